Background: an optimization exercise with open tools, aiming at small area, a short achievable clock period and few clock cycles per item. Do not read the settings as production practice. RTL that was checked went through simulation tests only; none was proved equivalent to the original. Order is by start time. A run may have started before the one above it ended, and the first run may already hold edits. The series may have gaps, and a smaller design here may also do less where the tests do not look. For runs 4, 8, 11, 12, 17, 21, 23, 24, 26, 28 and 29, only the layout was checked, not whether the RTL still works.

==> design.v <==
module JAM (
input CLK,
input RST,
output reg [2:0] W,
output reg [2:0] J,
input [6:0] Cost,
output reg [3:0] MatchCount,
output reg [9:0] MinCost,
output reg Valid );
reg [5:0]state;
reg [2:0]num[0:7];
reg [2:0]back_num[0:7];
reg [3:0]ans_count;  
reg [9:0]ans_min;    
reg [15:0]count;     
reg [15:0]sum_cost;
reg [15:0] i;
reg [15:0] r;
reg [15:0] change_point1;   
reg [15:0] change_point2;   
reg [15:0] right_min;  
always @(posedge CLK or posedge RST) 
begin
    if(RST)
    begin
        state <= 0;
        num[0] <= 0;
        num[1] <= 1;
        num[2] <= 2;
        num[3] <= 3;
        num[4] <= 4;
        num[5] <= 5;
        num[6] <= 6;
        num[7] <= 7;
        back_num[0] <= 0;
        back_num[1] <= 0;
        back_num[2] <= 0;
        back_num[3] <= 0;
        back_num[4] <= 0;
        back_num[5] <= 0;
        back_num[6] <= 0;
        back_num[7] <= 0;
        ans_count <= 0;
        ans_min <= 1023;
        count <= 1;
        sum_cost <= 0;
        i <= 0;
        r <= 7;
        W <= 0;
        J <= 0;
        MatchCount <= 0;
        MinCost <= 0;
        Valid <= 0;
    end
    else 
    begin
    	case(state)
    		5'd0:    
    		begin
    			W <= i;
    			J <= num[i[2:0]];
    			if(i>0)begin
    				sum_cost <= sum_cost + Cost;
    			end
    			i <= i + 1;
    			state <= 0;
    			if(i == 8)begin    
    				W <= i;
    				J <= num[i[2:0]];
    				sum_cost <= sum_cost + Cost;
				state <= 1;
    			end
    		end
    		5'd1:
    		begin
    			if(sum_cost < ans_min)    
    			begin
    				ans_min <= sum_cost;
    				ans_count <= 1;   
    			end
    			else if(sum_cost == ans_min)   
    			begin
    				ans_count <= ans_count + 1;
    			end
    			else    
    			begin	
    			end
    			if( num[0]==7 && num[1]==6 && num[2]==5 && num[3]==4 && num[4]==3 && num[5]==2 && num[6]==1 && num[7]==0)
    			begin   
    				state <= 5;   
    			end
    			r <= 7;
    			if(num[7]>num[6])begin
    				change_point1 <= 6;   
    				i <= 7;
    				change_point2 <= 7;
    				right_min <= num[7];   
    				state <= 2;
    			end
    			else if(num[6]>num[5])begin
    				change_point1 <= 5;   
    				i <= 6;
    				change_point2 <= 6;
    				right_min <= num[6];   
    				state <= 2;
    			end
    			else if(num[5]>num[4])begin
    				change_point1 <= 4;   
    				i <= 5;
    				change_point2 <= 5;
    				right_min <= num[5];   
    				state <= 2;
    			end
    			else if(num[4]>num[3])begin
    				change_point1 <= 3;   
    				i <= 4;
    				change_point2 <= 4;
    				right_min <= num[4];   
    				state <= 2;
    			end
    			else if(num[3]>num[2])begin
    				change_point1 <= 2;   
    				i <= 3;
    				change_point2 <= 3;
    				right_min <= num[3];   
    				state <= 2;
    			end
    			else if(num[2]>num[1])begin
    				change_point1 <= 1;   
    				i <= 2;
    				change_point2 <= 2;
    				right_min <= num[2];   
    				state <= 2;
    			end
    			else if(num[1]>num[0])begin
    				change_point1 <= 0;   
    				i <= 1;
    				change_point2 <= 1;
    				right_min <= num[1];   
    				state <= 2;
    			end
    		end
    		5'd5:    
    		begin
    			MatchCount <= ans_count;
    			MinCost <= ans_min;
    			Valid <= 1;
    		end
    		5'd2:    
    		begin
    			if(i <= 7)
    			begin
    				i <= i + 1;
    				if(num[i] < right_min && num[i] > num[change_point1] )   
    				begin
    					right_min <= num[i];
    					change_point2 <= i;
    				end
    			end
    			else    
    			begin
    				num[change_point1] <= num[change_point2];
    				num[change_point2] <= num[change_point1];	
    				r <= 0;
    				state <= 3;
    			end
    		end
    		5'd3:
    		begin
    			back_num[0] <= num[7];
    			back_num[1] <= num[6];
    			back_num[2] <= num[5];
    			back_num[3] <= num[4];
    			back_num[4] <= num[3];
    			back_num[5] <= num[2];
    			back_num[6] <= num[1];
    			back_num[7] <= num[0];
    			change_point1 <= change_point1 + 1;
    			r <= 0;
    			state <= 4;
    		end
    		5'd4:     
    		begin
    			if(change_point1 == 7)
    			begin
    				num[7] <= back_num[0];
    				i <= 0;
    				r <= 7;
    				sum_cost <= 0;
    				state <= 0;
    			end
    			else if(change_point1 == 6)
    			begin
    				num[6] <= back_num[0];
    				num[7] <= back_num[1];
    				i <= 0;
    				r <= 7;
    				sum_cost <= 0;
    				state <= 0;
    			end
    			else if(change_point1 == 5)
    			begin
    				num[5] <= back_num[0];
    				num[6] <= back_num[1];
    				num[7] <= back_num[2];
    				i <= 0;
    				r <= 7;
    				sum_cost <= 0;
    				state <= 0;
    			end
    			else if(change_point1 == 4)
    			begin
    				num[4] <= back_num[0];
    				num[5] <= back_num[1];
    				num[6] <= back_num[2];
    				num[7] <= back_num[3];
    				i <= 0;
    				r <= 7;
    				sum_cost <= 0;
    				state <= 0;
    			end
    			else if(change_point1 == 3)
    			begin
    				num[3] <= back_num[0];
    				num[4] <= back_num[1];
    				num[5] <= back_num[2];
    				num[6] <= back_num[3];
    				num[7] <= back_num[4];
    				i <= 0;
    				r <= 7;
    				sum_cost <= 0;
    				state <= 0;
    			end
    			else if(change_point1 == 2)
    			begin
    				num[2] <= back_num[0];
    				num[3] <= back_num[1];
    				num[4] <= back_num[2];
    				num[5] <= back_num[3];
    				num[6] <= back_num[4];
    				num[7] <= back_num[5];
    				i <= 0;
    				r <= 7;
    				sum_cost <= 0;
    				state <= 0;
    			end
    			else if(change_point1 == 1)
    			begin
    				num[1] <= back_num[0];
    				num[2] <= back_num[1];
    				num[3] <= back_num[2];
    				num[4] <= back_num[3];
    				num[5] <= back_num[4];
    				num[6] <= back_num[5];
    				num[7] <= back_num[6];
    				i <= 0;
    				r <= 7;
    				sum_cost <= 0;
    				state <= 0;
    			end
    			else if(change_point1 == 0)
    			begin
    				num[0] <= back_num[0];
    				num[1] <= back_num[1];
    				num[2] <= back_num[2];
    				num[3] <= back_num[3];
    				num[4] <= back_num[4];
    				num[5] <= back_num[5];
    				num[6] <= back_num[6];
    				num[7] <= back_num[7];
    				i <= 0;
    				r <= 7;
    				sum_cost <= 0;
    				state <= 0;
    			end
    		end
    	endcase
    end
end
endmodule
==> run.sh <==
#!/bin/bash
# synth_recipe.tcl (not shown) runs the flow's synth.tcl, then flattens the netlist and writes it again
# the make line also repeats each setting of config.mk as NAME=value (left out here)
make -C /OpenROAD-flow-scripts/flow DESIGN_CONFIG=/design/flow/config.mk WORK_HOME=/design/flow/orfs CLKGATE_MAP_FILE= SYNTH_SCRIPT=/design/flow/synth_recipe.tcl finish
==> config.mk <==
export PLATFORM = sky130hd
export DESIGN_NAME = JAM
export DESIGN_NICKNAME = JAM
export VERILOG_FILES = /design/flow/design.v
export SDC_FILE = /design/flow/constraint.sdc
export NUM_CORES = 4
export LEC_CHECK = 0
export CAP_MARGIN = 20
export CORE_MARGIN = 2
export CORE_UTILIZATION = 40
export SLEW_MARGIN = 20
==> constraint.sdc <==
create_clock -name core_clock -period 5.0 [get_ports {CLK}]
set_input_delay 1.0000 -clock core_clock [delete_from_list [all_inputs] [get_ports {CLK}]]
set_output_delay 1.0000 -clock core_clock [all_outputs]
set_load 0.01 [all_outputs]
==> results_dict.tcl, run 1 <==
set metrics [dict create \
    status "complete, no violations" \
    synth_ff_type "dfrtp_1" \
    core_um2 25100 \
    worstSetupEndpointType "flip-flop" \
    start_util 0.405 \
    async_reset_ff_frac 0.843 \
    hp-start "MinCost[5]" \
    worstHoldPathCells 2 \
    min_period_ns 3.99 \
    ctsHoldBuffers 0 \
    remaining_drc_errors 0 \
    slew_viol_final 0 \
    finalSetupTns_ns 0 \
    slew_headroom 0.372 \
    synth_edf_count 22 \
    cts_tree "yes" \
    syn_nets 1229 \
    cp-start-kind "flip-flop" \
    synthMuxAreaShare 0.0660 \
    dpl.hpwl_um 22400 \
    antenna_cells 0 \
    period_share 0.799 \
    grt_pass1_vias 8748 \
    num_rows 58 \
    cap_violations 0 \
    drt_first_pass_iters 8 \
    seq_area_frac_synth 0.358 \
    grt_use_total 0.241 \
    routedWlPerCell_um 20.9 \
    grt_pass1_wl_um 49700 \
    cts.repair.resized 0 \
    numCtsBuffers 17 \
    clk_path_buf_depth 2 \
    io_pins 30 \
    fp.dieH_um 164 \
    skew_ns 0.0124 \
    num_vias 9173 \
    drt_iter0_drc 1057 \
    post_cts_buffers 0 \
    r2r-end "change_point2[0]" \
    path_clk_slew_ns 0.07 \
    cp_data_arrival_time_ns 4.06 \
    routed_wl_um 31500 \
    rr_worst_depth 12 \
    grt-ovfl-total 0 \
    synth-xor-area-share 0.0181 \
    rsz0062_at_grt "false" \
    die_x_um 164 \
    synthAdderAreaFrac 0.0708 \
    yosysUniqueCellTypes 97 \
    ff2ff_setup_slack_ns 1.01 \
    holdPathEnd "MinCost[5]" \
    nets 1227 \
    fmax_mhz 250 \
    ys.warnings.count 3 \
    reg2reg_from "change_point1[2]" \
    drive_gt1_frac 0.120 \
    htree_levels 4 \
    die_area_um2 26700 \
    clock-sinks 140 \
    ant_nets 0 \
    cts_root_buf "clkbuf_16" \
    antenna_found_initial 0 \
    hp-class "reg2reg" \
    synth_compound_area_frac 0.229 \
    required_ns 5.07 \
    avgSynthCellArea_um2 8.75 \
    ys_ff_latch 140 \
    synth_simple_gate_area_frac 0.204 \
    area_growth_syn_to_layout_pct 10.8 \
    hold_violations 0 \
    vias_per_cell 6.10 \
    gp_congestion 0.997 \
    insertion_delay_ns 0.44 \
    port_buffers 29 \
    setup_violations 0 \
    grt_max_degree 62 \
    synth_top_family_by_area "compound AO/OA/AOI/OAI gates" \
    syn_area_um2 10200 \
    crit_type "reg2reg" \
    tightest_slew_ns 0.942 \
    synthCells 1163 \
    cp_max_fo 31 \
]
==> sequential cells by signal (all words and copies together), names as in the netlist, 4 cells and up <==
| register | flops |
|---|---|
| MatchCount | 4 |
| ans_min | 10 |
| back_num | 24 |
| i | 16 |
| sum_cost | 16 |
| MinCost | 10 |
| ans_count | 4 |
| change_point1 | 16 |
| num | 24 |
==> how the worst max path moves through the flow <==
| stage | slack [ns] | cells after the start | to | start |
|---|---|---|---|---|
| global placement | 1.14 | 12 | change_point2[0] | change_point1[2] |
| floorplan | 0.91 | 1 | J[0] | RST |
| detailed placement | 1.08 | 12 | change_point2[1] | change_point1[2] |
| global route | 0.82 | 12 | change_point2[2] | change_point1[2] |
| finish | 1.01 | 12 | change_point2[0] | change_point1[2] |
| CTS | 1.07 | 12 | change_point2[0] | change_point1[2] |
==> per-stage QoR <==
| stage | cell area [µm²] | util | hold slack (ns) | setup slack (ns) | cells |
|---|---|---|---|---|---|
| 2_1_floorplan | 10200 | - | 0.445 | 0.907 | 1163 |
| 3_3_place_gp | 10700 | 0.426 | 0.451 | 1.14 | 1472 |
| 3_5_place_dp | 10700 | 0.426 | 0.469 | 1.08 | 1472 |
| 4_1_cts | 11300 | 0.449 | 0.484 | 1.07 | 1504 |
| 5_1_grt | 11300 | 0.449 | 0.512 | 0.817 | 1504 |
| 6_report | 11300 | 0.449 | 0.480 | 1.01 | 1504 |
==> logic make-up after synthesis <==
family | Yosys count
compound gates | 344
xor+xnor | 21
fa+ha+maj | 57
buf+inv | 129
flops | 140
mux | 62
simple gates | 410
==> critical path, cell delays in order, from the launching register on <==
cell and delay, ns:
edfxtp_1 0.32, buf_4 0.32, inv_2 0.21, ha_1 0.31, a22oi_1 0.21, o21ai_0 0.14, o32ai_2 0.68, ha_1 0.24
nor2b_1 0.15, o21a_1 0.12, o2111ai_1 0.09, a311o_1 0.35, a21oi_1 0.47
==> cell usage after synthesis, drive strengths merged, types with 21 or more instances <==
cell type	n	share of area
nand2	147	0.055
o21ai	120	0.059
nor2	98	0.037
dfrtp	96	0.24
inv	67	0.025
ha	56	0.069
a21oi	50	0.025
mux2i	42	0.041
nand3	40	0.021
clkbuf	34	0.013
buf	28	0.017
nor3	28	0.017
a211oi	24	0.020
dfstp	22	0.057
edfxtp	22	0.065
a31oi	21	0.013
==> layout make-up <==
| class | count | area [µm²] |
|---|---|---|
| fillers | 2512 | 13800 |
| multi-input cells | 894 | 6000 |
| flip-flops and latches | 140 | 3640 |
| clock buffers | 17 | 425 |
| well taps | 330 | 413 |
| repair buffers | 41 | 393 |
| inverters | 67 | 254 |
| clock inverters | 15 | 149 |
==> cell usage in the layout (no fill, tap or decap), types with 10 or more instances in the layout <==
cell	netlist	final
a21oi_1	48	48
dfrtp_1	96	96
o211ai_1	13	13
nand4_1	13	13
a31oi_1	21	21
xor2_1	15	15
clkbuf_16	0	17
mux2i_1	42	42
nor2b_1	11	11
mux2_2	15	15
buf_4	6	11
nor2_1	95	95
clkdlybuf4s50_1	0	29
inv_1	64	63
dfstp_2	22	22
a211oi_1	21	20
o31ai_1	10	10
edfxtp_1	22	22
a22oi_1	15	15
nand3_1	37	37
o21ai_0	114	114
nand2_1	146	146
ha_1	56	56
and3_1	13	13
nor3_1	23	21
==> routing by layer <==
layer  up-vias  global-route usage  part of all wire
met4         0              0.0909             0.033
li1       4289                   -                 -
met3        89              0.0460             0.090
met2       432               0.366              0.44
met1      4363               0.339              0.44
met5         -                   0                 0
Testbench counts, summed over its fixed seeds: cycles 14,242,368, items 24.
Power of run 1 is not shown: the default activity estimate is doubtful for this run.
==> inputs of run 2 (changes only) <==
==> design.v (replaced) <==
module JAM #(parameter Q = 1) (
input CLK,
input RST,
output reg [2:0] W,
output reg [2:0] J,
input [6:0] Cost,
output [3:0] MatchCount,
output [9:0] MinCost,
output reg Valid );
localparam P = 1 << Q;
localparam K_NONE = 3'd0, K_CR = 3'd1, K_INIT = 3'd2, K_H = 3'd3, K_SCAN = 3'd4, K_EXT = 3'd5;
localparam S_CR = 4'd0, S_WCR = 4'd1, S_INIT = 4'd2, S_WROW = 4'd3, S_SCAN = 4'd4,
           S_EXT = 4'd5, S_WEXT = 4'd6, S_RY = 4'd8, S_RYW = 4'd9, S_DONE = 4'd10;
function [3:0] pop8;
    input [7:0] x;
    pop8 = x[0] + x[1] + x[2] + x[3] + x[4] + x[5] + x[6] + x[7];
endfunction
function [3:0] mul16;
    input [3:0] a, b;
    reg [7:0] t;
    begin
        t = a * b;
        mul16 = t[3:0];
    end
endfunction
reg [3:0] st;
reg [2:0] ak;           
reg       afirst, alast;
reg [7:0] vsel;         
reg [2:0] bk;           
reg       ev;           
reg [7:0] rowasg;       
reg       aug_on;
reg       s1v;
reg [2:0] bi, bj;
reg       bfirst, blast;
reg [7:0] cs;           
reg [7:0] v [0:7];      
reg [7:0] d [0:7];      
reg [2:0] prow [0:7];   
reg [7:0] pval;         
reg [2:0] way [0:7];    
reg [7:0] wset;         
reg [7:0] ready;
reg [7:0] rv; reg rtb; reg [2:0] rj; reg [7:0] rmask;
reg [7:0] mu; reg [2:0] jst; reg jst_m;
reg [8:0] base;
reg [2:0] js;
reg [2:0] row_cur, aug_row, aug_j;
reg [7:0] pend;
reg [9:0] acc;
reg [7:0] T [0:7];
reg [7:0] Fr, Gp, U0, U1, X;
reg [3:0] racc;
assign MinCost = acc;
assign MatchCount = racc;
wire       is_cr = bk == K_CR, is_init = bk == K_INIT, is_scan = bk == K_SCAN, is_ext = bk == K_EXT;
wire [7:0] dold = d[bj];
wire [9:0] nd = {base[8], base} + {2'b00, cs};
wire       lt = nd[8:0] < {1'b0, dold};
reg  [7:0] cv; reg ctb; reg [2:0] cidx;
always @* begin
    cv = cs; ctb = 1'b0; cidx = bj;
    case (bk)
        K_CR:   begin ctb = rowasg[bi]; cidx = bi; end
        K_INIT: begin ctb = pval[bj]; end
        K_SCAN: begin cv = lt ? nd[7:0] : dold; ctb = pval[bj]; end
        default: ;
    endcase
end
wire       take = bfirst || ({cv, ctb} < {rv, rtb});
wire       same = cv == rv;
wire [7:0] fv = take ? cv : rv;
wire       ftb = take ? ctb : rtb;
wire [2:0] fidx = take ? cidx : rj;
wire [7:0] ohj = 8'd1 << bj;
wire [7:0] fmask = (bfirst || cv < rv) ? ohj : same ? (rmask | ohj) : rmask;
wire       decide = ev && st == S_WROW;
wire       dec_free = decide && !jst_m;
wire       dec_exp = decide && jst_m;
wire       start_next = (ev && st == S_WCR) || dec_free;
wire       any_todo = ~rowasg != 8'd0;
reg  [2:0] next_row;
integer k;
always @* begin
    next_row = 3'd0;
    for (k = 7; k >= 0; k = k - 1)
        if (!rowasg[k]) next_row = k;
end
wire       vu_en = start_next || st == S_INIT || (st == S_EXT && !(W == 3'd7 && J == 3'd7));
wire [2:0] icol = start_next ? 3'd0 : J + 3'd1;
wire [7:0] vnew = ready[icol] ? v[icol] + d[icol] - mu : v[icol];
reg  [2:0] sj;
always @* begin
    sj = 3'd0;
    for (k = 7; k >= 0; k = k - 1)
        if (pend[k]) sj = k;
end
wire [7:0] pend_n = pend & ~(8'd1 << sj);
wire       slast = pend_n == 8'd0;
wire [7:0] Xn = (X - Gp) & Gp;
reg  [7:0] Fc;
always @* begin
    Fc = 8'd0;
    for (k = 0; k < 8; k = k + 1)
        if (T[k] != 8'd0 && (T[k] & (T[k] - 8'd1)) == 8'd0) Fc = Fc | T[k];
end
wire [7:0] Gc = ~Fc;
wire [7:0] u0c = Gc & (~Gc + 8'd1);
wire [7:0] G1 = Gc & ~u0c;
wire [7:0] u0q = (Q >= 1) ? u0c : 8'd0;
wire [7:0] u1c = (Q >= 2) ? (G1 & (~G1 + 8'd1)) : 8'd0;
reg [15:0] pp [0:P-1];
reg        psg [0:P-1];
reg        pv [0:P-1];
genvar g;
generate for (g = 0; g < P; g = g + 1) begin : ry
    wire [7:0] pat = ((g & 1) ? U0 : 8'd0) | ((g & 2) ? U1 : 8'd0);
    wire       ok = !((g & 1) && U0 == 8'd0) && !((g & 2) && U1 == 8'd0);
    wire [7:0] S = Fr | X | pat;
    wire [3:0] r0 = pop8(T[0] & S), r1 = pop8(T[1] & S), r2 = pop8(T[2] & S), r3 = pop8(T[3] & S);
    wire [3:0] r4 = pop8(T[4] & S), r5 = pop8(T[5] & S), r6 = pop8(T[6] & S), r7 = pop8(T[7] & S);
    always @(posedge CLK) begin
        pp[g] <= {mul16(r0, r1), mul16(r2, r3), mul16(r4, r5), mul16(r6, r7)};
        psg[g] <= ^S;
        pv[g] <= ok;
    end
    wire [3:0] prod = mul16(mul16(pp[g][15:12], pp[g][11:8]), mul16(pp[g][7:4], pp[g][3:0]));
    wire [3:0] term = !pv[g] ? 4'd0 : psg[g] ? (4'd0 - prod) : prod;
end endgenerate
wire [3:0] tsum;
generate
    if (P == 1) assign tsum = ry[0].term;
    else if (P == 2) assign tsum = ry[0].term + ry[1].term;
    else assign tsum = ry[0].term + ry[1].term + ry[2].term + ry[3].term;
endgenerate
always @(posedge CLK or posedge RST) begin
    if (RST) begin
        st <= S_CR; W <= 3'd0; J <= 3'd0; ak <= K_CR; afirst <= 1'b1; alast <= 1'b0;
        vsel <= 8'd0; bk <= K_NONE; ev <= 1'b0; rowasg <= 8'd0; aug_on <= 1'b0;
        s1v <= 1'b0; Valid <= 1'b0;
    end else begin
        bk <= ak;
        ev <= blast && ((is_cr && bj == 3'd7) || is_init || is_scan || (is_ext && bi == 3'd7));
        if (is_cr && blast && !ftb) rowasg[fidx] <= 1'b1;
        if (dec_free) aug_on <= wset[jst];
        else if (aug_on) aug_on <= wset[aug_j];
        s1v <= st == S_RY;
        vsel <= vnew;
        case (st)
            S_CR: begin
                if (W == 3'd7 && J == 3'd7) begin
                    st <= S_WCR; ak <= K_NONE;
                end else begin
                    W <= W + 3'd1; if (W == 3'd7) J <= J + 3'd1;
                    ak <= K_CR; afirst <= W == 3'd7; alast <= W == 3'd6;
                end
                vsel <= 8'd0;
            end
            S_INIT: begin
                J <= J + 3'd1; ak <= K_INIT; afirst <= 1'b0; alast <= J == 3'd6;
                if (J == 3'd6) st <= S_WROW;
            end
            S_SCAN: begin
                J <= sj; ak <= K_SCAN; afirst <= ak == K_H; alast <= slast;
                vsel <= v[sj];
                if (slast) st <= S_WROW;
            end
            S_EXT: begin
                if (W == 3'd7 && J == 3'd7) begin
                    st <= S_WEXT; ak <= K_NONE;
                end else begin
                    J <= J + 3'd1; if (J == 3'd7) W <= W + 3'd1;
                    ak <= K_EXT; afirst <= J == 3'd7; alast <= J == 3'd6;
                end
            end
            S_WCR, S_WROW: begin
                ak <= K_NONE;
                if (dec_exp) begin
                    W <= prow[jst]; J <= jst; ak <= K_H; afirst <= 1'b0; alast <= 1'b0;
                    vsel <= v[jst]; st <= S_SCAN;
                end
            end
            S_WEXT: begin
                ak <= K_NONE;
                if (ev) st <= S_RY;
            end
            S_RY: if (Xn == 8'd0) st <= S_RYW;
            S_RYW: begin Valid <= 1'b1; st <= S_DONE; end
            default: ;
        endcase
        if (start_next) begin
            J <= 3'd0; afirst <= 1'b1; alast <= 1'b0;
            if (any_todo) begin
                rowasg[next_row] <= 1'b1; W <= next_row; ak <= K_INIT; st <= S_INIT;
            end else begin
                W <= 3'd0; ak <= K_EXT; st <= S_EXT;
            end
        end
    end
end
always @(posedge CLK) begin
    cs <= {1'b0, Cost} - vsel;
    bi <= W; bj <= J; bfirst <= afirst; blast <= alast;
    if (is_cr || is_init || is_scan || is_ext) begin
        rv <= fv; rtb <= ftb; rj <= fidx; rmask <= fmask;
    end
    if (is_init) d[bj] <= cs;
    if (is_scan && lt) begin
        d[bj] <= nd[7:0]; way[bj] <= js; wset[bj] <= 1'b1;
    end
    if (bk == K_H) base <= {1'b0, mu} - {1'b0, cs};
    if (blast && (is_init || is_scan)) begin
        mu <= fv; jst <= fidx; jst_m <= ftb;
    end
    if (blast && is_cr) begin
        v[bj] <= fv; prow[bj] <= fidx; pval[bj] <= ~ftb;
        acc <= (bj == 3'd0 ? 10'd0 : acc) + {2'b00, fv};
    end
    if (blast && is_ext) T[bi] <= fmask;
    if (st == S_CR) ready <= 8'd0;
    if (vu_en) begin
        v[icol] <= vnew;
        if (icol == 3'd7) begin
            ready <= 8'd0;
            if (st == S_INIT) wset <= 8'd0;
        end
    end
    if (dec_exp) begin
        ready[jst] <= 1'b1; js <= jst;
        pend <= ~ready & ~(8'd1 << jst);
    end
    if (st == S_SCAN) pend <= pend_n;
    if (start_next && any_todo) row_cur <= next_row;
    if (dec_free) begin
        acc <= acc + {2'b00, mu};
        prow[jst] <= wset[jst] ? prow[way[jst]] : row_cur; pval[jst] <= 1'b1;
        aug_j <= way[jst]; aug_row <= row_cur;
    end else if (aug_on) begin
        prow[aug_j] <= wset[aug_j] ? prow[way[aug_j]] : aug_row;
        aug_j <= way[aug_j];
    end
    if (st == S_WEXT) begin
        Fr <= Fc; Gp <= Gc & ~u0q & ~u1c; U0 <= u0q; U1 <= u1c; X <= 8'd0; racc <= 4'd0;
    end
    if (st == S_RY) X <= Xn;
    if (s1v) racc <= racc + tsum;
end
endmodule
==> results_dict.tcl, run 2 <==
set metrics [dict create \
    status "complete, but fails checks" \
    so_faults "negative setup slack" \
    yosysUniqueCellTypes 111 \
    drive_gt1_frac 0.199 \
    area_growth_syn_to_layout_pct 19.8 \
    synth_area_leader_cell "edfxtp_1" \
    synth_edf_count 345 \
    worstSetupEndpointType "flip-flop" \
    hold_violations 0 \
    hp-class "reg2reg" \
    place_inst 4303 \
    avgSynthCellArea_um2 10.4 \
    routed_wl_um 100000 \
    fmax_mhz 157 \
    insertion_delay_ns 0.61 \
    r2r-end "acc[8]" \
    fin_cells 4428 \
    crit_type "reg2reg" \
    cp_slowest_cell "edfxtp_1" \
    slew_viol_final 0 \
    crit_path_start "base[0]" \
    async_reset_ff_frac 0.0819 \
    setup_slack_ns -1.38 \
    holdPathEnd "blast" \
    reg2reg_from "base[0]" \
    cap_violations 0 \
    clk_path_buf_depth 3 \
    min_period_ns 6.38 \
    cp_data_arrival_time_ns 6.73 \
    die_x_um 285 \
    grt-ovfl-total 0 \
    nets 3627 \
    htree_levels 2 \
    drt_first_pass_iters 7 \
    tightest_slew_ns 1.13 \
    period_share 1.28 \
    yosysTopAreaCellShare 0.328 \
    syn_nets 3343 \
    hp-start "alast" \
    grt_pass1_wl_um 151000 \
    fillers 7270 \
    remaining_drc_errors 0 \
    routedWlPerCell_um 22.7 \
    cts_root_buf "clkbuf_16" \
    cp-start-kind "flip-flop" \
    reg.largest.list "T: 64 flops, d: 64 flops, v: 64 flops" \
    rsz0062_at_grt "true" \
    num_vias 25200 \
    gp_congestion 0.942 \
    synthCells 3052 \
    setup_violations 209 \
    syn_area_um2 31600 \
    drt_iter0_drc 2414 \
    synth_most_common_cell "nand2_1" \
    ant_nets 0 \
    cts_tree "yes" \
    seq_area_frac_synth 0.409 \
    layout_common_cells "386 x nand2_1, 345 x edfxtp_1, 291 x buf_4" \
    num_rows 103 \
    path_clk_slew_ns 0.06 \
    rr_worst_depth 36 \
    core_um2 78600 \
    required_ns 5.36 \
    slew_headroom 0.247 \
    grt_use_total 0.242 \
    port_buffers 29 \
    synth_ff_type "edfxtp_1" \
    ys_ff_latch 464 \
    final_area_um2 37900 \
    max_stage_delay_ns 0.36 \
    synth_common_cells "393 x nand2_1, 345 x edfxtp_1, 212 x nor2_1" \
    io_pins 30 \
    antenna_cells 0 \
    dpl.hpwl_um 76100 \
    ff2ff_setup_slack_ns -1.38 \
    grt_max_degree 39 \
    skew_ns 0.0236 \
    start_util 0.402 \
    dpl-instance-area_um2 35100 \
    worstHoldPathCells 0 \
    fp.dieH_um 285 \
    ys.warnings.count 4 \
    whs_ns 0.383 \
    clock-sinks 464 \
    synth_area_leaders "edfxtp_1 33%, ha_1 8.0%, dfxtp_1 5.1%" \
    numCtsBuffers 51 \
    cp_max_fo 7 \
    final_common_cell "nand2_1" \
    die_area_um2 81300 \
    antenna_found_initial 1 \
    finalSetupTns_ns -57.94 \
    vias_per_cell 5.69 \
    grt_pass1_vias 25100 \
]
run 2: through the flow:
stage,utilization,setup slack [ns]
2_1_floorplan,-,-1.31
3_3_place_gp,0.447,-1.34
3_5_place_dp,0.447,-1.42
4_1_cts,0.473,-1.31
5_1_grt,0.482,-1.76
6_report,0.482,-1.38
run 2: kinds of logic after synthesis:
kind of cell               Yosys count  synth area share
AOI/OAI and AO/OA                  579             0.124
xor gates and xnor gates           167            0.0478
adders and majority gates          285             0.132
buffers and inverters              302            0.0378
DFF                                464             0.409
muxes                              180            0.0842
and+or+nand+nor                   1075             0.166
run 2: routing by layer:
| metal | track usage | routed length (µm) | up-vias |
|---|---|---|---|
| li1 | - | - | 11700 |
| met1 | 0.297 | 39700 | 12300 |
| met2 | 0.421 | 49500 | 977 |
| met3 | 0.0355 | 6490 | 276 |
| met4 | 0.105 | 4820 | 0 |
| met5 | 0 | 0 | - |
run 2: worst max-delay path by stage:
stage / slack [ns] / depth (start not counted) / to
global placement: -1.34 / 34 / acc[8]
CTS: -1.31 / 32 / acc[8]
finish: -1.38 / 36 / acc[8]
floorplan: -1.31 / 33 / acc[8]
detailed placement: -1.42 / 34 / acc[8]
global route: -1.76 / 34 / acc[8]
run 2: what timing repair did:
item                                    4_1_cts  5_1_grt
hold endpoints to repair                      0        0
cloned                                        0        1
endpoints found under the setup margin      217      224
hold buffers                                  0        0
resized for setup                            45      112
pin swaps                                    20       51
setup buffers                                13       18
run 2: critical path: cells and delay by family (launching register included):
| family | cells | cell delay [ns] |
|---|---|---|
| flops | 1 | 0.36 |
| compound gates | 14 | 2.58 |
| simple gates | 10 | 1.31 |
| buf+inv | 7 | 0.68 |
| fa+ha+maj | 5 | 1.17 |
run 2: area by class of cell:
class                      instances  area, µm²  area share
inverter                         189        709      0.0187
clock buffer                      64       1450      0.0383
timing repair buffer             344       2820      0.0745
sequential                       464      12900       0.341
tap                             1050       1310      0.0347
clock inverter                    31        355     0.00938
multi-input combinational       2286      18300       0.483
Testbench counts for the RTL of run 2, summed over its fixed seeds: cycles 5,795, items 24.
Power of run 2 is not shown: the default activity estimate is doubtful for this run.
==> inputs of run 3 (changes only) <==
--- a/design.v
+++ b/design.v
@@ -1,3 +1,3 @@
-module JAM #(parameter Q = 1) (
+module JAM #(parameter Q = 2) (
 input CLK,
 input RST,
==> results_dict.tcl, run 3 <==
set metrics [dict create \
    seq_area_frac_synth 0.360 \
    setup_violations 227 \
    numCtsBuffers 57 \
    htree_levels 2 \
    synth_edf_count 350 \
    required_ns 5.42 \
    synth_common_cells "491 x nand2_1, 350 x edfxtp_1, 310 x ha_1" \
    cp_max_fo 7 \
    worstSetupEndpointType "flip-flop" \
    fin_cells 5524 \
    so_faults "negative setup slack" \
    clk_path_buf_depth 3 \
    port_buffers 29 \
    clock-sinks 505 \
    remaining_drc_errors 0 \
    setup_slack_ns -2.05 \
    slew_viol_final 0 \
    dpl.hpwl_um 93400 \
    tightest_slew_ns 1.15 \
    die_area_um2 98400 \
    num_rows 113 \
    syn_nets 4293 \
    synth_most_common_cell "nand2_1" \
    routedWlPerCell_um 22.4 \
    yosysUniqueCellTypes 114 \
    path_clk_slew_ns 0.06 \
    holdPathEnd "blast" \
    die_x_um 314 \
    ant_nets 0 \
    antenna_cells 0 \
    rr_worst_depth 35 \
    r2r-end "acc[9]" \
    hp-start "alast" \
    crit_family "compound AO/OA/AOI/OAI gates" \
    max_stage_delay_ns 0.47 \
    status "complete, but fails checks" \
    crit_buf_inv 3 \
    antenna_found_initial 2 \
    yosysTopAreaCellShare 0.274 \
    crit_type "reg2reg" \
    drive_gt1_frac 0.205 \
    fp.dieH_um 314 \
    grt_use_total 0.251 \
    fmax_mhz 142 \
    hold_violations 0 \
    grt_max_degree 39 \
    synth_area_leaders "edfxtp_1 27%, ha_1 10%, fa_1 7.7%" \
    worstHoldPathCells 0 \
    syn_area_um2 38400 \
    gp_congestion 0.999 \
    start_util 0.404 \
    vias_per_cell 5.60 \
    cts_tree "yes" \
    grt_pass1_vias 31100 \
    cts_root_buf "clkbuf_16" \
    place_inst 5343 \
    reg2reg_from "base[1]" \
    skew_ns 0.0480 \
    final_common_cell "nand2_1" \
    routed_wl_um 124000 \
    nets 4677 \
    drt_iter0_drc 2726 \
    cp-start-kind "flip-flop" \
    min_period_ns 7.05 \
    period_share 1.41 \
    insertion_delay_ns 0.67 \
    post-place-ws_ns -2.14 \
    hp-class "reg2reg" \
    ys_ff_latch 505 \
    ff2ff_setup_slack_ns -2.05 \
    drt_first_pass_iters 6 \
    async_reset_ff_frac 0.0752 \
    layout_common_cells "488 x nand2_1, 387 x buf_4, 350 x edfxtp_1" \
    slew_headroom 0.227 \
    rsz0062_at_grt "true" \
    synthCells 3826 \
    grt-ovfl-total 0 \
    io_pins 30 \
    area_growth_syn_to_layout_pct 20.5 \
    grt_pass1_wl_um 188000 \
    ys.warnings.count 4 \
    fillers 8790 \
    synth_ff_type "edfxtp_1" \
    crit_path_frequent_cell "a21o_1" \
    cap_violations 0 \
    cp_data_arrival_time_ns 7.47 \
    avgSynthCellArea_um2 10.0 \
    cp_slowest_cell "a2111o_1" \
    num_vias 30900 \
    synth_area_leader_cell "edfxtp_1" \
    core_um2 95000 \
]
run 3: changes by cell type after synthesis, moves of 22 or more:
cell,delta
a21oi_1,+41
a22oi_1,+22
and2_1,+76
dfxtp_1,+36
fa_1,+68
ha_1,+108
inv_1,+91
nand2_1,+98
nor2b_1,+48
o21ai_0,-38
xnor2_1,+97
run 3: how the worst max path moves through the flow:
stage	start	to	cells past startpoint
final	base[1]	acc[9]	35
after global routing	base[1]	acc[9]	35
after CTS	base[0]	acc[9]	34
after detailed placement	base[0]	acc[9]	35
after global placement	base[1]	acc[9]	34
after floorplan	base[1]	acc[9]	33
run 3: area by class of cell:
type                    instances  area (µm²)  area share
multi-input cells            2901       24100       0.520
flip-flops and latches        505       13800       0.299
well taps                    1265        1580      0.0342
repair buffers                460        3770      0.0816
clock buffers                  73        1550      0.0335
clock inverters                35         408     0.00882
inverters                     285        1070      0.0232
run 3: worst reg2reg max path: cells and delay by family (launching register included):
family                   cells  cell delay (ns)
adder cells (fa/ha/maj)      4             0.90
flip-flops                   1             0.38
AND/OR/NAND/NOR              7             0.94
AO/OA/AOI/OAI               20             3.84
buffers and inverters        3             0.44
multiplexers                 1             0.33
run 3: cells by family (layout without fill, tap and decap cells):
group,Yosys count,in the layout,synth area share
xor+xnor,281,281,0.0661
buf+inv,427,853,0.0444
compound gates,617,624,0.109
mux,172,172,0.0636
flops,505,505,0.360
simple gates,1359,1359,0.177
fa+ha+maj,465,465,0.180
run 3: through the flow:
| stage | cell area [µm²] | hold WS [ns] | TNS, ns | utilization |
|---|---|---|---|---|
| 5_1_grt | 46300 | 0.407 | -191.05 | 0.487 |
| 6_report | 46300 | 0.390 | -126.88 | 0.487 |
| 3_3_place_gp | 42800 | 0.359 | -129.17 | 0.450 |
| 3_5_place_dp | 42800 | 0.371 | -144.53 | 0.450 |
| 2_1_floorplan | 38700 | 0.347 | -60.84 | - |
| 4_1_cts | 46100 | 0.387 | -122.99 | 0.485 |
run 3: routing by layer:
metal	wire [µm]	vias to the layer above	GRT usage
li1	-	14300	-
met1	51300	15200	0.327
met3	9240	271	0.0410
met2	58000	1237	0.416
met4	5320	2	0.0992
met5	13	-	0
run 3: what timing repair did:
item	CTS	global route
gates resized for setup	207	22
pin swaps	187	48
setup endpoints to repair	229	232
buffers inserted	61	9
hold buffers	0	0
gates cloned	9	0
Testbench counts for the RTL of run 3, summed over its fixed seeds: cycles 5,155, items 24.
Power of run 3 is not shown: the default activity estimate is doubtful for this run.
==> inputs of run 4 (changes only) <==
==> design.v (replaced) <==
module JAM (
input CLK,
input RST,
output reg [2:0] W,
output reg [2:0] J,
input [6:0] Cost,
output [3:0] MatchCount,
output reg [9:0] MinCost,
output reg Valid );
localparam K_NONE = 3'd0, K_CR = 3'd1, K_INIT = 3'd2, K_H = 3'd3, K_SCAN = 3'd4, K_EXT = 3'd5;
localparam S_CR = 4'd0, S_WCR = 4'd1, S_INIT = 4'd2, S_WROW = 4'd3, S_HB = 4'd4, S_SCAN = 4'd5,
           S_EXT = 4'd6, S_WEXT = 4'd7, S_RY = 4'd8, S_RYW = 4'd9, S_DONE = 4'd10;
function [3:0] pop8;
    input [7:0] x;
    pop8 = x[0] + x[1] + x[2] + x[3] + x[4] + x[5] + x[6] + x[7];
endfunction
function [3:0] mul16;
    input [3:0] a, b;
    reg [7:0] t;
    begin
        t = a * b;
        mul16 = t[3:0];
    end
endfunction
reg [3:0] st;
reg [2:0] ak;           
reg       afirst, alast;
reg [9:0] vsel;         
reg [2:0] bk;           
reg       ev;           
reg       accf, accl;        
reg [7:0] rowasg;       
reg       aug_on;
reg       s1v;
reg [2:0] bi, bj;
reg       bfirst, blast;
reg [8:0] cs;           
reg [7:0] dB;           
reg [7:0] v [0:7];      
reg [7:0] d [0:7];      
reg [2:0] prow [0:7];   
reg [7:0] pval;         
reg [2:0] way [0:7];    
reg [7:0] wset;         
reg [7:0] ready;
reg [7:0] rv; reg rtb; reg [2:0] rj; reg [7:0] rmask;
reg [7:0] mu; reg [2:0] jst; reg jst_m;
reg [7:0] hreg;
reg [2:0] js;
reg [2:0] row_cur, aug_row, aug_j;
reg [7:0] pend;
reg [3:0] rcnt;         
reg [7:0] Fm;           
reg [3:0] rs [0:7];     
reg [7:0] Gp, Xg, B, cr, cu;
reg       fin, par;
reg [2:0] ic;           
reg [2:0] sj;           
reg [3:0] racc;
assign MatchCount = racc;
wire is_cr = bk == K_CR, is_init = bk == K_INIT, is_scan = bk == K_SCAN, is_ext = bk == K_EXT;
wire       ctb = is_cr ? (rowasg[bi] || (accf && !rtb && rj == bi)) : is_ext ? 1'b0 : pval[bj];
wire       lt = cs < {1'b0, dB};
wire       k1 = {cs, ctb} < {1'b0, rv, rtb};
wire       k2 = {dB, ctb} < {rv, rtb};
wire       take = bfirst || (is_scan && !lt ? k2 : k1);
wire [7:0] cv = is_scan && !lt ? dB : cs[7:0];
wire [7:0] fv = take ? cv : rv;
wire       ftb = take ? ctb : rtb;
wire [2:0] cidx = is_cr ? bi : bj;
wire [2:0] fidx = take ? cidx : rj;
wire [7:0] ohj = 8'd1 << bj;
wire       ceq = cs[7:0] == rv;
wire [7:0] fmask = (bfirst || k1) ? ohj : ceq ? (rmask | ohj) : rmask;
wire [3:0] fcnt = (bfirst || k1) ? 4'd1 : ceq ? rcnt + 4'd1 : rcnt;
wire       decide = ev && st == S_WROW;
wire       dec_free = decide && !jst_m;
wire       dec_exp = decide && jst_m;
wire       start_next = (ev && st == S_WCR) || dec_free;
wire       any_todo = ~rowasg != 8'd0;
reg  [2:0] next_row;
integer k;
always @* begin
    next_row = 3'd0;
    for (k = 7; k >= 0; k = k - 1)
        if (!rowasg[k]) next_row = k;
end
wire       vu_en = start_next || st == S_INIT || (st == S_EXT && !(W == 3'd7 && J == 3'd7));
wire [2:0] icol = ic;
wire [7:0] vnew = ready[icol] ? v[icol] + d[icol] - mu : v[icol];
function [2:0] low3;
    input [7:0] x;
    integer m;
    begin
        low3 = 3'd0;
        for (m = 7; m >= 0; m = m - 1)
            if (x[m]) low3 = m;
    end
endfunction
wire [7:0] pend_n = pend & ~(8'd1 << sj);
wire       slast = pend_n == 8'd0;
wire [7:0] pend_0 = ~ready & ~(8'd1 << jst);
wire [7:0] hsrc = bk == K_H ? cs[7:0] : hreg;
wire [7:0] vs = v[sj];
wire [9:0] vscan = {{2{vs[7]}}, vs} - {2'b00, mu} + {2'b00, hsrc};
wire [7:0] vj = v[jst];
wire [7:0] Gc = ~Fm;
wire [7:0] u0c = Gc & (~Gc + 8'd1);
wire [7:0] G1 = Gc & ~u0c;
wire [7:0] Bn = (B - Gp) & Gp;
reg  [7:0] tcol;        
always @* begin
    for (k = 0; k < 8; k = k + 1)
        tcol[k] = (d[k] & cr) != 8'd0;
end
wire       cin = (Xg & cr) != 8'd0;    
reg [7:0] pp0, pp1;
reg       pv1, par1;
reg [3:0] ra [0:7];
reg [3:0] rb [0:7];
always @* begin
    for (k = 0; k < 8; k = k + 1) begin
        ra[k] = rs[k];
        rb[k] = rs[k] - {3'b000, cu[k]};
    end
end
always @(posedge CLK) begin
    pp0 <= {mul16(mul16(ra[0], ra[1]), mul16(ra[2], ra[3])), mul16(mul16(ra[4], ra[5]), mul16(ra[6], ra[7]))};
    pp1 <= {mul16(mul16(rb[0], rb[1]), mul16(rb[2], rb[3])), mul16(mul16(rb[4], rb[5]), mul16(rb[6], rb[7]))};
end
wire [3:0] prod0 = mul16(pp0[7:4], pp0[3:0]);
wire [3:0] prod1 = mul16(pp1[7:4], pp1[3:0]);
wire [3:0] tsum = (par1 ? 4'd0 - prod0 : prod0) + (!pv1 ? 4'd0 : par1 ? prod1 : 4'd0 - prod1);
always @(posedge CLK or posedge RST) begin
    if (RST) begin
        st <= S_CR; W <= 3'd0; J <= 3'd0; ak <= K_CR; afirst <= 1'b1; alast <= 1'b0;
        vsel <= 10'd0; bk <= K_NONE; ev <= 1'b0; accf <= 1'b0; accl <= 1'b0; rowasg <= 8'd0; aug_on <= 1'b0;
        s1v <= 1'b0; Valid <= 1'b0; MinCost <= 10'd0;
    end else begin
        bk <= ak;
        ev <= (blast && (is_init || is_scan || (is_ext && bi == 3'd7))) || (accf && accl);
        accf <= blast && is_cr;
        accl <= blast && is_cr && bj == 3'd7;
        if (accf) MinCost <= MinCost + {2'b00, rv};
        if (dec_free) MinCost <= MinCost + {2'b00, mu};
        if (accf && !rtb) rowasg[rj] <= 1'b1;
        if (dec_free) aug_on <= wset[jst];
        else if (aug_on) aug_on <= wset[aug_j];
        s1v <= st == S_RY;
        if (st == S_RY && fin) st <= S_RYW;
        vsel <= {{2{vnew[7]}}, vnew};
        case (st)
            S_CR: begin
                if (W == 3'd7 && J == 3'd7) begin
                    st <= S_WCR; ak <= K_NONE;
                end else begin
                    W <= W + 3'd1; if (W == 3'd7) J <= J + 3'd1;
                    ak <= K_CR; afirst <= W == 3'd7; alast <= W == 3'd6;
                end
                vsel <= 10'd0;
            end
            S_INIT: begin
                J <= J + 3'd1; ak <= K_INIT; afirst <= 1'b0; alast <= J == 3'd6;
                if (J == 3'd6) st <= S_WROW;
            end
            S_HB: begin
                ak <= K_NONE; st <= S_SCAN;
            end
            S_SCAN: begin
                J <= sj; ak <= K_SCAN; afirst <= bk == K_H; alast <= slast;
                vsel <= vscan;
                if (slast) st <= S_WROW;
            end
            S_EXT: begin
                if (W == 3'd7 && J == 3'd7) begin
                    st <= S_WEXT; ak <= K_NONE;
                end else begin
                    J <= J + 3'd1; if (J == 3'd7) W <= W + 3'd1;
                    ak <= K_EXT; afirst <= J == 3'd7; alast <= J == 3'd6;
                end
            end
            S_WCR, S_WROW: begin
                ak <= K_NONE;
                if (dec_exp) begin
                    W <= prow[jst]; J <= jst; ak <= K_H; afirst <= 1'b0; alast <= 1'b0;
                    vsel <= {{2{vj[7]}}, vj}; st <= S_HB;
                end
            end
            S_WEXT: begin
                ak <= K_NONE;
                if (ev) st <= S_RY;
            end
            S_RYW: begin Valid <= 1'b1; st <= S_DONE; end
            default: ;
        endcase
        if (start_next) begin
            J <= 3'd0; afirst <= 1'b1; alast <= 1'b0;
            if (any_todo) begin
                rowasg[next_row] <= 1'b1; W <= next_row; ak <= K_INIT; st <= S_INIT;
            end else begin
                W <= 3'd0; ak <= K_EXT; st <= S_EXT;
            end
        end
    end
end
always @(posedge CLK) begin
    cs <= {3'b000, Cost} - vsel;
    dB <= d[J];
    bi <= W; bj <= J; bfirst <= afirst; blast <= alast;
    if (is_cr || is_init || is_scan || is_ext) begin
        rv <= fv; rtb <= ftb; rj <= fidx; rmask <= fmask;
    end
    if (is_init) d[bj] <= cs[7:0];
    if (is_scan && lt) begin
        d[bj] <= cs[7:0]; way[bj] <= js; wset[bj] <= 1'b1;
    end
    if (bk == K_H) hreg <= cs[7:0];
    if (blast && (is_init || is_scan)) begin
        mu <= fv; jst <= fidx; jst_m <= ftb;
    end
    if (blast && is_cr) begin
        v[bj] <= fv; prow[bj] <= fidx; pval[bj] <= ~ftb;
    end
    if (blast && is_ext) begin
        d[bi] <= fmask; rs[bi] <= fcnt;
        if (fcnt == 4'd1) Fm <= Fm | fmask;
    end
    if (is_ext) rcnt <= fcnt;
    if (st == S_CR) Fm <= 8'd0;
    if (st == S_CR) ready <= 8'd0;
    if (st == S_CR) ic <= 3'd0;
    if (vu_en) begin
        ic <= ic + 3'd1;
        v[icol] <= vnew;
        if (icol == 3'd7) begin
            ready <= 8'd0;
            if (st == S_INIT) wset <= 8'd0;
        end
    end
    if (dec_exp) begin
        ready[jst] <= 1'b1; js <= jst;
        pend <= pend_0; sj <= low3(pend_0);
    end
    if (st == S_SCAN) begin
        pend <= pend_n; sj <= low3(pend_n);
    end
    if (start_next && any_todo) row_cur <= next_row;
    if (dec_free) begin
        prow[jst] <= wset[jst] ? prow[way[jst]] : row_cur; pval[jst] <= 1'b1;
        aug_j <= way[jst]; aug_row <= row_cur;
    end else if (aug_on) begin
        prow[aug_j] <= wset[aug_j] ? prow[way[aug_j]] : aug_row;
        aug_j <= way[aug_j];
    end
    if (st == S_WEXT) begin
        Gp <= G1; Xg <= G1; B <= G1 & (~G1 + 8'd1); cr <= G1 & (~G1 + 8'd1); fin <= G1 == 8'd0;
        for (k = 0; k < 8; k = k + 1) cu[k] <= (d[k] & u0c) != 8'd0;
        pv1 <= u0c != 8'd0; par <= 1'b0; racc <= 4'd0;
    end
    if (st == S_RY) begin
        par1 <= par;
        if (!fin) begin
            for (k = 0; k < 8; k = k + 1)
                if (tcol[k]) rs[k] <= cin ? rs[k] - 4'd1 : rs[k] + 4'd1;
            Xg <= Xg ^ cr; par <= !par;
            B <= Bn; cr <= Bn & (~Bn + 8'd1); fin <= Bn == 8'd0;
        end
    end
    if (s1v) racc <= racc + tsum;
end
endmodule
==> results_dict.tcl, run 4 <==
set metrics [dict create \
    worstSetupEndpointType "flip-flop" \
    multi_input_area_um2 15600 \
    fmax_mhz 223 \
    dpl.hpwl_um 61400 \
    r2r-end "v[2][6]" \
    io_pins 30 \
    cts_root_buf "clkbuf_16" \
    crit_type "reg2reg" \
    worstHoldPathCells 0 \
    period_share 0.896 \
    avgSynthCellArea_um2 11.2 \
    yosysTopAreaCellShare 0.302 \
    grt_pass1_vias 21500 \
    required_ns 5.45 \
    max_stage_delay_ns 0.66 \
    synth_area_leader_cell "edfxtp_1" \
    drive_gt1_frac 0.129 \
    antenna_cells 0 \
    seq_area_frac_synth 0.428 \
    cap_violations 0 \
    clock-sinks 460 \
    slew_viol_final 0 \
    num_rows 98 \
    hp-class "reg2reg" \
    min_period_ns 4.48 \
    fp.dieH_um 273 \
    cts.repair.resized 0 \
    async_reset_ff_frac 0.111 \
    ys_ff_latch 460 \
    remaining_drc_errors 0 \
    rsz0062_at_grt "false" \
    grt_use_total 0.217 \
    synth_edf_count 291 \
    ys.warnings.count 3 \
    cp-start-kind "flip-flop" \
    post_cts_buffers 0 \
    port_buffers 29 \
    syn_nets 2822 \
    die_x_um 273 \
    ant_nets 0 \
    clk_path_buf_depth 3 \
    hp-start "alast" \
    synth_most_common_cell "edfxtp_1" \
    fillers 6610 \
    core_um2 71600 \
    finalSetupTns_ns 0 \
    numCtsBuffers 51 \
    routedWlPerCell_um 22.4 \
    yosysUniqueCellTypes 78 \
    insertion_delay_ns 0.62 \
    cts_tree "yes" \
    ctsHoldBuffers 0 \
    worstPathCellList "buf_4 > mux4_2 > mux2i_1 > ha_1 > inv_1 > ha_1 > fa_1 > a21o_1 > a21oi_1 > o21bai_1 > a21oi_1 > xor2_1 > o21ai_1 > nand2_1 > o21ai_1" \
    syn_area_um2 28900 \
    area_growth_syn_to_layout_pct 11.0 \
    drt_first_pass_iters 6 \
    gp_congestion 0.917 \
    grt-ovfl-total 0 \
    start_util 0.404 \
    cp_slowest_cell "dfxtp_2" \
    path_clk_slew_ns 0.06 \
    htree_levels 2 \
    slew_headroom 0.282 \
    synth_ff_type "edfxtp_1" \
    antenna_found_initial 0 \
    ff2ff_setup_slack_ns 0.52 \
    skew_ns 0.0232 \
    num_vias 20800 \
    nets 2844 \
    holdPathEnd "blast" \
    grt_pass1_wl_um 126000 \
    regArea_um2 12400 \
    cp_max_fo 14 \
    cp_data_arrival_time_ns 4.93 \
    vias_per_cell 5.77 \
    final_common_cell "edfxtp_1" \
    status "complete, no violations" \
    synth_common_cells "291 x edfxtp_1, 239 x nand2_1, 190 x ha_1" \
    synth_area_leaders "edfxtp_1 30%, mux4_2 9.3%, ha_1 8.2%" \
    routed_wl_um 80700 \
    whs_ns 0.376 \
    rr_worst_depth 15 \
    die_area_um2 74500 \
    drt_iter0_drc 1671 \
    grt_max_degree 33 \
    synthCells 2593 \
    reg.largest.list "d: 64 flops, v: 64 flops, rs: 32 flops" \
    hold_violations 0 \
    layout_common_cells "291 x edfxtp_1, 239 x nand2_1, 190 x ha_1" \
    setup_violations 0 \
    tightest_slew_ns 1.07 \
]
[run 4: cell count changes after synthesis, moves of 68 or more]
cell and change:
and2_1 -124, nand2_1 -252, fa_1 -118, inv_1 -152
ha_1 -120, nor2b_1 -101, mux4_2 +68
[run 4: stage by stage]
step	setup slack (ns)	std cells	instance area (µm²)	util
global placement	0.741	3512	30400	0.424
global route	0.196	3608	32100	0.448
detailed placement	0.587	3512	30400	0.424
CTS	0.559	3608	32100	0.448
finish	0.521	3608	32100	0.448
floorplan	0.190	2593	28900	-
[run 4: worst max path at each step]
stage	endpoint	slack (ns)	cells past startpoint
2_1_floorplan	v[0][7]	0.19	17
3_3_place_gp	v[7][7]	0.74	14
3_5_place_dp	v[2][6]	0.59	15
4_1_cts	v[2][6]	0.56	15
5_1_grt	v[3][6]	0.20	15
6_report	v[2][6]	0.52	15
[run 4: per-layer routing]
layer / part of all wire / global-route usage / vias to the layer above
li1: - / - / 9636
met1: 0.43 / 0.286 / 10400
met2: 0.49 / 0.373 / 630
met3: 0.048 / 0.0237 / 134
met4: 0.029 / 0.0677 / 0
met5: 0 / 0 / -
[run 4: logic make-up after synthesis]
family,after synthesis,synth area share
adders and majority gates,221,0.103
AOI/OAI and AO/OA,511,0.113
other,1,0.000130
xor gates and xnor gates,178,0.0539
DFF,460,0.428
and+or+nand+nor,663,0.106
muxes,305,0.161
buffers and inverters,254,0.0339
[run 4: cell type report]
| type | count | share of cell area |
|---|---|---|
| Multi-Input combinational cell | 1879 | 0.486 |
| Sequential cell | 460 | 0.386 |
| Clock buffer | 67 | 0.0425 |
| Tap cell | 950 | 0.0370 |
| Timing Repair Buffer | 84 | 0.0219 |
| Inverter | 139 | 0.0162 |
| Clock inverter | 29 | 0.0111 |
[run 4: worst max-delay path, delay by kind of cell (launching register included)]
kind	cells	cell delay, ns
DFF	1	0.66
AOI/OAI and AO/OA	6	1.36
adders and majority gates	3	0.84
muxes	2	0.85
buffers and inverters	2	0.39
and+or+nand+nor	1	0.11
xor gates and xnor gates	1	0.10
Power of run 4 is not shown: the default activity estimate is doubtful for this run.
==> inputs of run 5 (changes only) <==
--- a/design.v
+++ b/design.v
@@ -11,8 +11,4 @@
 localparam S_CR = 4'd0, S_WCR = 4'd1, S_INIT = 4'd2, S_WROW = 4'd3, S_HB = 4'd4, S_SCAN = 4'd5,
            S_EXT = 4'd6, S_WEXT = 4'd7, S_RY = 4'd8, S_RYW = 4'd9, S_DONE = 4'd10;
-function [3:0] pop8;
-    input [7:0] x;
-    pop8 = x[0] + x[1] + x[2] + x[3] + x[4] + x[5] + x[6] + x[7];
-endfunction
 function [3:0] mul16;
     input [3:0] a, b;
@@ -23,18 +19,29 @@
     end
 endfunction
+function [2:0] low3;
+    input [7:0] x;
+    integer m;
+    begin
+        low3 = 3'd0;
+        for (m = 7; m >= 0; m = m - 1)
+            if (x[m]) low3 = m;
+    end
+endfunction
 reg [3:0] st;
 reg [2:0] ak;           
 reg       afirst, alast;
-reg [9:0] vsel;         
+reg [7:0] vsel;         
+reg [9:0] corr;         
 reg [2:0] bk;           
 reg       ev;           
-reg       accf, accl;        
+reg       accf, accl;   
 reg [7:0] rowasg;       
 reg       aug_on;
 reg       s1v;
+reg [2:0] vi;           
 reg [2:0] bi, bj;
 reg       bfirst, blast;
 reg [8:0] cs;           
-reg [7:0] dB;           
+reg [7:0] dA, dB;       
 reg [7:0] v [0:7];      
 reg [7:0] d [0:7];      
@@ -44,17 +51,15 @@
 reg [7:0] wset;         
 reg [7:0] ready;
-reg [7:0] rv; reg rtb; reg [2:0] rj; reg [7:0] rmask;
+reg [7:0] rv; reg rtb; reg [2:0] rj; reg [7:0] rmask; reg [3:0] rcnt;
 reg [7:0] mu; reg [2:0] jst; reg jst_m;
-reg [7:0] hreg;
+reg [9:0] mvj;          
 reg [2:0] js;
+reg       fresh;        
 reg [2:0] row_cur, aug_row, aug_j;
 reg [7:0] pend;
-reg [3:0] rcnt;         
 reg [7:0] Fm;           
 reg [3:0] rs [0:7];     
 reg [7:0] Gp, Xg, B, cr, cu;
 reg       fin, par;
-reg [2:0] ic;           
-reg [2:0] sj;           
 reg [3:0] racc;
 assign MatchCount = racc;
@@ -86,23 +91,9 @@
         if (!rowasg[k]) next_row = k;
 end
-wire       vu_en = start_next || st == S_INIT || (st == S_EXT && !(W == 3'd7 && J == 3'd7));
-wire [2:0] icol = ic;
-wire [7:0] vnew = ready[icol] ? v[icol] + d[icol] - mu : v[icol];
-function [2:0] low3;
-    input [7:0] x;
-    integer m;
-    begin
-        low3 = 3'd0;
-        for (m = 7; m >= 0; m = m - 1)
-            if (x[m]) low3 = m;
-    end
-endfunction
-wire [7:0] pend_n = pend & ~(8'd1 << sj);
+wire [7:0] vv = v[vi];
+wire [7:0] dv = d[vi];
+wire [9:0] cnew = ready[vi] ? {2'b00, dv} - {2'b00, mu} : 10'd0;
+wire [7:0] pend_n = pend & ~(8'd1 << vi);
 wire       slast = pend_n == 8'd0;
-wire [7:0] pend_0 = ~ready & ~(8'd1 << jst);
-wire [7:0] hsrc = bk == K_H ? cs[7:0] : hreg;
-wire [7:0] vs = v[sj];
-wire [9:0] vscan = {{2{vs[7]}}, vs} - {2'b00, mu} + {2'b00, hsrc};
-wire [7:0] vj = v[jst];
 wire [7:0] Gc = ~Fm;
 wire [7:0] u0c = Gc & (~Gc + 8'd1);
@@ -135,6 +126,6 @@
     if (RST) begin
         st <= S_CR; W <= 3'd0; J <= 3'd0; ak <= K_CR; afirst <= 1'b1; alast <= 1'b0;
-        vsel <= 10'd0; bk <= K_NONE; ev <= 1'b0; accf <= 1'b0; accl <= 1'b0; rowasg <= 8'd0; aug_on <= 1'b0;
-        s1v <= 1'b0; Valid <= 1'b0; MinCost <= 10'd0;
+        vsel <= 8'd0; corr <= 10'd0; bk <= K_NONE; ev <= 1'b0; accf <= 1'b0; accl <= 1'b0;
+        rowasg <= 8'd0; aug_on <= 1'b0; s1v <= 1'b0; Valid <= 1'b0; MinCost <= 10'd0; vi <= 3'd0;
     end else begin
         bk <= ak;
@@ -145,9 +136,8 @@
         if (dec_free) MinCost <= MinCost + {2'b00, mu};
         if (accf && !rtb) rowasg[rj] <= 1'b1;
-        if (dec_free) aug_on <= wset[jst];
+        if (dec_free) aug_on <= 1'b1;
         else if (aug_on) aug_on <= wset[aug_j];
         s1v <= st == S_RY;
-        if (st == S_RY && fin) st <= S_RYW;
-        vsel <= {{2{vnew[7]}}, vnew};
+        vsel <= vv; corr <= cnew;
         case (st)
             S_CR: begin
@@ -158,16 +148,19 @@
                     ak <= K_CR; afirst <= W == 3'd7; alast <= W == 3'd6;
                 end
-                vsel <= 10'd0;
+                vsel <= 8'd0; corr <= 10'd0;
             end
             S_INIT: begin
-                J <= J + 3'd1; ak <= K_INIT; afirst <= 1'b0; alast <= J == 3'd6;
-                if (J == 3'd6) st <= S_WROW;
+                J <= vi; vi <= vi + 3'd1;
+                ak <= K_INIT; afirst <= 1'b0; alast <= vi == 3'd7;
+                if (vi == 3'd7) st <= S_WROW;
             end
             S_HB: begin
-                ak <= K_NONE; st <= S_SCAN;
+                ak <= K_NONE; st <= S_SCAN; vi <= low3(pend);
             end
             S_SCAN: begin
-                J <= sj; ak <= K_SCAN; afirst <= bk == K_H; alast <= slast;
-                vsel <= vscan;
+                J <= vi; vi <= slast ? 3'd0 : low3(pend_n);
+                ak <= K_SCAN; afirst <= bk == K_H; alast <= slast;
+                if (bk == K_H) corr <= {1'b0, cs} - mvj;
+                else corr <= corr;
                 if (slast) st <= S_WROW;
             end
@@ -176,5 +169,5 @@
                     st <= S_WEXT; ak <= K_NONE;
                 end else begin
-                    J <= J + 3'd1; if (J == 3'd7) W <= W + 3'd1;
+                    J <= vi; vi <= vi + 3'd1; if (J == 3'd7) W <= W + 3'd1;
                     ak <= K_EXT; afirst <= J == 3'd7; alast <= J == 3'd6;
                 end
@@ -184,5 +177,5 @@
                 if (dec_exp) begin
                     W <= prow[jst]; J <= jst; ak <= K_H; afirst <= 1'b0; alast <= 1'b0;
-                    vsel <= {{2{vj[7]}}, vj}; st <= S_HB;
+                    vsel <= 8'd0; corr <= 10'd0; vi <= jst; st <= S_HB;
                 end
             end
@@ -191,9 +184,10 @@
                 if (ev) st <= S_RY;
             end
+            S_RY: if (fin) st <= S_RYW;
             S_RYW: begin Valid <= 1'b1; st <= S_DONE; end
             default: ;
         endcase
         if (start_next) begin
-            J <= 3'd0; afirst <= 1'b1; alast <= 1'b0;
+            J <= 3'd0; vi <= 3'd1; afirst <= 1'b1; alast <= 1'b0;
             if (any_todo) begin
                 rowasg[next_row] <= 1'b1; W <= next_row; ak <= K_INIT; st <= S_INIT;
@@ -205,9 +199,11 @@
 end
 always @(posedge CLK) begin
-    cs <= {3'b000, Cost} - vsel;
-    dB <= d[J];
+    dA <= dv;
+    cs <= {3'b000, Cost} - {{2{vsel[7]}}, vsel} - corr;
+    dB <= dA;
     bi <= W; bj <= J; bfirst <= afirst; blast <= alast;
+    if (ak == K_INIT || ak == K_EXT) v[J] <= vsel + corr[7:0];
     if (is_cr || is_init || is_scan || is_ext) begin
-        rv <= fv; rtb <= ftb; rj <= fidx; rmask <= fmask;
+        rv <= fv; rtb <= ftb; rj <= fidx; rmask <= fmask; rcnt <= fcnt;
     end
     if (is_init) d[bj] <= cs[7:0];
@@ -215,5 +211,4 @@
         d[bj] <= cs[7:0]; way[bj] <= js; wset[bj] <= 1'b1;
     end
-    if (bk == K_H) hreg <= cs[7:0];
     if (blast && (is_init || is_scan)) begin
         mu <= fv; jst <= fidx; jst_m <= ftb;
@@ -226,27 +221,22 @@
         if (fcnt == 4'd1) Fm <= Fm | fmask;
     end
-    if (is_ext) rcnt <= fcnt;
-    if (st == S_CR) Fm <= 8'd0;
-    if (st == S_CR) ready <= 8'd0;
-    if (st == S_CR) ic <= 3'd0;
-    if (vu_en) begin
-        ic <= ic + 3'd1;
-        v[icol] <= vnew;
-        if (icol == 3'd7) begin
-            ready <= 8'd0;
-            if (st == S_INIT) wset <= 8'd0;
-        end
-    end
+    if (st == S_CR) begin
+        ready <= 8'd0; Fm <= 8'd0;
+    end
+    if ((st == S_INIT || st == S_EXT) && vi == 3'd7) ready <= 8'd0;
+    if (decide) fresh <= 1'b0;
+    if (decide && fresh) wset <= 8'd0;
     if (dec_exp) begin
         ready[jst] <= 1'b1; js <= jst;
-        pend <= pend_0; sj <= low3(pend_0);
-    end
-    if (st == S_SCAN) begin
-        pend <= pend_n; sj <= low3(pend_n);
-    end
-    if (start_next && any_todo) row_cur <= next_row;
+        pend <= ~ready & ~(8'd1 << jst);
+    end
+    if (st == S_HB) mvj <= {2'b00, mu} + {{2{vv[7]}}, vv};
+    if (st == S_SCAN) pend <= pend_n;
+    if (start_next) begin
+        fresh <= 1'b1;
+        if (any_todo) row_cur <= next_row;
+    end
     if (dec_free) begin
-        prow[jst] <= wset[jst] ? prow[way[jst]] : row_cur; pval[jst] <= 1'b1;
-        aug_j <= way[jst]; aug_row <= row_cur;
+        pval[jst] <= 1'b1; aug_j <= jst; aug_row <= row_cur;
     end else if (aug_on) begin
         prow[aug_j] <= wset[aug_j] ? prow[way[aug_j]] : aug_row;
==> results_dict.tcl, run 5 <==
set metrics [dict create \
    skew_ns 0.0307 \
    reg2reg_from "bj[2]" \
    yosysTopAreaCellShare 0.315 \
    rsz0062_at_grt "false" \
    final_common_cell "nand2_1" \
    crit_path_frequent_cell "o21ai_0" \
    avgSynthCellArea_um2 10.6 \
    hold_violations 0 \
    grt_pass1_wl_um 121000 \
    remaining_drc_errors 0 \
    worstSetupEndpointType "flip-flop" \
    cp_slowest_cell "dfxtp_1" \
    synth_ff_type "edfxtp_1" \
    layout_common_cells "305 x nand2_1, 294 x edfxtp_1, 215 x ha_1" \
    reg.largest.list "d: 64 flops, v: 64 flops, rs: 32 flops" \
    drive_gt1_frac 0.0893 \
    tightest_slew_ns 1.11 \
    dpl.hpwl_um 58300 \
    htree_levels 2 \
    fp.dieH_um 269 \
    routed_wl_um 77600 \
    setup_violations 0 \
    worstPathCellList "nor2_1 > buf_4 > a221o_1 > o21ai_0 > o21ai_0 > a311oi_1 > a21o_1 > buf_4 > mux2i_2 > o21ai_0" \
    seq_area_frac_synth 0.452 \
    synth_area_leaders "edfxtp_1 32%, ha_1 9.6%, dfxtp_1 8.1%" \
    grt-ovfl-total 0 \
    rr_worst_depth 10 \
    holdPathEnd "dB[5]" \
    clock-sinks 469 \
    syn_area_um2 28000 \
    hp-class "reg2reg" \
    area_growth_syn_to_layout_pct 11.8 \
    core_um2 68900 \
    ff2ff_setup_slack_ns 0.95 \
    routedWlPerCell_um 21.2 \
    num_vias 20500 \
    antenna_cells 0 \
    clk_path_buf_depth 3 \
    synth_edf_count 294 \
    drt_first_pass_iters 6 \
    cp_data_arrival_time_ns 4.37 \
    finalSetupTns_ns 0 \
    grt_use_total 0.217 \
    synth_most_common_cell "nand2_1" \
    ys_ff_latch 469 \
    synth_common_cells "305 x nand2_1, 294 x edfxtp_1, 215 x ha_1" \
    crit_family "compound AO/OA/AOI/OAI gates" \
    ant_nets 0 \
    cp-start-kind "flip-flop" \
    synthCells 2652 \
    required_ns 5.32 \
    cts_tree "yes" \
    r2r-end "v[4][3]" \
    insertion_delay_ns 0.63 \
    min_period_ns 4.05 \
    cp_max_fo 18 \
    io_pins 30 \
    yosysUniqueCellTypes 75 \
    hp-start "dA[5]" \
    grt_max_degree 34 \
    vias_per_cell 5.59 \
    cts.repair.resized 0 \
    cts_root_buf "clkbuf_16" \
    start_util 0.406 \
    syn_nets 2901 \
    max_stage_delay_ns 0.89 \
    grt_pass1_vias 20300 \
    crit_buf_inv 2 \
    numCtsBuffers 54 \
    post_cts_buffers 0 \
    worstHoldPathCells 0 \
    slew_viol_final 0 \
    ctsHoldBuffers 0 \
    drt_iter0_drc 1716 \
    period_share 0.810 \
    die_area_um2 72100 \
    port_buffers 29 \
    num_rows 96 \
    fmax_mhz 247 \
    synth_area_leader_cell "edfxtp_1" \
    slew_headroom 0.257 \
    crit_type "reg2reg" \
    antenna_found_initial 1 \
    gp_congestion 0.967 \
    ys.warnings.count 3 \
    cap_violations 0 \
    nets 2935 \
    status "complete, no violations" \
    path_clk_slew_ns 0.06 \
    die_x_um 269 \
    async_reset_ff_frac 0.132 \
]
-- run 5: changes by cell type in the layout (fill, tap and decap cells not counted), moves of 14 or more --
cell	change
inv_1	+37
mux4_2	-68
ha_1	+25
mux2_2	-23
mux2i_1	-46
a22o_1	-14
nand2_1	+66
nand3_1	+16
a31oi_1	+14
o21ai_0	+49
o21ai_1	-20
-- run 5: worst reg2reg max path, delay by kind of cell (launching register included) --
| kind | cells | cell delay [ns] |
|---|---|---|
| flops | 1 | 0.89 |
| mux | 1 | 0.60 |
| buf+inv | 2 | 0.61 |
| simple gates | 1 | 0.10 |
| compound gates | 6 | 1.56 |
-- run 5: kinds of logic after synthesis --
kind of cell               Yosys count  share of synthesized area
xor gates and xnor gates           190                     0.0595
adders and majority gates          242                      0.115
DFF                                469                      0.452
and+or+nand+nor                    762                      0.123
AOI/OAI and AO/OA                  558                      0.126
muxes                              168                     0.0887
buffers and inverters              262                     0.0359
other                                1                   0.000134
-- run 5: cell type report --
| class | instances | area, µm² |
|---|---|---|
| Timing Repair Buffer | 73 | 621 |
| Fill cell | 6472 | 37600 |
| Clock buffer | 69 | 1500 |
| Clock inverter | 33 | 348 |
| Tap cell | 931 | 1160 |
| Multi-Input combinational cell | 1921 | 14400 |
| Sequential cell | 469 | 12600 |
| Inverter | 167 | 627 |
-- run 5: how the worst max path moves through the flow --
stage / to / startpoint / cells after the start / slack, ns
after global placement: v[4][3] / bj[2] / 10 / 1.14
after CTS: v[4][3] / bj[2] / 10 / 1.04
after global routing: v[1][3] / bj[2] / 10 / 0.71
after floorplan: mvj[7] / vi[0] / 13 / 1.30
final: v[4][3] / bj[2] / 10 / 0.95
after detailed placement: v[4][3] / bj[2] / 10 / 1.07
-- run 5: per-stage QoR --
| stage | instances | hold WS, ns | util | area (µm²) | worst slack [ns] |
|---|---|---|---|---|---|
| CTS | 3662 | 0.326 | 0.454 | 31300 | 1.04 |
| floorplan | 2652 | 0.310 | - | 28000 | 1.30 |
| global route | 3663 | 0.337 | 0.454 | 31300 | 0.713 |
| finish | 3663 | 0.322 | 0.454 | 31300 | 0.949 |
| detailed placement | 3560 | 0.315 | 0.427 | 29400 | 1.07 |
| global placement | 3560 | 0.315 | 0.427 | 29400 | 1.14 |
-- run 5: layer usage --
metal  track usage  routed length (µm)  up-vias
met5             0                   8        -
met3        0.0282                4400      127
met2         0.361               36800      598
met1         0.297               34500    10100
li1              -                   -     9650
met4        0.0617                1890        2
Testbench counts for the RTL of run 5, summed over its fixed seeds: cycles 5,898, items 24.
Power of run 5 is not shown: the default activity estimate is doubtful for this run.
==> inputs of run 6 (changes only) <==
--- a/config.mk
+++ b/config.mk
@@ -8,4 +8,5 @@
 export CAP_MARGIN = 20
 export CORE_MARGIN = 2
-export CORE_UTILIZATION = 40
+export CORE_UTILIZATION = 60
+export SETUP_SLACK_MARGIN = 1.5
 export SLEW_MARGIN = 20
==> results_dict.tcl, run 6 <==
set metrics [dict create \
    antenna_found_initial 0 \
    start_util 0.605 \
    synth_top_family_by_area "compound AO/OA/AOI/OAI gates" \
    min_period_ns 3.58 \
    yosysUniqueCellTypes 75 \
    grt_pass1_vias 20800 \
    fmax_mhz 279 \
    synthCells 2652 \
    synthAdderAreaFrac 0.115 \
    regArea_um2 12700 \
    crit_type "reg2reg" \
    multi_input_area_um2 15000 \
    tightest_slew_ns 1.16 \
    cp-start-kind "flip-flop" \
    fp.dieH_um 220 \
    core_um2 46300 \
    area_growth_syn_to_layout_pct 12.9 \
    synth_compound_area_frac 0.126 \
    cp_data_arrival_time_ns 3.92 \
    ctsHoldBuffers 0 \
    io_pins 30 \
    reg.largest.list "d: 64 flops, v: 64 flops, rs: 32 flops" \
    syn_nets 2901 \
    ant_nets 0 \
    avgSynthCellArea_um2 10.6 \
    required_ns 5.34 \
    slew_headroom 0.221 \
    skew_ns 0.0234 \
    hold_violations 0 \
    num_vias 21300 \
    port_buffers 29 \
    grt_max_degree 40 \
    drt_iter0_drc 2134 \
    drive_gt1_frac 0.127 \
    status "complete, no violations" \
    cts_tree "yes" \
    synthMuxAreaShare 0.0887 \
    max_stage_delay_ns 0.39 \
    synth_most_common_cell "nand2_1" \
    finalSetupTns_ns 0 \
    cp_max_fo 5 \
    rsz0062_at_grt "true" \
    remaining_drc_errors 0 \
    synth_simple_gate_area_frac 0.123 \
    vias_per_cell 6.33 \
    synth_edf_count 294 \
    routed_wl_um 79700 \
    numCtsBuffers 50 \
    nets 2961 \
    ys_ff_latch 469 \
    routedWlPerCell_um 23.7 \
    worstPathCellList "and2_4 > ha_4 > inv_2 > ha_4 > mux2_4 > nand2_4 > fa_1 > inv_1 > ha_2 > inv_2 > fa_2 > xnor2_2 > xnor2_2 > xnor2_1 > xnor2_1 > nand3_1 > and3b_1" \
    yosysTopAreaCellShare 0.315 \
    antenna_cells 0 \
    dpl.hpwl_um 57400 \
    worstSetupEndpointType "flip-flop" \
    cap_violations 0 \
    drt_first_pass_iters 5 \
    ff2ff_setup_slack_ns 1.42 \
    cp_slowest_cell "fa_1" \
    crit_path_start "pp1[4]" \
    period_share 0.716 \
    synth_ff_type "edfxtp_1" \
    num_rows 79 \
    crit_path_end "racc[3]" \
    ys.warnings.count 3 \
    grt_pass1_wl_um 121000 \
    rr_worst_depth 17 \
    layout_common_cells "303 x nand2_1, 294 x edfxtp_1, 194 x nor2_1" \
    die_x_um 220 \
    synth_common_cells "305 x nand2_1, 294 x edfxtp_1, 215 x ha_1" \
    async_reset_ff_frac 0.132 \
    hp-class "reg2reg" \
    grt-ovfl-total 0 \
    slew_viol_final 0 \
    die_area_um2 48400 \
    htree_levels 2 \
    clk_path_buf_depth 3 \
    cts_root_buf "clkbuf_16" \
    synth_area_leader_cell "edfxtp_1" \
    synth_area_leaders "edfxtp_1 32%, ha_1 9.6%, dfxtp_1 8.1%" \
    setup_violations 0 \
    fillers 3522 \
    seq_area_frac_synth 0.452 \
    insertion_delay_ns 0.61 \
    path_clk_slew_ns 0.06 \
    syn_area_um2 28000 \
    r2r-end "racc[3]" \
    whs_ns 0.327 \
    reg2reg_from "pp1[4]" \
    gp_congestion 0.961 \
    grt_use_total 0.330 \
    clock-sinks 469 \
    synth-xor-area-share 0.0595 \
    final_common_cell "nand2_1" \
]
-- run 6: cell counts after synthesis --
No cell type changed its count.
-- run 6: kinds of logic (layout without fill, tap and decap cells) --
kind of cell / Yosys count / after routing
fa+ha+maj: 242 / 242
other cells: 1 / 1
compound gates: 558 / 558
simple gates: 762 / 762
buf+inv: 262 / 359
flops: 469 / 469
mux: 168 / 173
xor+xnor: 190 / 190
-- run 6: what timing repair did --
item | CTS | global route
setup endpoints to repair | 193 | 220
buffers inserted | 13 | 17
cloned | 0 | 5
pin swaps | 26 | 29
gates resized for setup | 56 | 56
-- run 6: layout make-up --
type	count	share of cell area
Sequential cell	469	0.401
Clock inverter	23	0.00705
Inverter	167	0.0199
Multi-Input combinational cell	1926	0.473
Tap cell	607	0.0240
Clock buffer	71	0.0456
Timing Repair Buffer	98	0.0292
-- run 6: worst min-delay path by stage --
stage | cells after the start | slack [ns] | start | end
6_report | 0 | 0.33 | dA[2] | dB[2]
5_1_grt | 0 | 0.33 | dA[2] | dB[2]
4_1_cts | 0 | 0.33 | dA[2] | dB[2]
3_5_place_dp | 0 | 0.31 | dA[4] | dB[4]
3_3_place_gp | 0 | 0.31 | dA[5] | dB[5]
2_1_floorplan | 0 | 0.31 | dA[0] | dB[0]
-- run 6: metrics by stage --
stage,worst slack (ns),util,std cells,instance area (µm²)
final,1.42,0.683,3361,31600
after global routing,1.26,0.683,3361,31600
after CTS,1.40,0.671,3338,31100
after detailed placement,0.977,0.628,3231,29000
after global placement,1.02,0.628,3231,29000
after floorplan,1.51,-,2652,28000
-- run 6: routing by layer --
| layer | GRT usage | vias to the layer above | share of wire |
|---|---|---|---|
| li1 | - | 9726 | - |
| met1 | 0.425 | 10500 | 0.41 |
| met2 | 0.564 | 858 | 0.49 |
| met4 | 0.132 | 0 | 0.042 |
| met3 | 0.0458 | 225 | 0.063 |
| met5 | 0 | - | 0 |
-- run 6: critical path, delay by kind of cell, from the launching register on --
family / cells / cell delay (ns)
adder cells (fa/ha/maj): 5 / 1.38
AND/OR/NAND/NOR: 4 / 0.51
multiplexers: 1 / 0.29
buffers and inverters: 3 / 0.15
flip-flops: 1 / 0.36
XOR/XNOR: 4 / 0.65
Power of run 6 is not shown: the default activity estimate is doubtful for this run.
==> inputs of run 7 (changes only) <==
--- a/config.mk
+++ b/config.mk
@@ -9,4 +9,4 @@
 export CORE_MARGIN = 2
 export CORE_UTILIZATION = 60
-export SETUP_SLACK_MARGIN = 1.5
+export SETUP_SLACK_MARGIN = 2.2
 export SLEW_MARGIN = 20
==> results_dict.tcl, run 7 <==
set metrics [dict create \
    rsz0062_at_grt "true" \
    drt_iter0_drc 1998 \
    crit_buf_inv 0 \
    cp_max_fo 3 \
    period_share 0.699 \
    num_rows 79 \
    antenna_cells 0 \
    clock-sinks 469 \
    cts_tree "yes" \
    dpl.hpwl_um 56600 \
    reg.largest.list "d: 64 flops, v: 64 flops, rs: 32 flops" \
    synth_area_leader_cell "edfxtp_1" \
    fmax_mhz 286 \
    grt-ovfl-total 0 \
    worstPathCellList "and2_4 > ha_4 > ha_4 > ha_4 > xor2_1 > nand2_1 > fa_1 > fa_2 > xnor2_2 > xnor2_1 > xnor2_1 > xnor2_1 > nand3_1 > and3b_1" \
    insertion_delay_ns 0.63 \
    grt_use_total 0.339 \
    cap_violations 0 \
    start_util 0.605 \
    core_um2 46300 \
    status "complete, no violations" \
    synth_area_leaders "edfxtp_1 32%, ha_1 9.6%, dfxtp_1 8.1%" \
    cts_root_buf "clkbuf_16" \
    port_buffers 29 \
    ff2ff_setup_slack_ns 1.50 \
    worstSetupEndpointType "flip-flop" \
    cp-start-kind "flip-flop" \
    ys_ff_latch 469 \
    antenna_found_initial 0 \
    gp_congestion 1.00 \
    synth_edf_count 294 \
    remaining_drc_errors 0 \
    vias_per_cell 6.27 \
    slew_viol_final 0 \
    required_ns 5.37 \
    syn_nets 2901 \
    layout_common_cells "294 x edfxtp_1, 281 x nand2_1, 177 x nor2_1" \
    skew_ns 0.0305 \
    synth_ff_type "edfxtp_1" \
    io_pins 30 \
    tightest_slew_ns 0.939 \
    hold_violations 0 \
    grt_pass1_vias 21700 \
    routedWlPerCell_um 24.0 \
    avgSynthCellArea_um2 10.6 \
    ys.warnings.count 3 \
    cp_data_arrival_time_ns 3.87 \
    hp-class "reg2reg" \
    cp_slowest_cell "fa_1" \
    numCtsBuffers 52 \
    synth_most_common_cell "nand2_1" \
    area_growth_syn_to_layout_pct 25.1 \
    fillers 3064 \
    crit_family "adder cells" \
    die_area_um2 48400 \
    yosysTopAreaCellShare 0.315 \
    ctsHoldBuffers 0 \
    async_reset_ff_frac 0.132 \
    htree_levels 2 \
    fp.dieH_um 220 \
    path_clk_slew_ns 0.07 \
    nets 3108 \
    die_x_um 220 \
    min_period_ns 3.50 \
    final_common_cell "edfxtp_1" \
    slew_headroom 0.369 \
    finalSetupTns_ns 0 \
    drive_gt1_frac 0.252 \
    num_vias 22000 \
    grt_pass1_wl_um 124000 \
    ant_nets 0 \
    seq_area_frac_synth 0.452 \
    crit_type "reg2reg" \
    synthCells 2652 \
    drt_first_pass_iters 8 \
    max_stage_delay_ns 0.49 \
    setup_violations 0 \
    grt_max_degree 41 \
    routed_wl_um 84000 \
    clk_path_buf_depth 3 \
    yosysUniqueCellTypes 75 \
    synth_common_cells "305 x nand2_1, 294 x edfxtp_1, 215 x ha_1" \
    syn_area_um2 28000 \
]
[run 7: layer usage]
metal  global-route usage  share of wire
met5                    0              0
met1                0.410           0.38
met4                0.153          0.051
met3               0.0576          0.066
met2                0.592           0.50
[run 7: worst reg2reg max path: stages (launching register included)]
cell     delay, ns
dfxtp_2       0.33
and2_4        0.16
ha_4          0.26
ha_4          0.20
ha_4          0.26
xor2_1        0.15
nand2_1       0.10
fa_1          0.50
fa_2          0.42
xnor2_2       0.14
xnor2_1       0.16
xnor2_1       0.16
xnor2_1       0.17
nand3_1       0.09
and3b_1       0.17
[run 7: logic make-up (layout without fill, tap and decap cells)]
logic type / Yosys count / after routing / synth area share
XOR/XNOR: 190 / 190 / 0.0595
other: 1 / 1 / 0.000134
flip-flops: 469 / 469 / 0.452
buffers and inverters: 262 / 506 / 0.0359
AO/OA/AOI/OAI: 558 / 558 / 0.126
AND/OR/NAND/NOR: 762 / 764 / 0.123
multiplexers: 168 / 172 / 0.0887
adder cells (fa/ha/maj): 242 / 242 / 0.115
[run 7: final cells by class]
cell class                      count  area [µm²]  share of cell area
Multi-Input combinational cell   1927       16500               0.471
Sequential cell                   469       12700               0.363
Timing Repair Buffer              242        2560              0.0732
Clock buffer                       65        1440              0.0412
Tap cell                          607         759              0.0217
Inverter                          167         654              0.0187
Clock inverter                     32         394              0.0113
[run 7: final timing paths]
check,from,to,cells after the start
worst max-delay path,pp1[5],racc[3],14
worst min-delay path,dA[5],dB[5],0
worst max register to register,pp1[5],racc[3],14
worst min register to register,dA[5],dB[5],0
max in group asynchronous,RST,afirst,3
min in group asynchronous,RST,rowasg[7],2
[run 7: repair_timing]
item	in CTS	in global routing
endpoints found under the hold margin	0	0
endpoints found under the setup margin	451	416
buffers inserted	116	56
gates resized for setup	263	238
gates cloned	10	2
pin swaps	115	123
[run 7: metrics by stage]
stage          cells  instance area [µm²]  hold WS [ns]  utilization  setup WS (ns)
6_report        3509                35000         0.328        0.757           1.50
2_1_floorplan   2652                28400         0.310            -           1.56
4_1_cts         3451                33600         0.311        0.725           1.46
3_3_place_gp    3228                29300         0.314        0.632           1.28
5_1_grt         3509                35000         0.320        0.757           1.37
3_5_place_dp    3228                29300         0.315        0.632           1.16
Power of run 7 is not shown: the default activity estimate is doubtful for this run.
==> inputs of run 8 (changes only) <==
--- a/design.v
+++ b/design.v
@@ -10,5 +10,5 @@
 localparam K_NONE = 3'd0, K_CR = 3'd1, K_INIT = 3'd2, K_H = 3'd3, K_SCAN = 3'd4, K_EXT = 3'd5;
 localparam S_CR = 4'd0, S_WCR = 4'd1, S_INIT = 4'd2, S_WROW = 4'd3, S_HB = 4'd4, S_SCAN = 4'd5,
-           S_EXT = 4'd6, S_WEXT = 4'd7, S_RY = 4'd8, S_RYW = 4'd9, S_DONE = 4'd10;
+           S_EXT = 4'd6, S_WEXT = 4'd7, S_RY = 4'd8, S_RYW = 4'd9, S_RYW2 = 4'd11, S_DONE = 4'd10;
 function [3:0] mul16;
     input [3:0] a, b;
@@ -35,5 +35,5 @@
 reg [2:0] bk;           
 reg       ev;           
-reg       accf, accl;   
+reg       accf;         
 reg [7:0] rowasg;       
 reg       aug_on;
@@ -83,5 +83,6 @@
 wire       dec_exp = decide && jst_m;
 wire       start_next = (ev && st == S_WCR) || dec_free;
-wire       any_todo = ~rowasg != 8'd0;
+wire [7:0] rowasg_f = rowasg | ((accf && !rtb) ? (8'd1 << rj) : 8'd0);
+wire       any_todo = ~rowasg_f != 8'd0;
 reg  [2:0] next_row;
 integer k;
@@ -89,5 +90,5 @@
     next_row = 3'd0;
     for (k = 7; k >= 0; k = k - 1)
-        if (!rowasg[k]) next_row = k;
+        if (!rowasg_f[k]) next_row = k;
 end
 wire [7:0] vv = v[vi];
@@ -122,15 +123,19 @@
 wire [3:0] prod0 = mul16(pp0[7:4], pp0[3:0]);
 wire [3:0] prod1 = mul16(pp1[7:4], pp1[3:0]);
-wire [3:0] tsum = (par1 ? 4'd0 - prod0 : prod0) + (!pv1 ? 4'd0 : par1 ? prod1 : 4'd0 - prod1);
+reg  [3:0] q0, q1;
+reg        par2, s2v;
+always @(posedge CLK) begin
+    q0 <= prod0; q1 <= pv1 ? prod1 : 4'd0; par2 <= par1;
+end
+wire [3:0] tsum = par2 ? q1 - q0 : q0 - q1;
 always @(posedge CLK or posedge RST) begin
     if (RST) begin
         st <= S_CR; W <= 3'd0; J <= 3'd0; ak <= K_CR; afirst <= 1'b1; alast <= 1'b0;
-        vsel <= 8'd0; corr <= 10'd0; bk <= K_NONE; ev <= 1'b0; accf <= 1'b0; accl <= 1'b0;
-        rowasg <= 8'd0; aug_on <= 1'b0; s1v <= 1'b0; Valid <= 1'b0; MinCost <= 10'd0; vi <= 3'd0;
+        vsel <= 8'd0; corr <= 10'd0; bk <= K_NONE; ev <= 1'b0; accf <= 1'b0;
+        rowasg <= 8'd0; aug_on <= 1'b0; s1v <= 1'b0; s2v <= 1'b0; Valid <= 1'b0; MinCost <= 10'd0; vi <= 3'd0;
     end else begin
         bk <= ak;
-        ev <= (blast && (is_init || is_scan || (is_ext && bi == 3'd7))) || (accf && accl);
+        ev <= blast && ((is_cr && bj == 3'd7) || is_init || is_scan || (is_ext && bi == 3'd7));
         accf <= blast && is_cr;
-        accl <= blast && is_cr && bj == 3'd7;
         if (accf) MinCost <= MinCost + {2'b00, rv};
         if (dec_free) MinCost <= MinCost + {2'b00, mu};
@@ -139,4 +144,5 @@
         else if (aug_on) aug_on <= wset[aug_j];
         s1v <= st == S_RY;
+        s2v <= s1v;
         vsel <= vv; corr <= cnew;
         case (st)
@@ -185,5 +191,6 @@
             end
             S_RY: if (fin) st <= S_RYW;
-            S_RYW: begin Valid <= 1'b1; st <= S_DONE; end
+            S_RYW: st <= S_RYW2;
+            S_RYW2: begin Valid <= 1'b1; st <= S_DONE; end
             default: ;
         endcase
@@ -257,5 +264,5 @@
         end
     end
-    if (s1v) racc <= racc + tsum;
+    if (s2v) racc <= racc + tsum;
 end
 endmodule
--- a/config.mk
+++ b/config.mk
@@ -9,4 +9,4 @@
 export CORE_MARGIN = 2
 export CORE_UTILIZATION = 60
-export SETUP_SLACK_MARGIN = 2.2
+export SETUP_SLACK_MARGIN = 1.5
 export SLEW_MARGIN = 20
==> results_dict.tcl, run 8 <==
set metrics [dict create \
    synth_compound_area_frac 0.126 \
    max_stage_delay_ns 0.42 \
    yosysTopAreaCellShare 0.311 \
    cp_num_cells 16 \
    core_um2 46600 \
    finalSetupTns_ns 0 \
    top_layer "met5" \
    required_ns 5.47 \
    cp_max_fo 6 \
    skew_ns 0.0195 \
    cp_data_arrival_time_ns 3.91 \
    worstHoldPathCells 0 \
    synth_common_cells "303 x nand2_1, 294 x edfxtp_1, 223 x ha_1" \
    crit_path_start "st[3]" \
    avgSynthCellArea_um2 10.7 \
    synthMuxAreaShare 0.0900 \
    synthAdderAreaFrac 0.116 \
    tightest_slew_ns 1.13 \
    syn_nets 2906 \
    hold_violations 0 \
    final_util 0.686 \
    rr_worst_depth 16 \
    cts_root_buf "clkbuf_16" \
    min_period_ns 3.44 \
    worstPathCellList "nor2b_1 > and3_2 > nand2b_4 > clkinvlp_4 > buf_4 > o21ai_0 > ha_1 > fa_1 > a21o_1 > a21oi_2 > nor2b_1 > o21a_1 > o21a_1 > o21ai_0 > a21oi_1 > xor2_1" \
    num_rows 79 \
    synth_edf_count 294 \
    setup_violations 0 \
    rsz0062_at_grt "true" \
    ys_ff_latch 478 \
    cts_tree "yes" \
    antenna_cells 0 \
    drt-met1-wl_um 31600 \
    grt_pass1_wl_um 120000 \
    insertion_delay_ns 0.61 \
    hp-class "reg2reg" \
    clk_path_buf_depth 3 \
    crit_buf_inv 2 \
    met2_length_um 38300 \
    remaining_drc_errors 0 \
    synth_simple_gate_area_frac 0.124 \
    clock-sinks 478 \
    dpl.hpwl_um 57200 \
    synthCells 2650 \
    area_growth_syn_to_layout_pct 12.6 \
    port_buffers 29 \
    path_clk_slew_ns 0.06 \
    wl_met3_um 4430 \
    final_common_cell "nand2_1" \
    crit_family "compound AO/OA/AOI/OAI gates" \
    status "complete, no violations" \
    synth_most_common_cell "nand2_1" \
    nets 2983 \
    period_share 0.688 \
    num_vias 21000 \
    final_area_um2 31900 \
    cp-start-kind "flip-flop" \
    grt_pass1_vias 21000 \
    syn_area_um2 28300 \
    ys.warnings.count 3 \
    slew_viol_final 0 \
    crit_type "reg2reg" \
    grt_use_total 0.313 \
    ant_nets 0 \
    reg2reg_from "st[3]" \
    yosysUniqueCellTypes 81 \
    synth_area_leader_cell "edfxtp_1" \
    seq_area_frac_synth 0.452 \
    drt_iter0_drc 1741 \
    cap_violations 0 \
    synth_area_leaders "edfxtp_1 31%, ha_1 9.8%, dfxtp_1 8.6%" \
    die_area_um2 49000 \
    fmax_mhz 291 \
    fp.dieH_um 221 \
    routedWlPerCell_um 22.8 \
    drive_gt1_frac 0.122 \
    cp_slowest_cell "fa_1" \
    vias_per_cell 6.22 \
    numCtsBuffers 51 \
    gp_congestion 1.00 \
    antenna_found_initial 1 \
    reg.largest.list "d: 64 flops, v: 64 flops, rs: 32 flops" \
    drt_first_pass_iters 7 \
    hp-start "dA[4]" \
    worstSetupEndpointType "flip-flop" \
    ctsHoldBuffers 0 \
    grt-ovfl-total 0 \
    dpl-instance-area_um2 29400 \
    layout_common_cells "302 x nand2_1, 294 x edfxtp_1, 214 x nor2_1" \
    routed_wl_um 77000 \
    synth_top_family_by_area "compound AO/OA/AOI/OAI gates" \
    htree_levels 2 \
    async_reset_ff_frac 0.130 \
    synth-xor-area-share 0.0575 \
    slew_headroom 0.239 \
    grt_max_degree 37 \
    io_pins 30 \
    start_util 0.609 \
    synth_ff_type "edfxtp_1" \
    die_x_um 221 \
]
[run 8: final timing paths]
kind,to,slack [ns]
max,MinCost[8],1.56
max in group asynchronous,vsel[1],3.20
min in group asynchronous,s2v,0.88
min reg2reg,dB[4],0.33
min,dB[4],0.33
max reg2reg,MinCost[8],1.56
[run 8: worst reg2reg max path: cells and delay by family, from the launching register on]
family	cells	cell delay (ns)
and+or+nand+nor	4	0.68
adders and majority gates	2	0.65
AOI/OAI and AO/OA	7	1.09
buffers and inverters	2	0.32
DFF	1	0.38
xor gates and xnor gates	1	0.19
[run 8: cell type report]
class,count,area [µm²]
inverter,156,591
timing repair buffer,114,1070
sequential,478,12800
clock buffer,75,1500
clock inverter,20,188
fill,3519,14600
multi-input combinational,1926,15000
tap,607,759
[run 8: per-layer routing]
layer  GRT usage  vias to the layer above
met5           0                        -
met4       0.105                        2
met3      0.0390                      196
met2       0.546                      825
met1       0.406                    10300
li1            -                     9736
[run 8: metrics by stage]
step / hold slack, ns / setup slack [ns] / instances
global route: 0.336 / 1.37 / 3376
global placement: 0.315 / 1.04 / 3233
detailed placement: 0.313 / 0.987 / 3233
floorplan: 0.310 / 1.49 / 2650
CTS: 0.331 / 1.39 / 3356
finish: 0.330 / 1.56 / 3376
[run 8: logic make-up after synthesis]
group           count (synthesis)
compound gates                552
xor+xnor                      186
fa+ha+maj                     249
buf+inv                       248
flops                         478
mux                           168
other cells                     1
simple gates                  768
[run 8: repair_timing]
action                                 in CTS  in global routing
setup buffers                              28                 17
gates cloned                                0                  2
gates resized for setup                    16                 51
setup endpoints to repair                 135                138
pin swaps                                  11                 20
endpoints found under the hold margin       0                  0
Power of run 8 is not shown: the default activity estimate is doubtful for this run.
==> inputs of run 9 (changes only) <==
==> design.v (replaced) <==
module JAM (
input CLK,
input RST,
output reg [2:0] W,
output reg [2:0] J,
input [6:0] Cost,
output [3:0] MatchCount,
output reg [9:0] MinCost,
output reg Valid );
localparam K_NONE = 3'd0, K_CR = 3'd1, K_INIT = 3'd2, K_H = 3'd3, K_SCAN = 3'd4, K_EXT = 3'd5;
localparam S_CR = 0, S_WCR = 1, S_INIT = 2, S_WROW = 3, S_HB = 4, S_SCAN = 5,
           S_EXT = 6, S_WEXT = 7, S_RY = 8, S_RYW = 9, S_RYW2 = 10, S_DONE = 11;
function [3:0] mul16;
    input [3:0] a, b;
    reg [7:0] t;
    begin
        t = a * b;
        mul16 = t[3:0];
    end
endfunction
function [2:0] low3;
    input [7:0] x;
    integer m;
    begin
        low3 = 3'd0;
        for (m = 7; m >= 0; m = m - 1)
            if (x[m]) low3 = m;
    end
endfunction
reg [11:0] st;
reg [2:0] ak;           
reg       afirst, alast;
reg [7:0] vsel;         
reg [9:0] corr;         
reg [2:0] bk;           
reg       ev;           
reg       accf, dfd;    
reg [7:0] rowasg;       
reg       aug_on;
reg       s1v;
reg [7:0] vo;           
reg [2:0] bi, bj;
reg       bfirst, blast;
reg [8:0] cs;           
reg [7:0] dA, dB;       
reg [7:0] v [0:7];      
reg [7:0] d [0:7];      
reg [2:0] prow [0:7];   
reg [7:0] pval;         
reg [2:0] way [0:7];    
reg [7:0] wset;         
reg [7:0] ready;
reg [7:0] rv; reg rtb; reg [2:0] rj; reg [7:0] rmask; reg [3:0] rcnt;
reg [7:0] mu; reg [2:0] jst; reg jst_m;
reg [2:0] cbj;           
reg       fresh;        
reg [2:0] row_cur, aug_row, aug_j;
reg [7:0] pend;
reg [7:0] Fm;           
reg [3:0] rs [0:7];     
reg [7:0] Gp, Xg, B, cr, cu;
reg       fin, par;
reg [3:0] racc;
assign MatchCount = racc;
wire is_cr = bk == K_CR, is_init = bk == K_INIT, is_scan = bk == K_SCAN, is_ext = bk == K_EXT;
wire       ctb = is_cr ? (rowasg[bi] || (accf && !rtb && rj == bi)) : is_ext ? 1'b0 : pval[bj];
wire       lt = cs < {1'b0, dB};
wire       k1 = {cs, ctb} < {1'b0, rv, rtb};
wire       k2 = {dB, ctb} < {rv, rtb};
wire       take = bfirst || (is_scan && !lt ? k2 : k1);
wire [7:0] cv = is_scan && !lt ? dB : cs[7:0];
wire [7:0] fv = take ? cv : rv;
wire       ftb = take ? ctb : rtb;
wire [2:0] cidx = is_cr ? bi : bj;
wire [2:0] fidx = take ? cidx : rj;
wire [7:0] ohj = 8'd1 << bj;
wire       ceq = cs[7:0] == rv;
wire [7:0] fmask = (bfirst || k1) ? ohj : ceq ? (rmask | ohj) : rmask;
wire [3:0] fcnt = (bfirst || k1) ? 4'd1 : ceq ? rcnt + 4'd1 : rcnt;
wire       decide = ev && st[S_WROW];
wire       dec_free = decide && !jst_m;
wire       dec_exp = decide && jst_m;
wire       start_next = (ev && st[S_WCR]) || dec_free;
wire [7:0] rowasg_f = rowasg | ((accf && !rtb) ? (8'd1 << rj) : 8'd0);
wire       any_todo = ~rowasg_f != 8'd0;
reg  [2:0] next_row;
integer k;
always @* begin
    next_row = 3'd0;
    for (k = 7; k >= 0; k = k - 1)
        if (!rowasg_f[k]) next_row = k;
end
reg  [7:0] vv, dv;
always @* begin
    vv = 8'd0; dv = 8'd0;
    for (k = 0; k < 8; k = k + 1) begin
        vv = vv | (v[k] & {8{vo[k]}});
        dv = dv | (d[k] & {8{vo[k]}});
    end
end
wire [9:0] cnew = (ready & vo) != 8'd0 ? {2'b00, dv} - {2'b00, mu} : 10'd0;
wire [7:0] pend_n = pend & ~vo;
wire       slast = pend_n == 8'd0;
wire [7:0] pend_0 = ~ready & ~vo;    
wire [2:0] vo_e = {vo[4] | vo[5] | vo[6] | vo[7], vo[2] | vo[3] | vo[6] | vo[7], vo[1] | vo[3] | vo[5] | vo[7]};
wire [7:0] vo_r = {vo[6:0], vo[7]};
wire [7:0] Gc = ~Fm;
wire [7:0] u0c = Gc & (~Gc + 8'd1);
wire [7:0] G1 = Gc & ~u0c;
wire [7:0] Bn = (B - Gp) & Gp;
reg  [7:0] tcol;        
always @* begin
    for (k = 0; k < 8; k = k + 1)
        tcol[k] = (d[k] & cr) != 8'd0;
end
wire       cin = (Xg & cr) != 8'd0;    
reg [15:0] pp0, pp1;
reg       pv1, par1;
reg [3:0] ra [0:7];
reg [3:0] rb [0:7];
always @* begin
    for (k = 0; k < 8; k = k + 1) begin
        ra[k] = rs[k];
        rb[k] = rs[k] - {3'b000, cu[k]};
    end
end
always @(posedge CLK) begin
    pp0 <= {mul16(ra[0], ra[1]), mul16(ra[2], ra[3]), mul16(ra[4], ra[5]), mul16(ra[6], ra[7])};
    pp1 <= {mul16(rb[0], rb[1]), mul16(rb[2], rb[3]), mul16(rb[4], rb[5]), mul16(rb[6], rb[7])};
end
wire [3:0] prod0 = mul16(mul16(pp0[15:12], pp0[11:8]), mul16(pp0[7:4], pp0[3:0]));
wire [3:0] prod1 = mul16(mul16(pp1[15:12], pp1[11:8]), mul16(pp1[7:4], pp1[3:0]));
reg  [3:0] q0, q1;
reg        par2, s2v;
always @(posedge CLK) begin
    q0 <= prod0; q1 <= pv1 ? prod1 : 4'd0; par2 <= par1;
end
wire [3:0] tsum = par2 ? q1 - q0 : q0 - q1;
always @(posedge CLK or posedge RST) begin
    if (RST) begin
        st <= 12'd1 << S_CR; W <= 3'd0; J <= 3'd0; ak <= K_CR; afirst <= 1'b1; alast <= 1'b0;
        vsel <= 8'd0; corr <= 10'd0; bk <= K_NONE; ev <= 1'b0; accf <= 1'b0; dfd <= 1'b0;
        rowasg <= 8'd0; aug_on <= 1'b0; s1v <= 1'b0; s2v <= 1'b0; Valid <= 1'b0; MinCost <= 10'd0; vo <= 8'd1;
    end else begin
        bk <= ak;
        ev <= blast && ((is_cr && bj == 3'd7) || is_init || is_scan || (is_ext && bi == 3'd7));
        if (blast && (is_init || is_scan)) vo <= ftb ? (8'd1 << fidx) : 8'd1;
        accf <= blast && is_cr;
        dfd <= dec_free;
        if (accf || dfd) MinCost <= MinCost + {2'b00, rv};
        if (accf && !rtb) rowasg[rj] <= 1'b1;
        if (dec_free) aug_on <= 1'b1;
        else if (aug_on) aug_on <= wset[aug_j];
        s1v <= st[S_RY];
        s2v <= s1v;
        vsel <= vv; corr <= cnew;
            if (st[S_CR]) begin
                if (W == 3'd7 && J == 3'd7) begin
                    st <= 12'd1 << S_WCR; ak <= K_NONE;
                end else begin
                    W <= W + 3'd1; if (W == 3'd7) J <= J + 3'd1;
                    ak <= K_CR; afirst <= W == 3'd7; alast <= W == 3'd6;
                end
                vsel <= 8'd0; corr <= 10'd0;
            end
            if (st[S_INIT]) begin
                J <= vo_e; vo <= vo_r;
                ak <= K_INIT; afirst <= 1'b0; alast <= vo[7];
                if (vo[7]) st <= 12'd1 << S_WROW;
            end
            if (st[S_HB]) begin
                ak <= K_NONE; st <= 12'd1 << S_SCAN;
            end
            if (st[S_SCAN]) begin
                J <= vo_e; vo <= slast ? 8'd1 : pend_n & (~pend_n + 8'd1);
                ak <= K_SCAN; afirst <= bk == K_H; alast <= slast;
                if (bk == K_H) corr <= {1'b0, cs} - {2'b00, mu};
                else corr <= corr;
                if (slast) st <= 12'd1 << S_WROW;
            end
            if (st[S_EXT]) begin
                if (W == 3'd7 && J == 3'd7) begin
                    st <= 12'd1 << S_WEXT; ak <= K_NONE;
                end else begin
                    J <= vo_e; vo <= vo_r; if (J == 3'd7) W <= W + 3'd1;
                    ak <= K_EXT; afirst <= J == 3'd7; alast <= J == 3'd6;
                end
            end
            if (st[S_WCR] || st[S_WROW]) begin
                ak <= K_NONE;
                if (dec_exp) begin
                    W <= prow[jst]; J <= jst; ak <= K_H; afirst <= 1'b0; alast <= 1'b0;
                    corr <= 10'd0; vo <= pend_0 & (~pend_0 + 8'd1); st <= 12'd1 << S_HB;
                end
            end
            if (st[S_WEXT]) begin
                ak <= K_NONE;
                if (ev) st <= 12'd1 << S_RY;
            end
            if (st[S_RY]) if (fin) st <= 12'd1 << S_RYW;
            if (st[S_RYW]) st <= 12'd1 << S_RYW2;
            if (st[S_RYW2]) begin Valid <= 1'b1; st <= 12'd1 << S_DONE; end
        if (start_next) begin
            J <= 3'd0; vo <= 8'd2; afirst <= 1'b1; alast <= 1'b0;
            if (any_todo) begin
                rowasg[next_row] <= 1'b1; W <= next_row; ak <= K_INIT; st <= 12'd1 << S_INIT;
            end else begin
                W <= 3'd0; ak <= K_EXT; st <= 12'd1 << S_EXT;
            end
        end
    end
end
always @(posedge CLK) begin
    dA <= dv;
    cs <= {3'b000, Cost} - {{2{vsel[7]}}, vsel} - corr;
    dB <= dA;
    bi <= W; bj <= J; bfirst <= afirst; blast <= alast;
    if (ak == K_INIT || ak == K_EXT) v[J] <= vsel + corr[7:0];
    if (is_cr || is_init || is_scan || is_ext) begin
        rv <= fv; rtb <= ftb; rj <= fidx; rmask <= fmask; rcnt <= fcnt;
    end
    if (is_init) d[bj] <= cs[7:0];
    if (is_scan && lt) begin
        d[bj] <= cs[7:0]; way[bj] <= jst; wset[bj] <= 1'b1;
    end
    if (blast && (is_init || is_scan)) begin
        mu <= fv; jst <= fidx; jst_m <= ftb;
    end
    if (blast && is_cr) cbj <= bj;
    if (accf) begin
        v[cbj] <= rv; prow[cbj] <= rj; pval[cbj] <= ~rtb;
    end
    if (blast && is_ext) begin
        d[bi] <= fmask; rs[bi] <= fcnt;
        if (fcnt == 4'd1) Fm <= Fm | fmask;
    end
    if (st[S_CR]) begin
        ready <= 8'd0; Fm <= 8'd0;
    end
    if ((st[S_INIT] || st[S_EXT]) && vo[7]) ready <= 8'd0;
    if (decide) fresh <= 1'b0;
    if (decide && fresh) wset <= 8'd0;
    if (dec_exp) begin
        ready[jst] <= 1'b1;
        pend <= pend_0;
    end
    if (st[S_SCAN]) pend <= pend_n;
    if (start_next) begin
        fresh <= 1'b1;
        if (any_todo) row_cur <= next_row;
    end
    if (dec_free) begin
        pval[jst] <= 1'b1; aug_j <= jst; aug_row <= row_cur;
    end else if (aug_on) begin
        prow[aug_j] <= wset[aug_j] ? prow[way[aug_j]] : aug_row;
        aug_j <= way[aug_j];
    end
    if (st[S_WEXT]) begin
        Gp <= G1; Xg <= G1; B <= G1 & (~G1 + 8'd1); cr <= G1 & (~G1 + 8'd1); fin <= G1 == 8'd0;
        for (k = 0; k < 8; k = k + 1) cu[k] <= (d[k] & u0c) != 8'd0;
        pv1 <= u0c != 8'd0; par <= 1'b0; racc <= 4'd0;
    end
    if (st[S_RY]) begin
        par1 <= par;
        if (!fin) begin
            for (k = 0; k < 8; k = k + 1)
                if (tcol[k]) rs[k] <= cin ? rs[k] - 4'd1 : rs[k] + 4'd1;
            Xg <= Xg ^ cr; par <= !par;
            B <= Bn; cr <= Bn & (~Bn + 8'd1); fin <= Bn == 8'd0;
        end
    end
    if (s2v) racc <= racc + tsum;
end
endmodule
--- a/config.mk
+++ b/config.mk
@@ -9,4 +9,4 @@
 export CORE_MARGIN = 2
 export CORE_UTILIZATION = 60
-export SETUP_SLACK_MARGIN = 1.5
+export SETUP_SLACK_MARGIN = 2.5
 export SLEW_MARGIN = 20
==> results_dict.tcl, run 9 <==
set metrics [dict create \
    status "complete, no violations" \
    drt-met1-wl_um 34300 \
    cts_tree "yes" \
    skew_ns 0.0203 \
    worstPathCellList "inv_2 > ha_4 > nand4_1 > buf_4 > nor2_4 > and2_4 > nand4_1 > xor2_2 > o21ai_2 > a211o_4 > o22ai_1" \
    cp-start-kind "flip-flop" \
    min_period_ns 2.79 \
    cp_slowest_cell "a211o_4" \
    cp_max_fo 8 \
    seq_area_frac_synth 0.466 \
    synth_most_common_cell "nand2_1" \
    numCtsBuffers 54 \
    clock-sinks 498 \
    grt_pass1_vias 22800 \
    path_clk_slew_ns 0.07 \
    clk_path_buf_depth 3 \
    fillers 2980 \
    crit_type "reg2reg" \
    num_vias 23300 \
    avgSynthCellArea_um2 10.3 \
    async_reset_ff_frac 0.151 \
    place_inst 3300 \
    ys.warnings.count 3 \
    crit_buf_inv 2 \
    drive_gt1_frac 0.267 \
    ys_ff_latch 498 \
    cp_data_arrival_time_ns 3.32 \
    dpl.hpwl_um 58800 \
    synthCells 2759 \
    finalSetupTns_ns 0 \
    vias_per_cell 6.43 \
    regArea_um2 13300 \
    synth_area_leader_cell "edfxtp_1" \
    htree_levels 2 \
    cts_root_buf "clkbuf_16" \
    multi_input_area_um2 16300 \
    final_area_um2 35300 \
    grt-ovfl-total 0 \
    core_um2 46600 \
    yosysUniqueCellTypes 83 \
    port_buffers 29 \
    grt_max_degree 34 \
    synth_common_cells "295 x nand2_1, 285 x edfxtp_1, 233 x nor2_1" \
    reg.largest.list "d: 64 flops, v: 64 flops, rs: 32 flops" \
    required_ns 5.53 \
    routed_wl_um 89900 \
    grt_pass1_wl_um 134000 \
    crit_family "simple AND/OR/NAND/NOR gates" \
    rsz0062_at_grt "true" \
    synth_area_leaders "edfxtp_1 30%, dfxtp_1 9.7%, ha_1 9.3%" \
    whs_ns 0.325 \
    antenna_found_initial 1 \
    antenna_cells 0 \
    ant_nets 0 \
    syn_nets 3002 \
    fp.dieH_um 221 \
    top_layer "met5" \
    hp-class "reg2reg" \
    dpl-instance-area_um2 29500 \
    slew_viol_final 0 \
    routedWlPerCell_um 24.8 \
    crit_path_frequent_cell "nand4_1" \
    gp_congestion 0.999 \
    io_pins 30 \
    num_rows 79 \
    met2_length_um 42600 \
    yosysTopAreaCellShare 0.302 \
    period_share 0.558 \
    synth_ff_type "edfxtp_1" \
    insertion_delay_ns 0.61 \
    tightest_slew_ns 1.02 \
    synth_edf_count 285 \
    fin_cells 3622 \
    syn_area_um2 28300 \
    cap_violations 0 \
    worstSetupEndpointType "flip-flop" \
    wl_met3_um 8360 \
    nets 3213 \
    start_util 0.609 \
    slew_headroom 0.315 \
    die_x_um 221 \
    die_area_um2 49000 \
    area_growth_syn_to_layout_pct 24.5 \
    hold_violations 0 \
    final_common_cell "edfxtp_1" \
    remaining_drc_errors 0 \
    drt_first_pass_iters 6 \
    grt_use_total 0.355 \
    setup_violations 0 \
    max_stage_delay_ns 0.41 \
    drt_iter0_drc 2894 \
    ctsHoldBuffers 0 \
    layout_common_cells "285 x edfxtp_1, 280 x nand2_1, 205 x nor2_1" \
    fmax_mhz 358 \
]
[run 9: changes by cell type after synthesis, sizes merged, moves of 19 or more]
cell	before	now
mux2i	91	61
clkbuf	74	108
o21ai	155	177
mux4	56	15
a22oi	42	115
mux2	21	54
nor2	215	235
nand3	25	44
[run 9: final timing paths]
check | startpoint | end | slack [ns] | cells past startpoint
hold reg to reg | dA[5] | dB[5] | 0.32 | 0
max in group asynchronous | RST | corr[0] | 3.23 | 3
setup / recovery | rv[6] | Fm[5] | 2.21 | 11
min in group asynchronous | RST | J[0] | 0.83 | 2
hold / removal | dA[5] | dB[5] | 0.32 | 0
setup reg to reg | rv[6] | Fm[5] | 2.21 | 11
[run 9: through the flow]
stage / setup WS, ns / utilization
4_1_cts: 2.33 / 0.735
3_5_place_dp: 1.37 / 0.633
5_1_grt: 2.13 / 0.758
3_3_place_gp: 1.58 / 0.633
2_1_floorplan: 2.18 / -
6_report: 2.21 / 0.758
[run 9: metal layers]
layer,vias up,track usage
met5,-,0
met4,2,0.161
met3,300,0.0555
met2,1322,0.589
met1,11300,0.461
li1,10400,-
[run 9: cell families (layout without fill, tap and decap cells)]
| logic type | after synthesis | in the layout | synth area share |
|---|---|---|---|
| AND/OR/NAND/NOR | 805 | 810 | 0.130 |
| AO/OA/AOI/OAI | 631 | 632 | 0.146 |
| flip-flops | 498 | 498 | 0.466 |
| buffers and inverters | 283 | 533 | 0.0381 |
| adder cells (fa/ha/maj) | 234 | 234 | 0.109 |
| XOR/XNOR | 177 | 177 | 0.0547 |
| multiplexers | 130 | 130 | 0.0556 |
| other | 1 | 1 | 0.000132 |
[run 9: timing repair]
item | in CTS | in global routing
buffers inserted | 167 | 45
setup endpoints to repair | 432 | 348
resized for setup | 353 | 165
cloned | 6 | 3
pin swaps | 155 | 95
[run 9: layout make-up]
class                   count  share of cell area
flip-flops and latches    498               0.378
repair buffers            269              0.0674
inverters                 163              0.0178
multi-input cells        1984               0.463
clock inverters            28             0.00883
clock buffers              73              0.0437
well taps                 607              0.0215
Testbench counts for the RTL of run 9, summed over its fixed seeds: cycles 5,898, items 24.
Power of run 9 is not shown: the default activity estimate is doubtful for this run.
==> inputs of run 10 (changes only) <==
--- a/config.mk
+++ b/config.mk
@@ -9,4 +9,4 @@
 export CORE_MARGIN = 2
 export CORE_UTILIZATION = 60
-export SETUP_SLACK_MARGIN = 2.5
+export SETUP_SLACK_MARGIN = 2.0
 export SLEW_MARGIN = 20
==> results_dict.tcl, run 10 <==
set metrics [dict create \
    start_util 0.609 \
    min_period_ns 3.01 \
    cp_max_fo 15 \
    synth_common_cells "295 x nand2_1, 285 x edfxtp_1, 233 x nor2_1" \
    synth_area_leader_cell "edfxtp_1" \
    skew_ns 0.0325 \
    cp_slowest_cell "dfrtp_1" \
    antenna_cells 0 \
    crit_family "simple AND/OR/NAND/NOR gates" \
    routedWlPerCell_um 23.4 \
    vias_per_cell 6.36 \
    reg.largest.list "d: 64 flops, v: 64 flops, rs: 32 flops" \
    cap_violations 0 \
    drive_gt1_frac 0.117 \
    hold_violations 0 \
    gp_congestion 1.01 \
    fin_cells 3450 \
    fmax_mhz 332 \
    grt_pass1_wl_um 124000 \
    die_area_um2 49000 \
    seq_area_frac_synth 0.466 \
    fillers 3625 \
    reg2reg_from "vo[2]" \
    grt_use_total 0.325 \
    hp-class "reg2reg" \
    fp.dieH_um 221 \
    syn_area_um2 28300 \
    place_inst 3307 \
    synth_compound_area_frac 0.146 \
    cts_root_buf "clkbuf_16" \
    numCtsBuffers 53 \
    grt-ovfl-total 0 \
    final_common_cell "nand2_1" \
    grt_pass1_vias 21400 \
    synthAdderAreaFrac 0.109 \
    area_growth_syn_to_layout_pct 12.0 \
    synth_simple_gate_area_frac 0.130 \
    ctsHoldBuffers 0 \
    synth_area_leaders "edfxtp_1 30%, dfxtp_1 9.7%, ha_1 9.3%" \
    period_share 0.602 \
    required_ns 5.53 \
    routed_wl_um 80700 \
    io_pins 30 \
    crit_type "reg2reg" \
    cts_tree "yes" \
    cp-start-kind "flip-flop" \
    crit_path_frequent_cell "o21ai_0" \
    synth-xor-area-share 0.0547 \
    async_reset_ff_frac 0.151 \
    layout_common_cells "294 x nand2_1, 285 x edfxtp_1, 230 x nor2_1" \
    drt_first_pass_iters 6 \
    grt_max_degree 43 \
    crit_buf_inv 1 \
    nets 3041 \
    num_rows 79 \
    ys_ff_latch 498 \
    synthCells 2759 \
    drt_iter0_drc 2132 \
    synth_ff_type "edfxtp_1" \
    die_x_um 221 \
    synth_most_common_cell "nand2_1" \
    ant_nets 0 \
    htree_levels 2 \
    insertion_delay_ns 0.63 \
    core_um2 46600 \
    num_vias 21900 \
    tightest_slew_ns 1.11 \
    dpl.hpwl_um 58200 \
    ys.warnings.count 3 \
    synth_top_family_by_area "compound AO/OA/AOI/OAI gates" \
    synthMuxAreaShare 0.0556 \
    slew_viol_final 0 \
    antenna_found_initial 0 \
    slew_headroom 0.258 \
    hp-start "dA[2]" \
    path_clk_slew_ns 0.07 \
    synth_edf_count 285 \
    clk_path_buf_depth 3 \
    rsz0062_at_grt "false" \
    yosysTopAreaCellShare 0.302 \
    status "complete, no violations" \
    max_stage_delay_ns 0.76 \
    clock-sinks 498 \
    port_buffers 29 \
    cp_data_arrival_time_ns 3.54 \
    syn_nets 3002 \
    remaining_drc_errors 0 \
    worstPathCellList "buf_4 > nand2b_1 > o21ai_0 > nor4_1 > o21ai_0 > or4_1 > a31oi_1 > o2bb2ai_1" \
    worstSetupEndpointType "flip-flop" \
    finalSetupTns_ns 0 \
    avgSynthCellArea_um2 10.3 \
    yosysUniqueCellTypes 83 \
    crit_path_start "vo[2]" \
    setup_violations 0 \
]
run 10: routing by layer:
layer  GRT usage  vias to the layer above  part of all wire
met5           0                        -                 0
met4       0.135                        0             0.043
met3      0.0451                      216             0.081
met2       0.536                     1025              0.47
met1       0.434                    10700              0.40
li1            -                    10000                 -
run 10: worst paths after layout:
path	endpoint	slack, ns	cells after the start
setup / recovery	vo[0]	1.99	8
hold / removal	dB[2]	0.32	0
setup reg to reg	vo[0]	1.99	8
hold reg to reg	dB[2]	0.32	0
max in group asynchronous	vo[5]	3.11	3
min in group asynchronous	dfd	0.83	2
run 10: cell type report:
cell class,count,area [µm²],area share
Multi-Input combinational cell,1980,14500,0.455
Tap cell,607,759,0.0239
Timing Repair Buffer,102,871,0.0274
Sequential cell,498,13200,0.417
Inverter,163,617,0.0194
Clock inverter,34,344,0.0108
Clock buffer,66,1470,0.0463
run 10: per-stage QoR:
step                      area [µm²]  hold WS, ns   util  setup WS (ns)
after floorplan                28300        0.310      -           2.05
after global placement         29200        0.313  0.627           1.42
after detailed placement       29200        0.314  0.627           1.30
after CTS                      31300        0.330  0.673           1.77
after global routing           31800        0.330  0.682           1.96
final                          31800        0.324  0.682           1.99
run 10: repair_timing:
action	4_1_cts	5_1_grt
resized for setup	36	65
pin swaps	6	14
gates cloned	2	0
endpoints found under the setup margin	208	283
buffers inserted	17	24
run 10: cells by family after synthesis:
logic type,count (synthesis)
compound gates,631
other cells,1
mux,130
xor+xnor,177
simple gates,805
fa+ha+maj,234
flops,498
buf+inv,283
Power of run 10 is not shown: the default activity estimate is doubtful for this run.
==> inputs of run 11 (changes only) <==
--- a/design.v
+++ b/design.v
@@ -19,4 +19,16 @@
     end
 endfunction
+function [7:0] lowbit;
+    input [7:0] x;
+    integer m;
+    reg seen;
+    begin
+        seen = 1'b0;
+        for (m = 0; m < 8; m = m + 1) begin
+            lowbit[m] = x[m] & ~seen;
+            seen = seen | x[m];
+        end
+    end
+endfunction
 function [2:0] low3;
     input [7:0] x;
@@ -31,6 +43,7 @@
 reg [2:0] ak;           
 reg       afirst, alast;
-reg [7:0] vsel;         
-reg [9:0] corr;         
+reg [9:0] off;          
+reg [8:0] hm;           
+reg       fsc;          
 reg [2:0] bk;           
 reg       ev;           
@@ -99,5 +112,11 @@
     end
 end
-wire [9:0] cnew = (ready & vo) != 8'd0 ? {2'b00, dv} - {2'b00, mu} : 10'd0;
+wire [9:0] vx = {{2{vv[7]}}, vv};
+wire       rdy = (ready & vo) != 8'd0;
+wire [9:0] madd = rdy ? -{2'b00, mu} : (st[S_WROW] && jst_m) ? {2'b00, mu} : 10'd0;
+wire [9:0] off_ie = vx + madd;
+wire [9:0] sa = fsc ? off : vx;
+wire [8:0] sb = fsc ? cs : hm;
+wire [9:0] off_sc = sa + {sb[8], sb};
 wire [7:0] pend_n = pend & ~vo;
 wire       slast = pend_n == 8'd0;
@@ -106,5 +125,5 @@
 wire [7:0] vo_r = {vo[6:0], vo[7]};
 wire [7:0] Gc = ~Fm;
-wire [7:0] u0c = Gc & (~Gc + 8'd1);
+wire [7:0] u0c = lowbit(Gc);
 wire [7:0] G1 = Gc & ~u0c;
 wire [7:0] Bn = (B - Gp) & Gp;
@@ -140,5 +159,5 @@
     if (RST) begin
         st <= 12'd1 << S_CR; W <= 3'd0; J <= 3'd0; ak <= K_CR; afirst <= 1'b1; alast <= 1'b0;
-        vsel <= 8'd0; corr <= 10'd0; bk <= K_NONE; ev <= 1'b0; accf <= 1'b0; dfd <= 1'b0;
+        off <= 10'd0; bk <= K_NONE; ev <= 1'b0; accf <= 1'b0; dfd <= 1'b0;
         rowasg <= 8'd0; aug_on <= 1'b0; s1v <= 1'b0; s2v <= 1'b0; Valid <= 1'b0; MinCost <= 10'd0; vo <= 8'd1;
     end else begin
@@ -154,5 +173,5 @@
         s1v <= st[S_RY];
         s2v <= s1v;
-        vsel <= vv; corr <= cnew;
+        off <= off_ie;
             if (st[S_CR]) begin
                 if (W == 3'd7 && J == 3'd7) begin
@@ -162,5 +181,5 @@
                     ak <= K_CR; afirst <= W == 3'd7; alast <= W == 3'd6;
                 end
-                vsel <= 8'd0; corr <= 10'd0;
+                off <= 10'd0;
             end
             if (st[S_INIT]) begin
@@ -173,8 +192,7 @@
             end
             if (st[S_SCAN]) begin
-                J <= vo_e; vo <= slast ? 8'd1 : pend_n & (~pend_n + 8'd1);
-                ak <= K_SCAN; afirst <= bk == K_H; alast <= slast;
-                if (bk == K_H) corr <= {1'b0, cs} - {2'b00, mu};
-                else corr <= corr;
+                J <= vo_e; vo <= slast ? 8'd1 : lowbit(pend_n);
+                ak <= K_SCAN; afirst <= fsc; alast <= slast;
+                off <= off_sc;
                 if (slast) st <= 12'd1 << S_WROW;
             end
@@ -191,5 +209,5 @@
                 if (dec_exp) begin
                     W <= prow[jst]; J <= jst; ak <= K_H; afirst <= 1'b0; alast <= 1'b0;
-                    corr <= 10'd0; vo <= pend_0 & (~pend_0 + 8'd1); st <= 12'd1 << S_HB;
+                    vo <= lowbit(pend_0); st <= 12'd1 << S_HB;
                 end
             end
@@ -213,8 +231,10 @@
 always @(posedge CLK) begin
     dA <= dv;
-    cs <= {3'b000, Cost} - {{2{vsel[7]}}, vsel} - corr;
+    cs <= {3'b000, Cost} - off;
+    if (fsc) hm <= cs;
+    fsc <= st[S_HB];
     dB <= dA;
     bi <= W; bj <= J; bfirst <= afirst; blast <= alast;
-    if (ak == K_INIT || ak == K_EXT) v[J] <= vsel + corr[7:0];
+    if (ak == K_INIT || ak == K_EXT || ak == K_H) v[J] <= off[7:0];
     if (is_cr || is_init || is_scan || is_ext) begin
         rv <= fv; rtb <= ftb; rj <= fidx; rmask <= fmask; rcnt <= fcnt;
@@ -257,5 +277,5 @@
     end
     if (st[S_WEXT]) begin
-        Gp <= G1; Xg <= G1; B <= G1 & (~G1 + 8'd1); cr <= G1 & (~G1 + 8'd1); fin <= G1 == 8'd0;
+        Gp <= G1; Xg <= G1; B <= lowbit(G1); cr <= lowbit(G1); fin <= G1 == 8'd0;
         for (k = 0; k < 8; k = k + 1) cu[k] <= (d[k] & u0c) != 8'd0;
         pv1 <= u0c != 8'd0; par <= 1'b0; racc <= 4'd0;
@@ -265,7 +285,7 @@
         if (!fin) begin
             for (k = 0; k < 8; k = k + 1)
-                if (tcol[k]) rs[k] <= cin ? rs[k] - 4'd1 : rs[k] + 4'd1;
+                if (tcol[k]) rs[k] <= rs[k] + {cin, cin, cin, 1'b1};
             Xg <= Xg ^ cr; par <= !par;
-            B <= Bn; cr <= Bn & (~Bn + 8'd1); fin <= Bn == 8'd0;
+            B <= Bn; cr <= lowbit(Bn); fin <= Bn == 8'd0;
         end
     end
==> results_dict.tcl, run 11 <==
set metrics [dict create \
    status "complete, no violations" \
    gp_congestion 1.01 \
    crit_type "reg2reg" \
    htree_levels 2 \
    drt_iter0_drc 2503 \
    vias_per_cell 6.43 \
    seq_area_frac_synth 0.472 \
    grt_pass1_wl_um 126000 \
    tightest_slew_ns 1.08 \
    antenna_cells 0 \
    grt_pass1_vias 21600 \
    dpl-instance-area_um2 28800 \
    syn_area_um2 27900 \
    grt_max_degree 43 \
    slew_viol_final 0 \
    start_util 0.604 \
    yosysUniqueCellTypes 82 \
    dpl.hpwl_um 59800 \
    reg.largest.list "d: 64 flops, v: 64 flops, rs: 32 flops" \
    clock-sinks 500 \
    drt_first_pass_iters 7 \
    regArea_um2 13300 \
    path_clk_slew_ns 0.06 \
    num_rows 79 \
    slew_headroom 0.271 \
    syn_nets 2956 \
    port_buffers 29 \
    hp-class "reg2reg" \
    ys_ff_latch 500 \
    cp_max_fo 3 \
    synth_most_common_cell "nand2_1" \
    area_growth_syn_to_layout_pct 16.3 \
    synth_common_cells "312 x nand2_1, 285 x edfxtp_1, 219 x nor2_1" \
    multi_input_area_um2 14600 \
    yosysTopAreaCellShare 0.306 \
    cts_root_buf "clkbuf_16" \
    cp_data_arrival_time_ns 3.70 \
    die_x_um 220 \
    synth_area_leaders "edfxtp_1 31%, dfxtp_1 11%, ha_1 8.8%" \
    cts_tree "yes" \
    min_period_ns 3.19 \
    final_common_cell "nand2_1" \
    layout_common_cells "308 x nand2_1, 285 x edfxtp_1, 208 x nor2_1" \
    fillers 3376 \
    ant_nets 0 \
    ys.warnings.count 3 \
    fp.dieH_um 220 \
    routed_wl_um 84700 \
    grt-ovfl-total 0 \
    cp-start-kind "flip-flop" \
    rsz0062_at_grt "true" \
    routedWlPerCell_um 24.2 \
    grt_use_total 0.346 \
    num_vias 22500 \
    fmax_mhz 313 \
    antenna_found_initial 1 \
    insertion_delay_ns 0.62 \
    finalSetupTns_ns 0 \
    cap_violations 0 \
    worstSetupEndpointType "flip-flop" \
    ctsHoldBuffers 0 \
    remaining_drc_errors 0 \
    hold_violations 0 \
    synth_ff_type "edfxtp_1" \
    io_pins 30 \
    numCtsBuffers 54 \
    die_area_um2 48300 \
    async_reset_ff_frac 0.134 \
    setup_violations 0 \
    period_share 0.639 \
    synthCells 2736 \
    required_ns 5.51 \
    skew_ns 0.0245 \
    setup_slack_ns 1.81 \
    synth_edf_count 285 \
    avgSynthCellArea_um2 10.2 \
    drive_gt1_frac 0.164 \
    nets 3063 \
    clk_path_buf_depth 3 \
    core_um2 46300 \
    synth_area_leader_cell "edfxtp_1" \
    final_area_um2 32500 \
    post-place-ws_ns 1.26 \
]
## run 11: cell types whose count changed in the layout (fill, tap and decap cells not counted), moves of 12 or more
| cell | before | now |
|---|---|---|
| buf_4 | 69 | 114 |
| buf_6 | 2 | 15 |
| ha_1 | 201 | 183 |
| inv_1 | 157 | 124 |
| mux2i_1 | 58 | 46 |
| nand2_1 | 294 | 308 |
| nand2b_1 | 25 | 13 |
| nand4_1 | 19 | 31 |
| nor2_1 | 230 | 208 |
| nor2b_1 | 20 | 32 |
## run 11: path summary, 6_finish.rpt
kind	start	to	slack, ns	depth (start not counted)
max	vo[6]	off[8]	1.81	15
min	dA[2]	dB[2]	0.34	0
max reg2reg	vo[6]	off[8]	1.81	15
min reg2reg	dA[2]	dB[2]	0.34	0
max in group asynchronous	RST	ak[0]	3.08	3
min in group asynchronous	RST	MinCost[9]	0.92	2
## run 11: per-layer routing
| metal | routed length, µm | track usage | vias to the layer above |
|---|---|---|---|
| li1 | - | - | 10200 |
| met1 | 33200 | 0.445 | 10800 |
| met2 | 40000 | 0.571 | 1187 |
| met3 | 6890 | 0.0587 | 283 |
| met4 | 4620 | 0.164 | 2 |
| met5 | 10 | 0 | - |
## run 11: final cells by class
type	instances	area share
inverters	136	0.0160
clock inverters	22	0.00458
flip-flops and latches	500	0.408
well taps	607	0.0234
clock buffers	79	0.0506
repair buffers	170	0.0494
multi-input cells	1981	0.448
## run 11: cells by family (layout without fill, tap and decap cells)
family | after synthesis | count (layout) | synth area share
muxes | 119 | 119 | 0.0519
and+or+nand+nor | 818 | 818 | 0.135
buffers and inverters | 256 | 407 | 0.0352
xor gates and xnor gates | 172 | 172 | 0.0539
DFF | 500 | 500 | 0.472
adders and majority gates | 212 | 212 | 0.0989
AOI/OAI and AO/OA | 659 | 660 | 0.153
## run 11: stage by stage
| step | hold WS, ns | instances | utilization |
|---|---|---|---|
| after floorplan | 0.310 | 2736 | - |
| after global placement | 0.321 | 3283 | 0.622 |
| after detailed placement | 0.317 | 3283 | 0.622 |
| after CTS | 0.344 | 3446 | 0.683 |
| after global routing | 0.346 | 3495 | 0.703 |
| final | 0.335 | 3495 | 0.703 |
## run 11: critical path, cell delays in order, from the launching register on
cell and delay (ns):
dfrtp_2 0.43, buf_12 0.14, a22oi_2 0.15, nand4_1 0.12
buf_6 0.15, mux2_4 0.28, ha_4 0.17, fa_2 0.34
a21o_1 0.20, a21oi_2 0.16, o21bai_1 0.11, a21oi_2 0.19
o21bai_1 0.10, a21oi_1 0.22, xor2_1 0.11, a22o_1 0.22
## run 11: what timing repair did
action,4_1_cts,5_1_grt
cloned,4,2
setup endpoints to repair,260,263
gates resized for setup,116,120
setup buffers,58,47
pin swaps,29,62
Power of run 11 is not shown: the default activity estimate is doubtful for this run.
==> inputs of run 12 (changes only) <==
--- a/design.v
+++ b/design.v
@@ -43,6 +43,6 @@
 reg [2:0] ak;           
 reg       afirst, alast;
-reg [9:0] off;          
-reg [8:0] hm;           
+reg [7:0] off;          
+reg [9:0] corr;         
 reg       fsc;          
 reg [2:0] bk;           
@@ -75,5 +75,5 @@
 reg       fin, par;
 reg [3:0] racc;
-assign MatchCount = racc;
+assign MatchCount = racc + (s2v ? tsum : 4'd0);
 wire is_cr = bk == K_CR, is_init = bk == K_INIT, is_scan = bk == K_SCAN, is_ext = bk == K_EXT;
 wire       ctb = is_cr ? (rowasg[bi] || (accf && !rtb && rj == bi)) : is_ext ? 1'b0 : pval[bj];
@@ -114,9 +114,6 @@
 wire [9:0] vx = {{2{vv[7]}}, vv};
 wire       rdy = (ready & vo) != 8'd0;
-wire [9:0] madd = rdy ? -{2'b00, mu} : (st[S_WROW] && jst_m) ? {2'b00, mu} : 10'd0;
-wire [9:0] off_ie = vx + madd;
-wire [9:0] sa = fsc ? off : vx;
-wire [8:0] sb = fsc ? cs : hm;
-wire [9:0] off_sc = sa + {sb[8], sb};
+wire [9:0] cnew = rdy ? -{2'b00, mu} : (st[S_WROW] && jst_m) ? {2'b00, mu} : 10'd0;
+wire [9:0] ceff = fsc ? {cs[8], cs} : corr;
 wire [7:0] pend_n = pend & ~vo;
 wire       slast = pend_n == 8'd0;
@@ -159,5 +156,5 @@
     if (RST) begin
         st <= 12'd1 << S_CR; W <= 3'd0; J <= 3'd0; ak <= K_CR; afirst <= 1'b1; alast <= 1'b0;
-        off <= 10'd0; bk <= K_NONE; ev <= 1'b0; accf <= 1'b0; dfd <= 1'b0;
+        off <= 8'd0; corr <= 10'd0; bk <= K_NONE; ev <= 1'b0; accf <= 1'b0; dfd <= 1'b0;
         rowasg <= 8'd0; aug_on <= 1'b0; s1v <= 1'b0; s2v <= 1'b0; Valid <= 1'b0; MinCost <= 10'd0; vo <= 8'd1;
     end else begin
@@ -173,5 +170,5 @@
         s1v <= st[S_RY];
         s2v <= s1v;
-        off <= off_ie;
+        off <= vv; corr <= cnew;
             if (st[S_CR]) begin
                 if (W == 3'd7 && J == 3'd7) begin
@@ -181,5 +178,5 @@
                     ak <= K_CR; afirst <= W == 3'd7; alast <= W == 3'd6;
                 end
-                off <= 10'd0;
+                off <= 8'd0; corr <= 10'd0;
             end
             if (st[S_INIT]) begin
@@ -188,11 +185,8 @@
                 if (vo[7]) st <= 12'd1 << S_WROW;
             end
-            if (st[S_HB]) begin
-                ak <= K_NONE; st <= 12'd1 << S_SCAN;
-            end
             if (st[S_SCAN]) begin
                 J <= vo_e; vo <= slast ? 8'd1 : lowbit(pend_n);
-                ak <= K_SCAN; afirst <= fsc; alast <= slast;
-                off <= off_sc;
+                ak <= K_SCAN; afirst <= ak == K_H; alast <= slast;
+                corr <= ceff;
                 if (slast) st <= 12'd1 << S_WROW;
             end
@@ -209,5 +203,5 @@
                 if (dec_exp) begin
                     W <= prow[jst]; J <= jst; ak <= K_H; afirst <= 1'b0; alast <= 1'b0;
-                    vo <= lowbit(pend_0); st <= 12'd1 << S_HB;
+                    vo <= lowbit(pend_0); st <= 12'd1 << S_SCAN;
                 end
             end
@@ -217,6 +211,5 @@
             end
             if (st[S_RY]) if (fin) st <= 12'd1 << S_RYW;
-            if (st[S_RYW]) st <= 12'd1 << S_RYW2;
-            if (st[S_RYW2]) begin Valid <= 1'b1; st <= 12'd1 << S_DONE; end
+            if (st[S_RYW]) begin Valid <= 1'b1; st <= 12'd1 << S_DONE; end
         if (start_next) begin
             J <= 3'd0; vo <= 8'd2; afirst <= 1'b1; alast <= 1'b0;
@@ -231,10 +224,9 @@
 always @(posedge CLK) begin
     dA <= dv;
-    cs <= {3'b000, Cost} - off;
-    if (fsc) hm <= cs;
-    fsc <= st[S_HB];
+    cs <= {3'b000, Cost} - {{2{off[7]}}, off} - ceff;
+    fsc <= st[S_SCAN] && ak == K_H;
     dB <= dA;
     bi <= W; bj <= J; bfirst <= afirst; blast <= alast;
-    if (ak == K_INIT || ak == K_EXT || ak == K_H) v[J] <= off[7:0];
+    if (ak == K_INIT || ak == K_EXT || ak == K_H) v[J] <= off + corr[7:0];
     if (is_cr || is_init || is_scan || is_ext) begin
         rv <= fv; rtb <= ftb; rj <= fidx; rmask <= fmask; rcnt <= fcnt;
==> results_dict.tcl, run 12 <==
set metrics [dict create \
    dpl.hpwl_um 55300 \
    synth_ff_type "edfxtp_1" \
    seq_area_frac_synth 0.477 \
    synth_most_common_cell "nand2_1" \
    crit_family "adder cells" \
    skew_ns 0.0348 \
    remaining_drc_errors 0 \
    clk_path_buf_depth 3 \
    cp_data_arrival_time_ns 2.92 \
    drive_gt1_frac 0.144 \
    core_um2 45400 \
    min_period_ns 3.92 \
    die_area_um2 47800 \
    routedWlPerCell_um 23.3 \
    multi_input_area_um2 14300 \
    worstSetupEndpointType "output pin" \
    path_clk_slew_ns 0.06 \
    synth_area_leaders "edfxtp_1 31%, dfxtp_1 10%, ha_1 8.9%" \
    avgSynthCellArea_um2 10.3 \
    hold_violations 0 \
    max_stage_delay_ns 0.39 \
    syn_nets 2899 \
    syn_area_um2 27600 \
    regArea_um2 13200 \
    synth_common_cells "293 x nand2_1, 285 x edfxtp_1, 235 x nor2_1" \
    ys.warnings.count 3 \
    slew_headroom 0.244 \
    drt_first_pass_iters 7 \
    required_ns 4.00 \
    status "complete, no violations" \
    cts_tree "yes" \
    synthMuxAreaShare 0.0457 \
    ant_nets 0 \
    tightest_slew_ns 1.13 \
    ys_ff_latch 497 \
    async_reset_ff_frac 0.147 \
    crit_buf_inv 4 \
    num_rows 78 \
    ctsHoldBuffers 0 \
    synth_simple_gate_area_frac 0.132 \
    layout_common_cells "291 x nand2_1, 285 x edfxtp_1, 223 x nor2_1" \
    fin_cells 3376 \
    fillers 3437 \
    numCtsBuffers 52 \
    cap_violations 0 \
    synth_edf_count 285 \
    synth-xor-area-share 0.0580 \
    htree_levels 2 \
    area_growth_syn_to_layout_pct 14.2 \
    clock-sinks 497 \
    rsz0062_at_grt "true" \
    start_util 0.609 \
    grt-ovfl-total 0 \
    finalSetupTns_ns 0 \
    synth_area_leader_cell "edfxtp_1" \
    synthCells 2672 \
    worstHoldPathCells 0 \
    reg.largest.list "d: 64 flops, v: 64 flops, rs: 32 flops" \
    synth_compound_area_frac 0.151 \
    die_x_um 219 \
    drt_iter0_drc 2043 \
    vias_per_cell 6.32 \
    rr_worst_depth 11 \
    grt_max_degree 44 \
    grt_pass1_vias 21200 \
    insertion_delay_ns 0.62 \
    yosysTopAreaCellShare 0.310 \
    fp.dieH_um 219 \
    antenna_found_initial 1 \
    synth_top_family_by_area "compound AO/OA/AOI/OAI gates" \
    worstPathCellList "inv_4 > ha_4 > inv_4 > fa_1 > mux2_4 > nand2_4 > inv_2 > ha_4 > a21o_1 > a21oi_2 > xnor2_2 > xnor2_1 > buf_2" \
    yosysUniqueCellTypes 81 \
    cp_slowest_cell "fa_1" \
    num_vias 21300 \
    cts_root_buf "clkbuf_16" \
    antenna_cells 0 \
    cp_num_cells 13 \
    gp_congestion 0.937 \
    setup_violations 0 \
    nets 2961 \
    grt_use_total 0.329 \
    cp_max_fo 2 \
    final_common_cell "nand2_1" \
    grt_pass1_wl_um 121000 \
    port_buffers 29 \
    crit_type "reg2out" \
    slew_viol_final 0 \
    routed_wl_um 78500 \
    fmax_mhz 255 \
    synthAdderAreaFrac 0.104 \
    period_share 0.784 \
    cp-start-kind "flip-flop" \
    place_inst 3213 \
    io_pins 30 \
    hp-class "reg2reg" \
]
run 12: cell types whose count changed after synthesis, moves of 14 or more:
cell | before | now
a22oi_1 | 117 | 93
a21oi_1 | 124 | 164
nand2_1 | 312 | 293
o21ai_0 | 188 | 158
mux2_2 | 58 | 39
nor2_1 | 219 | 235
nand4_1 | 31 | 16
xor2_1 | 48 | 62
run 12: per-layer routing:
layer | track usage | vias to the layer above | share of wire | wire length [µm]
met2 | 0.560 | 928 | 0.49 | 38300
li1 | - | 9779 | - | -
met3 | 0.0429 | 239 | 0.067 | 5240
met4 | 0.146 | 2 | 0.046 | 3600
met1 | 0.419 | 10400 | 0.40 | 31300
met5 | 0 | - | 0.00013 | 10
run 12: path summary, 6_finish.rpt:
kind                            endpoint  slack, ns   from
max                        MatchCount[3]       1.08  q0[0]
min                                dB[1]       0.32  dA[1]
max reg2reg                        mu[4]       2.01  bj[1]
min reg2reg                        dB[1]       0.32  dA[1]
max in group asynchronous          st[5]       3.11    RST
min in group asynchronous            s2v       0.78    RST
run 12: what timing repair did:
action | CTS | global route
buffers inserted | 34 | 29
pin swaps | 35 | 31
gates cloned | 2 | 1
setup endpoints to repair | 262 | 208
gates resized for setup | 126 | 76
run 12: layout make-up:
type / instances / share of cell area
clock inverter: 33 / 0.0108
sequential: 497 / 0.419
inverter: 126 / 0.0154
clock buffer: 63 / 0.0439
multi-input combinational: 1939 / 0.454
timing repair buffer: 117 / 0.0334
tap: 600 / 0.0238
timing repair inverter: 1 / 0.000159
run 12: cells by family (layout without fill, tap and decap cells):
group | after synthesis | in the layout
adder cells (fa/ha/maj) | 218 | 218
multiplexers | 105 | 105
flip-flops | 497 | 497
buffers and inverters | 236 | 340
AO/OA/AOI/OAI | 642 | 642
AND/OR/NAND/NOR | 791 | 791
XOR/XNOR | 183 | 183
run 12: per-stage QoR:
stage | setup slack, ns | util | area, µm² | hold slack, ns
after global placement | 1.20 | 0.627 | 28400 | 0.333
after global routing | 0.991 | 0.695 | 31600 | 0.334
final | 1.08 | 0.695 | 31600 | 0.322
after CTS | 1.01 | 0.683 | 31000 | 0.325
after detailed placement | 1.18 | 0.627 | 28400 | 0.315
after floorplan | 1.77 | - | 27700 | 0.310
Power of run 12 is not shown: the default activity estimate is doubtful for this run.
==> inputs of run 13 (changes only) <==
--- a/design.v
+++ b/design.v
@@ -75,5 +75,5 @@
 reg       fin, par;
 reg [3:0] racc;
-assign MatchCount = racc + (s2v ? tsum : 4'd0);
+assign MatchCount = racc;
 wire is_cr = bk == K_CR, is_init = bk == K_INIT, is_scan = bk == K_SCAN, is_ext = bk == K_EXT;
 wire       ctb = is_cr ? (rowasg[bi] || (accf && !rtb && rj == bi)) : is_ext ? 1'b0 : pval[bj];
@@ -211,5 +211,6 @@
             end
             if (st[S_RY]) if (fin) st <= 12'd1 << S_RYW;
-            if (st[S_RYW]) begin Valid <= 1'b1; st <= 12'd1 << S_DONE; end
+            if (st[S_RYW]) st <= 12'd1 << S_RYW2;
+            if (st[S_RYW2]) begin Valid <= 1'b1; st <= 12'd1 << S_DONE; end
         if (start_next) begin
             J <= 3'd0; vo <= 8'd2; afirst <= 1'b1; alast <= 1'b0;
==> results_dict.tcl, run 13 <==
set metrics [dict create \
    hp-class "reg2reg" \
    slew_viol_final 0 \
    status "complete, no violations" \
    drive_gt1_frac 0.115 \
    holdPathEnd "dB[5]" \
    cp_slowest_cell "dfxtp_2" \
    synth_edf_count 285 \
    seq_area_frac_synth 0.474 \
    cts_tree "yes" \
    setup_violations 0 \
    rr_worst_depth 8 \
    port_buffers 29 \
    hp-start "dA[5]" \
    synth_ff_type "edfxtp_1" \
    crit_type "reg2reg" \
    syn_nets 2948 \
    worstPathCellList "inv_2 > a2111oi_0 > nor4_2 > o41ai_2 > a21oi_1 > buf_4 > a22oi_1 > o21ai_2" \
    final_common_cell "nand2_1" \
    remaining_drc_errors 0 \
    fp.dieH_um 219 \
    path_clk_slew_ns 0.06 \
    reg.largest.list "d: 64 flops, v: 64 flops, rs: 32 flops" \
    yosysUniqueCellTypes 86 \
    area_growth_syn_to_layout_pct 12.7 \
    synth_most_common_cell "nand2_1" \
    crit_family "compound AO/OA/AOI/OAI gates" \
    finalSetupTns_ns 0 \
    htree_levels 2 \
    cp-start-kind "flip-flop" \
    clock-sinks 498 \
    reg2reg_from "bj[0]" \
    start_util 0.611 \
    ys.warnings.count 3 \
    fmax_mhz 331 \
    skew_ns 0.0233 \
    ff2ff_setup_slack_ns 1.98 \
    synth_area_leader_cell "edfxtp_1" \
    grt_pass1_wl_um 126000 \
    max_stage_delay_ns 0.50 \
    drt_first_pass_iters 7 \
    worstSetupEndpointType "flip-flop" \
    hold_violations 0 \
    avgSynthCellArea_um2 10.2 \
    nets 2986 \
    cts_root_buf "clkbuf_16" \
    layout_common_cells "301 x nand2_1, 285 x edfxtp_1, 226 x nor2_1" \
    core_um2 45600 \
    r2r-end "d[4][1]" \
    whs_ns 0.344 \
    yosysTopAreaCellShare 0.307 \
    io_pins 30 \
    syn_area_um2 27900 \
    clk_path_buf_depth 3 \
    numCtsBuffers 53 \
    ys_ff_latch 498 \
    cp_data_arrival_time_ns 3.35 \
    min_period_ns 3.02 \
    synth_common_cells "302 x nand2_1, 285 x edfxtp_1, 232 x nor2_1" \
    num_rows 78 \
    cp_max_fo 14 \
    vias_per_cell 6.44 \
    required_ns 5.33 \
    gp_congestion 0.992 \
    grt_use_total 0.346 \
    cap_violations 0 \
    synth_area_leaders "edfxtp_1 31%, dfxtp_1 10%, ha_1 8.7%" \
    tightest_slew_ns 1.08 \
    async_reset_ff_frac 0.149 \
    drt_iter0_drc 2325 \
    slew_headroom 0.278 \
    period_share 0.604 \
    synthCells 2726 \
    grt_pass1_vias 21600 \
    ant_nets 0 \
    dpl.hpwl_um 60400 \
    antenna_cells 0 \
    crit_buf_inv 2 \
    insertion_delay_ns 0.61 \
    worstHoldPathCells 0 \
    grt-ovfl-total 0 \
    routed_wl_um 82700 \
    num_vias 22000 \
    die_area_um2 48200 \
    rsz0062_at_grt "true" \
    fillers 3417 \
    antenna_found_initial 0 \
    routedWlPerCell_um 24.3 \
    grt_max_degree 35 \
    die_x_um 219 \
]
-- run 13: through the flow --
stage / utilization / std cells / setup slack, ns / instance area [µm²]
6_report: 0.689 / 3409 / 1.98 / 31400
5_1_grt: 0.689 / 3409 / 1.90 / 31400
4_1_cts: 0.678 / 3382 / 2.00 / 30900
3_5_place_dp: 0.629 / 3266 / 1.14 / 28700
3_3_place_gp: 0.629 / 3266 / 1.24 / 28700
2_1_floorplan: - / 2726 / 1.98 / 27900
-- run 13: area by class of cell --
class | count | area, µm² | share of cell area
clock buffers | 71 | 1490 | 0.0474
multi-input cells | 1983 | 14200 | 0.452
inverters | 129 | 485 | 0.0155
repair buffers | 99 | 818 | 0.0261
well taps | 600 | 751 | 0.0239
flip-flops and latches | 498 | 13200 | 0.422
clock inverters | 29 | 410 | 0.0131
-- run 13: worst max-delay path by stage --
stage | startpoint | to | slack [ns] | cells past startpoint
6_report | bj[0] | d[4][1] | 1.98 | 8
5_1_grt | bj[2] | d[4][1] | 1.90 | 8
4_1_cts | bj[1] | d[4][1] | 2.00 | 8
3_5_place_dp | cs[7] | mu[7] | 1.14 | 8
3_3_place_gp | cs[7] | mu[7] | 1.24 | 8
2_1_floorplan | Cost[0] | cs[7] | 1.98 | 10
-- run 13: repair_timing --
action                     CTS  global route
resized for setup           61            64
hold buffers                 0             0
gates cloned                 0             1
buffers inserted            16            26
pin swaps                   19            15
setup endpoints to repair  233           259
-- run 13: cell families (layout without fill, tap and decap cells) --
family / Yosys count / count (layout) / share of synthesized area
simple gates: 849 / 850 / 0.142
flops: 498 / 498 / 0.474
buf+inv: 246 / 328 / 0.0343
mux: 80 / 80 / 0.0387
compound gates: 670 / 670 / 0.157
fa+ha+maj: 214 / 214 / 0.101
xor+xnor: 169 / 169 / 0.0536
-- run 13: routing by layer --
metal | up-vias | share of wire | global-route usage
met2 | 1148 | 0.48 | 0.578
met5 | - | 0 | 0
li1 | 10000 | - | -
met3 | 332 | 0.080 | 0.0613
met4 | 0 | 0.060 | 0.189
met1 | 10500 | 0.38 | 0.427
Testbench counts for the RTL of run 13, summed over its fixed seeds: cycles 5,819, items 24.
Power of run 13 is not shown: the default activity estimate is doubtful for this run.
==> inputs of run 14 (changes only) <==
--- a/config.mk
+++ b/config.mk
@@ -8,5 +8,6 @@
 export CAP_MARGIN = 20
 export CORE_MARGIN = 2
-export CORE_UTILIZATION = 60
+export CORE_UTILIZATION = 70
+export CTS_BUF_LIST = sky130_fd_sc_hd__clkbuf_4
 export SETUP_SLACK_MARGIN = 2.0
 export SLEW_MARGIN = 20
==> results_dict.tcl, run 14 <==
set metrics [dict create \
    status "complete, no violations" \
    io_pins 30 \
    skew_ns 0.0418 \
    vias_per_cell 6.69 \
    num_vias 23300 \
    synth_edf_count 285 \
    yosysTopAreaCellShare 0.307 \
    slew_headroom 0.268 \
    path_clk_slew_ns 0.07 \
    grt_use_total 0.403 \
    rr_worst_depth 9 \
    num_rows 73 \
    insertion_delay_ns 0.91 \
    port_buffers 29 \
    whs_ns 0.332 \
    min_period_ns 3.00 \
    cp_max_fo 17 \
    clk_path_buf_depth 3 \
    async_reset_ff_frac 0.149 \
    routed_wl_um 83900 \
    hp-class "reg2reg" \
    fmax_mhz 333 \
    place_inst 3187 \
    seq_area_frac_synth 0.474 \
    numCtsBuffers 133 \
    cp_slowest_cell "dfxtp_4" \
    reg2reg_from "bj[2]" \
    ff2ff_setup_slack_ns 2.00 \
    clock-sinks 498 \
    antenna_found_initial 3 \
    synth_area_leader_cell "edfxtp_1" \
    drt_first_pass_iters 9 \
    nets 3061 \
    synthCells 2726 \
    worstHoldPathCells 0 \
    syn_nets 2948 \
    holdPathEnd "par2" \
    synth_most_common_cell "nand2_1" \
    routedWlPerCell_um 24.1 \
    final_area_um2 31100 \
    ys.warnings.count 3 \
    avgSynthCellArea_um2 10.2 \
    synthMuxAreaShare 0.0387 \
    setup_violations 0 \
    cp-start-kind "flip-flop" \
    drt_iter0_drc 2499 \
    synth_top_family_by_area "compound AO/OA/AOI/OAI gates" \
    fp.dieH_um 203 \
    die_area_um2 41400 \
    reg.largest.list "d: 64 flops, v: 64 flops, rs: 32 flops" \
    dpl-instance-area_um2 28500 \
    synth_common_cells "302 x nand2_1, 285 x edfxtp_1, 232 x nor2_1" \
    cap_violations 0 \
    synthAdderAreaFrac 0.101 \
    cp_data_arrival_time_ns 3.58 \
    slew_viol_final 0 \
    ys_ff_latch 498 \
    tightest_slew_ns 1.09 \
    ctsHoldBuffers 0 \
    crit_path_frequent_cell "buf_4" \
    synth_simple_gate_area_frac 0.142 \
    cts_root_buf "clkbuf_4" \
    htree_levels 4 \
    start_util 0.704 \
    max_stage_delay_ns 0.46 \
    grt_pass1_vias 23100 \
    die_x_um 203 \
    synth_area_leaders "edfxtp_1 31%, dfxtp_1 10%, ha_1 8.7%" \
    gp_congestion 0.964 \
    worstSetupEndpointType "flip-flop" \
    remaining_drc_errors 0 \
    period_share 0.601 \
    synth_compound_area_frac 0.157 \
    synth_ff_type "edfxtp_1" \
    final_common_cell "nand2_1" \
    worstPathCellList "mux2_2 > o32ai_1 > nor4_1 > o41ai_2 > buf_4 > a21oi_1 > buf_4 > a22oi_1 > o21ai_2" \
    crit_type "reg2reg" \
    dpl.hpwl_um 58200 \
    area_growth_syn_to_layout_pct 11.6 \
    grt_pass1_wl_um 127000 \
    grt_max_degree 40 \
    required_ns 5.58 \
    fin_cells 3478 \
    finalSetupTns_ns 0 \
    synth-xor-area-share 0.0536 \
    drive_gt1_frac 0.151 \
    hold_violations 0 \
    cts_tree "yes" \
    grt-ovfl-total 0 \
    rsz0062_at_grt "true" \
    hp-start "par1" \
    core_um2 39500 \
    syn_area_um2 27900 \
    r2r-end "d[0][7]" \
    layout_common_cells "301 x nand2_1, 285 x edfxtp_1, 227 x nor2_1" \
    ant_nets 0 \
    yosysUniqueCellTypes 86 \
]
==> run 14: cell count changes in the layout (fill, tap and decap cells not counted), moves of 5 or more <==
cell	before	now
clkbuf_4	0	202
clkbuf_16	56	0
clkinv_1	4	29
clkbuf_1	12	0
bufinv_16	10	2
inv_2	1	8
buf_4	70	65
dfxtp_1	122	127
dfxtp_2	13	8
==> run 14: how the worst max path moves through the flow <==
stage | startpoint | end | depth (start not counted)
6_report | bj[2] | d[0][7] | 9
5_1_grt | cs[7] | vo[2] | 8
2_1_floorplan | Cost[0] | cs[7] | 10
3_3_place_gp | cs[7] | mu[7] | 8
4_1_cts | cs[7] | d[2][0] | 8
3_5_place_dp | cs[7] | mu[7] | 8
==> run 14: cell families (layout without fill, tap and decap cells) <==
group,after synthesis,count (layout)
compound gates,670,670
xor+xnor,169,169
fa+ha+maj,214,214
buf+inv,246,469
flops,498,498
mux,80,80
other cells,0,4
simple gates,849,849
==> run 14: layout make-up <==
class                      instances  area (µm²)
multi-input combinational       1982       14200
clock inverter                    43         229
sequential                       498       13200
clock buffer                     202        1520
fill                            2577        8450
antenna                            4        10.0
timing repair buffer              95         798
tap                              525         657
inverter                         129         489
==> run 14: repair_timing <==
| item | in CTS | in global routing |
|---|---|---|
| hold endpoints to repair | 0 | 0 |
| gates cloned | 0 | 0 |
| gates resized for setup | 63 | 45 |
| pin swaps | 21 | 18 |
| setup endpoints to repair | 201 | 255 |
| buffers inserted | 19 | 23 |
==> run 14: layer usage <==
metal  vias to the layer above  part of all wire  GRT usage
met2                      1587              0.48      0.660
met3                       359              0.10     0.0896
met5                         -                 0          0
met1                     11100              0.36      0.487
met4                         0             0.062      0.251
li1                      10300                 -          -
==> run 14: per-stage QoR <==
step,setup slack (ns),util
floorplan,1.98,-
global placement,1.32,0.722
detailed placement,1.27,0.722
CTS,1.85,0.775
global route,1.92,0.786
finish,2.00,0.786
==> run 14: critical path: cells and delay by family, from the launching register on <==
family,cells,cell delay [ns]
AOI/OAI and AO/OA,5,1.28
DFF,1,0.46
buffers and inverters,2,0.41
muxes,1,0.38
and+or+nand+nor,1,0.16
Power of run 14 is not shown: the default activity estimate is doubtful for this run.
==> inputs of run 15 (changes only) <==
--- a/config.mk
+++ b/config.mk
@@ -9,5 +9,5 @@
 export CORE_MARGIN = 2
 export CORE_UTILIZATION = 70
-export CTS_BUF_LIST = sky130_fd_sc_hd__clkbuf_4
+export CTS_BUF_LIST = sky130_fd_sc_hd__clkbuf_8
 export SETUP_SLACK_MARGIN = 2.0
 export SLEW_MARGIN = 20
==> results_dict.tcl, run 15 <==
set metrics [dict create \
    ant_nets 0 \
    drive_gt1_frac 0.121 \
    cts_tree "yes" \
    synth_common_cells "302 x nand2_1, 285 x edfxtp_1, 232 x nor2_1" \
    period_share 0.628 \
    grt_max_degree 40 \
    reg.largest.list "d: 64 flops, v: 64 flops, rs: 32 flops" \
    remaining_drc_errors 0 \
    status "complete, no violations" \
    io_pins 30 \
    fillers 2530 \
    crit_type "reg2reg" \
    seq_area_frac_synth 0.474 \
    htree_levels 3 \
    slew_viol_final 0 \
    tightest_slew_ns 1.25 \
    dpl-instance-area_um2 28500 \
    die_area_um2 41400 \
    vias_per_cell 6.72 \
    r2r-end "q1[3]" \
    drt_first_pass_iters 6 \
    crit_path_end "q1[3]" \
    whs_ns 0.350 \
    grt-ovfl-total 0 \
    die_x_um 203 \
    ys_ff_latch 498 \
    worstSetupEndpointType "flip-flop" \
    ctsHoldBuffers 0 \
    area_growth_syn_to_layout_pct 11.4 \
    port_buffers 29 \
    clk_path_buf_depth 3 \
    routed_wl_um 83600 \
    rr_worst_depth 13 \
    start_util 0.704 \
    max_stage_delay_ns 0.34 \
    final_area_um2 31000 \
    grt_pass1_vias 22700 \
    fmax_mhz 318 \
    antenna_found_initial 1 \
    drt_iter0_drc 2624 \
    setup_violations 0 \
    avgSynthCellArea_um2 10.2 \
    cp_data_arrival_time_ns 3.69 \
    dpl.hpwl_um 58200 \
    finalSetupTns_ns 0 \
    num_vias 22800 \
    ys.warnings.count 3 \
    reg2reg_from "pp1[4]" \
    hp-class "reg2reg" \
    synthCells 2726 \
    synth_area_leader_cell "edfxtp_1" \
    required_ns 5.55 \
    min_period_ns 3.14 \
    path_clk_slew_ns 0.07 \
    nets 3015 \
    slew_headroom 0.161 \
    cp-start-kind "flip-flop" \
    core_um2 39500 \
    skew_ns 0.0350 \
    async_reset_ff_frac 0.149 \
    synth_area_leaders "edfxtp_1 31%, dfxtp_1 10%, ha_1 8.7%" \
    syn_nets 2948 \
    clock-sinks 498 \
    cp_slowest_cell "dfxtp_4" \
    yosysTopAreaCellShare 0.307 \
    cp_max_fo 2 \
    cts_root_buf "clkbuf_8" \
    layout_common_cells "302 x nand2_1, 285 x edfxtp_1, 227 x nor2_1" \
    gp_congestion 0.964 \
    synth_edf_count 285 \
    crit_path_frequent_cell "ha_4" \
    syn_area_um2 27900 \
    multi_input_area_um2 14200 \
    rsz0062_at_grt "true" \
    num_rows 73 \
    grt_pass1_wl_um 127000 \
    numCtsBuffers 82 \
    fp.dieH_um 203 \
    grt_use_total 0.401 \
    synth_ff_type "edfxtp_1" \
    crit_path_start "pp1[4]" \
    ff2ff_setup_slack_ns 1.86 \
    yosysUniqueCellTypes 86 \
    cap_violations 0 \
    worstPathCellList "and2_4 > ha_4 > ha_4 > ha_4 > and3_4 > ha_4 > ha_4 > xnor2_2 > xnor2_2 > xnor2_2 > xnor2_2 > o21ai_2 > and3b_1" \
    final_common_cell "nand2_1" \
    regArea_um2 13200 \
    hold_violations 0 \
    routedWlPerCell_um 24.7 \
    insertion_delay_ns 0.68 \
    synth_most_common_cell "nand2_1" \
]
-- run 15: cell type report --
cell class                      count  area share
Antenna cell                        1   0.0000807
Clock buffer                       94      0.0417
Clock inverter                     59      0.0113
Inverter                          129      0.0158
Multi-Input combinational cell   1982       0.457
Sequential cell                   498       0.426
Tap cell                          525      0.0212
Timing Repair Buffer              100      0.0269
-- run 15: worst max-delay path, delay by kind of cell (launching register included) --
family | cells | cell delay, ns
adders and majority gates | 5 | 1.13
xor gates and xnor gates | 4 | 0.89
and+or+nand+nor | 3 | 0.54
DFF | 1 | 0.34
AOI/OAI and AO/OA | 1 | 0.12
-- run 15: metal layers --
metal,share of wire,track usage
met1,0.36,0.490
met2,0.48,0.660
met3,0.10,0.0724
met4,0.064,0.254
met5,0,0
-- run 15: worst min-delay path by stage --
stage / start / endpoint / slack (ns) / depth (start not counted)
2_1_floorplan: dA[0] / dB[0] / 0.31 / 0
3_3_place_gp: par1 / par2 / 0.33 / 0
3_5_place_dp: par1 / par2 / 0.33 / 0
4_1_cts: par1 / par2 / 0.34 / 0
5_1_grt: s1v / s2v / 0.36 / 0
6_report: par1 / par2 / 0.35 / 0
-- run 15: cells by family after synthesis --
| family | Yosys count | share of synthesized area |
|---|---|---|
| fa+ha+maj | 214 | 0.101 |
| buf+inv | 246 | 0.0343 |
| flops | 498 | 0.474 |
| simple gates | 849 | 0.142 |
| mux | 80 | 0.0387 |
| compound gates | 670 | 0.157 |
| xor+xnor | 169 | 0.0536 |
-- run 15: metrics by stage --
stage	utilization	setup WS [ns]	cells
after global placement	0.722	1.32	3187
final	0.784	1.86	3388
after detailed placement	0.722	1.27	3187
after global routing	0.784	1.77	3387
after CTS	0.773	1.98	3358
after floorplan	-	1.98	2726
-- run 15: what timing repair did --
item	4_1_cts	5_1_grt
buffers inserted	18	28
pin swaps	21	19
endpoints found under the hold margin	0	0
resized for setup	63	46
setup endpoints to repair	203	261
Power of run 15 is not shown: the default activity estimate is doubtful for this run.
==> inputs of run 16 (changes only) <==
--- a/config.mk
+++ b/config.mk
@@ -9,5 +9,4 @@
 export CORE_MARGIN = 2
 export CORE_UTILIZATION = 70
-export CTS_BUF_LIST = sky130_fd_sc_hd__clkbuf_8
 export SETUP_SLACK_MARGIN = 2.0
 export SLEW_MARGIN = 20
==> results_dict.tcl, run 16 <==
set metrics [dict create \
    yosysUniqueCellTypes 86 \
    routed_wl_um 84300 \
    synth_area_leaders "edfxtp_1 31%, dfxtp_1 10%, ha_1 8.7%" \
    grt_max_degree 40 \
    num_rows 73 \
    synth-xor-area-share 0.0536 \
    hold_violations 0 \
    synthMuxAreaShare 0.0387 \
    min_period_ns 3.05 \
    drive_gt1_frac 0.111 \
    grt_use_total 0.402 \
    crit_path_frequent_cell "ha_4" \
    grt_pass1_vias 22700 \
    die_area_um2 41400 \
    max_stage_delay_ns 0.33 \
    numCtsBuffers 51 \
    routedWlPerCell_um 25.3 \
    grt_pass1_wl_um 127000 \
    status "complete, no violations" \
    insertion_delay_ns 0.61 \
    syn_area_um2 27900 \
    ant_nets 0 \
    drt_first_pass_iters 6 \
    cap_violations 0 \
    required_ns 5.50 \
    reg.largest.list "d: 64 flops, v: 64 flops, rs: 32 flops" \
    fmax_mhz 328 \
    layout_common_cells "302 x nand2_1, 285 x edfxtp_1, 227 x nor2_1" \
    ys_ff_latch 498 \
    final_util 0.791 \
    avgSynthCellArea_um2 10.2 \
    clk_path_buf_depth 3 \
    cp_slowest_cell "dfxtp_2" \
    rr_worst_depth 13 \
    r2r-end "q1[3]" \
    syn_nets 2948 \
    tightest_slew_ns 1.14 \
    htree_levels 2 \
    synth_simple_gate_area_frac 0.142 \
    remaining_drc_errors 0 \
    die_x_um 203 \
    final_common_cell "nand2_1" \
    grt-ovfl-total 0 \
    num_vias 22700 \
    fillers 2439 \
    synth_common_cells "302 x nand2_1, 285 x edfxtp_1, 232 x nor2_1" \
    gp_congestion 0.964 \
    io_pins 30 \
    seq_area_frac_synth 0.474 \
    worstHoldPathCells 0 \
    reg2reg_from "pp1[5]" \
    worstSetupEndpointType "flip-flop" \
    nets 2983 \
    worstPathCellList "and2_4 > ha_4 > ha_4 > ha_4 > and3_4 > ha_4 > ha_4 > ha_4 > xor2_4 > xnor2_2 > xnor2_2 > nor3_2 > and3b_1" \
    yosysTopAreaCellShare 0.307 \
    vias_per_cell 6.83 \
    multi_input_area_um2 14200 \
    synth_ff_type "edfxtp_1" \
    period_share 0.610 \
    crit_type "reg2reg" \
    cp-start-kind "flip-flop" \
    cts_tree "yes" \
    setup_violations 0 \
    ys.warnings.count 3 \
    antenna_found_initial 0 \
    path_clk_slew_ns 0.06 \
    slew_headroom 0.232 \
    hp-start "dA[1]" \
    cp_data_arrival_time_ns 3.55 \
    ctsHoldBuffers 0 \
    cp_max_fo 3 \
    core_um2 39500 \
    antenna_cells 0 \
    rsz0062_at_grt "true" \
    synthAdderAreaFrac 0.101 \
    synth_most_common_cell "nand2_1" \
    synthCells 2726 \
    synth_compound_area_frac 0.157 \
    dpl.hpwl_um 58200 \
    fp.dieH_um 203 \
    clock-sinks 498 \
    finalSetupTns_ns 0 \
    holdPathEnd "dB[1]" \
    cts_root_buf "clkbuf_16" \
    synth_area_leader_cell "edfxtp_1" \
    ff2ff_setup_slack_ns 1.95 \
    whs_ns 0.353 \
    skew_ns 0.0156 \
    async_reset_ff_frac 0.149 \
    regArea_um2 13200 \
    slew_viol_final 0 \
    synth_top_family_by_area "compound AO/OA/AOI/OAI gates" \
    hp-class "reg2reg" \
    synth_edf_count 285 \
    drt_iter0_drc 2772 \
    port_buffers 29 \
    start_util 0.704 \
    area_growth_syn_to_layout_pct 12.3 \
]
-- run 16: changes by cell type in the layout (fill, tap and decap cells not counted), sizes merged --
cell	change
clkbuf	-33
inv	-22
clkinv	-12
bufinv	+9
buf	-1
diode	-1
-- run 16: layout make-up --
| cell class | count | share of cell area |
|---|---|---|
| clock buffer | 61 | 0.0441 |
| clock inverter | 34 | 0.0154 |
| inverter | 129 | 0.0156 |
| multi-input combinational | 1982 | 0.454 |
| sequential | 498 | 0.423 |
| tap | 525 | 0.0210 |
| timing repair buffer | 99 | 0.0265 |
-- run 16: repair_timing --
| item | CTS | global route |
|---|---|---|
| gates cloned | 0 | 0 |
| pin swaps | 18 | 26 |
| gates resized for setup | 66 | 45 |
| endpoints found under the setup margin | 206 | 240 |
| setup buffers | 18 | 28 |
-- run 16: routing by layer --
layer / track usage / vias to the layer above / share of wire
met3: 0.0746 / 366 / 0.096
met4: 0.250 / 0 / 0.074
met1: 0.493 / 10900 / 0.36
met2: 0.661 / 1493 / 0.47
li1: - / 9978 / -
met5: 0 / - / 0
-- run 16: worst max-delay path by stage --
stage                     slack (ns)  cells past startpoint  startpoint     to
after floorplan                 1.98                     10     Cost[0]  cs[7]
after global placement          1.32                      8       cs[7]  mu[7]
after detailed placement        1.27                      8       cs[7]  mu[7]
after CTS                       1.97                      8       cs[7]  vo[2]
after global routing            1.92                      8       cs[7]  vo[2]
final                           1.95                     13      pp1[5]  q1[3]
-- run 16: cells by family after synthesis --
group | Yosys count
xor gates and xnor gates | 169
adders and majority gates | 214
AOI/OAI and AO/OA | 670
and+or+nand+nor | 849
buffers and inverters | 246
DFF | 498
muxes | 80
-- run 16: critical path: cells and delay by family (launching register included) --
family	cells	cell delay, ns
XOR/XNOR	3	0.48
AND/OR/NAND/NOR	4	0.76
flip-flops	1	0.33
adder cells (fa/ha/maj)	6	1.36
-- run 16: per-stage QoR --
stage | cell area (µm²) | setup slack, ns | cells
after CTS | 30800 | 1.97 | 3300
final | 31300 | 1.95 | 3328
after floorplan | 27900 | 1.98 | 2726
after global placement | 28500 | 1.32 | 3187
after detailed placement | 28500 | 1.27 | 3187
after global routing | 31300 | 1.92 | 3328
Power of run 16 is not shown: the default activity estimate is doubtful for this run.
==> inputs of run 17 (changes only) <==
--- a/design.v
+++ b/design.v
@@ -48,4 +48,5 @@
 reg [2:0] bk;           
 reg       ev;           
+reg       extd;         
 reg       accf, dfd;    
 reg [7:0] rowasg;       
@@ -66,4 +67,5 @@
 reg [7:0] rv; reg rtb; reg [2:0] rj; reg [7:0] rmask; reg [3:0] rcnt;
 reg [7:0] mu; reg [2:0] jst; reg jst_m;
+reg [2:0] bid;           
 reg [2:0] cbj;           
 reg       fresh;        
@@ -88,4 +90,6 @@
 wire [2:0] fidx = take ? cidx : rj;
 wire [7:0] ohj = 8'd1 << bj;
+wire [7:0] ohc = 8'd1 << cidx;
+wire [7:0] ohr = 8'd1 << rj;
 wire       ceq = cs[7:0] == rv;
 wire [7:0] fmask = (bfirst || k1) ? ohj : ceq ? (rmask | ohj) : rmask;
@@ -156,10 +160,11 @@
     if (RST) begin
         st <= 12'd1 << S_CR; W <= 3'd0; J <= 3'd0; ak <= K_CR; afirst <= 1'b1; alast <= 1'b0;
-        off <= 8'd0; corr <= 10'd0; bk <= K_NONE; ev <= 1'b0; accf <= 1'b0; dfd <= 1'b0;
+        off <= 8'd0; corr <= 10'd0; bk <= K_NONE; ev <= 1'b0; accf <= 1'b0; dfd <= 1'b0; extd <= 1'b0;
         rowasg <= 8'd0; aug_on <= 1'b0; s1v <= 1'b0; s2v <= 1'b0; Valid <= 1'b0; MinCost <= 10'd0; vo <= 8'd1;
     end else begin
         bk <= ak;
-        ev <= blast && ((is_cr && bj == 3'd7) || is_init || is_scan || (is_ext && bi == 3'd7));
-        if (blast && (is_init || is_scan)) vo <= ftb ? (8'd1 << fidx) : 8'd1;
+        ev <= (blast && ((is_cr && bj == 3'd7) || is_init || is_scan)) || (extd && bid == 3'd7);
+        extd <= blast && is_ext;
+        if (blast && (is_init || is_scan)) vo <= take ? (ctb ? ohc : 8'd1) : (rtb ? ohr : 8'd1);
         accf <= blast && is_cr;
         dfd <= dec_free;
@@ -244,7 +249,8 @@
         v[cbj] <= rv; prow[cbj] <= rj; pval[cbj] <= ~rtb;
     end
-    if (blast && is_ext) begin
-        d[bi] <= fmask; rs[bi] <= fcnt;
-        if (fcnt == 4'd1) Fm <= Fm | fmask;
+    if (blast && is_ext) bid <= bi;
+    if (extd) begin
+        d[bid] <= rmask; rs[bid] <= rcnt;
+        if (rcnt == 4'd1) Fm <= Fm | rmask;
     end
     if (st[S_CR]) begin
==> results_dict.tcl, run 17 <==
set metrics [dict create \
    status "complete, no violations" \
    antenna_found_initial 1 \
    syn_area_um2 28300 \
    cap_violations 0 \
    grt_pass1_wl_um 123000 \
    min_period_ns 2.98 \
    die_x_um 205 \
    async_reset_ff_frac 0.149 \
    drt_iter0_drc 2615 \
    synth_edf_count 288 \
    cp_max_fo 19 \
    required_ns 5.36 \
    num_rows 73 \
    gp_congestion 0.990 \
    grt-ovfl-total 0 \
    max_stage_delay_ns 0.90 \
    worstSetupEndpointType "flip-flop" \
    synth_area_leader_cell "edfxtp_1" \
    place_inst 3186 \
    tightest_slew_ns 1.14 \
    start_util 0.710 \
    synth_most_common_cell "nand2_1" \
    synth_area_leaders "edfxtp_1 31%, dfxtp_1 9.8%, ha_1 8.6%" \
    routed_wl_um 81100 \
    dpl.hpwl_um 56800 \
    ys_ff_latch 502 \
    reg2reg_from "st[8]" \
    fillers 2465 \
    slew_viol_final 0 \
    synthCells 2727 \
    io_pins 30 \
    crit_family "compound AO/OA/AOI/OAI gates" \
    grt_max_degree 33 \
    syn_nets 2951 \
    path_clk_slew_ns 0.07 \
    core_um2 39800 \
    grt_pass1_vias 21800 \
    hp-start "dA[0]" \
    slew_headroom 0.232 \
    synth_common_cells "303 x nand2_1, 288 x edfxtp_1, 230 x nor2_1" \
    cp_slowest_cell "a41oi_1" \
    clock-sinks 502 \
    final_area_um2 31500 \
    hp-class "reg2reg" \
    grt_use_total 0.385 \
    nets 2980 \
    crit_type "reg2reg" \
    fmax_mhz 336 \
    cp_data_arrival_time_ns 3.33 \
    period_share 0.595 \
    htree_levels 2 \
    drive_gt1_frac 0.127 \
    routedWlPerCell_um 24.4 \
    setup_violations 0 \
    finalSetupTns_ns 0 \
    vias_per_cell 6.71 \
    num_vias 22300 \
    port_buffers 29 \
    worstPathCellList "nand2b_1 > a41oi_1 > mux2_2" \
    crit_path_start "st[8]" \
    synth_ff_type "edfxtp_1" \
    rsz0062_at_grt "true" \
    yosysUniqueCellTypes 82 \
    fp.dieH_um 205 \
    fin_cells 3323 \
    cts_root_buf "clkbuf_16" \
    cts_tree "yes" \
    final_common_cell "nand2_1" \
    clk_path_buf_depth 3 \
    ctsHoldBuffers 0 \
    hold_violations 0 \
    cp-start-kind "flip-flop" \
    die_area_um2 42000 \
    layout_common_cells "303 x nand2_1, 288 x edfxtp_1, 227 x nor2_1" \
    ys.warnings.count 3 \
    seq_area_frac_synth 0.471 \
    avgSynthCellArea_um2 10.4 \
    remaining_drc_errors 0 \
    whs_ns 0.327 \
    crit_buf_inv 0 \
    dpl-instance-area_um2 29000 \
    numCtsBuffers 50 \
    insertion_delay_ns 0.62 \
    ant_nets 0 \
    reg.largest.list "d: 64 flops, v: 64 flops, rs: 32 flops" \
    skew_ns 0.0215 \
    area_growth_syn_to_layout_pct 11.3 \
    yosysTopAreaCellShare 0.306 \
    drt_first_pass_iters 6 \
]
==> run 17: cell types whose count changed in the layout (fill, tap and decap cells not counted), moves of 12 or more <==
cell / before / now
ha_1: 177 / 190
mux2_2: 21 / 99
nand3_1: 49 / 34
o21ai_0: 134 / 150
o21ai_1: 36 / 5
xnor2_1: 102 / 127
xor2_1: 55 / 43
==> run 17: worst paths after layout <==
kind	cells past startpoint	slack, ns	to
max	3	2.02	rs[5][3]
min reg2reg	0	0.33	dB[0]
min	0	0.33	dB[0]
max in group asynchronous	3	3.36	afirst
min in group asynchronous	2	0.78	MinCost[4]
max reg2reg	3	2.02	rs[5][3]
==> run 17: cell type report <==
class | count | area [µm²] | share of cell area
inverter | 117 | 440 | 0.0140
clock inverter | 19 | 262 | 0.00831
timing repair buffer | 105 | 902 | 0.0287
sequential | 502 | 13300 | 0.424
antenna | 1 | 2.50 | 0.0000796
clock buffer | 74 | 1500 | 0.0475
multi-input combinational | 1980 | 14300 | 0.456
tap | 525 | 657 | 0.0209
==> run 17: cells by family after synthesis <==
kind of cell	Yosys count	share of synthesized area
buffers and inverters	246	0.0335
and+or+nand+nor	815	0.133
adders and majority gates	216	0.101
AOI/OAI and AO/OA	609	0.138
muxes	166	0.0708
DFF	502	0.471
xor gates and xnor gates	173	0.0536
==> run 17: repair_timing <==
| item | 4_1_cts | 5_1_grt |
|---|---|---|
| setup endpoints to repair | 141 | 150 |
| setup buffers | 18 | 24 |
| pin swaps | 9 | 13 |
| cloned | 1 | 0 |
| gates resized for setup | 38 | 46 |
==> run 17: routing by layer <==
layer | global-route usage | up-vias | part of all wire
li1 | - | 9922 | -
met1 | 0.479 | 10700 | 0.37
met2 | 0.640 | 1323 | 0.48
met3 | 0.0730 | 324 | 0.093
met4 | 0.206 | 0 | 0.058
met5 | 0 | - | 0
==> run 17: metrics by stage <==
step / utilization / setup slack (ns)
floorplan: - / 2.05
CTS: 0.779 / 1.86
global placement: 0.727 / 1.43
finish: 0.790 / 2.02
global route: 0.790 / 1.97
detailed placement: 0.727 / 1.37
Power of run 17 is not shown: the default activity estimate is doubtful for this run.
==> inputs of run 18 (changes only) <==
--- a/design.v
+++ b/design.v
@@ -48,5 +48,4 @@
 reg [2:0] bk;           
 reg       ev;           
-reg       extd;         
 reg       accf, dfd;    
 reg [7:0] rowasg;       
@@ -67,5 +66,4 @@
 reg [7:0] rv; reg rtb; reg [2:0] rj; reg [7:0] rmask; reg [3:0] rcnt;
 reg [7:0] mu; reg [2:0] jst; reg jst_m;
-reg [2:0] bid;           
 reg [2:0] cbj;           
 reg       fresh;        
@@ -90,6 +88,4 @@
 wire [2:0] fidx = take ? cidx : rj;
 wire [7:0] ohj = 8'd1 << bj;
-wire [7:0] ohc = 8'd1 << cidx;
-wire [7:0] ohr = 8'd1 << rj;
 wire       ceq = cs[7:0] == rv;
 wire [7:0] fmask = (bfirst || k1) ? ohj : ceq ? (rmask | ohj) : rmask;
@@ -160,11 +156,10 @@
     if (RST) begin
         st <= 12'd1 << S_CR; W <= 3'd0; J <= 3'd0; ak <= K_CR; afirst <= 1'b1; alast <= 1'b0;
-        off <= 8'd0; corr <= 10'd0; bk <= K_NONE; ev <= 1'b0; accf <= 1'b0; dfd <= 1'b0; extd <= 1'b0;
+        off <= 8'd0; corr <= 10'd0; bk <= K_NONE; ev <= 1'b0; accf <= 1'b0; dfd <= 1'b0;
         rowasg <= 8'd0; aug_on <= 1'b0; s1v <= 1'b0; s2v <= 1'b0; Valid <= 1'b0; MinCost <= 10'd0; vo <= 8'd1;
     end else begin
         bk <= ak;
-        ev <= (blast && ((is_cr && bj == 3'd7) || is_init || is_scan)) || (extd && bid == 3'd7);
-        extd <= blast && is_ext;
-        if (blast && (is_init || is_scan)) vo <= take ? (ctb ? ohc : 8'd1) : (rtb ? ohr : 8'd1);
+        ev <= blast && ((is_cr && bj == 3'd7) || is_init || is_scan || (is_ext && bi == 3'd7));
+        if (blast && (is_init || is_scan)) vo <= ftb ? (8'd1 << fidx) : 8'd1;
         accf <= blast && is_cr;
         dfd <= dec_free;
@@ -249,8 +244,7 @@
         v[cbj] <= rv; prow[cbj] <= rj; pval[cbj] <= ~rtb;
     end
-    if (blast && is_ext) bid <= bi;
-    if (extd) begin
-        d[bid] <= rmask; rs[bid] <= rcnt;
-        if (rcnt == 4'd1) Fm <= Fm | rmask;
+    if (blast && is_ext) begin
+        d[bi] <= fmask; rs[bi] <= fcnt;
+        if (fcnt == 4'd1) Fm <= Fm | fmask;
     end
     if (st[S_CR]) begin
--- a/config.mk
+++ b/config.mk
@@ -6,4 +6,5 @@
 export NUM_CORES = 4
 export LEC_CHECK = 0
+export ABC_AREA = 1
 export CAP_MARGIN = 20
 export CORE_MARGIN = 2
==> results_dict.tcl, run 18 <==
set metrics [dict create \
    tightest_slew_ns 1.13 \
    hp-start "dA[1]" \
    finalSetupTns_ns 0 \
    async_reset_ff_frac 0.149 \
    area_growth_syn_to_layout_pct 11.8 \
    grt_pass1_wl_um 126000 \
    drive_gt1_frac 0.100 \
    synth_common_cells "641 x nand2_1, 411 x inv_1, 285 x edfxtp_1" \
    period_share 0.614 \
    insertion_delay_ns 0.61 \
    slew_viol_final 0 \
    drt_first_pass_iters 7 \
    dpl.hpwl_um 58400 \
    htree_levels 2 \
    cap_violations 0 \
    reg.largest.list "d: 64 flops, v: 64 flops, rs: 32 flops" \
    fin_cells 3760 \
    ff2ff_setup_slack_ns 1.93 \
    cp_data_arrival_time_ns 3.60 \
    max_stage_delay_ns 0.39 \
    numCtsBuffers 52 \
    vias_per_cell 6.40 \
    cp-start-kind "flip-flop" \
    syn_nets 3355 \
    final_area_um2 31200 \
    synth_area_leaders "edfxtp_1 31%, dfxtp_1 10%, ha_1 8.6%" \
    reg2reg_from "pp1[2]" \
    dpl-instance-area_um2 28700 \
    clock-sinks 498 \
    nets 3414 \
    layout_common_cells "634 x nand2_1, 399 x inv_1, 285 x edfxtp_1" \
    clk_path_buf_depth 3 \
    syn_area_um2 27900 \
    rsz0062_at_grt "true" \
    slew_headroom 0.249 \
    crit_type "reg2reg" \
    routed_wl_um 83000 \
    post-place-ws_ns 1.20 \
    ant_nets 0 \
    status "complete, no violations" \
    skew_ns 0.0304 \
    ys_ff_latch 498 \
    die_area_um2 41500 \
    yosysTopAreaCellShare 0.306 \
    final_common_cell "nand2_1" \
    cp_slowest_cell "dfxtp_1" \
    crit_path_frequent_cell "ha_4" \
    gp_congestion 1.01 \
    core_um2 39500 \
    num_vias 24000 \
    grt_max_degree 34 \
    synth_edf_count 285 \
    grt-ovfl-total 0 \
    avgSynthCellArea_um2 8.92 \
    worstPathCellList "nand2_2 > inv_2 > ha_4 > ha_4 > ha_4 > inv_1 > nor2_2 > ha_1 > ha_1 > ha_2 > xnor2_2 > xor2_1 > xor2_1 > o21ai_1 > a21oi_1" \
    grt_use_total 0.393 \
    antenna_found_initial 1 \
    die_x_um 204 \
    r2r-end "q1[3]" \
    min_period_ns 3.07 \
    num_rows 73 \
    drt_iter0_drc 2930 \
    setup_slack_ns 1.93 \
    remaining_drc_errors 0 \
    io_pins 30 \
    ctsHoldBuffers 0 \
    rr_worst_depth 15 \
    cts_root_buf "clkbuf_16" \
    holdPathEnd "dB[1]" \
    path_clk_slew_ns 0.06 \
    ys.warnings.count 3 \
    fp.dieH_um 204 \
    hp-class "reg2reg" \
    port_buffers 29 \
    synth_most_common_cell "nand2_1" \
    fillers 2538 \
    setup_violations 0 \
    hold_violations 0 \
    fmax_mhz 326 \
    synth_ff_type "edfxtp_1" \
    cts_tree "yes" \
    yosysUniqueCellTypes 71 \
    seq_area_frac_synth 0.472 \
    start_util 0.706 \
    required_ns 5.53 \
    cp_max_fo 2 \
    place_inst 3628 \
    grt_pass1_vias 23400 \
    synthCells 3133 \
    synth_area_leader_cell "edfxtp_1" \
    worstHoldPathCells 0 \
    worstSetupEndpointType "flip-flop" \
    routedWlPerCell_um 22.1 \
]
## run 18: cell count changes after synthesis, sizes merged, moves of 43 or more
cell	delta
nand2	+351
inv	+306
o21ai	+119
a22oi	-99
mux2	-83
nand3	+65
xnor2	-57
mux2i	-50
nor2b	-45
and2	-43
## run 18: how the worst max path moves through the flow
stage / slack, ns / start / endpoint
after CTS: 2.01 / rv[2] / d[3][5]
after global placement: 1.36 / cr[3] / rs[4][3]
after detailed placement: 1.20 / cr[3] / rs[7][3]
final: 1.93 / pp1[2] / q1[3]
after global routing: 1.82 / pp1[2] / q1[3]
after floorplan: 1.88 / Xg[1] / rs[4][3]
## run 18: final cells by class
cell class / instances / area [µm²] / area share
Multi-Input combinational cell: 2122 / 13200 / 0.424
Sequential cell: 498 / 13200 / 0.424
Clock buffer: 78 / 1520 / 0.0487
Antenna cell: 1 / 2.50 / 0.0000801
Clock inverter: 18 / 171 / 0.00549
Tap cell: 525 / 657 / 0.0210
Inverter: 427 / 1630 / 0.0522
Timing Repair Buffer: 88 / 749 / 0.0240
Timing Repair inverter: 3 / 20.0 / 0.000641
## run 18: critical path, delay by kind of cell (launching register included)
kind                     cells  cell delay (ns)
flip-flops                   1             0.39
AND/OR/NAND/NOR              2             0.12
adder cells (fa/ha/maj)      6             1.47
AO/OA/AOI/OAI                2             0.25
buffers and inverters        2             0.13
XOR/XNOR                     3             0.60
## run 18: cell families after synthesis
group | after synthesis | synth area share
AO/OA/AOI/OAI | 637 | 0.139
XOR/XNOR | 144 | 0.0452
AND/OR/NAND/NOR | 1111 | 0.165
flip-flops | 498 | 0.472
multiplexers | 17 | 0.00681
adder cells (fa/ha/maj) | 213 | 0.101
buffers and inverters | 513 | 0.0705
## run 18: routing by layer
layer  up-vias  global-route usage  part of all wire  routed length, µm
met5         -                   0                 0                  0
met4         0               0.169             0.047               3910
met3       319              0.0810              0.11               9480
met2      1631               0.624              0.45              37700
met1     11300               0.526              0.38              31900
li1      10800                   -                 -                  -
## run 18: timing repair
item	in CTS	in global routing
setup buffers	23	9
endpoints found under the setup margin	245	242
gates resized for setup	61	82
hold endpoints to repair	0	0
pin swaps	10	19
cloned	2	1
## run 18: per-stage QoR
| step | utilization | hold slack, ns |
|---|---|---|
| after floorplan | - | 0.310 |
| final | 0.790 | 0.327 |
| after CTS | 0.779 | 0.329 |
| after detailed placement | 0.727 | 0.315 |
| after global placement | 0.727 | 0.316 |
| after global routing | 0.790 | 0.339 |
Testbench counts for the RTL of run 18, summed over its fixed seeds: cycles 5,819, items 24.
Power of run 18 is not shown: the default activity estimate is doubtful for this run.
==> inputs of run 19 (changes only) <==
--- a/config.mk
+++ b/config.mk
@@ -6,8 +6,7 @@
 export NUM_CORES = 4
 export LEC_CHECK = 0
-export ABC_AREA = 1
 export CAP_MARGIN = 20
 export CORE_MARGIN = 2
 export CORE_UTILIZATION = 70
-export SETUP_SLACK_MARGIN = 2.0
+export SETUP_SLACK_MARGIN = 2.4
 export SLEW_MARGIN = 20
==> results_dict.tcl, run 19 <==
set metrics [dict create \
    min_period_ns 3.24 \
    tightest_slew_ns 1.17 \
    antenna_found_initial 7 \
    cts_root_buf "clkbuf_16" \
    remaining_drc_errors 0 \
    num_vias 24600 \
    cts_tree "yes" \
    synth-xor-area-share 0.0536 \
    numCtsBuffers 51 \
    vias_per_cell 7.07 \
    ys_ff_latch 498 \
    final_util 0.861 \
    crit_type "reg2reg" \
    synth_ff_type "edfxtp_1" \
    grt_pass1_vias 23500 \
    cp-start-kind "flip-flop" \
    async_reset_ff_frac 0.149 \
    synth_simple_gate_area_frac 0.142 \
    yosysTopAreaCellShare 0.307 \
    yosysUniqueCellTypes 86 \
    required_ns 5.51 \
    fp.dieH_um 203 \
    clk_path_buf_depth 3 \
    dpl-instance-area_um2 28700 \
    period_share 0.648 \
    avgSynthCellArea_um2 10.2 \
    synthMuxAreaShare 0.0387 \
    rr_worst_depth 11 \
    clock-sinks 498 \
    grt_pass1_wl_um 133000 \
    gp_congestion 1.03 \
    ys.warnings.count 3 \
    grt_use_total 0.423 \
    place_inst 3194 \
    seq_area_frac_synth 0.474 \
    drt_first_pass_iters 9 \
    cp_max_fo 6 \
    synth_common_cells "302 x nand2_1, 285 x edfxtp_1, 232 x nor2_1" \
    htree_levels 2 \
    finalSetupTns_ns 0 \
    grt-ovfl-total 0 \
    fmax_mhz 309 \
    io_pins 30 \
    final_common_cell "nand2_1" \
    reg.largest.list "d: 64 flops, v: 64 flops, rs: 32 flops" \
    cp_data_arrival_time_ns 3.75 \
    die_area_um2 41400 \
    final_area_um2 34100 \
    ant_nets 0 \
    fin_cells 3473 \
    start_util 0.704 \
    synth_edf_count 285 \
    synth_most_common_cell "nand2_1" \
    setup_violations 0 \
    cap_violations 0 \
    synth_top_family_by_area "compound AO/OA/AOI/OAI gates" \
    worstSetupEndpointType "flip-flop" \
    drt_iter0_drc 3498 \
    slew_viol_final 0 \
    syn_area_um2 27900 \
    synth_compound_area_frac 0.157 \
    status "complete, no violations" \
    area_growth_syn_to_layout_pct 22.3 \
    hp-class "reg2reg" \
    worstHoldPathCells 0 \
    nets 3125 \
    synthCells 2726 \
    dpl.hpwl_um 58900 \
    routedWlPerCell_um 27.8 \
    layout_common_cells "298 x nand2_1, 285 x edfxtp_1, 219 x nor2_1" \
    routed_wl_um 96700 \
    rsz0062_at_grt "true" \
    port_buffers 29 \
    path_clk_slew_ns 0.07 \
    num_rows 73 \
    insertion_delay_ns 0.63 \
    hold_violations 0 \
    grt_max_degree 34 \
    slew_headroom 0.223 \
    syn_nets 2948 \
    die_x_um 203 \
    synth_area_leaders "edfxtp_1 31%, dfxtp_1 10%, ha_1 8.7%" \
    drive_gt1_frac 0.230 \
    skew_ns 0.0250 \
    synthAdderAreaFrac 0.101 \
    core_um2 39500 \
    synth_area_leader_cell "edfxtp_1" \
    ctsHoldBuffers 0 \
]
## run 19: logic make-up (layout without fill, tap and decap cells)
group | count (synthesis) | in the layout
AO/OA/AOI/OAI | 670 | 671
adder cells (fa/ha/maj) | 214 | 214
multiplexers | 80 | 80
AND/OR/NAND/NOR | 849 | 854
XOR/XNOR | 169 | 169
buffers and inverters | 246 | 459
flip-flops | 498 | 498
other | 0 | 3
## run 19: critical path: stages (launching register included)
cell     delay [ns]
dfxtp_1        0.69
and2_1         0.23
ha_1           0.43
and2_1         0.28
ha_4           0.26
ha_4           0.16
xnor2_1        0.22
xnor2_1        0.21
xnor2_2        0.14
xnor2_2        0.21
o21ai_1        0.12
and3b_1        0.19
## run 19: cell type report
class                           instances  area (µm²)
Antenna cell                            3        7.51
Clock buffer                           70        1420
Timing Repair inverter                  1        5.00
Timing Repair Buffer                  234        2030
Clock inverter                         25         297
Multi-Input combinational cell       1988       15900
Inverter                              129         508
Fill cell                            1906        5480
Tap cell                              525         657
Sequential cell                       498       13300
## run 19: per-stage QoR
| step | setup WS, ns | hold slack [ns] |
|---|---|---|
| 3_5_place_dp | 1.36 | 0.313 |
| 2_1_floorplan | 1.98 | 0.310 |
| 4_1_cts | 2.09 | 0.338 |
| 3_3_place_gp | 1.37 | 0.324 |
| 5_1_grt | 1.73 | 0.343 |
| 6_report | 1.76 | 0.345 |
## run 19: repair_timing
action | 4_1_cts | 5_1_grt
gates cloned | 4 | 5
pin swaps | 84 | 125
setup buffers | 92 | 80
gates resized for setup | 205 | 251
setup endpoints to repair | 339 | 316
## run 19: metal layers
metal,share of wire,wire [µm],track usage
met5,0.00023,22,0
met4,0.091,8760,0.290
met3,0.11,10900,0.0949
met2,0.46,44800,0.696
met1,0.33,32200,0.497
## run 19: path summary, 6_finish.rpt
path / start / end / slack [ns]
setup reg to reg: pp1[8] / q1[3] / 1.76
max in group asynchronous: RST / ak[0] / 3.18
min in group asynchronous: RST / off[3] / 0.88
hold / removal: dA[0] / dB[0] / 0.34
setup / recovery: pp1[8] / q1[3] / 1.76
hold reg to reg: dA[0] / dB[0] / 0.34
Power of run 19 is not shown: the default activity estimate is doubtful for this run.
==> inputs of run 20 (changes only) <==
--- a/config.mk
+++ b/config.mk
@@ -9,4 +9,4 @@
 export CORE_MARGIN = 2
 export CORE_UTILIZATION = 70
-export SETUP_SLACK_MARGIN = 2.4
+export SETUP_SLACK_MARGIN = 2.6
 export SLEW_MARGIN = 20
==> results_dict.tcl, run 20 <==
set metrics [dict create \
    syn_area_um2 27900 \
    syn_nets 2948 \
    port_buffers 29 \
    nets 3174 \
    synth_common_cells "302 x nand2_1, 285 x edfxtp_1, 232 x nor2_1" \
    cp_data_arrival_time_ns 3.52 \
    reg.largest.list "d: 64 flops, v: 64 flops, rs: 32 flops" \
    whs_ns 0.342 \
    ys_ff_latch 498 \
    clock-sinks 498 \
    multi_input_area_um2 16500 \
    routedWlPerCell_um 28.6 \
    core_um2 39500 \
    dpl.hpwl_um 57300 \
    finalSetupTns_ns 0 \
    grt_pass1_wl_um 138000 \
    fillers 1618 \
    yosysTopAreaCellShare 0.307 \
    grt.busiest_layer "met2" \
    hp-start "dA[4]" \
    start_util 0.704 \
    final_common_cell "nand2_1" \
    cts_tree "yes" \
    grtUsageMet3 0.0815 \
    grt-ovfl-total 0 \
    synth_area_leaders "edfxtp_1 31%, dfxtp_1 10%, ha_1 8.7%" \
    synth_area_leader_cell "edfxtp_1" \
    max_stage_delay_ns 0.55 \
    num_vias 25400 \
    path_clk_slew_ns 0.07 \
    worstSetupEndpointType "flip-flop" \
    hold_violations 0 \
    htree_levels 2 \
    remaining_drc_errors 0 \
    cts_root_buf "clkbuf_16" \
    numCtsBuffers 50 \
    slew_viol_final 0 \
    rsz0062_at_grt "true" \
    routed_wl_um 101000 \
    seq_area_frac_synth 0.474 \
    drt_first_pass_iters 11 \
    crit_path_start "bj[1]" \
    cp_max_fo 8 \
    grtUsageMet2 0.732 \
    drt_iter0_drc 4317 \
    synthCells 2726 \
    hp-class "reg2reg" \
    status "complete, no violations" \
    cap_violations 0 \
    grt_pass1_vias 24400 \
    ant_nets 0 \
    ys.warnings.count 3 \
    regArea_um2 13300 \
    required_ns 5.38 \
    period_share 0.627 \
    layout_common_cells "292 x nand2_1, 285 x edfxtp_1, 213 x nor2_1" \
    skew_ns 0.0245 \
    min_period_ns 3.14 \
    grt_use_total 0.438 \
    crit_type "reg2reg" \
    setup_violations 0 \
    yosysUniqueCellTypes 86 \
    die_area_um2 41400 \
    die_x_um 203 \
    worstPathCellList "clkinvlp_4 > a2111oi_4 > nor4_2 > buf_4 > buf_6 > a2111o_1 > buf_6 > o21a_4 > buf_12 > nand3_4 > o21ai_2" \
    io_pins 30 \
    place_inst 3196 \
    insertion_delay_ns 0.64 \
    crit_path_frequent_cell "buf_6" \
    tightest_slew_ns 1.08 \
    final_util 0.891 \
    grt_max_degree 36 \
    cp_slowest_cell "a2111oi_4" \
    synth_ff_type "edfxtp_1" \
    fmax_mhz 319 \
    synth_most_common_cell "nand2_1" \
    gp_congestion 0.991 \
    fin_cells 3520 \
    vias_per_cell 7.21 \
    drive_gt1_frac 0.285 \
    async_reset_ff_frac 0.149 \
    clk_path_buf_depth 3 \
    area_growth_syn_to_layout_pct 26.4 \
    slew_headroom 0.272 \
    avgSynthCellArea_um2 10.2 \
    reg2reg_from "bj[1]" \
    fp.dieH_um 203 \
    antenna_found_initial 0 \
    met1_usage 0.512 \
    synth_edf_count 285 \
    cp-start-kind "flip-flop" \
    num_rows 73 \
]
-- run 20: cell counts after synthesis --
No cell type changed its count.
-- run 20: logic make-up after synthesis --
| kind of cell | after synthesis | share of synthesized area |
|---|---|---|
| compound gates | 670 | 0.157 |
| xor+xnor | 169 | 0.0536 |
| fa+ha+maj | 214 | 0.101 |
| buf+inv | 246 | 0.0343 |
| flops | 498 | 0.474 |
| mux | 80 | 0.0387 |
| simple gates | 849 | 0.142 |
-- run 20: layout make-up --
| cell class | instances | share of cell area |
|---|---|---|
| Timing Repair Buffer | 281 | 0.0713 |
| Multi-Input combinational cell | 1991 | 0.470 |
| Sequential cell | 498 | 0.378 |
| Tap cell | 525 | 0.0186 |
| Timing Repair inverter | 1 | 0.000142 |
| Inverter | 129 | 0.0148 |
| Clock inverter | 14 | 0.00238 |
| Antenna cell | 1 | 0.0000710 |
| Clock buffer | 80 | 0.0449 |
-- run 20: repair_timing --
item	in CTS	in global routing
pin swaps	160	125
buffers inserted	152	64
setup endpoints to repair	425	371
cloned	11	1
hold buffers	0	0
gates resized for setup	429	194
-- run 20: worst max-delay path: cells and delay by family, from the launching register on --
family,cells,cell delay [ns]
buf+inv,5,0.86
compound gates,4,1.40
flops,1,0.40
simple gates,2,0.22
-- run 20: path summary, 6_finish.rpt --
| kind | endpoint | slack [ns] | depth (start not counted) |
|---|---|---|---|
| worst min register to register | dB[4] | 0.34 | 0 |
| worst min-delay path | dB[4] | 0.34 | 0 |
| worst max register to register | rv[6] | 1.86 | 11 |
| min in group asynchronous | MinCost[9] | 0.90 | 2 |
| worst max-delay path | rv[6] | 1.86 | 11 |
| max in group asynchronous | accf | 3.03 | 3 |
-- run 20: routing by layer --
metal  wire length [µm]  up-vias
li1                   -    10400
met1              32000    11900
met2              46500     2284
met3              12400      820
met4               9720        2
met5                 35        -
-- run 20: metrics by stage --
stage,worst slack (ns),instance area [µm²]
finish,1.86,35200
global route,1.83,35200
CTS,2.14,33800
detailed placement,1.39,29000
global placement,1.41,29000
floorplan,1.99,28400
Power of run 20 is not shown: the default activity estimate is doubtful for this run.
==> inputs of run 21 (changes only) <==
--- a/design.v
+++ b/design.v
@@ -44,6 +44,7 @@
 reg       afirst, alast;
 reg [7:0] off;          
-reg [9:0] corr;         
+reg       rdyA;         
 reg       fsc;          
+reg [2:0] ck;           
 reg [2:0] bk;           
 reg       ev;           
@@ -55,6 +56,12 @@
 reg [2:0] bi, bj;
 reg       bfirst, blast;
-reg [8:0] cs;           
+reg [9:0] raw;          
+reg       rdyB;
 reg [7:0] dA, dB;       
+reg [9:0] dBc;          
+reg [9:0] hm;           
+reg [2:0] ci, cj;       
+reg       cfirst, clast;
+reg [7:0] cv;           
 reg [7:0] v [0:7];      
 reg [7:0] d [0:7];      
@@ -77,18 +84,23 @@
 assign MatchCount = racc;
 wire is_cr = bk == K_CR, is_init = bk == K_INIT, is_scan = bk == K_SCAN, is_ext = bk == K_EXT;
-wire       ctb = is_cr ? (rowasg[bi] || (accf && !rtb && rj == bi)) : is_ext ? 1'b0 : pval[bj];
-wire       lt = cs < {1'b0, dB};
-wire       k1 = {cs, ctb} < {1'b0, rv, rtb};
-wire       k2 = {dB, ctb} < {rv, rtb};
-wire       take = bfirst || (is_scan && !lt ? k2 : k1);
-wire [7:0] cv = is_scan && !lt ? dB : cs[7:0];
+wire [9:0] c1corr = is_scan ? hm : rdyB ? -{2'b00, mu} : 10'd0;
+wire [9:0] nd = raw - c1corr;
+wire       lt = $signed(raw) < $signed(dBc);
+wire [7:0] cand = (is_scan && !lt) ? dB : nd[7:0];
+wire [9:0] hm_c = raw - {2'b00, mu};
+wire is2_cr = ck == K_CR, is2_init = ck == K_INIT, is2_scan = ck == K_SCAN, is2_ext = ck == K_EXT;
+wire       ctb = is2_cr ? (rowasg[ci] || (accf && !rtb && rj == ci)) : is2_ext ? 1'b0 : pval[cj];
+wire       k1 = {cv, ctb} < {rv, rtb};
+wire       take = cfirst || k1;
 wire [7:0] fv = take ? cv : rv;
 wire       ftb = take ? ctb : rtb;
-wire [2:0] cidx = is_cr ? bi : bj;
+wire [2:0] cidx = is2_cr ? ci : cj;
 wire [2:0] fidx = take ? cidx : rj;
-wire [7:0] ohj = 8'd1 << bj;
-wire       ceq = cs[7:0] == rv;
-wire [7:0] fmask = (bfirst || k1) ? ohj : ceq ? (rmask | ohj) : rmask;
-wire [3:0] fcnt = (bfirst || k1) ? 4'd1 : ceq ? rcnt + 4'd1 : rcnt;
+wire [7:0] ohj = 8'd1 << cj;
+wire [7:0] ohc = 8'd1 << cidx;
+wire [7:0] ohr = 8'd1 << rj;
+wire       ceq = cv == rv;
+wire [7:0] fmask = (cfirst || k1) ? ohj : ceq ? (rmask | ohj) : rmask;
+wire [3:0] fcnt = (cfirst || k1) ? 4'd1 : ceq ? rcnt + 4'd1 : rcnt;
 wire       decide = ev && st[S_WROW];
 wire       dec_free = decide && !jst_m;
@@ -114,6 +126,4 @@
 wire [9:0] vx = {{2{vv[7]}}, vv};
 wire       rdy = (ready & vo) != 8'd0;
-wire [9:0] cnew = rdy ? -{2'b00, mu} : (st[S_WROW] && jst_m) ? {2'b00, mu} : 10'd0;
-wire [9:0] ceff = fsc ? {cs[8], cs} : corr;
 wire [7:0] pend_n = pend & ~vo;
 wire       slast = pend_n == 8'd0;
@@ -145,22 +155,25 @@
     pp1 <= {mul16(rb[0], rb[1]), mul16(rb[2], rb[3]), mul16(rb[4], rb[5]), mul16(rb[6], rb[7])};
 end
-wire [3:0] prod0 = mul16(mul16(pp0[15:12], pp0[11:8]), mul16(pp0[7:4], pp0[3:0]));
-wire [3:0] prod1 = mul16(mul16(pp1[15:12], pp1[11:8]), mul16(pp1[7:4], pp1[3:0]));
-reg  [3:0] q0, q1;
+reg  [7:0] q0, q1;
 reg        par2, s2v;
 always @(posedge CLK) begin
-    q0 <= prod0; q1 <= pv1 ? prod1 : 4'd0; par2 <= par1;
-end
-wire [3:0] tsum = par2 ? q1 - q0 : q0 - q1;
+    q0 <= {mul16(pp0[15:12], pp0[11:8]), mul16(pp0[7:4], pp0[3:0])};
+    q1 <= pv1 ? {mul16(pp1[15:12], pp1[11:8]), mul16(pp1[7:4], pp1[3:0])} : 8'd0;
+    par2 <= par1;
+end
+wire [3:0] prod0 = mul16(q0[7:4], q0[3:0]);
+wire [3:0] prod1 = mul16(q1[7:4], q1[3:0]);
+wire [3:0] tsum = par2 ? prod1 - prod0 : prod0 - prod1;
 always @(posedge CLK or posedge RST) begin
     if (RST) begin
         st <= 12'd1 << S_CR; W <= 3'd0; J <= 3'd0; ak <= K_CR; afirst <= 1'b1; alast <= 1'b0;
-        off <= 8'd0; corr <= 10'd0; bk <= K_NONE; ev <= 1'b0; accf <= 1'b0; dfd <= 1'b0;
+        off <= 8'd0; bk <= K_NONE; ck <= K_NONE; ev <= 1'b0; accf <= 1'b0; dfd <= 1'b0;
         rowasg <= 8'd0; aug_on <= 1'b0; s1v <= 1'b0; s2v <= 1'b0; Valid <= 1'b0; MinCost <= 10'd0; vo <= 8'd1;
     end else begin
         bk <= ak;
-        ev <= blast && ((is_cr && bj == 3'd7) || is_init || is_scan || (is_ext && bi == 3'd7));
-        if (blast && (is_init || is_scan)) vo <= ftb ? (8'd1 << fidx) : 8'd1;
-        accf <= blast && is_cr;
+        ck <= bk == K_H ? K_NONE : bk;
+        ev <= clast && ((is2_cr && cj == 3'd7) || is2_init || is2_scan || (is2_ext && ci == 3'd7));
+        if (clast && (is2_init || is2_scan)) vo <= take ? (ctb ? ohc : 8'd1) : (rtb ? ohr : 8'd1);
+        accf <= clast && is2_cr;
         dfd <= dec_free;
         if (accf || dfd) MinCost <= MinCost + {2'b00, rv};
@@ -170,5 +183,5 @@
         s1v <= st[S_RY];
         s2v <= s1v;
-        off <= vv; corr <= cnew;
+        off <= vv;
             if (st[S_CR]) begin
                 if (W == 3'd7 && J == 3'd7) begin
@@ -178,5 +191,5 @@
                     ak <= K_CR; afirst <= W == 3'd7; alast <= W == 3'd6;
                 end
-                off <= 8'd0; corr <= 10'd0;
+                off <= 8'd0;
             end
             if (st[S_INIT]) begin
@@ -188,5 +201,4 @@
                 J <= vo_e; vo <= slast ? 8'd1 : lowbit(pend_n);
                 ak <= K_SCAN; afirst <= ak == K_H; alast <= slast;
-                corr <= ceff;
                 if (slast) st <= 12'd1 << S_WROW;
             end
@@ -225,25 +237,30 @@
 always @(posedge CLK) begin
     dA <= dv;
-    cs <= {3'b000, Cost} - {{2{off[7]}}, off} - ceff;
+    raw <= {3'b000, Cost} - {{2{off[7]}}, off};
+    rdyA <= rdy;
+    rdyB <= rdyA && (ak == K_INIT || ak == K_EXT);
     fsc <= st[S_SCAN] && ak == K_H;
     dB <= dA;
+    dBc <= {2'b00, dA} + (fsc ? hm_c : hm);
     bi <= W; bj <= J; bfirst <= afirst; blast <= alast;
-    if (ak == K_INIT || ak == K_EXT || ak == K_H) v[J] <= off + corr[7:0];
-    if (is_cr || is_init || is_scan || is_ext) begin
+    if (ak == K_INIT || ak == K_EXT || ak == K_H) v[J] <= off + ((ak == K_H) ? mu : rdyA ? -mu : 8'd0);
+    if (bk == K_H) hm <= hm_c;
+    cv <= cand; ci <= bi; cj <= bj; cfirst <= bfirst; clast <= blast;
+    if (is_init) d[bj] <= nd[7:0];
+    if (is_scan && lt) begin
+        d[bj] <= nd[7:0]; way[bj] <= jst; wset[bj] <= 1'b1;
+    end
+    if (is2_cr || is2_init || is2_scan || is2_ext) begin
         rv <= fv; rtb <= ftb; rj <= fidx; rmask <= fmask; rcnt <= fcnt;
     end
-    if (is_init) d[bj] <= cs[7:0];
-    if (is_scan && lt) begin
-        d[bj] <= cs[7:0]; way[bj] <= jst; wset[bj] <= 1'b1;
-    end
-    if (blast && (is_init || is_scan)) begin
+    if (clast && (is2_init || is2_scan)) begin
         mu <= fv; jst <= fidx; jst_m <= ftb;
     end
-    if (blast && is_cr) cbj <= bj;
+    if (clast && is2_cr) cbj <= cj;
     if (accf) begin
         v[cbj] <= rv; prow[cbj] <= rj; pval[cbj] <= ~rtb;
     end
-    if (blast && is_ext) begin
-        d[bi] <= fmask; rs[bi] <= fcnt;
+    if (clast && is2_ext) begin
+        d[ci] <= fmask; rs[ci] <= fcnt;
         if (fcnt == 4'd1) Fm <= Fm | fmask;
     end
--- a/config.mk
+++ b/config.mk
@@ -9,4 +9,4 @@
 export CORE_MARGIN = 2
 export CORE_UTILIZATION = 70
-export SETUP_SLACK_MARGIN = 2.6
+export SETUP_SLACK_MARGIN = 2.2
 export SLEW_MARGIN = 20
==> results_dict.tcl, run 21 <==
set metrics [dict create \
    status "complete, no violations" \
    synth_top_family_by_area "compound AO/OA/AOI/OAI gates" \
    synth_edf_count 295 \
    setup_violations 0 \
    start_util 0.712 \
    ctsHoldBuffers 0 \
    routed_wl_um 107000 \
    gp_congestion 0.988 \
    crit_type "reg2reg" \
    syn_nets 3149 \
    nets 3297 \
    drt_iter0_drc 3872 \
    synthAdderAreaFrac 0.0951 \
    yosysTopAreaCellShare 0.295 \
    grt_pass1_wl_um 146000 \
    synth_compound_area_frac 0.147 \
    place_inst 3403 \
    routedWlPerCell_um 29.3 \
    path_clk_slew_ns 0.07 \
    antenna_found_initial 4 \
    synthCells 2923 \
    grt_use_total 0.433 \
    grt_max_degree 48 \
    cap_violations 0 \
    tightest_slew_ns 1.23 \
    cts_tree "yes" \
    num_rows 75 \
    ys_ff_latch 538 \
    skew_ns 0.0320 \
    required_ns 5.57 \
    hp-class "reg2reg" \
    grt-ovfl-total 0 \
    io_pins 30 \
    htree_levels 2 \
    whs_ns 0.333 \
    synthMuxAreaShare 0.0635 \
    die_area_um2 44500 \
    period_share 0.711 \
    num_vias 26600 \
    syn_area_um2 30000 \
    synth_simple_gate_area_frac 0.137 \
    fillers 2050 \
    core_um2 42100 \
    slew_viol_final 0 \
    async_reset_ff_frac 0.126 \
    synth_most_common_cell "nand2_1" \
    dpl.hpwl_um 62600 \
    clk_path_buf_depth 3 \
    die_x_um 211 \
    hold_violations 0 \
    synth_ff_type "edfxtp_1" \
    cp-start-kind "flip-flop" \
    synth_common_cells "324 x nand2_1, 295 x edfxtp_1, 230 x nor2_1" \
    numCtsBuffers 54 \
    post-place-ws_ns 1.25 \
    seq_area_frac_synth 0.469 \
    reg.largest.list "d: 64 flops, v: 64 flops, rs: 32 flops" \
    avgSynthCellArea_um2 10.3 \
    vias_per_cell 7.26 \
    min_period_ns 3.56 \
    fmax_mhz 281 \
    drive_gt1_frac 0.201 \
    synth_area_leader_cell "edfxtp_1" \
    grt_pass1_vias 25600 \
    insertion_delay_ns 0.65 \
    port_buffers 29 \
    setup_slack_ns 1.44 \
    worstSetupEndpointType "flip-flop" \
    cp_data_arrival_time_ns 4.13 \
    rsz0062_at_grt "true" \
    fin_cells 3657 \
    layout_common_cells "319 x nand2_1, 295 x edfxtp_1, 219 x nor2_1" \
    slew_headroom 0.171 \
    yosysUniqueCellTypes 76 \
    remaining_drc_errors 0 \
    fp.dieH_um 211 \
    finalSetupTns_ns 0 \
    final_common_cell "nand2_1" \
    cp_max_fo 4 \
    area_growth_syn_to_layout_pct 19.3 \
    synth-xor-area-share 0.0557 \
    cts_root_buf "clkbuf_16" \
    drt_first_pass_iters 10 \
    synth_area_leaders "edfxtp_1 30%, dfxtp_1 12%, ha_1 8.3%" \
    ant_nets 0 \
    ys.warnings.count 3 \
    clock-sinks 538 \
]
run 21: path summary, 6_finish.rpt:
check                        endpoint  slack [ns]  cells past startpoint  startpoint
setup / recovery                cv[7]        1.44                     14       mu[0]
hold / removal                  ci[2]        0.33                      0       bi[2]
setup reg to reg                cv[7]        1.44                     14       mu[0]
hold reg to reg                 ci[2]        0.33                      0       bi[2]
max in group asynchronous   rowasg[5]        3.08                      3         RST
min in group asynchronous  MinCost[2]        0.74                      2         RST
run 21: cell families after synthesis:
group / count (synthesis)
buffers and inverters: 268
XOR/XNOR: 191
multiplexers: 158
AND/OR/NAND/NOR: 883
adder cells (fa/ha/maj): 218
AO/OA/AOI/OAI: 667
flip-flops: 538
run 21: layout make-up:
type / instances / area (µm²) / area share
clock inverters: 17 / 150 / 0.00419
inverters: 148 / 558 / 0.0156
flip-flops and latches: 538 / 14100 / 0.394
clock buffers: 85 / 1660 / 0.0462
diodes: 1 / 2.50 / 0.0000699
well taps: 539 / 674 / 0.0188
repair buffers: 207 / 1940 / 0.0542
multi-input cells: 2122 / 16700 / 0.466
run 21: routing by layer:
metal | part of all wire | vias to the layer above | GRT usage | wire [µm]
met2 | 0.46 | 2346 | 0.727 | 48900
met3 | 0.12 | 839 | 0.0801 | 13300
met1 | 0.32 | 12400 | 0.507 | 34700
met5 | 0.00030 | - | 0 | 32
met4 | 0.093 | 4 | 0.294 | 10000
li1 | - | 10900 | - | -
run 21: worst max-delay path, stage by stage (launching register included):
cell,delay (ns)
edfxtp_1,0.48
buf_4,0.20
or4_4,0.46
nor2_4,0.18
xnor2_1,0.34
a22oi_1,0.21
ha_2,0.34
or3_4,0.38
o21ai_2,0.07
a21oi_2,0.06
xnor2_2,0.15
buf_4,0.17
clkbuf_16,0.16
buf_4,0.14
mux2i_1,0.15
run 21: stage by stage:
step	utilization	instance area (µm²)
6_report	0.850	35800
5_1_grt	0.850	35800
4_1_cts	0.817	34400
3_5_place_dp	0.736	31000
3_3_place_gp	0.736	31000
2_1_floorplan	-	30200
run 21: repair_timing:
item | 4_1_cts | 5_1_grt
pin swaps | 73 | 82
setup buffers | 86 | 55
gates cloned | 6 | 4
endpoints found under the hold margin | 0 | 0
gates resized for setup | 166 | 199
endpoints found under the setup margin | 336 | 332
Power of run 21 is not shown: the default activity estimate is doubtful for this run.
==> inputs of run 22 (changes only) <==
==> design.v: back to that of run 13 <==
==> results_dict.tcl, run 22 <==
set metrics [dict create \
    die_x_um 203 \
    syn_nets 2948 \
    clock-sinks 498 \
    slew_viol_final 0 \
    cp_data_arrival_time_ns 3.36 \
    place_inst 3188 \
    io_pins 30 \
    multi_input_area_um2 14700 \
    routedWlPerCell_um 25.2 \
    grt_use_total 0.396 \
    async_reset_ff_frac 0.149 \
    routed_wl_um 84700 \
    clk_path_buf_depth 3 \
    finalSetupTns_ns 0 \
    remaining_drc_errors 0 \
    num_vias 22900 \
    synth_most_common_cell "nand2_1" \
    setup_violations 0 \
    drive_gt1_frac 0.150 \
    crit_type "reg2reg" \
    setup_slack_ns 2.13 \
    synth_common_cells "302 x nand2_1, 285 x edfxtp_1, 232 x nor2_1" \
    syn_area_um2 27900 \
    period_share 0.574 \
    path_clk_slew_ns 0.06 \
    synthCells 2726 \
    tightest_slew_ns 1.06 \
    avgSynthCellArea_um2 10.2 \
    yosysUniqueCellTypes 86 \
    cts_root_buf "clkbuf_16" \
    hold_violations 0 \
    antenna_cells 0 \
    ant_nets 0 \
    drt_first_pass_iters 8 \
    grt-ovfl-total 0 \
    num_rows 73 \
    slew_headroom 0.283 \
    core_um2 39500 \
    reg.largest.list "d: 64 flops, v: 64 flops, rs: 32 flops" \
    synth_area_leader_cell "edfxtp_1" \
    grt_max_degree 42 \
    drt_iter0_drc 2787 \
    yosysTopAreaCellShare 0.307 \
    vias_per_cell 6.79 \
    hp-class "reg2reg" \
    ctsHoldBuffers 0 \
    synth_area_leaders "edfxtp_1 31%, dfxtp_1 10%, ha_1 8.7%" \
    worstHoldPathCells 0 \
    post-place-ws_ns 1.37 \
    area_growth_syn_to_layout_pct 14.7 \
    gp_congestion 0.996 \
    grt_pass1_vias 22400 \
    port_buffers 29 \
    fillers 2362 \
    rsz0062_at_grt "true" \
    cap_violations 0 \
    cp_max_fo 2 \
    grt_pass1_wl_um 126000 \
    ys.warnings.count 3 \
    numCtsBuffers 52 \
    rr_worst_depth 13 \
    seq_area_frac_synth 0.474 \
    fmax_mhz 348 \
    synth_edf_count 285 \
    start_util 0.704 \
    insertion_delay_ns 0.61 \
    cts_tree "yes" \
    fp.dieH_um 203 \
    layout_common_cells "301 x nand2_1, 285 x edfxtp_1, 223 x nor2_1" \
    antenna_found_initial 1 \
    htree_levels 2 \
    min_period_ns 2.87 \
    final_common_cell "nand2_1" \
    required_ns 5.49 \
    skew_ns 0.0284 \
    nets 3018 \
    fin_cells 3364 \
    worstSetupEndpointType "flip-flop" \
    synth_ff_type "edfxtp_1" \
    status "complete, no violations" \
    dpl.hpwl_um 58200 \
    ys_ff_latch 498 \
    die_area_um2 41400 \
    regArea_um2 13200 \
    cp-start-kind "flip-flop" \
]
run 22: cell types whose count changed in the layout (fill, tap and decap cells not counted), moves of 12 or more:
cell,previous run,this run
a21oi_1,105,156
a21oi_4,18,4
and2_1,57,41
buf_12,15,2
buf_4,146,99
dfxtp_1,153,119
mux2i_1,92,36
nand2_1,319,301
nand2b_1,33,17
nand3_1,30,48
nor3_2,14,1
o21ai_0,150,136
o22ai_1,5,17
run 22: metrics by stage:
stage | util | hold WS [ns] | cell area [µm²]
detailed placement | 0.723 | 0.312 | 28600
global placement | 0.723 | 0.318 | 28600
finish | 0.808 | 0.327 | 31900
floorplan | - | 0.310 | 27900
global route | 0.808 | 0.348 | 31900
CTS | 0.785 | 0.336 | 31000
run 22: critical path, stage by stage, from the launching register on:
cell and delay, ns:
dfxtp_2 0.33, and2_4 0.16, ha_4 0.27, ha_4 0.20
ha_4 0.26, and3_4 0.17, ha_4 0.20, ha_4 0.24
ha_4 0.16, xor2_2 0.14, xnor2_1 0.18, xnor2_1 0.18
o21ai_1 0.10, and3b_1 0.17
run 22: cell families after synthesis:
logic type | count (synthesis) | synth area share
mux | 80 | 0.0387
xor+xnor | 169 | 0.0536
compound gates | 670 | 0.157
simple gates | 849 | 0.142
fa+ha+maj | 214 | 0.101
flops | 498 | 0.474
buf+inv | 246 | 0.0343
run 22: timing repair:
action | in CTS | in global routing
buffers inserted | 38 | 39
gates cloned | 0 | 1
hold endpoints to repair | 0 | 0
setup endpoints to repair | 291 | 293
pin swaps | 32 | 57
gates resized for setup | 100 | 114
run 22: area by class of cell:
| cell class | instances | area share |
|---|---|---|
| clock inverter | 31 | 0.0101 |
| timing repair buffer | 132 | 0.0343 |
| multi-input combinational | 1983 | 0.460 |
| tap | 525 | 0.0206 |
| clock buffer | 66 | 0.0443 |
| inverter | 129 | 0.0157 |
| sequential | 498 | 0.415 |
run 22: worst paths after layout:
path	from	endpoint	slack, ns
worst max-delay path	pp1[5]	q1[3]	2.13
min in group asynchronous	RST	MinCost[7]	0.71
max in group asynchronous	RST	st[0]	3.22
worst min-delay path	dA[0]	dB[0]	0.33
worst min register to register	dA[0]	dB[0]	0.33
worst max register to register	pp1[5]	q1[3]	2.13
run 22: routing by layer:
metal	global-route usage	up-vias	share of wire
li1	-	10100	-
met1	0.495	10900	0.36
met2	0.653	1506	0.47
met3	0.0674	352	0.097
met4	0.230	2	0.067
met5	0	-	0.00015
Testbench counts for the RTL of run 22, summed over its fixed seeds: cycles 5,819, items 24.
Power of run 22 is not shown: the default activity estimate is doubtful for this run.
==> inputs of run 23 (changes only) <==
--- a/design.v
+++ b/design.v
@@ -88,4 +88,6 @@
 wire [2:0] fidx = take ? cidx : rj;
 wire [7:0] ohj = 8'd1 << bj;
+wire [7:0] ohc = 8'd1 << cidx;
+wire [7:0] ohr = 8'd1 << rj;
 wire       ceq = cs[7:0] == rv;
 wire [7:0] fmask = (bfirst || k1) ? ohj : ceq ? (rmask | ohj) : rmask;
@@ -145,12 +147,14 @@
     pp1 <= {mul16(rb[0], rb[1]), mul16(rb[2], rb[3]), mul16(rb[4], rb[5]), mul16(rb[6], rb[7])};
 end
-wire [3:0] prod0 = mul16(mul16(pp0[15:12], pp0[11:8]), mul16(pp0[7:4], pp0[3:0]));
-wire [3:0] prod1 = mul16(mul16(pp1[15:12], pp1[11:8]), mul16(pp1[7:4], pp1[3:0]));
-reg  [3:0] q0, q1;
+reg  [7:0] q0, q1;
 reg        par2, s2v;
 always @(posedge CLK) begin
-    q0 <= prod0; q1 <= pv1 ? prod1 : 4'd0; par2 <= par1;
-end
-wire [3:0] tsum = par2 ? q1 - q0 : q0 - q1;
+    q0 <= {mul16(pp0[15:12], pp0[11:8]), mul16(pp0[7:4], pp0[3:0])};
+    q1 <= pv1 ? {mul16(pp1[15:12], pp1[11:8]), mul16(pp1[7:4], pp1[3:0])} : 8'd0;
+    par2 <= par1;
+end
+wire [3:0] prod0 = mul16(q0[7:4], q0[3:0]);
+wire [3:0] prod1 = mul16(q1[7:4], q1[3:0]);
+wire [3:0] tsum = par2 ? prod1 - prod0 : prod0 - prod1;
 always @(posedge CLK or posedge RST) begin
     if (RST) begin
@@ -161,5 +165,5 @@
         bk <= ak;
         ev <= blast && ((is_cr && bj == 3'd7) || is_init || is_scan || (is_ext && bi == 3'd7));
-        if (blast && (is_init || is_scan)) vo <= ftb ? (8'd1 << fidx) : 8'd1;
+        if (blast && (is_init || is_scan)) vo <= take ? (ctb ? ohc : 8'd1) : (rtb ? ohr : 8'd1);
         accf <= blast && is_cr;
         dfd <= dec_free;
==> results_dict.tcl, run 23 <==
set metrics [dict create \
    start_util 0.714 \
    grt_pass1_wl_um 125000 \
    die_area_um2 41300 \
    crit_path_end "racc[3]" \
    synth_most_common_cell "nand2_1" \
    insertion_delay_ns 0.61 \
    ctsHoldBuffers 0 \
    synth_top_family_by_area "compound AO/OA/AOI/OAI gates" \
    finalSetupTns_ns 0 \
    nets 2976 \
    cp_slowest_cell "dfxtp_1" \
    synth_compound_area_frac 0.146 \
    r2r-end "racc[3]" \
    regArea_um2 13400 \
    ant_nets 0 \
    synthMuxAreaShare 0.0521 \
    grt-ovfl-total 0 \
    hp-start "s1v" \
    remaining_drc_errors 0 \
    routedWlPerCell_um 25.7 \
    area_growth_syn_to_layout_pct 14.8 \
    crit_buf_inv 1 \
    cp_max_fo 2 \
    htree_levels 2 \
    clock-sinks 506 \
    routed_wl_um 85200 \
    reg2reg_from "q0[2]" \
    rr_worst_depth 13 \
    ys_ff_latch 506 \
    synth_ff_type "edfxtp_1" \
    crit_type "reg2reg" \
    grt_pass1_vias 22100 \
    crit_path_frequent_cell "ha_4" \
    fmax_mhz 333 \
    antenna_found_initial 0 \
    port_buffers 29 \
    dpl.hpwl_um 54900 \
    synth_area_leaders "edfxtp_1 31%, dfxtp_1 11%, ha_1 8.6%" \
    io_pins 30 \
    period_share 0.601 \
    worstPathCellList "and2_4 > ha_4 > ha_4 > ha_4 > inv_2 > ha_4 > xnor2_4 > ha_4 > a21oi_4 > xnor2_2 > xnor2_1 > xnor2_1 > and2_1" \
    cp_data_arrival_time_ns 3.36 \
    async_reset_ff_frac 0.146 \
    synthAdderAreaFrac 0.101 \
    final_common_cell "nand2_1" \
    drt_first_pass_iters 6 \
    max_stage_delay_ns 0.40 \
    cts_root_buf "clkbuf_16" \
    reg.largest.list "d: 64 flops, v: 64 flops, rs: 32 flops" \
    numCtsBuffers 52 \
    rsz0062_at_grt "true" \
    setup_violations 0 \
    syn_area_um2 27800 \
    cp-start-kind "flip-flop" \
    fp.dieH_um 203 \
    seq_area_frac_synth 0.481 \
    clk_path_buf_depth 3 \
    multi_input_area_um2 14400 \
    grt_max_degree 37 \
    skew_ns 0.0185 \
    fillers 2177 \
    num_vias 22700 \
    synth_edf_count 285 \
    ys.warnings.count 3 \
    worstSetupEndpointType "flip-flop" \
    tightest_slew_ns 1.17 \
    path_clk_slew_ns 0.06 \
    synth-xor-area-share 0.0549 \
    synth_common_cells "300 x nand2_1, 285 x edfxtp_1, 230 x nor2_1" \
    die_x_um 203 \
    synth_area_leader_cell "edfxtp_1" \
    met2_length_um 41300 \
    yosysTopAreaCellShare 0.308 \
    crit_family "adder cells" \
    crit_path_start "q0[2]" \
    core_um2 38900 \
    status "complete, no violations" \
    grt_use_total 0.394 \
    hold_violations 0 \
    cts_tree "yes" \
    synth_simple_gate_area_frac 0.131 \
    cap_violations 0 \
    drive_gt1_frac 0.145 \
    num_rows 72 \
    syn_nets 2909 \
    vias_per_cell 6.83 \
    drt_iter0_drc 3002 \
    layout_common_cells "296 x nand2_1, 285 x edfxtp_1, 216 x nor2_1" \
    yosysUniqueCellTypes 79 \
    top_layer "met4" \
    slew_viol_final 0 \
    gp_congestion 0.962 \
    drt-met1-wl_um 30500 \
    cp_num_cells 13 \
    wl_met3_um 8400 \
    slew_headroom 0.212 \
    required_ns 5.36 \
    min_period_ns 3.01 \
    synthCells 2689 \
    avgSynthCellArea_um2 10.3 \
    hp-class "reg2reg" \
    ff2ff_setup_slack_ns 1.99 \
]
## run 23: cell count changes in the layout (fill, tap and decap cells not counted), sizes merged, moves of 8 or more
cell	change
and3	-8
and2	+12
o21ai	-9
nand3	-18
xnor2	+11
clkinv	-9
buf	-9
mux2	+15
dfxtp	+8
nand4	-13
a21oi	-14
mux2i	+25
## run 23: final cells by class
type,count,share of cell area
Multi-Input combinational cell,1939,0.451
Sequential cell,506,0.420
Clock buffer,68,0.0440
Timing Repair Buffer,123,0.0340
Tap cell,518,0.0203
Inverter,134,0.0161
Clock inverter,30,0.0142
Antenna cell,1,0.0000785
## run 23: how the worst min path moves through the flow
stage | end | slack (ns) | cells past startpoint
finish | s2v | 0.35 | 0
global route | s2v | 0.36 | 0
CTS | s2v | 0.35 | 0
detailed placement | s2v | 0.34 | 0
global placement | s2v | 0.34 | 0
floorplan | dB[0] | 0.31 | 0
## run 23: cells by family (layout without fill, tap and decap cells)
logic type                 after synthesis  in the layout
AOI/OAI and AO/OA                      633            635
xor gates and xnor gates               174            174
adders and majority gates              212            212
buffers and inverters                  247            355
DFF                                    506            506
muxes                                  116            116
other                                    0              1
and+or+nand+nor                        801            802
## run 23: per-layer routing
layer	vias up	track usage
met1	10900	0.488
met4	0	0.204
met5	-	0
met3	380	0.0698
li1	9860	-
met2	1562	0.665
## run 23: repair_timing
item / 4_1_cts / 5_1_grt
cloned: 2 / 1
gates resized for setup: 89 / 106
pin swaps: 24 / 59
setup buffers: 38 / 35
endpoints found under the setup margin: 281 / 285
## run 23: stage by stage
| step | area [µm²] | utilization | setup slack [ns] | hold WS (ns) | std cells |
|---|---|---|---|---|---|
| 4_1_cts | 31100 | 0.798 | 2.00 | 0.345 | 3282 |
| 2_1_floorplan | 27800 | - | 2.11 | 0.310 | 2689 |
| 3_3_place_gp | 28500 | 0.732 | 1.20 | 0.337 | 3144 |
| 6_report | 31900 | 0.819 | 1.99 | 0.348 | 3319 |
| 5_1_grt | 31900 | 0.819 | 1.93 | 0.356 | 3318 |
| 3_5_place_dp | 28500 | 0.732 | 1.13 | 0.336 | 3144 |
Power of run 23 is not shown: the default activity estimate is doubtful for this run.
==> inputs of run 24 (changes only) <==
--- a/config.mk
+++ b/config.mk
@@ -11,2 +11,3 @@
 export SETUP_SLACK_MARGIN = 2.2
 export SLEW_MARGIN = 20
+export TNS_END_PERCENT = 10
==> results_dict.tcl, run 24 <==
set metrics [dict create \
    setup_slack_ns 2.02 \
    antenna_found_initial 0 \
    hp-start "dA[6]" \
    worstHoldPathCells 0 \
    fp.dieH_um 203 \
    setup_violations 0 \
    synthCells 2689 \
    met2_length_um 39900 \
    final_common_cell "nand2_1" \
    nets 2967 \
    cp_data_arrival_time_ns 3.28 \
    required_ns 5.30 \
    gp_congestion 0.992 \
    crit_type "reg2reg" \
    synth_common_cells "300 x nand2_1, 285 x edfxtp_1, 230 x nor2_1" \
    grt_pass1_vias 22000 \
    remaining_drc_errors 0 \
    ff2ff_setup_slack_ns 2.02 \
    synth_area_leader_cell "edfxtp_1" \
    clk_path_buf_depth 3 \
    finalSetupTns_ns 0 \
    synth_edf_count 285 \
    wl_met3_um 7830 \
    cts_tree "yes" \
    top_layer "met4" \
    syn_area_um2 27800 \
    cp_max_fo 32 \
    num_rows 72 \
    grt_max_degree 38 \
    die_area_um2 41300 \
    tightest_slew_ns 1.10 \
    synth_most_common_cell "nand2_1" \
    dpl.hpwl_um 55400 \
    clock-sinks 506 \
    synth_ff_type "edfxtp_1" \
    async_reset_ff_frac 0.146 \
    synth_area_leaders "edfxtp_1 31%, dfxtp_1 11%, ha_1 8.6%" \
    routedWlPerCell_um 24.8 \
    die_x_um 203 \
    hp-class "reg2reg" \
    ys.warnings.count 3 \
    area_growth_syn_to_layout_pct 13.0 \
    insertion_delay_ns 0.63 \
    status "complete, no violations" \
    hold_violations 0 \
    fmax_mhz 335 \
    layout_common_cells "298 x nand2_1, 285 x edfxtp_1, 220 x nor2_1" \
    seq_area_frac_synth 0.481 \
    start_util 0.714 \
    antenna_cells 0 \
    grt_use_total 0.381 \
    ant_nets 0 \
    r2r-end "rs[2][3]" \
    period_share 0.597 \
    yosysTopAreaCellShare 0.308 \
    worstSetupEndpointType "flip-flop" \
    slew_viol_final 0 \
    vias_per_cell 6.77 \
    cp-start-kind "flip-flop" \
    grt-ovfl-total 0 \
    avgSynthCellArea_um2 10.3 \
    syn_nets 2909 \
    reg2reg_from "cr[1]" \
    drt-met1-wl_um 29200 \
    drt_iter0_drc 2769 \
    cts_root_buf "clkbuf_16" \
    skew_ns 0.0314 \
    rsz0062_at_grt "true" \
    ys_ff_latch 506 \
    min_period_ns 2.98 \
    drive_gt1_frac 0.126 \
    yosysUniqueCellTypes 79 \
    htree_levels 2 \
    num_vias 22400 \
    post-place-ws_ns 1.42 \
    core_um2 38900 \
    rr_worst_depth 10 \
    ctsHoldBuffers 0 \
    whs_ns 0.340 \
    path_clk_slew_ns 0.07 \
    reg.largest.list "d: 64 flops, v: 64 flops, rs: 32 flops" \
    io_pins 30 \
    numCtsBuffers 52 \
    port_buffers 29 \
    grt_pass1_wl_um 121000 \
    holdPathEnd "dB[6]" \
    drt_first_pass_iters 9 \
    routed_wl_um 82200 \
    cap_violations 0 \
    slew_headroom 0.257 \
]
[run 24: timing repair]
| action | in CTS | in global routing |
|---|---|---|
| endpoints found under the setup margin | 278 | 334 |
| resized for setup | 42 | 105 |
| buffers inserted | 18 | 40 |
| pin swaps | 7 | 40 |
| gates cloned | 0 | 2 |
[run 24: logic make-up after synthesis]
group                      count (synthesis)  share of synthesized area
buffers and inverters                    247                     0.0342
AOI/OAI and AO/OA                        633                      0.146
xor gates and xnor gates                 174                     0.0548
muxes                                    116                     0.0521
and+or+nand+nor                          801                      0.131
DFF                                      506                      0.481
adders and majority gates                212                      0.101
[run 24: stage by stage]
step | util | std cells | cell area, µm²
after floorplan | - | 2689 | 27800
after global placement | 0.734 | 3151 | 28500
after detailed placement | 0.734 | 3151 | 28500
after CTS | 0.785 | 3267 | 30600
after global routing | 0.807 | 3309 | 31400
final | 0.807 | 3309 | 31400
[run 24: how the worst max path moves through the flow]
stage	start	end	slack, ns	cells after the start
CTS	cs[4]	d[5][4]	1.98	7
global route	rv[7]	rs[2][3]	1.88	9
global placement	rv[7]	rs[1][0]	1.60	10
floorplan	q0[4]	racc[3]	2.11	13
finish	cr[1]	rs[2][3]	2.02	10
detailed placement	rv[7]	rs[4][0]	1.42	10
[run 24: worst max-delay path, cell delays in order (launching register included)]
cell	delay, ns
dfxtp_1	0.46
ha_1	0.27
nor4_1	0.44
nand2_1	0.14
buf_4	0.29
ha_1	0.34
a21o_1	0.18
a21oi_1	0.17
xnor2_1	0.09
nand2_1	0.10
o21ai_0	0.15
[run 24: final cells by class]
cell class	instances	area [µm²]
Clock buffer	65	1370
Clock inverter	33	325
Fill cell	2251	7530
Inverter	134	515
Multi-Input combinational cell	1936	14100
Sequential cell	506	13400
Tap cell	518	648
Timing Repair Buffer	116	996
Timing Repair inverter	1	5.00
[run 24: per-layer routing]
metal,vias up,global-route usage
met1,10700,0.475
met2,1462,0.643
met5,-,0
met4,0,0.196
li1,9843,-
met3,403,0.0662
Power of run 24 is not shown: the default activity estimate is doubtful for this run.
==> inputs of run 25 (changes only) <==
--- a/design.v
+++ b/design.v
@@ -88,6 +88,4 @@
 wire [2:0] fidx = take ? cidx : rj;
 wire [7:0] ohj = 8'd1 << bj;
-wire [7:0] ohc = 8'd1 << cidx;
-wire [7:0] ohr = 8'd1 << rj;
 wire       ceq = cs[7:0] == rv;
 wire [7:0] fmask = (bfirst || k1) ? ohj : ceq ? (rmask | ohj) : rmask;
@@ -147,14 +145,12 @@
     pp1 <= {mul16(rb[0], rb[1]), mul16(rb[2], rb[3]), mul16(rb[4], rb[5]), mul16(rb[6], rb[7])};
 end
-reg  [7:0] q0, q1;
+wire [3:0] prod0 = mul16(mul16(pp0[15:12], pp0[11:8]), mul16(pp0[7:4], pp0[3:0]));
+wire [3:0] prod1 = mul16(mul16(pp1[15:12], pp1[11:8]), mul16(pp1[7:4], pp1[3:0]));
+reg  [3:0] q0, q1;
 reg        par2, s2v;
 always @(posedge CLK) begin
-    q0 <= {mul16(pp0[15:12], pp0[11:8]), mul16(pp0[7:4], pp0[3:0])};
-    q1 <= pv1 ? {mul16(pp1[15:12], pp1[11:8]), mul16(pp1[7:4], pp1[3:0])} : 8'd0;
-    par2 <= par1;
-end
-wire [3:0] prod0 = mul16(q0[7:4], q0[3:0]);
-wire [3:0] prod1 = mul16(q1[7:4], q1[3:0]);
-wire [3:0] tsum = par2 ? prod1 - prod0 : prod0 - prod1;
+    q0 <= prod0; q1 <= pv1 ? prod1 : 4'd0; par2 <= par1;
+end
+wire [3:0] tsum = par2 ? q1 - q0 : q0 - q1;
 always @(posedge CLK or posedge RST) begin
     if (RST) begin
@@ -165,5 +161,5 @@
         bk <= ak;
         ev <= blast && ((is_cr && bj == 3'd7) || is_init || is_scan || (is_ext && bi == 3'd7));
-        if (blast && (is_init || is_scan)) vo <= take ? (ctb ? ohc : 8'd1) : (rtb ? ohr : 8'd1);
+        if (blast && (is_init || is_scan)) vo <= ftb ? (8'd1 << fidx) : 8'd1;
         accf <= blast && is_cr;
         dfd <= dec_free;
--- a/config.mk
+++ b/config.mk
@@ -9,5 +9,4 @@
 export CORE_MARGIN = 2
 export CORE_UTILIZATION = 70
-export SETUP_SLACK_MARGIN = 2.2
+export SETUP_SLACK_MARGIN = 2.1
 export SLEW_MARGIN = 20
-export TNS_END_PERCENT = 10
==> results_dict.tcl, run 25 <==
set metrics [dict create \
    status "complete, no violations" \
    fillers 2402 \
    hold_violations 0 \
    dpl-instance-area_um2 28600 \
    synthAdderAreaFrac 0.101 \
    antenna_found_initial 0 \
    avgSynthCellArea_um2 10.2 \
    setup_violations 0 \
    final_common_cell "nand2_1" \
    skew_ns 0.0337 \
    port_buffers 29 \
    ant_nets 0 \
    drive_gt1_frac 0.126 \
    insertion_delay_ns 0.63 \
    slew_headroom 0.234 \
    layout_common_cells "301 x nand2_1, 285 x edfxtp_1, 226 x nor2_1" \
    whs_ns 0.351 \
    htree_levels 2 \
    synthCells 2726 \
    ys_ff_latch 498 \
    gp_congestion 0.981 \
    min_period_ns 2.91 \
    slew_viol_final 0 \
    period_share 0.583 \
    crit_type "reg2reg" \
    grt_pass1_wl_um 127000 \
    synth_simple_gate_area_frac 0.142 \
    path_clk_slew_ns 0.06 \
    synth_common_cells "302 x nand2_1, 285 x edfxtp_1, 232 x nor2_1" \
    synth-xor-area-share 0.0536 \
    clk_path_buf_depth 3 \
    ctsHoldBuffers 0 \
    reg.largest.list "d: 64 flops, v: 64 flops, rs: 32 flops" \
    die_area_um2 41400 \
    seq_area_frac_synth 0.474 \
    cp_data_arrival_time_ns 3.42 \
    synth_top_family_by_area "compound AO/OA/AOI/OAI gates" \
    grt_pass1_vias 22300 \
    cp-start-kind "flip-flop" \
    synth_most_common_cell "nand2_1" \
    syn_area_um2 27900 \
    drt_iter0_drc 2840 \
    syn_nets 2948 \
    fmax_mhz 343 \
    numCtsBuffers 52 \
    area_growth_syn_to_layout_pct 12.9 \
    async_reset_ff_frac 0.149 \
    grt-ovfl-total 0 \
    cts_tree "yes" \
    synthMuxAreaShare 0.0387 \
    grt_use_total 0.401 \
    num_vias 22800 \
    synth_ff_type "edfxtp_1" \
    required_ns 5.50 \
    routedWlPerCell_um 25.0 \
    grt_max_degree 45 \
    final_area_um2 31500 \
    ys.warnings.count 3 \
    finalSetupTns_ns 0 \
    synth_area_leader_cell "edfxtp_1" \
    remaining_drc_errors 0 \
    synth_area_leaders "edfxtp_1 31%, dfxtp_1 10%, ha_1 8.7%" \
    cap_violations 0 \
    rsz0062_at_grt "true" \
    nets 3002 \
    dpl.hpwl_um 57800 \
    cts_root_buf "clkbuf_16" \
    tightest_slew_ns 1.14 \
    start_util 0.704 \
    num_rows 73 \
    die_x_um 203 \
    core_um2 39500 \
    final_util 0.796 \
    synth_compound_area_frac 0.157 \
    drt_first_pass_iters 6 \
    hp-class "reg2reg" \
    yosysUniqueCellTypes 86 \
    cp_max_fo 2 \
    io_pins 30 \
    clock-sinks 498 \
    yosysTopAreaCellShare 0.307 \
    synth_edf_count 285 \
    vias_per_cell 6.80 \
    worstSetupEndpointType "flip-flop" \
    routed_wl_um 83600 \
    antenna_cells 0 \
    fp.dieH_um 203 \
]
## run 25: cell types whose count changed in the layout (fill, tap and decap cells not counted), sizes merged, moves of 9 or more
| cell | previous run | this run |
|---|---|---|
| a21oi | 148 | 164 |
| and2 | 63 | 51 |
| clkbuf | 66 | 76 |
| inv | 135 | 126 |
| mux2 | 37 | 22 |
| mux2i | 64 | 39 |
| nand3 | 33 | 51 |
| nand4 | 14 | 27 |
| xnor2 | 122 | 111 |
## run 25: final cells by class
| cell class | instances | area (µm²) | share of cell area |
|---|---|---|---|
| clock buffers | 76 | 1510 | 0.0480 |
| well taps | 525 | 657 | 0.0209 |
| repair buffers | 117 | 966 | 0.0307 |
| flip-flops and latches | 498 | 13200 | 0.421 |
| inverters | 129 | 493 | 0.0157 |
| multi-input cells | 1982 | 14300 | 0.456 |
| clock inverters | 22 | 243 | 0.00771 |
## run 25: final timing paths
path / start / endpoint / slack, ns / cells after the start
worst max-delay path: pp1[4] / q1[3] / 2.09 / 13
max in group asynchronous: RST / st[9] / 3.09 / 3
worst max register to register: pp1[4] / q1[3] / 2.09 / 13
worst min-delay path: s1v / s2v / 0.35 / 0
worst min register to register: s1v / s2v / 0.35 / 0
min in group asynchronous: RST / corr[1] / 0.79 / 2
## run 25: stage by stage
stage                     setup slack [ns]  cells
after floorplan                       1.98   2726
after global placement                1.41   3193
after detailed placement              1.26   3193
after global routing                  2.00   3349
final                                 2.09   3349
after CTS                             2.07   3318
## run 25: what timing repair did
action                     in CTS  in global routing
pin swaps                      24                 24
cloned                          0                  0
buffers inserted               27                 31
gates resized for setup        83                 80
setup endpoints to repair     259                262
## run 25: routing by layer
| layer | vias up | wire [µm] | global-route usage |
|---|---|---|---|
| met2 | 1473 | 39600 | 0.664 |
| li1 | 10000 | - | - |
| met5 | - | 0 | 0.00714 |
| met4 | 0 | 4920 | 0.203 |
| met3 | 336 | 8630 | 0.0791 |
| met1 | 10900 | 30400 | 0.503 |
## run 25: logic make-up after synthesis
kind of cell | count (synthesis)
AO/OA/AOI/OAI | 670
XOR/XNOR | 169
AND/OR/NAND/NOR | 849
multiplexers | 80
flip-flops | 498
adder cells (fa/ha/maj) | 214
buffers and inverters | 246
## run 25: critical path, cell delays in order (launching register included)
cell and delay, ns:
dfxtp_4 0.35, and2_4 0.14, ha_4 0.26, ha_4 0.20
ha_4 0.28, and3_4 0.18, ha_4 0.20, ha_4 0.22
ha_4 0.16, xor2_2 0.18, xnor2_2 0.15, xnor2_1 0.14
nor3_1 0.14, and3b_1 0.20
Testbench counts for the RTL of run 25, summed over its fixed seeds: cycles 5,819, items 24.
Power of run 25 is not shown: the default activity estimate is doubtful for this run.
==> inputs of run 26 (changes only) <==
--- a/design.v
+++ b/design.v
@@ -88,4 +88,6 @@
 wire [2:0] fidx = take ? cidx : rj;
 wire [7:0] ohj = 8'd1 << bj;
+wire [7:0] ohc = 8'd1 << cidx;
+wire [7:0] ohr = 8'd1 << rj;
 wire       ceq = cs[7:0] == rv;
 wire [7:0] fmask = (bfirst || k1) ? ohj : ceq ? (rmask | ohj) : rmask;
@@ -145,12 +147,14 @@
     pp1 <= {mul16(rb[0], rb[1]), mul16(rb[2], rb[3]), mul16(rb[4], rb[5]), mul16(rb[6], rb[7])};
 end
-wire [3:0] prod0 = mul16(mul16(pp0[15:12], pp0[11:8]), mul16(pp0[7:4], pp0[3:0]));
-wire [3:0] prod1 = mul16(mul16(pp1[15:12], pp1[11:8]), mul16(pp1[7:4], pp1[3:0]));
-reg  [3:0] q0, q1;
+reg  [7:0] q0, q1;
 reg        par2, s2v;
 always @(posedge CLK) begin
-    q0 <= prod0; q1 <= pv1 ? prod1 : 4'd0; par2 <= par1;
-end
-wire [3:0] tsum = par2 ? q1 - q0 : q0 - q1;
+    q0 <= {mul16(pp0[15:12], pp0[11:8]), mul16(pp0[7:4], pp0[3:0])};
+    q1 <= pv1 ? {mul16(pp1[15:12], pp1[11:8]), mul16(pp1[7:4], pp1[3:0])} : 8'd0;
+    par2 <= par1;
+end
+wire [3:0] prod0 = mul16(q0[7:4], q0[3:0]);
+wire [3:0] prod1 = mul16(q1[7:4], q1[3:0]);
+wire [3:0] tsum = par2 ? prod1 - prod0 : prod0 - prod1;
 always @(posedge CLK or posedge RST) begin
     if (RST) begin
@@ -161,5 +165,5 @@
         bk <= ak;
         ev <= blast && ((is_cr && bj == 3'd7) || is_init || is_scan || (is_ext && bi == 3'd7));
-        if (blast && (is_init || is_scan)) vo <= ftb ? (8'd1 << fidx) : 8'd1;
+        if (blast && (is_init || is_scan)) vo <= take ? (ctb ? ohc : 8'd1) : (rtb ? ohr : 8'd1);
         accf <= blast && is_cr;
         dfd <= dec_free;
==> results_dict.tcl, run 26 <==
set metrics [dict create \
    slew_viol_final 0 \
    syn_area_um2 27800 \
    antenna_found_initial 0 \
    grt_pass1_wl_um 120000 \
    cts_root_buf "clkbuf_16" \
    synth_ff_type "edfxtp_1" \
    nets 2965 \
    synthCells 2689 \
    numCtsBuffers 52 \
    vias_per_cell 6.63 \
    grt_use_total 0.375 \
    die_area_um2 41300 \
    ys_ff_latch 506 \
    path_clk_slew_ns 0.06 \
    setup_violations 0 \
    place_inst 3149 \
    synth_area_leader_cell "edfxtp_1" \
    gp_congestion 0.984 \
    seq_area_frac_synth 0.481 \
    io_pins 30 \
    routedWlPerCell_um 23.5 \
    ys.warnings.count 3 \
    final_common_cell "nand2_1" \
    insertion_delay_ns 0.61 \
    syn_nets 2909 \
    grt-ovfl-total 0 \
    worstSetupEndpointType "flip-flop" \
    min_period_ns 2.97 \
    cts_tree "yes" \
    htree_levels 2 \
    start_util 0.714 \
    drt_first_pass_iters 8 \
    routed_wl_um 77800 \
    die_x_um 203 \
    synth_edf_count 285 \
    area_growth_syn_to_layout_pct 12.6 \
    synth_most_common_cell "nand2_1" \
    rsz0062_at_grt "true" \
    skew_ns 0.0139 \
    yosysUniqueCellTypes 79 \
    dpl.hpwl_um 54300 \
    drt_iter0_drc 2541 \
    hp-class "reg2reg" \
    synth_area_leaders "edfxtp_1 31%, dfxtp_1 11%, ha_1 8.6%" \
    reg.largest.list "d: 64 flops, v: 64 flops, rs: 32 flops" \
    slew_headroom 0.373 \
    fmax_mhz 337 \
    fillers 2413 \
    grt_pass1_vias 21500 \
    tightest_slew_ns 0.934 \
    finalSetupTns_ns 0 \
    port_buffers 29 \
    clock-sinks 506 \
    hold_violations 0 \
    synth_common_cells "300 x nand2_1, 285 x edfxtp_1, 230 x nor2_1" \
    crit_type "reg2reg" \
    status "complete, no violations" \
    num_rows 72 \
    drive_gt1_frac 0.128 \
    cp_data_arrival_time_ns 3.32 \
    clk_path_buf_depth 3 \
    remaining_drc_errors 0 \
    fin_cells 3306 \
    layout_common_cells "298 x nand2_1, 285 x edfxtp_1, 219 x nor2_1" \
    yosysTopAreaCellShare 0.308 \
    async_reset_ff_frac 0.146 \
    cp-start-kind "flip-flop" \
    required_ns 5.35 \
    period_share 0.594 \
    ctsHoldBuffers 0 \
    core_um2 38900 \
    avgSynthCellArea_um2 10.3 \
    grt_max_degree 37 \
    fp.dieH_um 203 \
    ant_nets 0 \
    cp_max_fo 2 \
    num_vias 21900 \
    cap_violations 0 \
]
-- run 26: area by class of cell --
type | count | area, µm² | share of cell area
multi-input cells | 1938 | 14100 | 0.450
inverters | 134 | 515 | 0.0165
repair buffers | 113 | 963 | 0.0308
flip-flops and latches | 506 | 13400 | 0.428
well taps | 518 | 648 | 0.0207
diodes | 1 | 2.50 | 0.0000800
clock inverters | 26 | 196 | 0.00628
clock buffers | 70 | 1470 | 0.0470
-- run 26: what timing repair did --
action	in CTS	in global routing
pin swaps	16	28
setup buffers	26	32
cloned	1	1
hold endpoints to repair	0	0
setup endpoints to repair	267	277
resized for setup	67	86
-- run 26: worst paths after layout --
kind / slack [ns] / startpoint / depth (start not counted) / to
max: 2.03 / q0[2] / 13 / racc[3]
min: 0.34 / dA[5] / 0 / dB[5]
max reg2reg: 2.03 / q0[2] / 13 / racc[3]
min reg2reg: 0.34 / dA[5] / 0 / dB[5]
max in group asynchronous: 3.41 / RST / 3 / J[2]
min in group asynchronous: 0.75 / RST / 2 / bk[2]
-- run 26: metrics by stage --
| step | util | hold slack (ns) | setup WS (ns) | instance area (µm²) |
|---|---|---|---|---|
| detailed placement | 0.732 | 0.319 | 1.17 | 28500 |
| global placement | 0.732 | 0.334 | 1.27 | 28500 |
| floorplan | - | 0.310 | 2.07 | 27800 |
| CTS | 0.787 | 0.340 | 1.94 | 30600 |
| finish | 0.804 | 0.341 | 2.03 | 31300 |
| global route | 0.804 | 0.347 | 1.96 | 31300 |
-- run 26: logic make-up (layout without fill, tap and decap cells) --
family | count (synthesis) | in the layout | synth area share
compound gates | 633 | 634 | 0.146
other cells | 0 | 1 | 0
xor+xnor | 174 | 174 | 0.0548
flops | 506 | 506 | 0.481
fa+ha+maj | 212 | 212 | 0.101
buf+inv | 247 | 343 | 0.0342
mux | 116 | 116 | 0.0521
simple gates | 801 | 802 | 0.131
-- run 26: worst max-delay path, stage by stage (launching register included) --
cell and delay [ns]:
dfxtp_1 0.33, and2_4 0.17, ha_4 0.28, ha_4 0.20, ha_4 0.27, inv_2 0.05
ha_4 0.25, xnor2_2 0.14, ha_1 0.31, a21oi_2 0.16, xnor2_1 0.15, xnor2_1 0.15
xnor2_1 0.11, and2_1 0.16
-- run 26: routing by layer --
metal	GRT usage	routed length (µm)	vias to the layer above
met5	0	0	-
met4	0.171	3720	0
met3	0.0585	7040	262
met1	0.472	29100	10500
li1	-	-	9833
met2	0.642	38000	1300
Power of run 26 is not shown: the default activity estimate is doubtful for this run.
==> inputs of run 27 (changes only) <==
--- a/design.v
+++ b/design.v
@@ -88,6 +88,4 @@
 wire [2:0] fidx = take ? cidx : rj;
 wire [7:0] ohj = 8'd1 << bj;
-wire [7:0] ohc = 8'd1 << cidx;
-wire [7:0] ohr = 8'd1 << rj;
 wire       ceq = cs[7:0] == rv;
 wire [7:0] fmask = (bfirst || k1) ? ohj : ceq ? (rmask | ohj) : rmask;
@@ -147,14 +145,12 @@
     pp1 <= {mul16(rb[0], rb[1]), mul16(rb[2], rb[3]), mul16(rb[4], rb[5]), mul16(rb[6], rb[7])};
 end
-reg  [7:0] q0, q1;
+wire [3:0] prod0 = mul16(mul16(pp0[15:12], pp0[11:8]), mul16(pp0[7:4], pp0[3:0]));
+wire [3:0] prod1 = mul16(mul16(pp1[15:12], pp1[11:8]), mul16(pp1[7:4], pp1[3:0]));
+reg  [3:0] q0, q1;
 reg        par2, s2v;
 always @(posedge CLK) begin
-    q0 <= {mul16(pp0[15:12], pp0[11:8]), mul16(pp0[7:4], pp0[3:0])};
-    q1 <= pv1 ? {mul16(pp1[15:12], pp1[11:8]), mul16(pp1[7:4], pp1[3:0])} : 8'd0;
-    par2 <= par1;
-end
-wire [3:0] prod0 = mul16(q0[7:4], q0[3:0]);
-wire [3:0] prod1 = mul16(q1[7:4], q1[3:0]);
-wire [3:0] tsum = par2 ? prod1 - prod0 : prod0 - prod1;
+    q0 <= prod0; q1 <= pv1 ? prod1 : 4'd0; par2 <= par1;
+end
+wire [3:0] tsum = par2 ? q1 - q0 : q0 - q1;
 always @(posedge CLK or posedge RST) begin
     if (RST) begin
@@ -165,5 +161,5 @@
         bk <= ak;
         ev <= blast && ((is_cr && bj == 3'd7) || is_init || is_scan || (is_ext && bi == 3'd7));
-        if (blast && (is_init || is_scan)) vo <= take ? (ctb ? ohc : 8'd1) : (rtb ? ohr : 8'd1);
+        if (blast && (is_init || is_scan)) vo <= ftb ? (8'd1 << fidx) : 8'd1;
         accf <= blast && is_cr;
         dfd <= dec_free;
--- a/config.mk
+++ b/config.mk
@@ -9,4 +9,4 @@
 export CORE_MARGIN = 2
 export CORE_UTILIZATION = 70
-export SETUP_SLACK_MARGIN = 2.1
+export SETUP_SLACK_MARGIN = 2.3
 export SLEW_MARGIN = 20
==> results_dict.tcl, run 27 <==
set metrics [dict create \
    rsz0062_at_grt "true" \
    io_pins 30 \
    synth_ff_type "edfxtp_1" \
    htree_levels 2 \
    antenna_found_initial 3 \
    die_area_um2 41400 \
    slew_viol_final 0 \
    finalSetupTns_ns 0 \
    grt_use_total 0.409 \
    nets 3070 \
    remaining_drc_errors 0 \
    die_x_um 203 \
    insertion_delay_ns 0.63 \
    ant_nets 0 \
    layout_common_cells "297 x nand2_1, 285 x edfxtp_1, 224 x nor2_1" \
    async_reset_ff_frac 0.149 \
    period_share 0.583 \
    drive_gt1_frac 0.184 \
    clk_path_buf_depth 3 \
    tightest_slew_ns 1.21 \
    area_growth_syn_to_layout_pct 17.7 \
    grt_pass1_wl_um 129000 \
    ys.warnings.count 3 \
    path_clk_slew_ns 0.07 \
    skew_ns 0.0315 \
    setup_violations 0 \
    synth_common_cells "302 x nand2_1, 285 x edfxtp_1, 232 x nor2_1" \
    min_period_ns 2.92 \
    grt-ovfl-total 0 \
    drt_first_pass_iters 8 \
    reg.largest.list "d: 64 flops, v: 64 flops, rs: 32 flops" \
    grt_pass1_vias 22900 \
    hp-class "reg2reg" \
    yosysTopAreaCellShare 0.307 \
    syn_nets 2948 \
    required_ns 5.50 \
    cp-start-kind "flip-flop" \
    routedWlPerCell_um 26.2 \
    yosysUniqueCellTypes 86 \
    cts_root_buf "clkbuf_16" \
    core_um2 39500 \
    slew_headroom 0.188 \
    hold_violations 0 \
    cp_data_arrival_time_ns 3.42 \
    dpl.hpwl_um 58300 \
    synth_area_leaders "edfxtp_1 31%, dfxtp_1 10%, ha_1 8.7%" \
    drt_iter0_drc 3272 \
    start_util 0.704 \
    routed_wl_um 89600 \
    ys_ff_latch 498 \
    crit_type "reg2reg" \
    synthCells 2726 \
    status "complete, no violations" \
    num_rows 73 \
    worstSetupEndpointType "flip-flop" \
    fp.dieH_um 203 \
    gp_congestion 1.00 \
    syn_area_um2 27900 \
    grt_max_degree 36 \
    synth_most_common_cell "nand2_1" \
    seq_area_frac_synth 0.474 \
    final_common_cell "nand2_1" \
    synth_area_leader_cell "edfxtp_1" \
    fmax_mhz 343 \
    synth_edf_count 285 \
    port_buffers 29 \
    cap_violations 0 \
    vias_per_cell 6.91 \
    cts_tree "yes" \
    num_vias 23600 \
    avgSynthCellArea_um2 10.2 \
    cp_max_fo 2 \
    numCtsBuffers 51 \
    clock-sinks 498 \
]
run 27: metrics by stage:
step / area (µm²) / hold slack (ns) / instances / util / setup slack, ns
after global placement: 28600 / 0.319 / 3186 / 0.723 / 1.39
after detailed placement: 28600 / 0.315 / 3186 / 0.723 / 1.38
after global routing: 32800 / 0.344 / 3416 / 0.829 / 2.04
after CTS: 31500 / 0.336 / 3344 / 0.796 / 2.10
after floorplan: 28000 / 0.310 / 2726 / - / 1.98
final: 32800 / 0.336 / 3418 / 0.829 / 2.08
run 27: final timing paths:
check                           slack (ns)         end  startpoint  depth (start not counted)
worst max-delay path                  2.08       q1[3]      pp1[4]                         13
worst min-delay path                  0.34       dB[0]       dA[0]                          0
worst max register to register        2.08       q1[3]      pp1[4]                         13
worst min register to register        0.34       dB[0]       dA[0]                          0
max in group asynchronous             3.24        accf         RST                          3
min in group asynchronous             0.85  MinCost[7]         RST                          2
run 27: what timing repair did:
item / CTS / global route
hold buffers: 0 / 0
hold endpoints to repair: 0 / 0
setup endpoints to repair: 313 / 304
gates resized for setup: 164 / 156
buffers inserted: 61 / 67
gates cloned: 1 / 5
pin swaps: 61 / 98
run 27: cell type report:
class | instances | area, µm²
repair buffers | 181 | 1490
diodes | 2 | 5.00
multi-input cells | 1987 | 15200
clock inverters | 28 | 234
inverters | 129 | 504
flip-flops and latches | 498 | 13300
well taps | 525 | 657
fillers | 2141 | 6760
clock buffers | 68 | 1460
run 27: kinds of logic (layout without fill, tap and decap cells):
| group | count (synthesis) | in the layout | share of synthesized area |
|---|---|---|---|
| and+or+nand+nor | 849 | 852 | 0.142 |
| AOI/OAI and AO/OA | 670 | 672 | 0.157 |
| DFF | 498 | 498 | 0.474 |
| buffers and inverters | 246 | 406 | 0.0343 |
| adders and majority gates | 214 | 214 | 0.101 |
| xor gates and xnor gates | 169 | 169 | 0.0536 |
| muxes | 80 | 80 | 0.0387 |
| other | 0 | 2 | 0 |
run 27: worst max-delay path, stage by stage, from the launching register on:
cell and delay [ns]:
dfxtp_4 0.35, and2_4 0.16, ha_4 0.26, ha_4 0.20, ha_4 0.27, and3_4 0.18
ha_4 0.20, ha_4 0.24, ha_4 0.16, xor2_2 0.14, xnor2_1 0.19, xnor2_1 0.17
o21ai_1 0.10, and3b_1 0.19
run 27: layer usage:
layer	GRT usage	vias up	routed length, µm
met5	0	-	11
met4	0.256	2	6100
met3	0.0823	435	10200
met2	0.658	1675	41900
met1	0.511	11300	31400
li1	-	10200	-
Testbench counts for the RTL of run 27, summed over its fixed seeds: cycles 5,819, items 24.
Power of run 27 is not shown: the default activity estimate is doubtful for this run.
==> inputs of run 28 (changes only) <==
--- a/design.v
+++ b/design.v
@@ -88,4 +88,6 @@
 wire [2:0] fidx = take ? cidx : rj;
 wire [7:0] ohj = 8'd1 << bj;
+wire [7:0] ohc = 8'd1 << cidx;
+wire [7:0] ohr = 8'd1 << rj;
 wire       ceq = cs[7:0] == rv;
 wire [7:0] fmask = (bfirst || k1) ? ohj : ceq ? (rmask | ohj) : rmask;
@@ -145,12 +147,14 @@
     pp1 <= {mul16(rb[0], rb[1]), mul16(rb[2], rb[3]), mul16(rb[4], rb[5]), mul16(rb[6], rb[7])};
 end
-wire [3:0] prod0 = mul16(mul16(pp0[15:12], pp0[11:8]), mul16(pp0[7:4], pp0[3:0]));
-wire [3:0] prod1 = mul16(mul16(pp1[15:12], pp1[11:8]), mul16(pp1[7:4], pp1[3:0]));
-reg  [3:0] q0, q1;
+reg  [7:0] q0, q1;
 reg        par2, s2v;
 always @(posedge CLK) begin
-    q0 <= prod0; q1 <= pv1 ? prod1 : 4'd0; par2 <= par1;
-end
-wire [3:0] tsum = par2 ? q1 - q0 : q0 - q1;
+    q0 <= {mul16(pp0[15:12], pp0[11:8]), mul16(pp0[7:4], pp0[3:0])};
+    q1 <= pv1 ? {mul16(pp1[15:12], pp1[11:8]), mul16(pp1[7:4], pp1[3:0])} : 8'd0;
+    par2 <= par1;
+end
+wire [3:0] prod0 = mul16(q0[7:4], q0[3:0]);
+wire [3:0] prod1 = mul16(q1[7:4], q1[3:0]);
+wire [3:0] tsum = par2 ? prod1 - prod0 : prod0 - prod1;
 always @(posedge CLK or posedge RST) begin
     if (RST) begin
@@ -161,5 +165,5 @@
         bk <= ak;
         ev <= blast && ((is_cr && bj == 3'd7) || is_init || is_scan || (is_ext && bi == 3'd7));
-        if (blast && (is_init || is_scan)) vo <= ftb ? (8'd1 << fidx) : 8'd1;
+        if (blast && (is_init || is_scan)) vo <= take ? (ctb ? ohc : 8'd1) : (rtb ? ohr : 8'd1);
         accf <= blast && is_cr;
         dfd <= dec_free;
==> results_dict.tcl, run 28 <==
set metrics [dict create \
    die_area_um2 41300 \
    layout_common_cells "293 x nand2_1, 285 x edfxtp_1, 213 x nor2_1" \
    cts_tree "yes" \
    synth_ff_type "edfxtp_1" \
    port_buffers 29 \
    die_x_um 203 \
    required_ns 5.39 \
    grt_pass1_wl_um 127000 \
    fin_cells 3360 \
    synth_area_leaders "edfxtp_1 31%, dfxtp_1 11%, ha_1 8.6%" \
    cp-start-kind "flip-flop" \
    path_clk_slew_ns 0.07 \
    clk_path_buf_depth 3 \
    grtUsageMet2 0.680 \
    start_util 0.714 \
    grt_max_degree 38 \
    cap_violations 0 \
    grt_use_total 0.401 \
    syn_nets 2909 \
    htree_levels 2 \
    numCtsBuffers 51 \
    grt-ovfl-total 0 \
    final_common_cell "nand2_1" \
    ys_ff_latch 506 \
    async_reset_ff_frac 0.146 \
    synth_common_cells "300 x nand2_1, 285 x edfxtp_1, 230 x nor2_1" \
    ant_nets 0 \
    yosysTopAreaCellShare 0.308 \
    met1_usage 0.486 \
    syn_area_um2 27800 \
    antenna_cells 0 \
    routed_wl_um 88800 \
    vias_per_cell 6.88 \
    dpl.hpwl_um 54200 \
    yosysUniqueCellTypes 79 \
    nets 3020 \
    ys.warnings.count 3 \
    reg.largest.list "d: 64 flops, v: 64 flops, rs: 32 flops" \
    routedWlPerCell_um 26.4 \
    antenna_found_initial 4 \
    seq_area_frac_synth 0.481 \
    cts_root_buf "clkbuf_16" \
    hp-class "reg2reg" \
    synth_most_common_cell "nand2_1" \
    drive_gt1_frac 0.184 \
    skew_ns 0.0279 \
    drt_iter0_drc 3379 \
    grtUsageMet3 0.0698 \
    synth_edf_count 285 \
    worstSetupEndpointType "flip-flop" \
    remaining_drc_errors 0 \
    avgSynthCellArea_um2 10.3 \
    fp.dieH_um 203 \
    io_pins 30 \
    drt_first_pass_iters 7 \
    fmax_mhz 315 \
    crit_type "reg2reg" \
    num_vias 23100 \
    insertion_delay_ns 0.64 \
    grt_pass1_vias 22600 \
    tightest_slew_ns 1.15 \
    finalSetupTns_ns 0 \
    cp_max_fo 4 \
    cp_data_arrival_time_ns 3.56 \
    gp_congestion 0.974 \
    status "complete, no violations" \
    setup_violations 0 \
    place_inst 3144 \
    rsz0062_at_grt "true" \
    clock-sinks 506 \
    num_rows 72 \
    period_share 0.635 \
    slew_viol_final 0 \
    synthCells 2689 \
    grt.busiest_layer "met2" \
    synth_area_leader_cell "edfxtp_1" \
    area_growth_syn_to_layout_pct 17.4 \
    core_um2 38900 \
    min_period_ns 3.17 \
    hold_violations 0 \
    slew_headroom 0.232 \
    ctsHoldBuffers 0 \
]
==> run 28: cell types whose count changed in the layout (fill, tap and decap cells not counted), sizes merged, moves of 9 or more <==
cell and delta:
nand3 -18, o21ai -9, mux2 +15, and2 +12, nand4 -13, xnor2 +11, a21oi -16, buf -16
mux2i +25
==> run 28: cells by family (layout without fill, tap and decap cells) <==
| group | Yosys count | after routing | share of synthesized area |
|---|---|---|---|
| muxes | 116 | 116 | 0.0521 |
| and+or+nand+nor | 801 | 804 | 0.131 |
| adders and majority gates | 212 | 212 | 0.101 |
| AOI/OAI and AO/OA | 633 | 634 | 0.146 |
| xor gates and xnor gates | 174 | 174 | 0.0548 |
| buffers and inverters | 247 | 396 | 0.0342 |
| DFF | 506 | 506 | 0.481 |
==> run 28: through the flow <==
stage | setup WS, ns | util | hold slack, ns | cell area (µm²)
4_1_cts | 2.05 | 0.809 | 0.329 | 31500
3_3_place_gp | 1.54 | 0.733 | 0.315 | 28500
3_5_place_dp | 1.48 | 0.733 | 0.312 | 28500
5_1_grt | 1.77 | 0.838 | 0.335 | 32600
2_1_floorplan | 2.11 | - | 0.310 | 27800
6_report | 1.83 | 0.838 | 0.322 | 32600
==> run 28: path summary, 6_finish.rpt <==
kind | endpoint | cells past startpoint | startpoint | slack (ns)
max reg2reg | racc[3] | 13 | q0[4] | 1.83
max in group asynchronous | J[2] | 3 | RST | 3.11
min in group asynchronous | MinCost[8] | 2 | RST | 0.83
max | racc[3] | 13 | q0[4] | 1.83
min | dB[4] | 0 | dA[4] | 0.32
min reg2reg | dB[4] | 0 | dA[4] | 0.32
==> run 28: area by class of cell <==
cell class / count / area, µm²
repair buffers: 167 / 1440
fillers: 2009 / 6290
flip-flops and latches: 506 / 13400
well taps: 518 / 648
clock buffers: 74 / 1470
inverters: 134 / 523
multi-input cells: 1940 / 14800
clock inverters: 21 / 268
==> run 28: worst max-delay path: stages, from the launching register on <==
cell and delay [ns]:
dfxtp_1 0.40, and2_4 0.18, ha_4 0.20, ha_4 0.23, ha_4 0.29, inv_2 0.04, ha_4 0.22, xnor2_2 0.13
ha_1 0.34, a21oi_2 0.17, xnor2_1 0.10, xnor2_1 0.29, xnor2_1 0.16, and2_1 0.18
==> run 28: repair_timing <==
| item | 4_1_cts | 5_1_grt |
|---|---|---|
| gates cloned | 3 | 3 |
| setup buffers | 61 | 52 |
| pin swaps | 62 | 74 |
| resized for setup | 159 | 154 |
| setup endpoints to repair | 320 | 304 |
==> run 28: routing by layer <==
layer  routed length [µm]  vias up
met2                42000     1662
li1                     -     9949
met4                 6400        4
met5                   25        -
met3                 9350      486
met1                31000    11000
Power of run 28 is not shown: the default activity estimate is doubtful for this run.
==> inputs of run 29 (changes only) <==
--- a/config.mk
+++ b/config.mk
@@ -9,4 +9,5 @@
 export CORE_MARGIN = 2
 export CORE_UTILIZATION = 70
-export SETUP_SLACK_MARGIN = 2.3
+export CTS_BUF_LIST = sky130_fd_sc_hd__clkbuf_4
+export SETUP_SLACK_MARGIN = 2.2
 export SLEW_MARGIN = 20
==> results_dict.tcl, run 29 <==
set metrics [dict create \
    min_period_ns 3.44 \
    synth_most_common_cell "nand2_1" \
    cp_num_cells 3 \
    avgSynthCellArea_um2 10.3 \
    period_share 0.689 \
    fp.dieH_um 203 \
    synth_area_leader_cell "edfxtp_1" \
    cp_slowest_cell "a41oi_1" \
    numCtsBuffers 132 \
    r2r-end "rs[2][3]" \
    core_um2 38900 \
    worstSetupEndpointType "flip-flop" \
    die_x_um 203 \
    rsz0062_at_grt "true" \
    hp-class "reg2reg" \
    die_area_um2 41300 \
    synth_area_leaders "edfxtp_1 31%, dfxtp_1 11%, ha_1 8.6%" \
    cts_root_buf "clkbuf_4" \
    num_vias 23200 \
    cap_violations 0 \
    final_common_cell "nand2_1" \
    tightest_slew_ns 1.21 \
    slew_viol_final 0 \
    holdPathEnd "s2v" \
    ctsHoldBuffers 0 \
    area_growth_syn_to_layout_pct 15.0 \
    synth_ff_type "edfxtp_1" \
    nets 3068 \
    seq_area_frac_synth 0.481 \
    slew_headroom 0.186 \
    yosysTopAreaCellShare 0.308 \
    max_stage_delay_ns 1.12 \
    grt_max_degree 37 \
    syn_area_um2 27800 \
    status "complete, no violations" \
    io_pins 30 \
    synthCells 2689 \
    yosysUniqueCellTypes 79 \
    layout_common_cells "295 x nand2_1, 285 x edfxtp_1, 215 x nor2_1" \
    setup_violations 0 \
    crit_buf_inv 0 \
    worstPathCellList "nand2b_1 > a41oi_1 > o21ai_0" \
    vias_per_cell 6.68 \
    routed_wl_um 86700 \
    grt_pass1_vias 22900 \
    fmax_mhz 290 \
    path_clk_slew_ns 0.09 \
    ys_ff_latch 506 \
    gp_congestion 0.962 \
    drive_gt1_frac 0.190 \
    reg.largest.list "d: 64 flops, v: 64 flops, rs: 32 flops" \
    synth_common_cells "300 x nand2_1, 285 x edfxtp_1, 230 x nor2_1" \
    routedWlPerCell_um 24.9 \
    finalSetupTns_ns 0 \
    drt_first_pass_iters 9 \
    grt_use_total 0.398 \
    async_reset_ff_frac 0.146 \
    clk_path_buf_depth 3 \
    cp_data_arrival_time_ns 3.90 \
    start_util 0.714 \
    hold_violations 0 \
    grt_pass1_wl_um 125000 \
    cts_tree "yes" \
    reg2reg_from "st[8]" \
    synth_edf_count 285 \
    remaining_drc_errors 0 \
    port_buffers 29 \
    clock-sinks 506 \
    insertion_delay_ns 0.91 \
    dpl.hpwl_um 54900 \
    cp_max_fo 19 \
    grt-ovfl-total 0 \
    ff2ff_setup_slack_ns 1.56 \
    worstHoldPathCells 0 \
    ant_nets 0 \
    rr_worst_depth 3 \
    crit_family "compound AO/OA/AOI/OAI gates" \
    crit_type "reg2reg" \
    cp-start-kind "flip-flop" \
    antenna_found_initial 3 \
    skew_ns 0.0655 \
    drt_iter0_drc 3152 \
    htree_levels 4 \
    ys.warnings.count 3 \
    syn_nets 2909 \
    required_ns 5.46 \
    num_rows 72 \
    hp-start "s1v" \
]
## run 29: cell counts after synthesis
No cell type changed its count.
## run 29: area by class of cell
cell class	count	area, µm²
repair buffers	136	1160
clock inverters	44	322
multi-input cells	1938	14400
well taps	518	648
flip-flops and latches	506	13400
diodes	1	2.50
fillers	2231	6960
inverters	134	514
clock buffers	201	1510
## run 29: cell families (layout without fill, tap and decap cells)
logic type               after synthesis  in the layout  synth area share
adder cells (fa/ha/maj)              212            212             0.101
other                                  0              1                 0
multiplexers                         116            116            0.0521
XOR/XNOR                             174            174            0.0548
flip-flops                           506            506             0.481
AO/OA/AOI/OAI                        633            634             0.146
buffers and inverters                247            515            0.0342
AND/OR/NAND/NOR                      801            802             0.131
## run 29: worst max path at each step
stage | startpoint | to
2_1_floorplan | q0[4] | racc[3]
3_5_place_dp | dB[7] | flip-flop
5_1_grt | st[8] | rs[2][3]
6_report | st[8] | rs[2][3]
3_3_place_gp | dB[6] | mu[3]
4_1_cts | dB[6] | d[4][5]
## run 29: routing by layer
metal | wire, µm | vias up | track usage
met1 | 30600 | 11000 | 0.477
met4 | 5890 | 4 | 0.229
li1 | - | 10100 | -
met2 | 41200 | 1668 | 0.660
met5 | 26 | - | 0
met3 | 8990 | 462 | 0.0930
## run 29: stage by stage
| step | utilization | hold WS (ns) | std cells | setup WS, ns | cell area, µm² |
|---|---|---|---|---|---|
| 5_1_grt | 0.821 | 0.360 | 3478 | 1.64 | 32000 |
| 6_report | 0.821 | 0.340 | 3478 | 1.56 | 32000 |
| 3_5_place_dp | 0.732 | 0.336 | 3144 | 1.13 | 28500 |
| 4_1_cts | 0.799 | 0.349 | 3436 | 2.00 | 31100 |
| 3_3_place_gp | 0.732 | 0.337 | 3144 | 1.20 | 28500 |
| 2_1_floorplan | - | 0.310 | 2689 | 2.11 | 27800 |
## run 29: what timing repair did
item,4_1_cts,5_1_grt
buffers inserted,46,40
pin swaps,28,49
cloned,1,1
setup endpoints to repair,295,297
gates resized for setup,110,111
Power of run 29 is not shown: the default activity estimate is doubtful for this run.
==> inputs of run 30 (changes only) <==
--- a/design.v
+++ b/design.v
@@ -88,6 +88,4 @@
 wire [2:0] fidx = take ? cidx : rj;
 wire [7:0] ohj = 8'd1 << bj;
-wire [7:0] ohc = 8'd1 << cidx;
-wire [7:0] ohr = 8'd1 << rj;
 wire       ceq = cs[7:0] == rv;
 wire [7:0] fmask = (bfirst || k1) ? ohj : ceq ? (rmask | ohj) : rmask;
@@ -147,14 +145,12 @@
     pp1 <= {mul16(rb[0], rb[1]), mul16(rb[2], rb[3]), mul16(rb[4], rb[5]), mul16(rb[6], rb[7])};
 end
-reg  [7:0] q0, q1;
+wire [3:0] prod0 = mul16(mul16(pp0[15:12], pp0[11:8]), mul16(pp0[7:4], pp0[3:0]));
+wire [3:0] prod1 = mul16(mul16(pp1[15:12], pp1[11:8]), mul16(pp1[7:4], pp1[3:0]));
+reg  [3:0] q0, q1;
 reg        par2, s2v;
 always @(posedge CLK) begin
-    q0 <= {mul16(pp0[15:12], pp0[11:8]), mul16(pp0[7:4], pp0[3:0])};
-    q1 <= pv1 ? {mul16(pp1[15:12], pp1[11:8]), mul16(pp1[7:4], pp1[3:0])} : 8'd0;
-    par2 <= par1;
-end
-wire [3:0] prod0 = mul16(q0[7:4], q0[3:0]);
-wire [3:0] prod1 = mul16(q1[7:4], q1[3:0]);
-wire [3:0] tsum = par2 ? prod1 - prod0 : prod0 - prod1;
+    q0 <= prod0; q1 <= pv1 ? prod1 : 4'd0; par2 <= par1;
+end
+wire [3:0] tsum = par2 ? q1 - q0 : q0 - q1;
 always @(posedge CLK or posedge RST) begin
     if (RST) begin
@@ -165,5 +161,5 @@
         bk <= ak;
         ev <= blast && ((is_cr && bj == 3'd7) || is_init || is_scan || (is_ext && bi == 3'd7));
-        if (blast && (is_init || is_scan)) vo <= take ? (ctb ? ohc : 8'd1) : (rtb ? ohr : 8'd1);
+        if (blast && (is_init || is_scan)) vo <= ftb ? (8'd1 << fidx) : 8'd1;
         accf <= blast && is_cr;
         dfd <= dec_free;
==> results_dict.tcl, run 30 <==
set metrics [dict create \
    vias_per_cell 6.67 \
    tightest_slew_ns 1.04 \
    syn_area_um2 27900 \
    num_vias 23500 \
    final_common_cell "nand2_1" \
    port_buffers 29 \
    cp-start-kind "flip-flop" \
    synthCells 2726 \
    core_um2 39500 \
    path_clk_slew_ns 0.07 \
    async_reset_ff_frac 0.149 \
    cts_root_buf "clkbuf_4" \
    layout_common_cells "301 x nand2_1, 285 x edfxtp_1, 223 x nor2_1" \
    skew_ns 0.0527 \
    synth_most_common_cell "nand2_1" \
    grt_pass1_wl_um 127000 \
    antenna_found_initial 4 \
    yosysUniqueCellTypes 86 \
    ys.warnings.count 3 \
    synth_edf_count 285 \
    syn_nets 2948 \
    synth_area_leader_cell "edfxtp_1" \
    worstSetupEndpointType "flip-flop" \
    multi_input_area_um2 14600 \
    hold_violations 0 \
    fillers 2460 \
    start_util 0.704 \
    finalSetupTns_ns 0 \
    rr_worst_depth 13 \
    routed_wl_um 85600 \
    die_x_um 203 \
    synth_area_leaders "edfxtp_1 31%, dfxtp_1 10%, ha_1 8.7%" \
    reg.largest.list "d: 64 flops, v: 64 flops, rs: 32 flops" \
    nets 3106 \
    ant_nets 0 \
    yosysTopAreaCellShare 0.307 \
    grt-ovfl-total 0 \
    num_rows 73 \
    io_pins 30 \
    grt_pass1_vias 23100 \
    htree_levels 4 \
    grt_max_degree 42 \
    status "complete, no violations" \
    place_inst 3188 \
    drive_gt1_frac 0.189 \
    required_ns 5.79 \
    slew_headroom 0.296 \
    avgSynthCellArea_um2 10.2 \
    area_growth_syn_to_layout_pct 14.6 \
    rsz0062_at_grt "true" \
    setup_violations 0 \
    hp-class "reg2reg" \
    crit_type "reg2reg" \
    insertion_delay_ns 0.90 \
    r2r-end "q1[3]" \
    period_share 0.587 \
    cp_data_arrival_time_ns 3.72 \
    grt_use_total 0.402 \
    clock-sinks 498 \
    holdPathEnd "dB[7]" \
    gp_congestion 0.996 \
    hp-start "dA[7]" \
    worstHoldPathCells 0 \
    cp_max_fo 2 \
    seq_area_frac_synth 0.474 \
    clk_path_buf_depth 3 \
    ys_ff_latch 498 \
    ff2ff_setup_slack_ns 2.07 \
    reg2reg_from "pp1[2]" \
    fp.dieH_um 203 \
    cap_violations 0 \
    drt_first_pass_iters 6 \
    synth_common_cells "302 x nand2_1, 285 x edfxtp_1, 232 x nor2_1" \
    regArea_um2 13300 \
    drt_iter0_drc 2705 \
    synth_ff_type "edfxtp_1" \
    die_area_um2 41400 \
    dpl.hpwl_um 58200 \
    fin_cells 3521 \
    cts_tree "yes" \
    fmax_mhz 341 \
    min_period_ns 2.93 \
    slew_viol_final 0 \
    numCtsBuffers 133 \
    remaining_drc_errors 0 \
    routedWlPerCell_um 24.3 \
]
## run 30: cells by family (layout without fill, tap and decap cells)
group	Yosys count	after routing	share of synthesized area
and+or+nand+nor	849	849	0.142
xor gates and xnor gates	169	169	0.0536
other	0	3	0
AOI/OAI and AO/OA	670	671	0.157
buffers and inverters	246	512	0.0343
muxes	80	80	0.0387
adders and majority gates	214	214	0.101
DFF	498	498	0.474
## run 30: layout make-up
| cell class | instances | share of cell area |
|---|---|---|
| well taps | 525 | 0.0206 |
| multi-input cells | 1983 | 0.457 |
| inverters | 129 | 0.0157 |
| repair buffers | 139 | 0.0349 |
| flip-flops and latches | 498 | 0.415 |
| clock buffers | 204 | 0.0480 |
| diodes | 3 | 0.000235 |
| clock inverters | 40 | 0.00804 |
## run 30: layer usage
layer / up-vias / share of wire / global-route usage
met4: 2 / 0.063 / 0.247
met2: 1563 / 0.48 / 0.655
met5: - / 0.00023 / 0
li1: 10300 / - / -
met3: 370 / 0.10 / 0.0885
met1: 11200 / 0.36 / 0.489
## run 30: worst max-delay path by stage
stage / start / to / slack [ns]
3_5_place_dp: Cost[0] / cs[7] / 1.37
2_1_floorplan: Cost[0] / cs[7] / 1.98
4_1_cts: pp1[4] / q1[3] / 2.09
6_report: pp1[2] / q1[3] / 2.07
5_1_grt: pp1[4] / q1[3] / 1.99
3_3_place_gp: Cost[0] / cs[7] / 1.40
## run 30: what timing repair did
item | in CTS | in global routing
setup endpoints to repair | 289 | 277
hold buffers | 0 | 0
pin swaps | 27 | 47
gates cloned | 0 | 1
resized for setup | 123 | 93
buffers inserted | 41 | 43
## run 30: critical path, cell delays in order, from the launching register on
cell and delay [ns]:
dfxtp_1 0.33, and2_4 0.17, ha_4 0.25, ha_4 0.25
ha_4 0.24, and3_4 0.15, ha_4 0.28, ha_4 0.20
ha_4 0.15, xor2_1 0.16, xnor2_1 0.18, xnor2_1 0.12
nor3_1 0.17, and3b_1 0.20
## run 30: metrics by stage
stage | area, µm² | worst slack (ns) | hold WS (ns) | util
6_report | 31900 | 2.07 | 0.342 | 0.807
5_1_grt | 31900 | 1.99 | 0.351 | 0.807
4_1_cts | 31100 | 2.09 | 0.339 | 0.787
3_5_place_dp | 28600 | 1.37 | 0.312 | 0.723
3_3_place_gp | 28600 | 1.40 | 0.318 | 0.723
2_1_floorplan | 27900 | 1.98 | 0.310 | -
Testbench counts for the RTL of run 30, summed over its fixed seeds: cycles 5,819, items 24.
Power of run 30 is not shown: the default activity estimate is doubtful for this run.
==> inputs of run 31 (changes only) <==
--- a/config.mk
+++ b/config.mk
@@ -9,5 +9,5 @@
 export CORE_MARGIN = 2
 export CORE_UTILIZATION = 70
-export CTS_BUF_LIST = sky130_fd_sc_hd__clkbuf_4
+export CTS_CLUSTER_SIZE = 30
 export SETUP_SLACK_MARGIN = 2.2
 export SLEW_MARGIN = 20
==> results_dict.tcl, run 31 <==
set metrics [dict create \
    die_x_um 203 \
    final_util 0.808 \
    cp-start-kind "flip-flop" \
    regArea_um2 13200 \
    cp_max_fo 2 \
    slew_headroom 0.283 \
    grt_use_total 0.396 \
    layout_common_cells "301 x nand2_1, 285 x edfxtp_1, 223 x nor2_1" \
    vias_per_cell 6.79 \
    antenna_found_initial 1 \
    cp_data_arrival_time_ns 3.36 \
    ys.warnings.count 3 \
    port_buffers 29 \
    skew_ns 0.0284 \
    final_common_cell "nand2_1" \
    cp_slowest_cell "dfxtp_2" \
    cts_tree "yes" \
    synth_top_family_by_area "compound AO/OA/AOI/OAI gates" \
    syn_area_um2 27900 \
    synth_compound_area_frac 0.157 \
    path_clk_slew_ns 0.06 \
    synth_edf_count 285 \
    period_share 0.574 \
    drt_iter0_drc 2787 \
    drt-met1-wl_um 30800 \
    crit_buf_inv 0 \
    remaining_drc_errors 0 \
    status "complete, no violations" \
    numCtsBuffers 52 \
    slew_viol_final 0 \
    synth_area_leaders "edfxtp_1 31%, dfxtp_1 10%, ha_1 8.7%" \
    wl_met3_um 8190 \
    area_growth_syn_to_layout_pct 14.7 \
    synthMuxAreaShare 0.0387 \
    routed_wl_um 84700 \
    antenna_cells 0 \
    num_vias 22900 \
    drt_first_pass_iters 8 \
    worstSetupEndpointType "flip-flop" \
    ant_nets 0 \
    crit_family "adder cells" \
    grt-ovfl-total 0 \
    hp-class "reg2reg" \
    syn_nets 2948 \
    routedWlPerCell_um 25.2 \
    synth_area_leader_cell "edfxtp_1" \
    setup_slack_ns 2.13 \
    worstPathCellList "and2_4 > ha_4 > ha_4 > ha_4 > and3_4 > ha_4 > ha_4 > ha_4 > xor2_2 > xnor2_1 > xnor2_1 > o21ai_1 > and3b_1" \
    dpl.hpwl_um 58200 \
    fillers 2362 \
    grt_max_degree 42 \
    synthAdderAreaFrac 0.101 \
    core_um2 39500 \
    die_area_um2 41400 \
    ctsHoldBuffers 0 \
    num_rows 73 \
    cap_violations 0 \
    start_util 0.704 \
    crit_path_frequent_cell "ha_4" \
    clock-sinks 498 \
    synth_ff_type "edfxtp_1" \
    fp.dieH_um 203 \
    hold_violations 0 \
    fmax_mhz 348 \
    synth_common_cells "302 x nand2_1, 285 x edfxtp_1, 232 x nor2_1" \
    grt_pass1_vias 22400 \
    post-place-ws_ns 1.37 \
    htree_levels 2 \
    synth-xor-area-share 0.0536 \
    avgSynthCellArea_um2 10.2 \
    setup_violations 0 \
    synth_simple_gate_area_frac 0.142 \
    io_pins 30 \
    gp_congestion 0.996 \
    tightest_slew_ns 1.06 \
    insertion_delay_ns 0.61 \
    nets 3018 \
    synthCells 2726 \
    required_ns 5.49 \
    clk_path_buf_depth 3 \
    max_stage_delay_ns 0.33 \
    multi_input_area_um2 14700 \
    finalSetupTns_ns 0 \
    yosysUniqueCellTypes 86 \
    grt_pass1_wl_um 126000 \
    rsz0062_at_grt "true" \
    synth_most_common_cell "nand2_1" \
    ys_ff_latch 498 \
    yosysTopAreaCellShare 0.307 \
    reg.largest.list "d: 64 flops, v: 64 flops, rs: 32 flops" \
    async_reset_ff_frac 0.149 \
    seq_area_frac_synth 0.474 \
    min_period_ns 2.87 \
    met2_length_um 40000 \
    cts_root_buf "clkbuf_16" \
    crit_type "reg2reg" \
    drive_gt1_frac 0.150 \
    top_layer "met5" \
]
[run 31: path summary, 6_finish.rpt]
check	from	to	slack, ns	depth (start not counted)
setup / recovery	pp1[5]	q1[3]	2.13	13
max in group asynchronous	RST	st[0]	3.22	4
hold reg to reg	dA[0]	dB[0]	0.33	0
setup reg to reg	pp1[5]	q1[3]	2.13	13
hold / removal	dA[0]	dB[0]	0.33	0
min in group asynchronous	RST	MinCost[7]	0.71	2
[run 31: what timing repair did]
action / 4_1_cts / 5_1_grt
cloned: 0 / 1
gates resized for setup: 100 / 114
endpoints found under the setup margin: 291 / 293
pin swaps: 32 / 57
setup buffers: 38 / 39
[run 31: per-layer routing]
metal	vias up	GRT usage
met1	10900	0.495
li1	10100	-
met4	2	0.230
met2	1506	0.653
met3	352	0.0674
met5	-	0
[run 31: cell type report]
type	instances	share of cell area
clock buffer	66	0.0443
clock inverter	31	0.0101
inverter	129	0.0157
multi-input combinational	1983	0.460
sequential	498	0.415
tap	525	0.0206
timing repair buffer	132	0.0343
[run 31: through the flow]
stage | area [µm²] | hold WS [ns] | std cells
2_1_floorplan | 27900 | 0.310 | 2726
3_3_place_gp | 28600 | 0.318 | 3188
3_5_place_dp | 28600 | 0.312 | 3188
4_1_cts | 31000 | 0.336 | 3323
5_1_grt | 31900 | 0.348 | 3364
6_report | 31900 | 0.327 | 3364
[run 31: logic make-up (layout without fill, tap and decap cells)]
logic type	count (synthesis)	count (layout)
fa+ha+maj	214	214
simple gates	849	849
compound gates	670	671
flops	498	498
buf+inv	246	358
mux	80	80
xor+xnor	169	169
Power of run 31 is not shown: the default activity estimate is doubtful for this run.
==> inputs of run 32 (changes only) <==
--- a/config.mk
+++ b/config.mk
@@ -9,4 +9,5 @@
 export CORE_MARGIN = 2
 export CORE_UTILIZATION = 70
+export CTS_BUF_LIST = sky130_fd_sc_hd__clkbuf_8
 export CTS_CLUSTER_SIZE = 30
 export SETUP_SLACK_MARGIN = 2.2
==> results_dict.tcl, run 32 <==
set metrics [dict create \
    cp-start-kind "flip-flop" \
    layout_common_cells "300 x nand2_1, 285 x edfxtp_1, 222 x nor2_1" \
    ctsHoldBuffers 0 \
    worstHoldPathCells 0 \
    tightest_slew_ns 1.14 \
    syn_nets 2948 \
    ys_ff_latch 498 \
    dpl.hpwl_um 58200 \
    fillers 2404 \
    fmax_mhz 322 \
    max_stage_delay_ns 0.38 \
    fp.dieH_um 203 \
    ys.warnings.count 3 \
    finalSetupTns_ns 0 \
    place_inst 3188 \
    synth_edf_count 285 \
    required_ns 5.54 \
    area_growth_syn_to_layout_pct 14.9 \
    fin_cells 3440 \
    syn_area_um2 27900 \
    period_share 0.622 \
    cp_max_fo 2 \
    antenna_found_initial 0 \
    htree_levels 3 \
    dpl-instance-area_um2 28600 \
    ant_nets 0 \
    async_reset_ff_frac 0.149 \
    hp-class "reg2reg" \
    insertion_delay_ns 0.67 \
    grt_pass1_wl_um 127000 \
    synth_ff_type "edfxtp_1" \
    yosysTopAreaCellShare 0.307 \
    start_util 0.704 \
    slew_viol_final 0 \
    cts_tree "yes" \
    grt_use_total 0.398 \
    crit_path_frequent_cell "ha_4" \
    die_area_um2 41400 \
    setup_violations 0 \
    synth_common_cells "302 x nand2_1, 285 x edfxtp_1, 232 x nor2_1" \
    cts_root_buf "clkbuf_8" \
    num_vias 23300 \
    crit_buf_inv 0 \
    hp-start "dA[7]" \
    synth_area_leader_cell "edfxtp_1" \
    antenna_cells 0 \
    multi_input_area_um2 14700 \
    final_area_um2 32000 \
    rsz0062_at_grt "true" \
    regArea_um2 13200 \
    port_buffers 29 \
    routedWlPerCell_um 25.2 \
    reg2reg_from "pp1[2]" \
    cap_violations 0 \
    final_common_cell "nand2_1" \
    core_um2 39500 \
    numCtsBuffers 82 \
    rr_worst_depth 13 \
    synth_area_leaders "edfxtp_1 31%, dfxtp_1 10%, ha_1 8.7%" \
    num_rows 73 \
    seq_area_frac_synth 0.474 \
    crit_family "adder cells" \
    grt-ovfl-total 0 \
    crit_type "reg2reg" \
    synthCells 2726 \
    grt_max_degree 42 \
    cp_data_arrival_time_ns 3.65 \
    min_period_ns 3.11 \
    hold_violations 0 \
    clk_path_buf_depth 3 \
    yosysUniqueCellTypes 86 \
    ff2ff_setup_slack_ns 1.89 \
    worstSetupEndpointType "flip-flop" \
    cp_slowest_cell "dfxtp_1" \
    nets 3068 \
    skew_ns 0.0405 \
    drt_first_pass_iters 6 \
    drive_gt1_frac 0.163 \
    routed_wl_um 86800 \
    clock-sinks 498 \
    synth_most_common_cell "nand2_1" \
    vias_per_cell 6.78 \
    io_pins 30 \
    avgSynthCellArea_um2 10.2 \
    status "complete, no violations" \
    r2r-end "q1[3]" \
    grt_pass1_vias 22600 \
    slew_headroom 0.232 \
    reg.largest.list "d: 64 flops, v: 64 flops, rs: 32 flops" \
    holdPathEnd "dB[7]" \
    drt_iter0_drc 3030 \
    die_x_um 203 \
    path_clk_slew_ns 0.06 \
    remaining_drc_errors 0 \
    gp_congestion 0.996 \
    worstPathCellList "and2_4 > ha_4 > ha_4 > ha_4 > and3_4 > ha_4 > ha_4 > ha_4 > xor2_1 > xnor2_1 > xnor2_1 > o21ai_1 > and3b_1" \
]
run 32: cell count changes in the layout (fill, tap and decap cells not counted), moves of 4 or more:
cell,change
buf_4,+19
clkbuf_1,-8
clkbuf_16,-52
clkbuf_8,+87
clkinv_1,-7
clkinv_2,-6
ha_1,-5
ha_4,+6
inv_1,+44
o21ai_1,+5
o21ai_4,-4
xnor2_2,+4
run 32: metal layers:
layer / track usage / share of wire / up-vias
li1: - / - / 10200
met1: 0.498 / 0.36 / 11100
met2: 0.648 / 0.47 / 1602
met3: 0.0757 / 0.10 / 391
met4: 0.235 / 0.067 / 0
met5: 0 / 0 / -
run 32: worst max path at each step:
stage	from	end	slack, ns	cells past startpoint
6_report	pp1[2]	q1[3]	1.89	13
5_1_grt	pp1[2]	q1[3]	1.85	13
4_1_cts	pp1[4]	q1[3]	2.09	13
3_5_place_dp	Cost[0]	cs[7]	1.37	11
3_3_place_gp	Cost[0]	cs[7]	1.40	11
2_1_floorplan	Cost[0]	cs[7]	1.98	10
run 32: kinds of logic after synthesis:
family          share of synthesized area
simple gates                        0.142
compound gates                      0.157
flops                               0.474
buf+inv                            0.0343
fa+ha+maj                           0.101
xor+xnor                           0.0536
mux                                0.0387
run 32: worst reg2reg max path, stage by stage, from the launching register on:
cell and delay, ns:
dfxtp_1 0.38, and2_4 0.20, ha_4 0.21, ha_4 0.22, ha_4 0.27, and3_4 0.24, ha_4 0.23, ha_4 0.28
ha_4 0.12, xor2_1 0.17, xnor2_1 0.11, xnor2_1 0.25, o21ai_1 0.14, and3b_1 0.18
run 32: final cells by class:
cell class / instances / share of cell area
inverter: 129 / 0.0156
clock buffer: 93 / 0.0400
tap: 525 / 0.0205
sequential: 498 / 0.414
timing repair buffer: 152 / 0.0389
multi-input combinational: 1983 / 0.460
clock inverter: 60 / 0.0110
run 32: through the flow:
stage          setup slack [ns]  utilization  hold WS [ns]
6_report                   1.89        0.809         0.339
3_5_place_dp               1.37        0.723         0.312
2_1_floorplan              1.98            -         0.310
3_3_place_gp               1.40        0.723         0.318
5_1_grt                    1.85        0.809         0.347
4_1_cts                    2.09        0.786         0.337
run 32: repair_timing:
action,CTS,global route
resized for setup,113,107
hold endpoints to repair,0,0
pin swaps,44,59
gates cloned,0,2
endpoints found under the setup margin,289,268
buffers inserted,49,47
Power of run 32 is not shown: the default activity estimate is doubtful for this run.
==> inputs of run 33 (changes only) <==
--- a/config.mk
+++ b/config.mk
@@ -10,5 +10,5 @@
 export CORE_UTILIZATION = 70
 export CTS_BUF_LIST = sky130_fd_sc_hd__clkbuf_8
-export CTS_CLUSTER_SIZE = 30
+export CTS_CLUSTER_SIZE = 24
 export SETUP_SLACK_MARGIN = 2.2
 export SLEW_MARGIN = 20
==> results_dict.tcl, run 33 <==
set metrics [dict create \
    drive_gt1_frac 0.163 \
    synth_area_leader_cell "edfxtp_1" \
    required_ns 5.54 \
    die_area_um2 41400 \
    worstSetupEndpointType "flip-flop" \
    num_rows 73 \
    antenna_cells 0 \
    clock-sinks 498 \
    cap_violations 0 \
    ys.warnings.count 3 \
    final_util 0.809 \
    die_x_um 203 \
    async_reset_ff_frac 0.149 \
    insertion_delay_ns 0.67 \
    cp_data_arrival_time_ns 3.65 \
    reg.largest.list "d: 64 flops, v: 64 flops, rs: 32 flops" \
    ys_ff_latch 498 \
    avgSynthCellArea_um2 10.2 \
    yosysTopAreaCellShare 0.307 \
    reg2reg_from "pp1[2]" \
    rsz0062_at_grt "true" \
    grt_max_degree 42 \
    crit_path_start "pp1[2]" \
    grt_pass1_wl_um 127000 \
    setup_violations 0 \
    slew_headroom 0.232 \
    grt-ovfl-total 0 \
    finalSetupTns_ns 0 \
    hp-start "dA[7]" \
    dpl.hpwl_um 58200 \
    layout_common_cells "300 x nand2_1, 285 x edfxtp_1, 222 x nor2_1" \
    status "complete, no violations" \
    start_util 0.704 \
    synth_common_cells "302 x nand2_1, 285 x edfxtp_1, 232 x nor2_1" \
    routed_wl_um 86800 \
    fp.dieH_um 203 \
    crit_type "reg2reg" \
    numCtsBuffers 82 \
    tightest_slew_ns 1.14 \
    io_pins 30 \
    path_clk_slew_ns 0.06 \
    routedWlPerCell_um 25.2 \
    ant_nets 0 \
    synthCells 2726 \
    ctsHoldBuffers 0 \
    antenna_found_initial 0 \
    syn_area_um2 27900 \
    nets 3068 \
    skew_ns 0.0405 \
    cp_max_fo 2 \
    grt_use_total 0.398 \
    num_vias 23300 \
    htree_levels 3 \
    synth_most_common_cell "nand2_1" \
    grt_pass1_vias 22600 \
    cp-start-kind "flip-flop" \
    clk_path_buf_depth 3 \
    synth_ff_type "edfxtp_1" \
    cts_tree "yes" \
    seq_area_frac_synth 0.474 \
    cts_root_buf "clkbuf_8" \
    period_share 0.622 \
    slew_viol_final 0 \
    vias_per_cell 6.78 \
    drt_iter0_drc 3030 \
    gp_congestion 0.996 \
    final_common_cell "nand2_1" \
    fmax_mhz 322 \
    port_buffers 29 \
    syn_nets 2948 \
    hold_violations 0 \
    remaining_drc_errors 0 \
    synth_edf_count 285 \
    core_um2 39500 \
    synth_area_leaders "edfxtp_1 31%, dfxtp_1 10%, ha_1 8.7%" \
    yosysUniqueCellTypes 86 \
    min_period_ns 3.11 \
    hp-class "reg2reg" \
    area_growth_syn_to_layout_pct 14.9 \
    drt_first_pass_iters 6 \
]
-- run 33: cell counts in the layout (fill, tap and decap cells not counted) --
No cell type changed its count.
-- run 33: through the flow --
| step | instance area [µm²] | worst slack (ns) | cells | hold WS [ns] |
|---|---|---|---|---|
| after floorplan | 27900 | 1.98 | 2726 | 0.310 |
| after global placement | 28600 | 1.40 | 3188 | 0.318 |
| after detailed placement | 28600 | 1.37 | 3188 | 0.312 |
| after CTS | 31100 | 2.09 | 3390 | 0.337 |
| after global routing | 32000 | 1.85 | 3440 | 0.347 |
| final | 32000 | 1.89 | 3440 | 0.339 |
-- run 33: final timing paths --
path,slack (ns),end,cells past startpoint
max,1.89,q1[3],13
min,0.34,dB[7],0
max reg2reg,1.89,q1[3],13
min reg2reg,0.34,dB[7],0
max in group asynchronous,3.23,st[5],4
min in group asynchronous,0.68,corr[1],2
-- run 33: area by class of cell --
cell class,instances,area [µm²]
Sequential cell,498,13200
Clock inverter,60,353
Multi-Input combinational cell,1983,14700
Inverter,129,500
Clock buffer,93,1280
Fill cell,2404,7540
Tap cell,525,657
Timing Repair Buffer,152,1240
-- run 33: repair_timing --
item | in CTS | in global routing
gates cloned | 0 | 2
pin swaps | 44 | 59
resized for setup | 113 | 107
buffers inserted | 49 | 47
setup endpoints to repair | 289 | 268
-- run 33: kinds of logic (layout without fill, tap and decap cells) --
logic type      count (synthesis)  after routing  synth area share
buf+inv                       246            434            0.0343
fa+ha+maj                     214            214             0.101
compound gates                670            671             0.157
mux                            80             80            0.0387
flops                         498            498             0.474
xor+xnor                      169            169            0.0536
simple gates                  849            849             0.142
-- run 33: layer usage --
layer	wire length, µm	vias to the layer above	track usage
met5	0	-	0
met2	40500	1602	0.648
met4	5820	0	0.235
met3	9110	391	0.0757
li1	-	10200	-
met1	31300	11100	0.498
-- run 33: worst max-delay path, stage by stage (launching register included) --
cell     delay [ns]
dfxtp_1        0.38
and2_4         0.20
ha_4           0.21
ha_4           0.22
ha_4           0.27
and3_4         0.24
ha_4           0.23
ha_4           0.28
ha_4           0.12
xor2_1         0.17
xnor2_1        0.11
xnor2_1        0.25
o21ai_1        0.14
and3b_1        0.18
Power of run 33 is not shown: the default activity estimate is doubtful for this run.
==> inputs of run 34 (changes only) <==
--- a/config.mk
+++ b/config.mk
@@ -9,6 +9,5 @@
 export CORE_MARGIN = 2
 export CORE_UTILIZATION = 70
-export CTS_BUF_LIST = sky130_fd_sc_hd__clkbuf_8
-export CTS_CLUSTER_SIZE = 24
+export CTS_CLUSTER_SIZE = 40
 export SETUP_SLACK_MARGIN = 2.2
 export SLEW_MARGIN = 20
==> results_dict.tcl, run 34 <==
set metrics [dict create \
    period_share 0.574 \
    insertion_delay_ns 0.61 \
    core_um2 39500 \
    nets 3018 \
    status "complete, no violations" \
    ys.warnings.count 3 \
    synth_common_cells "302 x nand2_1, 285 x edfxtp_1, 232 x nor2_1" \
    synth_edf_count 285 \
    port_buffers 29 \
    ctsHoldBuffers 0 \
    cts_tree "yes" \
    tightest_slew_ns 1.06 \
    remaining_drc_errors 0 \
    routedWlPerCell_um 25.2 \
    seq_area_frac_synth 0.474 \
    synth_most_common_cell "nand2_1" \
    start_util 0.704 \
    slew_headroom 0.283 \
    yosysUniqueCellTypes 86 \
    grt-ovfl-total 0 \
    ant_nets 0 \
    fp.dieH_um 203 \
    syn_nets 2948 \
    grt_max_degree 42 \
    antenna_cells 0 \
    grt_pass1_vias 22400 \
    async_reset_ff_frac 0.149 \
    reg.largest.list "d: 64 flops, v: 64 flops, rs: 32 flops" \
    area_growth_syn_to_layout_pct 14.7 \
    rsz0062_at_grt "true" \
    crit_path_start "pp1[5]" \
    numCtsBuffers 52 \
    synth_area_leader_cell "edfxtp_1" \
    yosysTopAreaCellShare 0.307 \
    clock-sinks 498 \
    die_area_um2 41400 \
    dpl.hpwl_um 58200 \
    skew_ns 0.0284 \
    vias_per_cell 6.79 \
    cp_data_arrival_time_ns 3.36 \
    min_period_ns 2.87 \
    gp_congestion 0.996 \
    avgSynthCellArea_um2 10.2 \
    reg2reg_from "pp1[5]" \
    final_area_um2 31900 \
    grt_pass1_wl_um 126000 \
    hp-class "reg2reg" \
    setup_violations 0 \
    whs_ns 0.327 \
    synthCells 2726 \
    fmax_mhz 348 \
    clk_path_buf_depth 3 \
    num_vias 22900 \
    htree_levels 2 \
    final_util 0.808 \
    die_x_um 203 \
    antenna_found_initial 1 \
    ys_ff_latch 498 \
    routed_wl_um 84700 \
    required_ns 5.49 \
    cts_root_buf "clkbuf_16" \
    dpl-instance-area_um2 28600 \
    drive_gt1_frac 0.150 \
    hold_violations 0 \
    worstHoldPathCells 0 \
    path_clk_slew_ns 0.06 \
    slew_viol_final 0 \
    layout_common_cells "301 x nand2_1, 285 x edfxtp_1, 223 x nor2_1" \
    grt_use_total 0.396 \
    final_common_cell "nand2_1" \
    synth_ff_type "edfxtp_1" \
    hp-start "dA[0]" \
    worstSetupEndpointType "flip-flop" \
    io_pins 30 \
    cap_violations 0 \
    cp_max_fo 2 \
    num_rows 73 \
    finalSetupTns_ns 0 \
    cp-start-kind "flip-flop" \
    drt_iter0_drc 2787 \
    syn_area_um2 27900 \
    crit_type "reg2reg" \
    synth_area_leaders "edfxtp_1 31%, dfxtp_1 10%, ha_1 8.7%" \
    drt_first_pass_iters 8 \
    rr_worst_depth 13 \
]
## run 34: area by class of cell
class | count | area [µm²]
clock buffer | 66 | 1410
timing repair buffer | 132 | 1100
sequential | 498 | 13200
multi-input combinational | 1983 | 14700
tap | 525 | 657
clock inverter | 31 | 322
inverter | 129 | 500
fill | 2362 | 7600
## run 34: critical path, stage by stage (launching register included)
cell and delay, ns:
dfxtp_2 0.33, and2_4 0.16, ha_4 0.27, ha_4 0.20
ha_4 0.26, and3_4 0.17, ha_4 0.20, ha_4 0.24
ha_4 0.16, xor2_2 0.14, xnor2_1 0.18, xnor2_1 0.18
o21ai_1 0.10, and3b_1 0.17
## run 34: path summary, 6_finish.rpt
check	endpoint	slack (ns)
setup / recovery	q1[3]	2.13
hold / removal	dB[0]	0.33
setup reg to reg	q1[3]	2.13
hold reg to reg	dB[0]	0.33
max in group asynchronous	st[0]	3.22
min in group asynchronous	MinCost[7]	0.71
## run 34: layer usage
layer | global-route usage | routed length, µm
met2 | 0.653 | 40000
met3 | 0.0674 | 8190
met4 | 0.230 | 5720
met1 | 0.495 | 30800
met5 | 0 | 13
## run 34: repair_timing
action,4_1_cts,5_1_grt
pin swaps,32,57
gates resized for setup,100,114
setup endpoints to repair,291,293
setup buffers,38,39
cloned,0,1
## run 34: logic make-up after synthesis
family          Yosys count  share of synthesized area
compound gates          670                      0.157
xor+xnor                169                     0.0536
fa+ha+maj               214                      0.101
buf+inv                 246                     0.0343
flops                   498                      0.474
mux                      80                     0.0387
simple gates            849                      0.142
## run 34: stage by stage
step / setup slack (ns) / cells
4_1_cts: 2.11 / 3323
3_5_place_dp: 1.37 / 3188
2_1_floorplan: 1.98 / 2726
6_report: 2.13 / 3364
3_3_place_gp: 1.40 / 3188
5_1_grt: 2.02 / 3364
Power of run 34 is not shown: the default activity estimate is doubtful for this run.
==> inputs of run 35 (changes only) <==
--- a/config.mk
+++ b/config.mk
@@ -8,6 +8,5 @@
 export CAP_MARGIN = 20
 export CORE_MARGIN = 2
-export CORE_UTILIZATION = 70
-export CTS_CLUSTER_SIZE = 40
+export CORE_UTILIZATION = 80
 export SETUP_SLACK_MARGIN = 2.2
 export SLEW_MARGIN = 20
==> results_dict.tcl, run 35 <==
set metrics [dict create \
    async_reset_ff_frac 0.149 \
    num_rows 68 \
    synth_common_cells "302 x nand2_1, 285 x edfxtp_1, 232 x nor2_1" \
    ctsHoldBuffers 0 \
    post-place-ws_ns 1.26 \
    yosysTopAreaCellShare 0.307 \
    grt_max_degree 36 \
    syn_nets 2948 \
    numCtsBuffers 50 \
    gp_congestion 1.04 \
    yosysUniqueCellTypes 86 \
    ys.warnings.count 3 \
    dpl-instance-area_um2 28500 \
    grt_use_total 0.899 \
    worst_path_end_type "register data pin" \
    clk_path_buf_depth 3 \
    port_buffers 29 \
    synthCells 2726 \
    ys_ff_latch 498 \
    synth_area_leader_cell "edfxtp_1" \
    io_pins 30 \
    fp.dieH_um 191 \
    worst_endpoint "q0[3]$_DFF_P_/D" \
    grt-ovfl-total 380 \
    synth_most_common_cell "nand2_1" \
    die_x_um 191 \
    avgSynthCellArea_um2 10.2 \
    status "stopped before the end" \
    cts_root_buf "clkbuf_16" \
    synth_ff_type "edfxtp_1" \
    synth_edf_count 285 \
    clock-sinks 498 \
    haltStage "global routing" \
    start_util 0.808 \
    syn_area_um2 27900 \
    seq_area_frac_synth 0.474 \
    dpl.hpwl_um 60400 \
    synth_area_leaders "edfxtp_1 31%, dfxtp_1 10%, ha_1 8.7%" \
    error_line "[ERROR GRT-0232] Routing congestion too high. Check the congestion heatmap in the GUI." \
    htree_levels 2 \
]
## run 35: per-stage QoR
stage / std cells / hold slack [ns] / utilization
after floorplan: 2726 / 0.310 / -
after global placement: 3118 / 0.317 / 0.827
after detailed placement: 3118 / 0.316 / 0.827
after CTS: 3254 / 0.339 / 0.907
## run 35: routing by layer
layer	GRT usage	GRT overflow
met1	0.890	17
met2	0.996	183
met3	0.809	36
met4	0.921	142
met5	0.604	2
## run 35: worst max path at each step
stage / start / endpoint / slack [ns] / depth (start not counted)
2_1_floorplan: Cost[0] / cs[7] / 1.98 / 10
3_3_place_gp: Cost[0] / cs[7] / 1.43 / 11
3_5_place_dp: rv[4] / rs[4][1] / 1.26 / 9
4_1_cts: pp1[2] / q1[3] / 1.99 / 13
## run 35: kinds of logic after synthesis
group	count (synthesis)	synth area share
compound gates	670	0.157
xor+xnor	169	0.0536
fa+ha+maj	214	0.101
buf+inv	246	0.0343
flops	498	0.474
mux	80	0.0387
simple gates	849	0.142
## run 35: repair_timing
item / CTS
pin swaps: 30
endpoints found under the setup margin: 295
buffers inserted: 42
cloned: 1
gates resized for setup: 126
==> inputs of run 36 (changes only) <==
--- a/config.mk
+++ b/config.mk
@@ -8,5 +8,6 @@
 export CAP_MARGIN = 20
 export CORE_MARGIN = 2
-export CORE_UTILIZATION = 80
+export CORE_UTILIZATION = 70
 export SETUP_SLACK_MARGIN = 2.2
 export SLEW_MARGIN = 20
+export TNS_END_PERCENT = 10
==> results_dict.tcl, run 36 <==
set metrics [dict create \
    hp-class "reg2reg" \
    status "complete, no violations" \
    routed_wl_um 85100 \
    path_clk_slew_ns 0.06 \
    skew_ns 0.0275 \
    hold_violations 0 \
    synth_area_leaders "edfxtp_1 31%, dfxtp_1 10%, ha_1 8.7%" \
    io_pins 30 \
    port_buffers 29 \
    grt_pass1_wl_um 128000 \
    synth_area_leader_cell "edfxtp_1" \
    crit_type "reg2reg" \
    synth_common_cells "302 x nand2_1, 285 x edfxtp_1, 232 x nor2_1" \
    antenna_cells 0 \
    fmax_mhz 337 \
    ys.warnings.count 3 \
    rsz0062_at_grt "true" \
    worstPathCellList "and2_1 > ha_1 > and2_1 > ha_4 > ha_4 > ha_4 > xor2_4 > xnor2_2 > xnor2_2 > nor3_2 > and3b_1" \
    clock-sinks 498 \
    min_period_ns 2.97 \
    layout_common_cells "300 x nand2_1, 285 x edfxtp_1, 228 x nor2_1" \
    syn_area_um2 27900 \
    remaining_drc_errors 0 \
    synth_edf_count 285 \
    required_ns 5.48 \
    setup_violations 0 \
    slew_headroom 0.275 \
    num_vias 22700 \
    grt_use_total 0.405 \
    core_um2 39500 \
    num_rows 73 \
    drt_first_pass_iters 6 \
    fillers 2367 \
    seq_area_frac_synth 0.474 \
    final_common_cell "nand2_1" \
    htree_levels 2 \
    synthCells 2726 \
    synth_most_common_cell "nand2_1" \
    cp-start-kind "flip-flop" \
    grt_max_degree 36 \
    finalSetupTns_ns 0 \
    ff2ff_setup_slack_ns 2.03 \
    vias_per_cell 6.77 \
    cp_slowest_cell "dfxtp_1" \
    avgSynthCellArea_um2 10.2 \
    nets 3007 \
    start_util 0.704 \
    syn_nets 2948 \
    ant_nets 0 \
    clk_path_buf_depth 3 \
    cp_max_fo 6 \
    die_area_um2 41400 \
    insertion_delay_ns 0.61 \
    cts_tree "yes" \
    grt_pass1_vias 22500 \
    routedWlPerCell_um 25.4 \
    yosysUniqueCellTypes 86 \
    ys_ff_latch 498 \
    reg.largest.list "d: 64 flops, v: 64 flops, rs: 32 flops" \
    grt-ovfl-total 0 \
    numCtsBuffers 51 \
    synth_ff_type "edfxtp_1" \
    gp_congestion 0.960 \
    max_stage_delay_ns 0.58 \
    worstSetupEndpointType "flip-flop" \
    cp_data_arrival_time_ns 3.45 \
    antenna_found_initial 0 \
    drive_gt1_frac 0.135 \
    crit_path_frequent_cell "ha_4" \
    drt_iter0_drc 2611 \
    die_x_um 203 \
    fp.dieH_um 203 \
    tightest_slew_ns 1.08 \
    period_share 0.593 \
    crit_family "adder cells" \
    cap_violations 0 \
    crit_buf_inv 0 \
    cts_root_buf "clkbuf_16" \
    async_reset_ff_frac 0.149 \
    area_growth_syn_to_layout_pct 13.5 \
    slew_viol_final 0 \
    yosysTopAreaCellShare 0.307 \
    dpl.hpwl_um 58700 \
]
==> run 36: cell counts after synthesis <==
Identical to the previous run, type by type.
==> run 36: kinds of logic after synthesis <==
kind of cell / share of synthesized area
adder cells (fa/ha/maj): 0.101
XOR/XNOR: 0.0536
multiplexers: 0.0387
AO/OA/AOI/OAI: 0.157
flip-flops: 0.474
AND/OR/NAND/NOR: 0.142
buffers and inverters: 0.0343
==> run 36: worst paths after layout <==
kind | start | to | cells past startpoint
max in group asynchronous | RST | st[0] | 3
min in group asynchronous | RST | MinCost[9] | 2
min reg2reg | dA[4] | dB[4] | 0
max reg2reg | pp1[8] | q1[3] | 11
min | dA[4] | dB[4] | 0
max | pp1[8] | q1[3] | 11
==> run 36: area by class of cell <==
cell class | count | area, µm² | area share
sequential | 498 | 13200 | 0.419
inverter | 129 | 497 | 0.0157
timing repair buffer | 123 | 1010 | 0.0320
tap | 525 | 657 | 0.0208
multi-input combinational | 1982 | 14500 | 0.460
clock buffer | 70 | 1410 | 0.0446
clock inverter | 24 | 253 | 0.00800
==> run 36: routing by layer <==
layer / GRT usage / routed length, µm / vias up
li1: - / - / 10000
met1: 0.491 / 30400 / 10800
met2: 0.686 / 41200 / 1505
met3: 0.0797 / 8410 / 374
met4: 0.218 / 5060 / 0
met5: 0 / 0 / -
==> run 36: through the flow <==
step                hold slack [ns]  std cells  worst slack [ns]  utilization  instance area [µm²]
global route                  0.352       3351              1.98        0.799                31600
detailed placement            0.314       3190              1.30        0.723                28600
CTS                           0.333       3313              2.06        0.781                30900
floorplan                     0.310       2726              1.98            -                27900
finish                        0.334       3351              2.03        0.799                31600
global placement              0.325       3190              1.36        0.723                28600
==> run 36: repair_timing <==
action	in CTS	in global routing
pin swaps	17	48
gates resized for setup	96	83
hold buffers	0	0
setup buffers	29	38
setup endpoints to repair	280	285
Power of run 36 is not shown: the default activity estimate is doubtful for this run.
==> inputs of run 37 (changes only) <==
--- a/config.mk
+++ b/config.mk
@@ -8,6 +8,5 @@
 export CAP_MARGIN = 20
 export CORE_MARGIN = 2
-export CORE_UTILIZATION = 70
+export CORE_UTILIZATION = 75
 export SETUP_SLACK_MARGIN = 2.2
 export SLEW_MARGIN = 20
-export TNS_END_PERCENT = 10
==> results_dict.tcl, run 37 <==
set metrics [dict create \
    status "complete, no violations" \
    tightest_slew_ns 1.35 \
    fmax_mhz 313 \
    async_reset_ff_frac 0.149 \
    clock-sinks 498 \
    synth_ff_type "edfxtp_1" \
    port_buffers 29 \
    insertion_delay_ns 0.63 \
    min_period_ns 3.20 \
    nets 3019 \
    yosysUniqueCellTypes 86 \
    drive_gt1_frac 0.160 \
    required_ns 5.47 \
    synthCells 2726 \
    ant_nets 0 \
    antenna_found_initial 5 \
    setup_violations 0 \
    seq_area_frac_synth 0.474 \
    fp.dieH_um 197 \
    crit_path_start "rs[0][1]" \
    dpl.hpwl_um 58000 \
    reg2reg_from "rs[0][1]" \
    synth_edf_count 285 \
    grtUsageMet2 0.735 \
    die_x_um 197 \
    ys.warnings.count 3 \
    finalSetupTns_ns 0 \
    skew_ns 0.0279 \
    cp_max_fo 5 \
    area_growth_syn_to_layout_pct 15.5 \
    syn_area_um2 27900 \
    gp_congestion 0.999 \
    grtUsageMet3 0.0986 \
    synth_area_leader_cell "edfxtp_1" \
    die_area_um2 38700 \
    cts_tree "yes" \
    layout_common_cells "299 x nand2_1, 285 x edfxtp_1, 222 x nor2_1" \
    grt_max_degree 36 \
    synth_common_cells "302 x nand2_1, 285 x edfxtp_1, 232 x nor2_1" \
    slew_headroom 0.0984 \
    grt_pass1_wl_um 134000 \
    numCtsBuffers 50 \
    syn_nets 2948 \
    slew_viol_final 0 \
    num_vias 24400 \
    met1_usage 0.547 \
    worstSetupEndpointType "flip-flop" \
    io_pins 30 \
    drt_first_pass_iters 9 \
    grt.busiest_layer "met2" \
    hold_violations 0 \
    yosysTopAreaCellShare 0.307 \
    whs_ns 0.332 \
    start_util 0.761 \
    routed_wl_um 95200 \
    drt_iter0_drc 3567 \
    ctsHoldBuffers 0 \
    rr_worst_depth 8 \
    worstHoldPathCells 0 \
    hp-class "reg2reg" \
    vias_per_cell 7.37 \
    cts_root_buf "clkbuf_16" \
    grt-ovfl-total 0 \
    cap_violations 0 \
    path_clk_slew_ns 0.07 \
    rsz0062_at_grt "true" \
    synth_most_common_cell "nand2_1" \
    routedWlPerCell_um 28.8 \
    hp-start "dA[4]" \
    remaining_drc_errors 0 \
    grt_use_total 0.455 \
    avgSynthCellArea_um2 10.2 \
    ys_ff_latch 498 \
    clk_path_buf_depth 3 \
    reg.largest.list "d: 64 flops, v: 64 flops, rs: 32 flops" \
    cp-start-kind "flip-flop" \
    num_rows 70 \
    final_common_cell "nand2_1" \
    synth_area_leaders "edfxtp_1 31%, dfxtp_1 10%, ha_1 8.7%" \
    period_share 0.640 \
    final_util 0.879 \
    crit_type "reg2reg" \
    cp_data_arrival_time_ns 3.67 \
    htree_levels 2 \
    core_um2 36600 \
    grt_pass1_vias 23800 \
]
## run 37: layout make-up
type	count	area, µm²
flip-flops and latches	498	13300
clock buffers	67	1540
multi-input cells	1984	14800
repair buffers	134	1120
well taps	468	586
inverters	129	498
clock inverters	27	358
diodes	2	5.00
fillers	1654	4430
## run 37: through the flow
step / instance area (µm²) / setup slack (ns) / std cells
6_report: 32200 / 1.80 / 3309
5_1_grt: 32200 / 1.85 / 3307
4_1_cts: 31200 / 2.01 / 3265
3_5_place_dp: 28600 / 1.36 / 3136
3_3_place_gp: 28600 / 1.43 / 3136
2_1_floorplan: 27900 / 1.98 / 2726
## run 37: cell families after synthesis
kind of cell,share of synthesized area
AOI/OAI and AO/OA,0.157
xor gates and xnor gates,0.0536
adders and majority gates,0.101
buffers and inverters,0.0343
DFF,0.474
muxes,0.0387
and+or+nand+nor,0.142
## run 37: path summary, 6_finish.rpt
path	slack (ns)	endpoint
max	1.80	pp0[15]
min	0.33	dB[4]
max reg2reg	1.80	pp0[15]
min reg2reg	0.33	dB[4]
max in group asynchronous	3.14	J[2]
min in group asynchronous	0.85	MinCost[7]
## run 37: routing by layer
metal	up-vias	wire [µm]
li1	10100	-
met1	11500	30400
met2	2125	43000
met3	684	12900
met4	10	8780
met5	-	105
## run 37: repair_timing
action	in CTS	in global routing
endpoints found under the setup margin	284	298
pin swaps	36	56
cloned	0	2
gates resized for setup	111	132
buffers inserted	35	40
## run 37: critical path, cell delays in order (launching register included)
cell	delay [ns]
edfxtp_1	0.50
inv_1	0.20
nor2_1	0.37
ha_1	0.32
ha_1	0.31
ha_1	0.21
xnor2_1	0.14
xnor2_1	0.83
xnor2_1	0.15
Power of run 37 is not shown: the default activity estimate is doubtful for this run.
==> inputs of run 38 (changes only) <==
--- a/config.mk
+++ b/config.mk
@@ -8,5 +8,6 @@
 export CAP_MARGIN = 20
 export CORE_MARGIN = 2
-export CORE_UTILIZATION = 75
-export SETUP_SLACK_MARGIN = 2.2
+export CORE_UTILIZATION = 70
+export SETUP_SLACK_MARGIN = 2.4
 export SLEW_MARGIN = 20
+export TNS_END_PERCENT = 10
==> results_dict.tcl, run 38 <==
set metrics [dict create \
    grt_max_degree 48 \
    async_reset_ff_frac 0.149 \
    status "complete, no violations" \
    area_growth_syn_to_layout_pct 14.6 \
    insertion_delay_ns 0.61 \
    ant_nets 0 \
    rsz0062_at_grt "true" \
    gp_congestion 0.970 \
    regArea_um2 13300 \
    reg.largest.list "d: 64 flops, v: 64 flops, rs: 32 flops" \
    cts_tree "yes" \
    worstHoldPathCells 0 \
    grt_use_total 0.399 \
    hp-start "dA[2]" \
    clk_path_buf_depth 3 \
    cp_data_arrival_time_ns 3.42 \
    grt_pass1_vias 22400 \
    io_pins 30 \
    die_x_um 203 \
    htree_levels 2 \
    period_share 0.586 \
    grt-ovfl-total 0 \
    numCtsBuffers 51 \
    cp-start-kind "flip-flop" \
    tightest_slew_ns 1.09 \
    cts_root_buf "clkbuf_16" \
    holdPathEnd "dB[2]" \
    slew_headroom 0.268 \
    rr_worst_depth 13 \
    avgSynthCellArea_um2 10.2 \
    num_rows 73 \
    routed_wl_um 85600 \
    synthCells 2726 \
    clock-sinks 498 \
    path_clk_slew_ns 0.06 \
    seq_area_frac_synth 0.474 \
    crit_buf_inv 0 \
    required_ns 5.49 \
    drt_first_pass_iters 6 \
    syn_area_um2 27900 \
    yosysUniqueCellTypes 86 \
    hold_violations 0 \
    synth_area_leaders "edfxtp_1 31%, dfxtp_1 10%, ha_1 8.7%" \
    ff2ff_setup_slack_ns 2.07 \
    ys_ff_latch 498 \
    final_common_cell "nand2_1" \
    setup_violations 0 \
    ctsHoldBuffers 0 \
    worstPathCellList "and2_4 > ha_4 > ha_4 > ha_4 > and3_4 > ha_4 > ha_4 > ha_4 > xor2_2 > xnor2_1 > xnor2_1 > o21ai_1 > and3b_1" \
    remaining_drc_errors 0 \
    min_period_ns 2.93 \
    nets 3020 \
    grt_pass1_wl_um 127000 \
    ys.warnings.count 3 \
    num_vias 22900 \
    cp_slowest_cell "dfxtp_4" \
    synth_edf_count 285 \
    core_um2 39500 \
    syn_nets 2948 \
    dpl.hpwl_um 57600 \
    die_area_um2 41400 \
    cap_violations 0 \
    synth_ff_type "edfxtp_1" \
    fp.dieH_um 203 \
    yosysTopAreaCellShare 0.307 \
    fillers 2363 \
    crit_family "adder cells" \
    skew_ns 0.0189 \
    layout_common_cells "299 x nand2_1, 285 x edfxtp_1, 222 x nor2_1" \
    finalSetupTns_ns 0 \
    r2r-end "q1[3]" \
    start_util 0.704 \
    crit_type "reg2reg" \
    max_stage_delay_ns 0.35 \
    routedWlPerCell_um 25.4 \
    slew_viol_final 0 \
    drive_gt1_frac 0.150 \
    cp_max_fo 2 \
    port_buffers 29 \
    synth_common_cells "302 x nand2_1, 285 x edfxtp_1, 232 x nor2_1" \
    worstSetupEndpointType "flip-flop" \
    antenna_found_initial 2 \
    reg2reg_from "pp1[4]" \
    hp-class "reg2reg" \
    drt_iter0_drc 2694 \
    crit_path_frequent_cell "ha_4" \
    synth_most_common_cell "nand2_1" \
    synth_area_leader_cell "edfxtp_1" \
    vias_per_cell 6.80 \
    fmax_mhz 342 \
    multi_input_area_um2 14700 \
]
## run 38: cell count changes in the layout (fill, tap and decap cells not counted), moves of 6 or more
cell,before,now
buf_6,7,1
clkbuf_1,2,14
o21ai_1,37,43
xnor2_2,14,7
xnor2_1,97,103
## run 38: through the flow
step | worst slack, ns | std cells | instance area (µm²) | util | hold WS (ns)
global placement | 1.35 | 3188 | 28600 | 0.723 | 0.333
floorplan | 1.98 | 2726 | 28000 | - | 0.310
CTS | 2.06 | 3323 | 31000 | 0.783 | 0.338
global route | 2.01 | 3366 | 31900 | 0.807 | 0.347
finish | 2.07 | 3368 | 31900 | 0.807 | 0.340
detailed placement | 1.31 | 3188 | 28600 | 0.723 | 0.315
## run 38: how the worst max path moves through the flow
stage          depth (start not counted)  slack (ns)      end    start
2_1_floorplan                         10        1.98    cs[7]  Cost[0]
3_3_place_gp                          10        1.35  d[7][7]    rv[1]
3_5_place_dp                           8        1.31    mu[7]    cs[7]
4_1_cts                               13        2.06    q1[3]   pp1[4]
5_1_grt                               13        2.01    q1[3]   pp1[4]
6_report                              13        2.07    q1[3]   pp1[4]
## run 38: layout make-up
type / instances / area share
Sequential cell: 498 / 0.415
Antenna cell: 2 / 0.000157
Tap cell: 525 / 0.0206
Timing Repair Buffer: 133 / 0.0356
Multi-Input combinational cell: 1985 / 0.461
Inverter: 129 / 0.0156
Clock buffer: 73 / 0.0452
Clock inverter: 23 / 0.00627
## run 38: layer usage
layer | vias up | track usage | wire (µm)
li1 | 10100 | - | -
met1 | 10900 | 0.509 | 30800
met2 | 1570 | 0.648 | 40300
met3 | 372 | 0.0756 | 9110
met4 | 0 | 0.216 | 5360
met5 | - | 0 | 0
## run 38: kinds of logic (layout without fill, tap and decap cells)
| family | Yosys count | count (layout) | share of synthesized area |
|---|---|---|---|
| buffers and inverters | 246 | 358 | 0.0343 |
| other | 0 | 2 | 0 |
| multiplexers | 80 | 80 | 0.0387 |
| AO/OA/AOI/OAI | 670 | 671 | 0.157 |
| flip-flops | 498 | 498 | 0.474 |
| AND/OR/NAND/NOR | 849 | 851 | 0.142 |
| XOR/XNOR | 169 | 169 | 0.0536 |
| adder cells (fa/ha/maj) | 214 | 214 | 0.101 |
## run 38: what timing repair did
item	CTS	global route
gates resized for setup	101	133
buffers inserted	36	42
endpoints found under the setup margin	353	387
pin swaps	27	67
gates cloned	3	1
endpoints found under the hold margin	0	0
Power of run 38 is not shown: the default activity estimate is doubtful for this run.
==> inputs of run 39 (changes only) <==
--- a/config.mk
+++ b/config.mk
@@ -9,5 +9,4 @@
 export CORE_MARGIN = 2
 export CORE_UTILIZATION = 70
-export SETUP_SLACK_MARGIN = 2.4
+export SETUP_SLACK_MARGIN = 2.15
 export SLEW_MARGIN = 20
-export TNS_END_PERCENT = 10
==> results_dict.tcl, run 39 <==
set metrics [dict create \
    vias_per_cell 6.82 \
    cap_violations 0 \
    met1_usage 0.507 \
    grt_pass1_vias 22300 \
    period_share 0.584 \
    grt_pass1_wl_um 128000 \
    synth_most_common_cell "nand2_1" \
    crit_type "reg2reg" \
    synth_area_leaders "edfxtp_1 31%, dfxtp_1 10%, ha_1 8.7%" \
    htree_levels 2 \
    num_rows 73 \
    grtUsageMet2 0.667 \
    min_period_ns 2.92 \
    cp_max_fo 7 \
    status "complete, no violations" \
    yosysTopAreaCellShare 0.307 \
    grtUsageMet3 0.0722 \
    synth_compound_area_frac 0.157 \
    tightest_slew_ns 1.03 \
    worstHoldPathCells 0 \
    drt_first_pass_iters 7 \
    hp-class "reg2reg" \
    ys.warnings.count 3 \
    grt_use_total 0.404 \
    syn_area_um2 27900 \
    synth_ff_type "edfxtp_1" \
    drive_gt1_frac 0.139 \
    numCtsBuffers 51 \
    final_common_cell "nand2_1" \
    num_vias 22900 \
    routed_wl_um 85800 \
    synth-xor-area-share 0.0536 \
    yosysUniqueCellTypes 86 \
    grt.busiest_layer "met2" \
    finalSetupTns_ns 0 \
    fmax_mhz 343 \
    syn_nets 2948 \
    port_buffers 29 \
    path_clk_slew_ns 0.06 \
    synthMuxAreaShare 0.0387 \
    synth_common_cells "302 x nand2_1, 285 x edfxtp_1, 232 x nor2_1" \
    insertion_delay_ns 0.63 \
    dpl.hpwl_um 58500 \
    async_reset_ff_frac 0.149 \
    fp.dieH_um 203 \
    required_ns 5.50 \
    synthCells 2726 \
    start_util 0.704 \
    setup_violations 0 \
    synthAdderAreaFrac 0.101 \
    cp-start-kind "flip-flop" \
    drt_iter0_drc 2651 \
    worstSetupEndpointType "flip-flop" \
    antenna_found_initial 2 \
    cts_root_buf "clkbuf_16" \
    layout_common_cells "301 x nand2_1, 285 x edfxtp_1, 225 x nor2_1" \
    ys_ff_latch 498 \
    synth_area_leader_cell "edfxtp_1" \
    io_pins 30 \
    grt_max_degree 36 \
    slew_headroom 0.307 \
    rsz0062_at_grt "true" \
    synth_top_family_by_area "compound AO/OA/AOI/OAI gates" \
    die_x_um 203 \
    nets 3006 \
    ant_nets 0 \
    hold_violations 0 \
    synth_edf_count 285 \
    die_area_um2 41400 \
    clock-sinks 498 \
    cp_data_arrival_time_ns 3.42 \
    routedWlPerCell_um 25.6 \
    grt-ovfl-total 0 \
    synth_simple_gate_area_frac 0.142 \
    reg.largest.list "d: 64 flops, v: 64 flops, rs: 32 flops" \
    gp_congestion 1.04 \
    seq_area_frac_synth 0.474 \
    skew_ns 0.0279 \
    clk_path_buf_depth 3 \
    remaining_drc_errors 0 \
    area_growth_syn_to_layout_pct 13.3 \
    slew_viol_final 0 \
    rr_worst_depth 12 \
    cts_tree "yes" \
    core_um2 39500 \
    avgSynthCellArea_um2 10.2 \
]
## run 39: worst max-delay path: stages (launching register included)
cell and delay [ns]:
dfxtp_1 0.48, and2_1 0.26, ha_4 0.23, ha_4 0.26
and3_4 0.18, ha_4 0.20, ha_4 0.22, ha_4 0.15
xor2_1 0.16, xnor2_1 0.19, xnor2_1 0.18, o21ai_1 0.11
and3b_1 0.20
## run 39: through the flow
stage,hold WS (ns),utilization,worst slack [ns],instances,cell area (µm²)
3_5_place_dp,0.320,0.722,1.17,3189,28600
4_1_cts,0.339,0.779,2.08,3315,30800
6_report,0.344,0.798,2.08,3353,31600
3_3_place_gp,0.338,0.722,1.24,3189,28600
5_1_grt,0.353,0.798,1.99,3352,31600
2_1_floorplan,0.310,-,1.98,2726,27900
## run 39: path summary, 6_finish.rpt
check / from / to / slack (ns)
worst max-delay path: pp1[0] / q1[3] / 2.08
worst min-delay path: dA[7] / dB[7] / 0.34
worst max register to register: pp1[0] / q1[3] / 2.08
worst min register to register: dA[7] / dB[7] / 0.34
max in group asynchronous: RST / st[0] / 3.20
min in group asynchronous: RST / MinCost[7] / 0.83
## run 39: area by class of cell
class / count / area (µm²)
multi-input cells: 1983 / 14600
flip-flops and latches: 498 / 13300
fillers: 2371 / 7990
clock buffers: 65 / 1350
repair buffers: 121 / 996
well taps: 525 / 657
inverters: 129 / 499
clock inverters: 31 / 244
diodes: 1 / 2.50
## run 39: timing repair
item	in CTS	in global routing
setup buffers	30	36
resized for setup	99	105
endpoints found under the setup margin	280	288
hold buffers	0	0
cloned	0	1
pin swaps	19	39
## run 39: logic make-up after synthesis
family                   after synthesis
AO/OA/AOI/OAI                        670
XOR/XNOR                             169
adder cells (fa/ha/maj)              214
buffers and inverters                246
flip-flops                           498
multiplexers                          80
AND/OR/NAND/NOR                      849
## run 39: metal layers
metal | wire (µm) | up-vias | share of wire
met5 | 13 | - | 0.00015
met4 | 5760 | 2 | 0.067
met3 | 8440 | 383 | 0.098
met2 | 40600 | 1564 | 0.47
met1 | 31000 | 10900 | 0.36
li1 | - | 10000 | -
Power of run 39 is not shown: the default activity estimate is doubtful for this run.
==> inputs of run 40 (changes only) <==
--- a/config.mk
+++ b/config.mk
@@ -9,4 +9,4 @@
 export CORE_MARGIN = 2
 export CORE_UTILIZATION = 70
-export SETUP_SLACK_MARGIN = 2.15
+export SETUP_SLACK_MARGIN = 2.25
 export SLEW_MARGIN = 20
==> results_dict.tcl, run 40 <==
set metrics [dict create \
    port_buffers 29 \
    synth_area_leaders "edfxtp_1 31%, dfxtp_1 10%, ha_1 8.7%" \
    synthAdderAreaFrac 0.101 \
    synth_area_leader_cell "edfxtp_1" \
    worstSetupEndpointType "flip-flop" \
    synth_common_cells "302 x nand2_1, 285 x edfxtp_1, 232 x nor2_1" \
    fin_cells 3412 \
    grt_max_degree 36 \
    cp-start-kind "flip-flop" \
    syn_area_um2 27900 \
    yosysUniqueCellTypes 86 \
    io_pins 30 \
    multi_input_area_um2 14800 \
    num_rows 73 \
    fillers 2195 \
    grt_pass1_wl_um 130000 \
    num_vias 23600 \
    rr_worst_depth 12 \
    die_x_um 203 \
    setup_violations 0 \
    hold_violations 0 \
    regArea_um2 13300 \
    max_stage_delay_ns 0.60 \
    grt_pass1_vias 22500 \
    place_inst 3191 \
    synth_most_common_cell "nand2_1" \
    cap_violations 0 \
    synth_simple_gate_area_frac 0.142 \
    synth_top_family_by_area "compound AO/OA/AOI/OAI gates" \
    synthCells 2726 \
    ctsHoldBuffers 0 \
    rsz0062_at_grt "true" \
    ant_nets 0 \
    core_um2 39500 \
    worstHoldPathCells 0 \
    synth_ff_type "edfxtp_1" \
    clk_path_buf_depth 3 \
    insertion_delay_ns 0.62 \
    synthMuxAreaShare 0.0387 \
    slew_headroom 0.230 \
    avgSynthCellArea_um2 10.2 \
    drt_first_pass_iters 7 \
    htree_levels 2 \
    seq_area_frac_synth 0.474 \
    syn_nets 2948 \
    min_period_ns 3.09 \
    period_share 0.619 \
    skew_ns 0.0233 \
    clock-sinks 498 \
    cts_root_buf "clkbuf_16" \
    yosysTopAreaCellShare 0.307 \
    antenna_found_initial 2 \
    finalSetupTns_ns 0 \
    reg.largest.list "d: 64 flops, v: 64 flops, rs: 32 flops" \
    async_reset_ff_frac 0.149 \
    ff2ff_setup_slack_ns 1.91 \
    final_common_cell "nand2_1" \
    grt-ovfl-total 0 \
    fp.dieH_um 203 \
    drt_iter0_drc 3006 \
    synth-xor-area-share 0.0536 \
    remaining_drc_errors 0 \
    gp_congestion 1.01 \
    routed_wl_um 91400 \
    fmax_mhz 323 \
    numCtsBuffers 51 \
    grt_use_total 0.414 \
    tightest_slew_ns 1.15 \
    required_ns 5.50 \
    worstPathCellList "buf_4 > and2_4 > ha_4 > ha_4 > ha_4 > xnor2_1 > xnor2_1 > xnor3_1 > nand3_1 > xnor2_1 > nor3_1 > and3b_1" \
    synth_edf_count 285 \
    vias_per_cell 6.92 \
    drive_gt1_frac 0.174 \
    layout_common_cells "300 x nand2_1, 285 x edfxtp_1, 222 x nor2_1" \
    slew_viol_final 0 \
    crit_type "reg2reg" \
    nets 3066 \
    path_clk_slew_ns 0.07 \
    cts_tree "yes" \
    dpl.hpwl_um 59300 \
    routedWlPerCell_um 26.8 \
    ys_ff_latch 498 \
    cp_data_arrival_time_ns 3.59 \
    cp_slowest_cell "xnor3_1" \
    area_growth_syn_to_layout_pct 16.7 \
    start_util 0.704 \
    ys.warnings.count 3 \
    die_area_um2 41400 \
    synth_compound_area_frac 0.157 \
    status "complete, no violations" \
    cp_max_fo 6 \
    hp-class "reg2reg" \
]
==> run 40: what timing repair did <==
action	4_1_cts	5_1_grt
pin swaps	38	90
cloned	1	4
endpoints found under the setup margin	312	278
setup buffers	42	78
resized for setup	116	145
==> run 40: area by class of cell <==
class	instances	area share
Multi-Input combinational cell	1986	0.457
Sequential cell	498	0.408
Timing Repair Buffer	178	0.0450
Clock buffer	69	0.0445
Tap cell	525	0.0202
Inverter	129	0.0156
Clock inverter	26	0.00963
Antenna cell	1	0.0000770
==> run 40: path summary, 6_finish.rpt <==
kind	startpoint	to
worst min register to register	dA[1]	dB[1]
worst max register to register	pp1[12]	q1[3]
worst min-delay path	dA[1]	dB[1]
max in group asynchronous	RST	st[0]
min in group asynchronous	RST	MinCost[8]
worst max-delay path	pp1[12]	q1[3]
==> run 40: kinds of logic (layout without fill, tap and decap cells) <==
group	after synthesis	after routing
other	0	1
XOR/XNOR	169	169
adder cells (fa/ha/maj)	214	214
flip-flops	498	498
multiplexers	80	80
buffers and inverters	246	402
AND/OR/NAND/NOR	849	852
AO/OA/AOI/OAI	670	671
==> run 40: per-stage QoR <==
step | hold WS [ns] | utilization | worst slack (ns) | instance area [µm²]
2_1_floorplan | 0.310 | - | 1.98 | 28000
3_3_place_gp | 0.320 | 0.724 | 1.42 | 28600
3_5_place_dp | 0.314 | 0.724 | 1.32 | 28600
4_1_cts | 0.327 | 0.789 | 2.09 | 31200
5_1_grt | 0.341 | 0.822 | 1.82 | 32500
6_report | 0.330 | 0.822 | 1.91 | 32500
==> run 40: critical path: cells and delay by family (launching register included) <==
kind | cells | cell delay [ns]
fa+ha+maj | 3 | 0.57
buf+inv | 1 | 0.20
simple gates | 4 | 0.75
flops | 1 | 0.32
xor+xnor | 4 | 1.14
==> run 40: layer usage <==
metal / GRT usage / vias up / routed length [µm]
met5: 0 / - / 13
met4: 0.265 / 2 / 7340
met3: 0.0692 / 484 / 9260
met2: 0.707 / 1692 / 43600
met1: 0.486 / 11300 / 31100
li1: - / 10200 / -
Power of run 40 is not shown: the default activity estimate is doubtful for this run.
==> inputs of run 41 (changes only) <==
--- a/config.mk
+++ b/config.mk
@@ -6,7 +6,7 @@
 export NUM_CORES = 4
 export LEC_CHECK = 0
-export CAP_MARGIN = 20
+export CAP_MARGIN = 10
 export CORE_MARGIN = 2
 export CORE_UTILIZATION = 70
-export SETUP_SLACK_MARGIN = 2.25
-export SLEW_MARGIN = 20
+export SETUP_SLACK_MARGIN = 2.2
+export SLEW_MARGIN = 10
==> results_dict.tcl, run 41 <==
set metrics [dict create \
    status "complete, no violations" \
    slew_viol_final 0 \
    ys.warnings.count 3 \
    routed_wl_um 84700 \
    r2r-end "q1[3]" \
    required_ns 5.49 \
    clock-sinks 498 \
    drt_first_pass_iters 8 \
    dpl-instance-area_um2 28600 \
    layout_common_cells "301 x nand2_1, 285 x edfxtp_1, 223 x nor2_1" \
    die_x_um 203 \
    synthCells 2726 \
    synth_most_common_cell "nand2_1" \
    regArea_um2 13200 \
    post-place-ws_ns 1.37 \
    cp_data_arrival_time_ns 3.35 \
    multi_input_area_um2 14700 \
    io_pins 30 \
    vias_per_cell 6.81 \
    grt_pass1_wl_um 126000 \
    insertion_delay_ns 0.61 \
    grt_pass1_vias 22400 \
    setup_slack_ns 2.13 \
    min_period_ns 2.87 \
    fillers 2365 \
    drt_iter0_drc 2762 \
    syn_nets 2948 \
    dpl.hpwl_um 58200 \
    synth_ff_type "edfxtp_1" \
    yosysTopAreaCellShare 0.307 \
    cts_root_buf "clkbuf_16" \
    numCtsBuffers 52 \
    start_util 0.704 \
    reg2reg_from "pp1[5]" \
    ff2ff_setup_slack_ns 2.13 \
    slew_headroom 0.282 \
    async_reset_ff_frac 0.149 \
    core_um2 39500 \
    ys_ff_latch 498 \
    synth_common_cells "302 x nand2_1, 285 x edfxtp_1, 232 x nor2_1" \
    reg.largest.list "d: 64 flops, v: 64 flops, rs: 32 flops" \
    yosysUniqueCellTypes 86 \
    port_buffers 29 \
    clk_path_buf_depth 3 \
    final_common_cell "nand2_1" \
    antenna_found_initial 1 \
    antenna_cells 0 \
    skew_ns 0.0260 \
    die_area_um2 41400 \
    htree_levels 2 \
    synth_area_leader_cell "edfxtp_1" \
    setup_violations 0 \
    grt_max_degree 42 \
    rr_worst_depth 13 \
    cts_tree "yes" \
    hp-start "dA[0]" \
    holdPathEnd "dB[0]" \
    grt-ovfl-total 0 \
    gp_congestion 0.996 \
    synth_area_leaders "edfxtp_1 31%, dfxtp_1 10%, ha_1 8.7%" \
    seq_area_frac_synth 0.474 \
    nets 3017 \
    hp-class "reg2reg" \
    period_share 0.573 \
    hold_violations 0 \
    remaining_drc_errors 0 \
    fp.dieH_um 203 \
    worstHoldPathCells 0 \
    area_growth_syn_to_layout_pct 14.6 \
    ant_nets 0 \
    tightest_slew_ns 1.06 \
    avgSynthCellArea_um2 10.2 \
    path_clk_slew_ns 0.06 \
    ctsHoldBuffers 0 \
    grt_use_total 0.396 \
    syn_area_um2 27900 \
    worstSetupEndpointType "flip-flop" \
    num_rows 73 \
    num_vias 22900 \
    rsz0062_at_grt "true" \
    final_util 0.807 \
    crit_type "reg2reg" \
    fmax_mhz 349 \
    drive_gt1_frac 0.150 \
    cp_max_fo 2 \
    synth_edf_count 285 \
    finalSetupTns_ns 0 \
    cap_violations 0 \
    cp-start-kind "flip-flop" \
    final_area_um2 31900 \
    routedWlPerCell_um 25.2 \
]
-- run 41: worst max-delay path by stage --
stage                     cells after the start    end     from  slack, ns
after floorplan                              10  cs[7]  Cost[0]       1.98
after global placement                       11  cs[7]  Cost[0]       1.40
after detailed placement                     11  cs[7]  Cost[0]       1.37
after CTS                                    13  q1[3]   pp1[1]       2.11
after global routing                         13  q1[3]   pp1[5]       2.02
final                                        13  q1[3]   pp1[5]       2.13
-- run 41: layout make-up --
cell class	count	area share
Multi-Input combinational cell	1983	0.461
Timing Repair Buffer	131	0.0337
Tap cell	525	0.0206
Clock inverter	31	0.0101
Sequential cell	498	0.415
Inverter	129	0.0157
Clock buffer	66	0.0443
-- run 41: logic make-up (layout without fill, tap and decap cells) --
group                      Yosys count  in the layout  synth area share
muxes                               80             80            0.0387
DFF                                498            498             0.474
buffers and inverters              246            357            0.0343
xor gates and xnor gates           169            169            0.0536
and+or+nand+nor                    849            849             0.142
AOI/OAI and AO/OA                  670            671             0.157
adders and majority gates          214            214             0.101
-- run 41: timing repair --
action,in CTS,in global routing
gates cloned,0,1
gates resized for setup,100,114
buffers inserted,38,39
endpoints found under the hold margin,0,0
pin swaps,32,58
endpoints found under the setup margin,291,293
-- run 41: per-stage QoR --
| stage | hold slack, ns | cells |
|---|---|---|
| 2_1_floorplan | 0.310 | 2726 |
| 3_3_place_gp | 0.318 | 3188 |
| 3_5_place_dp | 0.312 | 3188 |
| 4_1_cts | 0.336 | 3323 |
| 5_1_grt | 0.348 | 3363 |
| 6_report | 0.325 | 3363 |
-- run 41: critical path, stage by stage, from the launching register on --
cell     delay, ns
dfxtp_2       0.33
and2_4        0.16
ha_4          0.27
ha_4          0.20
ha_4          0.26
and3_4        0.17
ha_4          0.20
ha_4          0.24
ha_4          0.16
xor2_2        0.14
xnor2_1       0.18
xnor2_1       0.18
o21ai_1       0.10
and3b_1       0.17
-- run 41: routing by layer --
layer,part of all wire,track usage
met2,0.47,0.653
met5,0.00011,0
met3,0.096,0.0674
met4,0.066,0.230
met1,0.36,0.495
Power of run 41 is not shown: the default activity estimate is doubtful for this run.
==> inputs of run 42 (changes only) <==
--- a/config.mk
+++ b/config.mk
@@ -6,7 +6,7 @@
 export NUM_CORES = 4
 export LEC_CHECK = 0
-export CAP_MARGIN = 10
+export CAP_MARGIN = 5
 export CORE_MARGIN = 2
 export CORE_UTILIZATION = 70
 export SETUP_SLACK_MARGIN = 2.2
-export SLEW_MARGIN = 10
+export SLEW_MARGIN = 5
==> results_dict.tcl, run 42 <==
set metrics [dict create \
    clk_path_buf_depth 3 \
    fp.dieH_um 203 \
    ant_nets 0 \
    synth_ff_type "edfxtp_1" \
    avgSynthCellArea_um2 10.2 \
    grt_pass1_vias 22400 \
    cp_max_fo 2 \
    synthCells 2726 \
    ys.warnings.count 3 \
    fillers 2365 \
    cts_tree "yes" \
    ctsHoldBuffers 0 \
    cp_data_arrival_time_ns 3.35 \
    final_common_cell "nand2_1" \
    grt-ovfl-total 0 \
    crit_path_start "pp1[5]" \
    cts_root_buf "clkbuf_16" \
    worstHoldPathCells 0 \
    fmax_mhz 349 \
    slew_headroom 0.186 \
    remaining_drc_errors 0 \
    rr_worst_depth 13 \
    status "complete, no violations" \
    hp-start "dA[0]" \
    vias_per_cell 6.81 \
    die_area_um2 41400 \
    ff2ff_setup_slack_ns 2.13 \
    tightest_slew_ns 1.22 \
    htree_levels 2 \
    yosysUniqueCellTypes 86 \
    syn_nets 2948 \
    async_reset_ff_frac 0.149 \
    worstSetupEndpointType "flip-flop" \
    slew_viol_final 0 \
    crit_type "reg2reg" \
    num_rows 73 \
    num_vias 22900 \
    grt_use_total 0.396 \
    port_buffers 29 \
    regArea_um2 13200 \
    cp-start-kind "flip-flop" \
    whs_ns 0.326 \
    numCtsBuffers 52 \
    final_util 0.807 \
    synth_edf_count 285 \
    skew_ns 0.0257 \
    synth_area_leader_cell "edfxtp_1" \
    grt_pass1_wl_um 126000 \
    synth_most_common_cell "nand2_1" \
    io_pins 30 \
    multi_input_area_um2 14700 \
    cap_violations 0 \
    start_util 0.704 \
    holdPathEnd "dB[0]" \
    synth_common_cells "302 x nand2_1, 285 x edfxtp_1, 232 x nor2_1" \
    routedWlPerCell_um 25.2 \
    reg2reg_from "pp1[5]" \
    setup_violations 0 \
    rsz0062_at_grt "true" \
    reg.largest.list "d: 64 flops, v: 64 flops, rs: 32 flops" \
    ys_ff_latch 498 \
    drt_first_pass_iters 8 \
    dpl.hpwl_um 58200 \
    hp-class "reg2reg" \
    place_inst 3188 \
    routed_wl_um 84700 \
    gp_congestion 0.996 \
    required_ns 5.49 \
    fin_cells 3363 \
    grt_max_degree 42 \
    drive_gt1_frac 0.150 \
    layout_common_cells "301 x nand2_1, 285 x edfxtp_1, 223 x nor2_1" \
    nets 3017 \
    min_period_ns 2.87 \
    drt_iter0_drc 2763 \
    finalSetupTns_ns 0 \
    core_um2 39500 \
    antenna_found_initial 1 \
    die_x_um 203 \
    period_share 0.573 \
    antenna_cells 0 \
    hold_violations 0 \
    insertion_delay_ns 0.61 \
    synth_area_leaders "edfxtp_1 31%, dfxtp_1 10%, ha_1 8.7%" \
    seq_area_frac_synth 0.474 \
    syn_area_um2 27900 \
    clock-sinks 498 \
    yosysTopAreaCellShare 0.307 \
    path_clk_slew_ns 0.06 \
    r2r-end "q1[3]" \
    area_growth_syn_to_layout_pct 14.6 \
]
run 42: changes by cell type in the layout (fill, tap and decap cells not counted):
cell | previous run | this run
nor2b_2 | 2 | 3
nor2b_4 | 5 | 4
run 42: cells by family after synthesis:
family                     share of synthesized area
muxes                                         0.0387
buffers and inverters                         0.0343
and+or+nand+nor                                0.142
AOI/OAI and AO/OA                              0.157
xor gates and xnor gates                      0.0536
DFF                                            0.474
adders and majority gates                      0.101
run 42: worst max-delay path by stage:
stage | cells past startpoint | to | slack, ns
after CTS | 13 | q1[3] | 2.11
after detailed placement | 11 | cs[7] | 1.37
after global placement | 11 | cs[7] | 1.40
after floorplan | 10 | cs[7] | 1.98
after global routing | 13 | q1[3] | 2.02
final | 13 | q1[3] | 2.13
run 42: metal layers:
metal | routed length, µm | global-route usage | vias to the layer above
li1 | - | - | 10100
met1 | 30700 | 0.495 | 11000
met2 | 40200 | 0.653 | 1462
met3 | 8160 | 0.0674 | 343
met4 | 5640 | 0.230 | 2
met5 | 9 | 0 | -
run 42: per-stage QoR:
stage | setup WS, ns | cell area, µm²
floorplan | 1.98 | 27900
global placement | 1.40 | 28600
detailed placement | 1.37 | 28600
CTS | 2.11 | 31000
global route | 2.02 | 31900
finish | 2.13 | 31900
run 42: final cells by class:
cell class | count | share of cell area
clock inverters | 31 | 0.0101
well taps | 525 | 0.0206
clock buffers | 66 | 0.0443
flip-flops and latches | 498 | 0.415
multi-input cells | 1983 | 0.461
inverters | 129 | 0.0157
repair buffers | 131 | 0.0337
run 42: worst max-delay path, stage by stage (launching register included):
cell	delay (ns)
dfxtp_2	0.33
and2_4	0.16
ha_4	0.27
ha_4	0.20
ha_4	0.26
and3_4	0.17
ha_4	0.20
ha_4	0.24
ha_4	0.16
xor2_2	0.14
xnor2_1	0.18
xnor2_1	0.18
o21ai_1	0.10
and3b_1	0.17
run 42: what timing repair did:
| item | in CTS | in global routing |
|---|---|---|
| pin swaps | 32 | 58 |
| cloned | 0 | 1 |
| resized for setup | 100 | 114 |
| buffers inserted | 38 | 39 |
| endpoints found under the setup margin | 291 | 293 |
Power of run 42 is not shown: the default activity estimate is doubtful for this run.

separate check: timing with driven ports:
The flow's constraints put no driver on any port. The routed layouts listed below were extracted and timed again, unchanged, in two steps.
Step 1 assumes that a clkbuf_16 drives the clock port and a buf_2 every other input.
Step 2 adds t to the input delays and takes it off the output delays; t is the mean of the earliest and latest rising clock arrival at the registers after step 1. Input paths then give back, and output paths get back, about the clock's delay inside the block.
a / b / c = ideal / step 1 / step 2; a / b = the first two.
| run | t (ns) | setup WS [ns] | worst hold slack (ns) |
|---|---|---|---|
| run 1 | 0.483 | 1.006 / 1.006 / 1.006 | 0.480 / 0.480 / 0.480 |
| run 2 | 0.667 | -1.375 / -1.375 / -1.375 | 0.383 / 0.383 / 0.383 |
| run 3 | 0.712 | -2.052 / -2.052 / -2.052 | 0.390 / 0.390 / 0.390 |
| run 4 | 0.678 | 0.521 / 0.521 / 0.521 | 0.376 / 0.376 / 0.376 |
| run 5 | 0.678 | 0.949 / 0.949 / 0.949 | 0.322 / 0.322 / 0.322 |
| run 6 | 0.657 | 1.421 / 1.421 / 1.288 | 0.327 / 0.327 / 0.327 |
| run 7 | 0.675 | 1.503 / 1.503 / 1.503 | 0.328 / 0.328 / 0.328 |
| run 8 | 0.661 | 1.562 / 1.562 / 1.308 | 0.330 / 0.330 / 0.330 |
| run 9 | 0.663 | 2.208 / 2.208 / 1.971 | 0.325 / 0.325 / 0.325 |
| run 10 | 0.671 | 1.992 / 1.992 / 1.468 | 0.324 / 0.324 / 0.324 |
| run 11 | 0.665 | 1.807 / 1.807 / 1.684 | 0.335 / 0.335 / 0.335 |
| run 12 | 0.662 | 1.081 / 1.018 / 1.494 | 0.322 / 0.322 / 0.322 |
| run 13 | 0.663 | 1.978 / 1.978 / 1.513 | 0.344 / 0.344 / 0.344 |
| run 14 | 0.939 | 1.995 / 1.982 / 1.302 | 0.332 / 0.332 / 0.332 |
| run 15 | 0.714 | 1.860 / 1.860 / 1.414 | 0.350 / 0.350 / 0.350 |
| run 16 | 0.667 | 1.952 / 1.952 / 1.443 | 0.353 / 0.353 / 0.353 |
| run 17 | 0.668 | 2.024 / 2.024 / 1.547 | 0.327 / 0.327 / 0.327 |
| run 18 | 0.658 | 1.930 / 1.930 / 1.486 | 0.327 / 0.327 / 0.327 |
| run 19 | 0.680 | 1.759 / 1.759 / 1.682 | 0.345 / 0.345 / 0.345 |
| run 20 | 0.681 | 1.863 / 1.863 / 1.638 | 0.342 / 0.342 / 0.342 |
| run 21 | 0.697 | 1.444 / 1.444 / 1.444 | 0.333 / 0.333 / 0.333 |
| run 22 | 0.659 | 2.129 / 2.129 / 1.636 | 0.327 / 0.327 / 0.327 |
| run 23 | 0.659 | 1.993 / 1.993 / 1.675 | 0.348 / 0.348 / 0.348 |
| run 24 | 0.669 | 2.016 / 2.016 / 1.524 | 0.340 / 0.340 / 0.340 |
| run 25 | 0.670 | 2.085 / 2.085 / 1.547 | 0.351 / 0.351 / 0.351 |
| run 26 | 0.654 | 2.029 / 2.029 / 1.614 | 0.341 / 0.341 / 0.341 |
| run 27 | 0.669 | 2.083 / 2.083 / 1.516 | 0.336 / 0.336 / 0.336 |
| run 28 | 0.680 | 1.825 / 1.825 / 1.687 | 0.322 / 0.322 / 0.322 |
| run 29 | 0.916 | 1.557 / 1.557 / 1.477 | 0.340 / 0.340 / 0.340 |
| run 30 | 0.936 | 2.066 / 2.066 / 1.443 | 0.342 / 0.342 / 0.342 |
| run 31 | 0.659 | 2.129 / 2.129 / 1.636 | 0.327 / 0.327 / 0.327 |
| run 32 | 0.710 | 1.890 / 1.890 / 1.594 | 0.339 / 0.339 / 0.339 |
| run 33 | 0.710 | 1.890 / 1.890 / 1.594 | 0.339 / 0.339 / 0.339 |
| run 34 | 0.659 | 2.129 / 2.129 / 1.636 | 0.327 / 0.327 / 0.327 |
| run 36 | 0.661 | 2.034 / 2.034 / 1.564 | 0.334 / 0.334 / 0.334 |
| run 37 | 0.677 | 1.800 / 1.800 / 1.542 | 0.332 / 0.332 / 0.332 |
| run 38 | 0.654 | 2.072 / 2.061 / 1.658 | 0.340 / 0.340 / 0.340 |
| run 39 | 0.671 | 2.081 / 2.081 / 1.592 | 0.344 / 0.344 / 0.344 |
| run 40 | 0.669 | 1.906 / 1.906 / 1.591 | 0.330 / 0.330 / 0.330 |
| run 41 | 0.657 | 2.134 / 2.134 / 1.638 | 0.325 / 0.325 / 0.325 |
| run 42 | 0.657 | 2.134 / 2.134 / 1.637 | 0.326 / 0.326 / 0.326 |
For run 14, which loses most, drivers alone change the setup slack by -0.013 ns; drivers and shift together by -0.693 ns.
